Source: an optimization exercise on an open RTL-to-GDS flow (aim: small area, a short achievable clock period and few clock cycles per item). Production flows keep margins and buffers that such runs may drop.
Where RTL was checked, it was by simulation tests only, not by an equivalence proof against the original.
The runs stand in the order in which they began. Some may have run side by side, so a run need not build on the results above it, and the first need not be the original design.
The series may have gaps, and a smaller design here may also do less where the tests do not look.
Only the layout flow was run in runs 2 to 7, 14, 20, 23, 31 to 33, 38 and 48; the RTL was not checked for function there.

`flow/design.v`:
```
module systolic_array #(
    parameter DATAWIDTH = 16,
    parameter N_SIZE = 4
) (
    input clk, rst_n,
    input valid_in,
    input [N_SIZE*DATAWIDTH-1:0] matrix_a_in,  
    input [N_SIZE*DATAWIDTH-1:0] matrix_b_in,  
    output reg valid_out,
    output [N_SIZE*DATAWIDTH*2-1:0] matrix_out  
);
    wire [DATAWIDTH-1:0] a_in [0:N_SIZE-1];
    wire [DATAWIDTH-1:0] b_in [0:N_SIZE-1];
    reg [DATAWIDTH*2-1:0] c_out [0:N_SIZE-1];
    genvar g;
    generate
        for (g = 0; g < N_SIZE; g = g + 1) begin : ports
            assign a_in[g] = matrix_a_in[g*DATAWIDTH +: DATAWIDTH];
            assign b_in[g] = matrix_b_in[g*DATAWIDTH +: DATAWIDTH];
            assign matrix_out[g*2*DATAWIDTH +: 2*DATAWIDTH] = c_out[g];
        end
    endgenerate
    reg [DATAWIDTH-1:0] matrix_a_pipe [0:N_SIZE-1][0:N_SIZE-1];  
    reg [DATAWIDTH-1:0] matrix_b_pipe [0:N_SIZE-1][0:N_SIZE-1];  
    reg [DATAWIDTH*2-1:0] accumulator [0:N_SIZE-1][0:N_SIZE-1];  
    reg [DATAWIDTH-1:0] temp_a [0:N_SIZE-1];  
    reg [DATAWIDTH-1:0] temp_b [0:N_SIZE-1];  
    reg [N_SIZE*2-1:0] clock_cycle;  
    wire [N_SIZE*2-1:0] k = clock_cycle;  
    integer i, j, q;
    always @(posedge clk or negedge rst_n) begin
        if (!rst_n) begin
            clock_cycle <= 0;  
            for (i = 0; i < N_SIZE; i = i + 1) begin  
                for (j = 0; j < N_SIZE; j = j + 1) begin
                    matrix_a_pipe[i][j] <= 0;  
                    matrix_b_pipe[i][j] <= 0;  
                    accumulator[i][j] <= 0;  
                end
            end
        end
        else if (clock_cycle == N_SIZE*3 - 1) begin
            clock_cycle <= 0;
            for (i = 0; i < N_SIZE; i = i + 1) begin
                for (j = 0; j < N_SIZE; j = j + 1) begin
                    matrix_a_pipe[i][j] <= 0;
                    matrix_b_pipe[i][j] <= 0;
                    accumulator[i][j] <= 0;
                end
            end
        end
        else if (valid_in || clock_cycle != 0) begin
            if (clock_cycle < N_SIZE*2) begin
            if (clock_cycle < N_SIZE) begin
                for (q = 0; q < N_SIZE; q = q + 1) begin
                    matrix_a_pipe[q][0] <= a_in[q];  
                end
                for (q = 0; q < N_SIZE; q = q + 1) begin
                    matrix_b_pipe[0][q] <= b_in[q];  
                end
                temp_a[k] <= a_in[0];  
                temp_b[k] <= b_in[0];  
                accumulator[0][0] <= accumulator[0][0] + (a_in[0] * b_in[0]);  
            end
            for (q = 1; q < N_SIZE; q = q + 1) begin
                for (j = 1; j < N_SIZE; j = j + 1) begin
                    matrix_a_pipe[q][j] <= matrix_a_pipe[q][j-1];  
                    matrix_b_pipe[j][q] <= matrix_b_pipe[j-1][q];  
                end
            end
            if (clock_cycle > 1 && (clock_cycle < N_SIZE + 2) && N_SIZE > 1) begin
                accumulator[0][1] <= accumulator[0][1] + (temp_a[k-2] * matrix_b_pipe[1][1]);  
                accumulator[1][0] <= accumulator[1][0] + (temp_b[k-2] * matrix_a_pipe[1][1]);  
                accumulator[1][1] <= accumulator[1][1] + (matrix_a_pipe[1][1] * matrix_b_pipe[1][1]);  
            end
            if (clock_cycle > 2 && (clock_cycle < N_SIZE + 3) && N_SIZE > 2) begin  
                accumulator[0][2] <= accumulator[0][2] + (temp_a[k-3] * matrix_b_pipe[2][2]);  
                accumulator[1][2] <= accumulator[1][2] + (matrix_a_pipe[1][2] * matrix_b_pipe[2][2]);  
                accumulator[2][0] <= accumulator[2][0] + (temp_b[k-3] * matrix_a_pipe[2][2]);  
                accumulator[2][1] <= accumulator[2][1] + (matrix_b_pipe[2][1] * matrix_a_pipe[2][2]);  
                accumulator[2][2] <= accumulator[2][2] + (matrix_a_pipe[2][2] * matrix_b_pipe[2][2]);  
            end
            if (clock_cycle > 3 && (clock_cycle < N_SIZE + 4) && N_SIZE > 3) begin  
                accumulator[0][3] <= accumulator[0][3] + (temp_a[k-4] * matrix_b_pipe[3][3]);
                accumulator[1][3] <= accumulator[1][3] + (matrix_a_pipe[1][3] * matrix_b_pipe[3][3]);
                accumulator[2][3] <= accumulator[2][3] + (matrix_a_pipe[2][3] * matrix_b_pipe[3][3]);
                accumulator[3][0] <= accumulator[3][0] + (temp_b[k-4] * matrix_a_pipe[3][3]);
                accumulator[3][1] <= accumulator[3][1] + (matrix_b_pipe[3][1] * matrix_a_pipe[3][3]);
                accumulator[3][2] <= accumulator[3][2] + (matrix_b_pipe[3][2] * matrix_a_pipe[3][3]);
                accumulator[3][3] <= accumulator[3][3] + (matrix_a_pipe[3][3] * matrix_b_pipe[3][3]);
            end
            end
            clock_cycle <= clock_cycle + 1;  
        end
    end
    always @(*) begin
        valid_out = 0;
        for (i = 0; i < N_SIZE; i = i + 1) begin
            c_out[i] = 0;  
        end
        if (rst_n) begin
            for (j = 0; j < N_SIZE; j = j + 1) begin
                if (clock_cycle == N_SIZE*2 + j) begin
                    for (i = 0; i < N_SIZE; i = i + 1) begin
                        c_out[i] = accumulator[j][i];  
                    end
                    valid_out = 1;  
                end
            end
        end
    end
endmodule
```
`flow/run.sh`:
```
#!/bin/bash
# synth_recipe.tcl (not shown) runs the flow's synth.tcl, then flattens the netlist and writes it again
# the make line also repeats each setting of config.mk as NAME=value (left out here)
make -C /OpenROAD-flow-scripts/flow DESIGN_CONFIG=/design/flow/config.mk WORK_HOME=/design/flow/orfs CLKGATE_MAP_FILE= SYNTH_SCRIPT=/design/flow/synth_recipe.tcl finish
```
`flow/config.mk`:
```
export PLATFORM = sky130hd
export DESIGN_NAME = systolic_array
export DESIGN_NICKNAME = systolic_array
export VERILOG_FILES = /design/flow/design.v
export SDC_FILE = /design/flow/constraint.sdc
export NUM_CORES = 8
export LEC_CHECK = 0
export CAP_MARGIN = 20
export CORE_MARGIN = 2
export CORE_UTILIZATION = 40
export SLEW_MARGIN = 20
```
`flow/constraint.sdc`:
```
create_clock -name core_clock -period 10.0 [get_ports {clk}]
set_input_delay 2.0000 -clock core_clock [delete_from_list [all_inputs] [get_ports {clk}]]
set_output_delay 2.0000 -clock core_clock [all_outputs]
set_load 0.01 [all_outputs]
```
==> results_dict.tcl, run 1 <==
set metrics [dict create \
    outcome "finished clean" \
    crit_family "adder cells" \
    max_freq_ghz 0.111 \
    stdcell_count 28200 \
    design.core.area_mm2 0.479 \
    worst-path-buf-inv 8 \
    root_buffer "clkbuf_16" \
    critPathMostFrequentCell "fa_1" \
    wirelength_mm 595 \
    hold_viol 0 \
    synthXorXnorAreaFrac_pct 2.09 \
    min_period_ns 9.02 \
    worstMarginPinSlew_ns 1.27 \
    avgViaCountPerCell 5.22 \
    cts_resized 0 \
    holdBufCountCts 0 \
    synthMuxAreaShare_pct 0.515 \
    clock-skew-final_ns 0.0792 \
    rsz0062_at_grt "no" \
    final_cell_area_mm2 0.207 \
    slew_headroom_pct 15.6 \
    firstDrtPassIters 12 \
    nFillCells 47400 \
    grt.total_usage_pct 25.0 \
    ys.flop_type "dfrtp_1" \
    multi_input_area_mm2 0.143 \
    die_h_um 698 \
    worst_setup_path_start_kind "flop" \
    avgSynthCellArea_um2 8.69 \
    cts.sinks 1032 \
    required_ns 10.73 \
    numCtsBuffers 147 \
    yosys.area_share.simple_pct 16.2 \
    syn2layout_area_growth_pct 7.72 \
    fin_crit_sh_pct 90.2 \
    synth-compound-area-share_pct 7.53 \
    std_cell_rows 254 \
    setup_viol 0 \
    crit_slowest_cell "ha_2" \
    tritoncts "done" \
    placed_area_mm2 0.202 \
    mostFrequentLayoutCell "inv_1" \
    async_reset_ff_share_pct 87.6 \
    grt_pass1_vias 158000 \
    cts_max_path_buffers 4 \
    dp.final_hpwl_mm 455 \
    drtIter0Drc 10800 \
    clk_latency_ns 0.95 \
    gr-total-overflow 0 \
    initial_core_util_pct 40.2 \
    io_pins 260 \
    remaining_drc_errors 0 \
    io_buffers 259 \
    syn_inst 22100 \
    synth_warnings 7 \
    crit_type "flop to flop" \
    setup_tns_ns 0 \
    grt_pass1_wl_mm 942 \
    max_stage_delay_ns 0.87 \
    cp.arrival_ns 9.75 \
    yosysSeqAreaShare_pct 13.8 \
    final_util_pct 43.3 \
    wl_per_cell_um 21.1 \
    synth.distinct_cells 92 \
    ant_nets 0 \
    drive_gt1_share_pct 3.63 \
    slew_viol_final 0 \
    grt_max_degree 180 \
    cp-end-kind "flop" \
    final_nets 27000 \
    synth_edf_count 128 \
    die_x_um 698 \
    clk_pin_slew_ns 0.06 \
    antenna_found_initial 23 \
    die_area_mm2 0.487 \
    layout_common_cells "inv_1, nand2_1, fa_1" \
    synthesis.nets 27500 \
    synthAdderAreaFrac_pct 47.8 \
    ys_ff_latch 1032 \
    max-cap-violations 0 \
    regArea_mm2 0.0266 \
    synth_top_family_by_area "adder cells" \
    cts_setup_buffers 0 \
    cts_max_level 4 \
    dr_total_vias 147000 \
    hp-class "flop to flop" \
    place.gp.congestion 0.931 \
    dpl.cell_count 28000 \
    path_max_fanout 44 \
    mappedNetlistArea_mm2 0.192 \
]
==> worst min-delay path: cells and delay by family (launching register included) <==
kind	cells	cell delay, ns
DFF	1	0.35
and+or+nand+nor	2	0.10
==> registers in the layout, indices dropped and copies added (netlist names) <==
register / cells
clock_cycle: 8
temp_b: 64
temp_a: 64
matrix_a_pipe: 192
matrix_b_pipe: 192
accumulator: 512
==> cell families (layout without fill, tap and decap cells) <==
group | count (synthesis) | count (layout)
and+or+nand+nor | 6844 | 6844
buffers and inverters | 6226 | 5924
adders and majority gates | 5191 | 5191
AOI/OAI and AO/OA | 2280 | 2280
DFF | 1032 | 1032
xor gates and xnor gates | 460 | 460
muxes | 99 | 99
other | 0 | 7
==> cell type report <==
cell class	count	area share, %
Multi-Input combinational cell	14900	68.9
Sequential cell	1032	12.8
Inverter	5001	9.06
Tap cell	6400	3.86
Timing Repair Buffer	662	2.86
Clock buffer	188	1.96
Clock inverter	73	0.514
Antenna cell	7	0.00845
==> synth_stat cells (11+ instances only) <==
master / instances / area, um2
a2111oi_0: 11 / 96.3
a211o_1: 11 / 96.3
a211oi_1: 55 / 413
a21o_1: 255 / 1910
a21oi_1: 668 / 3340
a221oi_1: 12 / 105
a222oi_1: 96 / 961
a22o_1: 11 / 96.3
a31oi_1: 47 / 294
and2_1: 1532 / 9580
and3_1: 41 / 257
and4_1: 12 / 105
buf_1: 83 / 312
clkbuf_1: 1138 / 4270
dfrtp_1: 904 / 22600
edfxtp_1: 128 / 3840
fa_1: 3600 / 72100
ha_1: 1591 / 19900
inv_1: 5001 / 18800
mux2i_1: 99 / 991
nand2_1: 4182 / 15700
nand2b_1: 53 / 332
nand3_1: 622 / 3110
nand4_1: 38 / 238
nor2_1: 215 / 807
nor2b_1: 37 / 231
nor3_1: 43 / 215
o211a_1: 129 / 1290
o211ai_1: 23 / 173
o21a_1: 44 / 330
o21ai_0: 503 / 2520
o21ai_1: 185 / 926
o21bai_1: 39 / 293
o31ai_1: 70 / 526
or3_1: 17 / 106
xnor2_1: 250 / 2190
xor2_1: 210 / 1840
==> path summary, 6_finish.rpt <==
path / from / end / slack [ns] / cells past startpoint
max in group asynchronous: rst_n / matrix_a_pipe[10][9] / 7.04 / 3
min: matrix_b_pipe[6][13] / matrix_b_pipe[10][13] / 0.42 / 2
min in group asynchronous: rst_n / accumulator[7][4] / 1.08 / 1
max: clock_cycle[1] / accumulator[8][29] / 0.98 / 28
min reg2reg: matrix_b_pipe[6][13] / matrix_b_pipe[10][13] / 0.42 / 2
max reg2reg: clock_cycle[1] / accumulator[8][29] / 0.98 / 28
==> metal layers <==
| metal | global-route usage (%) | part of all wire, % | vias up |
|---|---|---|---|
| li1 | - | - | 65700 |
| met1 | 31.9 | 40 | 75700 |
| met2 | 41.7 | 47 | 4891 |
| met3 | 3.17 | 6.5 | 1114 |
| met4 | 12.7 | 6.3 | 10 |
| met5 | 0 | 0.011 | - |
==> stage by stage <==
| stage | setup slack, ns | hold slack, ns |
|---|---|---|
| after floorplan | 2.10 | 0.438 |
| after global routing | 0.663 | 0.459 |
| after global placement | 1.13 | 0.448 |
| after CTS | 1.13 | 0.409 |
| final | 0.984 | 0.415 |
| after detailed placement | 1.06 | 0.450 |
Testbench counts, summed over its fixed seeds: cycles 9,216, matrices 768.
Power of run 1 is left out: the tool's default activity adds up to more than one toggle a clock period on the data nets, which glitch-free logic cannot reach.
## Run 2: large edit since run 1, in outline
flow/design.v: 112 -> 2308 lines; modules unchanged: 0
  systolic_array: edited, 112 -> 2308 lines, shown in part
==> module systolic_array as of run 2, first 38 of 2308 lines <==
module systolic_array #(
    parameter DATAWIDTH = 16,
    parameter N_SIZE = 4
) (
    input clk, rst_n,
    input valid_in,
    input [N_SIZE*DATAWIDTH-1:0] matrix_a_in,  
    input [N_SIZE*DATAWIDTH-1:0] matrix_b_in,  
    output reg valid_out,
    output [N_SIZE*DATAWIDTH*2-1:0] matrix_out  
);
    reg [4:0] cnt;
    reg first;       
    always @(posedge clk or negedge rst_n) begin
        if (!rst_n) begin
            cnt <= 5'd0;
            valid_out <= 1'b0;
        end else begin
            if (cnt == 5'd0)
                cnt <= valid_in ? 5'd1 : 5'd0;
            else if (cnt == 5'd18)
                cnt <= 5'd0;
            else
                cnt <= cnt + 5'd1;
            valid_out <= (cnt == 5'd5) || (cnt == 5'd9) || (cnt == 5'd13) || (cnt == 5'd17);
        end
    end
    always @(posedge clk)
        first <= (cnt[1:0] == 2'd1);
    reg [15:0] ra1_0, ra1_1, ra1_2, ra1_3;
    reg [15:0] ra2_0, ra2_1, ra2_2, ra2_3;
    reg [15:0] ra3_0, ra3_1, ra3_2, ra3_3;
    reg [63:0] rb0, rb1, rb2, rb3;
    always @(posedge clk) begin
        ra1_0 <= valid_in ? matrix_a_in[16 +: 16] : ra1_3;
        ra2_0 <= valid_in ? matrix_a_in[32 +: 16] : ra2_3;
        ra3_0 <= valid_in ? matrix_a_in[48 +: 16] : ra3_3;
        rb0 <= valid_in ? matrix_b_in : rb3;
==> run 2 against run 1 <==
Effect of this change: register-to-register slack gained 4.8 ns; global-route usage decreased by 2.9 points; wire length is 76% lower; setup slack gained 4.8 ns; maximum frequency rose by 110%; core utilization is 2.5 points higher; area after synthesis is 74% lower; flip-flop and latch count fell by 179; cell area decreased by 72%.
==> results_dict.tcl, run 2 <==
set metrics [dict create \
    synth_warnings 1 \
    outcome "finished clean" \
    holdPathStages 0 \
    initial_core_util_pct 40.2 \
    synth.distinct_cells 74 \
    hp-class "flop to flop" \
    crit_type "flop to flop" \
    ys_ff_latch 853 \
    remaining_drc_errors 0 \
    async_reset_ff_share_pct 0.703 \
    synth_edf_count 0 \
    cts_max_level 3 \
    placed_area_mm2 0.0539 \
    cts_setup_buffers 0 \
    dr_total_vias 34100 \
    die_area_mm2 0.129 \
    required_ns 10.49 \
    grt_pass1_vias 36000 \
    ant_nets 0 \
    syn_inst 4690 \
    fin_ws_ns 5.75 \
    setup_viol 0 \
    cts.sinks 853 \
    io_buffers 259 \
    design.core.area_mm2 0.125 \
    worstMarginPinSlew_ns 1.21 \
    antenna_found_initial 12 \
    mostFrequentLayoutCell "dfxtp_1" \
    yosysSeqAreaShare_pct 34.0 \
    clock-skew-final_ns 0.0577 \
    grt_pass1_wl_mm 216 \
    timing.rr.start "bneg[5]" \
    ys.flop_type "dfxtp_1" \
    yosysMostFrequentCell "dfxtp_1" \
    die_h_um 358 \
    path_max_fanout 41 \
    std_cell_rows 130 \
    synthesis.nets 5581 \
    rsz0062_at_grt "no" \
    final_nets 5607 \
    grt_max_degree 65 \
    holdBufCountCts 0 \
    r2r-end "ps3[18]" \
    die_x_um 358 \
    slew_headroom_pct 18.9 \
    grt.total_usage_pct 22.0 \
    min_period_ns 4.25 \
    netlist.area_leader.share_pct 33.7 \
    max_freq_ghz 0.235 \
    firstDrtPassIters 6 \
    synth.area.top_cells "dfxtp_1, fa_1, xnor2_1, a22oi_1, ha_1" \
    io_pins 260 \
    cp-end-kind "flop" \
    clk_pin_slew_ns 0.06 \
    layout_common_cells "dfxtp_1, fa_1, inv_1" \
    worst_setup_path_start_kind "flop" \
    root_buffer "clkbuf_16" \
    clk_latency_ns 0.71 \
    place.gp.congestion 0.847 \
    hold_viol 0 \
    r2r_setup_slack_ns 5.75 \
    hold_path_end "rb2[49]" \
    wirelength_mm 141 \
    final_cell_area_mm2 0.0573 \
    avgSynthCellArea_um2 10.7 \
    cts_resized 0 \
    max-cap-violations 0 \
    tritoncts "done" \
    avgViaCountPerCell 5.29 \
    fin_crit_sh_pct 42.5 \
    drive_gt1_share_pct 8.08 \
    slew_viol_final 0 \
    mappedNetlistArea_mm2 0.0503 \
    setup_tns_ns 0 \
    wl_per_cell_um 21.9 \
    drtIter0Drc 2805 \
    worstHoldStart "rb1[49]" \
    yosysTopAreaCell "dfxtp_1" \
    cts_max_path_buffers 3 \
    place_ws_ns 5.75 \
    syn2layout_area_growth_pct 14.0 \
    reg2regPathDepth 7 \
    synth_commonest_cells "dfxtp_1, fa_1, inv_1, xnor2_1, a22oi_1" \
    cp.arrival_ns 4.74 \
    gr-total-overflow 0 \
    dp.final_hpwl_mm 94.7 \
    numCtsBuffers 93 \
]
==> run 2: cells by family (layout without fill, tap and decap cells) <==
kind of cell | count (synthesis) | after routing | share of synthesized area, %
simple gates | 516 | 516 | 5.22
xor+xnor | 679 | 679 | 11.8
compound gates | 854 | 854 | 11.9
buf+inv | 882 | 983 | 6.59
mux | 146 | 146 | 3.60
other cells | 0 | 3 | 0
flops | 853 | 853 | 34.0
fa+ha+maj | 760 | 760 | 26.8
==> run 2: worst max path at each step <==
stage | start | to | cells after the start
after floorplan | bneg[5] | pc0[24] | 10
after global routing | first | acc0[29] | 13
final | bneg[5] | ps3[18] | 7
after global placement | first | acc0[29] | 13
after CTS | first | acc0[29] | 13
after detailed placement | first | acc0[29] | 13
==> run 2: per-stage QoR <==
step | util [%] | hold WS, ns | instances
6_report | 45.8 | 0.303 | 6444
5_1_grt | 45.8 | 0.309 | 6441
4_1_cts | 45.8 | 0.301 | 6441
3_3_place_gp | 43.1 | 0.310 | 6271
2_1_floorplan | - | 0.310 | 4690
3_5_place_dp | 43.1 | 0.312 | 6271
==> run 2: layer usage <==
layer	GRT usage, %	routed length (um)	up-vias
li1	-	-	15400
met1	28.5	58100	16900
met2	36.0	65200	1447
met3	5.74	13200	311
met4	6.98	4280	18
met5	0.0741	108	-
==> run 2: worst max-delay path, stage by stage, from the launching register on <==
cell,delay (ns)
dfxtp_4,0.83
buf_4,0.83
xor2_1,0.20
fa_1,0.48
fa_1,0.49
fa_1,0.55
inv_1,0.06
fa_1,0.56
==> run 2: layout make-up <==
class	count	area (um2)
antenna	3	7.51
clock buffer	126	2670
clock inverter	44	722
fill	11500	67800
inverter	509	1910
multi-input combinational	2955	29800
sequential	853	17200
tap	1650	2060
timing repair buffer	304	2930
Power of run 2 is left out for the same reason.
## Run 3: large edit since run 2, in outline
flow/design.v: 2308 -> 2279 lines; modules unchanged: 0
  systolic_array: edited, 2308 -> 2279 lines, shown in part
==> module systolic_array, changes in run 3, first 18 of 2181 lines <==
@@ -13,2 +13,3 @@
     reg first;       
+    reg ld;          
     always @(posedge clk or negedge rst_n) begin
@@ -17,3 +18,5 @@
             valid_out <= 1'b0;
+            ld <= 1'b1;
         end else begin
+            ld <= (cnt == 5'd0) || (cnt == 5'd1) || (cnt == 5'd2) || (cnt == 5'd18);
             if (cnt == 5'd0)
@@ -34,6 +37,6 @@
     always @(posedge clk) begin
-        ra1_0 <= valid_in ? matrix_a_in[16 +: 16] : ra1_3;
-        ra2_0 <= valid_in ? matrix_a_in[32 +: 16] : ra2_3;
-        ra3_0 <= valid_in ? matrix_a_in[48 +: 16] : ra3_3;
-        rb0 <= valid_in ? matrix_b_in : rb3;
+        ra1_0 <= ld ? matrix_a_in[16 +: 16] : ra1_3;
+        ra2_0 <= ld ? matrix_a_in[32 +: 16] : ra2_3;
removed: flow/run.sh
==> flow/flow/run.sh (new file) <==
#!/bin/bash
# Layout flow: the standard ORFS flow (standard.sh), run with a larger setup slack
# margin so that the repair steps push the paths well below the 10 ns clock period.
# The SDC, the period and every other setting are the standard flow's own.
set -euo pipefail
bash standard.sh SETUP_SLACK_MARGIN=6.8 finish > standard_flow.log 2>&1
==> flow/standard.sh (new file) <==
#!/bin/bash
# synth_recipe.tcl (not shown) runs the flow's synth.tcl, then flattens the netlist and writes it again
# the make line also repeats each setting of config.mk as NAME=value (left out here)
make -C /OpenROAD-flow-scripts/flow DESIGN_CONFIG=/design/flow/config.mk WORK_HOME=/design/flow/orfs CLKGATE_MAP_FILE= SYNTH_SCRIPT=/design/flow/synth_recipe.tcl "${@:-finish}"
==> run 3 against run 2 <==
Effect of this change: final cell count is 3.4% higher; flip-flop and latch count is 1 higher; wire length is 19% higher; worst hold slack better by 0.0013 ns; setup slack better by 0.60 ns; core utilization is 6.8 points higher; clock-buffer cell count is 7 lower; first-iteration DRC count is 19% higher; sequential share of layout area is 2.9 points lower; global-route usage is 3.1 points higher; critical endpoint is now acc1[30]; largest cell class unchanged; highest routed layer unchanged.
==> results_dict.tcl, run 3 <==
set metrics [dict create \
    outcome "finished clean" \
    cts_resized 1233 \
    yosysTopAreaCell "dfxtp_1" \
    tritoncts "done" \
    synthXorXnorAreaFrac_pct 12.0 \
    synth_warnings 1 \
    yosys.area_share.simple_pct 4.95 \
    synth_commonest_cells "dfxtp_1, xnor2_1, fa_1, a22oi_1, inv_1" \
    synth_top_family_by_area "adder cells" \
    timing.rr.start "first" \
    crit_type "flop to flop" \
    setup_tns_ns 0 \
    ys.flop_type "dfxtp_1" \
    worst_setup_path_start_kind "flop" \
    hp-class "flop to flop" \
    yosysMostFrequentCell "dfxtp_1" \
    crit_start "first" \
    cts_setup_buffers 174 \
    numCtsBuffers 89 \
    cp-end-kind "flop" \
    required_ns 10.65 \
    cts_max_level 3 \
    std_cell_rows 129 \
    drive_gt1_share_pct 31.3 \
    avgViaCountPerCell 5.43 \
    mostFrequentLayoutCell "dfxtp_1" \
    netlist.area_leader.share_pct 34.2 \
    cts_max_path_buffers 3 \
    clk_pin_slew_ns 0.06 \
    synthAdderAreaFrac_pct 27.0 \
    cp.arrival_ns 4.29 \
    layout_common_cells "dfxtp_1, xnor2_1, fa_1" \
    hold_viol 0 \
    setup_viol 0 \
    worstMarginPinSlew_ns 1.05 \
    synthMuxAreaShare_pct 3.68 \
    synth.area.top_cells "dfxtp_1, fa_1, xnor2_1, a22oi_1, ha_1" \
    wl_per_cell_um 25.2 \
    synth-compound-area-share_pct 11.8 \
    syn2layout_area_growth_pct 30.8 \
    fin_crit_sh_pct 36.4 \
    holdBufCountCts 0 \
    cts.sinks 854 \
    dr_total_vias 36200 \
    synth_edf_count 0 \
    die_area_mm2 0.127 \
    dpl.cell_count 6129 \
    place.gp.congestion 0.864 \
    io_buffers 259 \
    die_h_um 356 \
    final_nets 5821 \
    path_max_fanout 9 \
    yosysSeqAreaShare_pct 34.5 \
    ant_nets 0 \
    syn_inst 4536 \
    max-cap-violations 0 \
    stdcell_count 6661 \
    die_x_um 356 \
    initial_core_util_pct 40.2 \
    async_reset_ff_share_pct 0.820 \
    slew_viol_final 0 \
    dp.final_hpwl_mm 90.1 \
    mappedNetlistArea_mm2 0.0497 \
    firstDrtPassIters 6 \
    ys_ff_latch 854 \
    design.core.area_mm2 0.123 \
    min_period_ns 3.64 \
    wirelength_mm 168 \
    grt.total_usage_pct 25.2 \
    slew_headroom_pct 30.3 \
    clock-skew-final_ns 0.0671 \
    gr-total-overflow 0 \
    max_freq_ghz 0.274 \
    synth.distinct_cells 75 \
    io_pins 260 \
    grt_max_degree 66 \
    grt_pass1_wl_mm 239 \
    drtIter0Drc 3339 \
    avgSynthCellArea_um2 10.9 \
    root_buffer "clkbuf_16" \
    rsz0062_at_grt "yes" \
    synthesis.nets 5415 \
    clk_latency_ns 0.72 \
    remaining_drc_errors 0 \
    antenna_found_initial 8 \
    worstHoldStart "rb1[53]" \
    grt_pass1_vias 37600 \
]
-- run 3: cell count changes after synthesis, moves of 11 or more --
cell,before,now
fa_1,528,540
ha_1,232,208
nand2_1,193,168
inv_1,508,446
a21oi_1,122,105
nand3_1,34,19
and2_1,19,30
buf_1,97,84
o21ai_1,17,4
xor2_1,185,89
xnor2_1,494,589
-- run 3: worst max-delay path, stage by stage (launching register included) --
cell	delay, ns
dfxtp_4	0.43
buf_6	0.13
buf_12	0.14
buf_16	0.16
nor2b_4	0.05
fa_1	0.49
ha_4	0.32
nand4_1	0.18
or3_4	0.38
o31ai_4	0.36
nor3_4	0.11
o31ai_4	0.31
nand3_2	0.13
a31oi_1	0.22
xor2_1	0.16
-- run 3: kinds of logic (layout without fill, tap and decap cells) --
kind of cell,count (synthesis),count (layout)
AOI/OAI and AO/OA,820,820
adders and majority gates,748,748
xor gates and xnor gates,678,678
muxes,147,147
buffers and inverters,805,1286
and+or+nand+nor,484,484
DFF,854,854
other,0,7
-- run 3: final cells by class --
| cell class | count | area, um2 |
|---|---|---|
| Clock buffer | 119 | 2520 |
| Tap cell | 1637 | 2050 |
| Multi-Input combinational cell | 2877 | 32100 |
| Clock inverter | 47 | 707 |
| Sequential cell | 854 | 17600 |
| Timing Repair Buffer | 669 | 8200 |
| Fill cell | 10500 | 58500 |
| Inverter | 451 | 1730 |
| Antenna cell | 7 | 17.5 |
-- run 3: final timing paths --
| kind | endpoint | slack [ns] | cells after the start |
|---|---|---|---|
| worst max-delay path | acc1[30] | 6.36 | 14 |
| worst max register to register | acc1[30] | 6.36 | 14 |
| worst min register to register | rb2[53] | 0.30 | 0 |
| max in group asynchronous | ld | 8.17 | 1 |
| min in group asynchronous | cnt[0] | 1.54 | 1 |
| worst min-delay path | rb2[53] | 0.30 | 0 |
-- run 3: layer usage --
metal  wire [um]  global-route usage, %
met5          41                      0
met4       10700                   12.1
met3       19100                   7.88
met2       72100                   38.5
met1       66000                   32.3
-- run 3: metrics by stage --
step	instance area [um2]	setup slack, ns	hold WS (ns)	util (%)
detailed placement	53600	5.37	0.312	43.4
global route	64900	6.25	0.315	52.6
floorplan	50100	6.64	0.310	-
finish	64900	6.36	0.305	52.6
CTS	61800	6.36	0.310	50.1
global placement	53600	5.46	0.310	43.4
Power of run 3 is left out for the same reason.
==> run 4, diff against run 3 <==
--- a/flow/flow/run.sh
+++ b/flow/flow/run.sh
@@ -5,2 +5,2 @@
 set -euo pipefail
-bash standard.sh SETUP_SLACK_MARGIN=6.8 finish > standard_flow.log 2>&1
+bash standard.sh SETUP_SLACK_MARGIN=6.5 BUFFER_PORTS_ARGS='-buffer_cell sky130_fd_sc_hd__buf_2' finish > standard_flow.log 2>&1
==> run 4 against run 3 <==
Effect of this change: largest cell class unchanged; register-to-register slack about the same; flip-flop and latch count stayed put; still clean; area after synthesis unchanged; core utilization is 5.1 points lower; maximum frequency barely moved; synthesized cell count stayed put; worst hold slack lost 0.022 ns; critical path depth up 1; cell area down 9.7%; clock-buffer cell count down 2; via count shrank 5.7%.
==> results_dict.tcl, run 4 <==
set metrics [dict create \
    final_cell_area_mm2 0.0587 \
    outcome "finished clean" \
    avgSynthCellArea_um2 10.9 \
    hold_viol 0 \
    clk_pin_slew_ns 0.07 \
    die_x_um 356 \
    placed_area_mm2 0.0522 \
    die_area_mm2 0.127 \
    synthAdderAreaFrac_pct 27.0 \
    clk_latency_ns 0.76 \
    remaining_drc_errors 0 \
    mostFrequentLayoutCell "dfxtp_1" \
    syn_inst 4536 \
    grt_pass1_wl_mm 214 \
    synth_warnings 1 \
    crit_start "first" \
    initial_core_util_pct 40.2 \
    path_max_fanout 6 \
    synth_commonest_cells "dfxtp_1, xnor2_1, fa_1, a22oi_1, inv_1" \
    crit_type "flop to flop" \
    yosysMostFrequentCell "dfxtp_1" \
    gr-total-overflow 0 \
    design.core.area_mm2 0.123 \
    synth-compound-area-share_pct 11.8 \
    worstMarginPinSlew_ns 1.05 \
    layout_common_cells "dfxtp_1, xnor2_1, fa_1" \
    numCtsBuffers 90 \
    final_nets 5582 \
    drtIter0Drc 2708 \
    worstHoldStart "rb2[31]" \
    synth_edf_count 0 \
    dr_total_vias 34100 \
    min_period_ns 3.65 \
    grt_max_degree 65 \
    avgViaCountPerCell 5.32 \
    rsz0062_at_grt "yes" \
    ant_nets 0 \
    synth_top_family_by_area "adder cells" \
    setup_tns_ns 0 \
    cts_max_level 3 \
    cp.arrival_ns 4.25 \
    required_ns 10.61 \
    timing.rr.start "first" \
    slew_viol_final 0 \
    yosysTopAreaCell "dfxtp_1" \
    place.gp.congestion 0.878 \
    synthXorXnorAreaFrac_pct 12.0 \
    synth.area.top_cells "dfxtp_1, fa_1, xnor2_1, a22oi_1, ha_1" \
    async_reset_ff_share_pct 0.820 \
    cts.sinks 854 \
    std_cell_rows 129 \
    holdBufCountCts 0 \
    max-cap-violations 0 \
    cts_max_path_buffers 3 \
    setup_viol 0 \
    root_buffer "clkbuf_16" \
    yosysSeqAreaShare_pct 34.5 \
    grt_pass1_vias 35800 \
    antenna_found_initial 10 \
    ys.flop_type "dfxtp_1" \
    ys_ff_latch 854 \
    worst_setup_path_start_kind "flop" \
    fin_crit_sh_pct 36.5 \
    cp-end-kind "flop" \
    io_buffers 259 \
    drive_gt1_share_pct 20.7 \
    max_freq_ghz 0.274 \
    tritoncts "done" \
    wl_per_cell_um 22.7 \
    io_pins 260 \
    yosys.area_share.simple_pct 4.95 \
    hp-class "flop to flop" \
    mappedNetlistArea_mm2 0.0497 \
    netlist.area_leader.share_pct 34.2 \
    clock-skew-final_ns 0.0857 \
    syn2layout_area_growth_pct 18.1 \
    synthesis.nets 5415 \
    wirelength_mm 146 \
    die_h_um 356 \
    synth.distinct_cells 75 \
    slew_headroom_pct 30.2 \
    grt.total_usage_pct 22.0 \
    dp.final_hpwl_mm 89.0 \
    firstDrtPassIters 8 \
    synthMuxAreaShare_pct 3.68 \
]
run 4: timing repair:
item                                    4_1_cts  5_1_grt
gates cloned                                  5       17
setup buffers                                33       56
endpoints found under the setup margin      206      121
pin swaps                                    27       89
resized for setup                           199      210
run 4: critical path: stages (launching register included):
cell and delay (ns):
dfxtp_4 0.36, buf_6 0.13, buf_16 0.13, buf_8 0.14, nor2b_4 0.11, fa_1 0.47, ha_4 0.29, a21oi_4 0.16
nand2_1 0.06, or4_4 0.48, a41o_1 0.27, a31oi_4 0.27, o221ai_4 0.16, a21oi_4 0.22, o211ai_1 0.11, nor3b_2 0.17
run 4: final cells by class:
class / count / area [um2]
fill: 11200 / 64800
multi-input combinational: 2877 / 30700
sequential: 854 / 17300
timing repair buffer: 429 / 3610
clock buffer: 117 / 2540
tap: 1637 / 2050
inverter: 451 / 1720
clock inverter: 50 / 785
antenna: 5 / 12.5
run 4: layer usage:
layer / vias up / global-route usage [%] / wire [um]
li1: 15200 / - / -
met1: 17000 / 28.6 / 59800
met2: 1539 / 34.5 / 64500
met3: 378 / 5.95 / 14100
met4: 12 / 9.00 / 6960
met5: - / 0 / 74
run 4: path summary, 6_finish.rpt:
kind	endpoint	slack [ns]	cells after the start
setup / recovery	acc0[28]	6.35	15
hold / removal	rb3[31]	0.28	0
setup reg to reg	acc0[28]	6.35	15
hold reg to reg	rb3[31]	0.28	0
max in group asynchronous	ld	8.69	1
min in group asynchronous	cnt[4]	1.08	1
run 4: cell families (layout without fill, tap and decap cells):
family / count (synthesis) / in the layout
compound gates: 820 / 820
xor+xnor: 678 / 678
fa+ha+maj: 748 / 748
buf+inv: 805 / 1047
flops: 854 / 854
mux: 147 / 147
other cells: 0 / 5
simple gates: 484 / 484
run 4: through the flow:
step	util [%]	setup slack, ns	cells	hold WS (ns)
floorplan	-	6.49	4536	0.310
global placement	42.2	5.50	6137	0.310
detailed placement	42.2	5.43	6137	0.312
global route	47.5	6.21	6416	0.278
CTS	46.0	6.38	6342	0.272
finish	47.5	6.35	6420	0.283
Power of run 4 is left out for the same reason.
==> run 5, diff against run 4 <==
--- a/flow/flow/run.sh
+++ b/flow/flow/run.sh
@@ -5,2 +5,2 @@
 set -euo pipefail
-bash standard.sh SETUP_SLACK_MARGIN=6.5 BUFFER_PORTS_ARGS='-buffer_cell sky130_fd_sc_hd__buf_2' finish > standard_flow.log 2>&1
+bash standard.sh SETUP_SLACK_MARGIN=6.0  finish > standard_flow.log 2>&1
==> run 5 against run 4 <==
Effect of this change: highest routed layer is now met4; clock-buffer cell count grew 7; synthesized cell count is the same; flip-flop and latch count is the same; setup slack lost 0.27 ns.
==> results_dict.tcl, run 5 <==
set metrics [dict create \
    worst_setup_path_start_kind "flop" \
    worstMarginPinSlew_ns 1.14 \
    layout_common_cells "dfxtp_1, xnor2_1, fa_1" \
    max_stage_delay_ns 0.62 \
    path_max_fanout 2 \
    avgViaCountPerCell 5.25 \
    rsz0062_at_grt "no" \
    synthAdderAreaFrac_pct 27.0 \
    max-cap-violations 0 \
    cp-end-kind "primary output" \
    netlist.area_leader.share_pct 34.2 \
    root_buffer "clkbuf_16" \
    synth-compound-area-share_pct 11.8 \
    antenna_found_initial 1 \
    wirelength_mm 135 \
    hp-class "flop to flop" \
    max_freq_ghz 0.256 \
    cp.arrival_ns 1.91 \
    mostFrequentLayoutCell "dfxtp_1" \
    drtIter0Drc 2513 \
    synthXorXnorAreaFrac_pct 12.0 \
    final_util_pct 46.1 \
    synth_edf_count 0 \
    slew_headroom_pct 23.7 \
    yosysSeqAreaShare_pct 34.5 \
    io_pins 260 \
    die_h_um 356 \
    holdBufCountCts 0 \
    worst-path-buf-inv 1 \
    synth_top_family_by_area "adder cells" \
    grt_max_degree 65 \
    synth_warnings 1 \
    hold_viol 0 \
    cts_max_path_buffers 3 \
    wl_met3_mm 9.60 \
    final_nets 5473 \
    numCtsBuffers 92 \
    avgSynthCellArea_um2 10.9 \
    clk_latency_ns 0.76 \
    syn_inst 4536 \
    top_layer "met4" \
    cts.sinks 854 \
    remaining_drc_errors 0 \
    grt_pass1_wl_mm 208 \
    synth.area.top_cells "dfxtp_1, fa_1, xnor2_1, a22oi_1, ha_1" \
    die_x_um 356 \
    yosysTopAreaCell "dfxtp_1" \
    required_ns 8.00 \
    io_buffers 259 \
    clk_pin_slew_ns 0.07 \
    firstDrtPassIters 6 \
    initial_core_util_pct 40.2 \
    outcome "finished clean" \
    setup_viol 0 \
    fin_ws_ns 6.09 \
    synth.distinct_cells 75 \
    gr-total-overflow 0 \
    crit_family "buffers and inverters" \
    syn2layout_area_growth_pct 14.7 \
    synthesis.nets 5415 \
    ys.flop_type "dfxtp_1" \
    dp.final_hpwl_mm 88.7 \
    dr_total_vias 33100 \
    ys_ff_latch 854 \
    tritoncts "done" \
    mappedNetlistArea_mm2 0.0497 \
    die_area_mm2 0.127 \
    ant_nets 0 \
    yosys.area_share.simple_pct 4.95 \
    place_ws_ns 5.46 \
    grt_pass1_vias 34900 \
    slew_viol_final 0 \
    min_period_ns 3.91 \
    wl_met2_mm 62.3 \
    yosysMostFrequentCell "dfxtp_1" \
    async_reset_ff_share_pct 0.820 \
    crit_slowest_cell "clkdlybuf4s50_1" \
    crit_type "flop to primary output" \
    cts_max_level 3 \
    synth_commonest_cells "dfxtp_1, xnor2_1, fa_1, a22oi_1, inv_1" \
    grt.total_usage_pct 21.3 \
    fin_crit_sh_pct 39.1 \
    setup_tns_ns 0 \
    synthMuxAreaShare_pct 3.68 \
    clock-skew-final_ns 0.0850 \
    place.gp.congestion 0.851 \
    design.core.area_mm2 0.123 \
    wl_per_cell_um 21.4 \
    path_cells "clkdlybuf4s50_1" \
    std_cell_rows 129 \
    met1_length_mm 58.6 \
    drive_gt1_share_pct 9.12 \
]
==> run 5: routing by layer <==
layer	vias to the layer above	global-route usage [%]
met5	-	0
met4	0	8.24
met3	268	3.86
met2	1282	34.2
met1	16600	28.6
li1	15000	-
==> run 5: what timing repair did <==
item	in CTS	in global routing
setup buffers	3	4
gates cloned	0	1
setup endpoints to repair	102	34
resized for setup	15	20
pin swaps	0	2
endpoints found under the hold margin	0	0
==> run 5: logic make-up (layout without fill, tap and decap cells) <==
logic type | after synthesis | after routing
AOI/OAI and AO/OA | 820 | 820
xor gates and xnor gates | 678 | 678
and+or+nand+nor | 484 | 484
DFF | 854 | 854
other | 0 | 2
adders and majority gates | 748 | 748
muxes | 147 | 147
buffers and inverters | 805 | 938
==> run 5: layout make-up <==
| cell class | count | area (um2) |
|---|---|---|
| sequential | 854 | 17200 |
| clock inverter | 45 | 654 |
| timing repair buffer | 318 | 3170 |
| tap | 1637 | 2050 |
| fill | 11500 | 66500 |
| clock buffer | 124 | 2650 |
| multi-input combinational | 2877 | 29500 |
| antenna | 2 | 5.00 |
| inverter | 451 | 1700 |
==> run 5: worst paths after layout <==
path | depth (start not counted) | slack (ns) | start | end
min in group asynchronous | 1 | 1.51 | rst_n | valid_out
worst max-delay path | 1 | 6.09 | acc2[4] | matrix_out[68]
worst min register to register | 0 | 0.29 | rb1[27] | rb2[27]
max in group asynchronous | 1 | 8.19 | rst_n | cnt[2]
worst max register to register | 9 | 6.13 | btwo[2] | pc2[17]
worst min-delay path | 0 | 0.29 | rb1[27] | rb2[27]
==> run 5: metrics by stage <==
step | hold slack (ns) | instance area, um2 | std cells
finish | 0.295 | 56900 | 6308
global route | 0.311 | 56900 | 6306
CTS | 0.295 | 56800 | 6301
detailed placement | 0.312 | 53400 | 6129
global placement | 0.310 | 53400 | 6128
floorplan | 0.310 | 49700 | 4536
Power of run 5 is left out for the same reason.
## Run 6: large edit since run 5, in outline
flow/design.v: 2279 -> 2307 lines; modules unchanged: 0
  systolic_array: edited, 2279 -> 2307 lines, not shown
--- a/flow/flow/run.sh
+++ b/flow/flow/run.sh
@@ -5,2 +5,2 @@
 set -euo pipefail
-bash standard.sh SETUP_SLACK_MARGIN=6.0  finish > standard_flow.log 2>&1
+bash standard.sh SETUP_SLACK_MARGIN=6.5 BUFFER_PORTS_ARGS='-buffer_cell sky130_fd_sc_hd__buf_2' finish > standard_flow.log 2>&1
==> run 6 against run 5 <==
Effect of this change: still clean; clock-buffer cell count shrank 2; core utilization grew 2.1 points; via count increased by 6.0%; setup slack lost 0.27 ns; area after synthesis decreased by 0.87%; clock skew decreased by 0.016 ns; register-to-register slack improved by 0.07 ns; sequential share of layout area shrank 0.63 points; largest cell class unchanged.
==> results_dict.tcl, run 6 <==
set metrics [dict create \
    layout_common_cells "dfxtp_1, mux2_2, fa_1" \
    cp.arrival_ns 4.83 \
    die_h_um 355 \
    worstHoldStart "ra3_1[13]" \
    dp.final_hpwl_mm 93.2 \
    cp-end-kind "flop" \
    worst_setup_path_start_kind "input port" \
    worst-path-buf-inv 1 \
    io_buffers 259 \
    tritoncts "done" \
    clk_latency_ns 0.75 \
    syn2layout_area_growth_pct 19.3 \
    drtIter0Drc 2537 \
    synth_edf_count 0 \
    slew_headroom_pct 34.0 \
    place.gp.congestion 0.861 \
    numCtsBuffers 91 \
    wl_per_cell_um 23.2 \
    syn_inst 4387 \
    cts.sinks 861 \
    whs_ns 0.293 \
    path_cells "buf_6 -> mux4_2 -> ha_4 -> fa_2 -> a21o_1 -> a21oi_2 -> o21bai_1 -> a21oi_2 -> a21oi_2 -> a2111o_1 -> a31o_2 -> a21o_1 -> a21o_1" \
    hold_path_end "ra3_2[13]" \
    reg2regPathDepth 8 \
    avgViaCountPerCell 5.54 \
    cts_max_path_buffers 3 \
    hp-class "flop to flop" \
    final_nets 5425 \
    ys.flop_type "dfxtp_1" \
    required_ns 10.65 \
    timing.rr.start "a3[15]" \
    cts_max_level 3 \
    min_period_ns 4.18 \
    synthesis.nets 5172 \
    antenna_found_initial 13 \
    synth.area.top_cells "dfxtp_1, fa_1, mux2_2, ha_1, a22oi_1" \
    holdBufCountCts 0 \
    wirelength_mm 147 \
    initial_core_util_pct 40.4 \
    setup_tns_ns 0 \
    path_max_fanout 2 \
    crit_slowest_cell "mux4_2" \
    grt.total_usage_pct 22.8 \
    firstDrtPassIters 6 \
    gr-total-overflow 0 \
    async_reset_ff_share_pct 0.813 \
    holdPathStages 0 \
    std_cell_rows 128 \
    root_buffer "clkbuf_16" \
    crit_family "compound AO/OA/AOI/OAI gates" \
    grt_pass1_wl_mm 222 \
    worstMarginPinSlew_ns 0.989 \
    yosysTopAreaCell "dfxtp_1" \
    synth_commonest_cells "dfxtp_1, mux2_2, fa_1, inv_1, clkbuf_1" \
    design.core.area_mm2 0.122 \
    synth.distinct_cells 65 \
    r2r-end "pc0[18]" \
    clock-skew-final_ns 0.0695 \
    r2r_setup_slack_ns 6.20 \
    hold_viol 0 \
    avgSynthCellArea_um2 11.2 \
    max-cap-violations 0 \
    drive_gt1_share_pct 33.6 \
    max_freq_ghz 0.239 \
    yosysMostFrequentCell "dfxtp_1" \
    synth_warnings 1 \
    slew_viol_final 0 \
    mostFrequentLayoutCell "dfxtp_1" \
    nFillCells 11000 \
    setup_viol 0 \
    dr_total_vias 35100 \
    die_area_mm2 0.126 \
    fin_crit_sh_pct 41.8 \
    die_x_um 355 \
    yosysSeqAreaShare_pct 35.1 \
    netlist.area_leader.share_pct 34.7 \
    grt_pass1_vias 36300 \
    io_pins 260 \
    mappedNetlistArea_mm2 0.0492 \
    rsz0062_at_grt "yes" \
    outcome "finished clean" \
    remaining_drc_errors 0 \
    crit_type "input port to flop" \
    grt_max_degree 66 \
    ant_nets 0 \
    clk_pin_slew_ns 0.06 \
    ys_ff_latch 861 \
    max_stage_delay_ns 0.52 \
]
run 6: worst register-to-register path: stages, from the launching register on:
cell	delay (ns)
dfxtp_2	0.72
buf_4	0.41
mux2_2	0.21
a22oi_1	0.08
fa_1	0.47
fa_1	0.53
fa_1	0.55
inv_1	0.06
fa_1	0.64
run 6: cell families after synthesis:
group           share of synthesized area, %
simple gates                            5.75
mux                                     15.1
fa+ha+maj                               23.5
flops                                   35.1
buf+inv                                 5.51
xor+xnor                                2.21
compound gates                          12.8
run 6: how the worst max path moves through the flow:
stage | start | depth (start not counted) | to
finish | matrix_a_in[0] | 13 | a3[17]
global route | matrix_a_in[0] | 13 | a3[17]
CTS | matrix_a_in[0] | 13 | a3[17]
detailed placement | matrix_a_in[1] | 13 | a3[17]
global placement | matrix_a_in[1] | 13 | a3[17]
floorplan | matrix_a_in[1] | 12 | a3[17]
run 6: final cells by class:
class	instances	area [um2]	share of cell area, %
multi-input combinational	2807	30800	52.5
sequential	861	17400	29.5
timing repair buffer	530	4040	6.87
clock buffer	122	2530	4.31
tap	1625	2030	3.46
inverter	349	1310	2.23
clock inverter	42	612	1.04
antenna	6	15.0	0.0256
run 6: repair_timing:
| action | CTS | global route |
|---|---|---|
| pin swaps | 104 | 108 |
| setup buffers | 94 | 59 |
| endpoints found under the hold margin | 0 | 0 |
| cloned | 4 | 5 |
| endpoints found under the setup margin | 193 | 124 |
| resized for setup | 237 | 170 |
run 6: per-layer routing:
layer / routed length [um] / track usage, % / up-vias / share of wire, %
li1: - / - / 15600 / -
met1: 62400 / 30.2 / 17700 / 42
met2: 67300 / 36.4 / 1441 / 46
met3: 12300 / 5.43 / 333 / 8.3
met4: 5200 / 8.10 / 12 / 3.5
met5: 72 / 0 / - / 0.049
run 6: stage by stage:
stage / util (%) / instances / area [um2] / setup slack (ns)
after detailed placement: 42.8 / 6010 / 52200 / 4.86
after global placement: 42.8 / 6010 / 52200 / 4.80
after floorplan: - / 4387 / 49500 / 5.17
after CTS: 47.1 / 6272 / 57400 / 5.89
final: 48.2 / 6342 / 58700 / 5.82
after global routing: 48.2 / 6338 / 58700 / 5.79
Power of run 6 is left out for the same reason.
==> run 7, diff against run 6 <==
==> flow/design.v: back to that of run 3 <==
--- a/flow/flow/run.sh
+++ b/flow/flow/run.sh
@@ -5,2 +5,2 @@
 set -euo pipefail
-bash standard.sh SETUP_SLACK_MARGIN=6.5 BUFFER_PORTS_ARGS='-buffer_cell sky130_fd_sc_hd__buf_2' finish > standard_flow.log 2>&1
+bash standard.sh SETUP_SLACK_MARGIN=6.3 BUFFER_PORTS_ARGS='-buffer_cell sky130_fd_sc_hd__buf_2' finish > standard_flow.log 2>&1
==> run 7 against run 6 <==
Effect of this change: maximum frequency grew 13%; first-iteration DRC count decreased by 4.4%; via count is 4.6% lower; highest routed layer unchanged.
==> results_dict.tcl, run 7 <==
set metrics [dict create \
    grt.total_usage_pct 21.8 \
    clk_latency_ns 0.75 \
    dr_total_vias 33500 \
    synth.area.top_cells "dfxtp_1, fa_1, xnor2_1, a22oi_1, ha_1" \
    drive_gt1_share_pct 17.5 \
    antenna_found_initial 4 \
    clk_pin_slew_ns 0.06 \
    min_period_ns 3.71 \
    setup_viol 0 \
    hp-class "flop to flop" \
    dp.final_hpwl_mm 88.8 \
    crit_type "flop to flop" \
    netlist.area_leader.share_pct 34.2 \
    tritoncts "done" \
    grt_pass1_vias 35700 \
    yosysTopAreaCell "dfxtp_1" \
    synth_warnings 1 \
    mostFrequentLayoutCell "dfxtp_1" \
    outcome "finished clean" \
    yosysMostFrequentCell "dfxtp_1" \
    initial_core_util_pct 40.2 \
    synth.distinct_cells 75 \
    hold_viol 0 \
    cp-end-kind "flop" \
    ys_ff_latch 854 \
    drtIter0Drc 2426 \
    slew_viol_final 0 \
    reg2regPathDepth 14 \
    cts.sinks 854 \
    async_reset_ff_share_pct 0.820 \
    ant_nets 0 \
    io_buffers 259 \
    synth_commonest_cells "dfxtp_1, xnor2_1, fa_1, a22oi_1, inv_1" \
    setup_tns_ns 0 \
    fin_ws_ns 6.29 \
    mappedNetlistArea_mm2 0.0497 \
    required_ns 10.61 \
    cts_max_level 3 \
    final_nets 5527 \
    layout_common_cells "dfxtp_1, xnor2_1, fa_1" \
    max-cap-violations 0 \
    avgViaCountPerCell 5.27 \
    grt_pass1_wl_mm 213 \
    worst_setup_path_start_kind "flop" \
    synth_edf_count 0 \
    io_pins 260 \
    wirelength_mm 139 \
    ys.flop_type "dfxtp_1" \
    die_area_mm2 0.127 \
    die_x_um 356 \
    fin_crit_sh_pct 37.1 \
    grt_max_degree 67 \
    gr-total-overflow 0 \
    place.gp.congestion 0.857 \
    syn2layout_area_growth_pct 14.6 \
    synthesis.nets 5415 \
    die_h_um 356 \
    yosysSeqAreaShare_pct 34.5 \
    clock-skew-final_ns 0.0665 \
    root_buffer "clkbuf_16" \
    place_ws_ns 4.94 \
    numCtsBuffers 91 \
    firstDrtPassIters 6 \
    slew_headroom_pct 33.2 \
    design.core.area_mm2 0.123 \
    cp.arrival_ns 4.32 \
    remaining_drc_errors 0 \
    avgSynthCellArea_um2 10.9 \
    std_cell_rows 129 \
    worstMarginPinSlew_ns 1.00 \
    wl_per_cell_um 21.8 \
    holdPathStages 0 \
    path_max_fanout 14 \
    cts_max_path_buffers 3 \
    rsz0062_at_grt "yes" \
    max_freq_ghz 0.270 \
    syn_inst 4536 \
]
## run 7: logic make-up after synthesis
| logic type | after synthesis | share of synthesized area (%) |
|---|---|---|
| AO/OA/AOI/OAI | 820 | 11.8 |
| XOR/XNOR | 678 | 12.0 |
| adder cells (fa/ha/maj) | 748 | 27.0 |
| buffers and inverters | 805 | 6.09 |
| flip-flops | 854 | 34.5 |
| multiplexers | 147 | 3.68 |
| AND/OR/NAND/NOR | 484 | 4.95 |
## run 7: final timing paths
path	start	endpoint	slack [ns]
worst max register to register	first	acc1[29]	6.29
worst min-delay path	rb2[36]	rb3[36]	0.28
min in group asynchronous	rst_n	cnt[0]	1.08
worst min register to register	rb2[36]	rb3[36]	0.28
worst max-delay path	first	acc1[29]	6.29
max in group asynchronous	rst_n	ld	8.70
## run 7: area by class of cell
cell class | count | area [um2]
Inverter | 451 | 1700
Timing Repair Buffer | 373 | 2630
Tap cell | 1637 | 2050
Sequential cell | 854 | 17200
Fill cell | 11500 | 66600
Multi-Input combinational cell | 2877 | 30000
Clock buffer | 122 | 2650
Antenna cell | 2 | 5.00
Clock inverter | 49 | 704
## run 7: layer usage
| layer | global-route usage, % | vias to the layer above | wire length (um) |
|---|---|---|---|
| met3 | 5.59 | 291 | 11900 |
| met1 | 28.8 | 16800 | 59100 |
| met2 | 34.3 | 1356 | 62800 |
| li1 | - | 15100 | - |
| met5 | 0 | - | 53 |
| met4 | 8.11 | 8 | 4990 |
## run 7: through the flow
step	hold WS [ns]	cells	instance area, um2	util [%]
global route	0.290	6363	56900	46.1
floorplan	0.310	4536	49700	-
CTS	0.277	6333	56100	45.4
global placement	0.310	6139	52200	42.3
finish	0.281	6365	56900	46.1
detailed placement	0.312	6139	52200	42.3
## run 7: worst max-delay path, cell delays in order (launching register included)
cell and delay [ns]:
dfxtp_4 0.48, buf_16 0.20, nor2b_1 0.07, fa_1 0.37, ha_1 0.25, fa_1 0.46
a21o_1 0.18, a21oi_2 0.17, nor2b_1 0.09, o21ai_2 0.23, or3_1 0.17, a32oi_2 0.12
a221o_1 0.40, nor4b_2 0.26, nor3_1 0.08
## run 7: what timing repair did
item	in CTS	in global routing
cloned	1	4
setup endpoints to repair	195	94
pin swaps	12	31
gates resized for setup	67	122
hold buffers	0	0
buffers inserted	22	26
Power of run 7 is left out for the same reason.
--- run 8: outline of the changes from run 7 ---
flow/design.v: 2279 -> 2291 lines; modules unchanged: 0
  systolic_array: edited, 2279 -> 2291 lines, not shown
==> run 8 against run 7 <==
Effect of this change: maximum frequency increased by 2.9%; first-iteration DRC count increased by 15%; register-to-register slack better by 0.10 ns; still clean; worst hold slack improved by 0.026 ns; clock-buffer cell count up 15; global-route usage fell by 0.11 points; clock skew up 0.014 ns; critical path depth fell by 5; critical endpoint is now pc2[21]; setup slack gained 0.10 ns.
==> results_dict.tcl, run 8 <==
set metrics [dict create \
    yosysTopAreaCell "dfxtp_1" \
    hp-class "flop to flop" \
    cp.arrival_ns 4.16 \
    synth.area.top_cells "dfxtp_1, fa_1, xnor2_1, a22oi_1, ha_1" \
    io_pins 260 \
    async_reset_ff_share_pct 0.713 \
    max-cap-violations 0 \
    gr-total-overflow 0 \
    grt_pass1_vias 37500 \
    max_freq_ghz 0.277 \
    reg2regPathDepth 9 \
    slew_viol_final 0 \
    wirelength_mm 149 \
    timing.rr.start "bone[4]" \
    firstDrtPassIters 6 \
    synth_commonest_cells "dfxtp_1, xnor2_1, fa_1, a22oi_1, inv_1" \
    crit_type "flop to flop" \
    crit_start "bone[4]" \
    hold_viol 0 \
    path_max_fanout 64 \
    dp.final_hpwl_mm 97.3 \
    die_x_um 369 \
    clk_pin_slew_ns 0.06 \
    regArea_mm2 0.0198 \
    yosysSeqAreaShare_pct 36.9 \
    numCtsBuffers 103 \
    place.gp.congestion 0.865 \
    holdPathStages 0 \
    ant_nets 0 \
    setup_viol 0 \
    ys.flop_type "dfxtp_1" \
    synth_edf_count 0 \
    synthMuxAreaShare_pct 3.87 \
    wl_per_cell_um 22.0 \
    grt_pass1_wl_mm 227 \
    netlist.area_leader.share_pct 36.6 \
    grt.total_usage_pct 21.6 \
    synth_warnings 1 \
    layout_common_cells "dfxtp_1, xnor2_1, fa_1" \
    drtIter0Drc 2790 \
    final_util_pct 45.3 \
    avgSynthCellArea_um2 10.9 \
    std_cell_rows 134 \
    rsz0062_at_grt "no" \
    worst_setup_path_start_kind "flop" \
    cts_max_level 3 \
    min_period_ns 3.61 \
    synth-compound-area-share_pct 11.6 \
    synthXorXnorAreaFrac_pct 11.1 \
    drive_gt1_share_pct 15.3 \
    syn2layout_area_growth_pct 12.8 \
    synth_top_family_by_area "adder cells" \
    root_buffer "clkbuf_16" \
    syn_inst 4877 \
    multi_input_area_mm2 0.0306 \
    clock-skew-final_ns 0.0800 \
    antenna_found_initial 18 \
    remaining_drc_errors 0 \
    r2r_setup_slack_ns 6.39 \
    cp-end-kind "flop" \
    synth.distinct_cells 87 \
    yosysMostFrequentCell "dfxtp_1" \
    final_cell_area_mm2 0.0602 \
    required_ns 10.56 \
    mappedNetlistArea_mm2 0.0534 \
    fin_ws_ns 6.39 \
    nFillCells 12400 \
    worstMarginPinSlew_ns 1.04 \
    yosys.area_share.simple_pct 5.30 \
    synthAdderAreaFrac_pct 25.1 \
    clk_latency_ns 0.76 \
    die_area_mm2 0.136 \
    worstHoldStart "rb1[36]" \
    slew_headroom_pct 30.9 \
    cts.sinks 982 \
    initial_core_util_pct 40.2 \
    placed_area_mm2 0.0559 \
    cts_max_path_buffers 3 \
    final_nets 5806 \
    dr_total_vias 35900 \
    io_buffers 259 \
    mostFrequentLayoutCell "dfxtp_1" \
    tritoncts "done" \
    holdBufCountCts 0 \
    setup_tns_ns 0 \
    ys_ff_latch 982 \
    place_ws_ns 5.64 \
    outcome "finished clean" \
    avgViaCountPerCell 5.28 \
    grt_max_degree 67 \
    design.core.area_mm2 0.133 \
    die_h_um 369 \
    fin_crit_sh_pct 36.1 \
    synthesis.nets 5756 \
]
## run 8: per-layer routing
metal	track usage, %	vias up	share of wire, %
li1	-	16100	-
met1	29.9	17800	44
met2	32.8	1614	43
met3	5.65	329	9.6
met4	7.24	24	3.0
met5	0	-	0.090
## run 8: path summary, 6_finish.rpt
path,endpoint
max,pc2[21]
min,rb2[36]
max reg2reg,pc2[21]
min reg2reg,rb2[36]
max in group asynchronous,ld
min in group asynchronous,valid_out
## run 8: final cells by class
| class | count | share of cell area, % |
|---|---|---|
| clock inverter | 54 | 1.25 |
| clock buffer | 137 | 4.81 |
| multi-input combinational | 3041 | 50.7 |
| sequential | 982 | 32.9 |
| tap | 1768 | 3.67 |
| inverter | 467 | 2.94 |
| antenna | 7 | 0.0291 |
| timing repair buffer | 332 | 3.72 |
## run 8: per-stage QoR
step / instances / hold WS (ns)
2_1_floorplan: 4877 / 0.310
3_3_place_gp: 6573 / 0.310
3_5_place_dp: 6573 / 0.312
4_1_cts: 6775 / 0.303
5_1_grt: 6782 / 0.304
6_report: 6788 / 0.307
## run 8: repair_timing
item,CTS,global route
pin swaps,2,6
resized for setup,57,52
buffers inserted,10,5
cloned,1,1
setup endpoints to repair,174,73
## run 8: worst max-delay path: stages (launching register included)
cell and delay (ns):
dfxtp_2 0.32, buf_6 0.56, a22oi_1 0.18, xnor2_1 0.19, fa_1 0.42, fa_1 0.55, inv_1 0.06, fa_1 0.54
inv_1 0.06, fa_1 0.46
## run 8: cells by family (layout without fill, tap and decap cells)
logic type,count (synthesis),in the layout
XOR/XNOR,678,678
AO/OA/AOI/OAI,870,870
flip-flops,982,982
adder cells (fa/ha/maj),748,748
multiplexers,167,167
other,0,7
AND/OR/NAND/NOR,578,578
buffers and inverters,854,990
Testbench counts for the RTL of run 8, summed over its fixed seeds: cycles 14,592, matrices 768.
Power of run 8 is left out for the same reason.
==> run 9, diff against run 8 <==
--- a/flow/flow/run.sh
+++ b/flow/flow/run.sh
@@ -5,2 +5,2 @@
 set -euo pipefail
-bash standard.sh SETUP_SLACK_MARGIN=6.3 BUFFER_PORTS_ARGS='-buffer_cell sky130_fd_sc_hd__buf_2' finish > standard_flow.log 2>&1
+bash standard.sh SETUP_SLACK_MARGIN=6.6 BUFFER_PORTS_ARGS='-buffer_cell sky130_fd_sc_hd__buf_2' finish > standard_flow.log 2>&1
==> run 9 against run 8 <==
Effect of this change: wire length up 2.3%; synthesized cell count did not move; non-clock buffer count grew 51; register-to-register slack better by 0.21 ns; clock skew fell by 0.041 ns; cell area grew 2.1%.
==> results_dict.tcl, run 9 <==
set metrics [dict create \
    final_util_pct 46.2 \
    slew_headroom_pct 30.1 \
    synth_edf_count 0 \
    avgViaCountPerCell 5.27 \
    place_ws_ns 5.66 \
    yosysSeqAreaShare_pct 36.9 \
    dr_total_vias 36100 \
    synth.distinct_cells 87 \
    dp.final_hpwl_mm 97.0 \
    crit_type "flop to flop" \
    path_max_fanout 4 \
    ys.flop_type "dfxtp_1" \
    clk_pin_slew_ns 0.06 \
    design.core.area_mm2 0.133 \
    cts_max_path_buffers 3 \
    grtUsageMet3_pct 5.64 \
    r2r_setup_slack_ns 6.60 \
    async_reset_ff_share_pct 0.713 \
    avgSynthCellArea_um2 10.9 \
    path_cells "clkinvlp_4 -> buf_12 -> fa_1 -> inv_2 -> fa_2 -> a211oi_2 -> o21bai_2 -> a211oi_4 -> nand3_2 -> a211oi_4 -> buf_4 -> xnor2_2 -> nor2b_1" \
    setup_viol 0 \
    hold_path_end "ra2_3[9]" \
    slew_viol_final 0 \
    final_nets 5858 \
    max_freq_ghz 0.294 \
    drtIter0Drc 3159 \
    netlist.area_leader.share_pct 36.6 \
    grt_pass1_vias 37400 \
    drive_gt1_share_pct 17.3 \
    io_pins 260 \
    remaining_drc_errors 0 \
    r2r-end "acc1[23]" \
    ant_nets 0 \
    gr-total-overflow 0 \
    tritoncts "done" \
    clk_latency_ns 0.75 \
    ys_ff_latch 982 \
    syn_inst 4877 \
    worstHoldStart "ra2_2[9]" \
    timing.rr.start "ps0[2]" \
    wirelength_mm 153 \
    synthesis.nets 5756 \
    synth_commonest_cells "dfxtp_1, xnor2_1, fa_1, a22oi_1, inv_1" \
    hold_viol 0 \
    top_usage_layer "met2" \
    cp.arrival_ns 4.01 \
    synth_warnings 1 \
    fin_crit_sh_pct 34.0 \
    grt.total_usage_pct 21.9 \
    holdPathStages 0 \
    crit_family "compound AO/OA/AOI/OAI gates" \
    die_x_um 369 \
    cts.sinks 982 \
    min_period_ns 3.40 \
    antenna_found_initial 23 \
    max-cap-violations 0 \
    worst_setup_path_start_kind "flop" \
    yosysMostFrequentCell "dfxtp_1" \
    die_area_mm2 0.136 \
    firstDrtPassIters 5 \
    syn2layout_area_growth_pct 15.2 \
    setup_tns_ns 0 \
    crit_slowest_cell "fa_1" \
    crit_start "ps0[2]" \
    critPathMostFrequentCell "a211oi_4" \
    use_met2_pct 33.2 \
    nFillCells 12200 \
    outcome "finished clean" \
    required_ns 10.61 \
    worst-path-buf-inv 4 \
    yosysTopAreaCell "dfxtp_1" \
    cp-end-kind "flop" \
    hp-class "flop to flop" \
    initial_core_util_pct 40.2 \
    holdBufCountCts 0 \
    numCtsBuffers 104 \
    grt_max_degree 65 \
    cts_max_level 3 \
    synth.area.top_cells "dfxtp_1, fa_1, xnor2_1, a22oi_1, ha_1" \
    grtUsageMet1_pct 30.4 \
    worstMarginPinSlew_ns 1.05 \
    fin_ws_ns 6.60 \
    wl_per_cell_um 22.3 \
    mappedNetlistArea_mm2 0.0534 \
    place.gp.congestion 0.873 \
    std_cell_rows 134 \
    mostFrequentLayoutCell "dfxtp_1" \
    grt_pass1_wl_mm 230 \
    max_stage_delay_ns 0.50 \
    clock-skew-final_ns 0.0391 \
    layout_common_cells "dfxtp_1, xnor2_1, fa_1" \
    reg2regPathDepth 13 \
    io_buffers 259 \
    root_buffer "clkbuf_16" \
    die_h_um 369 \
    rsz0062_at_grt "yes" \
]
## run 9: repair_timing
item,in CTS,in global routing
cloned,2,6
pin swaps,13,31
setup buffers,28,32
endpoints found under the hold margin,0,0
resized for setup,141,78
setup endpoints to repair,276,127
## run 9: final cells by class
class	count	area, um2	share of cell area [%]
clock inverters	56	886	1.44
flip-flops and latches	982	19800	32.2
inverters	467	1780	2.89
diodes	11	27.5	0.0448
repair buffers	383	2970	4.83
well taps	1768	2210	3.60
clock buffers	139	2950	4.79
multi-input cells	3041	30800	50.2
## run 9: cells by family after synthesis
| kind of cell | after synthesis | synth area share (%) |
|---|---|---|
| XOR/XNOR | 678 | 11.1 |
| multiplexers | 167 | 3.87 |
| buffers and inverters | 854 | 6.08 |
| flip-flops | 982 | 36.9 |
| AND/OR/NAND/NOR | 578 | 5.30 |
| adder cells (fa/ha/maj) | 748 | 25.1 |
| AO/OA/AOI/OAI | 870 | 11.6 |
## run 9: worst max path at each step
stage / cells after the start / to / slack, ns
4_1_cts: 9 / pc2[20] / 6.60
3_3_place_gp: 7 / pc2[20] / 5.73
6_report: 13 / acc1[23] / 6.60
5_1_grt: 13 / acc1[23] / 6.47
3_5_place_dp: 7 / pc2[20] / 5.66
2_1_floorplan: 10 / pc2[16] / 6.61
## run 9: metal layers
metal / routed length (um) / up-vias
li1: - / 16200
met1: 67000 / 18000
met2: 66300 / 1536
met3: 14500 / 331
met4: 4720 / 28
met5: 188 / -
## run 9: per-stage QoR
step / instances / area [um2] / hold WS (ns)
2_1_floorplan: 4877 / 53400 / 0.310
3_3_place_gp: 6573 / 55900 / 0.310
3_5_place_dp: 6573 / 55900 / 0.312
4_1_cts: 6798 / 60700 / 0.317
5_1_grt: 6838 / 61500 / 0.322
6_report: 6847 / 61500 / 0.312
Power of run 9 is left out for the same reason.
==> run 10, diff against run 9 <==
--- a/flow/flow/run.sh
+++ b/flow/flow/run.sh
@@ -5,2 +5,2 @@
 set -euo pipefail
-bash standard.sh SETUP_SLACK_MARGIN=6.6 BUFFER_PORTS_ARGS='-buffer_cell sky130_fd_sc_hd__buf_2' finish > standard_flow.log 2>&1
+bash standard.sh SETUP_SLACK_MARGIN=6.6 BUFFER_PORTS_ARGS='-buffer_cell sky130_fd_sc_hd__buf_2' CORE_UTILIZATION=65 finish > standard_flow.log 2>&1
==> run 10 against run 9 <==
Effect of this change: still clean; cell area shrank 1.4%; first-iteration DRC count grew 12%; clock skew grew 0.031 ns; register-to-register slack gained 0.03 ns; clock-buffer cell count shrank 8; critical endpoint is now pc1[21].
==> results_dict.tcl, run 10 <==
set metrics [dict create \
    outcome "finished clean" \
    ys.flop_type "dfxtp_1" \
    fin_crit_sh_pct 33.6 \
    grt.total_usage_pct 33.8 \
    numCtsBuffers 98 \
    hold_viol 0 \
    antenna_found_initial 17 \
    ys_ff_latch 982 \
    std_cell_rows 105 \
    mostFrequentLayoutCell "dfxtp_1" \
    async_reset_ff_share_pct 0.713 \
    netlist.area_leader.share_pct 36.6 \
    design.core.area_mm2 0.0817 \
    path_max_fanout 18 \
    firstDrtPassIters 6 \
    syn_inst 4877 \
    required_ns 10.54 \
    cts_max_path_buffers 3 \
    synth_edf_count 0 \
    die_h_um 291 \
    ant_nets 0 \
    cts.sinks 982 \
    clk_pin_slew_ns 0.06 \
    rsz0062_at_grt "yes" \
    hp-class "flop to flop" \
    grt_pass1_vias 37600 \
    tritoncts "done" \
    synth.distinct_cells 87 \
    crit_type "flop to flop" \
    synth_warnings 1 \
    wl_met2_mm 63.7 \
    io_buffers 259 \
    max_freq_ghz 0.297 \
    wl_per_cell_um 24.3 \
    crit_slowest_cell "dfxtp_2" \
    worstMarginPinSlew_ns 1.00 \
    holdBufCountCts 0 \
    regArea_mm2 0.0199 \
    drive_gt1_share_pct 17.5 \
    initial_core_util_pct 65.3 \
    nFillCells 5724 \
    slew_headroom_pct 33.3 \
    remaining_drc_errors 0 \
    synth_commonest_cells "dfxtp_1, xnor2_1, fa_1, a22oi_1, inv_1" \
    min_period_ns 3.36 \
    yosysSeqAreaShare_pct 36.9 \
    dp.final_hpwl_mm 89.3 \
    yosysTopAreaCell "dfxtp_1" \
    setup_viol 0 \
    wl_met3_mm 17.5 \
    final_nets 5878 \
    gr-total-overflow 0 \
    yosysMostFrequentCell "dfxtp_1" \
    grt_pass1_wl_mm 220 \
    clk_latency_ns 0.73 \
    critPathMostFrequentCell "fa_1" \
    worst_setup_path_start_kind "flop" \
    synth.area.top_cells "dfxtp_1, fa_1, xnor2_1, a22oi_1, ha_1" \
    fin_ws_ns 6.64 \
    place_ws_ns 5.64 \
    root_buffer "clkbuf_16" \
    avgSynthCellArea_um2 10.9 \
    cts_max_level 3 \
    syn2layout_area_growth_pct 13.6 \
    die_area_mm2 0.0844 \
    max-cap-violations 0 \
    setup_tns_ns 0 \
    multi_input_area_mm2 0.0308 \
    path_cells "a22oi_1 -> xnor2_1 -> fa_1 -> fa_1 -> inv_1 -> fa_1 -> inv_1 -> fa_1" \
    top_layer "met5" \
    layout_common_cells "dfxtp_1, xnor2_1, fa_1" \
    crit_family "adder cells" \
    die_x_um 291 \
    cp.arrival_ns 3.90 \
    clock-skew-final_ns 0.0704 \
    drtIter0Drc 3534 \
    avgViaCountPerCell 6.01 \
    io_pins 260 \
    wirelength_mm 149 \
    place.gp.congestion 0.900 \
    synthesis.nets 5756 \
    mappedNetlistArea_mm2 0.0534 \
    max_stage_delay_ns 0.68 \
    met1_length_mm 61.7 \
    cp-end-kind "flop" \
    dr_total_vias 37000 \
    worst-path-buf-inv 2 \
    slew_viol_final 0 \
    grt_max_degree 113 \
]
## run 10: cell counts after synthesis
Identical to the previous run, type by type.
## run 10: metal layers
| metal | vias to the layer above | track usage (%) |
|---|---|---|
| met5 | - | 0.737 |
| met4 | 18 | 11.5 |
| met3 | 478 | 9.59 |
| met2 | 2046 | 50.7 |
| met1 | 18200 | 47.4 |
| li1 | 16300 | - |
## run 10: path summary, 6_finish.rpt
| check | startpoint | end | slack, ns | cells after the start |
|---|---|---|---|---|
| max | rb0[27] | pc1[21] | 6.64 | 8 |
| min | rb1[52] | rb2[52] | 0.32 | 0 |
| max reg2reg | rb0[27] | pc1[21] | 6.64 | 8 |
| min reg2reg | rb1[52] | rb2[52] | 0.32 | 0 |
| max in group asynchronous | rst_n | ld | 8.66 | 1 |
| min in group asynchronous | rst_n | cnt[0] | 1.11 | 1 |
## run 10: timing repair
action / 4_1_cts / 5_1_grt
cloned: 3 / 15
setup buffers: 34 / 49
pin swaps: 24 / 24
gates resized for setup: 153 / 79
hold endpoints to repair: 0 / 0
setup endpoints to repair: 264 / 111
## run 10: kinds of logic after synthesis
kind of cell | synth area share, %
buffers and inverters | 6.08
muxes | 3.87
AOI/OAI and AO/OA | 11.6
DFF | 36.9
xor gates and xnor gates | 11.1
adders and majority gates | 25.1
and+or+nand+nor | 5.30
## run 10: metrics by stage
| stage | util, % | instances | cell area, um2 | hold WS (ns) |
|---|---|---|---|---|
| floorplan | - | 4877 | 53400 | 0.310 |
| global placement | 67.3 | 5868 | 55000 | 0.309 |
| detailed placement | 67.3 | 5868 | 55000 | 0.312 |
| CTS | 72.8 | 6086 | 59500 | 0.320 |
| global route | 74.2 | 6151 | 60600 | 0.323 |
| finish | 74.2 | 6154 | 60700 | 0.319 |
## run 10: layout make-up
class / count / share of cell area [%]
well taps: 1070 / 2.21
repair buffers: 409 / 5.67
inverters: 467 / 2.94
multi-input cells: 3041 / 50.8
clock inverters: 50 / 1.10
flip-flops and latches: 982 / 32.7
diodes: 4 / 0.0165
clock buffers: 131 / 4.55
Power of run 10 is left out for the same reason.
==> run 11, diff against run 10 <==
--- a/flow/flow/run.sh
+++ b/flow/flow/run.sh
@@ -5,2 +5,2 @@
 set -euo pipefail
-bash standard.sh SETUP_SLACK_MARGIN=6.6 BUFFER_PORTS_ARGS='-buffer_cell sky130_fd_sc_hd__buf_2' CORE_UTILIZATION=65 finish > standard_flow.log 2>&1
+bash standard.sh SETUP_SLACK_MARGIN=6.6 BUFFER_PORTS_ARGS='-buffer_cell sky130_fd_sc_hd__buf_2' CTS_CLUSTER_SIZE=30 CTS_CLUSTER_DIAMETER=60 finish > standard_flow.log 2>&1
==> run 11 against run 10 <==
Effect of this change: cell area rose by 0.57%; still clean on timing, DRC and antenna; largest cell class unchanged; wire length up 4.2%; flip-flop and latch count did not move; area after synthesis unchanged; critical path type unchanged; final cell count is 11% higher; global-route usage shrank 12 points; via count down 1.8%; clock skew shrank 0.028 ns; synthesized cell count stayed put; highest routed layer unchanged; maximum frequency increased by 0.28%.
==> results_dict.tcl, run 11 <==
set metrics [dict create \
    synthesis.nets 5756 \
    synth.distinct_cells 87 \
    setup_tns_ns 0 \
    place.gp.congestion 0.873 \
    grt_max_degree 65 \
    top_usage_layer "met2" \
    max_freq_ghz 0.298 \
    cp.arrival_ns 3.98 \
    setup_viol 0 \
    avgSynthCellArea_um2 10.9 \
    path_max_fanout 32 \
    worst-path-buf-inv 3 \
    clk_latency_ns 0.72 \
    dr_total_vias 36300 \
    grt.total_usage_pct 21.8 \
    ant_nets 0 \
    dp.final_hpwl_mm 97.0 \
    die_h_um 369 \
    final_cell_area_mm2 0.0610 \
    slew_viol_final 0 \
    wl_per_cell_um 22.8 \
    final_nets 5845 \
    slew_headroom_pct 30.8 \
    regArea_mm2 0.0198 \
    stdcell_count 6810 \
    synth_warnings 1 \
    numCtsBuffers 81 \
    tritoncts "done" \
    synth_commonest_cells "dfxtp_1, xnor2_1, fa_1, a22oi_1, inv_1" \
    cts.sinks 982 \
    firstDrtPassIters 6 \
    cts_max_level 3 \
    hold_viol 0 \
    fin_ws_ns 6.65 \
    grtUsageMet1_pct 30.1 \
    async_reset_ff_share_pct 0.713 \
    grt_pass1_wl_mm 229 \
    initial_core_util_pct 40.2 \
    cts_max_path_buffers 3 \
    crit_slowest_cell "fa_1" \
    rsz0062_at_grt "yes" \
    crit_type "flop to flop" \
    cp-end-kind "flop" \
    synth_edf_count 0 \
    required_ns 10.63 \
    crit_family "adder cells" \
    final_util_pct 45.9 \
    die_area_mm2 0.136 \
    design.core.area_mm2 0.133 \
    syn_inst 4877 \
    drive_gt1_share_pct 16.9 \
    fin_crit_sh_pct 33.5 \
    worstMarginPinSlew_ns 1.04 \
    min_period_ns 3.35 \
    yosysMostFrequentCell "dfxtp_1" \
    mostFrequentLayoutCell "dfxtp_1" \
    gr-total-overflow 0 \
    io_pins 260 \
    placed_area_mm2 0.0559 \
    synth.area.top_cells "dfxtp_1, fa_1, xnor2_1, a22oi_1, ha_1" \
    antenna_found_initial 24 \
    multi_input_area_mm2 0.0309 \
    std_cell_rows 134 \
    grt_pass1_vias 37300 \
    yosysSeqAreaShare_pct 36.9 \
    root_buffer "clkbuf_16" \
    critPathMostFrequentCell "fa_1" \
    ys_ff_latch 982 \
    nFillCells 12200 \
    ys.flop_type "dfxtp_1" \
    outcome "finished clean" \
    grtUsageMet3_pct 5.94 \
    dpl.cell_count 6573 \
    syn2layout_area_growth_pct 14.2 \
    mappedNetlistArea_mm2 0.0534 \
    drtIter0Drc 3281 \
    holdBufCountCts 0 \
    die_x_um 369 \
    worst_setup_path_start_kind "flop" \
    wirelength_mm 156 \
    clock-skew-final_ns 0.0426 \
    io_buffers 259 \
    avgViaCountPerCell 5.34 \
    layout_common_cells "dfxtp_1, xnor2_1, fa_1" \
    path_cells "buf_16 -> a22oi_1 -> xnor2_1 -> fa_1 -> fa_1 -> inv_1 -> fa_1 -> inv_1 -> fa_1" \
    use_met2_pct 33.1 \
    place_ws_ns 5.66 \
    yosysTopAreaCell "dfxtp_1" \
    whs_ns 0.318 \
    clk_pin_slew_ns 0.09 \
    max_stage_delay_ns 0.53 \
    max-cap-violations 0 \
    remaining_drc_errors 0 \
    netlist.area_leader.share_pct 36.6 \
    hp-class "flop to flop" \
]
run 11: cell types whose count changed in the layout (fill, tap and decap cells not counted), sizes merged:
cell / before / now
buf: 391 / 377
clkinv: 32 / 26
bufbuf: 3 / 2
clkbuf: 146 / 100
inv: 471 / 493
diode: 4 / 10
clkinvlp: 6 / 9
bufinv: 8 / 2
run 11: path summary, 6_finish.rpt:
kind | startpoint | to | slack [ns] | depth (start not counted)
max | btwo[4] | pc2[15] | 6.65 | 9
min in group asynchronous | rst_n | cnt[0] | 1.09 | 1
max in group asynchronous | rst_n | ld | 8.68 | 1
min reg2reg | rb2[60] | rb3[60] | 0.32 | 0
max reg2reg | btwo[4] | pc2[15] | 6.65 | 9
min | rb2[60] | rb3[60] | 0.32 | 0
run 11: worst register-to-register path, stage by stage, from the launching register on:
cell	delay [ns]
dfxtp_2	0.46
buf_16	0.25
a22oi_1	0.25
xnor2_1	0.18
fa_1	0.46
fa_1	0.52
inv_1	0.06
fa_1	0.53
inv_1	0.05
fa_1	0.52
run 11: metal layers:
layer	part of all wire, %	up-vias
li1	-	16200
met1	43	18100
met2	43	1635
met3	10	411
met4	3.8	34
met5	0.15	-
run 11: cell families after synthesis:
| group | count (synthesis) | share of synthesized area [%] |
|---|---|---|
| DFF | 982 | 36.9 |
| AOI/OAI and AO/OA | 870 | 11.6 |
| buffers and inverters | 854 | 6.08 |
| adders and majority gates | 748 | 25.1 |
| xor gates and xnor gates | 678 | 11.1 |
| and+or+nand+nor | 578 | 5.30 |
| muxes | 167 | 3.87 |
run 11: cell type report:
class	instances	area share (%)
multi-input cells	3041	50.6
flip-flops and latches	982	32.5
repair buffers	393	5.26
well taps	1768	3.63
clock buffers	86	3.44
inverters	467	2.91
clock inverters	63	1.61
diodes	10	0.0410
run 11: repair_timing:
| item | in CTS | in global routing |
|---|---|---|
| gates resized for setup | 142 | 87 |
| pin swaps | 17 | 28 |
| setup buffers | 28 | 35 |
| cloned | 2 | 13 |
| endpoints found under the setup margin | 277 | 122 |
Power of run 11 is left out for the same reason.
==> run 12, diff against run 11 <==
==> flow/flow/run.sh (replaced) <==
#!/bin/bash
# Layout flow: the standard ORFS flow (standard.sh) with three changes:
#  - after the standard synthesis, flow/fixpol.py removes most of the inverters that
#    Yosys' full-adder extraction leaves between full adders (each full adder may be used
#    in its inverted form, since FA(~a,~b,~c) = ~FA(a,b,c)); registers are not touched;
#  - the repair steps aim for a larger setup slack margin, so that the paths end well
#    below the 10 ns clock period; the SDC and the period are the standard flow's own;
#  - port buffers are buf_2, and the clock tree uses larger sink clusters.
set -euo pipefail
R=orfs/results/sky130hd/systolic_array/base
ARGS="SETUP_SLACK_MARGIN=6.8 CORE_UTILIZATION=65 CTS_CLUSTER_SIZE=30 CTS_CLUSTER_DIAMETER=60"
bash standard.sh synth > standard_synth.log 2>&1
cp $R/1_2_yosys.v $R/1_2_yosys.standard.v
python3 flow/fixpol.py $R/1_2_yosys.standard.v $R/1_2_yosys.v > fixpol.log 2>&1
bash standard.sh $ARGS BUFFER_PORTS_ARGS='-buffer_cell sky130_fd_sc_hd__buf_2' finish > standard_flow.log 2>&1
==> flow/flow/fixpol.py (new file) <==
#!/usr/bin/env python3
"""Remove inverters around full adders in a sky130hd gate netlist.

A full adder is self-dual: FA(~a, ~b, ~c) = (~sum, ~carry).  Yosys' extract_fa leaves many
inverters between full adders; this script picks, for each full adder, whether to use it
as is or in its inverted form (all inputs and both outputs inverted) so that as few
inverters as possible are needed, and rewrites the netlist.  Only inverters and full
adders change (and xor2/xnor2 cells may swap with each other); registers are untouched.

usage: fixpol.py in.v out.v
"""
import random
import re
import sys
from collections import defaultdict

OUTPINS = {'X', 'Y', 'Q', 'Q_N', 'SUM', 'COUT', 'HI', 'LO'}
P = 'sky130_fd_sc_hd__'
# cells that can be replaced by their complement: new type, output pin renames
SWAP = {
    'xnor2_1': ('xor2_1', {'Y': 'X'}), 'xor2_1': ('xnor2_1', {'X': 'Y'}),
    'nand2_1': ('and2_1', {'Y': 'X'}), 'and2_1': ('nand2_1', {'X': 'Y'}),
    'nor2_1': ('or2_1', {'Y': 'X'}), 'or2_1': ('nor2_1', {'X': 'Y'}),
}


def parse(txt):
    cells = []
    for m in re.finditer(r'^(\s*)(sky130_fd_sc_hd__\w+)\s+(\S+)\s*\((.*?)\);\n', txt, re.S | re.M):
        typ, name, body = m.group(2), m.group(3), m.group(4)
        pins = [(p, n.strip()) for p, n in re.findall(r'\.(\w+)\(([^()]*)\)', body)]
        cells.append({'typ': typ, 'name': name, 'pins': pins, 'span': m.span()})
    return cells


def esc(n):
    return n + ' ' if n.startswith('\\') else n


def norm(n):
    # escaped identifiers keep their trailing space in the text; compare stripped
    return n.strip()


def main():
    src, dst = sys.argv[1], sys.argv[2]
    txt = open(src).read()
    cells = parse(txt)
    drv = {}
    loads = defaultdict(list)
    for ci, c in enumerate(cells):
        for p, n in c['pins']:
            if p in OUTPINS:
                drv[n] = (ci, p)
            else:
                loads[n].append((ci, p))
    ports = set()
    for m in re.finditer(r'^\s*(?:input|output)\s+(?:\[[^\]]*\]\s*)?(\S+);', txt, re.M):
        ports.add(m.group(1))

    assigned = set()
    for m in re.finditer(r'^\s*assign\s+(.*?);', txt, re.M | re.S):
        for t in re.findall(r'(\\\S+|[A-Za-z_][\w$]*(?:\s*\[\d+\])?)', m.group(1)):
            assigned.add(t.strip())
            assigned.add(t.strip().split('[')[0].strip())

    def frozen_net(n):
        return n in assigned or n.split('[')[0].strip() in assigned

    def is_fa(ci):
        return cells[ci]['typ'] in (P + 'fa_1', P + 'fa_2', P + 'fa_4')

    def is_inv(ci):
        return cells[ci]['typ'] in (P + 'inv_1', P + 'inv_2')

    def port_net(n):
        base = n.lstrip('\\').split('[')[0].strip()
        return base in ports

    # inverters we may remove: input not driven by an inverter, output not a port and
    # not driving an inverter
    removable = set()
    for ci, c in enumerate(cells):
        if not is_inv(ci):
            continue
        pins = dict(c['pins'])
        a, y = pins['A'], pins['Y']
        if a in drv and is_inv(drv[a][0]):
            continue
        if port_net(y) or port_net(a) or not loads[y] or frozen_net(y) or frozen_net(a):
            continue
        if any(is_inv(l[0]) for l in loads[y]):
            continue
        removable.add(ci)

    # sources: nets that feed removable inverters or full adders
    # each load pin: (cell, pin) wants value V(src) ^ w
    want = defaultdict(list)      # src net -> list of [cell, pin, w]
    for ci, c in enumerate(cells):
        if ci in removable:
            continue
        for p, n in c['pins']:
            if p in OUTPINS:
                continue
            if n in drv and drv[n][0] in removable:
                a = dict(cells[drv[n][0]]['pins'])['A']
                want[a].append([ci, p, 1])
            elif n in drv and is_fa(drv[n][0]):
                want[n].append([ci, p, 0])
            elif is_fa(ci):
                want[n].append([ci, p, 0])
    fas = [ci for ci in range(len(cells)) if is_fa(ci)
           and not any(p in OUTPINS and (port_net(n) or frozen_net(n)) for p, n in cells[ci]['pins'])]
    flip = {ci: 0 for ci in fas}

    def phi(n):
        d = drv.get(n)
        if d and d[0] in flip:
            return flip[d[0]]
        return 0

    def swappable(n):
        d = drv.get(n)
        if not d:
            return False
        t = cells[d[0]]['typ']
        if len(loads[n]) != len(want[n]) or port_net(n) or frozen_net(n):
            return False
        return t[len(P):] in SWAP

    def net_cost(n):
        ph = phi(n)
        need = [(w ^ flip.get(ci, 0) ^ ph) for ci, p, w in want[n]]
        if not any(need):
            return 0
        if all(need) and swappable(n):
            return 0
        return 1

    touch = defaultdict(set)
    for n, lst in want.items():
        d = drv.get(n)
        if d and d[0] in flip:
            touch[d[0]].add(n)
        for ci, p, w in lst:
            if ci in flip:
                touch[ci].add(n)

    base = sum(net_cost(n) for n in want)
    cur = base
    rng = random.Random(1)
    best = dict(flip)
    bestc = cur
    for rnd in range(60):
        improved = True
        while improved:
            improved = False
            order = list(fas)
            rng.shuffle(order)
            for v in order:
                nets = touch[v]
                before = sum(net_cost(n) for n in nets)
                flip[v] ^= 1
                after = sum(net_cost(n) for n in nets)
                if after < before:
                    cur += after - before
                    improved = True
                else:
                    flip[v] ^= 1
        if cur < bestc:
            bestc = cur
            best = dict(flip)
        # perturb
        flip = dict(best)
        cur = bestc
        for v in rng.sample(fas, max(1, len(fas) // 20)):
            nets = touch[v]
            before = sum(net_cost(n) for n in nets)
            flip[v] ^= 1
            cur += sum(net_cost(n) for n in nets) - before
    flip = best
    sys.stderr.write("fixpol: inverters on adder nets %d -> %d (%d full adders flipped)\n"
                     % (base, bestc, sum(flip.values())))

    # rewrite
    newpins = {ci: list(c['pins']) for ci, c in enumerate(cells)}
    newtyp = {ci: c['typ'] for ci, c in enumerate(cells)}
    added = []
    k = 0
    for n, lst in want.items():
        ph = phi(n)
        need = [(w ^ flip.get(ci, 0) ^ ph) for ci, p, w in lst]
        target = {}
        if any(need) and all(need) and swappable(n):
            d = drv[n][0]
            t = newtyp[d]
            nt, ren = SWAP[t[len(P):]]
            newtyp[d] = P + nt
            newpins[d] = [(ren.get(pp, pp), nn_) for pp, nn_ in newpins[d]]
            for (ci, p, w) in lst:
                target[(ci, p)] = n
        elif any(need):
            nn = 'fixpol_n%d' % k
            added.append((k, n, nn))
            k += 1
            for (ci, p, w), q in zip(lst, need):
                target[(ci, p)] = nn if q else n
        else:
            for (ci, p, w) in lst:
                target[(ci, p)] = n
        for (ci, p), t in target.items():
            newpins[ci] = [(pp, t if pp == p else nn_) for pp, nn_ in newpins[ci]]
    # flipped full adders keep their pins (inputs were rewired above); their outputs now
    # carry the inverted values, which the loads above account for
    out = []
    pos = 0
    for ci, c in enumerate(cells):
        s, e = c['span']
        out.append(txt[pos:s])
        pos = e
        if ci in removable:
            continue
        indent = re.match(r'\s*', txt[s:e]).group(0)
        body = ",\n".join("%s  .%s(%s)" % (indent.strip('\n'), p, esc(n)) for p, n in newpins[ci])
        out.append("%s%s %s (\n%s\n%s);\n" % (indent, newtyp[ci], c['name'], body, indent.strip('\n')))
    rest = txt[pos:]
    decl = "".join("  wire %s;\n" % nn for _, _, nn in added)
    insts = "".join("  %sinv_1 fixpol_inv%d (\n    .A(%s),\n    .Y(%s)\n  );\n" % (P, i, esc(n), nn)
                    for i, n, nn in added)
    rest = rest.replace("endmodule", insts + "endmodule", 1)
    res = "".join(out) + rest
    # declare the new wires after the module's port list
    m = re.search(r'\);\n', res)
    res = res[:m.end()] + decl + res[m.end():]
    open(dst, 'w').write(res)


if __name__ == '__main__':
    main()
==> run 12 against run 11 <==
Effect of this change: global-route usage up 13 points; critical path type unchanged; clock skew up 0.0036 ns; core utilization up 29 points; highest routed layer unchanged; wire length up 0.28%; clock-buffer cell count down 12; synthesized cell count down 8.0%; critical path depth down 2.
==> results_dict.tcl, run 12 <==
set metrics [dict create \
    outcome "finished clean" \
    hold_path_end "ra3_2[5]" \
    worstHoldStart "ra3_1[5]" \
    root_buffer "clkbuf_16" \
    setup_tns_ns 0 \
    worst-path-buf-inv 1 \
    die_h_um 287 \
    slew_headroom_pct 29.6 \
    nFillCells 5311 \
    multi_input_area_mm2 0.0311 \
    io_buffers 259 \
    path_max_fanout 16 \
    grt_pass1_vias 36500 \
    die_x_um 287 \
    avgViaCountPerCell 6.39 \
    max_stage_delay_ns 0.84 \
    grt_pass1_wl_mm 217 \
    timing.rr.start "bone[6]" \
    crit_slowest_cell "xnor2_1" \
    wl_per_cell_um 27.3 \
    io_pins 260 \
    avgSynthCellArea_um2 11.6 \
    place.gp.congestion 0.927 \
    cts_max_level 3 \
    remaining_drc_errors 0 \
    layout_common_cells "dfxtp_1, fa_1, xnor2_1" \
    clock-skew-final_ns 0.0462 \
    cts.sinks 982 \
    antenna_found_initial 21 \
    syn_inst 4486 \
    fin_crit_sh_pct 39.2 \
    cts_max_path_buffers 3 \
    critical_path_depth 7 \
    syn2layout_area_growth_pct 13.7 \
    required_ns 10.51 \
    critPathMostFrequentCell "fa_1" \
    rsz0062_at_grt "yes" \
    numCtsBuffers 66 \
    mappedNetlistArea_mm2 0.0520 \
    clk_pin_slew_ns 0.11 \
    min_period_ns 3.92 \
    r2r-end "ps3[24]" \
    max-cap-violations 0 \
    tritoncts "done" \
    cp-end-kind "flop" \
    grt.total_usage_pct 34.8 \
    regArea_mm2 0.0199 \
    slew_viol_final 0 \
    firstDrtPassIters 7 \
    worstMarginPinSlew_ns 1.05 \
    synthesis.nets 5365 \
    max_freq_ghz 0.255 \
    setup_viol 0 \
    final_nets 5479 \
    ant_nets 0 \
    dr_total_vias 36500 \
    initial_core_util_pct 65.7 \
    grt_max_degree 69 \
    synth_warnings 1 \
    drtIter0Drc 4340 \
    cp.arrival_ns 4.42 \
    reg2regPathDepth 7 \
    drive_gt1_share_pct 19.9 \
    mostFrequentLayoutCell "dfxtp_1" \
    clk_latency_ns 0.67 \
    crit_family "adder cells" \
    wirelength_mm 156 \
    std_cell_rows 103 \
    holdPathStages 0 \
    crit_type "flop to flop" \
    gr-total-overflow 0 \
    r2r_setup_slack_ns 6.08 \
    dp.final_hpwl_mm 87.3 \
    die_area_mm2 0.0823 \
    path_cells "buf_16 -> a22oi_1 -> xnor2_1 -> fa_1 -> fa_1 -> fa_1 -> fa_1" \
    worst_setup_path_start_kind "flop" \
    hp-class "flop to flop" \
    hold_viol 0 \
    design.core.area_mm2 0.0791 \
]
-- run 12: final cells by class --
class,count,share of cell area [%]
multi-input combinational,3041,52.6
sequential,982,33.7
timing repair buffer,433,6.83
clock buffer,74,2.91
tap,1050,2.22
clock inverter,46,1.15
inverter,76,0.537
antenna,6,0.0254
-- run 12: worst max-delay path by stage --
stage          startpoint  endpoint  slack (ns)
6_report          bone[6]   ps3[24]        6.08
5_1_grt           bone[6]   pc3[22]        6.15
4_1_cts           bone[2]   pc0[17]        6.77
3_5_place_dp      bneg[7]   pc2[20]        5.79
3_3_place_gp      bneg[7]   pc0[20]        5.86
2_1_floorplan     btwo[6]   pc2[21]        6.80
-- run 12: worst reg2reg max path, delay by kind of cell, from the launching register on --
family | cells | cell delay [ns]
flops | 1 | 0.48
compound gates | 1 | 0.13
fa+ha+maj | 4 | 2.08
buf+inv | 1 | 0.21
xor+xnor | 1 | 0.84
-- run 12: routing by layer --
metal | vias to the layer above | wire length, um | GRT usage (%)
met2 | 2458 | 64600 | 52.2
met5 | - | 191 | 0
li1 | 15400 | - | -
met3 | 782 | 21600 | 10.4
met4 | 25 | 10900 | 15.0
met1 | 17800 | 58800 | 47.2
-- run 12: timing repair --
action | 4_1_cts | 5_1_grt
resized for setup | 182 | 165
pin swaps | 21 | 104
setup buffers | 46 | 33
gates cloned | 13 | 29
hold buffers | 0 | 0
endpoints found under the setup margin | 317 | 137
-- run 12: per-stage QoR --
step	cell area (um2)	hold slack (ns)	setup slack (ns)	instances	utilization, %
final	59200	0.309	6.08	5708	74.8
after global routing	59100	0.325	6.15	5703	74.8
after CTS	57500	0.315	6.77	5640	72.7
after detailed placement	53600	0.312	5.79	5461	67.7
after global placement	53600	0.310	5.86	5461	67.7
after floorplan	52100	0.310	6.80	4486	-
Power of run 12 is left out for the same reason.
==> run 13, diff against run 12 <==
--- a/flow/flow/run.sh
+++ b/flow/flow/run.sh
@@ -10,3 +10,3 @@
 R=orfs/results/sky130hd/systolic_array/base
-ARGS="SETUP_SLACK_MARGIN=6.8 CORE_UTILIZATION=65 CTS_CLUSTER_SIZE=30 CTS_CLUSTER_DIAMETER=60"
+ARGS="SETUP_SLACK_MARGIN=6.6 CORE_UTILIZATION=65 CTS_CLUSTER_SIZE=30 CTS_CLUSTER_DIAMETER=60"
 bash standard.sh synth > standard_synth.log 2>&1
==> run 13 against run 12 <==
Effect of this change: area after synthesis is the same; final cell count shrank 1.0%; critical path type unchanged; sequential share of layout area grew 0.96 points; non-clock buffer count shrank 67; critical endpoint is now pc3[20]; maximum frequency grew 17%; die area is the same; critical path depth shrank 1; wire length shrank 13%.
==> results_dict.tcl, run 13 <==
set metrics [dict create \
    max_stage_delay_ns 0.58 \
    wl_per_cell_um 24.0 \
    cts.sinks 982 \
    std_cell_rows 103 \
    path_max_fanout 28 \
    syn_inst 4486 \
    cts_max_path_buffers 3 \
    setup_viol 0 \
    hold_viol 0 \
    drtIter0Drc 3169 \
    remaining_drc_errors 0 \
    mostFrequentLayoutCell "dfxtp_1" \
    avgViaCountPerCell 6.15 \
    slew_viol_final 0 \
    grt.total_usage_pct 32.9 \
    firstDrtPassIters 8 \
    final_nets 5414 \
    slew_headroom_pct 32.5 \
    mappedNetlistArea_mm2 0.0520 \
    r2r_setup_slack_ns 6.66 \
    syn2layout_area_growth_pct 10.0 \
    numCtsBuffers 68 \
    ant_nets 0 \
    avgSynthCellArea_um2 11.6 \
    hp-class "flop to flop" \
    io_pins 260 \
    setup_tns_ns 0 \
    critPathMostFrequentCell "fa_1" \
    grt_max_degree 68 \
    worst_setup_path_start_kind "flop" \
    crit_type "flop to flop" \
    gr-total-overflow 0 \
    cts_max_level 3 \
    path_cells "buf_6 -> xnor2_1 -> fa_1 -> fa_1 -> fa_1 -> fa_1" \
    grt_pass1_vias 35700 \
    synth_warnings 1 \
    required_ns 10.50 \
    clk_pin_slew_ns 0.10 \
    crit_slowest_cell "dfxtp_4" \
    antenna_found_initial 20 \
    min_period_ns 3.34 \
    die_area_mm2 0.0823 \
    die_h_um 287 \
    dp.final_hpwl_mm 88.8 \
    io_buffers 259 \
    clk_latency_ns 0.66 \
    synthesis.nets 5365 \
    stdcell_count 5650 \
    crit_family "adder cells" \
    cp.arrival_ns 3.84 \
    dr_total_vias 34700 \
    fin_ws_ns 6.66 \
    place_ws_ns 5.78 \
    layout_common_cells "dfxtp_1, fa_1, xnor2_1" \
    tritoncts "done" \
    root_buffer "clkbuf_16" \
    cp-end-kind "flop" \
    grt_pass1_wl_mm 208 \
    fin_crit_sh_pct 33.4 \
    die_x_um 287 \
    max-cap-violations 0 \
    max_freq_ghz 0.299 \
    worstMarginPinSlew_ns 1.01 \
    place.gp.congestion 0.903 \
    initial_core_util_pct 65.7 \
    clock-skew-final_ns 0.0454 \
    worst-path-buf-inv 1 \
    wirelength_mm 136 \
    rsz0062_at_grt "yes" \
    nFillCells 5654 \
    drive_gt1_share_pct 16.7 \
    dpl.cell_count 5462 \
    design.core.area_mm2 0.0791 \
    outcome "finished clean" \
]
==> run 13: final timing paths <==
kind,endpoint,startpoint,cells past startpoint
worst min register to register,ra1_1[6],ra1_0[6],0
worst min-delay path,ra1_1[6],ra1_0[6],0
worst max register to register,pc3[20],bneg[3],6
min in group asynchronous,cnt[2],rst_n,1
max in group asynchronous,ld,rst_n,1
worst max-delay path,pc3[20],bneg[3],6
==> run 13: what timing repair did <==
action,in CTS,in global routing
gates resized for setup,104,56
gates cloned,2,2
buffers inserted,15,34
hold buffers,0,0
pin swaps,2,11
setup endpoints to repair,262,114
==> run 13: routing by layer <==
layer	global-route usage (%)	wire, um
met2	50.7	60700
met1	45.7	56600
met5	0	87
met3	8.21	13800
met4	11.4	4640
==> run 13: cell type report <==
class                   count  area [um2]  share of cell area [%]
diodes                     11        27.5                  0.0481
flip-flops and latches    982       19800                    34.7
clock buffers              75        1770                    3.09
well taps                1050        1310                    2.30
inverters                  76         312                   0.544
repair buffers            366        2620                    4.57
multi-input cells        3041       30600                    53.5
clock inverters            49         724                    1.27
==> run 13: through the flow <==
stage | instance area (um2) | utilization [%] | hold WS, ns
2_1_floorplan | 52000 | - | 0.310
3_3_place_gp | 53600 | 67.7 | 0.310
3_5_place_dp | 53600 | 67.7 | 0.312
4_1_cts | 56700 | 71.6 | 0.323
5_1_grt | 57200 | 72.3 | 0.321
6_report | 57200 | 72.3 | 0.324
Power of run 13 is left out for the same reason.
==> run 14, diff against run 13 <==
--- a/flow/design.v
+++ b/flow/design.v
@@ -29,5 +29,5 @@
     end
-    reg last;
+    reg first;       
     always @(posedge clk)
-        last <= (cnt[1:0] == 2'd0);
+        first <= (cnt[1:0] == 2'd1);
     reg [15:0] ra1_0, ra1_1, ra1_2, ra1_3;
@@ -628,4 +628,2 @@
     reg [31:0] ps0, pc0, acc0;
-    reg [31:0] out0;
-    wire [31:0] sum0 = acc0 + ps0 + pc0;
     always @(posedge clk) begin
@@ -633,4 +631,3 @@
         pc0 <= t0c;
-        out0 <= sum0;
-        acc0 <= last ? 32'd0 : sum0;
+        acc0 <= (first ? 32'd0 : acc0) + ps0 + pc0;
     end
@@ -1179,4 +1176,2 @@
     reg [31:0] ps1, pc1, acc1;
-    reg [31:0] out1;
-    wire [31:0] sum1 = acc1 + ps1 + pc1;
     always @(posedge clk) begin
@@ -1184,4 +1179,3 @@
         pc1 <= t1c;
-        out1 <= sum1;
-        acc1 <= last ? 32'd0 : sum1;
+        acc1 <= (first ? 32'd0 : acc1) + ps1 + pc1;
     end
@@ -1730,4 +1724,2 @@
     reg [31:0] ps2, pc2, acc2;
-    reg [31:0] out2;
-    wire [31:0] sum2 = acc2 + ps2 + pc2;
     always @(posedge clk) begin
@@ -1735,4 +1727,3 @@
         pc2 <= t2c;
-        out2 <= sum2;
-        acc2 <= last ? 32'd0 : sum2;
+        acc2 <= (first ? 32'd0 : acc2) + ps2 + pc2;
     end
@@ -2281,4 +2272,2 @@
     reg [31:0] ps3, pc3, acc3;
-    reg [31:0] out3;
-    wire [31:0] sum3 = acc3 + ps3 + pc3;
     always @(posedge clk) begin
@@ -2286,6 +2275,5 @@
         pc3 <= t3c;
-        out3 <= sum3;
-        acc3 <= last ? 32'd0 : sum3;
+        acc3 <= (first ? 32'd0 : acc3) + ps3 + pc3;
     end
-    assign matrix_out = {out3, out2, out1, out0};
+    assign matrix_out = {acc3, acc2, acc1, acc0};
 endmodule
==> run 14 against run 13 <==
Effect of this change: wire length down 1.7%; critical path depth is 9 higher; first-iteration DRC count is 3.6% lower; critical path type unchanged; final cell count decreased by 6.1%; maximum frequency is 11% lower; clock-buffer cell count down 13; sequential share of layout area down 3.5 points.
==> results_dict.tcl, run 14 <==
set metrics [dict create \
    outcome "finished clean" \
    drtIter0Drc 3056 \
    syn_inst 4160 \
    max_stage_delay_ns 0.46 \
    synth_warnings 1 \
    drive_gt1_share_pct 22.0 \
    crit_start "first" \
    cts_max_path_buffers 3 \
    place.gp.congestion 0.894 \
    mostFrequentLayoutCell "dfxtp_1" \
    cp-endpoint "acc1[30]" \
    r2r-end "acc1[30]" \
    syn2layout_area_growth_pct 14.7 \
    remaining_drc_errors 0 \
    grt_pass1_vias 33900 \
    firstDrtPassIters 8 \
    path_cells "buf_6 -> buf_12 -> buf_16 -> buf_12 -> nor2b_4 -> fa_1 -> ha_4 -> nand4_1 -> or3_4 -> o31ai_4 -> nor3_4 -> o31ai_4 -> nand3_1 -> a31oi_1 -> xor2_1" \
    timing.rr.start "first" \
    min_period_ns 3.78 \
    numCtsBuffers 60 \
    avgViaCountPerCell 6.21 \
    worstMarginPinSlew_ns 1.09 \
    root_buffer "clkbuf_16" \
    max_freq_ghz 0.265 \
    hp-class "flop to flop" \
    avgSynthCellArea_um2 11.6 \
    crit_slowest_cell "fa_1" \
    path_max_fanout 7 \
    design.core.area_mm2 0.0733 \
    cp.arrival_ns 4.37 \
    clock-skew-final_ns 0.0433 \
    cts.sinks 854 \
    max-cap-violations 0 \
    slew_headroom_pct 27.2 \
    holdBufCountCts 0 \
    antenna_found_initial 1 \
    hold_viol 0 \
    slew_viol_final 0 \
    dr_total_vias 33000 \
    dp.final_hpwl_mm 80.6 \
    rsz0062_at_grt "yes" \
    std_cell_rows 99 \
    grt_pass1_wl_mm 200 \
    mappedNetlistArea_mm2 0.0483 \
    worst_setup_path_start_kind "flop" \
    fin_crit_sh_pct 37.8 \
    layout_common_cells "dfxtp_1, fa_1, xnor2_1" \
    clk_pin_slew_ns 0.11 \
    required_ns 10.59 \
    reg2regPathDepth 15 \
    cp-end-kind "flop" \
    initial_core_util_pct 65.9 \
    setup_tns_ns 0 \
    grt_max_degree 74 \
    io_buffers 259 \
    die_h_um 277 \
    crit_type "flop to flop" \
    setup_viol 0 \
    clk_latency_ns 0.70 \
    die_x_um 277 \
    r2r_setup_slack_ns 6.22 \
    tritoncts "done" \
    wirelength_mm 134 \
    final_nets 5174 \
    io_pins 260 \
    synthesis.nets 5039 \
    die_area_mm2 0.0765 \
    grt.total_usage_pct 33.8 \
    wl_per_cell_um 25.2 \
    gr-total-overflow 0 \
    ant_nets 0 \
    cts_max_level 2 \
]
run 14: layout make-up:
class	instances	area, um2
well taps	959	1200
repair buffers	427	3510
multi-input cells	2877	30700
clock buffers	62	1520
diodes	2	5.00
inverters	75	309
flip-flops and latches	854	17300
fillers	4955	17900
clock inverters	49	900
run 14: timing repair:
| item | 4_1_cts | 5_1_grt |
|---|---|---|
| setup buffers | 32 | 75 |
| cloned | 7 | 8 |
| pin swaps | 21 | 112 |
| gates resized for setup | 149 | 250 |
| setup endpoints to repair | 262 | 151 |
run 14: metrics by stage:
stage	area [um2]	hold slack, ns	worst slack, ns	std cells	util [%]
floorplan	48400	0.310	6.58	4160	-
global placement	50000	0.310	5.42	5070	68.1
detailed placement	50000	0.312	5.35	5070	68.1
CTS	53400	0.321	6.30	5220	72.9
global route	55400	0.318	6.10	5303	75.6
finish	55400	0.319	6.22	5305	75.6
run 14: worst max-delay path: cells and delay by family, from the launching register on:
family	cells	cell delay, ns
xor+xnor	1	0.19
simple gates	5	0.96
buf+inv	4	0.56
compound gates	3	0.73
fa+ha+maj	2	0.77
flops	1	0.45
run 14: how the worst min path moves through the flow:
stage	cells past startpoint	slack, ns	startpoint	to
6_report	0	0.32	ra1_1[6]	ra1_2[6]
3_3_place_gp	0	0.31	rb2[5]	rb3[5]
4_1_cts	0	0.32	ra2_1[0]	ra2_2[0]
5_1_grt	0	0.32	rb2[45]	rb3[45]
3_5_place_dp	0	0.31	rb2[59]	rb3[59]
2_1_floorplan	0	0.31	ra1_0[0]	ra1_1[0]
run 14: routing by layer:
metal | up-vias | share of wire [%] | track usage (%)
met2 | 1713 | 46 | 54.2
met5 | - | 0 | 0
met1 | 16500 | 40 | 44.9
met3 | 402 | 9.4 | 7.42
li1 | 14400 | - | -
met4 | 0 | 4.7 | 13.4
Power of run 14 is left out for the same reason.
==> run 15, diff against run 14 <==
--- a/flow/design.v
+++ b/flow/design.v
@@ -29,5 +29,5 @@
     end
-    reg first;       
+    reg last;
     always @(posedge clk)
-        first <= (cnt[1:0] == 2'd1);
+        last <= (cnt[1:0] == 2'd0);
     reg [15:0] ra1_0, ra1_1, ra1_2, ra1_3;
@@ -628,2 +628,4 @@
     reg [31:0] ps0, pc0, acc0;
+    reg [31:0] out0;
+    wire [31:0] sum0 = acc0 + ps0 + pc0;
     always @(posedge clk) begin
@@ -631,3 +633,4 @@
         pc0 <= t0c;
-        acc0 <= (first ? 32'd0 : acc0) + ps0 + pc0;
+        out0 <= sum0;
+        acc0 <= last ? 32'd0 : sum0;
     end
@@ -1176,2 +1179,4 @@
     reg [31:0] ps1, pc1, acc1;
+    reg [31:0] out1;
+    wire [31:0] sum1 = acc1 + ps1 + pc1;
     always @(posedge clk) begin
@@ -1179,3 +1184,4 @@
         pc1 <= t1c;
-        acc1 <= (first ? 32'd0 : acc1) + ps1 + pc1;
+        out1 <= sum1;
+        acc1 <= last ? 32'd0 : sum1;
     end
@@ -1724,2 +1730,4 @@
     reg [31:0] ps2, pc2, acc2;
+    reg [31:0] out2;
+    wire [31:0] sum2 = acc2 + ps2 + pc2;
     always @(posedge clk) begin
@@ -1727,3 +1735,4 @@
         pc2 <= t2c;
-        acc2 <= (first ? 32'd0 : acc2) + ps2 + pc2;
+        out2 <= sum2;
+        acc2 <= last ? 32'd0 : sum2;
     end
@@ -2272,2 +2281,4 @@
     reg [31:0] ps3, pc3, acc3;
+    reg [31:0] out3;
+    wire [31:0] sum3 = acc3 + ps3 + pc3;
     always @(posedge clk) begin
@@ -2275,5 +2286,6 @@
         pc3 <= t3c;
-        acc3 <= (first ? 32'd0 : acc3) + ps3 + pc3;
+        out3 <= sum3;
+        acc3 <= last ? 32'd0 : sum3;
     end
-    assign matrix_out = {acc3, acc2, acc1, acc0};
+    assign matrix_out = {out3, out2, out1, out0};
 endmodule
--- a/flow/flow/run.sh
+++ b/flow/flow/run.sh
@@ -14,2 +14,2 @@
 python3 flow/fixpol.py $R/1_2_yosys.standard.v $R/1_2_yosys.v > fixpol.log 2>&1
-bash standard.sh $ARGS BUFFER_PORTS_ARGS='-buffer_cell sky130_fd_sc_hd__buf_2' finish > standard_flow.log 2>&1
+bash standard.sh $ARGS BUFFER_PORTS_ARGS='-buffer_cell sky130_fd_sc_hd__buf_2' CTS_BUF_LIST='sky130_fd_sc_hd__clkbuf_8 sky130_fd_sc_hd__clkbuf_16' finish > standard_flow.log 2>&1
==> run 15 against run 14 <==
Effect of this change: register-to-register slack better by 0.43 ns; area after synthesis up 7.6%; synthesized cell count up 7.8%; still clean; cell area up 3.2%; clock skew up 0.00089 ns; first-iteration DRC count up 5.1%.
==> results_dict.tcl, run 15 <==
set metrics [dict create \
    ant_nets 0 \
    remaining_drc_errors 0 \
    syn2layout_area_growth_pct 10.0 \
    tritoncts "done" \
    antenna_found_initial 20 \
    cts.sinks 982 \
    mappedNetlistArea_mm2 0.0520 \
    cp-end-kind "flop" \
    crit_type "flop to flop" \
    holdPathStages 0 \
    outcome "finished clean" \
    holdBufCountCts 0 \
    wirelength_mm 136 \
    max-cap-violations 0 \
    io_buffers 259 \
    min_period_ns 3.35 \
    root_buffer "clkbuf_16" \
    wl_per_cell_um 24.0 \
    numCtsBuffers 68 \
    die_x_um 287 \
    dr_total_vias 34800 \
    path_max_fanout 28 \
    grt_pass1_vias 35700 \
    hold_viol 0 \
    dp.final_hpwl_mm 88.8 \
    avgViaCountPerCell 6.16 \
    max_freq_ghz 0.299 \
    firstDrtPassIters 6 \
    synth_warnings 1 \
    drive_gt1_share_pct 16.7 \
    drtIter0Drc 3212 \
    grt.total_usage_pct 32.9 \
    rsz0062_at_grt "yes" \
    initial_core_util_pct 65.7 \
    design.core.area_mm2 0.0791 \
    setup_tns_ns 0 \
    die_h_um 287 \
    final_nets 5414 \
    grt_pass1_wl_mm 208 \
    worstMarginPinSlew_ns 1.01 \
    cts_max_path_buffers 3 \
    syn_inst 4486 \
    reg2regPathDepth 6 \
    cts_max_level 3 \
    layout_common_cells "dfxtp_1, fa_1, xnor2_1" \
    hp-class "flop to flop" \
    avgSynthCellArea_um2 11.6 \
    setup_viol 0 \
    die_area_mm2 0.0823 \
    synthesis.nets 5365 \
    clk_pin_slew_ns 0.10 \
    slew_headroom_pct 32.6 \
    fin_crit_sh_pct 33.5 \
    mostFrequentLayoutCell "dfxtp_1" \
    gr-total-overflow 0 \
    worst_setup_path_start_kind "flop" \
    grt_max_degree 68 \
    place.gp.congestion 0.903 \
    io_pins 260 \
    cp.arrival_ns 3.85 \
    std_cell_rows 103 \
    clock-skew-final_ns 0.0442 \
    slew_viol_final 0 \
    required_ns 10.50 \
    clk_latency_ns 0.66 \
]
-- run 15: cell type report --
type                            instances  area, um2
Clock buffer                           71       1750
Sequential cell                       982      19800
Inverter                               76        312
Fill cell                            5655      21900
Multi-Input combinational cell       3041      30600
Clock inverter                         53        739
Tap cell                             1050       1310
Antenna cell                           10       25.0
Timing Repair Buffer                  366       2620
-- run 15: critical path, stage by stage (launching register included) --
cell,delay (ns)
dfxtp_4,0.59
buf_6,0.42
xnor2_1,0.17
fa_1,0.45
fa_1,0.52
fa_1,0.52
fa_1,0.49
-- run 15: final timing paths --
check | startpoint | endpoint | slack [ns]
max | bneg[3] | pc3[20] | 6.65
min reg2reg | ra1_0[6] | ra1_1[6] | 0.32
max reg2reg | bneg[3] | pc3[20] | 6.65
max in group asynchronous | rst_n | ld | 8.61
min in group asynchronous | rst_n | cnt[2] | 1.15
min | ra1_0[6] | ra1_1[6] | 0.32
-- run 15: metal layers --
layer | part of all wire [%] | track usage, % | wire, um
met1 | 42 | 45.7 | 56400
met2 | 45 | 50.7 | 60800
met3 | 10 | 8.21 | 14000
met4 | 3.4 | 11.4 | 4600
met5 | 0.064 | 0 | 87
-- run 15: timing repair --
| item | in CTS | in global routing |
|---|---|---|
| resized for setup | 104 | 56 |
| endpoints found under the setup margin | 262 | 114 |
| buffers inserted | 15 | 34 |
| gates cloned | 2 | 2 |
| pin swaps | 2 | 11 |
-- run 15: through the flow --
step           hold slack [ns]  setup WS (ns)  utilization (%)  cell area, um2  cells
6_report                 0.325           6.65             72.3           57200   5649
5_1_grt                  0.320           6.55             72.3           57200   5641
4_1_cts                  0.323           6.59             71.6           56700   5603
3_5_place_dp             0.312           5.78             67.7           53600   5462
3_3_place_gp             0.310           5.88             67.7           53600   5462
2_1_floorplan            0.310           6.61                -           52000   4486
Testbench counts for the RTL of run 15, summed over its fixed seeds: cycles 14,592, matrices 768.
Power of run 15 is left out for the same reason.
==> run 16, diff against run 15 <==
--- a/flow/flow/run.sh
+++ b/flow/flow/run.sh
@@ -14,2 +14,2 @@
 python3 flow/fixpol.py $R/1_2_yosys.standard.v $R/1_2_yosys.v > fixpol.log 2>&1
-bash standard.sh $ARGS BUFFER_PORTS_ARGS='-buffer_cell sky130_fd_sc_hd__buf_2' CTS_BUF_LIST='sky130_fd_sc_hd__clkbuf_8 sky130_fd_sc_hd__clkbuf_16' finish > standard_flow.log 2>&1
+bash standard.sh $ARGS BUFFER_PORTS_ARGS='-buffer_cell sky130_fd_sc_hd__buf_2' PRE_RESIZE_TCL=$PWD/flow/pre_resize.tcl finish > standard_flow.log 2>&1
==> flow/flow/pre_resize.tcl (new file) <==
set_max_fanout 20 [current_design]
==> run 16 against run 15 <==
Effect of this change: flip-flop and latch count unchanged; highest routed layer unchanged; maximum frequency down 1.9%; sequential share of layout area shrank 1.6 points; global-route usage is 3.0 points higher; register-to-register slack lost 0.07 ns; cell area increased by 4.9%; non-clock buffer count grew 131; synthesized cell count is the same; critical path type unchanged; clock skew rose by 0.0040 ns; still clean.
==> results_dict.tcl, run 16 <==
set metrics [dict create \
    wirelength_mm 149 \
    crit_type "flop to flop" \
    hold_viol 0 \
    gr-total-overflow 0 \
    r2r_setup_slack_ns 6.59 \
    grt_pass1_wl_mm 224 \
    remaining_drc_errors 0 \
    avgViaCountPerCell 6.26 \
    clk_pin_slew_ns 0.10 \
    crit_start "btwo[1]" \
    cp-endpoint "pc1[14]" \
    root_buffer "clkbuf_16" \
    min_period_ns 3.41 \
    worst-path-buf-inv 4 \
    outcome "finished clean" \
    setup_tns_ns 0 \
    critical_path_depth 10 \
    design.core.area_mm2 0.0791 \
    dr_total_vias 36200 \
    ant_nets 0 \
    hp-class "flop to flop" \
    worst_setup_path_start_kind "flop" \
    mappedNetlistArea_mm2 0.0520 \
    worstMarginPinSlew_ns 0.993 \
    slew_viol_final 0 \
    max_freq_ghz 0.293 \
    drtIter0Drc 4301 \
    drive_gt1_share_pct 21.5 \
    setup_viol 0 \
    avgSynthCellArea_um2 11.6 \
    cts_max_level 3 \
    die_x_um 287 \
    syn2layout_area_growth_pct 15.4 \
    required_ns 10.53 \
    firstDrtPassIters 7 \
    path_max_fanout 10 \
    io_pins 260 \
    place.gp.congestion 0.903 \
    clk_latency_ns 0.66 \
    wl_per_cell_um 25.9 \
    std_cell_rows 103 \
    crit_slowest_cell "fa_2" \
    cp-end-kind "flop" \
    rsz0062_at_grt "yes" \
    crit_family "adder cells" \
    die_h_um 287 \
    grt.total_usage_pct 36.0 \
    path_cells "buf_12 -> buf_12 -> buf_12 -> buf_4 -> a22oi_1 -> xnor2_1 -> fa_1 -> fa_1 -> fa_2 -> fa_1" \
    max_stage_delay_ns 0.57 \
    slew_headroom_pct 33.6 \
    cp.arrival_ns 3.94 \
    initial_core_util_pct 65.7 \
    cts_max_path_buffers 3 \
    grt_max_degree 32 \
    grt_pass1_vias 36800 \
    final_nets 5546 \
    dp.final_hpwl_mm 101 \
    syn_inst 4486 \
    max-cap-violations 0 \
    numCtsBuffers 69 \
    antenna_found_initial 21 \
    io_buffers 259 \
    fin_crit_sh_pct 34.1 \
    r2r-end "pc1[14]" \
    mostFrequentLayoutCell "dfxtp_1" \
    synthesis.nets 5365 \
    timing.rr.start "btwo[1]" \
    clock-skew-final_ns 0.0481 \
    synth_warnings 1 \
    tritoncts "done" \
    layout_common_cells "dfxtp_1, fa_1, xnor2_1" \
    cts.sinks 982 \
    die_area_mm2 0.0823 \
    reg2regPathDepth 10 \
]
run 16: layout make-up:
class | count | area [um2]
fill | 5256 | 19100
inverter | 76 | 309
clock inverter | 45 | 729
antenna | 8 | 20.0
tap | 1050 | 1310
multi-input combinational | 3041 | 31200
timing repair buffer | 497 | 4720
clock buffer | 81 | 1920
sequential | 982 | 19800
run 16: through the flow:
step	area (um2)	setup slack (ns)	cells	utilization (%)	hold WS, ns
6_report	60000	6.59	5780	75.8	0.317
5_1_grt	60000	6.54	5774	75.8	0.320
4_1_cts	58600	6.57	5726	74.1	0.318
3_5_place_dp	54500	2.44	5562	68.9	0.312
3_3_place_gp	53600	5.88	5462	67.7	0.310
2_1_floorplan	52000	6.61	4486	-	0.310
run 16: metal layers:
metal	part of all wire (%)	track usage, %	up-vias
li1	-	-	15600
met3	12	10.9	539
met2	44	53.9	2260
met1	39	48.8	17800
met4	4.6	15.3	16
met5	0.067	0	-
run 16: worst register-to-register path, stage by stage, from the launching register on:
cell and delay (ns):
dfxtp_4 0.36, buf_12 0.14, buf_12 0.16, buf_12 0.17
buf_4 0.16, a22oi_1 0.25, xnor2_1 0.14, fa_1 0.52
fa_1 0.44, fa_2 0.57, fa_1 0.39
run 16: worst min path at each step:
stage | cells after the start | from | slack, ns | end
after floorplan | 0 | ra1_0[0] | 0.31 | ra1_1[0]
after global placement | 0 | ra1_1[5] | 0.31 | ra1_2[5]
after detailed placement | 0 | ra1_2[14] | 0.31 | ra1_3[14]
after CTS | 0 | rb2[59] | 0.32 | rb3[59]
after global routing | 0 | rb2[27] | 0.32 | rb3[27]
final | 0 | rb2[27] | 0.32 | rb3[27]
run 16: timing repair:
item | in CTS | in global routing
gates resized for setup | 673 | 196
setup buffers | 18 | 33
pin swaps | 34 | 121
hold buffers | 0 | 0
gates cloned | 20 | 13
setup endpoints to repair | 440 | 132
Power of run 16 is left out for the same reason.
--- run 17: outline of the changes from run 16 ---
flow/design.v: 2291 -> 2351 lines; modules unchanged: 0
  systolic_array: edited, 2291 -> 2351 lines, shown in part
==> module systolic_array, changes in run 17, first 8 of 80 lines <==
@@ -629,3 +629,18 @@
     reg [31:0] out0;
-    wire [31:0] sum0 = acc0 + ps0 + pc0;
+    wire [31:0] cs0 = acc0 ^ ps0 ^ pc0;
+    wire [31:0] cc0 = (acc0 & ps0) | (acc0 & pc0) | (ps0 & pc0);
+    wire [31:0] ca0 = {cc0[30:0], 1'b0};
+    wire [31:0] g0_0 = cs0 & ca0;
+    wire [31:0] p0_0 = cs0 ^ ca0;
removed: flow/flow/pre_resize.tcl
--- a/flow/flow/run.sh
+++ b/flow/flow/run.sh
@@ -14,2 +14,2 @@
 python3 flow/fixpol.py $R/1_2_yosys.standard.v $R/1_2_yosys.v > fixpol.log 2>&1
-bash standard.sh $ARGS BUFFER_PORTS_ARGS='-buffer_cell sky130_fd_sc_hd__buf_2' PRE_RESIZE_TCL=$PWD/flow/pre_resize.tcl finish > standard_flow.log 2>&1
+bash standard.sh $ARGS BUFFER_PORTS_ARGS='-buffer_cell sky130_fd_sc_hd__buf_2' finish > standard_flow.log 2>&1
==> run 17 against run 16 <==
Effect of this change: core utilization decreased by 2.0 points; wire length is 14% lower; clock skew is 0.0050 ns higher; sequential share of layout area increased by 2.3 points; final cell count decreased by 7.8%; critical path depth grew 2; die area fell by 3.8%; critical endpoint is now out3[30].
==> results_dict.tcl, run 17 <==
set metrics [dict create \
    outcome "finished clean" \
    place.gp.congestion 0.897 \
    crit_family "compound AO/OA/AOI/OAI gates" \
    fin_ws_ns 6.58 \
    design.core.area_mm2 0.0761 \
    rsz0062_at_grt "yes" \
    dpl.cell_count 5128 \
    avgSynthCellArea_um2 12.1 \
    dr_total_vias 31900 \
    required_ns 10.52 \
    gr-total-overflow 0 \
    fin_crit_sh_pct 34.2 \
    dp.final_hpwl_mm 78.1 \
    clock-skew-final_ns 0.0532 \
    setup_tns_ns 0 \
    initial_core_util_pct 65.7 \
    setup_viol 0 \
    max_freq_ghz 0.293 \
    drive_gt1_share_pct 18.6 \
    layout_common_cells "dfxtp_1, fa_1, a22oi_1" \
    root_buffer "clkbuf_16" \
    tritoncts "done" \
    die_h_um 281 \
    drtIter0Drc 2740 \
    holdPathStages 0 \
    wl_per_cell_um 24.0 \
    avgViaCountPerCell 5.99 \
    cp.arrival_ns 3.93 \
    grt_pass1_wl_mm 193 \
    clk_latency_ns 0.68 \
    slew_viol_final 0 \
    max_stage_delay_ns 0.52 \
    crit_type "flop to flop" \
    place_ws_ns 5.72 \
    worstMarginPinSlew_ns 1.08 \
    synthesis.nets 5012 \
    reg2regPathDepth 12 \
    numCtsBuffers 68 \
    cp-end-kind "flop" \
    cts.sinks 982 \
    crit_slowest_cell "fa_2" \
    mappedNetlistArea_mm2 0.0500 \
    die_area_mm2 0.0792 \
    r2r-end "out3[30]" \
    worstHoldStart "rb2[23]" \
    grt_max_degree 92 \
    cts_max_level 3 \
    cts_max_path_buffers 3 \
    io_buffers 259 \
    grt_pass1_vias 33200 \
    mostFrequentLayoutCell "dfxtp_1" \
    timing.rr.start "ps0[2]" \
    remaining_drc_errors 0 \
    worst-path-buf-inv 1 \
    firstDrtPassIters 6 \
    stdcell_count 5332 \
    worst_setup_path_start_kind "flop" \
    critPathMostFrequentCell "a211oi_4" \
    path_max_fanout 4 \
    std_cell_rows 101 \
    clk_pin_slew_ns 0.09 \
    slew_headroom_pct 27.8 \
    crit_start "ps0[2]" \
    max-cap-violations 0 \
    min_period_ns 3.42 \
    final_nets 5138 \
    path_cells "fa_2 -> ha_4 -> a21o_1 -> nand4_1 -> a31oi_4 -> o211ai_1 -> buf_4 -> a211oi_4 -> o2111ai_4 -> a211oi_4 -> o21a_1 -> nor2_1" \
    ant_nets 0 \
    syn_inst 4121 \
    io_pins 260 \
    die_x_um 281 \
    hold_path_end "rb3[23]" \
    hp-class "flop to flop" \
    synth_warnings 1 \
    critical_path_depth 12 \
    hold_viol 0 \
    antenna_found_initial 6 \
    syn2layout_area_growth_pct 12.3 \
    wirelength_mm 128 \
    r2r_setup_slack_ns 6.58 \
    grt.total_usage_pct 32.1 \
]
run 17: routing by layer:
layer	global-route usage, %	vias up	part of all wire, %
li1	-	14100	-
met4	11.0	12	4.2
met3	8.83	344	10
met2	50.6	1563	45
met5	0	-	0.063
met1	42.9	16000	41
run 17: worst max-delay path by stage:
stage,endpoint
floorplan,pc0[13]
global placement,pc0[24]
detailed placement,pc3[24]
CTS,out2[31]
global route,acc1[31]
finish,out3[30]
run 17: cell type report:
type                            count  area (um2)
Clock buffer                       72        1720
Inverter                          102         420
Antenna cell                        1        2.50
Tap cell                         1030        1290
Fill cell                        5272       19900
Multi-Input combinational cell   2701       29000
Timing Repair Buffer              392        2980
Sequential cell                   982       19800
Clock inverter                     52         900
run 17: metrics by stage:
step / hold slack (ns) / utilization (%) / cell area, um2
final: 0.315 / 73.8 / 56200
after global routing: 0.321 / 73.8 / 56100
after CTS: 0.314 / 72.4 / 55100
after detailed placement: 0.312 / 68.1 / 51800
after global placement: 0.310 / 68.1 / 51800
after floorplan: 0.310 / - / 50000
run 17: timing repair:
| item | in CTS | in global routing |
|---|---|---|
| pin swaps | 8 | 43 |
| resized for setup | 124 | 110 |
| hold buffers | 0 | 0 |
| setup buffers | 22 | 47 |
| cloned | 1 | 9 |
| setup endpoints to repair | 303 | 137 |
Testbench counts for the RTL of run 17, summed over its fixed seeds: cycles 14,592, matrices 768.
Power of run 17 is left out for the same reason.
==> run 18, diff against run 17 <==
--- a/flow/flow/run.sh
+++ b/flow/flow/run.sh
@@ -10,3 +10,3 @@
 R=orfs/results/sky130hd/systolic_array/base
-ARGS="SETUP_SLACK_MARGIN=6.6 CORE_UTILIZATION=65 CTS_CLUSTER_SIZE=30 CTS_CLUSTER_DIAMETER=60"
+ARGS="SETUP_SLACK_MARGIN=6.6 CORE_UTILIZATION=75 CTS_CLUSTER_SIZE=30 CTS_CLUSTER_DIAMETER=60"
 bash standard.sh synth > standard_synth.log 2>&1
==> run 18 against run 17 <==
Effect of this change: area after synthesis is the same; highest routed layer unchanged; largest cell class unchanged; flip-flop and latch count is the same; non-clock buffer count shrank 8; critical endpoint is now acc2[31]; via count grew 4.2%; first-iteration DRC count grew 47%; clock skew shrank 0.012 ns; die area shrank 13%; setup slack lost 0.086 ns; clock-buffer cell count shrank 3; maximum frequency shrank 2.4%; critical path depth is the same; core utilization grew 10 points.
==> results_dict.tcl, run 18 <==
set metrics [dict create \
    dp.final_hpwl_mm 78.2 \
    path_cells "buf_4 -> fa_2 -> ha_1 -> a21oi_2 -> a21oi_4 -> o2111a_2 -> o311ai_4 -> a21oi_2 -> o2111ai_4 -> nand3_4 -> o31ai_4 -> mux2i_1" \
    path_max_fanout 4 \
    io_pins 260 \
    hold_path_end "rb2[10]" \
    worst-path-buf-inv 1 \
    ant_nets 0 \
    syn_inst 4121 \
    worstHoldStart "rb1[10]" \
    die_area_mm2 0.0687 \
    cp.arrival_ns 4.11 \
    avgViaCountPerCell 6.46 \
    timing.rr.start "ps0[2]" \
    avgSynthCellArea_um2 12.1 \
    die_h_um 262 \
    grt_max_degree 69 \
    tritoncts "done" \
    worst_setup_path_start_kind "flop" \
    min_period_ns 3.50 \
    critPathMostFrequentCell "a21oi_2" \
    worstMarginPinSlew_ns 1.03 \
    synthesis.nets 5012 \
    root_buffer "clkbuf_16" \
    layout_common_cells "dfxtp_1, fa_1, a22oi_1" \
    grt.total_usage_pct 37.8 \
    nFillCells 3468 \
    syn2layout_area_growth_pct 11.0 \
    remaining_drc_errors 0 \
    clk_pin_slew_ns 0.11 \
    fin_crit_sh_pct 35.0 \
    max-cap-violations 0 \
    final_nets 5121 \
    synth_warnings 1 \
    setup_tns_ns 0 \
    die_x_um 262 \
    max_freq_ghz 0.286 \
    required_ns 10.61 \
    slew_viol_final 0 \
    clock-skew-final_ns 0.0408 \
    firstDrtPassIters 10 \
    dr_total_vias 33300 \
    cp-end-kind "flop" \
    clk_latency_ns 0.68 \
    numCtsBuffers 59 \
    crit_slowest_cell "dfxtp_4" \
    design.core.area_mm2 0.0659 \
    crit_type "flop to flop" \
    drive_gt1_share_pct 18.2 \
    cts.sinks 982 \
    std_cell_rows 94 \
    gr-total-overflow 0 \
    mostFrequentLayoutCell "dfxtp_1" \
    crit_family "compound AO/OA/AOI/OAI gates" \
    r2r-end "acc2[31]" \
    slew_headroom_pct 31.5 \
    io_buffers 259 \
    r2r_setup_slack_ns 6.50 \
    initial_core_util_pct 75.9 \
    hp-class "flop to flop" \
    mappedNetlistArea_mm2 0.0500 \
    place.gp.congestion 0.894 \
    setup_viol 0 \
    wirelength_mm 134 \
    grt_pass1_wl_mm 197 \
    max_stage_delay_ns 0.50 \
    hold_viol 0 \
    holdPathStages 0 \
    outcome "finished clean" \
    drtIter0Drc 4026 \
    cts_max_path_buffers 3 \
    wl_per_cell_um 26.0 \
    reg2regPathDepth 12 \
    cts_max_level 2 \
    antenna_found_initial 8 \
    grt_pass1_vias 35000 \
    rsz0062_at_grt "yes" \
]
[run 18: cell count changes in the layout (fill, tap and decap cells not counted), moves of 5 or more]
| cell | previous run | this run |
|---|---|---|
| buf_8 | 8 | 3 |
| clkbuf_16 | 77 | 66 |
| clkbuf_8 | 0 | 5 |
| diode_2 | 1 | 7 |
| inv_12 | 13 | 5 |
[run 18: layer usage]
layer	vias to the layer above	share of wire (%)	GRT usage (%)
li1	14000	-	-
met1	16400	36	48.2
met2	2163	45	60.1
met3	691	12	10.3
met4	8	6.3	18.5
met5	-	0.10	0.486
[run 18: per-stage QoR]
step           instance area, um2  instances  utilization, %  worst slack [ns]  hold slack, ns
2_1_floorplan               50000       4121               -              6.47           0.310
3_3_place_gp                51600       4959            78.3              5.74           0.309
3_5_place_dp                51600       4959            78.3              5.70           0.312
4_1_cts                     54500       5092            82.7              6.55           0.323
5_1_grt                     55500       5143            84.2              6.42           0.327
6_report                    55500       5146            84.2              6.50           0.321
[run 18: area by class of cell]
type,count,area (um2),share of cell area [%]
antenna,7,17.5,0.0316
clock buffer,69,1560,2.82
clock inverter,37,682,1.23
inverter,102,407,0.733
multi-input combinational,2701,29000,52.3
sequential,982,19800,35.7
tap,864,1080,1.95
timing repair buffer,384,2860,5.16
[run 18: worst max-delay path by stage]
stage	startpoint	to	slack, ns	depth (start not counted)
finish	ps0[2]	acc2[31]	6.50	12
global placement	bneg[0]	pc3[16]	5.74	6
CTS	bneg[1]	pc0[15]	6.55	7
floorplan	bneg[2]	pc0[13]	6.47	8
detailed placement	bneg[0]	pc3[15]	5.70	6
global route	ps0[2]	acc3[31]	6.42	12
[run 18: what timing repair did]
item,in CTS,in global routing
gates cloned,0,7
pin swaps,5,55
hold buffers,0,0
gates resized for setup,107,101
buffers inserted,27,40
endpoints found under the setup margin,270,143
Power of run 18 is left out for the same reason.
==> run 19, diff against run 18 <==
--- a/flow/flow/run.sh
+++ b/flow/flow/run.sh
@@ -10,3 +10,3 @@
 R=orfs/results/sky130hd/systolic_array/base
-ARGS="SETUP_SLACK_MARGIN=6.6 CORE_UTILIZATION=75 CTS_CLUSTER_SIZE=30 CTS_CLUSTER_DIAMETER=60"
+ARGS="SETUP_SLACK_MARGIN=6.6 CORE_UTILIZATION=65 CTS_CLUSTER_SIZE=35 CTS_CLUSTER_DIAMETER=50"
 bash standard.sh synth > standard_synth.log 2>&1
==> run 19 against run 18 <==
Effect of this change: maximum frequency up 2.8%; worst hold slack worse by 0.0031 ns; flip-flop and latch count unchanged; clock skew rose by 0.019 ns; final cell count grew 4.6%; die area increased by 15%; first-iteration DRC count down 27%; register-to-register slack better by 0.095 ns; synthesized cell count unchanged; area after synthesis did not move; global-route usage shrank 5.6 points.
==> results_dict.tcl, run 19 <==
set metrics [dict create \
    numCtsBuffers 90 \
    die_h_um 281 \
    syn_inst 4121 \
    root_buffer "clkbuf_16" \
    mappedNetlistArea_mm2 0.0500 \
    setup_viol 0 \
    worstMarginPinSlew_ns 1.08 \
    grt_pass1_wl_mm 194 \
    std_cell_rows 101 \
    crit_type "flop to flop" \
    firstDrtPassIters 7 \
    remaining_drc_errors 0 \
    tritoncts "done" \
    avgSynthCellArea_um2 12.1 \
    synth_warnings 1 \
    io_buffers 259 \
    drtIter0Drc 2944 \
    dp.final_hpwl_mm 78.1 \
    outcome "finished clean" \
    initial_core_util_pct 65.7 \
    cp-end-kind "flop" \
    io_pins 260 \
    layout_common_cells "dfxtp_1, fa_1, a22oi_1" \
    crit_slowest_cell "fa_2" \
    gr-total-overflow 0 \
    slew_viol_final 0 \
    cts_max_path_buffers 3 \
    worst_setup_path_start_kind "flop" \
    cts.sinks 982 \
    rsz0062_at_grt "yes" \
    slew_headroom_pct 28.1 \
    antenna_found_initial 7 \
    place.gp.congestion 0.897 \
    clock-skew-final_ns 0.0599 \
    dr_total_vias 32100 \
    wirelength_mm 129 \
    fin_crit_sh_pct 34.1 \
    nFillCells 5172 \
    grt.total_usage_pct 32.2 \
    cp.arrival_ns 3.98 \
    grt_max_degree 92 \
    cts_max_level 3 \
    clk_pin_slew_ns 0.08 \
    hp-class "flop to flop" \
    path_max_fanout 4 \
    max-cap-violations 0 \
    mostFrequentLayoutCell "dfxtp_1" \
    path_cells "fa_2 -> ha_4 -> a21o_1 -> nand4_1 -> a31oi_4 -> buf_4 -> o21ai_2 -> a21boi_2 -> o31ai_4 -> a21oi_2 -> a21oi_2 -> fa_2 -> xnor2_1 -> and2_1" \
    wl_per_cell_um 24.0 \
    syn2layout_area_growth_pct 13.8 \
    synthesis.nets 5012 \
    final_nets 5164 \
    max_stage_delay_ns 0.52 \
    avgViaCountPerCell 5.96 \
    clk_latency_ns 0.70 \
    die_x_um 281 \
    die_area_mm2 0.0792 \
    drive_gt1_share_pct 19.5 \
    min_period_ns 3.41 \
    setup_tns_ns 0 \
    hold_viol 0 \
    holdBufCountCts 0 \
    grt_pass1_vias 33400 \
    max_freq_ghz 0.294 \
    required_ns 10.58 \
    design.core.area_mm2 0.0761 \
    ant_nets 0 \
]
## run 19: changes by cell type in the layout (fill, tap and decap cells not counted), sizes merged
cell	before	now
clkbuf	76	105
clkinv	20	30
bufinv	0	2
diode	7	1
inv	113	137
bufbuf	0	1
buf	377	383
clkinvlp	6	10
## run 19: metal layers
layer / global-route usage (%) / vias to the layer above / routed length, um
met1: 42.8 / 16000 / 52200
met5: 0 / - / 67
met4: 10.6 / 10 / 5160
met3: 8.62 / 352 / 14000
met2: 51.5 / 1604 / 58000
li1: - / 14100 / -
## run 19: repair_timing
item	4_1_cts	5_1_grt
pin swaps	15	35
gates resized for setup	128	94
gates cloned	1	12
setup buffers	22	48
setup endpoints to repair	301	124
## run 19: worst max-delay path: cells and delay by family (launching register included)
| kind | cells | cell delay [ns] |
|---|---|---|
| adder cells (fa/ha/maj) | 3 | 1.14 |
| AO/OA/AOI/OAI | 7 | 1.03 |
| flip-flops | 1 | 0.50 |
| AND/OR/NAND/NOR | 2 | 0.35 |
| XOR/XNOR | 1 | 0.15 |
| buffers and inverters | 1 | 0.14 |
## run 19: area by class of cell
class                           instances  area [um2]  area share, %
Multi-Input combinational cell       2701       29000           50.9
Timing Repair Buffer                  396        3050           5.35
Clock inverter                         77        1060           1.87
Antenna cell                            1        2.50        0.00440
Sequential cell                       982       19800           34.9
Tap cell                             1030        1290           2.27
Clock buffer                           93        2270           4.00
Inverter                              102         424          0.746
## run 19: worst paths after layout
path	depth (start not counted)	from	endpoint	slack (ns)
min in group asynchronous	1	rst_n	cnt[0]	1.12
hold / removal	0	ra3_1[4]	ra3_2[4]	0.32
setup / recovery	14	ps0[2]	acc3[17]	6.59
max in group asynchronous	1	rst_n	ld	8.65
hold reg to reg	0	ra3_1[4]	ra3_2[4]	0.32
setup reg to reg	14	ps0[2]	acc3[17]	6.59
## run 19: metrics by stage
step	utilization (%)	setup WS, ns	instances	instance area [um2]	hold slack, ns
floorplan	-	6.47	4121	50000	0.310
global placement	68.1	5.77	5128	51800	0.310
detailed placement	68.1	5.72	5128	51800	0.312
CTS	73.3	6.60	5321	55800	0.321
global route	74.8	6.48	5382	56900	0.318
finish	74.8	6.59	5382	56900	0.318
Power of run 19 is left out for the same reason.
==> run 20, diff against run 19 <==
--- a/flow/design.v
+++ b/flow/design.v
@@ -85,2 +85,24 @@
     end
+    reg [7:0] bnegn, bonen, btwon;
+    reg btopn;
+    always @(posedge clk) begin
+        bnegn <= ~{ax[15], ax[13], ax[11], ax[9], ax[7], ax[5], ax[3], ax[1]};
+        bonen[0] <= ~(ax[0] ^ 1'b0);
+        btwon[0] <= ~((ax[1] & ~ax[0] & ~1'b0) | (~ax[1] & ax[0] & 1'b0));
+        bonen[1] <= ~(ax[2] ^ ax[1]);
+        btwon[1] <= ~((ax[3] & ~ax[2] & ~ax[1]) | (~ax[3] & ax[2] & ax[1]));
+        bonen[2] <= ~(ax[4] ^ ax[3]);
+        btwon[2] <= ~((ax[5] & ~ax[4] & ~ax[3]) | (~ax[5] & ax[4] & ax[3]));
+        bonen[3] <= ~(ax[6] ^ ax[5]);
+        btwon[3] <= ~((ax[7] & ~ax[6] & ~ax[5]) | (~ax[7] & ax[6] & ax[5]));
+        bonen[4] <= ~(ax[8] ^ ax[7]);
+        btwon[4] <= ~((ax[9] & ~ax[8] & ~ax[7]) | (~ax[9] & ax[8] & ax[7]));
+        bonen[5] <= ~(ax[10] ^ ax[9]);
+        btwon[5] <= ~((ax[11] & ~ax[10] & ~ax[9]) | (~ax[11] & ax[10] & ax[9]));
+        bonen[6] <= ~(ax[12] ^ ax[11]);
+        btwon[6] <= ~((ax[13] & ~ax[12] & ~ax[11]) | (~ax[13] & ax[12] & ax[11]));
+        bonen[7] <= ~(ax[14] ^ ax[13]);
+        btwon[7] <= ~((ax[15] & ~ax[14] & ~ax[13]) | (~ax[15] & ax[14] & ax[13]));
+        btopn <= ~ax[15];
+    end
     wire [15:0] b0 = rb0[0 +: 16];
@@ -1220,11 +1242,11 @@
     wire [16:0] b2y = {b2, 1'b0};
-    wire [16:0] pp2_0 = ((bone[0] ? b2x : 17'd0) | (btwo[0] ? b2y : 17'd0)) ^ {17{bneg[0]}};
-    wire [16:0] pp2_1 = ((bone[1] ? b2x : 17'd0) | (btwo[1] ? b2y : 17'd0)) ^ {17{bneg[1]}};
-    wire [16:0] pp2_2 = ((bone[2] ? b2x : 17'd0) | (btwo[2] ? b2y : 17'd0)) ^ {17{bneg[2]}};
-    wire [16:0] pp2_3 = ((bone[3] ? b2x : 17'd0) | (btwo[3] ? b2y : 17'd0)) ^ {17{bneg[3]}};
-    wire [16:0] pp2_4 = ((bone[4] ? b2x : 17'd0) | (btwo[4] ? b2y : 17'd0)) ^ {17{bneg[4]}};
-    wire [16:0] pp2_5 = ((bone[5] ? b2x : 17'd0) | (btwo[5] ? b2y : 17'd0)) ^ {17{bneg[5]}};
-    wire [16:0] pp2_6 = ((bone[6] ? b2x : 17'd0) | (btwo[6] ? b2y : 17'd0)) ^ {17{bneg[6]}};
-    wire [16:0] pp2_7 = ((bone[7] ? b2x : 17'd0) | (btwo[7] ? b2y : 17'd0)) ^ {17{bneg[7]}};
-    wire [15:0] pp2_8 = btop ? b2 : 16'd0;
+    wire [16:0] pp2_0 = ((~bonen[0] ? b2x : 17'd0) | (~btwon[0] ? b2y : 17'd0)) ^ {17{~bnegn[0]}};
+    wire [16:0] pp2_1 = ((~bonen[1] ? b2x : 17'd0) | (~btwon[1] ? b2y : 17'd0)) ^ {17{~bnegn[1]}};
+    wire [16:0] pp2_2 = ((~bonen[2] ? b2x : 17'd0) | (~btwon[2] ? b2y : 17'd0)) ^ {17{~bnegn[2]}};
+    wire [16:0] pp2_3 = ((~bonen[3] ? b2x : 17'd0) | (~btwon[3] ? b2y : 17'd0)) ^ {17{~bnegn[3]}};
+    wire [16:0] pp2_4 = ((~bonen[4] ? b2x : 17'd0) | (~btwon[4] ? b2y : 17'd0)) ^ {17{~bnegn[4]}};
+    wire [16:0] pp2_5 = ((~bonen[5] ? b2x : 17'd0) | (~btwon[5] ? b2y : 17'd0)) ^ {17{~bnegn[5]}};
+    wire [16:0] pp2_6 = ((~bonen[6] ? b2x : 17'd0) | (~btwon[6] ? b2y : 17'd0)) ^ {17{~bnegn[6]}};
+    wire [16:0] pp2_7 = ((~bonen[7] ? b2x : 17'd0) | (~btwon[7] ? b2y : 17'd0)) ^ {17{~bnegn[7]}};
+    wire [15:0] pp2_8 = ~btopn ? b2 : 16'd0;
     wire m2_s0;
@@ -1523,4 +1545,4 @@
     assign m2_c29 = (pp2_6[4] & pp2_7[2]) | (pp2_6[4] & pp2_8[0]) | (pp2_7[2] & pp2_8[0]);
-    assign m2_s30 = bneg[0] ^ pp2_1[15] ^ pp2_2[13];
-    assign m2_c31 = (bneg[0] & pp2_1[15]) | (bneg[0] & pp2_2[13]) | (pp2_1[15] & pp2_2[13]);
+    assign m2_s30 = ~bnegn[0] ^ pp2_1[15] ^ pp2_2[13];
+    assign m2_c31 = (~bnegn[0] & pp2_1[15]) | (~bnegn[0] & pp2_2[13]) | (pp2_1[15] & pp2_2[13]);
     assign m2_s32 = pp2_3[11] ^ pp2_4[9] ^ pp2_5[7];
@@ -1529,4 +1551,4 @@
     assign m2_c35 = (pp2_6[5] & pp2_7[3]) | (pp2_6[5] & pp2_8[1]) | (pp2_7[3] & pp2_8[1]);
-    assign m2_s36 = bneg[0] ^ pp2_1[16] ^ pp2_2[14];
-    assign m2_c37 = (bneg[0] & pp2_1[16]) | (bneg[0] & pp2_2[14]) | (pp2_1[16] & pp2_2[14]);
+    assign m2_s36 = ~bnegn[0] ^ pp2_1[16] ^ pp2_2[14];
+    assign m2_c37 = (~bnegn[0] & pp2_1[16]) | (~bnegn[0] & pp2_2[14]) | (pp2_1[16] & pp2_2[14]);
     assign m2_s38 = pp2_3[12] ^ pp2_4[10] ^ pp2_5[8];
@@ -1535,4 +1557,4 @@
     assign m2_c41 = (pp2_6[6] & pp2_7[4]) | (pp2_6[6] & pp2_8[2]) | (pp2_7[4] & pp2_8[2]);
-    assign m2_s42 = ~bneg[0] ^ ~bneg[1] ^ pp2_2[15];
-    assign m2_c43 = (~bneg[0] & ~bneg[1]) | (~bneg[0] & pp2_2[15]) | (~bneg[1] & pp2_2[15]);
+    assign m2_s42 = bnegn[0] ^ bnegn[1] ^ pp2_2[15];
+    assign m2_c43 = (bnegn[0] & bnegn[1]) | (bnegn[0] & pp2_2[15]) | (bnegn[1] & pp2_2[15]);
     assign m2_s44 = pp2_3[13] ^ pp2_4[11] ^ pp2_5[9];
@@ -1547,4 +1569,4 @@
     assign m2_c53 = pp2_7[6] & pp2_8[4];
-    assign m2_s54 = ~bneg[2] ^ pp2_3[15] ^ pp2_4[13];
-    assign m2_c55 = (~bneg[2] & pp2_3[15]) | (~bneg[2] & pp2_4[13]) | (pp2_3[15] & pp2_4[13]);
+    assign m2_s54 = bnegn[2] ^ pp2_3[15] ^ pp2_4[13];
+    assign m2_c55 = (bnegn[2] & pp2_3[15]) | (bnegn[2] & pp2_4[13]) | (pp2_3[15] & pp2_4[13]);
     assign m2_s56 = pp2_5[11] ^ pp2_6[9] ^ pp2_7[7];
@@ -1555,4 +1577,4 @@
     assign m2_c61 = pp2_5[12] & pp2_6[10];
-    assign m2_s62 = ~bneg[3] ^ pp2_4[15] ^ pp2_5[13];
-    assign m2_c63 = (~bneg[3] & pp2_4[15]) | (~bneg[3] & pp2_5[13]) | (pp2_4[15] & pp2_5[13]);
+    assign m2_s62 = bnegn[3] ^ pp2_4[15] ^ pp2_5[13];
+    assign m2_c63 = (bnegn[3] & pp2_4[15]) | (bnegn[3] & pp2_5[13]) | (pp2_4[15] & pp2_5[13]);
     assign m2_s64 = 1'b1 ^ pp2_4[16];
@@ -1573,4 +1595,4 @@
     assign m2_c79 = (pp2_2[6] & pp2_3[4]) | (pp2_2[6] & pp2_4[2]) | (pp2_3[4] & pp2_4[2]);
-    assign m2_s80 = pp2_5[0] ^ bneg[5] ^ m2_s0;
-    assign m2_c81 = (pp2_5[0] & bneg[5]) | (pp2_5[0] & m2_s0) | (bneg[5] & m2_s0);
+    assign m2_s80 = pp2_5[0] ^ ~bnegn[5] ^ m2_s0;
+    assign m2_c81 = (pp2_5[0] & ~bnegn[5]) | (pp2_5[0] & m2_s0) | (~bnegn[5] & m2_s0);
     assign m2_s82 = pp2_2[7] ^ pp2_3[5] ^ pp2_4[3];
@@ -1579,4 +1601,4 @@
     assign m2_c85 = (pp2_5[1] & m2_c1) | (pp2_5[1] & m2_s2) | (m2_c1 & m2_s2);
-    assign m2_s86 = pp2_5[2] ^ pp2_6[0] ^ bneg[6];
-    assign m2_c87 = (pp2_5[2] & pp2_6[0]) | (pp2_5[2] & bneg[6]) | (pp2_6[0] & bneg[6]);
+    assign m2_s86 = pp2_5[2] ^ pp2_6[0] ^ ~bnegn[6];
+    assign m2_c87 = (pp2_5[2] & pp2_6[0]) | (pp2_5[2] & ~bnegn[6]) | (pp2_6[0] & ~bnegn[6]);
     assign m2_s88 = m2_c3 ^ m2_s4 ^ m2_s6;
@@ -1587,4 +1609,4 @@
     assign m2_c93 = (m2_c7 & m2_s8) | (m2_c7 & m2_s10) | (m2_s8 & m2_s10);
-    assign m2_s94 = bneg[7] ^ m2_c9 ^ m2_c11;
-    assign m2_c95 = (bneg[7] & m2_c9) | (bneg[7] & m2_c11) | (m2_c9 & m2_c11);
+    assign m2_s94 = ~bnegn[7] ^ m2_c9 ^ m2_c11;
+    assign m2_c95 = (~bnegn[7] & m2_c9) | (~bnegn[7] & m2_c11) | (m2_c9 & m2_c11);
     assign m2_s96 = m2_s12 ^ m2_s14 ^ m2_s16;
@@ -1631,4 +1653,4 @@
     assign m2_c137 = (pp2_8[8] & m2_c63) | (pp2_8[8] & m2_s64) | (m2_c63 & m2_s64);
-    assign m2_s138 = ~bneg[4] ^ pp2_5[15] ^ pp2_6[13];
-    assign m2_c139 = (~bneg[4] & pp2_5[15]) | (~bneg[4] & pp2_6[13]) | (pp2_5[15] & pp2_6[13]);
+    assign m2_s138 = bnegn[4] ^ pp2_5[15] ^ pp2_6[13];
+    assign m2_c139 = (bnegn[4] & pp2_5[15]) | (bnegn[4] & pp2_6[13]) | (pp2_5[15] & pp2_6[13]);
     assign m2_s140 = pp2_7[11] ^ pp2_8[9] ^ m2_c65;
@@ -1639,4 +1661,4 @@
     assign m2_c145 = pp2_7[12] & pp2_8[10];
-    assign m2_s146 = ~bneg[5] ^ pp2_6[15] ^ pp2_7[13];
-    assign m2_c147 = (~bneg[5] & pp2_6[15]) | (~bneg[5] & pp2_7[13]) | (pp2_6[15] & pp2_7[13]);
+    assign m2_s146 = bnegn[5] ^ pp2_6[15] ^ pp2_7[13];
+    assign m2_c147 = (bnegn[5] & pp2_6[15]) | (bnegn[5] & pp2_7[13]) | (pp2_6[15] & pp2_7[13]);
     assign m2_s148 = 1'b1 ^ pp2_6[16];
@@ -1647,8 +1669,8 @@
     assign m2_c153 = pp2_0[5] & pp2_1[3];
-    assign m2_s154 = pp2_2[2] ^ pp2_3[0] ^ bneg[3];
-    assign m2_c155 = (pp2_2[2] & pp2_3[0]) | (pp2_2[2] & bneg[3]) | (pp2_3[0] & bneg[3]);
+    assign m2_s154 = pp2_2[2] ^ pp2_3[0] ^ ~bnegn[3];
+    assign m2_c155 = (pp2_2[2] & pp2_3[0]) | (pp2_2[2] & ~bnegn[3]) | (pp2_3[0] & ~bnegn[3]);
     assign m2_s156 = pp2_2[3] ^ pp2_3[1] ^ m2_c67;
     assign m2_c157 = (pp2_2[3] & pp2_3[1]) | (pp2_2[3] & m2_c67) | (pp2_3[1] & m2_c67);
-    assign m2_s158 = bneg[4] ^ m2_c69 ^ m2_s70;
-    assign m2_c159 = (bneg[4] & m2_c69) | (bneg[4] & m2_s70) | (m2_c69 & m2_s70);
+    assign m2_s158 = ~bnegn[4] ^ m2_c69 ^ m2_s70;
+    assign m2_c159 = (~bnegn[4] & m2_c69) | (~bnegn[4] & m2_s70) | (m2_c69 & m2_s70);
     assign m2_s160 = m2_c71 ^ m2_c73 ^ m2_s74;
@@ -1693,4 +1715,4 @@
     assign m2_c199 = (pp2_7[14] & pp2_8[12]) | (pp2_7[14] & m2_c147) | (pp2_8[12] & m2_c147);
-    assign m2_s200 = ~bneg[6] ^ pp2_7[15] ^ pp2_8[13];
-    assign m2_c201 = (~bneg[6] & pp2_7[15]) | (~bneg[6] & pp2_8[13]) | (pp2_7[15] & pp2_8[13]);
+    assign m2_s200 = bnegn[6] ^ pp2_7[15] ^ pp2_8[13];
+    assign m2_c201 = (bnegn[6] & pp2_7[15]) | (bnegn[6] & pp2_8[13]) | (pp2_7[15] & pp2_8[13]);
     assign m2_s202 = 1'b1 ^ pp2_7[16];
@@ -1701,4 +1723,4 @@
     assign m2_c207 = pp2_0[3] & pp2_1[1];
-    assign m2_s208 = pp2_2[0] ^ bneg[2] ^ m2_s150;
-    assign m2_c209 = (pp2_2[0] & bneg[2]) | (pp2_2[0] & m2_s150) | (bneg[2] & m2_s150);
+    assign m2_s208 = pp2_2[0] ^ ~bnegn[2] ^ m2_s150;
+    assign m2_c209 = (pp2_2[0] & ~bnegn[2]) | (pp2_2[0] & m2_s150) | (~bnegn[2] & m2_s150);
     assign m2_s210 = pp2_2[1] ^ m2_c151 ^ m2_s152;
@@ -1755,6 +1777,6 @@
     assign m2_c261 = (pp2_8[14] & m2_c201) | (pp2_8[14] & m2_s202) | (m2_c201 & m2_s202);
-    assign m2_s262 = ~bneg[7] ^ pp2_8[15] ^ m2_c203;
-    assign m2_c263 = (~bneg[7] & pp2_8[15]) | (~bneg[7] & m2_c203) | (pp2_8[15] & m2_c203);
-    wire [31:0] t2s = {m2_c261, m2_c259, m2_c257, m2_c255, m2_c253, m2_c251, m2_c249, m2_c247, m2_c245, m2_c243, m2_c241, m2_c239, m2_c237, m2_c235, m2_c233, m2_c231, m2_c229, m2_c227, m2_c225, m2_c223, m2_c221, m2_c219, m2_c217, m2_c215, m2_c213, m2_c211, m2_c209, m2_c207, m2_c205, bneg[1], pp2_0[1], pp2_0[0]};
-    wire [31:0] t2c = {m2_s262, m2_s260, m2_s258, m2_s256, m2_s254, m2_s252, m2_s250, m2_s248, m2_s246, m2_s244, m2_s242, m2_s240, m2_s238, m2_s236, m2_s234, m2_s232, m2_s230, m2_s228, m2_s226, m2_s224, m2_s222, m2_s220, m2_s218, m2_s216, m2_s214, m2_s212, m2_s210, m2_s208, m2_s206, m2_s204, 1'b0, bneg[0]};
+    assign m2_s262 = bnegn[7] ^ pp2_8[15] ^ m2_c203;
+    assign m2_c263 = (bnegn[7] & pp2_8[15]) | (bnegn[7] & m2_c203) | (pp2_8[15] & m2_c203);
+    wire [31:0] t2s = {m2_c261, m2_c259, m2_c257, m2_c255, m2_c253, m2_c251, m2_c249, m2_c247, m2_c245, m2_c243, m2_c241, m2_c239, m2_c237, m2_c235, m2_c233, m2_c231, m2_c229, m2_c227, m2_c225, m2_c223, m2_c221, m2_c219, m2_c217, m2_c215, m2_c213, m2_c211, m2_c209, m2_c207, m2_c205, ~bnegn[1], pp2_0[1], pp2_0[0]};
+    wire [31:0] t2c = {m2_s262, m2_s260, m2_s258, m2_s256, m2_s254, m2_s252, m2_s250, m2_s248, m2_s246, m2_s244, m2_s242, m2_s240, m2_s238, m2_s236, m2_s234, m2_s232, m2_s230, m2_s228, m2_s226, m2_s224, m2_s222, m2_s220, m2_s218, m2_s216, m2_s214, m2_s212, m2_s210, m2_s208, m2_s206, m2_s204, 1'b0, ~bnegn[0]};
     reg [31:0] ps2, pc2, acc2;
@@ -1786,11 +1808,11 @@
     wire [16:0] b3y = {b3, 1'b0};
-    wire [16:0] pp3_0 = ((bone[0] ? b3x : 17'd0) | (btwo[0] ? b3y : 17'd0)) ^ {17{bneg[0]}};
-    wire [16:0] pp3_1 = ((bone[1] ? b3x : 17'd0) | (btwo[1] ? b3y : 17'd0)) ^ {17{bneg[1]}};
-    wire [16:0] pp3_2 = ((bone[2] ? b3x : 17'd0) | (btwo[2] ? b3y : 17'd0)) ^ {17{bneg[2]}};
-    wire [16:0] pp3_3 = ((bone[3] ? b3x : 17'd0) | (btwo[3] ? b3y : 17'd0)) ^ {17{bneg[3]}};
-    wire [16:0] pp3_4 = ((bone[4] ? b3x : 17'd0) | (btwo[4] ? b3y : 17'd0)) ^ {17{bneg[4]}};
-    wire [16:0] pp3_5 = ((bone[5] ? b3x : 17'd0) | (btwo[5] ? b3y : 17'd0)) ^ {17{bneg[5]}};
-    wire [16:0] pp3_6 = ((bone[6] ? b3x : 17'd0) | (btwo[6] ? b3y : 17'd0)) ^ {17{bneg[6]}};
-    wire [16:0] pp3_7 = ((bone[7] ? b3x : 17'd0) | (btwo[7] ? b3y : 17'd0)) ^ {17{bneg[7]}};
-    wire [15:0] pp3_8 = btop ? b3 : 16'd0;
+    wire [16:0] pp3_0 = ((~bonen[0] ? b3x : 17'd0) | (~btwon[0] ? b3y : 17'd0)) ^ {17{~bnegn[0]}};
+    wire [16:0] pp3_1 = ((~bonen[1] ? b3x : 17'd0) | (~btwon[1] ? b3y : 17'd0)) ^ {17{~bnegn[1]}};
+    wire [16:0] pp3_2 = ((~bonen[2] ? b3x : 17'd0) | (~btwon[2] ? b3y : 17'd0)) ^ {17{~bnegn[2]}};
+    wire [16:0] pp3_3 = ((~bonen[3] ? b3x : 17'd0) | (~btwon[3] ? b3y : 17'd0)) ^ {17{~bnegn[3]}};
+    wire [16:0] pp3_4 = ((~bonen[4] ? b3x : 17'd0) | (~btwon[4] ? b3y : 17'd0)) ^ {17{~bnegn[4]}};
+    wire [16:0] pp3_5 = ((~bonen[5] ? b3x : 17'd0) | (~btwon[5] ? b3y : 17'd0)) ^ {17{~bnegn[5]}};
+    wire [16:0] pp3_6 = ((~bonen[6] ? b3x : 17'd0) | (~btwon[6] ? b3y : 17'd0)) ^ {17{~bnegn[6]}};
+    wire [16:0] pp3_7 = ((~bonen[7] ? b3x : 17'd0) | (~btwon[7] ? b3y : 17'd0)) ^ {17{~bnegn[7]}};
+    wire [15:0] pp3_8 = ~btopn ? b3 : 16'd0;
     wire m3_s0;
@@ -2089,4 +2111,4 @@
     assign m3_c29 = (pp3_6[4] & pp3_7[2]) | (pp3_6[4] & pp3_8[0]) | (pp3_7[2] & pp3_8[0]);
-    assign m3_s30 = bneg[0] ^ pp3_1[15] ^ pp3_2[13];
-    assign m3_c31 = (bneg[0] & pp3_1[15]) | (bneg[0] & pp3_2[13]) | (pp3_1[15] & pp3_2[13]);
+    assign m3_s30 = ~bnegn[0] ^ pp3_1[15] ^ pp3_2[13];
+    assign m3_c31 = (~bnegn[0] & pp3_1[15]) | (~bnegn[0] & pp3_2[13]) | (pp3_1[15] & pp3_2[13]);
     assign m3_s32 = pp3_3[11] ^ pp3_4[9] ^ pp3_5[7];
@@ -2095,4 +2117,4 @@
     assign m3_c35 = (pp3_6[5] & pp3_7[3]) | (pp3_6[5] & pp3_8[1]) | (pp3_7[3] & pp3_8[1]);
-    assign m3_s36 = bneg[0] ^ pp3_1[16] ^ pp3_2[14];
-    assign m3_c37 = (bneg[0] & pp3_1[16]) | (bneg[0] & pp3_2[14]) | (pp3_1[16] & pp3_2[14]);
+    assign m3_s36 = ~bnegn[0] ^ pp3_1[16] ^ pp3_2[14];
+    assign m3_c37 = (~bnegn[0] & pp3_1[16]) | (~bnegn[0] & pp3_2[14]) | (pp3_1[16] & pp3_2[14]);
     assign m3_s38 = pp3_3[12] ^ pp3_4[10] ^ pp3_5[8];
@@ -2101,4 +2123,4 @@
     assign m3_c41 = (pp3_6[6] & pp3_7[4]) | (pp3_6[6] & pp3_8[2]) | (pp3_7[4] & pp3_8[2]);
-    assign m3_s42 = ~bneg[0] ^ ~bneg[1] ^ pp3_2[15];
-    assign m3_c43 = (~bneg[0] & ~bneg[1]) | (~bneg[0] & pp3_2[15]) | (~bneg[1] & pp3_2[15]);
+    assign m3_s42 = bnegn[0] ^ bnegn[1] ^ pp3_2[15];
+    assign m3_c43 = (bnegn[0] & bnegn[1]) | (bnegn[0] & pp3_2[15]) | (bnegn[1] & pp3_2[15]);
     assign m3_s44 = pp3_3[13] ^ pp3_4[11] ^ pp3_5[9];
@@ -2113,4 +2135,4 @@
     assign m3_c53 = pp3_7[6] & pp3_8[4];
-    assign m3_s54 = ~bneg[2] ^ pp3_3[15] ^ pp3_4[13];
-    assign m3_c55 = (~bneg[2] & pp3_3[15]) | (~bneg[2] & pp3_4[13]) | (pp3_3[15] & pp3_4[13]);
+    assign m3_s54 = bnegn[2] ^ pp3_3[15] ^ pp3_4[13];
+    assign m3_c55 = (bnegn[2] & pp3_3[15]) | (bnegn[2] & pp3_4[13]) | (pp3_3[15] & pp3_4[13]);
     assign m3_s56 = pp3_5[11] ^ pp3_6[9] ^ pp3_7[7];
@@ -2121,4 +2143,4 @@
     assign m3_c61 = pp3_5[12] & pp3_6[10];
-    assign m3_s62 = ~bneg[3] ^ pp3_4[15] ^ pp3_5[13];
-    assign m3_c63 = (~bneg[3] & pp3_4[15]) | (~bneg[3] & pp3_5[13]) | (pp3_4[15] & pp3_5[13]);
+    assign m3_s62 = bnegn[3] ^ pp3_4[15] ^ pp3_5[13];
+    assign m3_c63 = (bnegn[3] & pp3_4[15]) | (bnegn[3] & pp3_5[13]) | (pp3_4[15] & pp3_5[13]);
     assign m3_s64 = 1'b1 ^ pp3_4[16];
@@ -2139,4 +2161,4 @@
     assign m3_c79 = (pp3_2[6] & pp3_3[4]) | (pp3_2[6] & pp3_4[2]) | (pp3_3[4] & pp3_4[2]);
-    assign m3_s80 = pp3_5[0] ^ bneg[5] ^ m3_s0;
-    assign m3_c81 = (pp3_5[0] & bneg[5]) | (pp3_5[0] & m3_s0) | (bneg[5] & m3_s0);
+    assign m3_s80 = pp3_5[0] ^ ~bnegn[5] ^ m3_s0;
+    assign m3_c81 = (pp3_5[0] & ~bnegn[5]) | (pp3_5[0] & m3_s0) | (~bnegn[5] & m3_s0);
     assign m3_s82 = pp3_2[7] ^ pp3_3[5] ^ pp3_4[3];
@@ -2145,4 +2167,4 @@
     assign m3_c85 = (pp3_5[1] & m3_c1) | (pp3_5[1] & m3_s2) | (m3_c1 & m3_s2);
-    assign m3_s86 = pp3_5[2] ^ pp3_6[0] ^ bneg[6];
-    assign m3_c87 = (pp3_5[2] & pp3_6[0]) | (pp3_5[2] & bneg[6]) | (pp3_6[0] & bneg[6]);
+    assign m3_s86 = pp3_5[2] ^ pp3_6[0] ^ ~bnegn[6];
+    assign m3_c87 = (pp3_5[2] & pp3_6[0]) | (pp3_5[2] & ~bnegn[6]) | (pp3_6[0] & ~bnegn[6]);
     assign m3_s88 = m3_c3 ^ m3_s4 ^ m3_s6;
@@ -2153,4 +2175,4 @@
     assign m3_c93 = (m3_c7 & m3_s8) | (m3_c7 & m3_s10) | (m3_s8 & m3_s10);
-    assign m3_s94 = bneg[7] ^ m3_c9 ^ m3_c11;
-    assign m3_c95 = (bneg[7] & m3_c9) | (bneg[7] & m3_c11) | (m3_c9 & m3_c11);
+    assign m3_s94 = ~bnegn[7] ^ m3_c9 ^ m3_c11;
+    assign m3_c95 = (~bnegn[7] & m3_c9) | (~bnegn[7] & m3_c11) | (m3_c9 & m3_c11);
     assign m3_s96 = m3_s12 ^ m3_s14 ^ m3_s16;
@@ -2197,4 +2219,4 @@
     assign m3_c137 = (pp3_8[8] & m3_c63) | (pp3_8[8] & m3_s64) | (m3_c63 & m3_s64);
-    assign m3_s138 = ~bneg[4] ^ pp3_5[15] ^ pp3_6[13];
-    assign m3_c139 = (~bneg[4] & pp3_5[15]) | (~bneg[4] & pp3_6[13]) | (pp3_5[15] & pp3_6[13]);
+    assign m3_s138 = bnegn[4] ^ pp3_5[15] ^ pp3_6[13];
+    assign m3_c139 = (bnegn[4] & pp3_5[15]) | (bnegn[4] & pp3_6[13]) | (pp3_5[15] & pp3_6[13]);
     assign m3_s140 = pp3_7[11] ^ pp3_8[9] ^ m3_c65;
@@ -2205,4 +2227,4 @@
     assign m3_c145 = pp3_7[12] & pp3_8[10];
-    assign m3_s146 = ~bneg[5] ^ pp3_6[15] ^ pp3_7[13];
-    assign m3_c147 = (~bneg[5] & pp3_6[15]) | (~bneg[5] & pp3_7[13]) | (pp3_6[15] & pp3_7[13]);
+    assign m3_s146 = bnegn[5] ^ pp3_6[15] ^ pp3_7[13];
+    assign m3_c147 = (bnegn[5] & pp3_6[15]) | (bnegn[5] & pp3_7[13]) | (pp3_6[15] & pp3_7[13]);
     assign m3_s148 = 1'b1 ^ pp3_6[16];
@@ -2213,8 +2235,8 @@
     assign m3_c153 = pp3_0[5] & pp3_1[3];
-    assign m3_s154 = pp3_2[2] ^ pp3_3[0] ^ bneg[3];
-    assign m3_c155 = (pp3_2[2] & pp3_3[0]) | (pp3_2[2] & bneg[3]) | (pp3_3[0] & bneg[3]);
+    assign m3_s154 = pp3_2[2] ^ pp3_3[0] ^ ~bnegn[3];
+    assign m3_c155 = (pp3_2[2] & pp3_3[0]) | (pp3_2[2] & ~bnegn[3]) | (pp3_3[0] & ~bnegn[3]);
     assign m3_s156 = pp3_2[3] ^ pp3_3[1] ^ m3_c67;
     assign m3_c157 = (pp3_2[3] & pp3_3[1]) | (pp3_2[3] & m3_c67) | (pp3_3[1] & m3_c67);
-    assign m3_s158 = bneg[4] ^ m3_c69 ^ m3_s70;
-    assign m3_c159 = (bneg[4] & m3_c69) | (bneg[4] & m3_s70) | (m3_c69 & m3_s70);
+    assign m3_s158 = ~bnegn[4] ^ m3_c69 ^ m3_s70;
+    assign m3_c159 = (~bnegn[4] & m3_c69) | (~bnegn[4] & m3_s70) | (m3_c69 & m3_s70);
     assign m3_s160 = m3_c71 ^ m3_c73 ^ m3_s74;
@@ -2259,4 +2281,4 @@
     assign m3_c199 = (pp3_7[14] & pp3_8[12]) | (pp3_7[14] & m3_c147) | (pp3_8[12] & m3_c147);
-    assign m3_s200 = ~bneg[6] ^ pp3_7[15] ^ pp3_8[13];
-    assign m3_c201 = (~bneg[6] & pp3_7[15]) | (~bneg[6] & pp3_8[13]) | (pp3_7[15] & pp3_8[13]);
+    assign m3_s200 = bnegn[6] ^ pp3_7[15] ^ pp3_8[13];
+    assign m3_c201 = (bnegn[6] & pp3_7[15]) | (bnegn[6] & pp3_8[13]) | (pp3_7[15] & pp3_8[13]);
     assign m3_s202 = 1'b1 ^ pp3_7[16];
@@ -2267,4 +2289,4 @@
     assign m3_c207 = pp3_0[3] & pp3_1[1];
-    assign m3_s208 = pp3_2[0] ^ bneg[2] ^ m3_s150;
-    assign m3_c209 = (pp3_2[0] & bneg[2]) | (pp3_2[0] & m3_s150) | (bneg[2] & m3_s150);
+    assign m3_s208 = pp3_2[0] ^ ~bnegn[2] ^ m3_s150;
+    assign m3_c209 = (pp3_2[0] & ~bnegn[2]) | (pp3_2[0] & m3_s150) | (~bnegn[2] & m3_s150);
     assign m3_s210 = pp3_2[1] ^ m3_c151 ^ m3_s152;
@@ -2321,6 +2343,6 @@
     assign m3_c261 = (pp3_8[14] & m3_c201) | (pp3_8[14] & m3_s202) | (m3_c201 & m3_s202);
-    assign m3_s262 = ~bneg[7] ^ pp3_8[15] ^ m3_c203;
-    assign m3_c263 = (~bneg[7] & pp3_8[15]) | (~bneg[7] & m3_c203) | (pp3_8[15] & m3_c203);
-    wire [31:0] t3s = {m3_c261, m3_c259, m3_c257, m3_c255, m3_c253, m3_c251, m3_c249, m3_c247, m3_c245, m3_c243, m3_c241, m3_c239, m3_c237, m3_c235, m3_c233, m3_c231, m3_c229, m3_c227, m3_c225, m3_c223, m3_c221, m3_c219, m3_c217, m3_c215, m3_c213, m3_c211, m3_c209, m3_c207, m3_c205, bneg[1], pp3_0[1], pp3_0[0]};
-    wire [31:0] t3c = {m3_s262, m3_s260, m3_s258, m3_s256, m3_s254, m3_s252, m3_s250, m3_s248, m3_s246, m3_s244, m3_s242, m3_s240, m3_s238, m3_s236, m3_s234, m3_s232, m3_s230, m3_s228, m3_s226, m3_s224, m3_s222, m3_s220, m3_s218, m3_s216, m3_s214, m3_s212, m3_s210, m3_s208, m3_s206, m3_s204, 1'b0, bneg[0]};
+    assign m3_s262 = bnegn[7] ^ pp3_8[15] ^ m3_c203;
+    assign m3_c263 = (bnegn[7] & pp3_8[15]) | (bnegn[7] & m3_c203) | (pp3_8[15] & m3_c203);
+    wire [31:0] t3s = {m3_c261, m3_c259, m3_c257, m3_c255, m3_c253, m3_c251, m3_c249, m3_c247, m3_c245, m3_c243, m3_c241, m3_c239, m3_c237, m3_c235, m3_c233, m3_c231, m3_c229, m3_c227, m3_c225, m3_c223, m3_c221, m3_c219, m3_c217, m3_c215, m3_c213, m3_c211, m3_c209, m3_c207, m3_c205, ~bnegn[1], pp3_0[1], pp3_0[0]};
+    wire [31:0] t3c = {m3_s262, m3_s260, m3_s258, m3_s256, m3_s254, m3_s252, m3_s250, m3_s248, m3_s246, m3_s244, m3_s242, m3_s240, m3_s238, m3_s236, m3_s234, m3_s232, m3_s230, m3_s228, m3_s226, m3_s224, m3_s222, m3_s220, m3_s218, m3_s216, m3_s214, m3_s212, m3_s210, m3_s208, m3_s206, m3_s204, 1'b0, ~bnegn[0]};
     reg [31:0] ps3, pc3, acc3;
--- a/flow/flow/run.sh
+++ b/flow/flow/run.sh
@@ -10,3 +10,3 @@
 R=orfs/results/sky130hd/systolic_array/base
-ARGS="SETUP_SLACK_MARGIN=6.6 CORE_UTILIZATION=65 CTS_CLUSTER_SIZE=35 CTS_CLUSTER_DIAMETER=50"
+ARGS="SETUP_SLACK_MARGIN=6.6 CORE_UTILIZATION=65 CTS_CLUSTER_SIZE=30 CTS_CLUSTER_DIAMETER=60"
 bash standard.sh synth > standard_synth.log 2>&1
==> run 20 against run 19 <==
Effect of this change: flip-flop and latch count up 26; worst hold slack better by 0.0026 ns; final cell count up 0.63%; via count down 2.1%; clock-buffer cell count down 21; sequential share of layout area up 1.5 points; still clean; register-to-register slack about the same; first-iteration DRC count down 4.3%; die area up 0.50%; clock skew down 0.00094 ns.
==> results_dict.tcl, run 20 <==
set metrics [dict create \
    outcome "finished clean" \
    tritoncts "done" \
    slew_viol_final 0 \
    worst_setup_path_start_kind "flop" \
    path_cells "fa_1 -> ha_1 -> o211ai_1 -> o211ai_1 -> a211oi_4 -> buf_4 -> o21ai_4 -> a41oi_2 -> a31oi_4 -> a31oi_2 -> o21bai_2 -> mux2_1" \
    crit_slowest_cell "fa_1" \
    die_h_um 282 \
    root_buffer "clkbuf_16" \
    layout_common_cells "dfxtp_1, fa_1, xnor2_1" \
    syn2layout_area_growth_pct 11.2 \
    critPathMostFrequentCell "o211ai_1" \
    min_period_ns 3.40 \
    synth_warnings 1 \
    dp.final_hpwl_mm 78.3 \
    final_util_pct 73.3 \
    grt_pass1_wl_mm 182 \
    avgSynthCellArea_um2 12.1 \
    dpl.cell_count 5220 \
    grt.total_usage_pct 29.7 \
    drive_gt1_share_pct 17.9 \
    timing.rr.start "ps3[3]" \
    grt_max_degree 82 \
    die_x_um 282 \
    remaining_drc_errors 0 \
    stdcell_count 5416 \
    r2r-end "acc3[31]" \
    setup_viol 0 \
    worst-path-buf-inv 1 \
    drtIter0Drc 2816 \
    cp.arrival_ns 3.98 \
    hp-class "flop to flop" \
    die_area_mm2 0.0795 \
    setup_tns_ns 0 \
    mappedNetlistArea_mm2 0.0503 \
    io_pins 260 \
    io_buffers 259 \
    final_nets 5225 \
    clock-skew-final_ns 0.0589 \
    hold_path_end "rb3[52]" \
    grt_pass1_vias 32300 \
    clk_pin_slew_ns 0.11 \
    std_cell_rows 101 \
    worstMarginPinSlew_ns 1.10 \
    required_ns 10.57 \
    max_freq_ghz 0.294 \
    initial_core_util_pct 65.9 \
    firstDrtPassIters 8 \
    worstHoldStart "rb2[52]" \
    reg2regPathDepth 12 \
    dr_total_vias 31400 \
    mostFrequentLayoutCell "dfxtp_1" \
    numCtsBuffers 66 \
    synthesis.nets 5056 \
    wirelength_mm 116 \
    cts.sinks 1008 \
    fin_ws_ns 6.60 \
    antenna_found_initial 10 \
    cp-end-kind "flop" \
    r2r_setup_slack_ns 6.60 \
    clk_latency_ns 0.67 \
    fin_crit_sh_pct 34.0 \
    crit_family "compound AO/OA/AOI/OAI gates" \
    max-cap-violations 0 \
    path_max_fanout 3 \
    place.gp.congestion 0.872 \
    cts_max_path_buffers 3 \
    max_stage_delay_ns 0.49 \
    holdPathStages 0 \
    syn_inst 4165 \
    hold_viol 0 \
    wl_per_cell_um 21.3 \
    rsz0062_at_grt "yes" \
    gr-total-overflow 0 \
    design.core.area_mm2 0.0762 \
    crit_type "flop to flop" \
    avgViaCountPerCell 5.80 \
    slew_headroom_pct 26.6 \
    place_ws_ns 5.69 \
    cts_max_level 3 \
    holdBufCountCts 0 \
    ant_nets 0 \
]
## run 20: cell types whose count changed in the layout (fill, tap and decap cells not counted), moves of 24 or more
| cell | delta |
|---|---|
| nor2b_1 | +90 |
| buf_4 | +24 |
| dfxtp_1 | +50 |
| o22ai_1 | +240 |
| and2_1 | -113 |
| nor2_1 | +33 |
| inv_1 | +46 |
| nand2_1 | -26 |
| xnor2_1 | +24 |
| a22oi_1 | -240 |
| clkbuf_16 | -35 |
## run 20: area by class of cell
class | instances | area [um2]
clock buffer | 72 | 1710
tap | 1030 | 1290
timing repair inverter | 2 | 10.0
multi-input combinational | 2682 | 28500
inverter | 182 | 818
timing repair buffer | 392 | 2510
antenna | 3 | 7.51
sequential | 1008 | 20300
fill | 5392 | 20300
clock inverter | 45 | 758
## run 20: timing repair
item	in CTS	in global routing
pin swaps	10	24
buffers inserted	32	42
setup endpoints to repair	153	116
gates cloned	0	2
gates resized for setup	77	68
## run 20: per-layer routing
layer / vias up / global-route usage, % / share of wire, %
li1: 14200 / - / -
met1: 15600 / 44.9 / 46
met2: 1403 / 42.5 / 42
met3: 208 / 7.42 / 9.7
met4: 14 / 7.75 / 2.2
met5: - / 0.183 / 0.065
## run 20: worst max-delay path by stage
stage / cells after the start / end / slack, ns / startpoint
after CTS: 7 / pc2[19] / 6.59 / rb0[40]
after detailed placement: 6 / pc2[15] / 5.69 / bnegn[0]
final: 12 / acc3[31] / 6.60 / ps3[3]
after global placement: 6 / pc2[15] / 5.79 / bnegn[0]
after floorplan: 7 / pc0[22] / 6.58 / bneg[7]
after global routing: 12 / acc3[31] / 6.45 / ps3[3]
## run 20: per-stage QoR
stage               instance area, um2  hold slack [ns]
global placement                 52200            0.310
CTS                              55200            0.316
floorplan                        50300            0.310
finish                           55900            0.321
detailed placement               52200            0.312
global route                     55900            0.324
Power of run 20 is left out for the same reason.
==> run 21, diff against run 20 <==
==> flow/design.v: back to that of run 17 <==
--- a/flow/flow/run.sh
+++ b/flow/flow/run.sh
@@ -10,3 +10,3 @@
 R=orfs/results/sky130hd/systolic_array/base
-ARGS="SETUP_SLACK_MARGIN=6.6 CORE_UTILIZATION=65 CTS_CLUSTER_SIZE=30 CTS_CLUSTER_DIAMETER=60"
+ARGS="SLEW_MARGIN=70 SETUP_SLACK_MARGIN=6.6 CORE_UTILIZATION=65 CTS_CLUSTER_SIZE=30 CTS_CLUSTER_DIAMETER=60"
 bash standard.sh synth > standard_synth.log 2>&1
==> run 21 against run 20 <==
Effect of this change: still clean on timing, DRC and antenna; clock-buffer cell count fell by 5; wire length rose by 12%; flip-flop and latch count fell by 26; register-to-register slack improved by 0.04 ns; first-iteration DRC count rose by 7.1%; worst hold slack got worse by 0.0034 ns; final cell count fell by 1.5%; non-clock buffer count rose by 17; critical path type unchanged; highest routed layer unchanged.
==> results_dict.tcl, run 21 <==
set metrics [dict create \
    avgSynthCellArea_um2 12.1 \
    dp.final_hpwl_mm 84.0 \
    clock-skew-final_ns 0.0296 \
    cts_max_level 2 \
    remaining_drc_errors 0 \
    drive_gt1_share_pct 19.0 \
    mappedNetlistArea_mm2 0.0500 \
    die_area_mm2 0.0792 \
    clk_latency_ns 0.71 \
    outcome "finished clean" \
    die_h_um 281 \
    fin_crit_sh_pct 33.6 \
    design.core.area_mm2 0.0761 \
    place.gp.congestion 0.897 \
    max-cap-violations 0 \
    grt_max_degree 45 \
    setup_viol 0 \
    grt.total_usage_pct 31.8 \
    slew_headroom_pct 68.7 \
    grt_pass1_wl_mm 193 \
    syn_inst 4121 \
    required_ns 10.59 \
    grt_pass1_vias 33200 \
    initial_core_util_pct 65.7 \
    std_cell_rows 101 \
    setup_tns_ns 0 \
    antenna_found_initial 5 \
    min_period_ns 3.36 \
    final_util_pct 74.8 \
    cp-end-kind "flop" \
    cts.sinks 982 \
    cts_max_path_buffers 3 \
    layout_common_cells "dfxtp_1, fa_1, xnor2_1" \
    gr-total-overflow 0 \
    rsz0062_at_grt "yes" \
    io_buffers 259 \
    avgViaCountPerCell 5.99 \
    firstDrtPassIters 6 \
    syn2layout_area_growth_pct 13.9 \
    slew_viol_final 0 \
    clk_pin_slew_ns 0.10 \
    dr_total_vias 32000 \
    numCtsBuffers 60 \
    root_buffer "clkbuf_16" \
    hold_viol 0 \
    synthesis.nets 5012 \
    worstMarginPinSlew_ns 0.464 \
    max_stage_delay_ns 0.48 \
    path_max_fanout 3 \
    final_nets 5147 \
    wl_per_cell_um 24.1 \
    drtIter0Drc 3017 \
    hp-class "flop to flop" \
    crit_slowest_cell "fa_1" \
    mostFrequentLayoutCell "dfxtp_1" \
    critPathMostFrequentCell "a21o_1" \
    die_x_um 281 \
    crit_type "flop to flop" \
    ant_nets 0 \
    path_cells "buf_12 -> fa_1 -> ha_1 -> a21o_1 -> a21o_1 -> a41o_1 -> nand4_1 -> a21oi_2 -> o211ai_1 -> nand3_1 -> o31a_1 -> xnor2_1" \
    io_pins 260 \
    wirelength_mm 129 \
    synth_warnings 1 \
    max_freq_ghz 0.298 \
    worst_setup_path_start_kind "flop" \
    tritoncts "done" \
    cp.arrival_ns 3.95 \
]
run 21: per-stage QoR:
step / cells / setup slack (ns) / hold WS, ns / cell area (um2)
global route: 5336 / 6.50 / 0.323 / 56900
floorplan: 4121 / 6.47 / 0.310 / 50000
CTS: 5295 / 6.58 / 0.323 / 55800
global placement: 5128 / 5.77 / 0.310 / 51800
detailed placement: 5170 / 6.17 / 0.312 / 53000
finish: 5337 / 6.64 / 0.317 / 56900
run 21: timing repair:
| item | in CTS | in global routing |
|---|---|---|
| pin swaps | 9 | 59 |
| hold buffers | 0 | 0 |
| setup endpoints to repair | 117 | 109 |
| buffers inserted | 9 | 24 |
| cloned | 4 | 16 |
| resized for setup | 37 | 99 |
run 21: metal layers:
metal	up-vias	track usage, %	part of all wire (%)
met5	-	0	0.13
met4	12	10.3	3.9
met3	360	7.76	10
met2	1600	50.6	45
met1	15900	43.1	41
li1	14100	-	-
run 21: final timing paths:
path,depth (start not counted),startpoint,slack (ns),endpoint
min in group asynchronous,1,rst_n,1.10,cnt[0]
max in group asynchronous,1,rst_n,8.67,ld
worst min register to register,0,ra1_0[15],0.32,ra1_1[15]
worst min-delay path,0,ra1_0[15],0.32,ra1_1[15]
worst max register to register,12,ps0[2],6.64,out0[31]
worst max-delay path,12,ps0[2],6.64,out0[31]
run 21: worst max-delay path, delay by kind of cell, from the launching register on:
kind	cells	cell delay, ns
AO/OA/AOI/OAI	6	1.44
XOR/XNOR	1	0.14
AND/OR/NAND/NOR	2	0.37
buffers and inverters	1	0.14
adder cells (fa/ha/maj)	2	0.78
flip-flops	1	0.38
run 21: layout make-up:
class                           count  area, um2
Clock buffer                       67       1550
Multi-Input combinational cell   2701      29000
Fill cell                        5071      19100
Sequential cell                   982      19900
Clock inverter                     45        803
Timing Repair Buffer              409       3950
Inverter                          102        419
Antenna cell                        1       2.50
Tap cell                         1030       1290
Testbench counts for the RTL of run 21, summed over its fixed seeds: cycles 14,592, matrices 768.
Power of run 21 is left out for the same reason.
==> run 22, diff against run 21 <==
--- a/flow/flow/run.sh
+++ b/flow/flow/run.sh
@@ -10,3 +10,3 @@
 R=orfs/results/sky130hd/systolic_array/base
-ARGS="SLEW_MARGIN=70 SETUP_SLACK_MARGIN=6.6 CORE_UTILIZATION=65 CTS_CLUSTER_SIZE=30 CTS_CLUSTER_DIAMETER=60"
+ARGS="SETUP_SLACK_MARGIN=6.7 CORE_UTILIZATION=65 CTS_CLUSTER_SIZE=30 CTS_CLUSTER_DIAMETER=60"
 bash standard.sh synth > standard_synth.log 2>&1
==> run 22 against run 21 <==
Effect of this change: global-route usage rose by 0.95 points; core utilization rose by 0.21 points; cell area rose by 0.28%; wire length rose by 6.6%; maximum frequency rose by 1.7%.
==> results_dict.tcl, run 22 <==
set metrics [dict create \
    outcome "finished clean" \
    layout_common_cells "dfxtp_1, fa_1, xnor2_1" \
    die_h_um 281 \
    mostFrequentLayoutCell "dfxtp_1" \
    max_stage_delay_ns 0.50 \
    min_period_ns 3.30 \
    avgViaCountPerCell 6.08 \
    max_freq_ghz 0.303 \
    clock-skew-final_ns 0.0660 \
    cp-end-kind "flop" \
    final_nets 5175 \
    place.gp.congestion 0.894 \
    remaining_drc_errors 0 \
    root_buffer "clkbuf_16" \
    syn_inst 4121 \
    ant_nets 0 \
    crit_slowest_cell "dfxtp_4" \
    grt.total_usage_pct 32.8 \
    rsz0062_at_grt "yes" \
    std_cell_rows 101 \
    path_cells "fa_1 -> ha_1 -> a21o_1 -> nand4_1 -> a31oi_2 -> o21ai_2 -> a21boi_2 -> o31ai_4 -> a21oi_2 -> a21oi_2 -> fa_2 -> xnor2_2 -> and2_1" \
    timing.rr.start "ps0[2]" \
    hp-class "flop to flop" \
    gr-total-overflow 0 \
    required_ns 10.57 \
    grt_pass1_vias 33400 \
    slew_headroom_pct 27.5 \
    io_pins 260 \
    drive_gt1_share_pct 19.4 \
    cts_max_path_buffers 3 \
    setup_tns_ns 0 \
    hold_viol 0 \
    wirelength_mm 137 \
    critPathMostFrequentCell "a21oi_2" \
    cts_max_level 3 \
    final_cell_area_mm2 0.0571 \
    die_x_um 281 \
    crit_type "flop to flop" \
    holdBufCountCts 0 \
    reg2regPathDepth 13 \
    mappedNetlistArea_mm2 0.0500 \
    synthesis.nets 5012 \
    die_area_mm2 0.0792 \
    wl_per_cell_um 25.6 \
    grt_pass1_wl_mm 196 \
    cp.arrival_ns 3.87 \
    io_buffers 259 \
    crit_start "ps0[2]" \
    antenna_found_initial 11 \
    design.core.area_mm2 0.0761 \
    avgSynthCellArea_um2 12.1 \
    slew_viol_final 0 \
    grt_max_degree 92 \
    clk_pin_slew_ns 0.11 \
    placed_area_mm2 0.0518 \
    syn2layout_area_growth_pct 14.2 \
    setup_viol 0 \
    max-cap-violations 0 \
    worstMarginPinSlew_ns 1.09 \
    drtIter0Drc 3779 \
    firstDrtPassIters 7 \
    r2r_setup_slack_ns 6.70 \
    initial_core_util_pct 65.7 \
    cp-endpoint "acc3[17]" \
    clk_latency_ns 0.68 \
    cts.sinks 982 \
    fin_crit_sh_pct 33.0 \
    worst_setup_path_start_kind "flop" \
    dr_total_vias 32700 \
    numCtsBuffers 69 \
    synth_warnings 1 \
    r2r-end "acc3[17]" \
    tritoncts "done" \
    dp.final_hpwl_mm 78.1 \
    path_max_fanout 4 \
]
==> run 22: worst min-delay path by stage <==
stage / endpoint / start / slack, ns / cells after the start
final: rb2[20] / rb1[20] / 0.32 / 0
after CTS: rb2[22] / rb1[22] / 0.31 / 0
after detailed placement: ra1_2[2] / ra1_1[2] / 0.31 / 0
after floorplan: ra1_1[0] / ra1_0[0] / 0.31 / 0
after global routing: rb2[22] / rb1[22] / 0.32 / 0
after global placement: ra3_1[12] / ra3_0[12] / 0.31 / 0
==> run 22: critical path, delay by kind of cell (launching register included) <==
kind	cells	cell delay, ns
AOI/OAI and AO/OA	7	1.09
adders and majority gates	3	1.20
xor gates and xnor gates	1	0.15
DFF	1	0.50
and+or+nand+nor	2	0.31
==> run 22: what timing repair did <==
item                       4_1_cts  5_1_grt
pin swaps                       22       32
resized for setup              144      106
gates cloned                     6       24
buffers inserted                28       55
setup endpoints to repair      301      125
==> run 22: stage by stage <==
stage               setup slack [ns]  instances  utilization (%)  hold slack (ns)
floorplan                       6.72       4121                -            0.310
global placement                5.55       5130             68.1            0.309
detailed placement              5.52       5130             68.1            0.312
CTS                             6.67       5290             73.0            0.309
global route                    6.58       5370             75.1            0.318
finish                          6.70       5370             75.1            0.315
==> run 22: final cells by class <==
type                            instances  area [um2]
Multi-Input combinational cell       2701       29000
Sequential cell                       982       19900
Fill cell                            5131       19000
Timing Repair Buffer                  428        3800
Clock buffer                           75        1780
Tap cell                             1030        1290
Clock inverter                         51         888
Inverter                              102         418
Antenna cell                            1        2.50
==> run 22: routing by layer <==
layer  vias to the layer above  share of wire, %  global-route usage, %
met2                      1918                44                   51.7
met3                       544                12                   8.12
li1                      14100                 -                      -
met5                         -             0.039                      0
met4                        10               5.8                   12.6
met1                     16000                38                   43.9
Power of run 22 is left out for the same reason.
==> run 23: too many edits to list; what changed since run 22 <==
flow/design.v: 2351 -> 2255 lines; modules unchanged: 0
  systolic_array: edited, 2351 -> 2255 lines, shown in part
==> module systolic_array as of run 23, first 39 of 2255 lines <==
module systolic_array #(
    parameter DATAWIDTH = 16,
    parameter N_SIZE = 4
) (
    input clk, rst_n,
    input valid_in,
    input [N_SIZE*DATAWIDTH-1:0] matrix_a_in,  
    input [N_SIZE*DATAWIDTH-1:0] matrix_b_in,  
    output reg valid_out,
    output [N_SIZE*DATAWIDTH*2-1:0] matrix_out  
);
    reg [4:0] cnt;
    reg ld;          
    always @(posedge clk or negedge rst_n) begin
        if (!rst_n) begin
            cnt <= 5'd0;
            valid_out <= 1'b0;
            ld <= 1'b1;
        end else begin
            ld <= (cnt == 5'd0) || (cnt == 5'd1) || (cnt == 5'd2) || (cnt == 5'd18);
            if (cnt == 5'd0)
                cnt <= valid_in ? 5'd1 : 5'd0;
            else if (cnt == 5'd18)
                cnt <= 5'd0;
            else
                cnt <= cnt + 5'd1;
            valid_out <= (cnt == 5'd5) || (cnt == 5'd9) || (cnt == 5'd13) || (cnt == 5'd17);
        end
    end
    reg last;
    always @(posedge clk)
        last <= (cnt[1:0] == 2'd0);
    reg [15:0] ra1_0, ra1_1, ra1_2, ra1_3;
    reg [15:0] ra2_0, ra2_1, ra2_2, ra2_3;
    reg [15:0] ra3_0, ra3_1, ra3_2, ra3_3;
    reg [63:0] rb0, rb1, rb2, rb3;
    always @(posedge clk) begin
        ra1_0 <= ld ? matrix_a_in[16 +: 16] : ra1_3;
        ra2_0 <= ld ? matrix_a_in[32 +: 16] : ra2_3;
==> run 23 against run 22 <==
Effect of this change: setup slack got worse by 0.088 ns; global-route usage is 1.5 points higher; die area shrank 0.68%; sequential share of layout area is 0.35 points higher; highest routed layer unchanged.
==> results_dict.tcl, run 23 <==
set metrics [dict create \
    outcome "finished clean" \
    dp.final_hpwl_mm 80.3 \
    max_freq_ghz 0.295 \
    syn2layout_area_growth_pct 14.0 \
    remaining_drc_errors 0 \
    cp-end-kind "flop" \
    max-cap-violations 0 \
    antenna_found_initial 3 \
    setup_tns_ns 0 \
    grt.total_usage_pct 34.3 \
    holdPathStages 0 \
    reg2regPathDepth 16 \
    setup_viol 0 \
    slew_viol_final 0 \
    tritoncts "done" \
    cts_max_path_buffers 3 \
    hold_viol 0 \
    die_h_um 280 \
    layout_common_cells "dfxtp_1, fa_1, a22oi_1" \
    clock-skew-final_ns 0.0425 \
    wirelength_mm 142 \
    crit_type "flop to flop" \
    worstMarginPinSlew_ns 0.932 \
    root_buffer "clkbuf_16" \
    r2r_setup_slack_ns 6.61 \
    die_area_mm2 0.0786 \
    slew_headroom_pct 37.7 \
    gr-total-overflow 0 \
    place.gp.congestion 0.897 \
    min_period_ns 3.39 \
    holdBufCountCts 0 \
    wl_per_cell_um 27.2 \
    cts.sinks 982 \
    worst_setup_path_start_kind "flop" \
    nFillCells 4893 \
    die_x_um 280 \
    worstHoldStart "ra1_2[3]" \
    grt_pass1_wl_mm 205 \
    std_cell_rows 101 \
    initial_core_util_pct 65.5 \
    numCtsBuffers 61 \
    hold_path_end "ra1_3[3]" \
    grt_pass1_vias 34900 \
    drtIter0Drc 3324 \
    crit_start "ps0[2]" \
    r2r-end "acc2[17]" \
    avgViaCountPerCell 6.33 \
    clk_latency_ns 0.71 \
    syn_inst 4031 \
    design.core.area_mm2 0.0758 \
    required_ns 10.60 \
    avgSynthCellArea_um2 12.3 \
    io_buffers 259 \
    hp-class "flop to flop" \
    firstDrtPassIters 6 \
    io_pins 260 \
    path_max_fanout 4 \
    dr_total_vias 33000 \
    fin_crit_sh_pct 33.9 \
    cp.arrival_ns 3.99 \
    mostFrequentLayoutCell "dfxtp_1" \
    rsz0062_at_grt "yes" \
    synth_warnings 1 \
    drive_gt1_share_pct 20.4 \
    cts_max_level 2 \
    grt_max_degree 65 \
    clk_pin_slew_ns 0.11 \
    ant_nets 0 \
    final_nets 5064 \
    mappedNetlistArea_mm2 0.0497 \
    synthesis.nets 4910 \
    timing.rr.start "ps0[2]" \
]
[run 23: worst max path at each step]
stage,to,slack [ns],cells after the start
3_5_place_dp,pc1[21],5.63,7
2_1_floorplan,pc1[19],6.67,9
6_report,acc2[17],6.61,16
4_1_cts,out3[16],6.50,13
5_1_grt,acc2[17],6.46,16
3_3_place_gp,pc0[17],5.75,7
[run 23: cell type report]
class	instances	area (um2)	area share (%)
diodes	4	10.0	0.0177
clock buffers	66	1560	2.75
multi-input cells	2649	29000	51.2
well taps	978	1220	2.16
flip-flops and latches	982	19900	35.2
repair buffers	430	3870	6.85
inverters	61	263	0.464
clock inverters	44	797	1.41
[run 23: layer usage]
layer | vias to the layer above | routed length (um) | global-route usage, %
met5 | - | 21 | 0
met4 | 4 | 8710 | 15.7
met3 | 587 | 16500 | 8.98
met2 | 2078 | 63900 | 55.2
met1 | 16500 | 52500 | 43.5
li1 | 13800 | - | -
[run 23: timing repair]
item	4_1_cts	5_1_grt
pin swaps	57	41
setup endpoints to repair	260	134
buffers inserted	67	25
resized for setup	197	96
cloned	11	20
[run 23: through the flow]
stage	setup WS [ns]	cells	hold slack [ns]	utilization, %	area (um2)
after global routing	6.46	5211	0.331	74.6	56600
after global placement	5.75	4976	0.310	67.7	51300
final	6.61	5214	0.322	74.6	56600
after CTS	6.50	5165	0.327	73.1	55400
after floorplan	6.67	4031	0.310	-	49700
after detailed placement	5.63	4977	0.312	67.7	51300
[run 23: critical path: stages, from the launching register on]
cell,delay [ns]
dfxtp_4,0.41
buf_6,0.13
fa_2,0.56
ha_4,0.22
a211oi_2,0.19
o21ai_2,0.11
a41oi_2,0.23
o21ai_4,0.11
a21oi_2,0.17
o21bai_2,0.10
a21oi_2,0.14
nor2b_1,0.05
or2_1,0.24
fa_2,0.34
inv_2,0.07
xnor2_2,0.06
and2_1,0.15
Power of run 23 is left out for the same reason.
==> run 24, diff against run 23 <==
==> flow/design.v: back to that of run 17 <==
--- a/flow/flow/run.sh
+++ b/flow/flow/run.sh
@@ -10,3 +10,3 @@
 R=orfs/results/sky130hd/systolic_array/base
-ARGS="SETUP_SLACK_MARGIN=6.7 CORE_UTILIZATION=65 CTS_CLUSTER_SIZE=30 CTS_CLUSTER_DIAMETER=60"
+ARGS="SETUP_SLACK_MARGIN=6.7 CORE_UTILIZATION=65 CTS_CLUSTER_SIZE=45 CTS_CLUSTER_DIAMETER=50"
 bash standard.sh synth > standard_synth.log 2>&1
==> run 24 against run 23 <==
Effect of this change: still clean; worst hold slack worse by 0.0074 ns; register-to-register slack hardly changed; synthesized cell count is 2.2% higher; flip-flop and latch count stayed put; die area is 0.69% higher; clock-buffer cell count is 37 higher; critical path depth is 3 lower; critical endpoint is now acc3[31]; highest routed layer unchanged.
==> results_dict.tcl, run 24 <==
set metrics [dict create \
    rsz0062_at_grt "yes" \
    cp-end-kind "flop" \
    worstMarginPinSlew_ns 1.11 \
    slew_headroom_pct 26.1 \
    nFillCells 4939 \
    io_pins 260 \
    max_freq_ghz 0.295 \
    cts.sinks 982 \
    holdBufCountCts 0 \
    hold_viol 0 \
    wirelength_mm 139 \
    cp.arrival_ns 3.94 \
    fin_crit_sh_pct 33.9 \
    remaining_drc_errors 0 \
    initial_core_util_pct 65.7 \
    syn_inst 4121 \
    cts_max_level 3 \
    drive_gt1_share_pct 21.1 \
    setup_tns_ns 0 \
    max_stage_delay_ns 0.45 \
    design.core.area_mm2 0.0761 \
    synthesis.nets 5012 \
    path_cells "buf_12 -> fa_1 -> ha_1 -> a21o_1 -> nand4_1 -> a31oi_2 -> o211ai_1 -> buf_4 -> a211oi_4 -> o2111ai_4 -> a211oi_4 -> a21oi_2 -> mux2i_1" \
    grt.total_usage_pct 33.1 \
    max-cap-violations 0 \
    crit_family "compound AO/OA/AOI/OAI gates" \
    avgSynthCellArea_um2 12.1 \
    layout_common_cells "dfxtp_1, fa_1, a22oi_1" \
    wl_per_cell_um 25.6 \
    dr_total_vias 33200 \
    setup_viol 0 \
    ant_nets 0 \
    critPathMostFrequentCell "a211oi_4" \
    syn2layout_area_growth_pct 16.7 \
    clk_pin_slew_ns 0.08 \
    antenna_found_initial 10 \
    path_max_fanout 4 \
    tritoncts "done" \
    firstDrtPassIters 9 \
    root_buffer "clkbuf_16" \
    final_nets 5223 \
    clock-skew-final_ns 0.0539 \
    grt_pass1_vias 34100 \
    dp.final_hpwl_mm 78.1 \
    mappedNetlistArea_mm2 0.0500 \
    drtIter0Drc 3569 \
    min_period_ns 3.39 \
    io_buffers 259 \
    numCtsBuffers 96 \
    crit_type "flop to flop" \
    gr-total-overflow 0 \
    hp-class "flop to flop" \
    std_cell_rows 101 \
    place.gp.congestion 0.894 \
    clk_latency_ns 0.71 \
    avgViaCountPerCell 6.08 \
    mostFrequentLayoutCell "dfxtp_1" \
    required_ns 10.54 \
    slew_viol_final 0 \
    grt_pass1_wl_mm 198 \
    die_x_um 281 \
    die_h_um 281 \
    synth_warnings 1 \
    worst-path-buf-inv 2 \
    grt_max_degree 92 \
    worst_setup_path_start_kind "flop" \
    crit_slowest_cell "fa_1" \
    outcome "finished clean" \
    die_area_mm2 0.0792 \
    cts_max_path_buffers 3 \
]
-- run 24: cell count changes in the layout (fill, tap and decap cells not counted), sizes merged, moves of 13 or more --
cell and change:
or2 -15, a21oi +14, inv +67, buf +17
nor2 +17, o21ai +13, clkbuf +42, nor3 +20
xor2 -16, nand2 +14
-- run 24: cell type report --
class | count | area, um2 | area share, %
clock inverter | 78 | 1190 | 2.04
tap | 1030 | 1290 | 2.21
timing repair buffer | 449 | 3990 | 6.84
clock buffer | 103 | 2480 | 4.25
inverter | 102 | 415 | 0.712
multi-input combinational | 2701 | 29100 | 49.9
antenna | 4 | 10.0 | 0.0172
sequential | 982 | 19900 | 34.1
-- run 24: final timing paths --
check | from | endpoint | slack (ns) | cells after the start
min in group asynchronous | rst_n | cnt[0] | 1.11 | 1
max | ps0[2] | acc3[31] | 6.61 | 13
min reg2reg | rb1[20] | rb2[20] | 0.31 | 0
max in group asynchronous | rst_n | ld | 8.64 | 1
max reg2reg | ps0[2] | acc3[31] | 6.61 | 13
min | rb1[20] | rb2[20] | 0.31 | 0
-- run 24: metal layers --
layer / track usage, % / up-vias / wire (um)
met2: 52.0 / 1992 / 60700
met4: 13.7 / 10 / 8750
li1: - / 14300 / -
met1: 43.7 / 16300 / 52800
met3: 8.73 / 574 / 17100
met5: 0 / - / 79
-- run 24: what timing repair did --
item	CTS	global route
pin swaps	26	55
buffers inserted	45	59
setup endpoints to repair	305	146
gates cloned	5	25
gates resized for setup	151	114
-- run 24: per-stage QoR --
stage | worst slack, ns | hold slack, ns | std cells | area, um2 | util [%]
5_1_grt | 6.51 | 0.322 | 5446 | 58300 | 76.7
4_1_cts | 6.61 | 0.309 | 5361 | 56600 | 74.5
6_report | 6.61 | 0.315 | 5449 | 58400 | 76.7
2_1_floorplan | 6.72 | 0.310 | 4121 | 50000 | -
3_3_place_gp | 5.55 | 0.309 | 5130 | 51800 | 68.1
3_5_place_dp | 5.52 | 0.312 | 5130 | 51800 | 68.1
-- run 24: worst reg2reg max path, stage by stage, from the launching register on --
cell	delay, ns
dfxtp_4	0.41
buf_12	0.15
fa_1	0.46
ha_1	0.29
a21o_1	0.14
nand4_1	0.16
a31oi_2	0.26
o211ai_1	0.14
buf_4	0.18
a211oi_4	0.33
o2111ai_4	0.19
a211oi_4	0.33
a21oi_2	0.12
mux2i_1	0.13
Testbench counts for the RTL of run 24, summed over its fixed seeds: cycles 14,592, matrices 768.
Power of run 24 is left out for the same reason.
==> run 25, diff against run 24 <==
--- a/flow/flow/run.sh
+++ b/flow/flow/run.sh
@@ -10,3 +10,3 @@
 R=orfs/results/sky130hd/systolic_array/base
-ARGS="SETUP_SLACK_MARGIN=6.7 CORE_UTILIZATION=65 CTS_CLUSTER_SIZE=45 CTS_CLUSTER_DIAMETER=50"
+ARGS="SETUP_SLACK_MARGIN=6.7 CORE_UTILIZATION=65 CTS_CLUSTER_SIZE=40 CTS_CLUSTER_DIAMETER=40"
 bash standard.sh synth > standard_synth.log 2>&1
==> run 25 against run 24 <==
Effect of this change: still clean on timing, DRC and antenna; final cell count rose by 0.59%; die area did not move; flip-flop and latch count unchanged; sequential share of layout area decreased by 0.34 points; critical path depth shrank 1; core utilization grew 0.80 points; critical endpoint is now out0[31].
==> results_dict.tcl, run 25 <==
set metrics [dict create \
    max_freq_ghz 0.294 \
    io_pins 260 \
    std_cell_rows 101 \
    stdcell_count 5481 \
    place.gp.congestion 0.894 \
    mappedNetlistArea_mm2 0.0500 \
    grt.total_usage_pct 33.5 \
    setup_viol 0 \
    fin_crit_sh_pct 34.0 \
    wirelength_mm 140 \
    initial_core_util_pct 65.7 \
    worst_setup_path_start_kind "flop" \
    firstDrtPassIters 7 \
    grt_pass1_wl_mm 200 \
    synth_warnings 1 \
    path_max_fanout 4 \
    min_period_ns 3.40 \
    cp.arrival_ns 3.95 \
    design.core.area_mm2 0.0761 \
    required_ns 10.55 \
    dr_total_vias 33300 \
    cts_max_path_buffers 3 \
    remaining_drc_errors 0 \
    dpl.cell_count 5130 \
    die_x_um 281 \
    cts.sinks 982 \
    root_buffer "clkbuf_16" \
    syn_inst 4121 \
    mostFrequentLayoutCell "dfxtp_1" \
    die_area_mm2 0.0792 \
    numCtsBuffers 114 \
    outcome "finished clean" \
    gr-total-overflow 0 \
    grt_pass1_vias 34300 \
    nFillCells 4874 \
    clk_latency_ns 0.73 \
    max-cap-violations 0 \
    antenna_found_initial 8 \
    ant_nets 0 \
    layout_common_cells "dfxtp_1, fa_1, a22oi_1" \
    hp-class "flop to flop" \
    setup_tns_ns 0 \
    slew_viol_final 0 \
    tritoncts "done" \
    cts_max_level 3 \
    crit_type "flop to flop" \
    clk_pin_slew_ns 0.06 \
    clock-skew-final_ns 0.0691 \
    die_h_um 281 \
    slew_headroom_pct 30.3 \
    final_nets 5238 \
    drive_gt1_share_pct 21.7 \
    worstMarginPinSlew_ns 1.05 \
    synthesis.nets 5012 \
    io_buffers 259 \
    avgSynthCellArea_um2 12.1 \
    rsz0062_at_grt "yes" \
    hold_viol 0 \
    drtIter0Drc 3647 \
    grt_max_degree 92 \
    cp-end-kind "flop" \
    wl_per_cell_um 25.6 \
    syn2layout_area_growth_pct 17.9 \
    dp.final_hpwl_mm 78.1 \
    avgViaCountPerCell 6.08 \
]
-- run 25: area by class of cell --
class                      instances  area (um2)  share of cell area [%]
multi-input combinational       2701       29100                    49.4
sequential                       982       19900                    33.7
timing repair buffer             446        3980                    6.75
clock buffer                     127        2990                    5.08
tap                             1030        1290                    2.19
clock inverter                    90        1280                    2.17
inverter                         102         423                   0.717
antenna                            3        7.51                  0.0127
-- run 25: per-stage QoR --
step           hold slack, ns  worst slack (ns)  utilization (%)  area [um2]
4_1_cts                 0.307              6.65             75.3       57300
3_5_place_dp            0.312              5.52             68.1       51800
2_1_floorplan           0.310              6.72                -       50000
5_1_grt                 0.319              6.50             77.5       59000
6_report                0.321              6.60             77.5       59000
3_3_place_gp            0.309              5.55             68.1       51800
-- run 25: per-layer routing --
layer / track usage (%) / up-vias / part of all wire [%]
met3: 9.89 / 601 / 13
met2: 52.2 / 2030 / 44
met5: 0 / - / 0.099
li1: - / 14300 / -
met4: 14.4 / 10 / 6.2
met1: 43.6 / 16400 / 38
-- run 25: critical path, stage by stage (launching register included) --
cell and delay (ns):
dfxtp_4 0.46, buf_6 0.14, fa_1 0.43, ha_1 0.29, a21o_1 0.18, a21o_4 0.24, a41o_1 0.28, nand4_1 0.18
a21oi_2 0.13, o211ai_1 0.29, nand3_1 0.17, o31a_1 0.33, xnor2_1 0.14
-- run 25: final timing paths --
kind                       cells after the start     from  endpoint  slack, ns
max reg2reg                                   12   ps0[2]  out0[31]       6.60
min                                            0  rb1[20]   rb2[20]       0.32
min reg2reg                                    0  rb1[20]   rb2[20]       0.32
max                                           12   ps0[2]  out0[31]       6.60
min in group asynchronous                      1    rst_n    cnt[1]       1.11
max in group asynchronous                      1    rst_n        ld       8.65
-- run 25: repair_timing --
action | 4_1_cts | 5_1_grt
setup endpoints to repair | 302 | 117
gates cloned | 6 | 23
buffers inserted | 43 | 59
resized for setup | 154 | 114
pin swaps | 24 | 52
hold buffers | 0 | 0
Power of run 25 is left out for the same reason.
==> run 26, diff against run 25 <==
--- a/flow/flow/run.sh
+++ b/flow/flow/run.sh
@@ -10,3 +10,3 @@
 R=orfs/results/sky130hd/systolic_array/base
-ARGS="SETUP_SLACK_MARGIN=6.7 CORE_UTILIZATION=65 CTS_CLUSTER_SIZE=40 CTS_CLUSTER_DIAMETER=40"
+ARGS="SETUP_SLACK_MARGIN=6.7 CORE_UTILIZATION=65 CTS_CLUSTER_SIZE=25 CTS_CLUSTER_DIAMETER=80"
 bash standard.sh synth > standard_synth.log 2>&1
==> run 26 against run 25 <==
Effect of this change: still clean; maximum frequency up 0.66%; final cell count down 2.3%; non-clock buffer count up 14; core utilization down 3.3 points; area after synthesis unchanged; first-iteration DRC count down 0.77%; via count down 1.7%; critical path depth up 3; largest cell class unchanged; highest routed layer unchanged.
==> results_dict.tcl, run 26 <==
set metrics [dict create \
    path_cells "buf_12 -> fa_1 -> ha_1 -> a21o_1 -> nand4_1 -> a31oi_2 -> buf_4 -> o21ai_4 -> a21boi_2 -> o31ai_4 -> a21oi_2 -> a21oi_2 -> fa_2 -> xnor2_2 -> and2_1" \
    place.gp.congestion 0.894 \
    slew_viol_final 0 \
    avgSynthCellArea_um2 12.1 \
    max-cap-violations 0 \
    cp-end-kind "flop" \
    clock-skew-final_ns 0.0569 \
    cp.arrival_ns 3.94 \
    syn_inst 4121 \
    gr-total-overflow 0 \
    wirelength_mm 138 \
    drive_gt1_share_pct 19.5 \
    antenna_found_initial 11 \
    hold_viol 0 \
    critPathMostFrequentCell "a21oi_2" \
    synth_warnings 1 \
    final_cell_area_mm2 0.0565 \
    mostFrequentLayoutCell "dfxtp_1" \
    whs_ns 0.324 \
    outcome "finished clean" \
    avgViaCountPerCell 6.12 \
    min_period_ns 3.38 \
    die_h_um 281 \
    nFillCells 5231 \
    cts_max_path_buffers 3 \
    syn2layout_area_growth_pct 12.9 \
    std_cell_rows 101 \
    slew_headroom_pct 28.9 \
    mappedNetlistArea_mm2 0.0500 \
    setup_tns_ns 0 \
    io_pins 260 \
    synthesis.nets 5012 \
    firstDrtPassIters 8 \
    root_buffer "clkbuf_16" \
    clk_latency_ns 0.68 \
    wl_per_cell_um 25.8 \
    grt_pass1_wl_mm 195 \
    max_freq_ghz 0.296 \
    crit_slowest_cell "fa_1" \
    required_ns 10.56 \
    grt.total_usage_pct 32.6 \
    design.core.area_mm2 0.0761 \
    clk_pin_slew_ns 0.10 \
    numCtsBuffers 51 \
    path_max_fanout 4 \
    dr_total_vias 32800 \
    crit_type "flop to flop" \
    worstMarginPinSlew_ns 1.07 \
    drtIter0Drc 3619 \
    r2r_setup_slack_ns 6.62 \
    holdBufCountCts 0 \
    die_x_um 281 \
    hp-class "flop to flop" \
    worst_setup_path_start_kind "flop" \
    placed_area_mm2 0.0518 \
    cts.sinks 982 \
    layout_common_cells "dfxtp_1, fa_1, a22oi_1" \
    io_buffers 259 \
    tritoncts "done" \
    cts_max_level 2 \
    grt_pass1_vias 33100 \
    remaining_drc_errors 0 \
    setup_viol 0 \
    grt_max_degree 92 \
    rsz0062_at_grt "yes" \
    die_area_mm2 0.0792 \
    ant_nets 0 \
    initial_core_util_pct 65.7 \
    final_nets 5189 \
    max_stage_delay_ns 0.48 \
    fin_crit_sh_pct 33.8 \
    dp.final_hpwl_mm 78.1 \
]
## run 26: timing repair
item / CTS / global route
pin swaps: 47 / 55
gates resized for setup: 163 / 113
cloned: 5 / 27
hold endpoints to repair: 0 / 0
endpoints found under the setup margin: 311 / 140
buffers inserted: 53 / 60
## run 26: worst max-delay path: cells and delay by family (launching register included)
family	cells	cell delay, ns
AND/OR/NAND/NOR	2	0.31
buffers and inverters	2	0.30
adder cells (fa/ha/maj)	3	1.13
AO/OA/AOI/OAI	7	0.99
flip-flops	1	0.41
XOR/XNOR	1	0.14
## run 26: layout make-up
| type | count | area [um2] | area share [%] |
|---|---|---|---|
| Clock buffer | 58 | 1300 | 2.31 |
| Clock inverter | 19 | 307 | 0.543 |
| Tap cell | 1030 | 1290 | 2.28 |
| Timing Repair Buffer | 460 | 4090 | 7.25 |
| Multi-Input combinational cell | 2701 | 29200 | 51.7 |
| Antenna cell | 4 | 10.0 | 0.0177 |
| Sequential cell | 982 | 19900 | 35.2 |
| Inverter | 102 | 418 | 0.740 |
## run 26: metrics by stage
| stage | util, % | worst slack (ns) | cells |
|---|---|---|---|
| 5_1_grt | 74.2 | 6.49 | 5353 |
| 6_report | 74.2 | 6.62 | 5356 |
| 4_1_cts | 71.9 | 6.58 | 5265 |
| 2_1_floorplan | - | 6.72 | 4121 |
| 3_3_place_gp | 68.1 | 5.55 | 5130 |
| 3_5_place_dp | 68.1 | 5.52 | 5130 |
## run 26: worst paths after layout
check | cells after the start | endpoint | start
max | 15 | acc3[17] | ps0[2]
min | 0 | ra2_2[10] | ra2_1[10]
max reg2reg | 15 | acc3[17] | ps0[2]
min reg2reg | 0 | ra2_2[10] | ra2_1[10]
max in group asynchronous | 1 | ld | rst_n
min in group asynchronous | 1 | cnt[1] | rst_n
## run 26: layer usage
| metal | up-vias | track usage [%] | wire [um] |
|---|---|---|---|
| met5 | - | 0 | 90 |
| met4 | 10 | 11.5 | 8170 |
| met3 | 546 | 7.94 | 17100 |
| met2 | 1912 | 51.3 | 59900 |
| met1 | 16200 | 44.2 | 52800 |
| li1 | 14100 | - | - |
Power of run 26 is left out for the same reason.
==> run 27, diff against run 26 <==
--- a/flow/flow/run.sh
+++ b/flow/flow/run.sh
@@ -10,3 +10,3 @@
 R=orfs/results/sky130hd/systolic_array/base
-ARGS="SETUP_SLACK_MARGIN=6.7 CORE_UTILIZATION=65 CTS_CLUSTER_SIZE=25 CTS_CLUSTER_DIAMETER=80"
+ARGS="SETUP_SLACK_MARGIN=6.7 CORE_UTILIZATION=65 CTS_CLUSTER_SIZE=30 CTS_CLUSTER_DIAMETER=70"
 bash standard.sh synth > standard_synth.log 2>&1
==> run 27 against run 26 <==
Effect of this change: die area is the same; cell area down 0.55%; synthesized cell count stayed put; critical path depth down 3; register-to-register slack about the same; critical path type unchanged; global-route usage decreased by 0.24 points; critical endpoint is now out0[31]; sequential share of layout area rose by 0.20 points; core utilization shrank 0.40 points; area after synthesis stayed put; clock-buffer cell count is 3 lower.
==> results_dict.tcl, run 27 <==
set metrics [dict create \
    regArea_mm2 0.0199 \
    initial_core_util_pct 65.7 \
    design.core.area_mm2 0.0761 \
    clock-skew-final_ns 0.0368 \
    syn2layout_area_growth_pct 12.3 \
    ant_nets 0 \
    grt_max_degree 92 \
    grt_pass1_wl_mm 194 \
    setup_tns_ns 0 \
    nFillCells 5286 \
    outcome "finished clean" \
    slew_headroom_pct 30.8 \
    max_freq_ghz 0.297 \
    hold_viol 0 \
    clk_latency_ns 0.68 \
    place.gp.congestion 0.894 \
    cp-end-kind "flop" \
    std_cell_rows 101 \
    worst_setup_path_start_kind "flop" \
    multi_input_area_mm2 0.0290 \
    root_buffer "clkbuf_16" \
    path_cells "buf_4 -> fa_1 -> ha_1 -> a21o_1 -> a21o_4 -> a41o_1 -> nand4_1 -> a21oi_2 -> o211ai_1 -> nand3_1 -> o31a_1 -> xnor2_1" \
    min_period_ns 3.37 \
    fin_crit_sh_pct 33.7 \
    rsz0062_at_grt "yes" \
    die_area_mm2 0.0792 \
    holdBufCountCts 0 \
    hp-class "flop to flop" \
    required_ns 10.55 \
    drive_gt1_share_pct 19.0 \
    final_nets 5164 \
    crit_family "compound AO/OA/AOI/OAI gates" \
    synthesis.nets 5012 \
    remaining_drc_errors 0 \
    syn_inst 4121 \
    max-cap-violations 0 \
    crit_type "flop to flop" \
    setup_viol 0 \
    io_buffers 259 \
    io_pins 260 \
    mappedNetlistArea_mm2 0.0500 \
    cts.sinks 982 \
    wl_per_cell_um 25.5 \
    wirelength_mm 136 \
    antenna_found_initial 9 \
    tritoncts "done" \
    drtIter0Drc 3644 \
    layout_common_cells "dfxtp_1, fa_1, a22oi_1" \
    gr-total-overflow 0 \
    dp.final_hpwl_mm 78.1 \
    avgViaCountPerCell 6.11 \
    worstMarginPinSlew_ns 1.04 \
    worst-path-buf-inv 1 \
    cts_max_path_buffers 3 \
    die_h_um 281 \
    dr_total_vias 32600 \
    clk_pin_slew_ns 0.10 \
    cts_max_level 2 \
    cp.arrival_ns 3.92 \
    max_stage_delay_ns 0.48 \
    grt.total_usage_pct 32.3 \
    mostFrequentLayoutCell "dfxtp_1" \
    firstDrtPassIters 10 \
    avgSynthCellArea_um2 12.1 \
    slew_viol_final 0 \
    path_max_fanout 4 \
    crit_slowest_cell "dfxtp_4" \
    die_x_um 281 \
    synth_warnings 1 \
    grt_pass1_vias 33000 \
    numCtsBuffers 49 \
]
==> run 27: per-stage QoR <==
step | std cells | util, % | setup slack (ns) | hold WS, ns | cell area (um2)
4_1_cts | 5253 | 71.8 | 6.67 | 0.329 | 54600
6_report | 5335 | 73.8 | 6.63 | 0.325 | 56100
5_1_grt | 5333 | 73.8 | 6.54 | 0.335 | 56100
2_1_floorplan | 4121 | - | 6.72 | 0.310 | 50000
3_5_place_dp | 5130 | 68.1 | 5.52 | 0.312 | 51800
3_3_place_gp | 5130 | 68.1 | 5.55 | 0.309 | 51800
==> run 27: area by class of cell <==
class / count / share of cell area [%]
Multi-Input combinational cell: 2701 / 51.7
Sequential cell: 982 / 35.4
Timing Repair Buffer: 437 / 6.83
Tap cell: 1030 / 2.30
Clock buffer: 55 / 2.26
Inverter: 102 / 0.744
Clock inverter: 25 / 0.733
Antenna cell: 3 / 0.0134
==> run 27: path summary, 6_finish.rpt <==
path	cells past startpoint	startpoint	endpoint	slack (ns)
worst min register to register	0	rb2[49]	rb3[49]	0.32
worst max-delay path	12	ps0[2]	out0[31]	6.63
min in group asynchronous	1	rst_n	cnt[1]	1.14
worst max register to register	12	ps0[2]	out0[31]	6.63
worst min-delay path	0	rb2[49]	rb3[49]	0.32
max in group asynchronous	1	rst_n	ld	8.62
==> run 27: repair_timing <==
action                                  in CTS  in global routing
resized for setup                          154                 99
endpoints found under the setup margin     312                120
pin swaps                                   26                 46
buffers inserted                            38                 55
gates cloned                                 5                 24
==> run 27: layer usage <==
| layer | share of wire (%) | GRT usage [%] | up-vias |
|---|---|---|---|
| li1 | - | - | 14100 |
| met4 | 5.8 | 11.9 | 10 |
| met1 | 39 | 44.0 | 16200 |
| met3 | 12 | 7.49 | 493 |
| met5 | 0.088 | 0 | - |
| met2 | 44 | 50.9 | 1852 |
Power of run 27 is left out for the same reason.
==> run 28, diff against run 27 <==
--- a/flow/flow/run.sh
+++ b/flow/flow/run.sh
@@ -10,3 +10,3 @@
 R=orfs/results/sky130hd/systolic_array/base
-ARGS="SETUP_SLACK_MARGIN=6.7 CORE_UTILIZATION=65 CTS_CLUSTER_SIZE=30 CTS_CLUSTER_DIAMETER=70"
+ARGS="SETUP_SLACK_MARGIN=6.75 CORE_UTILIZATION=65 CTS_CLUSTER_SIZE=30 CTS_CLUSTER_DIAMETER=60"
 bash standard.sh synth > standard_synth.log 2>&1
==> run 28 against run 27 <==
Effect of this change: sequential share of layout area fell by 1.3 points; core utilization up 3.0 points; wire length up 12%; die area stayed put; final cell count rose by 1.5%; flip-flop and latch count is the same; clock-buffer cell count increased by 20; via count grew 5.0%; critical endpoint unchanged.
==> results_dict.tcl, run 28 <==
set metrics [dict create \
    worst_setup_path_start_kind "flop" \
    drive_gt1_share_pct 22.3 \
    required_ns 10.52 \
    synthesis.nets 5012 \
    wirelength_mm 152 \
    synth_warnings 1 \
    clk_latency_ns 0.67 \
    io_buffers 259 \
    min_period_ns 3.42 \
    root_buffer "clkbuf_16" \
    cp-end-kind "flop" \
    final_util_pct 76.8 \
    avgSynthCellArea_um2 12.1 \
    crit_start "ps0[2]" \
    nFillCells 4829 \
    initial_core_util_pct 65.7 \
    antenna_found_initial 6 \
    grt_max_degree 65 \
    rsz0062_at_grt "yes" \
    crit_slowest_cell "fa_1" \
    clk_pin_slew_ns 0.10 \
    max_stage_delay_ns 0.49 \
    syn_inst 4121 \
    numCtsBuffers 69 \
    hold_viol 0 \
    design.core.area_mm2 0.0761 \
    max_freq_ghz 0.292 \
    mappedNetlistArea_mm2 0.0500 \
    die_h_um 281 \
    std_cell_rows 101 \
    worst-path-buf-inv 1 \
    fin_crit_sh_pct 34.2 \
    slew_headroom_pct 33.9 \
    holdPathStages 0 \
    die_area_mm2 0.0792 \
    clock-skew-final_ns 0.0501 \
    cts_max_path_buffers 3 \
    mostFrequentLayoutCell "dfxtp_1" \
    io_pins 260 \
    outcome "finished clean" \
    worstHoldStart "ra1_1[6]" \
    setup_viol 0 \
    grt.total_usage_pct 34.1 \
    path_cells "buf_12 -> fa_1 -> ha_1 -> a21o_1 -> a21o_4 -> a41o_1 -> nand4_1 -> a21oi_4 -> o211ai_1 -> nand3_1 -> o31a_1 -> xnor2_1" \
    dp.final_hpwl_mm 77.8 \
    holdBufCountCts 0 \
    max-cap-violations 0 \
    path_max_fanout 3 \
    tritoncts "done" \
    stdcell_count 5414 \
    ant_nets 0 \
    dr_total_vias 34200 \
    grt_pass1_vias 34200 \
    place.gp.congestion 0.879 \
    timing.rr.start "ps0[2]" \
    cts_max_level 3 \
    cp.arrival_ns 3.95 \
    firstDrtPassIters 14 \
    reg2regPathDepth 12 \
    crit_family "compound AO/OA/AOI/OAI gates" \
    remaining_drc_errors 0 \
    avgViaCountPerCell 6.32 \
    gr-total-overflow 0 \
    worstMarginPinSlew_ns 0.992 \
    dpl.cell_count 5130 \
    hp-class "flop to flop" \
    syn2layout_area_growth_pct 16.9 \
    wl_per_cell_um 28.1 \
    cts.sinks 982 \
    final_nets 5216 \
    layout_common_cells "dfxtp_1, fa_1, xnor2_1" \
    setup_tns_ns 0 \
    drtIter0Drc 4204 \
    die_x_um 281 \
    crit_type "flop to flop" \
    critical_path_depth 12 \
    grt_pass1_wl_mm 203 \
    slew_viol_final 0 \
]
run 28: metrics by stage:
step / cell area (um2) / setup slack [ns] / hold WS [ns]
6_report: 58400 / 6.58 / 0.315
5_1_grt: 58400 / 6.52 / 0.309
4_1_cts: 56000 / 6.63 / 0.313
3_5_place_dp: 51800 / 5.62 / 0.312
2_1_floorplan: 50000 / 6.75 / 0.310
3_3_place_gp: 51800 / 5.71 / 0.310
run 28: path summary, 6_finish.rpt:
kind                            endpoint  slack (ns)
worst max-delay path            out0[31]        6.58
worst min-delay path            ra1_2[6]        0.31
worst max register to register  out0[31]        6.58
worst min register to register  ra1_2[6]        0.31
max in group asynchronous             ld        8.60
min in group asynchronous         cnt[1]        1.15
run 28: layout make-up:
class | instances | area, um2 | share of cell area (%)
Tap cell | 1030 | 1290 | 2.21
Sequential cell | 982 | 19900 | 34.1
Antenna cell | 7 | 17.5 | 0.0300
Timing Repair Buffer | 469 | 4680 | 8.01
Multi-Input combinational cell | 2701 | 29500 | 50.4
Inverter | 102 | 413 | 0.707
Clock buffer | 75 | 1810 | 3.10
Clock inverter | 48 | 811 | 1.39
run 28: metal layers:
| layer | part of all wire (%) | vias up | GRT usage [%] |
|---|---|---|---|
| li1 | - | 14200 | - |
| met5 | 0.074 | - | 0 |
| met1 | 36 | 16800 | 44.5 |
| met3 | 14 | 910 | 10.0 |
| met4 | 8.0 | 10 | 15.3 |
| met2 | 42 | 2327 | 53.1 |
run 28: what timing repair did:
item                       CTS  global route
pin swaps                   42           145
buffers inserted            42            59
setup endpoints to repair  316           143
resized for setup          193           206
gates cloned                11            42
Power of run 28 is left out for the same reason.
==> run 29, diff against run 28 <==
--- a/flow/flow/run.sh
+++ b/flow/flow/run.sh
@@ -10,3 +10,3 @@
 R=orfs/results/sky130hd/systolic_array/base
-ARGS="SETUP_SLACK_MARGIN=6.75 CORE_UTILIZATION=65 CTS_CLUSTER_SIZE=30 CTS_CLUSTER_DIAMETER=60"
+ARGS="GPL_ROUTABILITY_DRIVEN=0 SETUP_SLACK_MARGIN=6.7 CORE_UTILIZATION=65 CTS_CLUSTER_SIZE=30 CTS_CLUSTER_DIAMETER=60"
 bash standard.sh synth > standard_synth.log 2>&1
==> run 29 against run 28 <==
Effect of this change: wire length is 9.8% lower; via count is 4.6% lower; synthesized cell count stayed put; flip-flop and latch count stayed put; largest cell class unchanged.
==> results_dict.tcl, run 29 <==
set metrics [dict create \
    outcome "finished clean" \
    die_area_mm2 0.0792 \
    io_pins 260 \
    grt_pass1_wl_mm 196 \
    mappedNetlistArea_mm2 0.0500 \
    path_max_fanout 4 \
    slew_headroom_pct 27.5 \
    holdPathStages 0 \
    slew_viol_final 0 \
    initial_core_util_pct 65.7 \
    rsz0062_at_grt "yes" \
    die_h_um 281 \
    worstMarginPinSlew_ns 1.09 \
    drive_gt1_share_pct 19.4 \
    clock-skew-final_ns 0.0660 \
    worst_setup_path_start_kind "flop" \
    timing.rr.start "ps0[2]" \
    root_buffer "clkbuf_16" \
    min_period_ns 3.30 \
    crit_type "flop to flop" \
    r2r-end "acc3[17]" \
    max-cap-violations 0 \
    worst-path-buf-inv 0 \
    crit_family "adder cells" \
    final_nets 5175 \
    tritoncts "done" \
    hold_path_end "rb2[20]" \
    cts_max_path_buffers 3 \
    cp.arrival_ns 3.87 \
    design.core.area_mm2 0.0761 \
    clk_latency_ns 0.68 \
    die_x_um 281 \
    r2r_setup_slack_ns 6.70 \
    grt.total_usage_pct 32.8 \
    cts.sinks 982 \
    reg2regPathDepth 13 \
    grt_max_degree 92 \
    max_stage_delay_ns 0.50 \
    cp-end-kind "flop" \
    max_freq_ghz 0.303 \
    setup_tns_ns 0 \
    hp-class "flop to flop" \
    avgSynthCellArea_um2 12.1 \
    fin_crit_sh_pct 33.0 \
    cts_max_level 3 \
    required_ns 10.57 \
    critPathMostFrequentCell "a21oi_2" \
    grt_pass1_vias 33400 \
    numCtsBuffers 69 \
    path_cells "fa_1 -> ha_1 -> a21o_1 -> nand4_1 -> a31oi_2 -> o21ai_2 -> a21boi_2 -> o31ai_4 -> a21oi_2 -> a21oi_2 -> fa_2 -> xnor2_2 -> and2_1" \
    setup_viol 0 \
    antenna_found_initial 11 \
    syn2layout_area_growth_pct 14.2 \
    clk_pin_slew_ns 0.11 \
    syn_inst 4121 \
    avgViaCountPerCell 6.08 \
    mostFrequentLayoutCell "dfxtp_1" \
    drtIter0Drc 3779 \
    std_cell_rows 101 \
    dr_total_vias 32700 \
    wl_per_cell_um 25.6 \
    synthesis.nets 5012 \
    remaining_drc_errors 0 \
    firstDrtPassIters 7 \
    ant_nets 0 \
    hold_viol 0 \
    layout_common_cells "dfxtp_1, fa_1, xnor2_1" \
    synth_warnings 1 \
    gr-total-overflow 0 \
    io_buffers 259 \
    dp.final_hpwl_mm 78.1 \
    crit_slowest_cell "dfxtp_4" \
    worstHoldStart "rb1[20]" \
    wirelength_mm 137 \
]
-- run 29: per-layer routing --
layer / global-route usage [%] / wire (um) / vias to the layer above / part of all wire [%]
li1: - / - / 14100 / -
met1: 43.9 / 52600 / 16000 / 38
met2: 51.7 / 59800 / 1918 / 44
met3: 8.12 / 16900 / 544 / 12
met4: 12.6 / 8030 / 10 / 5.8
met5: 0 / 53 / - / 0.039
-- run 29: worst max-delay path by stage --
stage	depth (start not counted)	from	endpoint	slack [ns]
floorplan	7	bneg[6]	pc1[22]	6.72
finish	13	ps0[2]	acc3[17]	6.70
global placement	8	bneg[5]	pc2[24]	5.55
detailed placement	8	bneg[5]	pc1[24]	5.52
CTS	8	bneg[5]	pc1[24]	6.67
global route	12	ps0[2]	acc3[30]	6.58
-- run 29: final cells by class --
type	count	area (um2)
clock inverter	51	888
multi-input combinational	2701	29000
sequential	982	19900
fill	5131	19000
inverter	102	418
timing repair buffer	428	3800
tap	1030	1290
antenna	1	2.50
clock buffer	75	1780
-- run 29: stage by stage --
step           cells  cell area (um2)  utilization, %  hold WS [ns]  setup slack [ns]
2_1_floorplan   4121            50000               -         0.310              6.72
3_3_place_gp    5130            51800            68.1         0.309              5.55
3_5_place_dp    5130            51800            68.1         0.312              5.52
4_1_cts         5290            55500            73.0         0.309              6.67
5_1_grt         5370            57100            75.1         0.318              6.58
6_report        5370            57100            75.1         0.315              6.70
-- run 29: repair_timing --
item,in CTS,in global routing
gates resized for setup,144,106
setup buffers,28,55
gates cloned,6,24
hold buffers,0,0
pin swaps,22,32
endpoints found under the hold margin,0,0
setup endpoints to repair,301,125
Power of run 29 is left out for the same reason.
==> run 30, diff against run 29 <==
==> flow/flow/run.sh (replaced) <==
#!/bin/bash
# Layout flow: the standard ORFS flow (standard.sh) with three changes:
#  - after the standard synthesis, flow/fixpol.py removes most of the inverters that
#    Yosys' full-adder extraction leaves between full adders (each full adder may be used
#    in its inverted form, since FA(~a,~b,~c) = ~FA(a,b,c)); registers are not touched;
#  - the repair steps aim for a larger setup slack margin (larger still after global
#    routing), so that the paths end well below the 10 ns clock period; the SDC and the
#    period are the standard flow's own;
#  - port buffers are buf_2, and the clock tree uses larger sink clusters.
set -euo pipefail
R=orfs/results/sky130hd/systolic_array/base
ARGS="CORE_UTILIZATION=65 CTS_CLUSTER_SIZE=30 CTS_CLUSTER_DIAMETER=60"
bash standard.sh synth > standard_synth.log 2>&1
cp $R/1_2_yosys.v $R/1_2_yosys.standard.v
python3 flow/fixpol.py $R/1_2_yosys.standard.v $R/1_2_yosys.v > fixpol.log 2>&1
bash standard.sh $ARGS SETUP_SLACK_MARGIN=6.7 BUFFER_PORTS_ARGS='-buffer_cell sky130_fd_sc_hd__buf_2' cts > standard_flow_cts.log 2>&1
bash standard.sh $ARGS SETUP_SLACK_MARGIN=6.9 BUFFER_PORTS_ARGS='-buffer_cell sky130_fd_sc_hd__buf_2' finish > standard_flow.log 2>&1
==> run 30 against run 29 <==
Effect of this change: final cell count up 3.3%; clock-buffer cell count unchanged; first-iteration DRC count up 21%; maximum frequency down 5.2%; highest routed layer unchanged; core utilization up 5.7 points; global-route usage unchanged.
==> results_dict.tcl, run 30 <==
set metrics [dict create \
    outcome "finished clean" \
    stdcell_count 5548 \
    dpl.cell_count 5130 \
    nFillCells 4330 \
    drive_gt1_share_pct 32.8 \
    min_period_ns 3.48 \
    syn2layout_area_growth_pct 22.8 \
    wl_per_cell_um 29.0 \
    mostFrequentLayoutCell "dfxtp_1" \
    setup_viol 0 \
    die_x_um 281 \
    synth_warnings 1 \
    grt_pass1_vias 33400 \
    grt_pass1_wl_mm 196 \
    regArea_mm2 0.0200 \
    timing.rr.start "ps0[0]" \
    slew_headroom_pct 27.8 \
    final_util_pct 80.7 \
    grt.total_usage_pct 32.8 \
    antenna_found_initial 16 \
    setup_tns_ns 0 \
    synthesis.nets 5012 \
    crit_type "flop to flop" \
    rsz0062_at_grt "yes" \
    worstHoldStart "rb1[20]" \
    avgViaCountPerCell 6.45 \
    hp-class "flop to flop" \
    drtIter0Drc 4565 \
    worstMarginPinSlew_ns 1.08 \
    ant_nets 0 \
    io_buffers 259 \
    std_cell_rows 101 \
    firstDrtPassIters 14 \
    place.gp.congestion 0.894 \
    layout_common_cells "dfxtp_1, xnor2_1, fa_1" \
    r2r_setup_slack_ns 6.52 \
    r2r-end "acc0[26]" \
    final_nets 5345 \
    syn_inst 4121 \
    die_h_um 281 \
    hold_viol 0 \
    max-cap-violations 0 \
    avgSynthCellArea_um2 12.1 \
    cts_max_level 3 \
    dr_total_vias 35800 \
    remaining_drc_errors 0 \
    worst_setup_path_start_kind "flop" \
    grt_max_degree 92 \
    path_max_fanout 3 \
    fin_crit_sh_pct 34.8 \
    mappedNetlistArea_mm2 0.0500 \
    max_freq_ghz 0.287 \
    hold_path_end "rb2[20]" \
    initial_core_util_pct 65.7 \
    design.core.area_mm2 0.0761 \
    die_area_mm2 0.0792 \
    whs_ns 0.313 \
    cp-end-kind "flop" \
    cts.sinks 982 \
    clk_pin_slew_ns 0.10 \
    slew_viol_final 0 \
    root_buffer "clkbuf_16" \
    cp.arrival_ns 4.05 \
    wirelength_mm 161 \
    io_pins 260 \
    gr-total-overflow 0 \
    numCtsBuffers 69 \
    reg2regPathDepth 11 \
    required_ns 10.56 \
    holdPathStages 0 \
    dp.final_hpwl_mm 78.1 \
    clock-skew-final_ns 0.0484 \
    multi_input_area_mm2 0.0308 \
    cts_max_path_buffers 3 \
    clk_latency_ns 0.70 \
    tritoncts "done" \
]
-- run 30: worst max path at each step --
stage | start | to | slack, ns
floorplan | bneg[6] | pc1[22] | 6.72
global placement | bneg[5] | pc2[24] | 5.55
detailed placement | bneg[5] | pc1[24] | 5.52
CTS | bneg[5] | pc1[24] | 6.67
global route | ps0[2] | acc3[31] | 6.53
finish | ps0[0] | acc0[26] | 6.52
-- run 30: what timing repair did --
item / 4_1_cts / 5_1_grt
resized for setup: 144 / 732
pin swaps: 22 / 438
buffers inserted: 28 / 194
hold buffers: 0 / 0
endpoints found under the setup margin: 301 / 347
cloned: 6 / 55
-- run 30: cell type report --
class / instances / share of cell area (%)
diodes: 9 / 0.0367
clock buffers: 75 / 2.90
clock inverters: 51 / 1.45
inverters: 102 / 0.707
multi-input cells: 2701 / 50.1
flip-flops and latches: 982 / 32.6
well taps: 1030 / 2.10
repair buffers: 598 / 10.1
-- run 30: critical path, cell delays in order (launching register included) --
cell      delay (ns)
dfxtp_1         0.58
fa_1            0.50
ha_1            0.29
a21o_1          0.16
a21o_4          0.17
a41o_4          0.21
nand4_1         0.19
a21o_1          0.31
a211o_4         0.38
a311oi_2        0.30
or3_4           0.19
a21oi_1         0.06
-- run 30: through the flow --
stage	area, um2	setup slack [ns]
final	61400	6.52
after global routing	61400	6.53
after CTS	55500	6.67
after detailed placement	51800	5.52
after global placement	51800	5.55
after floorplan	50000	6.72
-- run 30: layer usage --
| layer | vias up | track usage, % | part of all wire, % | wire [um] |
|---|---|---|---|---|
| met5 | - | 0 | 0.64 | 1040 |
| met4 | 43 | 12.6 | 8.7 | 14100 |
| met3 | 1134 | 8.12 | 15 | 24000 |
| met2 | 2642 | 51.7 | 41 | 65400 |
| met1 | 17400 | 43.9 | 35 | 56600 |
| li1 | 14500 | - | - | - |
Power of run 30 is left out for the same reason.
--- run 31: outline of the changes from run 30 ---
flow/design.v: 2351 -> 2351 lines; modules unchanged: 0
  systolic_array: edited, 2351 -> 2351 lines, not shown
==> flow/flow/run.sh (replaced) <==
#!/bin/bash
# Layout flow: the standard ORFS flow (standard.sh) with three changes:
#  - after the standard synthesis, flow/fixpol.py removes most of the inverters that
#    Yosys' full-adder extraction leaves between full adders (each full adder may be used
#    in its inverted form, since FA(~a,~b,~c) = ~FA(a,b,c)); registers are not touched;
#  - the repair steps aim for a larger setup slack margin, so that the paths end well
#    below the 10 ns clock period; the SDC and the period are the standard flow's own;
#  - port buffers are buf_2, and the clock tree uses larger sink clusters.
set -euo pipefail
R=orfs/results/sky130hd/systolic_array/base
ARGS="SETUP_SLACK_MARGIN=6.7 CORE_UTILIZATION=65 CTS_CLUSTER_SIZE=30 CTS_CLUSTER_DIAMETER=60"
bash standard.sh synth > standard_synth.log 2>&1
cp $R/1_2_yosys.v $R/1_2_yosys.standard.v
python3 flow/fixpol.py $R/1_2_yosys.standard.v $R/1_2_yosys.v > fixpol.log 2>&1
bash standard.sh $ARGS BUFFER_PORTS_ARGS='-buffer_cell sky130_fd_sc_hd__buf_2' finish > standard_flow.log 2>&1
==> run 31 against run 30 <==
Effect of this change: flip-flop and latch count is the same; core utilization decreased by 7.0 points; final cell count rose by 2.3%; setup slack improved by 0.23 ns; clock skew is 0.013 ns higher; largest cell class unchanged.
==> results_dict.tcl, run 31 <==
set metrics [dict create \
    max_freq_ghz 0.307 \
    io_buffers 259 \
    wl_met3_mm 16.9 \
    avgSynthCellArea_um2 11.6 \
    crit_type "flop to flop" \
    grt_pass1_wl_mm 212 \
    cts_max_level 3 \
    gr-total-overflow 0 \
    remaining_drc_errors 0 \
    antenna_found_initial 14 \
    grt_max_degree 65 \
    max-cap-violations 0 \
    timing.rr.start "bneg[3]" \
    final_util_pct 73.7 \
    numCtsBuffers 74 \
    cts_max_path_buffers 3 \
    path_cells "buf_16 -> xnor2_1 -> fa_1 -> fa_1 -> fa_1 -> fa_1" \
    synthesis.nets 5367 \
    place.gp.congestion 0.888 \
    avgViaCountPerCell 6.23 \
    mostFrequentLayoutCell "dfxtp_1" \
    final_cell_area_mm2 0.0583 \
    layout_common_cells "dfxtp_1, fa_1, xnor2_1" \
    clock-skew-final_ns 0.0611 \
    r2r-end "pc1[18]" \
    crit_slowest_cell "dfxtp_4" \
    die_x_um 287 \
    syn_inst 4488 \
    mappedNetlistArea_mm2 0.0520 \
    hold_viol 0 \
    max_stage_delay_ns 0.64 \
    slew_headroom_pct 34.8 \
    clk_latency_ns 0.69 \
    cp.arrival_ns 3.79 \
    slew_viol_final 0 \
    cp-end-kind "flop" \
    synth_warnings 1 \
    required_ns 10.53 \
    grt.total_usage_pct 33.6 \
    tritoncts "done" \
    initial_core_util_pct 65.7 \
    drive_gt1_share_pct 17.8 \
    wl_per_cell_um 25.6 \
    r2r_setup_slack_ns 6.74 \
    drtIter0Drc 3619 \
    firstDrtPassIters 8 \
    worstMarginPinSlew_ns 0.979 \
    worstHoldStart "ra1_2[13]" \
    hold_path_end "ra1_3[13]" \
    path_max_fanout 23 \
    whs_ns 0.315 \
    cts.sinks 982 \
    met1_length_mm 57.7 \
    hp-class "flop to flop" \
    outcome "finished clean" \
    top_layer "met5" \
    holdPathStages 0 \
    io_pins 260 \
    die_area_mm2 0.0822 \
    rsz0062_at_grt "yes" \
    holdBufCountCts 0 \
    min_period_ns 3.26 \
    clk_pin_slew_ns 0.11 \
    design.core.area_mm2 0.0791 \
    worst_setup_path_start_kind "flop" \
    wl_met2_mm 63.3 \
    root_buffer "clkbuf_16" \
    grt_pass1_vias 36200 \
    dr_total_vias 35400 \
    nFillCells 5521 \
    setup_viol 0 \
    reg2regPathDepth 6 \
    wirelength_mm 145 \
    std_cell_rows 103 \
    final_nets 5440 \
    syn2layout_area_growth_pct 12.2 \
    critPathMostFrequentCell "fa_1" \
    dp.final_hpwl_mm 89.0 \
    ant_nets 0 \
    placed_area_mm2 0.0536 \
    fin_crit_sh_pct 32.6 \
    setup_tns_ns 0 \
    die_h_um 287 \
]
==> run 31: layout make-up <==
| class | instances | area [um2] | share of cell area, % |
|---|---|---|---|
| Sequential cell | 982 | 19900 | 34.1 |
| Clock inverter | 60 | 873 | 1.50 |
| Tap cell | 1050 | 1310 | 2.25 |
| Clock buffer | 77 | 1860 | 3.19 |
| Timing Repair Buffer | 381 | 3210 | 5.51 |
| Multi-Input combinational cell | 3037 | 30800 | 52.8 |
| Inverter | 85 | 368 | 0.631 |
| Antenna cell | 5 | 12.5 | 0.0215 |
==> run 31: what timing repair did <==
action | in CTS | in global routing
endpoints found under the setup margin | 301 | 111
resized for setup | 164 | 95
cloned | 3 | 18
pin swaps | 6 | 19
setup buffers | 19 | 29
==> run 31: through the flow <==
step / setup WS, ns / cells
after floorplan: 6.70 / 4488
after global placement: 5.81 / 5466
after detailed placement: 5.73 / 5466
after CTS: 6.65 / 5625
after global routing: 6.61 / 5672
final: 6.74 / 5677
==> run 31: worst max-delay path by stage <==
stage | depth (start not counted) | startpoint | end | slack, ns
2_1_floorplan | 7 | bneg[0] | pc1[13] | 6.70
3_3_place_gp | 7 | bneg[5] | pc0[24] | 5.81
3_5_place_dp | 7 | bneg[5] | pc2[24] | 5.73
4_1_cts | 9 | ps0[2] | acc2[27] | 6.65
5_1_grt | 9 | ps2[7] | acc2[30] | 6.61
6_report | 6 | bneg[3] | pc1[18] | 6.74
==> run 31: per-layer routing <==
metal	vias to the layer above	GRT usage [%]
met5	-	0
met4	18	14.0
met3	518	7.87
met2	2009	52.3
met1	17500	45.5
li1	15400	-
==> run 31: worst max-delay path: cells and delay by family, from the launching register on <==
| kind | cells | cell delay (ns) |
|---|---|---|
| xor gates and xnor gates | 1 | 0.17 |
| buffers and inverters | 1 | 0.29 |
| DFF | 1 | 0.64 |
| adders and majority gates | 4 | 1.94 |
Power of run 31 is left out for the same reason.
==> run 32: too many edits to list; what changed since run 31 <==
flow/design.v: 2351 -> 2351 lines; modules unchanged: 0
  systolic_array: edited, 2351 -> 2351 lines, shown in part
==> module systolic_array, changes in run 32, first 7 of 97 lines <==
@@ -37,3 +37,3 @@
     always @(posedge clk) begin
-        ra1_0 <= ld ? matrix_a_in[16 +: 16] : ra1_3;
+        ra1_0 <= matrix_a_in[16 +: 16];
         ra2_0 <= ld ? matrix_a_in[32 +: 16] : ra2_3;
@@ -634,12 +634,12 @@
     wire [31:0] p0_0 = cs0 ^ ca0;
==> run 32 against run 31 <==
Effect of this change: core utilization up 0.51 points; flip-flop and latch count stayed put; area after synthesis shrank 4.3%; worst hold slack improved by 0.0019 ns; still clean on timing, DRC and antenna; first-iteration DRC count down 20%; non-clock buffer count rose by 28; clock-buffer cell count shrank 6; wire length is 14% lower; sequential share of layout area grew 1.2 points.
==> results_dict.tcl, run 32 <==
set metrics [dict create \
    outcome "finished clean" \
    cts_max_path_buffers 3 \
    syn_inst 4103 \
    max_freq_ghz 0.298 \
    remaining_drc_errors 0 \
    worst_setup_path_start_kind "flop" \
    grt_max_degree 68 \
    gr-total-overflow 0 \
    root_buffer "clkbuf_16" \
    setup_viol 0 \
    die_x_um 281 \
    drive_gt1_share_pct 19.5 \
    setup_tns_ns 0 \
    cp.arrival_ns 3.90 \
    io_buffers 259 \
    grt_pass1_vias 32900 \
    tritoncts "done" \
    grt_pass1_wl_mm 187 \
    avgSynthCellArea_um2 12.1 \
    dr_total_vias 31800 \
    final_nets 5136 \
    grt.total_usage_pct 30.9 \
    wirelength_mm 125 \
    max-cap-violations 0 \
    numCtsBuffers 66 \
    initial_core_util_pct 65.6 \
    antenna_found_initial 14 \
    clk_pin_slew_ns 0.09 \
    place.gp.congestion 0.851 \
    drtIter0Drc 2897 \
    mappedNetlistArea_mm2 0.0498 \
    crit_type "flop to flop" \
    synth_warnings 1 \
    firstDrtPassIters 6 \
    clock-skew-final_ns 0.0487 \
    min_period_ns 3.35 \
    synthesis.nets 4994 \
    worstMarginPinSlew_ns 0.976 \
    cp-end-kind "flop" \
    die_h_um 281 \
    io_pins 260 \
    slew_headroom_pct 35.0 \
    hold_viol 0 \
    wl_per_cell_um 23.7 \
    path_max_fanout 4 \
    ant_nets 0 \
    cts_max_level 3 \
    syn2layout_area_growth_pct 13.1 \
    die_area_mm2 0.0788 \
    slew_viol_final 0 \
    std_cell_rows 101 \
    avgViaCountPerCell 6.02 \
    design.core.area_mm2 0.0758 \
    required_ns 10.54 \
    clk_latency_ns 0.67 \
    layout_common_cells "dfxtp_1, fa_1, xnor2_1" \
    mostFrequentLayoutCell "dfxtp_1" \
    rsz0062_at_grt "yes" \
    dp.final_hpwl_mm 74.7 \
    fin_crit_sh_pct 33.5 \
    cts.sinks 982 \
    hp-class "flop to flop" \
    r2r_setup_slack_ns 6.65 \
]
[run 32: stage by stage]
step	std cells	area (um2)	utilization (%)	hold WS (ns)	worst slack (ns)
5_1_grt	5276	56300	74.2	0.318	6.55
3_5_place_dp	5044	51400	67.8	0.312	5.70
6_report	5277	56300	74.2	0.317	6.65
2_1_floorplan	4103	49800	-	0.310	6.71
3_3_place_gp	5044	51400	67.8	0.310	5.79
4_1_cts	5214	55000	72.5	0.320	6.63
[run 32: routing by layer]
layer	routed length, um	vias to the layer above	GRT usage, %
met5	160	-	0.125
met1	50900	15800	42.1
met2	56200	1542	49.1
met3	12000	371	6.66
li1	-	14000	-
met4	5750	20	11.1
[run 32: worst max-delay path, stage by stage (launching register included)]
cell and delay [ns]:
dfxtp_2 0.33, fa_1 0.58, ha_4 0.21, a21o_1 0.17, a221o_1 0.35, a221o_1 0.34
a41oi_4 0.32, o21bai_4 0.11, a21o_1 0.16, a21o_1 0.18, a21oi_2 0.19, mux2_4 0.31
[run 32: path summary, 6_finish.rpt]
check / from / depth (start not counted) / end
setup / recovery: ps1[7] / 11 / acc1[19]
hold / removal: rb2[19] / 0 / rb3[19]
setup reg to reg: ps1[7] / 11 / acc1[19]
hold reg to reg: rb2[19] / 0 / rb3[19]
max in group asynchronous: rst_n / 1 / ld
min in group asynchronous: rst_n / 1 / cnt[1]
[run 32: what timing repair did]
action,in CTS,in global routing
resized for setup,160,126
endpoints found under the setup margin,260,161
setup buffers,46,51
hold buffers,0,0
gates cloned,5,9
pin swaps,37,49
[run 32: layout make-up]
type	instances	area (um2)
Timing Repair Buffer	409	3320
Clock inverter	48	724
Clock buffer	71	1700
Tap cell	978	1220
Antenna cell	3	7.51
Multi-Input combinational cell	2678	29000
Fill cell	5230	19500
Sequential cell	982	19900
Inverter	108	435
Power of run 32 is left out for the same reason.
--- run 33: outline of the changes from run 32 ---
flow/design.v: 2351 -> 2351 lines; modules unchanged: 0
  systolic_array: edited, 2351 -> 2351 lines, shown in part
==> module systolic_array, changes in run 33, first 3 of 92 lines <==
@@ -634,12 +634,12 @@
     wire [31:0] p0_0 = cs0 ^ ca0;
-    wire [31:0] g0_1 = {(g0_0[31] | (p0_0[31] & g0_0[30])), (g0_0[30]), (g0_0[29] | (p0_0[29] & g0_0[28])), (g0_0[28]), (g0_0[27] | (p0_0[27] & g0_0[26])), (g0_0[26]), (g0_0[25] | (p0_0[25] & g0_0[24])), (g0_0[24]), (g0_0[23] | (p0_0[23] & g0_0[22])), (g0_0[22]), (g0_0[21] | (p0_0[21] & g0_0[20])), (g0_0[20]), (g0_0[19] | (p0_0[19] & g0_0[18])), (g0_0[18]), (g0_0[17] | (p0_0[17] & g0_0[16])), (g0_0[16]), (g0_0[15] | (p0_0[15] & g0_0[14])), (g0_0[14]), (g0_0[13] | (p0_0[13] & g0_0[12])), (g0_0[12]), (g0_0[11] | (p0_0[11] & g0_0[10])), (g0_0[10]), (g0_0[9] | (p0_0[9] & g0_0[8])), (g0_0[8]), (g0_0[7] | (p0_0[7] & g0_0[6])), (g0_0[6]), (g0_0[5] | (p0_0[5] & g0_0[4])), (g0_0[4]), (g0_0[3] | (p0_0[3] & g0_0[2])), (g0_0[2]), (g0_0[1] | (p0_0[1] & g0_0[0])), (g0_0[0])};
==> run 33 against run 32 <==
Effect of this change: area after synthesis grew 3.8%; wire length grew 14%; non-clock buffer count grew 8; register-to-register slack lost 0.02 ns; sequential share of layout area shrank 1.3 points; flip-flop and latch count is the same; via count grew 11%; global-route usage grew 3.3 points; largest cell class unchanged; highest routed layer unchanged.
==> results_dict.tcl, run 33 <==
set metrics [dict create \
    outcome "finished clean" \
    die_area_mm2 0.0817 \
    remaining_drc_errors 0 \
    dpl.cell_count 5432 \
    ant_nets 0 \
    clock-skew-final_ns 0.0454 \
    std_cell_rows 103 \
    holdBufCountCts 0 \
    place.gp.congestion 0.883 \
    firstDrtPassIters 9 \
    max-cap-violations 0 \
    final_util_pct 74.0 \
    wirelength_mm 143 \
    setup_tns_ns 0 \
    synthesis.nets 5322 \
    antenna_found_initial 16 \
    design.core.area_mm2 0.0789 \
    clk_pin_slew_ns 0.09 \
    setup_viol 0 \
    required_ns 10.54 \
    drtIter0Drc 3381 \
    grt_pass1_wl_mm 214 \
    path_max_fanout 4 \
    worst_setup_path_start_kind "flop" \
    tritoncts "done" \
    cts_max_level 3 \
    wl_per_cell_um 25.2 \
    cp.arrival_ns 3.92 \
    grt_max_degree 67 \
    mostFrequentLayoutCell "dfxtp_1" \
    timing.rr.start "ps0[2]" \
    numCtsBuffers 71 \
    final_nets 5445 \
    crit_start "ps0[2]" \
    worstMarginPinSlew_ns 0.971 \
    slew_viol_final 0 \
    syn_inst 4443 \
    gr-total-overflow 0 \
    die_h_um 286 \
    mappedNetlistArea_mm2 0.0516 \
    synth_warnings 1 \
    grt.total_usage_pct 34.2 \
    fin_crit_sh_pct 33.7 \
    root_buffer "clkbuf_16" \
    crit_type "flop to flop" \
    drive_gt1_share_pct 18.2 \
    hp-class "flop to flop" \
    dp.final_hpwl_mm 85.8 \
    worstHoldStart "rb1[24]" \
    io_pins 260 \
    cts_max_path_buffers 3 \
    max_freq_ghz 0.297 \
    clk_latency_ns 0.68 \
    min_period_ns 3.37 \
    stdcell_count 5679 \
    rsz0062_at_grt "yes" \
    avgViaCountPerCell 6.19 \
    slew_headroom_pct 35.3 \
    layout_common_cells "dfxtp_1, fa_1, xnor2_1" \
    cp-end-kind "flop" \
    die_x_um 286 \
    avgSynthCellArea_um2 11.6 \
    cts.sinks 982 \
    io_buffers 259 \
    initial_core_util_pct 65.5 \
    hold_viol 0 \
    dr_total_vias 35200 \
    syn2layout_area_growth_pct 13.0 \
    grt_pass1_vias 36600 \
]
run 33: per-stage QoR:
stage / instance area, um2 / hold WS (ns) / worst slack, ns
2_1_floorplan: 51700 / 0.310 / 6.70
3_3_place_gp: 53300 / 0.310 / 5.73
3_5_place_dp: 53300 / 0.312 / 5.62
4_1_cts: 57400 / 0.319 / 6.64
5_1_grt: 58300 / 0.317 / 6.57
6_report: 58400 / 0.321 / 6.63
run 33: repair_timing:
item / 4_1_cts / 5_1_grt
endpoints found under the setup margin: 283 / 127
pin swaps: 22 / 33
buffers inserted: 68 / 30
gates resized for setup: 147 / 89
gates cloned: 4 / 9
run 33: final cells by class:
type / instances / area (um2)
clock inverter: 52 / 836
multi-input combinational: 3002 / 30600
inverter: 92 / 370
sequential: 982 / 19900
antenna: 6 / 15.0
clock buffer: 78 / 1860
timing repair buffer: 417 / 3460
tap: 1050 / 1310
fill: 5565 / 20500
run 33: metal layers:
| layer | wire length, um | up-vias | GRT usage [%] |
|---|---|---|---|
| li1 | - | 15300 | - |
| met1 | 55400 | 17300 | 46.0 |
| met2 | 63300 | 2018 | 53.0 |
| met3 | 16700 | 512 | 8.48 |
| met4 | 7370 | 16 | 14.8 |
| met5 | 101 | - | 0 |
run 33: worst max-delay path: stages (launching register included):
cell and delay [ns]:
dfxtp_4 0.46, fa_2 0.50, fa_2 0.41, inv_2 0.07, and2b_1 0.20, o211ai_2 0.23, a31oi_4 0.16, a221o_1 0.40
a211oi_4 0.37, o21bai_2 0.14, mux2_4 0.31
run 33: worst paths after layout:
check	end	slack, ns	cells after the start
worst max register to register	acc1[27]	6.63	10
max in group asynchronous	ld	8.62	1
worst min-delay path	rb2[24]	0.32	0
min in group asynchronous	valid_out	1.13	1
worst max-delay path	acc1[27]	6.63	10
worst min register to register	rb2[24]	0.32	0
Power of run 33 is left out for the same reason.
==> run 34, diff against run 33 <==
==> flow/design.v: back to that of run 17 <==
--- a/flow/flow/run.sh
+++ b/flow/flow/run.sh
@@ -10,3 +10,3 @@
 R=orfs/results/sky130hd/systolic_array/base
-ARGS="SETUP_SLACK_MARGIN=6.7 CORE_UTILIZATION=65 CTS_CLUSTER_SIZE=30 CTS_CLUSTER_DIAMETER=60"
+ARGS="SETUP_SLACK_MARGIN=6.7 CORE_UTILIZATION=60 CTS_CLUSTER_SIZE=30 CTS_CLUSTER_DIAMETER=60"
 bash standard.sh synth > standard_synth.log 2>&1
==> run 34 against run 33 <==
Effect of this change: setup slack improved by 0.034 ns; worst hold slack got worse by 0.022 ns; still clean on timing, DRC and antenna; maximum frequency increased by 1.0%; core utilization fell by 4.3 points; largest cell class unchanged; critical endpoint is now out0[31]; wire length decreased by 0.84%; final cell count down 4.7%.
==> results_dict.tcl, run 34 <==
set metrics [dict create \
    outcome "finished clean" \
    hold_viol 0 \
    max_stage_delay_ns 0.49 \
    mappedNetlistArea_mm2 0.0500 \
    worst-path-buf-inv 0 \
    min_period_ns 3.34 \
    initial_core_util_pct 60.8 \
    grt_max_degree 65 \
    antenna_found_initial 5 \
    die_h_um 293 \
    wl_per_cell_um 26.2 \
    hp-class "flop to flop" \
    die_area_mm2 0.0857 \
    dr_total_vias 32500 \
    std_cell_rows 105 \
    cp-end-kind "flop" \
    tritoncts "done" \
    hold_path_end "ra1_2[8]" \
    synth_warnings 1 \
    timing.rr.start "pc2[0]" \
    remaining_drc_errors 0 \
    path_cells "fa_1 -> ha_1 -> a21o_1 -> a21o_4 -> a41o_1 -> nand4_1 -> a21oi_2 -> o211ai_1 -> nand3_1 -> o31a_1 -> xnor2_1" \
    r2r_setup_slack_ns 6.66 \
    clk_latency_ns 0.69 \
    crit_slowest_cell "dfxtp_2" \
    max_freq_ghz 0.300 \
    grt_pass1_wl_mm 202 \
    path_max_fanout 4 \
    worst_setup_path_start_kind "flop" \
    worstMarginPinSlew_ns 0.959 \
    numCtsBuffers 74 \
    slew_viol_final 0 \
    r2r-end "out0[31]" \
    drtIter0Drc 3590 \
    drive_gt1_share_pct 19.8 \
    wirelength_mm 142 \
    io_pins 260 \
    dp.final_hpwl_mm 80.4 \
    gr-total-overflow 0 \
    grt.total_usage_pct 31.1 \
    syn_inst 4121 \
    setup_viol 0 \
    firstDrtPassIters 7 \
    synthesis.nets 5012 \
    die_x_um 293 \
    syn2layout_area_growth_pct 14.7 \
    reg2regPathDepth 11 \
    avgViaCountPerCell 6.00 \
    fin_crit_sh_pct 33.4 \
    design.core.area_mm2 0.0822 \
    slew_headroom_pct 36.1 \
    clk_pin_slew_ns 0.10 \
    cts_max_level 3 \
    mostFrequentLayoutCell "dfxtp_1" \
    root_buffer "clkbuf_16" \
    final_nets 5169 \
    max-cap-violations 0 \
    holdPathStages 0 \
    nFillCells 5905 \
    holdBufCountCts 0 \
    clock-skew-final_ns 0.0367 \
    cp.arrival_ns 3.88 \
    layout_common_cells "dfxtp_1, fa_1, a22oi_1" \
    cts_max_path_buffers 3 \
    cts.sinks 982 \
    worstHoldStart "ra1_1[8]" \
    crit_family "compound AO/OA/AOI/OAI gates" \
    place.gp.congestion 0.885 \
    crit_type "flop to flop" \
    rsz0062_at_grt "yes" \
    setup_tns_ns 0 \
    avgSynthCellArea_um2 12.1 \
    ant_nets 0 \
    grt_pass1_vias 33400 \
    required_ns 10.54 \
    io_buffers 259 \
]
[run 34: metal layers]
layer	share of wire (%)	vias to the layer above	global-route usage (%)
met5	0.040	-	0
met4	5.0	8	12.6
met2	43	1789	47.3
met1	40	16100	42.2
li1	-	14100	-
met3	12	431	8.73
[run 34: how the worst max path moves through the flow]
| stage | startpoint | end | slack, ns | cells past startpoint |
|---|---|---|---|---|
| 6_report | pc2[0] | out0[31] | 6.66 | 11 |
| 5_1_grt | ps0[2] | acc3[30] | 6.52 | 12 |
| 4_1_cts | ps0[2] | out2[31] | 6.62 | 12 |
| 3_5_place_dp | bneg[3] | pc0[24] | 5.75 | 6 |
| 3_3_place_gp | bneg[3] | pc2[24] | 5.82 | 6 |
| 2_1_floorplan | bneg[6] | pc1[22] | 6.72 | 7 |
[run 34: area by class of cell]
cell class / count / area (um2) / area share, %
clock inverters: 56 / 1080 / 1.89
diodes: 2 / 5.00 / 0.00873
well taps: 1070 / 1340 / 2.33
flip-flops and latches: 982 / 19900 / 34.7
repair buffers: 417 / 3590 / 6.27
clock buffers: 80 / 1870 / 3.27
inverters: 102 / 423 / 0.737
multi-input cells: 2701 / 29200 / 50.8
[run 34: stage by stage]
step	hold WS (ns)	area (um2)	utilization (%)	instances	setup WS (ns)
2_1_floorplan	0.310	50000	-	4121	6.72
4_1_cts	0.297	56000	68.0	5353	6.62
3_5_place_dp	0.312	51900	63.1	5172	5.75
3_3_place_gp	0.309	51900	63.1	5172	5.82
5_1_grt	0.292	57300	69.7	5408	6.52
6_report	0.298	57400	69.7	5410	6.66
[run 34: what timing repair did]
item / CTS / global route
buffers inserted: 40 / 32
endpoints found under the setup margin: 323 / 149
resized for setup: 162 / 118
cloned: 5 / 23
pin swaps: 34 / 44
Testbench counts for the RTL of run 34, summed over its fixed seeds: cycles 14,592, matrices 768.
Power of run 34 is left out for the same reason.
==> run 35, diff against run 34 <==
--- a/flow/flow/run.sh
+++ b/flow/flow/run.sh
@@ -10,3 +10,3 @@
 R=orfs/results/sky130hd/systolic_array/base
-ARGS="SETUP_SLACK_MARGIN=6.7 CORE_UTILIZATION=60 CTS_CLUSTER_SIZE=30 CTS_CLUSTER_DIAMETER=60"
+ARGS="SETUP_SLACK_MARGIN=6.7 CORE_UTILIZATION=65 CTS_CLUSTER_SIZE=30 CTS_CLUSTER_DIAMETER=60"
 bash standard.sh synth > standard_synth.log 2>&1
@@ -14,2 +14,2 @@
 python3 flow/fixpol.py $R/1_2_yosys.standard.v $R/1_2_yosys.v > fixpol.log 2>&1
-bash standard.sh $ARGS BUFFER_PORTS_ARGS='-buffer_cell sky130_fd_sc_hd__buf_2' finish > standard_flow.log 2>&1
+bash standard.sh $ARGS BUFFER_PORTS_ARGS='-buffer_cell sky130_fd_sc_hd__buf_1' finish > standard_flow.log 2>&1
==> run 35 against run 34 <==
Effect of this change: clock skew rose by 0.0078 ns; register-to-register slack worse by 0.11 ns; first-iteration DRC count is 1.8% lower; area after synthesis stayed put; via count increased by 0.63%; clock-buffer cell count down 6; wire length is 2.6% lower; cell area fell by 0.81%; flip-flop and latch count stayed put; sequential share of layout area is 0.28 points higher; global-route usage increased by 2.0 points.
==> results_dict.tcl, run 35 <==
set metrics [dict create \
    initial_core_util_pct 65.7 \
    crit_slowest_cell "dfxtp_4" \
    crit_type "flop to flop" \
    firstDrtPassIters 7 \
    hp-class "flop to flop" \
    drive_gt1_share_pct 13.6 \
    min_period_ns 3.44 \
    grtUsageMet3_pct 9.20 \
    gr-total-overflow 0 \
    max-cap-violations 0 \
    syn2layout_area_growth_pct 13.8 \
    worst_setup_path_start_kind "flop" \
    setup_tns_ns 0 \
    io_pins 260 \
    clk_latency_ns 0.67 \
    worstMarginPinSlew_ns 0.903 \
    clock-skew-final_ns 0.0444 \
    mappedNetlistArea_mm2 0.0500 \
    required_ns 10.55 \
    die_area_mm2 0.0792 \
    syn_inst 4121 \
    cts_max_path_buffers 3 \
    max_stage_delay_ns 0.46 \
    final_nets 5180 \
    holdBufCountCts 0 \
    cp-end-kind "flop" \
    synthesis.nets 5012 \
    remaining_drc_errors 0 \
    grt_pass1_wl_mm 198 \
    die_h_um 281 \
    ant_nets 0 \
    grtUsageMet1_pct 44.6 \
    placed_area_mm2 0.0515 \
    max_freq_ghz 0.290 \
    wl_per_cell_um 25.7 \
    fin_crit_sh_pct 34.4 \
    io_buffers 259 \
    mostFrequentLayoutCell "dfxtp_1" \
    drtIter0Drc 3524 \
    grt.total_usage_pct 33.2 \
    dr_total_vias 32700 \
    hold_viol 0 \
    dp.final_hpwl_mm 78.2 \
    wirelength_mm 138 \
    final_cell_area_mm2 0.0569 \
    regArea_mm2 0.0199 \
    clk_pin_slew_ns 0.10 \
    crit_family "compound AO/OA/AOI/OAI gates" \
    layout_common_cells "dfxtp_1, fa_1, a22oi_1" \
    multi_input_area_mm2 0.0291 \
    grt_pass1_vias 33700 \
    synth_warnings 1 \
    slew_headroom_pct 39.8 \
    grt_max_degree 92 \
    avgViaCountPerCell 6.09 \
    top_usage_layer "met2" \
    design.core.area_mm2 0.0761 \
    outcome "finished clean" \
    die_x_um 281 \
    numCtsBuffers 69 \
    cp.arrival_ns 3.99 \
    std_cell_rows 101 \
    slew_viol_final 0 \
    use_met2_pct 50.9 \
    antenna_found_initial 8 \
    place.gp.congestion 0.892 \
    setup_viol 0 \
    path_cells "buf_6 -> fa_1 -> ha_1 -> a21o_1 -> a21o_4 -> a41o_4 -> nand4_1 -> buf_4 -> a21o_1 -> a211o_1 -> and3b_2 -> xnor2_2 -> and2_1" \
    worst-path-buf-inv 2 \
    cts.sinks 982 \
    tritoncts "done" \
    nFillCells 5207 \
    cts_max_level 3 \
    rsz0062_at_grt "yes" \
    critPathMostFrequentCell "a21o_1" \
    root_buffer "clkbuf_16" \
    path_max_fanout 4 \
    avgSynthCellArea_um2 12.1 \
]
## run 35: through the flow
step | hold slack, ns | setup slack [ns] | cells | utilization [%]
finish | 0.319 | 6.56 | 5371 | 74.8
floorplan | 0.310 | 6.72 | 4121 | -
global route | 0.320 | 6.53 | 5369 | 74.8
CTS | 0.314 | 6.56 | 5311 | 72.8
detailed placement | 0.312 | 5.51 | 5134 | 67.7
global placement | 0.310 | 5.54 | 5134 | 67.7
## run 35: what timing repair did
item | CTS | global route
endpoints found under the setup margin | 311 | 141
cloned | 5 | 24
resized for setup | 158 | 122
pin swaps | 35 | 58
setup buffers | 51 | 33
## run 35: worst reg2reg max path: cells and delay by family (launching register included)
kind	cells	cell delay [ns]
AO/OA/AOI/OAI	5	1.09
flip-flops	1	0.46
XOR/XNOR	1	0.15
adder cells (fa/ha/maj)	2	0.75
AND/OR/NAND/NOR	3	0.59
buffers and inverters	2	0.33
## run 35: area by class of cell
cell class              count  area share [%]
diodes                      2         0.00880
flip-flops and latches    982            34.9
multi-input cells        2701            51.2
repair buffers            433            6.16
inverters                 102           0.748
clock inverters            47            1.54
clock buffers              74            3.14
well taps                1030            2.27
## run 35: worst paths after layout
check / from / to / slack (ns) / cells past startpoint
max: ps0[2] / acc0[24] / 6.56 / 13
min reg2reg: ra3_1[15] / ra3_2[15] / 0.32 / 0
max reg2reg: ps0[2] / acc0[24] / 6.56 / 13
min: ra3_1[15] / ra3_2[15] / 0.32 / 0
max in group asynchronous: rst_n / ld / 8.47 / 1
min in group asynchronous: rst_n / cnt[0] / 1.21 / 1
## run 35: per-layer routing
metal,part of all wire [%],vias to the layer above
met5,0.14,-
met4,5.8,16
met3,12,557
met2,43,1929
met1,38,16000
li1,-,14100
Power of run 35 is left out for the same reason.
==> run 36, diff against run 35 <==
--- a/flow/flow/run.sh
+++ b/flow/flow/run.sh
@@ -10,3 +10,3 @@
 R=orfs/results/sky130hd/systolic_array/base
-ARGS="SETUP_SLACK_MARGIN=6.7 CORE_UTILIZATION=65 CTS_CLUSTER_SIZE=30 CTS_CLUSTER_DIAMETER=60"
+ARGS="PLACE_DENSITY_LB_ADDON=0.1 SETUP_SLACK_MARGIN=6.7 CORE_UTILIZATION=65 CTS_CLUSTER_SIZE=30 CTS_CLUSTER_DIAMETER=60"
 bash standard.sh synth > standard_synth.log 2>&1
@@ -14,2 +14,2 @@
 python3 flow/fixpol.py $R/1_2_yosys.standard.v $R/1_2_yosys.v > fixpol.log 2>&1
-bash standard.sh $ARGS BUFFER_PORTS_ARGS='-buffer_cell sky130_fd_sc_hd__buf_1' finish > standard_flow.log 2>&1
+bash standard.sh $ARGS BUFFER_PORTS_ARGS='-buffer_cell sky130_fd_sc_hd__buf_2' finish > standard_flow.log 2>&1
==> run 36 against run 35 <==
Effect of this change: core utilization shrank 0.056 points; flip-flop and latch count did not move; critical path depth down 2; synthesized cell count unchanged; via count up 2.1%; sequential share of layout area up 0.050 points; first-iteration DRC count rose by 12%; area after synthesis unchanged; maximum frequency grew 3.1%; global-route usage is 0.35 points higher; cell area about the same; die area did not move; highest routed layer unchanged.
==> results_dict.tcl, run 36 <==
set metrics [dict create \
    dp.final_hpwl_mm 77.8 \
    tritoncts "done" \
    min_period_ns 3.34 \
    dr_total_vias 33400 \
    drive_gt1_share_pct 19.1 \
    drtIter0Drc 3937 \
    slew_headroom_pct 27.3 \
    path_max_fanout 4 \
    place.gp.congestion 0.873 \
    setup_viol 0 \
    layout_common_cells "dfxtp_1, fa_1, a22oi_1" \
    regArea_mm2 0.0199 \
    multi_input_area_mm2 0.0291 \
    avgViaCountPerCell 6.24 \
    cts_max_path_buffers 3 \
    ant_nets 0 \
    worst_setup_path_start_kind "flop" \
    crit_family "compound AO/OA/AOI/OAI gates" \
    grt_max_degree 92 \
    wirelength_mm 140 \
    crit_slowest_cell "dfxtp_4" \
    rsz0062_at_grt "yes" \
    remaining_drc_errors 0 \
    grt_pass1_wl_mm 201 \
    clock-skew-final_ns 0.0464 \
    max_freq_ghz 0.299 \
    io_pins 260 \
    final_util_pct 74.7 \
    die_x_um 281 \
    root_buffer "clkbuf_16" \
    crit_type "flop to flop" \
    slew_viol_final 0 \
    die_h_um 281 \
    initial_core_util_pct 65.7 \
    cp.arrival_ns 3.92 \
    synth_warnings 1 \
    gr-total-overflow 0 \
    worstMarginPinSlew_ns 1.09 \
    syn_inst 4121 \
    clk_pin_slew_ns 0.11 \
    max_stage_delay_ns 0.50 \
    firstDrtPassIters 10 \
    outcome "finished clean" \
    cts.sinks 982 \
    avgSynthCellArea_um2 12.1 \
    cts_max_level 3 \
    grt_pass1_vias 34200 \
    mostFrequentLayoutCell "dfxtp_1" \
    hold_viol 0 \
    grt.total_usage_pct 33.5 \
    synthesis.nets 5012 \
    required_ns 10.58 \
    design.core.area_mm2 0.0761 \
    setup_tns_ns 0 \
    std_cell_rows 101 \
    numCtsBuffers 68 \
    path_cells "fa_1 -> ha_1 -> a21o_1 -> nand4_1 -> a211o_1 -> a211oi_2 -> o2111ai_2 -> a311oi_2 -> a21oi_2 -> o21bai_2 -> mux2i_1" \
    cp-end-kind "flop" \
    fin_crit_sh_pct 33.4 \
    wl_per_cell_um 26.2 \
    max-cap-violations 0 \
    syn2layout_area_growth_pct 13.7 \
    antenna_found_initial 5 \
    final_nets 5155 \
    nFillCells 5126 \
    hp-class "flop to flop" \
    mappedNetlistArea_mm2 0.0500 \
    worst-path-buf-inv 0 \
    io_buffers 259 \
    die_area_mm2 0.0792 \
    clk_latency_ns 0.68 \
]
-- run 36: worst paths after layout --
| kind | startpoint | to | slack (ns) | depth (start not counted) |
|---|---|---|---|---|
| min | ra2_2[2] | ra2_3[2] | 0.32 | 0 |
| max in group asynchronous | rst_n | ld | 8.61 | 1 |
| min reg2reg | ra2_2[2] | ra2_3[2] | 0.32 | 0 |
| max reg2reg | ps0[2] | acc1[31] | 6.66 | 11 |
| max | ps0[2] | acc1[31] | 6.66 | 11 |
| min in group asynchronous | rst_n | cnt[2] | 1.15 | 1 |
-- run 36: metrics by stage --
step	cells	hold WS (ns)	instance area, um2	worst slack [ns]
6_report	5351	0.316	56800	6.66
5_1_grt	5349	0.327	56800	6.55
4_1_cts	5289	0.319	55500	6.67
3_5_place_dp	5123	0.312	51700	5.65
3_3_place_gp	5123	0.310	51700	5.67
2_1_floorplan	4121	0.310	50000	6.72
-- run 36: per-layer routing --
metal / up-vias / track usage, % / wire length, um
met4: 6 / 14.7 / 9130
met3: 698 / 9.23 / 19300
met1: 16300 / 44.4 / 51900
met5: - / 0.305 / 35
li1: 14100 / - / -
met2: 2264 / 51.9 / 59800
-- run 36: final cells by class --
| class | count | share of cell area [%] |
|---|---|---|
| tap | 1030 | 2.27 |
| multi-input combinational | 2701 | 51.1 |
| timing repair buffer | 409 | 6.32 |
| inverter | 102 | 0.735 |
| sequential | 982 | 35.0 |
| clock buffer | 77 | 3.16 |
| antenna | 3 | 0.0132 |
| clock inverter | 47 | 1.40 |
-- run 36: timing repair --
action / in CTS / in global routing
pin swaps: 30 / 45
setup buffers: 36 / 38
endpoints found under the setup margin: 315 / 142
gates cloned: 6 / 21
hold buffers: 0 / 0
gates resized for setup: 155 / 90
Power of run 36 is left out for the same reason.
==> run 37, diff against run 36 <==
--- a/flow/flow/run.sh
+++ b/flow/flow/run.sh
@@ -10,3 +10,3 @@
 R=orfs/results/sky130hd/systolic_array/base
-ARGS="PLACE_DENSITY_LB_ADDON=0.1 SETUP_SLACK_MARGIN=6.7 CORE_UTILIZATION=65 CTS_CLUSTER_SIZE=30 CTS_CLUSTER_DIAMETER=60"
+ARGS="GPL_TIMING_DRIVEN=0 SETUP_SLACK_MARGIN=6.7 CORE_UTILIZATION=65 CTS_CLUSTER_SIZE=30 CTS_CLUSTER_DIAMETER=60"
 bash standard.sh synth > standard_synth.log 2>&1
==> run 37 against run 36 <==
Effect of this change: die area did not move; critical path depth is 4 higher; critical path type unchanged; flip-flop and latch count stayed put; first-iteration DRC count rose by 23%; area after synthesis stayed put; register-to-register slack got worse by 0.31 ns; sequential share of layout area shrank 2.1 points; via count increased by 11%; final cell count increased by 5.4%; synthesized cell count unchanged; still clean on timing, DRC and antenna.
==> results_dict.tcl, run 37 <==
set metrics [dict create \
    outcome "finished clean" \
    slew_headroom_pct 26.0 \
    die_area_mm2 0.0792 \
    timing.rr.start "ps0[2]" \
    synth_warnings 1 \
    initial_core_util_pct 65.7 \
    wirelength_mm 184 \
    tritoncts "done" \
    max-cap-violations 0 \
    cp-end-kind "flop" \
    use_met2_pct 65.3 \
    place.gp.congestion 1.08 \
    design.core.area_mm2 0.0761 \
    remaining_drc_errors 0 \
    cp.arrival_ns 4.24 \
    grtUsageMet3_pct 20.5 \
    grt.total_usage_pct 45.0 \
    min_period_ns 3.66 \
    rsz0062_at_grt "yes" \
    path_max_fanout 3 \
    multi_input_area_mm2 0.0302 \
    dpl.cell_count 5412 \
    dr_total_vias 36900 \
    clk_latency_ns 0.70 \
    cts_max_path_buffers 3 \
    final_nets 5452 \
    grt_pass1_wl_mm 253 \
    gr-total-overflow 0 \
    mostFrequentLayoutCell "dfxtp_1" \
    drive_gt1_share_pct 27.8 \
    r2r-end "out0[31]" \
    layout_common_cells "dfxtp_1, fa_1, xnor2_1" \
    hold_viol 0 \
    clock-skew-final_ns 0.0658 \
    hp-class "flop to flop" \
    setup_tns_ns 0 \
    cts.sinks 982 \
    ant_nets 0 \
    grt_max_degree 32 \
    synthesis.nets 5012 \
    numCtsBuffers 53 \
    max_freq_ghz 0.274 \
    hold_path_end "rb3[34]" \
    grt_pass1_vias 37500 \
    io_pins 260 \
    top_usage_layer "met2" \
    drtIter0Drc 4838 \
    die_x_um 281 \
    grtUsageMet1_pct 55.0 \
    avgSynthCellArea_um2 12.1 \
    std_cell_rows 101 \
    io_buffers 259 \
    syn2layout_area_growth_pct 20.5 \
    clk_pin_slew_ns 0.10 \
    avgViaCountPerCell 6.55 \
    worstMarginPinSlew_ns 1.11 \
    r2r_setup_slack_ns 6.34 \
    required_ns 10.59 \
    slew_viol_final 0 \
    firstDrtPassIters 8 \
    worst_setup_path_start_kind "flop" \
    nFillCells 4460 \
    final_util_pct 79.2 \
    crit_type "flop to flop" \
    cts_max_level 2 \
    mappedNetlistArea_mm2 0.0500 \
    fin_crit_sh_pct 36.6 \
    worstHoldStart "rb2[34]" \
    stdcell_count 5642 \
    wl_per_cell_um 32.6 \
    antenna_found_initial 10 \
    die_h_um 281 \
    regArea_mm2 0.0198 \
    syn_inst 4121 \
    setup_viol 0 \
    dp.final_hpwl_mm 124 \
    root_buffer "clkbuf_16" \
    holdBufCountCts 0 \
    holdPathStages 0 \
    reg2regPathDepth 15 \
]
[run 37: changes by cell type in the layout (fill, tap and decap cells not counted), moves of 38 or more]
cell | before | now
buf_4 | 79 | 137
fa_1 | 550 | 495
a22oi_1 | 478 | 415
a22oi_2 | 2 | 65
buf_8 | 1 | 47
buf_6 | 3 | 71
clkbuf_8 | 4 | 66
xnor2_1 | 476 | 438
fa_2 | 2 | 57
[run 37: worst max path at each step]
stage / endpoint / slack, ns / start / cells past startpoint
global route: out0[31] / 6.27 / ps0[2] / 15
floorplan: pc1[22] / 6.72 / bneg[6] / 7
CTS: acc1[30] / 6.55 / ps0[2] / 12
finish: out0[31] / 6.34 / ps0[2] / 15
detailed placement: pc1[19] / 5.17 / bneg[7] / 8
global placement: pc1[19] / 5.18 / bneg[7] / 8
[run 37: stage by stage]
step	worst slack, ns	hold WS (ns)	instance area, um2
after global placement	5.18	0.310	52600
after floorplan	6.72	0.310	50000
after detailed placement	5.17	0.312	52700
final	6.34	0.326	60200
after global routing	6.27	0.323	60200
after CTS	6.55	0.323	57900
[run 37: area by class of cell]
type,count,area share [%]
repair buffers,385,4.01
diodes,12,0.0498
multi-input cells,2701,50.2
clock inverters,37,1.07
flip-flops and latches,982,32.9
well taps,1030,2.14
inverters,102,0.673
clock buffers,57,2.26
plain buffers,336,6.76
[run 37: timing repair]
action | in CTS | in global routing
endpoints found under the hold margin | 0 | 0
setup endpoints to repair | 348 | 183
buffers inserted | 46 | 76
gates resized for setup | 921 | 519
cloned | 0 | 2
pin swaps | 82 | 214
[run 37: worst max-delay path: stages (launching register included)]
cell and delay, ns:
dfxtp_4 0.37, buf_12 0.14, buf_6 0.11, fa_1 0.47, ha_1 0.29, a21o_1 0.25, a21o_1 0.24, a41o_1 0.27
nand4_1 0.17, buf_4 0.17, a21oi_4 0.08, o211ai_1 0.23, buf_4 0.17, nand3_2 0.07, o31a_1 0.38, xnor2_1 0.14
[run 37: metal layers]
layer | vias to the layer above | routed length [um]
li1 | 14700 | -
met1 | 18300 | 65200
met2 | 2909 | 77700
met3 | 1015 | 25900
met4 | 18 | 15100
met5 | - | 318
Power of run 37 is left out for the same reason.
--- run 38: outline of the changes from run 37 ---
flow/design.v: 2351 -> 2277 lines; modules unchanged: 0
  systolic_array: edited, 2351 -> 2277 lines, not shown
--- a/flow/flow/run.sh
+++ b/flow/flow/run.sh
@@ -10,3 +10,3 @@
 R=orfs/results/sky130hd/systolic_array/base
-ARGS="GPL_TIMING_DRIVEN=0 SETUP_SLACK_MARGIN=6.7 CORE_UTILIZATION=65 CTS_CLUSTER_SIZE=30 CTS_CLUSTER_DIAMETER=60"
+ARGS="SETUP_SLACK_MARGIN=6.7 CORE_UTILIZATION=65 CTS_CLUSTER_SIZE=30 CTS_CLUSTER_DIAMETER=60"
 bash standard.sh synth > standard_synth.log 2>&1
==> run 38 against run 37 <==
Effect of this change: cell area is 3.2% lower; via count down 3.5%; non-clock buffer count decreased by 335; die area increased by 4.1%; final cell count grew 1.8%; first-iteration DRC count decreased by 18%.
==> results_dict.tcl, run 38 <==
set metrics [dict create \
    outcome "finished clean" \
    cts.sinks 1008 \
    tritoncts "done" \
    grt_max_degree 73 \
    drtIter0Drc 3980 \
    wl_per_cell_um 24.1 \
    synthesis.nets 5380 \
    grt_pass1_wl_mm 208 \
    dp.final_hpwl_mm 92.6 \
    std_cell_rows 103 \
    hold_viol 0 \
    worstMarginPinSlew_ns 0.939 \
    wirelength_mm 139 \
    antenna_found_initial 9 \
    setup_tns_ns 0 \
    max-cap-violations 0 \
    rsz0062_at_grt "yes" \
    dr_total_vias 35700 \
    gr-total-overflow 0 \
    grt.total_usage_pct 32.9 \
    stdcell_count 5742 \
    diodes 0 \
    worst_setup_path_start_kind "flop" \
    mappedNetlistArea_mm2 0.0521 \
    syn2layout_area_growth_pct 12.0 \
    io_buffers 259 \
    layout_common_cells "dfxtp_1, fa_1, xnor2_1" \
    cts_max_path_buffers 3 \
    syn_inst 4513 \
    clk_latency_ns 0.67 \
    path_max_fanout 4 \
    drive_gt1_share_pct 18.8 \
    cts_max_level 3 \
    slew_viol_final 0 \
    die_area_mm2 0.0824 \
    place.gp.congestion 0.940 \
    mostFrequentLayoutCell "dfxtp_1" \
    cp-end-kind "flop" \
    final_nets 5506 \
    die_h_um 287 \
    setup_viol 0 \
    required_ns 10.52 \
    avgViaCountPerCell 6.21 \
    cp.arrival_ns 3.80 \
    nFillCells 5583 \
    min_period_ns 3.28 \
    ant_nets 0 \
    clock-skew-final_ns 0.0454 \
    firstDrtPassIters 6 \
    numCtsBuffers 71 \
    root_buffer "clkbuf_16" \
    grt_pass1_vias 35600 \
    dpl.cell_count 5526 \
    max_freq_ghz 0.305 \
    initial_core_util_pct 65.8 \
    clk_pin_slew_ns 0.10 \
    hp-class "flop to flop" \
    fin_crit_sh_pct 32.8 \
    slew_headroom_pct 37.4 \
    io_pins 260 \
    avgSynthCellArea_um2 11.5 \
    crit_type "flop to flop" \
    design.core.area_mm2 0.0791 \
    remaining_drc_errors 0 \
    synth_warnings 1 \
    die_x_um 287 \
]
## run 38: changes by cell type in the layout (fill, tap and decap cells not counted), sizes merged, moves of 41 or more
cell,before,now
a21o,29,73
a22oi,480,241
buf,564,379
clkbuf,213,87
nor2,58,131
o22ai,0,243
xnor2,480,528
xor2,171,130
## run 38: final timing paths
kind | from | end | slack (ns) | depth (start not counted)
setup / recovery | ps2[2] | out3[28] | 6.72 | 9
hold / removal | ra3_2[14] | ra3_3[14] | 0.32 | 0
setup reg to reg | ps2[2] | out3[28] | 6.72 | 9
hold reg to reg | ra3_2[14] | ra3_3[14] | 0.32 | 0
max in group asynchronous | rst_n | ld | 8.61 | 1
min in group asynchronous | rst_n | cnt[0] | 1.15 | 1
## run 38: final cells by class
cell class | instances | area [um2] | area share, %
multi-input cells | 3031 | 30700 | 52.6
inverters | 138 | 659 | 1.13
clock inverters | 46 | 682 | 1.17
repair buffers | 386 | 2700 | 4.63
well taps | 1050 | 1310 | 2.25
clock buffers | 80 | 1870 | 3.21
flip-flops and latches | 1008 | 20400 | 35.0
repair inverters | 3 | 22.5 | 0.0386
## run 38: per-layer routing
metal	routed length (um)	vias up	track usage, %
li1	-	15600	-
met1	60500	17600	49.5
met2	56200	2104	45.5
met3	18200	299	11.0
met4	3590	16	8.57
met5	99	-	0
## run 38: critical path: stages (launching register included)
cell and delay, ns:
dfxtp_1 0.35, fa_1 0.58, ha_1 0.25, a211oi_1 0.26, o21bai_1 0.17, a221o_2 0.50, a41oi_4 0.37, nor4_1 0.11
nor2_1 0.30, xnor2_1 0.26
## run 38: metrics by stage
stage,hold WS [ns],setup WS [ns],utilization (%),cell area [um2]
2_1_floorplan,0.310,6.70,-,52100
6_report,0.324,6.72,73.7,58300
4_1_cts,0.320,6.70,72.4,57300
3_5_place_dp,0.312,5.76,67.9,53700
3_3_place_gp,0.310,5.83,67.9,53700
5_1_grt,0.315,6.62,73.7,58300
## run 38: repair_timing
action / CTS / global route
resized for setup: 157 / 143
hold endpoints to repair: 0 / 0
hold buffers: 0 / 0
endpoints found under the setup margin: 200 / 153
setup buffers: 53 / 32
cloned: 0 / 5
pin swaps: 13 / 26
Power of run 38 is left out for the same reason.
--- run 39: outline of the changes from run 38 ---
flow/design.v: 2277 -> 2255 lines; modules unchanged: 0
  systolic_array: edited, 2277 -> 2255 lines, not shown
==> run 39 against run 38 <==
Effect of this change: wire length is 7.4% lower; worst hold slack worse by 0.0087 ns; final cell count is 8.8% lower; register-to-register slack worse by 0.08 ns; first-iteration DRC count is 25% lower; clock-buffer cell count is 5 lower; setup slack worse by 0.085 ns; clock skew is 0.0048 ns higher; critical path depth is 3 higher; largest cell class unchanged; via count is 10% lower; core utilization is 0.36 points higher; critical endpoint is now acc2[24].
==> results_dict.tcl, run 39 <==
set metrics [dict create \
    crit_slowest_cell "fa_1" \
    holdBufCountCts 0 \
    synth_warnings 1 \
    rsz0062_at_grt "yes" \
    io_buffers 259 \
    avgViaCountPerCell 6.10 \
    crit_type "flop to flop" \
    cts_max_path_buffers 3 \
    clk_pin_slew_ns 0.10 \
    antenna_found_initial 7 \
    nFillCells 5188 \
    firstDrtPassIters 8 \
    max-cap-violations 0 \
    grt.total_usage_pct 31.9 \
    syn_inst 4060 \
    cts.sinks 982 \
    final_util_pct 74.1 \
    std_cell_rows 101 \
    die_x_um 280 \
    setup_tns_ns 0 \
    die_h_um 280 \
    drive_gt1_share_pct 19.9 \
    root_buffer "clkbuf_16" \
    remaining_drc_errors 0 \
    cts_max_level 3 \
    io_pins 260 \
    outcome "finished clean" \
    cp-end-kind "flop" \
    wirelength_mm 128 \
    cp.arrival_ns 3.89 \
    regArea_mm2 0.0199 \
    grt_pass1_wl_mm 192 \
    required_ns 10.53 \
    slew_headroom_pct 32.2 \
    design.core.area_mm2 0.0757 \
    max_stage_delay_ns 0.58 \
    fin_ws_ns 6.64 \
    place.gp.congestion 0.858 \
    mostFrequentLayoutCell "dfxtp_1" \
    drtIter0Drc 2967 \
    placed_area_mm2 0.0512 \
    place_ws_ns 5.78 \
    grt_pass1_vias 33300 \
    wl_per_cell_um 24.5 \
    mappedNetlistArea_mm2 0.0495 \
    avgSynthCellArea_um2 12.2 \
    final_nets 5084 \
    worst_setup_path_start_kind "flop" \
    path_cells "fa_1 -> ha_1 -> a211o_1 -> a211o_1 -> buf_4 -> nand4_1 -> a31oi_4 -> buf_4 -> a31oi_4 -> nand2b_1 -> a21boi_1 -> or2_2" \
    gr-total-overflow 0 \
    worst-path-buf-inv 2 \
    slew_viol_final 0 \
    path_max_fanout 4 \
    crit_family "compound AO/OA/AOI/OAI gates" \
    die_area_mm2 0.0784 \
    critical_path_depth 12 \
    dp.final_hpwl_mm 77.6 \
    synthesis.nets 4939 \
    syn2layout_area_growth_pct 13.2 \
    tritoncts "done" \
    dr_total_vias 32000 \
    initial_core_util_pct 65.4 \
    max_freq_ghz 0.298 \
    setup_viol 0 \
    layout_common_cells "dfxtp_1, fa_1, a22oi_1" \
    reg2regPathDepth 12 \
    hold_viol 0 \
    ant_nets 0 \
    clk_latency_ns 0.67 \
    grt_max_degree 68 \
    holdPathStages 0 \
    min_period_ns 3.36 \
    final_cell_area_mm2 0.0561 \
    multi_input_area_mm2 0.0289 \
    numCtsBuffers 67 \
    worstMarginPinSlew_ns 1.02 \
    hp-class "flop to flop" \
    fin_crit_sh_pct 33.6 \
    clock-skew-final_ns 0.0502 \
]
==> run 39: routing by layer <==
metal / up-vias / wire (um) / GRT usage (%)
li1: 14000 / - / -
met1: 16000 / 52100 / 43.9
met2: 1627 / 58300 / 50.7
met3: 376 / 12200 / 5.90
met4: 2 / 5710 / 11.9
met5: - / 14 / 0
==> run 39: repair_timing <==
item,CTS,global route
resized for setup,163,108
gates cloned,4,14
setup buffers,44,45
endpoints found under the setup margin,220,140
pin swaps,38,39
==> run 39: cell type report <==
| cell class | count | share of cell area [%] |
|---|---|---|
| clock inverter | 48 | 1.20 |
| multi-input combinational | 2677 | 51.5 |
| antenna | 2 | 0.00893 |
| inverter | 61 | 0.455 |
| tap | 978 | 2.18 |
| clock buffer | 75 | 3.10 |
| timing repair buffer | 416 | 6.10 |
| sequential | 982 | 35.5 |
==> run 39: worst paths after layout <==
check / start / endpoint / slack (ns)
setup / recovery: acc2[2] / acc2[24] / 6.64
hold / removal: ra2_0[11] / ra2_1[11] / 0.32
setup reg to reg: acc2[2] / acc2[24] / 6.64
hold reg to reg: ra2_0[11] / ra2_1[11] / 0.32
max in group asynchronous: rst_n / ld / 8.63
min in group asynchronous: rst_n / valid_out / 1.14
==> run 39: through the flow <==
step           cells  hold WS, ns
2_1_floorplan   4060        0.310
3_3_place_gp    5007        0.310
3_5_place_dp    5007        0.312
4_1_cts         5178        0.318
5_1_grt         5239        0.319
6_report        5239        0.315
==> run 39: worst reg2reg max path, cell delays in order, from the launching register on <==
cell and delay, ns:
dfxtp_2 0.34, fa_1 0.58, ha_1 0.25, a211o_1 0.29, a211o_1 0.31, buf_4 0.15, nand4_1 0.19, a31oi_4 0.24
buf_4 0.22, a31oi_4 0.19, nand2b_1 0.13, a21boi_1 0.07, or2_2 0.27
Testbench counts for the RTL of run 39, summed over its fixed seeds: cycles 14,592, matrices 768.
Power of run 39 is left out for the same reason.
==> run 40, diff against run 39 <==
==> flow/design.v: back to that of run 17 <==
--- a/flow/flow/run.sh
+++ b/flow/flow/run.sh
@@ -10,3 +10,3 @@
 R=orfs/results/sky130hd/systolic_array/base
-ARGS="SETUP_SLACK_MARGIN=6.7 CORE_UTILIZATION=65 CTS_CLUSTER_SIZE=30 CTS_CLUSTER_DIAMETER=60"
+ARGS="TNS_END_PERCENT=40 SETUP_SLACK_MARGIN=6.7 CORE_UTILIZATION=65 CTS_CLUSTER_SIZE=30 CTS_CLUSTER_DIAMETER=60"
 bash standard.sh synth > standard_synth.log 2>&1
==> run 40 against run 39 <==
Effect of this change: die area rose by 0.92%; sequential share of layout area fell by 0.55 points; setup slack got worse by 0.12 ns; clock-buffer cell count fell by 9; synthesized cell count rose by 1.5%; critical endpoint is now pc2[17].
==> results_dict.tcl, run 40 <==
set metrics [dict create \
    outcome "finished clean" \
    crit_type "flop to flop" \
    synthesis.nets 5012 \
    dr_total_vias 33000 \
    ant_nets 0 \
    syn2layout_area_growth_pct 13.9 \
    cp.arrival_ns 4.05 \
    avgSynthCellArea_um2 12.1 \
    place.gp.congestion 0.881 \
    die_area_mm2 0.0792 \
    setup_viol 0 \
    avgViaCountPerCell 6.16 \
    cts_max_level 2 \
    slew_headroom_pct 29.8 \
    worstMarginPinSlew_ns 1.05 \
    firstDrtPassIters 10 \
    std_cell_rows 101 \
    hold_viol 0 \
    synth_warnings 1 \
    syn_inst 4121 \
    io_pins 260 \
    min_period_ns 3.48 \
    mappedNetlistArea_mm2 0.0500 \
    design.core.area_mm2 0.0761 \
    path_max_fanout 18 \
    clk_latency_ns 0.71 \
    drtIter0Drc 3542 \
    antenna_found_initial 9 \
    required_ns 10.57 \
    setup_tns_ns 0 \
    initial_core_util_pct 65.7 \
    cp-end-kind "flop" \
    root_buffer "clkbuf_16" \
    max_freq_ghz 0.288 \
    cts_max_path_buffers 3 \
    worst_setup_path_start_kind "flop" \
    numCtsBuffers 61 \
    nFillCells 5084 \
    layout_common_cells "dfxtp_1, fa_1, xnor2_1" \
    wl_per_cell_um 26.2 \
    remaining_drc_errors 0 \
    grt_pass1_wl_mm 196 \
    hp-class "flop to flop" \
    gr-total-overflow 0 \
    clk_pin_slew_ns 0.11 \
    final_util_pct 74.8 \
    max-cap-violations 0 \
    clock-skew-final_ns 0.0470 \
    drive_gt1_share_pct 19.3 \
    final_nets 5160 \
    grt_pass1_vias 33400 \
    grt.total_usage_pct 32.6 \
    tritoncts "done" \
    grt_max_degree 92 \
    wirelength_mm 140 \
    whs_ns 0.315 \
    die_x_um 281 \
    io_buffers 259 \
    rsz0062_at_grt "yes" \
    mostFrequentLayoutCell "dfxtp_1" \
    fin_crit_sh_pct 34.8 \
    slew_viol_final 0 \
    die_h_um 281 \
    dp.final_hpwl_mm 78.2 \
    cts.sinks 982 \
]
[run 40: cell count changes in the layout (fill, tap and decap cells not counted), moves of 10 or more]
cell / previous run / this run
mux2_2: 110 / 127
and2_1: 132 / 146
dfxtp_2: 42 / 29
inv_1: 52 / 94
nor3_1: 13 / 25
clkbuf_16: 81 / 93
xor2_1: 183 / 165
xnor2_1: 460 / 476
buf_6: 16 / 3
and3_1: 2 / 12
[run 40: critical path: stages (launching register included)]
cell and delay, ns:
dfxtp_2 0.73, a22oi_1 0.22, xnor2_1 0.21, fa_1 0.59
fa_1 0.54, fa_1 0.54, fa_1 0.49
[run 40: layout make-up]
type	count	area, um2	area share [%]
multi-input cells	2701	29100	51.1
flip-flops and latches	982	19900	34.9
well taps	1030	1290	2.26
repair buffers	421	3880	6.82
clock buffers	66	1570	2.75
diodes	3	7.51	0.0132
inverters	102	419	0.736
clock inverters	48	786	1.38
[run 40: final timing paths]
kind                         start      end  slack [ns]  cells after the start
setup / recovery           rb0[39]  pc2[17]        6.52                      6
hold / removal             rb1[29]  rb2[29]        0.32                      0
setup reg to reg           rb0[39]  pc2[17]        6.52                      6
hold reg to reg            rb1[29]  rb2[29]        0.32                      0
max in group asynchronous    rst_n       ld        8.66                      1
min in group asynchronous    rst_n   cnt[4]        1.10                      1
[run 40: timing repair]
action | CTS | global route
resized for setup | 172 | 108
pin swaps | 31 | 64
setup endpoints to repair | 340 | 132
cloned | 7 | 32
hold buffers | 0 | 0
setup buffers | 31 | 31
[run 40: stage by stage]
step	instances	instance area, um2	setup slack (ns)
after floorplan	4121	50000	6.66
after global placement	5135	51800	5.50
after detailed placement	5135	51800	5.41
after CTS	5287	55400	6.62
after global routing	5351	56900	6.47
final	5353	56900	6.52
[run 40: routing by layer]
layer | share of wire (%) | global-route usage, %
met5 | 0.12 | 0.427
met4 | 6.1 | 11.7
met3 | 12 | 8.13
met2 | 43 | 51.8
met1 | 38 | 43.6
Testbench counts for the RTL of run 40, summed over its fixed seeds: cycles 14,592, matrices 768.
Power of run 40 is left out for the same reason.
==> run 41, diff against run 40 <==
--- a/flow/flow/run.sh
+++ b/flow/flow/run.sh
@@ -10,3 +10,3 @@
 R=orfs/results/sky130hd/systolic_array/base
-ARGS="TNS_END_PERCENT=40 SETUP_SLACK_MARGIN=6.7 CORE_UTILIZATION=65 CTS_CLUSTER_SIZE=30 CTS_CLUSTER_DIAMETER=60"
+ARGS="TNS_END_PERCENT=10 SETUP_SLACK_MARGIN=6.7 CORE_UTILIZATION=65 CTS_CLUSTER_SIZE=30 CTS_CLUSTER_DIAMETER=60"
 bash standard.sh synth > standard_synth.log 2>&1
==> run 41 against run 40 <==
Effect of this change: still clean; maximum frequency grew 2.3%; global-route usage down 0.59 points; clock skew increased by 0.0045 ns; critical path depth grew 6; via count decreased by 2.9%; cell area fell by 1.9%; sequential share of layout area increased by 0.59 points; flip-flop and latch count is the same; wire length decreased by 9.0%.
==> results_dict.tcl, run 41 <==
set metrics [dict create \
    outcome "finished clean" \
    cp.arrival_ns 3.95 \
    tritoncts "done" \
    drtIter0Drc 2796 \
    hp-class "flop to flop" \
    holdBufCountCts 0 \
    mappedNetlistArea_mm2 0.0500 \
    numCtsBuffers 68 \
    design.core.area_mm2 0.0761 \
    setup_viol 0 \
    die_h_um 281 \
    path_cells "fa_1 -> ha_1 -> a21o_1 -> a21o_4 -> a41o_1 -> nand4_1 -> a21oi_2 -> or2_1 -> fa_1 -> inv_1 -> xnor2_1 -> and2_1" \
    critPathMostFrequentCell "fa_1" \
    max-cap-violations 0 \
    syn2layout_area_growth_pct 11.7 \
    die_area_mm2 0.0792 \
    std_cell_rows 101 \
    worstMarginPinSlew_ns 0.924 \
    setup_tns_ns 0 \
    io_pins 260 \
    remaining_drc_errors 0 \
    cp-end-kind "flop" \
    max_stage_delay_ns 0.50 \
    worst_setup_path_start_kind "flop" \
    mostFrequentLayoutCell "dfxtp_1" \
    clock-skew-final_ns 0.0515 \
    max_freq_ghz 0.294 \
    layout_common_cells "dfxtp_1, fa_1, a22oi_1" \
    grt_pass1_wl_mm 192 \
    place.gp.congestion 0.883 \
    rsz0062_at_grt "yes" \
    clk_latency_ns 0.67 \
    avgViaCountPerCell 6.01 \
    wl_per_cell_um 24.0 \
    required_ns 10.55 \
    io_buffers 259 \
    syn_inst 4121 \
    cts.sinks 982 \
    r2r_setup_slack_ns 6.60 \
    cts_max_path_buffers 3 \
    initial_core_util_pct 65.7 \
    dr_total_vias 32000 \
    path_max_fanout 4 \
    crit_slowest_cell "dfxtp_4" \
    grt_max_degree 66 \
    ant_nets 0 \
    wirelength_mm 128 \
    slew_viol_final 0 \
    grt.total_usage_pct 32.0 \
    final_nets 5125 \
    min_period_ns 3.40 \
    antenna_found_initial 5 \
    avgSynthCellArea_um2 12.1 \
    firstDrtPassIters 7 \
    drive_gt1_share_pct 17.7 \
    grt_pass1_vias 33200 \
    cts_max_level 3 \
    synth_warnings 1 \
    gr-total-overflow 0 \
    dp.final_hpwl_mm 77.5 \
    crit_type "flop to flop" \
    fin_crit_sh_pct 34.0 \
    clk_pin_slew_ns 0.09 \
    die_x_um 281 \
    root_buffer "clkbuf_16" \
    slew_headroom_pct 38.4 \
    nFillCells 5281 \
    synthesis.nets 5012 \
    hold_viol 0 \
]
## run 41: changes by cell type in the layout (fill, tap and decap cells not counted), sizes merged
cell      previous run  this run
buf                382       367
clkbuf              98        83
bufbuf               7         2
bufinv               0         3
clkinv              18        21
clkinvlp             4         2
inv                128       126
## run 41: cell type report
| class | count | area (um2) | share of cell area (%) |
|---|---|---|---|
| diodes | 3 | 7.51 | 0.0134 |
| inverters | 102 | 404 | 0.723 |
| repair buffers | 379 | 2900 | 5.19 |
| multi-input cells | 2701 | 28800 | 51.6 |
| flip-flops and latches | 982 | 19800 | 35.5 |
| well taps | 1030 | 1290 | 2.31 |
| clock inverters | 50 | 850 | 1.52 |
| clock buffers | 73 | 1750 | 3.14 |
## run 41: critical path: cells and delay by family (launching register included)
family	cells	cell delay (ns)
simple gates	3	0.63
fa+ha+maj	3	1.19
xor+xnor	1	0.09
compound gates	4	0.82
buf+inv	1	0.07
flops	1	0.50
## run 41: path summary, 6_finish.rpt
kind | startpoint | end | depth (start not counted)
max | ps0[2] | acc0[17] | 12
min | ra1_0[5] | ra1_1[5] | 0
max reg2reg | ps0[2] | acc0[17] | 12
min reg2reg | ra1_0[5] | ra1_1[5] | 0
max in group asynchronous | rst_n | ld | 1
min in group asynchronous | rst_n | cnt[1] | 1
## run 41: what timing repair did
action                                  4_1_cts  5_1_grt
buffers inserted                             30       24
cloned                                        2       10
endpoints found under the setup margin      299      155
hold endpoints to repair                      0        0
resized for setup                           128       56
pin swaps                                    10       14
## run 41: per-layer routing
metal	wire, um	vias to the layer above	GRT usage (%)	part of all wire, %
met2	57400	1635	49.6	45
met4	5720	4	12.8	4.5
met3	13500	362	8.53	11
met5	24	-	0	0.019
met1	51000	16000	43.0	40
li1	-	14000	-	-
## run 41: through the flow
stage / cell area, um2 / worst slack, ns / hold WS [ns] / instances / utilization (%)
after floorplan: 50000 / 6.53 / 0.310 / 4121 / -
after global placement: 51800 / 5.82 / 0.310 / 5128 / 68.1
after detailed placement: 51800 / 5.75 / 0.312 / 5128 / 68.1
after CTS: 55100 / 6.59 / 0.313 / 5283 / 72.5
after global routing: 55900 / 6.47 / 0.310 / 5319 / 73.4
final: 55900 / 6.60 / 0.313 / 5320 / 73.4
Power of run 41 is left out for the same reason.
==> run 42, diff against run 41 <==
--- a/flow/flow/run.sh
+++ b/flow/flow/run.sh
@@ -10,3 +10,3 @@
 R=orfs/results/sky130hd/systolic_array/base
-ARGS="TNS_END_PERCENT=10 SETUP_SLACK_MARGIN=6.7 CORE_UTILIZATION=65 CTS_CLUSTER_SIZE=30 CTS_CLUSTER_DIAMETER=60"
+ARGS="TNS_END_PERCENT=10 SETUP_SLACK_MARGIN=6.9 CORE_UTILIZATION=65 CTS_CLUSTER_SIZE=30 CTS_CLUSTER_DIAMETER=60"
 bash standard.sh synth > standard_synth.log 2>&1
==> run 42 against run 41 <==
Effect of this change: critical endpoint is now pc2[16]; critical path type unchanged; synthesized cell count stayed put; via count up 4.9%; core utilization is 2.5 points higher; highest routed layer unchanged; die area stayed put; still clean.
==> results_dict.tcl, run 42 <==
set metrics [dict create \
    outcome "finished clean" \
    tritoncts "done" \
    grt_max_degree 92 \
    cts.sinks 982 \
    grt_pass1_vias 34700 \
    nFillCells 5013 \
    antenna_found_initial 18 \
    remaining_drc_errors 0 \
    crit_slowest_cell "xor2_1" \
    die_area_mm2 0.0792 \
    initial_core_util_pct 65.7 \
    rsz0062_at_grt "yes" \
    multi_input_area_mm2 0.0294 \
    drive_gt1_share_pct 21.5 \
    grt_pass1_wl_mm 215 \
    cp.arrival_ns 4.07 \
    clk_pin_slew_ns 0.11 \
    worstMarginPinSlew_ns 1.07 \
    syn2layout_area_growth_pct 15.6 \
    layout_common_cells "dfxtp_1, fa_1, xnor2_1" \
    io_buffers 259 \
    synthesis.nets 5012 \
    ant_nets 0 \
    crit_type "flop to flop" \
    die_x_um 281 \
    dr_total_vias 33600 \
    synth_warnings 1 \
    hold_viol 0 \
    hp-class "flop to flop" \
    fin_crit_sh_pct 35.2 \
    firstDrtPassIters 7 \
    path_cells "buf_16 -> a22oi_2 -> xor2_1 -> fa_1 -> fa_2 -> fa_1 -> fa_2" \
    design.core.area_mm2 0.0761 \
    io_pins 260 \
    root_buffer "clkbuf_16" \
    cts_max_level 2 \
    clk_latency_ns 0.70 \
    cp-end-kind "flop" \
    grt.total_usage_pct 36.5 \
    slew_headroom_pct 28.8 \
    min_period_ns 3.52 \
    setup_tns_ns 0 \
    setup_viol 0 \
    worst_setup_path_start_kind "flop" \
    max-cap-violations 0 \
    wl_per_cell_um 26.7 \
    cts_max_path_buffers 3 \
    final_nets 5196 \
    holdBufCountCts 0 \
    regArea_mm2 0.0199 \
    mostFrequentLayoutCell "dfxtp_1" \
    syn_inst 4121 \
    max_stage_delay_ns 0.64 \
    avgSynthCellArea_um2 12.1 \
    clock-skew-final_ns 0.0512 \
    gr-total-overflow 0 \
    drtIter0Drc 3822 \
    numCtsBuffers 60 \
    die_h_um 281 \
    mappedNetlistArea_mm2 0.0500 \
    std_cell_rows 101 \
    worst-path-buf-inv 1 \
    place.gp.congestion 0.869 \
    crit_family "adder cells" \
    required_ns 10.55 \
    slew_viol_final 0 \
    dp.final_hpwl_mm 78.2 \
    max_freq_ghz 0.284 \
    wirelength_mm 144 \
    path_max_fanout 8 \
    avgViaCountPerCell 6.22 \
]
## run 42: routing by layer
metal / wire length (um) / share of wire, % / vias to the layer above / GRT usage, %
li1: - / - / 14200 / -
met1: 53900 / 38 / 16400 / 47.0
met5: 194 / 0.13 / - / 1.83
met4: 9840 / 6.8 / 12 / 19.3
met2: 61600 / 43 / 2171 / 54.4
met3: 18200 / 13 / 734 / 12.7
## run 42: final cells by class
cell class	count	area share (%)
clock buffer	64	2.68
multi-input combinational	2701	51.0
antenna	10	0.0433
tap	1030	2.23
sequential	982	34.4
inverter	102	0.723
clock inverter	45	1.24
timing repair buffer	458	7.68
## run 42: path summary, 6_finish.rpt
path,endpoint,from,cells after the start,slack (ns)
setup / recovery,pc2[16],btwo[2],7,6.48
hold / removal,ra2_2[5],ra2_1[5],0,0.31
setup reg to reg,pc2[16],btwo[2],7,6.48
hold reg to reg,ra2_2[5],ra2_1[5],0,0.31
max in group asynchronous,ld,rst_n,1,8.64
min in group asynchronous,valid_out,rst_n,1,1.13
## run 42: metrics by stage
stage / utilization [%] / std cells / setup slack, ns / area [um2] / hold WS (ns)
after floorplan: - / 4121 / 6.87 / 50200 / 0.310
after global placement: 68.1 / 5132 / 6.03 / 51800 / 0.310
after detailed placement: 68.1 / 5132 / 5.95 / 51800 / 0.312
after CTS: 74.6 / 5338 / 6.61 / 56700 / 0.311
after global routing: 75.9 / 5386 / 6.47 / 57800 / 0.308
final: 76.0 / 5392 / 6.48 / 57800 / 0.312
## run 42: what timing repair did
| item | 4_1_cts | 5_1_grt |
|---|---|---|
| endpoints found under the setup margin | 415 | 369 |
| buffers inserted | 56 | 43 |
| pin swaps | 74 | 89 |
| hold endpoints to repair | 0 | 0 |
| gates cloned | 41 | 1 |
| resized for setup | 256 | 122 |
Power of run 42 is left out for the same reason.
==> run 43, diff against run 42 <==
==> flow/run.sh (new file) <==
#!/bin/bash
# synth_recipe.tcl (not shown) runs the flow's synth.tcl, then flattens the netlist and writes it again
# the make line also repeats each setting of config.mk as NAME=value (left out here)
make -C /OpenROAD-flow-scripts/flow DESIGN_CONFIG=/design/flow/config.mk WORK_HOME=/design/flow/orfs CLKGATE_MAP_FILE= SYNTH_SCRIPT=/design/flow/synth_recipe.tcl finish
--- a/flow/config.mk
+++ b/flow/config.mk
@@ -9,3 +9,6 @@
 export CORE_MARGIN = 2
-export CORE_UTILIZATION = 40
+export CORE_UTILIZATION = 65
+export CTS_CLUSTER_DIAMETER = 60
+export CTS_CLUSTER_SIZE = 30
+export SETUP_SLACK_MARGIN = 5
 export SLEW_MARGIN = 20
removed: flow/flow/run.sh
removed: flow/flow/fixpol.py
removed: flow/standard.sh
==> run 43 against run 42 <==
Effect of this change: first-iteration DRC count shrank 28%; critical path type unchanged; flip-flop and latch count unchanged; via count decreased by 2.2%; sequential share of layout area is essentially flat; setup slack got worse by 0.78 ns; largest cell class unchanged; worst hold slack improved by 0.0025 ns; die area rose by 3.0%; cell area shrank 0.80%; clock skew shrank 0.0096 ns; area after synthesis grew 3.1%.
==> results_dict.tcl, run 43 <==
set metrics [dict create \
    synth_warnings 1 \
    io_pins 260 \
    final_nets 5485 \
    async_reset_ff_share_pct 0.713 \
    crit_family "adder cells" \
    worst-path-buf-inv 4 \
    grt.total_usage_pct 31.0 \
    root_buffer "clkbuf_16" \
    cts_resized 0 \
    grt_max_degree 66 \
    hold_viol 0 \
    initial_core_util_pct 65.4 \
    stdcell_count 5704 \
    yosysSeqAreaShare_pct 38.2 \
    grt_pass1_vias 34700 \
    design.core.area_mm2 0.0787 \
    critPathMostFrequentCell "fa_1" \
    syn2layout_area_growth_pct 11.3 \
    synth.area.top_cells "dfxtp_1, fa_1, xnor2_1, a22oi_1, ha_1" \
    mappedNetlistArea_mm2 0.0515 \
    setup_viol 0 \
    cts_max_path_buffers 3 \
    place.gp.congestion 0.876 \
    antenna_found_initial 7 \
    drive_gt1_share_pct 7.95 \
    worst_setup_path_start_kind "flop" \
    wl_per_cell_um 21.7 \
    outcome "finished clean" \
    synth.distinct_cells 69 \
    path_max_fanout 45 \
    synth_edf_count 0 \
    path_cells "buf_4 -> inv_2 -> buf_4 -> xnor2_1 -> fa_1 -> fa_1 -> fa_1 -> inv_1 -> fa_1" \
    worstMarginPinSlew_ns 1.12 \
    final_util_pct 72.8 \
    clk_pin_slew_ns 0.10 \
    holdBufCountCts 0 \
    yosysTopAreaCell "dfxtp_1" \
    required_ns 10.53 \
    layout_common_cells "dfxtp_1, xnor2_1, fa_1" \
    netlist.area_leader.share_pct 37.9 \
    firstDrtPassIters 6 \
    remaining_drc_errors 0 \
    cts_setup_buffers 0 \
    cp-end-kind "flop" \
    max_freq_ghz 0.233 \
    cp.arrival_ns 4.83 \
    cts_max_level 3 \
    hp-class "flop to flop" \
    dr_total_vias 32800 \
    std_cell_rows 103 \
    die_area_mm2 0.0815 \
    synth_commonest_cells "dfxtp_1, xnor2_1, fa_1, inv_1, a22oi_1" \
    gr-total-overflow 0 \
    mostFrequentLayoutCell "dfxtp_1" \
    cts.sinks 982 \
    grt_pass1_wl_mm 196 \
    ant_nets 0 \
    setup_tns_ns 0 \
    nFillCells 5663 \
    syn_inst 4551 \
    clock-skew-final_ns 0.0416 \
    rsz0062_at_grt "no" \
    min_period_ns 4.30 \
    die_h_um 286 \
    die_x_um 286 \
    max-cap-violations 0 \
    slew_viol_final 0 \
    io_buffers 259 \
    clk_latency_ns 0.67 \
    crit_type "flop to flop" \
    crit_slowest_cell "buf_4" \
    yosysMostFrequentCell "dfxtp_1" \
    tritoncts "done" \
    drtIter0Drc 2736 \
    dpl.cell_count 5570 \
    ys.flop_type "dfxtp_1" \
    fin_crit_sh_pct 43.0 \
    synthesis.nets 5442 \
    avgSynthCellArea_um2 11.3 \
    numCtsBuffers 72 \
    wirelength_mm 124 \
    ys_ff_latch 982 \
    avgViaCountPerCell 5.76 \
    max_stage_delay_ns 0.71 \
    slew_headroom_pct 25.3 \
    dp.final_hpwl_mm 81.6 \
]
==> run 43: logic make-up (layout without fill, tap and decap cells) <==
logic type               Yosys count  after routing  synth area share, %
other                              0              1                    0
multiplexers                     152            152                 3.65
AO/OA/AOI/OAI                    690            690                 9.77
buffers and inverters            868            970                 6.32
AND/OR/NAND/NOR                  448            448                 4.47
XOR/XNOR                         651            651                 11.1
adder cells (fa/ha/maj)          760            760                 26.5
flip-flops                       982            982                 38.2
==> run 43: path summary, 6_finish.rpt <==
path | startpoint | endpoint | slack (ns) | cells past startpoint
hold / removal | rb1[51] | rb2[51] | 0.31 | 0
setup / recovery | bneg[5] | pc1[24] | 5.70 | 9
max in group asynchronous | rst_n | ld | 8.12 | 1
min in group asynchronous | rst_n | cnt[4] | 1.58 | 1
hold reg to reg | rb1[51] | rb2[51] | 0.31 | 0
setup reg to reg | bneg[5] | pc1[24] | 5.70 | 9
==> run 43: layout make-up <==
cell class	count	area, um2	area share, %
diodes	1	2.50	0.00437
clock buffers	78	1870	3.25
clock inverters	55	892	1.56
inverters	532	2000	3.48
multi-input cells	2701	28600	49.8
flip-flops and latches	982	19700	34.4
well taps	1050	1310	2.29
repair buffers	305	2940	5.12
==> run 43: metal layers <==
metal / global-route usage, % / up-vias / share of wire, %
li1: - / 14700 / -
met1: 42.2 / 16400 / 42
met2: 50.1 / 1412 / 46
met3: 6.13 / 306 / 8.6
met4: 10.4 / 14 / 3.4
met5: 0 / - / 0.074
==> run 43: per-stage QoR <==
stage | setup slack, ns | hold WS [ns] | cell area, um2
2_1_floorplan | 6.29 | 0.310 | 51500
3_3_place_gp | 5.81 | 0.310 | 54600
3_5_place_dp | 5.76 | 0.312 | 54600
4_1_cts | 5.73 | 0.312 | 57300
5_1_grt | 5.43 | 0.318 | 57300
6_report | 5.70 | 0.314 | 57300
Power of run 43 is left out for the same reason.
==> run 44, diff against run 43 <==
==> flow/flow/run.sh (new file) <==
#!/bin/bash
# Layout flow: the standard ORFS flow (standard.sh) with three changes:
#  - after the standard synthesis, flow/fixpol.py removes most of the inverters that
#    Yosys' full-adder extraction leaves between full adders (each full adder may be used
#    in its inverted form, since FA(~a,~b,~c) = ~FA(a,b,c)); registers are not touched;
#  - the repair steps aim for a larger setup slack margin, so that the paths end well
#    below the 10 ns clock period; the SDC and the period are the standard flow's own;
#  - port buffers are buf_2, and the clock tree uses larger sink clusters.
set -euo pipefail
R=orfs/results/sky130hd/systolic_array/base
ARGS="SETUP_SLACK_MARGIN=6.7 CORE_UTILIZATION=65 CTS_CLUSTER_SIZE=30 CTS_CLUSTER_DIAMETER=60"
bash standard.sh synth > standard_synth.log 2>&1
cp $R/1_2_yosys.v $R/1_2_yosys.standard.v
python3 flow/fixpol.py $R/1_2_yosys.standard.v $R/1_2_yosys.v > fixpol.log 2>&1
bash standard.sh $ARGS BUFFER_PORTS_ARGS='-buffer_cell sky130_fd_sc_hd__buf_2' CTS_ARGS='-sink_clustering_enable -repair_clock_nets -sink_clustering_size 15 -sink_clustering_max_diameter 60 -sink_clustering_buffer sky130_fd_sc_hd__clkbuf_8' finish > standard_flow.log 2>&1
==> flow/flow/fixpol.py: back to that of run 12 <==
==> flow/standard.sh (new file) <==
#!/bin/bash
# synth_recipe.tcl (not shown) runs the flow's synth.tcl, then flattens the netlist and writes it again
# the make line also repeats each setting of config.mk as NAME=value (left out here)
make -C /OpenROAD-flow-scripts/flow DESIGN_CONFIG=/design/flow/config.mk WORK_HOME=/design/flow/orfs CLKGATE_MAP_FILE= SYNTH_SCRIPT=/design/flow/synth_recipe.tcl "${@:-finish}"
--- a/flow/config.mk
+++ b/flow/config.mk
@@ -9,6 +9,3 @@
 export CORE_MARGIN = 2
-export CORE_UTILIZATION = 65
-export CTS_CLUSTER_DIAMETER = 60
-export CTS_CLUSTER_SIZE = 30
-export SETUP_SLACK_MARGIN = 5
+export CORE_UTILIZATION = 40
 export SLEW_MARGIN = 20
removed: flow/run.sh
==> run 44 against run 43 <==
Effect of this change: flip-flop and latch count unchanged; die area down 2.9%; wire length up 10%; worst hold slack worse by 0.0021 ns; clock skew is 0.0042 ns lower; still clean on timing, DRC and antenna; highest routed layer unchanged; first-iteration DRC count is 32% higher; final cell count is 5.6% lower; setup slack gained 0.96 ns; global-route usage up 1.7 points.
==> results_dict.tcl, run 44 <==
set metrics [dict create \
    outcome "finished clean" \
    worstMarginPinSlew_ns 1.05 \
    grt_pass1_wl_mm 196 \
    root_buffer "clkbuf_16" \
    avgViaCountPerCell 6.08 \
    clk_pin_slew_ns 0.09 \
    crit_type "flop to flop" \
    io_buffers 259 \
    io_pins 260 \
    ant_nets 0 \
    setup_tns_ns 0 \
    timing.rr.start "ps0[2]" \
    cp-end-kind "flop" \
    syn_inst 4121 \
    min_period_ns 3.35 \
    cp.arrival_ns 3.89 \
    synth_warnings 1 \
    tritoncts "done" \
    setup_viol 0 \
    whs_ns 0.312 \
    dr_total_vias 32800 \
    place_ws_ns 5.52 \
    hold_viol 0 \
    drive_gt1_share_pct 19.9 \
    gr-total-overflow 0 \
    dp.final_hpwl_mm 78.1 \
    hp-class "flop to flop" \
    path_max_fanout 4 \
    syn2layout_area_growth_pct 12.3 \
    place.gp.congestion 0.894 \
    avgSynthCellArea_um2 12.1 \
    worst_setup_path_start_kind "flop" \
    slew_headroom_pct 30.1 \
    required_ns 10.54 \
    worstHoldStart "rb1[20]" \
    max-cap-violations 0 \
    crit_start "ps0[2]" \
    remaining_drc_errors 0 \
    grt_pass1_vias 33700 \
    final_nets 5207 \
    die_area_mm2 0.0792 \
    max_freq_ghz 0.299 \
    wl_per_cell_um 25.2 \
    mostFrequentLayoutCell "dfxtp_1" \
    design.core.area_mm2 0.0761 \
    final_util_pct 73.8 \
    clock-skew-final_ns 0.0373 \
    layout_common_cells "dfxtp_1, fa_1, a22oi_1" \
    cts_max_path_buffers 3 \
    clk_latency_ns 0.65 \
    initial_core_util_pct 65.7 \
    synthesis.nets 5012 \
    slew_viol_final 0 \
    die_x_um 281 \
    grt.total_usage_pct 32.7 \
    cts.sinks 982 \
    fin_ws_ns 6.65 \
    firstDrtPassIters 8 \
    grt_max_degree 92 \
    cts_max_level 3 \
    rsz0062_at_grt "yes" \
    wirelength_mm 136 \
    std_cell_rows 101 \
    mappedNetlistArea_mm2 0.0500 \
    fin_crit_sh_pct 33.5 \
    die_h_um 281 \
    antenna_found_initial 11 \
    nFillCells 5315 \
    drtIter0Drc 3617 \
    numCtsBuffers 85 \
]
==> run 44: worst paths after layout <==
path | endpoint | slack, ns | cells past startpoint
min in group asynchronous | cnt[4] | 1.17 | 1
setup / recovery | acc3[12] | 6.65 | 16
hold / removal | rb2[20] | 0.31 | 0
setup reg to reg | acc3[12] | 6.65 | 16
hold reg to reg | rb2[20] | 0.31 | 0
max in group asynchronous | ld | 8.60 | 1
==> run 44: cell type report <==
class,instances,area (um2),area share (%)
Clock inverter,31,340,0.606
Multi-Input combinational cell,2701,29100,51.8
Tap cell,1030,1290,2.30
Timing Repair Buffer,444,3840,6.84
Clock buffer,94,1320,2.34
Inverter,102,415,0.740
Antenna cell,2,5.00,0.00892
Sequential cell,982,19900,35.4
==> run 44: worst max-delay path, cell delays in order, from the launching register on <==
cell	delay, ns
dfxtp_4	0.50
fa_1	0.49
ha_1	0.29
a21o_1	0.19
nand4_1	0.15
a31oi_2	0.14
o21ai_2	0.18
a21boi_2	0.10
buf_4	0.14
buf_4	0.12
buf_4	0.12
buf_4	0.12
buf_4	0.12
buf_4	0.14
o21ai_0	0.16
a21boi_1	0.11
and2_1	0.17
==> run 44: metal layers <==
layer	track usage, %	wire length, um
met3	8.60	16300
met2	51.2	59400
met4	12.3	7580
met1	44.1	52600
met5	0	73
==> run 44: what timing repair did <==
item / in CTS / in global routing
hold buffers: 0 / 0
setup endpoints to repair: 307 / 129
cloned: 5 / 21
pin swaps: 28 / 48
gates resized for setup: 155 / 99
setup buffers: 41 / 62
==> run 44: stage by stage <==
stage                     std cells  cell area, um2
after detailed placement       5130           51800
final                          5386           56100
after floorplan                4121           50000
after global placement         5130           51800
after CTS                      5301           54600
after global routing           5385           56100
Power of run 44 is left out for the same reason.
==> run 45, diff against run 44 <==
--- a/flow/flow/run.sh
+++ b/flow/flow/run.sh
@@ -14,2 +14,2 @@
 python3 flow/fixpol.py $R/1_2_yosys.standard.v $R/1_2_yosys.v > fixpol.log 2>&1
-bash standard.sh $ARGS BUFFER_PORTS_ARGS='-buffer_cell sky130_fd_sc_hd__buf_2' CTS_ARGS='-sink_clustering_enable -repair_clock_nets -sink_clustering_size 15 -sink_clustering_max_diameter 60 -sink_clustering_buffer sky130_fd_sc_hd__clkbuf_8' finish > standard_flow.log 2>&1
+bash standard.sh $ARGS BUFFER_PORTS_ARGS='-buffer_cell sky130_fd_sc_hd__buf_2' CTS_ARGS='-sink_clustering_enable -repair_clock_nets -sink_clustering_size 20 -sink_clustering_max_diameter 50 -sink_clustering_buffer sky130_fd_sc_hd__clkbuf_8' finish > standard_flow.log 2>&1
==> run 45 against run 44 <==
Effect of this change: still clean; cell area rose by 1.3%; worst hold slack worse by 0.00051 ns; clock skew rose by 0.0016 ns; setup slack improved by 0.029 ns; non-clock buffer count is 18 lower; highest routed layer unchanged.
==> results_dict.tcl, run 45 <==
set metrics [dict create \
    outcome "finished clean" \
    rsz0062_at_grt "yes" \
    io_pins 260 \
    die_h_um 281 \
    r2r_setup_slack_ns 6.68 \
    wirelength_mm 136 \
    cp-endpoint "out0[31]" \
    die_x_um 281 \
    clk_latency_ns 0.67 \
    design.core.area_mm2 0.0761 \
    slew_viol_final 0 \
    dp.final_hpwl_mm 78.1 \
    setup_tns_ns 0 \
    grt_pass1_vias 33700 \
    avgSynthCellArea_um2 12.1 \
    required_ns 10.53 \
    root_buffer "clkbuf_16" \
    syn2layout_area_growth_pct 13.7 \
    drive_gt1_share_pct 20.6 \
    worst_setup_path_start_kind "flop" \
    crit_start "ps0[2]" \
    final_nets 5202 \
    stdcell_count 5424 \
    reg2regPathDepth 11 \
    mostFrequentLayoutCell "dfxtp_1" \
    gr-total-overflow 0 \
    wl_per_cell_um 25.1 \
    min_period_ns 3.32 \
    place.gp.congestion 0.894 \
    hold_viol 0 \
    ant_nets 0 \
    firstDrtPassIters 7 \
    cts.sinks 982 \
    grt_pass1_wl_mm 197 \
    met1_length_mm 52.7 \
    timing.rr.start "ps0[2]" \
    syn_inst 4121 \
    initial_core_util_pct 65.7 \
    synthesis.nets 5012 \
    io_buffers 259 \
    layout_common_cells "dfxtp_1, fa_1, a22oi_1" \
    path_max_fanout 4 \
    dr_total_vias 32800 \
    max-cap-violations 0 \
    cp.arrival_ns 3.84 \
    grt.total_usage_pct 32.9 \
    clock-skew-final_ns 0.0389 \
    holdBufCountCts 0 \
    drtIter0Drc 3499 \
    numCtsBuffers 98 \
    antenna_found_initial 10 \
    cts_max_level 3 \
    remaining_drc_errors 0 \
    setup_viol 0 \
    mappedNetlistArea_mm2 0.0500 \
    slew_headroom_pct 29.4 \
    wl_met2_mm 59.5 \
    fin_crit_sh_pct 33.2 \
    grt_max_degree 92 \
    clk_pin_slew_ns 0.11 \
    synth_warnings 1 \
    cts_max_path_buffers 3 \
    dpl.cell_count 5130 \
    std_cell_rows 101 \
    whs_ns 0.312 \
    worstHoldStart "rb1[20]" \
    worstMarginPinSlew_ns 1.06 \
    max_freq_ghz 0.302 \
    wl_met3_mm 15.8 \
    top_layer "met5" \
    tritoncts "done" \
    hp-class "flop to flop" \
    cp-end-kind "flop" \
    crit_type "flop to flop" \
    die_area_mm2 0.0792 \
    avgViaCountPerCell 6.04 \
    r2r-end "out0[31]" \
]
==> run 45: layer usage <==
| layer | vias to the layer above | track usage, % |
|---|---|---|
| met5 | - | 0 |
| met3 | 517 | 8.26 |
| met1 | 16200 | 44.1 |
| li1 | 14200 | - |
| met2 | 1883 | 51.1 |
| met4 | 10 | 13.9 |
==> run 45: critical path: stages, from the launching register on <==
cell and delay, ns:
dfxtp_4 0.51, fa_1 0.48, ha_1 0.32, a21o_1 0.17
a21o_4 0.24, a41o_1 0.27, nand4_1 0.18, a21oi_2 0.13
o211ai_1 0.29, nand3_1 0.15, o31a_1 0.32, xnor2_1 0.14
==> run 45: cell type report <==
class | count | area (um2)
multi-input combinational | 2701 | 29100
sequential | 982 | 19900
fill | 5182 | 19200
timing repair buffer | 426 | 3680
clock buffer | 111 | 1550
tap | 1030 | 1290
clock inverter | 71 | 993
inverter | 102 | 415
antenna | 1 | 2.50
==> run 45: worst min-delay path by stage <==
stage                            to  slack [ns]  cells after the start
after detailed placement   ra1_2[2]        0.31                      0
after global routing        rb2[20]        0.31                      0
after global placement    ra3_1[12]        0.31                      0
after CTS                   rb2[20]        0.30                      0
final                       rb2[20]        0.31                      0
after floorplan            ra1_1[0]        0.31                      0
==> run 45: per-stage QoR <==
step	setup slack (ns)	instance area, um2	utilization, %
global route	6.59	56900	74.8
floorplan	6.72	50000	-
CTS	6.65	55500	73.0
global placement	5.55	51800	68.1
finish	6.68	56900	74.8
detailed placement	5.52	51800	68.1
==> run 45: what timing repair did <==
item | CTS | global route
cloned | 5 | 20
setup endpoints to repair | 306 | 135
setup buffers | 46 | 40
gates resized for setup | 150 | 109
pin swaps | 23 | 50
Power of run 45 is left out for the same reason.
==> run 46, diff against run 45 <==
==> flow/design.v: back to that of run 39 <==
--- a/flow/flow/run.sh
+++ b/flow/flow/run.sh
@@ -14,2 +14,2 @@
 python3 flow/fixpol.py $R/1_2_yosys.standard.v $R/1_2_yosys.v > fixpol.log 2>&1
-bash standard.sh $ARGS BUFFER_PORTS_ARGS='-buffer_cell sky130_fd_sc_hd__buf_2' CTS_ARGS='-sink_clustering_enable -repair_clock_nets -sink_clustering_size 20 -sink_clustering_max_diameter 50 -sink_clustering_buffer sky130_fd_sc_hd__clkbuf_8' finish > standard_flow.log 2>&1
+bash standard.sh $ARGS BUFFER_PORTS_ARGS='-buffer_cell sky130_fd_sc_hd__buf_2' CTS_ARGS='-sink_clustering_enable -repair_clock_nets -sink_clustering_size 15 -sink_clustering_max_diameter 60 -sink_clustering_buffer sky130_fd_sc_hd__clkbuf_8' finish > standard_flow.log 2>&1
==> run 46 against run 45 <==
Effect of this change: global-route usage fell by 1.1 points; core utilization fell by 1.9 points; first-iteration DRC count fell by 19%; wire length fell by 6.2%; highest routed layer unchanged; non-clock buffer count fell by 17; clock skew rose by 0.0021 ns; synthesized cell count fell by 1.5%; die area fell by 0.91%; critical path depth rose by 8; worst hold slack improved by 0.0036 ns; setup slack got worse by 0.031 ns.
==> results_dict.tcl, run 46 <==
set metrics [dict create \
    die_x_um 280 \
    wirelength_mm 128 \
    grt_pass1_vias 33100 \
    multi_input_area_mm2 0.0289 \
    synthesis.nets 4939 \
    tritoncts "done" \
    die_h_um 280 \
    cp.arrival_ns 3.94 \
    mappedNetlistArea_mm2 0.0495 \
    path_max_fanout 4 \
    final_nets 5093 \
    layout_common_cells "dfxtp_1, fa_1, a22oi_1" \
    syn_inst 4060 \
    regArea_mm2 0.0199 \
    worst_setup_path_start_kind "flop" \
    fin_crit_sh_pct 33.5 \
    clk_latency_ns 0.67 \
    crit_type "flop to flop" \
    timing.rr.start "ps0[2]" \
    gr-total-overflow 0 \
    grt_pass1_wl_mm 191 \
    dp.final_hpwl_mm 77.6 \
    nFillCells 5306 \
    cts_max_level 3 \
    ant_nets 0 \
    hold_viol 0 \
    wl_per_cell_um 24.4 \
    io_buffers 259 \
    std_cell_rows 101 \
    clk_pin_slew_ns 0.09 \
    slew_viol_final 0 \
    initial_core_util_pct 65.4 \
    hp-class "flop to flop" \
    drtIter0Drc 2846 \
    antenna_found_initial 6 \
    holdBufCountCts 0 \
    avgSynthCellArea_um2 12.2 \
    max_freq_ghz 0.299 \
    outcome "finished clean" \
    required_ns 10.59 \
    worstMarginPinSlew_ns 1.05 \
    remaining_drc_errors 0 \
    synth_warnings 1 \
    crit_start "ps0[2]" \
    grt_max_degree 68 \
    place.gp.congestion 0.858 \
    min_period_ns 3.35 \
    rsz0062_at_grt "yes" \
    die_area_mm2 0.0784 \
    syn2layout_area_growth_pct 11.4 \
    clock-skew-final_ns 0.0411 \
    setup_viol 0 \
    worstHoldStart "rb1[60]" \
    design.core.area_mm2 0.0757 \
    setup_tns_ns 0 \
    max-cap-violations 0 \
    firstDrtPassIters 8 \
    root_buffer "clkbuf_16" \
    cts.sinks 982 \
    drive_gt1_share_pct 19.4 \
    numCtsBuffers 83 \
    avgViaCountPerCell 6.09 \
    io_pins 260 \
    cts_max_path_buffers 3 \
    dr_total_vias 31900 \
    grt.total_usage_pct 31.8 \
    cp-end-kind "flop" \
    slew_headroom_pct 30.2 \
    mostFrequentLayoutCell "dfxtp_1" \
]
==> run 46: worst paths after layout <==
kind | to | slack (ns) | cells after the start
worst max register to register | acc2[11] | 6.65 | 19
worst min register to register | rb2[60] | 0.32 | 0
worst min-delay path | rb2[60] | 0.32 | 0
worst max-delay path | acc2[11] | 6.65 | 19
min in group asynchronous | cnt[0] | 1.15 | 1
max in group asynchronous | ld | 8.61 | 1
==> run 46: cell type report <==
cell class	count	area share (%)
Inverter	61	0.467
Clock inverter	27	0.683
Clock buffer	93	2.32
Sequential cell	982	36.0
Tap cell	978	2.22
Antenna cell	6	0.0272
Timing Repair Buffer	409	5.91
Multi-Input combinational cell	2677	52.4
==> run 46: worst max-delay path: stages (launching register included) <==
cell	delay, ns
dfxtp_4	0.38
fa_2	0.58
ha_4	0.21
a211o_1	0.29
a211o_1	0.31
a21boi_2	0.18
buf_4	0.13
buf_6	0.08
buf_6	0.08
buf_6	0.08
buf_6	0.08
buf_6	0.08
buf_6	0.08
buf_6	0.08
buf_6	0.08
buf_6	0.08
nor2b_1	0.04
nor2_1	0.13
xnor2_1	0.17
and2_1	0.16
==> run 46: what timing repair did <==
action / in CTS / in global routing
setup endpoints to repair: 222 / 150
pin swaps: 27 / 45
gates cloned: 3 / 11
resized for setup: 151 / 110
setup buffers: 38 / 48
==> run 46: metal layers <==
| layer | up-vias | share of wire, % | GRT usage (%) |
|---|---|---|---|
| met5 | - | 0.011 | 0 |
| met4 | 2 | 4.5 | 12.1 |
| met3 | 378 | 9.1 | 6.47 |
| met2 | 1573 | 45 | 50.3 |
| met1 | 16000 | 41 | 43.4 |
| li1 | 14000 | - | - |
==> run 46: per-stage QoR <==
step,hold WS [ns],utilization [%],setup WS (ns),cells,instance area [um2]
2_1_floorplan,0.310,-,6.67,4060,49600
6_report,0.315,72.9,6.65,5233,55200
3_5_place_dp,0.312,67.7,5.78,5007,51200
4_1_cts,0.312,71.2,6.61,5168,53900
5_1_grt,0.317,72.9,6.55,5230,55200
3_3_place_gp,0.310,67.7,5.84,5007,51200
Testbench counts for the RTL of run 46, summed over its fixed seeds: cycles 14,592, matrices 768.
Power of run 46 is left out for the same reason.
==> run 47, diff against run 46 <==
==> flow/flow/run.sh (replaced) <==
#!/bin/bash
# Layout flow: the standard ORFS flow (standard.sh) with these changes:
#  - after the standard synthesis, flow/fixpol.py removes most of the inverters that
#    Yosys' full-adder extraction leaves between full adders (each full adder may be used
#    in its inverted form, since FA(~a,~b,~c) = ~FA(a,b,c)); registers are not touched;
#  - the repair steps aim for a larger setup slack margin, so that the paths end well
#    below the 10 ns clock period; the SDC and the period are the standard flow's own;
#  - port buffers are buf_2;
#  - the clock tree clusters up to 15 sinks within 60 um under each clkbuf_8 leaf buffer
#    (CTS_ARGS; it overrides the CTS_CLUSTER_* settings).
# Each step's full output goes to a log file in this folder; ORFS keeps its own logs
# under orfs/logs.
set -euo pipefail
R=orfs/results/sky130hd/systolic_array/base
ARGS="SETUP_SLACK_MARGIN=6.7 CORE_UTILIZATION=65 CTS_CLUSTER_SIZE=30 CTS_CLUSTER_DIAMETER=60"
CTS="-sink_clustering_enable -repair_clock_nets -sink_clustering_size 15 -sink_clustering_max_diameter 60 -sink_clustering_buffer sky130_fd_sc_hd__clkbuf_8"
bash standard.sh synth > standard_synth.log 2>&1
cp $R/1_2_yosys.v $R/1_2_yosys.standard.v
python3 flow/fixpol.py $R/1_2_yosys.standard.v $R/1_2_yosys.v > fixpol.log 2>&1
bash standard.sh $ARGS BUFFER_PORTS_ARGS='-buffer_cell sky130_fd_sc_hd__buf_2' CTS_ARGS="$CTS" finish > standard_flow.log 2>&1
--- a/flow/flow/fixpol.py
+++ b/flow/flow/fixpol.py
@@ -7,3 +7,4 @@
 inverters as possible are needed, and rewrites the netlist.  Only inverters and full
-adders change (and xor2/xnor2 cells may swap with each other); registers are untouched.
+adders change (and an xor2, xnor2, and2, nand2, or2 or nor2 driving only inverted
+inputs may be swapped for its complement); registers are untouched.
 
==> run 47 against run 46 <==
Effect of this change: wire length unchanged; area after synthesis unchanged; flip-flop and latch count unchanged; first-iteration DRC count unchanged; via count unchanged; worst hold slack unchanged; register-to-register slack about the same; setup slack unchanged; largest cell class unchanged; highest routed layer unchanged.
==> results_dict.tcl, run 47 <==
set metrics [dict create \
    required_ns 10.59 \
    clock-skew-final_ns 0.0411 \
    grt.total_usage_pct 31.8 \
    synth_warnings 1 \
    slew_headroom_pct 30.2 \
    tritoncts "done" \
    io_buffers 259 \
    outcome "finished clean" \
    mappedNetlistArea_mm2 0.0495 \
    die_area_mm2 0.0784 \
    antenna_found_initial 6 \
    die_x_um 280 \
    remaining_drc_errors 0 \
    drive_gt1_share_pct 19.4 \
    dr_total_vias 31900 \
    io_pins 260 \
    ant_nets 0 \
    syn2layout_area_growth_pct 11.4 \
    cp.arrival_ns 3.94 \
    numCtsBuffers 83 \
    firstDrtPassIters 8 \
    cts_max_path_buffers 3 \
    hp-class "flop to flop" \
    drtIter0Drc 2846 \
    critPathMostFrequentCell "buf_6" \
    wirelength_mm 128 \
    holdBufCountCts 0 \
    crit_type "flop to flop" \
    grt_pass1_wl_mm 191 \
    grt_pass1_vias 33100 \
    root_buffer "clkbuf_16" \
    max-cap-violations 0 \
    max_stage_delay_ns 0.58 \
    avgSynthCellArea_um2 12.2 \
    grt_max_degree 68 \
    setup_tns_ns 0 \
    syn_inst 4060 \
    design.core.area_mm2 0.0757 \
    fin_crit_sh_pct 33.5 \
    crit_slowest_cell "fa_2" \
    gr-total-overflow 0 \
    path_cells "fa_2 -> ha_4 -> a211o_1 -> a211o_1 -> a21boi_2 -> buf_4 -> buf_6 -> buf_6 -> buf_6 -> buf_6 -> buf_6 -> buf_6 -> buf_6 -> buf_6 -> buf_6 -> nor2b_1 -> nor2_1 -> xnor2_1 -> and2_1" \
    clk_latency_ns 0.67 \
    layout_common_cells "dfxtp_1, fa_1, a22oi_1" \
    avgViaCountPerCell 6.09 \
    cp-end-kind "flop" \
    synthesis.nets 4939 \
    std_cell_rows 101 \
    setup_viol 0 \
    worst_setup_path_start_kind "flop" \
    cts.sinks 982 \
    hold_viol 0 \
    initial_core_util_pct 65.4 \
    min_period_ns 3.35 \
    cts_max_level 3 \
    slew_viol_final 0 \
    clk_pin_slew_ns 0.09 \
    final_nets 5093 \
    path_max_fanout 4 \
    mostFrequentLayoutCell "dfxtp_1" \
    place.gp.congestion 0.858 \
    worstMarginPinSlew_ns 1.05 \
    wl_per_cell_um 24.4 \
    rsz0062_at_grt "yes" \
    die_h_um 280 \
    max_freq_ghz 0.299 \
    dp.final_hpwl_mm 77.6 \
]
-- run 47: what timing repair did --
item | 4_1_cts | 5_1_grt
gates resized for setup | 151 | 110
cloned | 3 | 11
setup buffers | 38 | 48
pin swaps | 27 | 45
endpoints found under the setup margin | 222 | 150
-- run 47: metal layers --
layer | vias to the layer above | wire length [um] | GRT usage [%]
li1 | 14000 | - | -
met1 | 16000 | 52500 | 43.4
met2 | 1573 | 57600 | 50.3
met3 | 378 | 11600 | 6.47
met4 | 2 | 5790 | 12.1
met5 | - | 14 | 0
-- run 47: per-stage QoR --
stage                     cell area, um2  util, %  hold slack [ns]  setup slack (ns)  instances
after floorplan                    49600        -            0.310              6.67       4060
after global placement             51200     67.7            0.310              5.84       5007
after detailed placement           51200     67.7            0.312              5.78       5007
after CTS                          53900     71.2            0.312              6.61       5168
after global routing               55200     72.9            0.317              6.55       5230
final                              55200     72.9            0.315              6.65       5233
-- run 47: path summary, 6_finish.rpt --
kind | start | end | slack [ns] | cells after the start
min in group asynchronous | rst_n | cnt[0] | 1.15 | 1
worst max-delay path | ps0[2] | acc2[11] | 6.65 | 19
worst max register to register | ps0[2] | acc2[11] | 6.65 | 19
worst min register to register | rb1[60] | rb2[60] | 0.32 | 0
worst min-delay path | rb1[60] | rb2[60] | 0.32 | 0
max in group asynchronous | rst_n | ld | 8.61 | 1
-- run 47: cell type report --
cell class / instances / area [um2]
well taps: 978 / 1220
clock buffers: 93 / 1280
flip-flops and latches: 982 / 19900
inverters: 61 / 258
clock inverters: 27 / 377
repair buffers: 409 / 3260
multi-input cells: 2677 / 28900
diodes: 6 / 15.0
fillers: 5306 / 20500
-- run 47: critical path: cells and delay by family (launching register included) --
| family | cells | cell delay (ns) |
|---|---|---|
| flip-flops | 1 | 0.38 |
| buffers and inverters | 10 | 0.85 |
| AO/OA/AOI/OAI | 3 | 0.78 |
| adder cells (fa/ha/maj) | 2 | 0.79 |
| AND/OR/NAND/NOR | 3 | 0.33 |
| XOR/XNOR | 1 | 0.17 |
Power of run 47 is left out for the same reason.
## Run 48: large edit since run 47, in outline
flow/design.v: 2255 -> 2255 lines; modules unchanged: 0
  systolic_array: edited, 2255 -> 2255 lines, not shown
==> flow/flow/run.sh (replaced) <==
#!/bin/bash
# Layout flow: the standard ORFS flow (standard.sh) with three changes:
#  - after the standard synthesis, flow/fixpol.py removes most of the inverters that
#    Yosys' full-adder extraction leaves between full adders (each full adder may be used
#    in its inverted form, since FA(~a,~b,~c) = ~FA(a,b,c)); registers are not touched;
#  - the repair steps aim for a larger setup slack margin, so that the paths end well
#    below the 10 ns clock period; the SDC and the period are the standard flow's own;
#  - port buffers are buf_2, and the clock tree uses larger sink clusters.
set -euo pipefail
R=orfs/results/sky130hd/systolic_array/base
ARGS="SETUP_SLACK_MARGIN=6.7 CORE_UTILIZATION=65 CTS_CLUSTER_SIZE=30 CTS_CLUSTER_DIAMETER=60"
bash standard.sh synth > standard_synth.log 2>&1
cp $R/1_2_yosys.v $R/1_2_yosys.standard.v
python3 flow/fixpol.py $R/1_2_yosys.standard.v $R/1_2_yosys.v > fixpol.log 2>&1
bash standard.sh $ARGS BUFFER_PORTS_ARGS='-buffer_cell sky130_fd_sc_hd__buf_2' CTS_ARGS='-sink_clustering_enable -repair_clock_nets -sink_clustering_size 15 -sink_clustering_max_diameter 60 -sink_clustering_buffer sky130_fd_sc_hd__clkbuf_8' finish > standard_flow.log 2>&1
--- a/flow/flow/fixpol.py
+++ b/flow/flow/fixpol.py
@@ -7,4 +7,3 @@
 inverters as possible are needed, and rewrites the netlist.  Only inverters and full
-adders change (and an xor2, xnor2, and2, nand2, or2 or nor2 driving only inverted
-inputs may be swapped for its complement); registers are untouched.
+adders change (and xor2/xnor2 cells may swap with each other); registers are untouched.
 
==> run 48 against run 47 <==
Effect of this change: still clean on timing, DRC and antenna; setup slack improved by 0.0020 ns; area after synthesis increased by 3.9%; highest routed layer unchanged; wire length up 12%; critical endpoint is now acc0[29]; first-iteration DRC count rose by 23%; critical path type unchanged; clock-buffer cell count is 5 higher; core utilization down 0.37 points; sequential share of layout area fell by 1.2 points.
==> results_dict.tcl, run 48 <==
set metrics [dict create \
    outcome "finished clean" \
    hold_path_end "ra3_3[5]" \
    wirelength_mm 142 \
    worst-path-buf-inv 2 \
    firstDrtPassIters 6 \
    holdPathStages 0 \
    syn2layout_area_growth_pct 10.9 \
    io_pins 260 \
    clk_latency_ns 0.65 \
    design.core.area_mm2 0.0787 \
    cts_max_level 3 \
    avgViaCountPerCell 6.25 \
    critPathMostFrequentCell "fa_2" \
    initial_core_util_pct 65.4 \
    root_buffer "clkbuf_16" \
    worst_setup_path_start_kind "flop" \
    holdBufCountCts 0 \
    min_period_ns 3.35 \
    slew_headroom_pct 34.1 \
    cp-end-kind "flop" \
    place.gp.congestion 0.921 \
    grt_pass1_vias 36200 \
    max-cap-violations 0 \
    crit_slowest_cell "dfxtp_4" \
    slew_viol_final 0 \
    layout_common_cells "dfxtp_1, fa_1, xnor2_1" \
    wl_per_cell_um 25.2 \
    cp.arrival_ns 3.89 \
    syn_inst 4434 \
    clk_pin_slew_ns 0.09 \
    critical_path_depth 12 \
    avgSynthCellArea_um2 11.6 \
    die_h_um 285 \
    dp.final_hpwl_mm 86.0 \
    max_freq_ghz 0.299 \
    r2r_setup_slack_ns 6.65 \
    path_max_fanout 5 \
    path_cells "buf_12 -> fa_2 -> ha_4 -> fa_2 -> inv_2 -> nor2b_1 -> o31a_1 -> o21ai_2 -> a31oi_4 -> a2111oi_4 -> a211o_1 -> mux2_2" \
    worstMarginPinSlew_ns 0.989 \
    drtIter0Drc 3499 \
    remaining_drc_errors 0 \
    mappedNetlistArea_mm2 0.0515 \
    setup_tns_ns 0 \
    required_ns 10.55 \
    drive_gt1_share_pct 17.6 \
    worstHoldStart "ra3_2[5]" \
    antenna_found_initial 18 \
    gr-total-overflow 0 \
    rsz0062_at_grt "yes" \
    std_cell_rows 103 \
    crit_family "compound AO/OA/AOI/OAI gates" \
    crit_type "flop to flop" \
    die_area_mm2 0.0815 \
    max_stage_delay_ns 0.42 \
    nFillCells 5557 \
    numCtsBuffers 86 \
    timing.rr.start "pc3[0]" \
    r2r-end "acc0[29]" \
    reg2regPathDepth 12 \
    grt.total_usage_pct 33.8 \
    final_nets 5419 \
    mostFrequentLayoutCell "dfxtp_1" \
    cts_max_path_buffers 3 \
    dr_total_vias 35300 \
    hold_viol 0 \
    fin_crit_sh_pct 33.5 \
    cts.sinks 982 \
    hp-class "flop to flop" \
    grt_pass1_wl_mm 211 \
    synth_warnings 1 \
    die_x_um 285 \
    clock-skew-final_ns 0.0317 \
    io_buffers 259 \
    grt_max_degree 69 \
    ant_nets 0 \
    setup_viol 0 \
    tritoncts "done" \
    synthesis.nets 5301 \
]
==> run 48: how the worst max path moves through the flow <==
stage | start | endpoint | slack (ns)
3_5_place_dp | bneg[5] | pc1[23] | 5.17
2_1_floorplan | bneg[0] | pc1[13] | 6.70
3_3_place_gp | bneg[5] | pc3[23] | 5.21
6_report | pc3[0] | acc0[29] | 6.65
5_1_grt | pc3[0] | acc0[29] | 6.62
4_1_cts | pc3[0] | acc1[31] | 6.65
==> run 48: layer usage <==
metal  vias up  track usage, %  part of all wire [%]
met3       585            10.0                    12
met5         -               0                 0.097
li1      15300               -                     -
met1     17300            44.2                    38
met4        22            15.8                   5.9
met2      2093            52.1                    44
==> run 48: metrics by stage <==
| stage | setup slack [ns] | instances | utilization [%] | hold WS (ns) | cell area, um2 |
|---|---|---|---|---|---|
| final | 6.65 | 5647 | 72.5 | 0.312 | 57100 |
| after global routing | 6.62 | 5644 | 72.5 | 0.316 | 57100 |
| after CTS | 6.65 | 5600 | 71.4 | 0.313 | 56200 |
| after detailed placement | 5.17 | 5424 | 67.5 | 0.312 | 53100 |
| after global placement | 5.21 | 5424 | 67.5 | 0.309 | 53100 |
| after floorplan | 6.70 | 4434 | - | 0.310 | 51500 |
==> run 48: timing repair <==
item / 4_1_cts / 5_1_grt
buffers inserted: 39 / 32
setup endpoints to repair: 288 / 103
gates cloned: 9 / 10
pin swaps: 18 / 26
gates resized for setup: 163 / 68
endpoints found under the hold margin: 0 / 0
==> run 48: area by class of cell <==
type / count / area [um2] / area share, %
Antenna cell: 5 / 12.5 / 0.0219
Sequential cell: 982 / 19900 / 34.8
Multi-Input combinational cell: 3018 / 30500 / 53.4
Clock inverter: 30 / 378 / 0.662
Inverter: 62 / 273 / 0.478
Clock buffer: 98 / 1360 / 2.38
Tap cell: 1050 / 1310 / 2.30
Timing Repair Buffer: 402 / 3420 / 5.98
Power of run 48 is left out for the same reason.
==> run 49, diff against run 48 <==
==> flow/design.v: back to that of run 39 <==
--- a/flow/flow/run.sh
+++ b/flow/flow/run.sh
@@ -14,2 +14,2 @@
 python3 flow/fixpol.py $R/1_2_yosys.standard.v $R/1_2_yosys.v > fixpol.log 2>&1
-bash standard.sh $ARGS BUFFER_PORTS_ARGS='-buffer_cell sky130_fd_sc_hd__buf_2' CTS_ARGS='-sink_clustering_enable -repair_clock_nets -sink_clustering_size 15 -sink_clustering_max_diameter 60 -sink_clustering_buffer sky130_fd_sc_hd__clkbuf_8' finish > standard_flow.log 2>&1
+bash standard.sh $ARGS BUFFER_PORTS_ARGS='-buffer_cell sky130_fd_sc_hd__buf_2' CTS_ARGS='-sink_clustering_enable -repair_clock_nets -sink_clustering_size 12 -sink_clustering_max_diameter 70 -sink_clustering_buffer sky130_fd_sc_hd__clkbuf_8' finish > standard_flow.log 2>&1
==> run 49 against run 48 <==
Effect of this change: sequential share of layout area grew 1.2 points; cell area shrank 3.6%; clock-buffer cell count grew 7; highest routed layer unchanged; non-clock buffer count grew 7; register-to-register slack lost 0.06 ns; core utilization grew 0.23 points; area after synthesis shrank 3.8%; global-route usage shrank 2.0 points; flip-flop and latch count is the same; final cell count shrank 7.4%.
==> results_dict.tcl, run 49 <==
set metrics [dict create \
    outcome "finished clean" \
    die_area_mm2 0.0784 \
    grt_pass1_vias 33300 \
    hp-class "flop to flop" \
    path_cells "fa_2 -> ha_4 -> a211o_1 -> a211o_1 -> buf_4 -> nand4_1 -> a31oi_4 -> buf_6 -> a211oi_4 -> o21bai_1 -> xor2_1 -> or2_1" \
    grt_pass1_wl_mm 191 \
    hold_viol 0 \
    timing.rr.start "ps0[2]" \
    dp.final_hpwl_mm 77.6 \
    cp-end-kind "flop" \
    std_cell_rows 101 \
    clk_latency_ns 0.67 \
    slew_viol_final 0 \
    firstDrtPassIters 6 \
    clock-skew-final_ns 0.0514 \
    worst_setup_path_start_kind "flop" \
    synthesis.nets 4939 \
    avgSynthCellArea_um2 12.2 \
    dr_total_vias 31700 \
    max-cap-violations 0 \
    io_buffers 259 \
    initial_core_util_pct 65.4 \
    reg2regPathDepth 12 \
    holdPathStages 0 \
    rsz0062_at_grt "yes" \
    min_period_ns 3.40 \
    ant_nets 0 \
    crit_type "flop to flop" \
    cts_max_path_buffers 3 \
    clk_pin_slew_ns 0.08 \
    wirelength_mm 125 \
    r2r_setup_slack_ns 6.60 \
    wl_per_cell_um 24.0 \
    tritoncts "done" \
    hold_path_end "rb2[13]" \
    setup_viol 0 \
    max_freq_ghz 0.294 \
    worstHoldStart "rb1[13]" \
    cts_max_level 3 \
    mappedNetlistArea_mm2 0.0495 \
    crit_slowest_cell "fa_2" \
    worstMarginPinSlew_ns 1.04 \
    grt_max_degree 68 \
    root_buffer "clkbuf_16" \
    syn2layout_area_growth_pct 11.1 \
    avgViaCountPerCell 6.07 \
    place.gp.congestion 0.858 \
    drtIter0Drc 2694 \
    gr-total-overflow 0 \
    synth_warnings 1 \
    grt.total_usage_pct 31.8 \
    remaining_drc_errors 0 \
    r2r-end "acc2[26]" \
    critPathMostFrequentCell "a211o_1" \
    die_x_um 280 \
    fin_crit_sh_pct 34.0 \
    max_stage_delay_ns 0.57 \
    slew_headroom_pct 30.9 \
    cts.sinks 982 \
    final_util_pct 72.7 \
    layout_common_cells "dfxtp_1, fa_1, a22oi_1" \
    design.core.area_mm2 0.0757 \
    cp.arrival_ns 3.96 \
    io_pins 260 \
    path_max_fanout 4 \
    numCtsBuffers 94 \
    drive_gt1_share_pct 19.3 \
    required_ns 10.55 \
    antenna_found_initial 7 \
    mostFrequentLayoutCell "dfxtp_1" \
    setup_tns_ns 0 \
    final_nets 5104 \
    syn_inst 4060 \
    die_h_um 280 \
]
[run 49: how the worst max path moves through the flow]
stage | start | end | cells after the start
6_report | ps0[2] | acc2[26] | 12
5_1_grt | ps0[2] | acc2[11] | 19
4_1_cts | ps0[2] | acc2[11] | 19
3_5_place_dp | bneg[5] | pc0[23] | 8
3_3_place_gp | bneg[5] | pc1[23] | 8
2_1_floorplan | bneg[7] | pc1[19] | 9
[run 49: layout make-up]
cell class	instances	area [um2]
Fill cell	5352	20600
Timing Repair Buffer	409	3190
Tap cell	978	1220
Multi-Input combinational cell	2677	28900
Clock buffer	105	1450
Antenna cell	3	7.51
Inverter	61	258
Sequential cell	982	19800
Clock inverter	13	214
[run 49: per-stage QoR]
stage | cells | hold slack, ns | area, um2 | setup slack [ns]
5_1_grt | 5228 | 0.302 | 55100 | 6.54
3_5_place_dp | 5007 | 0.312 | 51200 | 5.78
4_1_cts | 5169 | 0.300 | 53900 | 6.59
6_report | 5228 | 0.306 | 55100 | 6.60
3_3_place_gp | 5007 | 0.310 | 51200 | 5.84
2_1_floorplan | 4060 | 0.310 | 49600 | 6.67
[run 49: repair_timing]
item                                   CTS  global route
gates resized for setup                143           114
endpoints found under the hold margin    0             0
setup endpoints to repair              219           147
cloned                                   3             7
hold buffers                             0             0
setup buffers                           41            49
pin swaps                               28            46
[run 49: critical path: cells and delay by family (launching register included)]
kind / cells / cell delay [ns]
compound gates: 5 / 1.22
fa+ha+maj: 2 / 0.77
simple gates: 2 / 0.44
flops: 1 / 0.38
buf+inv: 2 / 0.34
xor+xnor: 1 / 0.16
[run 49: metal layers]
metal  track usage [%]  wire length [um]
met1              43.6             51400
met5                 0                10
met3              6.23             11400
met2              50.4             57300
met4              12.2              5390
Testbench counts for the RTL of run 49, summed over its fixed seeds: cycles 14,592, matrices 768.
Power of run 49 is left out for the same reason.
==> run 50, diff against run 49 <==
--- a/flow/flow/run.sh
+++ b/flow/flow/run.sh
@@ -10,3 +10,3 @@
 R=orfs/results/sky130hd/systolic_array/base
-ARGS="SETUP_SLACK_MARGIN=6.7 CORE_UTILIZATION=65 CTS_CLUSTER_SIZE=30 CTS_CLUSTER_DIAMETER=60"
+ARGS="SETUP_SLACK_MARGIN=6.65 CORE_UTILIZATION=65 CTS_CLUSTER_SIZE=30 CTS_CLUSTER_DIAMETER=60"
 bash standard.sh synth > standard_synth.log 2>&1
@@ -14,2 +14,2 @@
 python3 flow/fixpol.py $R/1_2_yosys.standard.v $R/1_2_yosys.v > fixpol.log 2>&1
-bash standard.sh $ARGS BUFFER_PORTS_ARGS='-buffer_cell sky130_fd_sc_hd__buf_2' CTS_ARGS='-sink_clustering_enable -repair_clock_nets -sink_clustering_size 12 -sink_clustering_max_diameter 70 -sink_clustering_buffer sky130_fd_sc_hd__clkbuf_8' finish > standard_flow.log 2>&1
+bash standard.sh $ARGS BUFFER_PORTS_ARGS='-buffer_cell sky130_fd_sc_hd__buf_2' CTS_ARGS='-sink_clustering_enable -repair_clock_nets -sink_clustering_size 15 -sink_clustering_max_diameter 60 -sink_clustering_buffer sky130_fd_sc_hd__clkbuf_8' finish > standard_flow.log 2>&1
==> run 50 against run 49 <==
Effect of this change: still clean on timing, DRC and antenna; synthesized cell count did not move; die area did not move; first-iteration DRC count rose by 4.4%; core utilization fell by 0.44 points; cell area fell by 0.60%; final cell count fell by 0.52%; register-to-register slack improved by 0.06 ns; clock skew fell by 0.014 ns; non-clock buffer count fell by 31; critical path depth fell by 1.
==> results_dict.tcl, run 50 <==
set metrics [dict create \
    slew_headroom_pct 29.6 \
    die_area_mm2 0.0784 \
    grt_max_degree 84 \
    worstMarginPinSlew_ns 1.06 \
    avgViaCountPerCell 6.08 \
    tritoncts "done" \
    worstHoldStart "ra1_2[13]" \
    dr_total_vias 31600 \
    hold_viol 0 \
    firstDrtPassIters 9 \
    crit_family "compound AO/OA/AOI/OAI gates" \
    cts.sinks 982 \
    syn_inst 4060 \
    worst-path-buf-inv 1 \
    clk_latency_ns 0.64 \
    reg2regPathDepth 11 \
    dp.final_hpwl_mm 74.9 \
    fin_crit_sh_pct 33.5 \
    place_ws_ns 5.14 \
    nFillCells 5341 \
    hp-class "flop to flop" \
    r2r_setup_slack_ns 6.65 \
    slew_viol_final 0 \
    final_nets 5064 \
    wl_per_cell_um 23.9 \
    cp.arrival_ns 3.89 \
    fin_ws_ns 6.65 \
    dpl.cell_count 5007 \
    crit_start "ps0[2]" \
    io_buffers 259 \
    crit_slowest_cell "fa_2" \
    die_h_um 280 \
    path_cells "buf_12 -> fa_2 -> ha_4 -> a211oi_2 -> o211ai_1 -> a21oi_2 -> o211ai_4 -> a2111oi_4 -> o31ai_2 -> xor2_1 -> or2_1" \
    cts_max_path_buffers 3 \
    clock-skew-final_ns 0.0376 \
    gr-total-overflow 0 \
    mappedNetlistArea_mm2 0.0495 \
    remaining_drc_errors 0 \
    grt.total_usage_pct 31.6 \
    initial_core_util_pct 65.4 \
    diodes 0 \
    drtIter0Drc 2813 \
    cp-endpoint "acc0[30]" \
    critical_path_depth 11 \
    setup_viol 0 \
    setup_tns_ns 0 \
    min_period_ns 3.35 \
    outcome "finished clean" \
    r2r-end "acc0[30]" \
    grt_pass1_vias 33100 \
    rsz0062_at_grt "yes" \
    worst_setup_path_start_kind "flop" \
    required_ns 10.54 \
    synthesis.nets 4939 \
    wirelength_mm 124 \
    place.gp.congestion 0.873 \
    max_freq_ghz 0.299 \
    clk_pin_slew_ns 0.10 \
    layout_common_cells "dfxtp_1, fa_1, a22oi_1" \
    max_stage_delay_ns 0.56 \
    drive_gt1_share_pct 18.6 \
    die_x_um 280 \
    cts_max_level 3 \
    stdcell_count 5201 \
    antenna_found_initial 8 \
    timing.rr.start "ps0[2]" \
    syn2layout_area_growth_pct 10.5 \
    path_max_fanout 4 \
    numCtsBuffers 85 \
    grt_pass1_wl_mm 190 \
    cp-end-kind "flop" \
    mostFrequentLayoutCell "dfxtp_1" \
    whs_ns 0.324 \
    root_buffer "clkbuf_16" \
    io_pins 260 \
    ant_nets 0 \
    design.core.area_mm2 0.0757 \
    synth_warnings 1 \
    std_cell_rows 101 \
    max-cap-violations 0 \
    crit_type "flop to flop" \
    avgSynthCellArea_um2 12.2 \
]
-- run 50: layout make-up --
class,instances,area (um2),area share [%]
Inverter,61,263,0.480
Clock inverter,27,374,0.684
Sequential cell,982,19800,36.2
Clock buffer,98,1350,2.47
Timing Repair Buffer,378,2940,5.37
Multi-Input combinational cell,2677,28700,52.5
Tap cell,978,1220,2.24
-- run 50: worst min path at each step --
stage	depth (start not counted)	slack [ns]	to
after floorplan	0	0.31	ra1_1[0]
final	0	0.32	ra1_3[13]
after global routing	0	0.32	ra1_1[10]
after CTS	0	0.33	rb3[26]
after global placement	0	0.31	ra3_3[12]
after detailed placement	0	0.31	ra1_1[14]
-- run 50: routing by layer --
layer | vias to the layer above | share of wire [%] | GRT usage (%)
li1 | 13900 | - | -
met1 | 15700 | 41 | 43.5
met2 | 1637 | 45 | 49.2
met3 | 340 | 9.7 | 6.72
met4 | 0 | 4.3 | 12.3
met5 | - | 0 | 0
-- run 50: per-stage QoR --
stage / cell area [um2] / utilization (%)
after floorplan: 49600 / -
after global placement: 51200 / 67.7
final: 54700 / 72.3
after global routing: 54700 / 72.3
after detailed placement: 51200 / 67.7
after CTS: 54000 / 71.4
-- run 50: what timing repair did --
action | CTS | global route
resized for setup | 147 | 79
hold buffers | 0 | 0
setup buffers | 37 | 22
gates cloned | 4 | 6
endpoints found under the setup margin | 214 | 127
pin swaps | 29 | 33
Power of run 50 is left out for the same reason.
==> run 51, diff against run 50 <==
==> flow/flow/run.sh (replaced) <==
#!/bin/bash
# Layout flow: the standard ORFS flow (standard.sh) with these changes:
#  - after the standard synthesis, flow/fixpol.py removes most of the inverters that
#    Yosys' full-adder extraction leaves between full adders (each full adder may be used
#    in its inverted form, since FA(~a,~b,~c) = ~FA(a,b,c)); registers are not touched;
#  - the repair steps aim for a larger setup slack margin, so that the paths end well
#    below the 10 ns clock period; the SDC and the period are the standard flow's own;
#  - port buffers are buf_2;
#  - the clock tree clusters up to 15 sinks within 60 um under each clkbuf_8 leaf buffer
#    (CTS_ARGS; it overrides the CTS_CLUSTER_* settings).
# Each step's full output goes to a log file in this folder; ORFS keeps its own logs
# under orfs/logs.
set -euo pipefail
R=orfs/results/sky130hd/systolic_array/base
ARGS="SETUP_SLACK_MARGIN=6.65 CORE_UTILIZATION=65 CTS_CLUSTER_SIZE=30 CTS_CLUSTER_DIAMETER=60"
CTS="-sink_clustering_enable -repair_clock_nets -sink_clustering_size 15 -sink_clustering_max_diameter 60 -sink_clustering_buffer sky130_fd_sc_hd__clkbuf_8"
bash standard.sh synth > standard_synth.log 2>&1
cp $R/1_2_yosys.v $R/1_2_yosys.standard.v
python3 flow/fixpol.py $R/1_2_yosys.standard.v $R/1_2_yosys.v > fixpol.log 2>&1
bash standard.sh $ARGS BUFFER_PORTS_ARGS='-buffer_cell sky130_fd_sc_hd__buf_2' CTS_ARGS="$CTS" finish > standard_flow.log 2>&1
--- a/flow/flow/fixpol.py
+++ b/flow/flow/fixpol.py
@@ -7,3 +7,4 @@
 inverters as possible are needed, and rewrites the netlist.  Only inverters and full
-adders change (and xor2/xnor2 cells may swap with each other); registers are untouched.
+adders change (and an xor2, xnor2, and2, nand2, or2 or nor2 driving only inverted
+inputs may be swapped for its complement); registers are untouched.
 
==> run 51 against run 50 <==
Effect of this change: still clean; worst hold slack is the same; first-iteration DRC count is the same; maximum frequency is the same; flip-flop and latch count is the same.
==> results_dict.tcl, run 51 <==
set metrics [dict create \
    grt_pass1_wl_mm 190 \
    cts_max_path_buffers 3 \
    grt_pass1_vias 33100 \
    syn2layout_area_growth_pct 10.5 \
    numCtsBuffers 85 \
    wl_per_cell_um 23.9 \
    mappedNetlistArea_mm2 0.0495 \
    crit_start "ps0[2]" \
    drtIter0Drc 2813 \
    whs_ns 0.324 \
    max_stage_delay_ns 0.56 \
    worstMarginPinSlew_ns 1.06 \
    slew_headroom_pct 29.6 \
    setup_tns_ns 0 \
    avgViaCountPerCell 6.08 \
    hold_viol 0 \
    rsz0062_at_grt "yes" \
    cp-end-kind "flop" \
    fin_crit_sh_pct 33.5 \
    clk_latency_ns 0.64 \
    mostFrequentLayoutCell "dfxtp_1" \
    worst_setup_path_start_kind "flop" \
    crit_type "flop to flop" \
    place.gp.congestion 0.873 \
    max_freq_ghz 0.299 \
    root_buffer "clkbuf_16" \
    dr_total_vias 31600 \
    remaining_drc_errors 0 \
    path_max_fanout 4 \
    die_h_um 280 \
    multi_input_area_mm2 0.0287 \
    cp-endpoint "acc0[30]" \
    required_ns 10.54 \
    max-cap-violations 0 \
    r2r-end "acc0[30]" \
    antenna_found_initial 8 \
    placed_area_mm2 0.0512 \
    die_x_um 280 \
    timing.rr.start "ps0[2]" \
    std_cell_rows 101 \
    avgSynthCellArea_um2 12.2 \
    outcome "finished clean" \
    setup_viol 0 \
    syn_inst 4060 \
    hp-class "flop to flop" \
    nFillCells 5341 \
    slew_viol_final 0 \
    cts_max_level 3 \
    die_area_mm2 0.0784 \
    cts.sinks 982 \
    regArea_mm2 0.0198 \
    firstDrtPassIters 9 \
    diodes 0 \
    final_cell_area_mm2 0.0547 \
    layout_common_cells "dfxtp_1, fa_1, a22oi_1" \
    final_nets 5064 \
    grt_max_degree 84 \
    r2r_setup_slack_ns 6.65 \
    path_cells "buf_12 -> fa_2 -> ha_4 -> a211oi_2 -> o211ai_1 -> a21oi_2 -> o211ai_4 -> a2111oi_4 -> o31ai_2 -> xor2_1 -> or2_1" \
    tritoncts "done" \
    synth_warnings 1 \
    wirelength_mm 124 \
    ant_nets 0 \
    io_pins 260 \
    clock-skew-final_ns 0.0376 \
    drive_gt1_share_pct 18.6 \
    min_period_ns 3.35 \
    crit_slowest_cell "fa_2" \
    reg2regPathDepth 11 \
    synthesis.nets 4939 \
    cp.arrival_ns 3.89 \
    gr-total-overflow 0 \
    dp.final_hpwl_mm 74.9 \
    clk_pin_slew_ns 0.10 \
    design.core.area_mm2 0.0757 \
    io_buffers 259 \
    grt.total_usage_pct 31.6 \
    initial_core_util_pct 65.4 \
]
==> run 51: cell counts in the layout (fill, tap and decap cells not counted) <==
No cell type changed its count.
==> run 51: worst min-delay path by stage <==
stage,startpoint,endpoint,slack (ns),cells past startpoint
after floorplan,ra1_0[0],ra1_1[0],0.31,0
after global placement,ra3_2[12],ra3_3[12],0.31,0
after detailed placement,ra1_0[14],ra1_1[14],0.31,0
after CTS,rb2[26],rb3[26],0.33,0
after global routing,ra1_0[10],ra1_1[10],0.32,0
final,ra1_2[13],ra1_3[13],0.32,0
==> run 51: timing repair <==
| item | 4_1_cts | 5_1_grt |
|---|---|---|
| gates resized for setup | 147 | 79 |
| hold buffers | 0 | 0 |
| cloned | 4 | 6 |
| setup buffers | 37 | 22 |
| setup endpoints to repair | 214 | 127 |
| pin swaps | 29 | 33 |
==> run 51: cell type report <==
| cell class | instances | area share [%] |
|---|---|---|
| Clock buffer | 98 | 2.47 |
| Clock inverter | 27 | 0.684 |
| Multi-Input combinational cell | 2677 | 52.5 |
| Inverter | 61 | 0.480 |
| Timing Repair Buffer | 378 | 5.37 |
| Tap cell | 978 | 2.24 |
| Sequential cell | 982 | 36.2 |
==> run 51: through the flow <==
stage | worst slack [ns] | instances | utilization, %
3_3_place_gp | 5.21 | 5007 | 67.7
4_1_cts | 6.58 | 5173 | 71.4
5_1_grt | 6.54 | 5201 | 72.3
2_1_floorplan | 6.65 | 4060 | -
6_report | 6.65 | 5201 | 72.3
3_5_place_dp | 5.14 | 5007 | 67.7
==> run 51: critical path, delay by kind of cell, from the launching register on <==
family / cells / cell delay (ns)
flops: 1 / 0.39
simple gates: 1 / 0.21
fa+ha+maj: 2 / 0.77
buf+inv: 1 / 0.14
xor+xnor: 1 / 0.20
compound gates: 6 / 1.53
==> run 51: metal layers <==
| layer | GRT usage, % | part of all wire [%] | up-vias |
|---|---|---|---|
| met5 | 0 | 0 | - |
| met4 | 12.3 | 4.3 | 0 |
| met3 | 6.72 | 9.7 | 340 |
| met2 | 49.2 | 45 | 1637 |
| met1 | 43.5 | 41 | 15700 |
| li1 | - | - | 13900 |
Power of run 51 is left out for the same reason.
==> run 52, diff against run 51 <==
==> flow/flow/run.sh (replaced) <==
#!/bin/bash
# Layout flow: the standard ORFS flow (standard.sh) with three changes:
#  - after the standard synthesis, flow/fixpol.py removes most of the inverters that
#    Yosys' full-adder extraction leaves between full adders (each full adder may be used
#    in its inverted form, since FA(~a,~b,~c) = ~FA(a,b,c)); registers are not touched;
#  - the repair steps aim for a larger setup slack margin, so that the paths end well
#    below the 10 ns clock period; the SDC and the period are the standard flow's own;
#  - port buffers are buf_2, and the clock tree uses larger sink clusters.
set -euo pipefail
R=orfs/results/sky130hd/systolic_array/base
ARGS="SETUP_SLACK_MARGIN=6.65 CORE_UTILIZATION=70 CTS_CLUSTER_SIZE=30 CTS_CLUSTER_DIAMETER=60"
bash standard.sh synth > standard_synth.log 2>&1
cp $R/1_2_yosys.v $R/1_2_yosys.standard.v
python3 flow/fixpol.py $R/1_2_yosys.standard.v $R/1_2_yosys.v > fixpol.log 2>&1
bash standard.sh $ARGS BUFFER_PORTS_ARGS='-buffer_cell sky130_fd_sc_hd__buf_2' CTS_ARGS='-sink_clustering_enable -repair_clock_nets -sink_clustering_size 15 -sink_clustering_max_diameter 60 -sink_clustering_buffer sky130_fd_sc_hd__clkbuf_8' finish > standard_flow.log 2>&1
--- a/flow/flow/fixpol.py
+++ b/flow/flow/fixpol.py
@@ -7,4 +7,3 @@
 inverters as possible are needed, and rewrites the netlist.  Only inverters and full
-adders change (and an xor2, xnor2, and2, nand2, or2 or nor2 driving only inverted
-inputs may be swapped for its complement); registers are untouched.
+adders change (and xor2/xnor2 cells may swap with each other); registers are untouched.
 
==> run 52 against run 51 <==
Effect of this change: register-to-register slack gained 0.02 ns; cell area shrank 0.19%; die area shrank 7.0%; sequential share of layout area grew 0.096 points; core utilization grew 5.7 points; setup slack gained 0.017 ns; global-route usage grew 3.0 points; wire length grew 3.1%; critical endpoint is now acc3[16]; highest routed layer is now met5.
==> results_dict.tcl, run 52 <==
set metrics [dict create \
    outcome "finished clean" \
    clock-skew-final_ns 0.0586 \
    remaining_drc_errors 0 \
    dp.final_hpwl_mm 79.1 \
    gr-total-overflow 0 \
    grt_max_degree 84 \
    max_freq_ghz 0.300 \
    grt_pass1_wl_mm 196 \
    nFillCells 4426 \
    min_period_ns 3.33 \
    avgViaCountPerCell 6.31 \
    synthesis.nets 4939 \
    dr_total_vias 32500 \
    grt_pass1_vias 35000 \
    io_buffers 259 \
    wirelength_mm 128 \
    cts_max_path_buffers 3 \
    numCtsBuffers 82 \
    rsz0062_at_grt "yes" \
    clk_pin_slew_ns 0.10 \
    final_nets 5056 \
    root_buffer "clkbuf_16" \
    design.core.area_mm2 0.0700 \
    cp.arrival_ns 3.87 \
    slew_headroom_pct 29.9 \
    crit_type "flop to flop" \
    path_max_fanout 4 \
    grt.total_usage_pct 34.5 \
    cp-end-kind "flop" \
    layout_common_cells "dfxtp_1, fa_1, a22oi_1" \
    syn2layout_area_growth_pct 10.3 \
    ant_nets 0 \
    io_pins 260 \
    mostFrequentLayoutCell "dfxtp_1" \
    wl_per_cell_um 24.9 \
    max-cap-violations 0 \
    hp-class "flop to flop" \
    required_ns 10.54 \
    regArea_mm2 0.0198 \
    cts_max_level 3 \
    multi_input_area_mm2 0.0287 \
    setup_tns_ns 0 \
    place.gp.congestion 0.900 \
    die_x_um 270 \
    synth_warnings 1 \
    drtIter0Drc 3317 \
    setup_viol 0 \
    worstMarginPinSlew_ns 1.05 \
    whs_ns 0.314 \
    std_cell_rows 97 \
    die_area_mm2 0.0729 \
    hold_viol 0 \
    worst_setup_path_start_kind "flop" \
    tritoncts "done" \
    firstDrtPassIters 8 \
    avgSynthCellArea_um2 12.2 \
    fin_crit_sh_pct 33.3 \
    die_h_um 270 \
    cts.sinks 982 \
    drive_gt1_share_pct 18.4 \
    antenna_found_initial 3 \
    syn_inst 4060 \
    clk_latency_ns 0.65 \
    mappedNetlistArea_mm2 0.0495 \
    initial_core_util_pct 70.7 \
    slew_viol_final 0 \
]
-- run 52: what timing repair did --
item,4_1_cts,5_1_grt
buffers inserted,32,27
hold buffers,0,0
gates cloned,4,8
endpoints found under the setup margin,212,143
pin swaps,23,38
gates resized for setup,131,90
-- run 52: per-stage QoR --
step / cells / util, % / setup WS (ns) / cell area (um2)
floorplan: 4060 / - / 6.65 / 49600
global placement: 4962 / 73.0 / 5.81 / 51100
detailed placement: 4962 / 73.0 / 5.71 / 51100
CTS: 5116 / 76.7 / 6.63 / 53700
global route: 5151 / 78.0 / 6.56 / 54600
finish: 5152 / 78.0 / 6.67 / 54600
-- run 52: area by class of cell --
class                   count  share of cell area (%)
diodes                      1                 0.00458
well taps                 940                    2.15
clock buffers              96                    2.42
clock inverters            22                   0.621
inverters                  61                   0.486
multi-input cells        2677                    52.6
flip-flops and latches    982                    36.3
repair buffers            373                    5.39
-- run 52: final timing paths --
path,startpoint,to,slack [ns],cells after the start
max in group asynchronous,rst_n,ld,8.60,1
worst max register to register,ps0[2],acc3[16],6.67,12
worst min register to register,rb1[56],rb2[56],0.31,0
min in group asynchronous,rst_n,cnt[4],1.17,1
worst max-delay path,ps0[2],acc3[16],6.67,12
worst min-delay path,rb1[56],rb2[56],0.31,0
-- run 52: worst max-delay path: stages (launching register included) --
cell and delay [ns]:
dfxtp_4 0.40, buf_6 0.13, fa_1 0.46, ha_1 0.32, a21o_1 0.19, and4_4 0.20
o211ai_1 0.30, a21boi_2 0.12, o21ai_2 0.20, a21oi_2 0.09, a211oi_2 0.27, fa_1 0.48
nor2_1 0.09
-- run 52: metal layers --
layer / GRT usage (%) / routed length [um] / vias to the layer above
met4: 16.4 / 7040 / 2
li1: - / - / 13800
met2: 55.0 / 58900 / 1898
met5: 0 / 11 / -
met1: 46.0 / 49600 / 16300
met3: 6.58 / 12500 / 459
Power of run 52 is left out for the same reason.
==> run 53, diff against run 52 <==
--- a/flow/flow/run.sh
+++ b/flow/flow/run.sh
@@ -10,3 +10,3 @@
 R=orfs/results/sky130hd/systolic_array/base
-ARGS="SETUP_SLACK_MARGIN=6.65 CORE_UTILIZATION=70 CTS_CLUSTER_SIZE=30 CTS_CLUSTER_DIAMETER=60"
+ARGS="SETUP_SLACK_MARGIN=6.6 CORE_UTILIZATION=65 CTS_CLUSTER_SIZE=30 CTS_CLUSTER_DIAMETER=60"
 bash standard.sh synth > standard_synth.log 2>&1
==> run 53 against run 52 <==
Effect of this change: still clean on timing, DRC and antenna; non-clock buffer count shrank 13; clock skew shrank 0.0032 ns; via count shrank 3.8%; first-iteration DRC count shrank 2.7%; core utilization shrank 6.3 points; final cell count grew 0.58%; wire length shrank 4.4%; cell area shrank 0.59%; highest routed layer unchanged.
==> results_dict.tcl, run 53 <==
set metrics [dict create \
    io_pins 260 \
    max_freq_ghz 0.299 \
    remaining_drc_errors 0 \
    min_period_ns 3.35 \
    final_nets 5043 \
    holdBufCountCts 0 \
    required_ns 10.52 \
    syn2layout_area_growth_pct 9.61 \
    gr-total-overflow 0 \
    io_buffers 259 \
    std_cell_rows 101 \
    nFillCells 5447 \
    synthesis.nets 4939 \
    wl_per_cell_um 23.6 \
    fin_crit_sh_pct 33.5 \
    worstMarginPinSlew_ns 1.04 \
    dr_total_vias 31300 \
    grt_max_degree 65 \
    synth_warnings 1 \
    dp.final_hpwl_mm 77.2 \
    syn_inst 4060 \
    drive_gt1_share_pct 17.5 \
    ant_nets 0 \
    grt_pass1_vias 32900 \
    die_area_mm2 0.0784 \
    root_buffer "clkbuf_16" \
    mappedNetlistArea_mm2 0.0495 \
    path_max_fanout 16 \
    firstDrtPassIters 8 \
    mostFrequentLayoutCell "dfxtp_1" \
    cts.sinks 982 \
    numCtsBuffers 82 \
    clk_latency_ns 0.67 \
    grt_pass1_wl_mm 189 \
    rsz0062_at_grt "yes" \
    setup_viol 0 \
    initial_core_util_pct 65.4 \
    avgViaCountPerCell 6.03 \
    worst_setup_path_start_kind "flop" \
    cp.arrival_ns 3.87 \
    cp-end-kind "flop" \
    drtIter0Drc 3229 \
    hold_viol 0 \
    cts_max_path_buffers 3 \
    crit_type "flop to flop" \
    die_x_um 280 \
    wirelength_mm 123 \
    cts_max_level 3 \
    slew_viol_final 0 \
    antenna_found_initial 6 \
    place.gp.congestion 0.862 \
    design.core.area_mm2 0.0757 \
    max-cap-violations 0 \
    slew_headroom_pct 30.7 \
    setup_tns_ns 0 \
    layout_common_cells "dfxtp_1, fa_1, a22oi_1" \
    clk_pin_slew_ns 0.10 \
    outcome "finished clean" \
    clock-skew-final_ns 0.0554 \
    avgSynthCellArea_um2 12.2 \
    hp-class "flop to flop" \
    tritoncts "done" \
    die_h_um 280 \
    grt.total_usage_pct 31.4 \
]
==> run 53: routing by layer <==
layer  track usage [%]  part of all wire, %  up-vias
met4              12.3                  3.9        4
met2              48.7                   45     1546
li1                  -                    -    13800
met1              43.4                   42    15600
met3              6.66                  9.2      312
met5                 0                0.021        -
==> run 53: timing repair <==
action,4_1_cts,5_1_grt
gates resized for setup,110,74
pin swaps,8,25
buffers inserted,20,18
gates cloned,5,3
setup endpoints to repair,204,125
==> run 53: path summary, 6_finish.rpt <==
| check | startpoint | endpoint | slack, ns | cells after the start |
|---|---|---|---|---|
| worst max-delay path | bneg[3] | pc1[23] | 6.65 | 8 |
| worst min-delay path | ra1_1[13] | ra1_2[13] | 0.32 | 0 |
| worst max register to register | bneg[3] | pc1[23] | 6.65 | 8 |
| worst min register to register | ra1_1[13] | ra1_2[13] | 0.32 | 0 |
| max in group asynchronous | rst_n | ld | 8.62 | 1 |
| min in group asynchronous | rst_n | valid_out | 1.15 | 1 |
==> run 53: worst max-delay path: stages, from the launching register on <==
cell and delay (ns):
dfxtp_4 0.46, buf_16 0.20, clkinv_8 0.13, buf_6 0.20, xor2_1 0.24, fa_1 0.48, fa_1 0.46, fa_1 0.50
fa_1 0.49
==> run 53: cell type report <==
type                            instances  area [um2]  area share (%)
Clock inverter                         24         339           0.624
Sequential cell                       982       19800            36.5
Timing Repair Buffer                  360        2710            4.99
Antenna cell                            4        10.0          0.0184
Inverter                               61         263           0.484
Multi-Input combinational cell       2677       28600            52.7
Clock buffer                           96        1330            2.45
Tap cell                              978        1220            2.25
==> run 53: per-stage QoR <==
step	cells	utilization, %	hold WS (ns)	instance area (um2)	setup slack [ns]
after floorplan	4060	-	0.310	49600	6.56
after global placement	5012	67.7	0.310	51300	5.40
after detailed placement	5012	67.7	0.312	51300	5.35
after CTS	5157	71.0	0.318	53700	6.60
after global routing	5180	71.7	0.322	54300	6.52
final	5182	71.7	0.320	54300	6.65
Power of run 53 is left out for the same reason.
==> run 54, diff against run 53 <==
==> flow/flow/run.sh (replaced) <==
#!/bin/bash
# Layout flow: the standard ORFS flow (standard.sh) with these changes:
#  - after the standard synthesis, flow/fixpol.py removes most of the inverters that
#    Yosys' full-adder extraction leaves between full adders (each full adder may be used
#    in its inverted form, since FA(~a,~b,~c) = ~FA(a,b,c)); registers are not touched;
#  - the repair steps aim for a larger setup slack margin, so that the paths end well
#    below the 10 ns clock period; the SDC and the period are the standard flow's own;
#  - port buffers are buf_2;
#  - the clock tree clusters up to 15 sinks within 60 um under each clkbuf_8 leaf buffer
#    (CTS_ARGS; it overrides the CTS_CLUSTER_* settings).
# Each step's full output goes to a log file in this folder; ORFS keeps its own logs
# under orfs/logs.
set -euo pipefail
R=orfs/results/sky130hd/systolic_array/base
ARGS="SETUP_SLACK_MARGIN=6.6 CORE_UTILIZATION=65 CTS_CLUSTER_SIZE=30 CTS_CLUSTER_DIAMETER=60"
CTS="-sink_clustering_enable -repair_clock_nets -sink_clustering_size 15 -sink_clustering_max_diameter 60 -sink_clustering_buffer sky130_fd_sc_hd__clkbuf_8"
bash standard.sh synth > standard_synth.log 2>&1
cp $R/1_2_yosys.v $R/1_2_yosys.standard.v
python3 flow/fixpol.py $R/1_2_yosys.standard.v $R/1_2_yosys.v > fixpol.log 2>&1
bash standard.sh $ARGS BUFFER_PORTS_ARGS='-buffer_cell sky130_fd_sc_hd__buf_2' CTS_ARGS="$CTS" finish > standard_flow.log 2>&1
--- a/flow/flow/fixpol.py
+++ b/flow/flow/fixpol.py
@@ -7,3 +7,4 @@
 inverters as possible are needed, and rewrites the netlist.  Only inverters and full
-adders change (and xor2/xnor2 cells may swap with each other); registers are untouched.
+adders change (and an xor2, xnor2, and2, nand2, or2 or nor2 driving only inverted
+inputs may be swapped for its complement); registers are untouched.
 
==> run 54 against run 53 <==
Effect of this change: non-clock buffer count did not move; synthesized cell count unchanged; first-iteration DRC count did not move; flip-flop and latch count stayed put; setup slack is the same; worst hold slack unchanged; cell area stayed put; sequential share of layout area stayed put; maximum frequency unchanged; critical path depth unchanged; die area is the same; global-route usage unchanged; critical path type unchanged; critical endpoint unchanged.
==> results_dict.tcl, run 54 <==
set metrics [dict create \
    outcome "finished clean" \
    io_pins 260 \
    wirelength_mm 123 \
    max_stage_delay_ns 0.50 \
    setup_viol 0 \
    syn_inst 4060 \
    crit_start "bneg[3]" \
    mostFrequentLayoutCell "dfxtp_1" \
    cp-end-kind "flop" \
    crit_type "flop to flop" \
    tritoncts "done" \
    place.gp.congestion 0.862 \
    clk_latency_ns 0.67 \
    regArea_mm2 0.0198 \
    hp-class "flop to flop" \
    wl_per_cell_um 23.6 \
    cts_max_path_buffers 3 \
    syn2layout_area_growth_pct 9.61 \
    grt.total_usage_pct 31.4 \
    grt_pass1_wl_mm 189 \
    avgSynthCellArea_um2 12.2 \
    nFillCells 5447 \
    critPathMostFrequentCell "fa_1" \
    fin_ws_ns 6.65 \
    reg2regPathDepth 8 \
    gr-total-overflow 0 \
    ant_nets 0 \
    cts.sinks 982 \
    final_nets 5043 \
    mappedNetlistArea_mm2 0.0495 \
    synthesis.nets 4939 \
    slew_viol_final 0 \
    worst-path-buf-inv 3 \
    crit_family "adder cells" \
    initial_core_util_pct 65.4 \
    drive_gt1_share_pct 17.5 \
    synth_warnings 1 \
    crit_slowest_cell "fa_1" \
    std_cell_rows 101 \
    die_x_um 280 \
    path_cells "buf_16 -> clkinv_8 -> buf_6 -> xor2_1 -> fa_1 -> fa_1 -> fa_1 -> fa_1" \
    firstDrtPassIters 8 \
    required_ns 10.52 \
    numCtsBuffers 82 \
    slew_headroom_pct 30.7 \
    layout_common_cells "dfxtp_1, fa_1, a22oi_1" \
    design.core.area_mm2 0.0757 \
    path_max_fanout 16 \
    clk_pin_slew_ns 0.10 \
    max_freq_ghz 0.299 \
    cp-endpoint "pc1[23]" \
    final_util_pct 71.7 \
    r2r-end "pc1[23]" \
    die_h_um 280 \
    worstMarginPinSlew_ns 1.04 \
    holdBufCountCts 0 \
    r2r_setup_slack_ns 6.65 \
    place_ws_ns 5.35 \
    grt_pass1_vias 32900 \
    io_buffers 259 \
    rsz0062_at_grt "yes" \
    drtIter0Drc 3229 \
    dr_total_vias 31300 \
    fin_crit_sh_pct 33.5 \
    avgViaCountPerCell 6.03 \
    clock-skew-final_ns 0.0554 \
    hold_viol 0 \
    timing.rr.start "bneg[3]" \
    antenna_found_initial 6 \
    max-cap-violations 0 \
    critical_path_depth 8 \
    dp.final_hpwl_mm 77.2 \
    remaining_drc_errors 0 \
    die_area_mm2 0.0784 \
    cts_max_level 3 \
    setup_tns_ns 0 \
    multi_input_area_mm2 0.0286 \
    min_period_ns 3.35 \
    grt_max_degree 65 \
    root_buffer "clkbuf_16" \
    worst_setup_path_start_kind "flop" \
    cp.arrival_ns 3.87 \
]
run 54: stage by stage:
step	area, um2	hold slack [ns]	instances
6_report	54300	0.320	5182
3_3_place_gp	51300	0.310	5012
3_5_place_dp	51300	0.312	5012
4_1_cts	53700	0.318	5157
5_1_grt	54300	0.322	5180
2_1_floorplan	49600	0.310	4060
run 54: routing by layer:
metal / GRT usage, % / up-vias / share of wire, %
met4: 12.3 / 4 / 3.9
met1: 43.4 / 15600 / 42
li1: - / 13800 / -
met3: 6.66 / 312 / 9.2
met5: 0 / - / 0.021
met2: 48.7 / 1546 / 45
run 54: worst min-delay path by stage:
| stage | start | to | slack [ns] | depth (start not counted) |
|---|---|---|---|---|
| finish | ra1_1[13] | ra1_2[13] | 0.32 | 0 |
| global route | ra1_1[13] | ra1_2[13] | 0.32 | 0 |
| CTS | rb1[59] | rb2[59] | 0.32 | 0 |
| detailed placement | ra1_0[5] | ra1_1[5] | 0.31 | 0 |
| global placement | rb2[25] | rb3[25] | 0.31 | 0 |
| floorplan | ra1_0[0] | ra1_1[0] | 0.31 | 0 |
run 54: area by class of cell:
class	count	area share, %
Sequential cell	982	36.5
Antenna cell	4	0.0184
Tap cell	978	2.25
Multi-Input combinational cell	2677	52.7
Inverter	61	0.484
Clock buffer	96	2.45
Timing Repair Buffer	360	4.99
Clock inverter	24	0.624
run 54: repair_timing:
item                                    4_1_cts  5_1_grt
buffers inserted                             20       18
gates resized for setup                     110       74
endpoints found under the setup margin      204      125
hold endpoints to repair                      0        0
cloned                                        5        3
pin swaps                                     8       25
Power of run 54 is left out for the same reason.
==> run 55, diff against run 54 <==
==> flow/flow/run.sh (replaced) <==
#!/bin/bash
# Layout flow: the standard ORFS flow (standard.sh) with three changes:
#  - after the standard synthesis, flow/fixpol.py removes most of the inverters that
#    Yosys' full-adder extraction leaves between full adders (each full adder may be used
#    in its inverted form, since FA(~a,~b,~c) = ~FA(a,b,c)); registers are not touched;
#  - the repair steps aim for a larger setup slack margin, so that the paths end well
#    below the 10 ns clock period; the SDC and the period are the standard flow's own;
#  - port buffers are buf_2, and the clock tree uses larger sink clusters.
set -euo pipefail
R=orfs/results/sky130hd/systolic_array/base
ARGS="SETUP_SLACK_MARGIN=6.6 CORE_UTILIZATION=70 CTS_CLUSTER_SIZE=30 CTS_CLUSTER_DIAMETER=60"
bash standard.sh synth > standard_synth.log 2>&1
cp $R/1_2_yosys.v $R/1_2_yosys.standard.v
python3 flow/fixpol.py $R/1_2_yosys.standard.v $R/1_2_yosys.v > fixpol.log 2>&1
bash standard.sh $ARGS BUFFER_PORTS_ARGS='-buffer_cell sky130_fd_sc_hd__buf_2' CTS_ARGS='-sink_clustering_enable -repair_clock_nets -sink_clustering_size 15 -sink_clustering_max_diameter 60 -sink_clustering_buffer sky130_fd_sc_hd__clkbuf_8' finish > standard_flow.log 2>&1
--- a/flow/flow/fixpol.py
+++ b/flow/flow/fixpol.py
@@ -7,4 +7,3 @@
 inverters as possible are needed, and rewrites the netlist.  Only inverters and full
-adders change (and an xor2, xnor2, and2, nand2, or2 or nor2 driving only inverted
-inputs may be swapped for its complement); registers are untouched.
+adders change (and xor2/xnor2 cells may swap with each other); registers are untouched.
 
==> run 55 against run 54 <==
Effect of this change: wire length increased by 1.6%; synthesized cell count stayed put; clock-buffer cell count is 4 lower; flip-flop and latch count unchanged; first-iteration DRC count is 3.0% higher; setup slack lost 0.026 ns; worst hold slack lost 0.0065 ns; die area decreased by 7.0%; area after synthesis stayed put; critical path type unchanged.
==> results_dict.tcl, run 55 <==
set metrics [dict create \
    outcome "finished clean" \
    worstMarginPinSlew_ns 1.09 \
    synthesis.nets 4939 \
    timing.rr.start "ps0[2]" \
    gr-total-overflow 0 \
    stdcell_count 5137 \
    crit_type "flop to flop" \
    cp-end-kind "flop" \
    io_buffers 259 \
    grt.total_usage_pct 34.5 \
    root_buffer "clkbuf_16" \
    hold_path_end "rb2[61]" \
    worstHoldStart "rb1[61]" \
    max-cap-violations 0 \
    die_h_um 270 \
    cp.arrival_ns 3.88 \
    tritoncts "done" \
    grt_pass1_wl_mm 197 \
    r2r_setup_slack_ns 6.63 \
    mostFrequentLayoutCell "dfxtp_1" \
    ant_nets 0 \
    required_ns 10.51 \
    max_freq_ghz 0.297 \
    fin_crit_sh_pct 33.7 \
    slew_viol_final 0 \
    syn2layout_area_growth_pct 9.30 \
    synth_warnings 1 \
    worst_setup_path_start_kind "flop" \
    rsz0062_at_grt "yes" \
    dp.final_hpwl_mm 79.2 \
    clock-skew-final_ns 0.0504 \
    setup_tns_ns 0 \
    clk_latency_ns 0.65 \
    layout_common_cells "dfxtp_1, fa_1, a22oi_1" \
    avgSynthCellArea_um2 12.2 \
    drtIter0Drc 3327 \
    cts.sinks 982 \
    dpl.cell_count 4968 \
    wirelength_mm 125 \
    io_pins 260 \
    final_nets 5045 \
    slew_headroom_pct 27.4 \
    die_x_um 270 \
    setup_viol 0 \
    mappedNetlistArea_mm2 0.0495 \
    cts_max_path_buffers 3 \
    avgViaCountPerCell 6.25 \
    nFillCells 4462 \
    crit_slowest_cell "fa_2" \
    initial_core_util_pct 70.7 \
    grt_max_degree 84 \
    remaining_drc_errors 0 \
    drive_gt1_share_pct 17.6 \
    r2r-end "acc2[17]" \
    path_max_fanout 4 \
    reg2regPathDepth 14 \
    std_cell_rows 97 \
    dr_total_vias 32100 \
    firstDrtPassIters 8 \
    antenna_found_initial 0 \
    holdPathStages 0 \
    place.gp.congestion 0.885 \
    min_period_ns 3.37 \
    path_cells "fa_2 -> ha_4 -> a211o_1 -> a211o_1 -> a21boi_2 -> o21ai_2 -> a21oi_2 -> o21ai_2 -> a21oi_2 -> inv_1 -> fa_2 -> inv_2 -> xnor2_2 -> and2_1" \
    clk_pin_slew_ns 0.10 \
    numCtsBuffers 81 \
    max_stage_delay_ns 0.59 \
    hold_viol 0 \
    wl_per_cell_um 24.2 \
    design.core.area_mm2 0.0700 \
    grt_pass1_vias 35500 \
    cts_max_level 3 \
    hp-class "flop to flop" \
    holdBufCountCts 0 \
    die_area_mm2 0.0729 \
    syn_inst 4060 \
]
-- run 55: cell types whose count changed in the layout (fill, tap and decap cells not counted), moves of 5 or more --
cell,change
clkinv_2,-5
clkbuf_8,-5
buf_4,+8
dfxtp_2,+7
-- run 55: worst max-delay path by stage --
stage | startpoint | to | cells after the start
finish | ps0[2] | acc2[17] | 14
global route | ps0[2] | acc2[16] | 13
CTS | bneg[4] | pc1[21] | 8
detailed placement | bneg[4] | pc1[21] | 8
global placement | bneg[4] | pc1[21] | 8
floorplan | bneg[6] | pc1[19] | 9
-- run 55: worst max-delay path, delay by kind of cell, from the launching register on --
| family | cells | cell delay (ns) |
|---|---|---|
| and+or+nand+nor | 1 | 0.17 |
| AOI/OAI and AO/OA | 7 | 1.35 |
| buffers and inverters | 2 | 0.13 |
| xor gates and xnor gates | 1 | 0.07 |
| DFF | 1 | 0.40 |
| adders and majority gates | 3 | 1.13 |
-- run 55: area by class of cell --
type / instances / area (um2) / share of cell area, %
diodes: 1 / 2.50 / 0.00462
flip-flops and latches: 982 / 19800 / 36.6
clock inverters: 21 / 338 / 0.624
well taps: 940 / 1180 / 2.17
repair buffers: 363 / 2670 / 4.94
inverters: 61 / 250 / 0.462
clock buffers: 92 / 1260 / 2.32
multi-input cells: 2677 / 28600 / 52.9
-- run 55: stage by stage --
step	util [%]	hold WS, ns	setup WS [ns]	area (um2)
6_report	77.3	0.313	6.63	54100
5_1_grt	77.3	0.319	6.49	54100
4_1_cts	76.5	0.320	6.58	53600
3_5_place_dp	73.1	0.312	5.54	51200
3_3_place_gp	73.1	0.310	5.65	51200
2_1_floorplan	-	0.310	6.56	49600
-- run 55: what timing repair did --
item                       4_1_cts  5_1_grt
pin swaps                       19       28
gates cloned                     4        4
resized for setup              126       66
setup endpoints to repair      212      128
buffers inserted                24       23
-- run 55: layer usage --
layer / wire length, um / global-route usage [%] / vias up
met4: 5520 / 14.0 / 0
met5: 0 / 0 / -
met2: 58400 / 55.8 / 1834
met3: 12600 / 7.49 / 398
li1: - / - / 13800
met1: 48100 / 45.5 / 16100
Power of run 55 is left out for the same reason.

[static timing again, ports no longer ideal]
How much do the figures lean on ideal ports? The routed layouts below were timed once more, with nothing changed but the port constraints. Step 1 (the two cells are an assumption about what drives the block):
set clk [get_ports {clk}]
set_driving_cell -lib_cell sky130_fd_sc_hd__clkbuf_16 $clk
set_driving_cell -lib_cell sky130_fd_sc_hd__buf_2 [delete_from_list [all_inputs] $clk]
Step 2 adds t to the input delays and takes it off the output delays; t is the mean of the earliest and latest rising clock arrival at the registers after step 1. Input paths then give back, and output paths get back, about the clock's delay inside the block. Three values: no drivers, after step 1, after step 2; two values: the first two.
run	t (ns)	setup WS [ns]	hold WS [ns]	worst setup path at the end	worst register clock-pin slew, ns
run 1	1.029	0.984 / 0.984 / 0.958	0.415 / 0.415 / 0.415	input to register	0.07 / 0.07
run 2	0.761	5.753 / 5.753 / 5.753	0.303 / 0.303 / 0.303	register to register	0.07 / 0.07
run 3	0.764	6.356 / 6.356 / 6.356	0.305 / 0.305 / 0.305	register to register	0.07 / 0.07
run 4	0.795	6.353 / 6.353 / 6.353	0.283 / 0.283 / 0.283	register to register	0.07 / 0.07
run 5	0.793	6.087 / 6.006 / 6.126	0.295 / 0.295 / 0.295	register to register	0.07 / 0.07
run 6	0.787	5.820 / 5.861 / 5.074	0.293 / 0.293 / 0.293	input to register	0.07 / 0.07
run 7	0.795	6.291 / 6.291 / 6.291	0.281 / 0.281 / 0.281	register to register	0.07 / 0.07
run 8	0.800	6.395 / 6.395 / 6.395	0.307 / 0.307 / 0.307	register to register	0.07 / 0.07
run 9	0.810	6.603 / 6.603 / 6.603	0.312 / 0.312 / 0.312	register to register	0.07 / 0.07
run 10	0.766	6.638 / 6.638 / 6.638	0.319 / 0.319 / 0.319	register to register	0.08 / 0.08
run 11	0.774	6.647 / 6.647 / 6.647	0.318 / 0.318 / 0.318	register to register	0.10 / 0.10
run 12	0.721	6.084 / 6.084 / 6.084	0.309 / 0.309 / 0.309	register to register	0.11 / 0.11
run 13	0.706	6.655 / 6.655 / 6.507	0.324 / 0.324 / 0.324	input to register	0.11 / 0.11
run 14	0.753	6.223 / 6.223 / 6.223	0.319 / 0.319 / 0.319	register to register	0.11 / 0.11
run 15	0.707	6.653 / 6.653 / 6.508	0.325 / 0.325 / 0.325	input to register	0.11 / 0.11
run 16	0.708	6.586 / 6.586 / 6.499	0.317 / 0.317 / 0.317	input to register	0.11 / 0.11
run 17	0.724	6.584 / 6.584 / 6.584	0.315 / 0.315 / 0.315	register to register	0.11 / 0.11
run 18	0.732	6.499 / 6.499 / 6.499	0.321 / 0.321 / 0.321	register to register	0.11 / 0.11
run 19	0.746	6.594 / 6.594 / 6.594	0.318 / 0.318 / 0.318	register to register	0.10 / 0.10
run 20	0.717	6.597 / 6.597 / 6.581	0.321 / 0.321 / 0.321	input to register	0.11 / 0.11
run 21	0.764	6.641 / 6.641 / 6.641	0.317 / 0.317 / 0.317	register to register	0.11 / 0.11
run 22	0.722	6.696 / 6.696 / 6.696	0.315 / 0.315 / 0.315	register to register	0.11 / 0.11
run 23	0.762	6.608 / 6.608 / 6.608	0.322 / 0.322 / 0.322	register to register	0.11 / 0.11
run 24	0.751	6.605 / 6.605 / 6.605	0.315 / 0.315 / 0.315	register to register	0.10 / 0.10
run 25	0.762	6.598 / 6.598 / 6.598	0.321 / 0.321 / 0.321	register to register	0.09 / 0.09
run 26	0.722	6.621 / 6.621 / 6.621	0.324 / 0.324 / 0.324	register to register	0.10 / 0.10
run 27	0.726	6.634 / 6.634 / 6.634	0.325 / 0.325 / 0.325	register to register	0.11 / 0.11
run 28	0.721	6.575 / 6.575 / 6.575	0.315 / 0.315 / 0.315	register to register	0.10 / 0.10
run 29	0.722	6.696 / 6.696 / 6.696	0.315 / 0.315 / 0.315	register to register	0.11 / 0.11
run 30	0.743	6.515 / 6.515 / 6.515	0.313 / 0.313 / 0.313	register to register	0.11 / 0.11
run 31	0.737	6.741 / 6.708 / 6.741	0.315 / 0.315 / 0.315	register to register	0.11 / 0.11
run 32	0.720	6.647 / 6.647 / 6.647	0.317 / 0.317 / 0.317	register to register	0.11 / 0.11
run 33	0.730	6.629 / 6.629 / 6.629	0.321 / 0.321 / 0.321	register to register	0.11 / 0.11
run 34	0.739	6.663 / 6.663 / 6.663	0.298 / 0.298 / 0.298	register to register	0.11 / 0.11
run 35	0.718	6.557 / 6.557 / 6.557	0.319 / 0.319 / 0.319	register to register	0.11 / 0.11
run 36	0.722	6.659 / 6.659 / 6.659	0.316 / 0.316 / 0.316	register to register	0.11 / 0.11
run 37	0.744	6.344 / 6.344 / 6.344	0.326 / 0.326 / 0.326	register to register	0.11 / 0.11
run 38	0.722	6.725 / 6.670 / 6.602	0.324 / 0.324 / 0.324	input to register	0.11 / 0.11
run 39	0.718	6.640 / 6.640 / 6.640	0.315 / 0.315 / 0.315	register to register	0.11 / 0.11
run 40	0.756	6.522 / 6.522 / 6.522	0.315 / 0.315 / 0.315	register to register	0.11 / 0.11
run 41	0.715	6.601 / 6.601 / 6.601	0.313 / 0.313 / 0.313	register to register	0.11 / 0.11
run 42	0.742	6.481 / 6.481 / 6.481	0.312 / 0.312 / 0.312	register to register	0.11 / 0.11
run 43	0.725	5.699 / 5.699 / 5.699	0.314 / 0.314 / 0.314	register to register	0.11 / 0.11
run 44	0.707	6.655 / 6.655 / 6.655	0.312 / 0.312 / 0.312	register to register	0.10 / 0.10
run 45	0.720	6.684 / 6.684 / 6.684	0.312 / 0.312 / 0.312	register to register	0.12 / 0.12
run 46	0.722	6.653 / 6.653 / 6.653	0.315 / 0.315 / 0.315	register to register	0.10 / 0.10
run 47	0.722	6.653 / 6.653 / 6.653	0.315 / 0.315 / 0.315	register to register	0.10 / 0.10
run 48	0.710	6.655 / 6.655 / 6.655	0.312 / 0.312 / 0.312	register to register	0.11 / 0.11
run 49	0.716	6.595 / 6.595 / 6.595	0.306 / 0.306 / 0.306	register to register	0.09 / 0.09
run 50	0.697	6.652 / 6.652 / 6.652	0.324 / 0.324 / 0.324	register to register	0.10 / 0.10
run 51	0.697	6.652 / 6.652 / 6.652	0.324 / 0.324 / 0.324	register to register	0.10 / 0.10
run 52	0.693	6.670 / 6.667 / 6.670	0.314 / 0.314 / 0.314	register to register	0.10 / 0.10
run 53	0.712	6.654 / 6.654 / 6.654	0.320 / 0.320 / 0.320	register to register	0.10 / 0.10
run 54	0.712	6.654 / 6.654 / 6.654	0.320 / 0.320 / 0.320	register to register	0.10 / 0.10
run 55	0.695	6.628 / 6.628 / 6.628	0.313 / 0.313 / 0.313	register to register	0.11 / 0.11
After both steps every run listed still meets setup and hold. For run 6, which loses most, drivers alone change the setup slack by +0.041 ns; drivers and shift together by -0.746 ns.
